Context: an optimization exercise on an open-source flow, tuned for small area, a short achievable clock period and few clock cycles per item. The choices shown serve that exercise and are no tape-out recipe.
Where RTL was checked, it was by simulation tests only, not by an equivalence proof against the original.
Order is by start time. A run may have started before the one above it ended, and the first run may already hold edits.
Not every run is shown, and edits may drop behaviour that the tests do not exercise.
Only the layout flow was run in runs 1 to 5, 8, 12 to 15, 17, 23 to 26, 32, 34, 35, 37, 38, 41, 42, 45 and 47; the RTL was not checked for function there.
Power and IR drop assume default switching activity.

==> flow/config.mk <==
export PLATFORM = sky130hd
export DESIGN_NAME = time_based_processor
export DESIGN_NICKNAME = time_based_processor
export VERILOG_FILES = /design/flow/design.v
export SDC_FILE = /design/flow/constraint.sdc
export NUM_CORES = 4
export LEC_CHECK = 0
export CAP_MARGIN = 20
export CORE_MARGIN = 2
export CORE_UTILIZATION = 40
export SLEW_MARGIN = 20
==> flow/constraint.sdc <==
create_clock -name core_clock -period 5.5 [get_ports {clk}]
set_input_delay 1.1000 -clock core_clock [delete_from_list [all_inputs] [get_ports {clk}]]
set_output_delay 1.1000 -clock core_clock [all_outputs]
set_load 0.01 [all_outputs]
==> flow/design.v <==
`timescale 1ns / 1ps
module time_based_processor(
    input           clk,             
    input           rst_n,           
    input  [7:0]    data_in,         
    input  [2:0]    opcode,          
    input           data_valid,      
    output [15:0]   data_out,        
    output          data_ready,      
    output [3:0]    status_flags     
);
    localparam OP_NOP     = 3'b000;
    localparam OP_ADD     = 3'b001;
    localparam OP_SUB     = 3'b010;
    localparam OP_MUL     = 3'b011;
    localparam OP_SHIFT   = 3'b100;
    localparam OP_FILTER  = 3'b101;
    localparam OP_INVERT  = 3'b110;
    localparam OP_COMPARE = 3'b111;
    reg        wait_b;        
    reg        busy;          
    reg        ready;         
    reg [1:0]  cnt;           
    reg [7:0]  operand_a;
    reg [2:0]  op;
    reg [15:0] result;
    reg        flag_ovf;
    reg        flag_zero;
    wire idle = ~(wait_b | busy | ready);
    wire [7:0] b = data_in;
    wire       first  = wait_b;
    wire [7:0] acc_in = first ? 8'h00 : result[15:8];
    wire [7:0] mb     = first ? b : result[7:0];
    wire [9:0] msum   = {2'b00, acc_in} + (mb[0] ? {2'b00, operand_a} : 10'd0)
                                        + (mb[1] ? {1'b0, operand_a, 1'b0} : 10'd0);
    wire [15:0] mstep = {msum, mb[7:2]};
    wire [8:0] sum  = {1'b0, operand_a} + {1'b0, b};
    wire [8:0] diff = {1'b0, operand_a} - {1'b0, b};
    wire       lt   = diff[8];
    wire       eq   = (operand_a == b);
    wire [7:0] shl  = operand_a << b[2:0];
    wire [7:0] shr  = operand_a >> b[2:0];
    reg [7:0] alu;
    reg       alu_ovf, alu_zero;
    always @(*) begin
        alu = 8'h00; alu_ovf = 1'b0; alu_zero = 1'b0;
        case (op)
            OP_ADD:     begin alu = sum[7:0];  alu_ovf = sum[8]; alu_zero = (operand_a == 8'h00) && (b == 8'h00); end
            OP_SUB:     begin alu = diff[7:0]; alu_ovf = lt;     alu_zero = eq; end
            OP_MUL:     begin alu = 8'h00;     alu_ovf = 1'b0;   alu_zero = (operand_a == 8'h00) || (b == 8'h00); end
            OP_SHIFT:   alu = b[3] ? shr : shl;
            OP_FILTER:  alu = operand_a & b;
            OP_COMPARE: begin alu = {6'b0, lt, ~lt & ~eq}; alu_zero = eq; end
            default:    alu = 8'h00;
        endcase
    end
    always @(posedge clk or negedge rst_n) begin
        if (!rst_n) begin
            wait_b <= 1'b0;
            busy   <= 1'b0;
            ready  <= 1'b0;
        end else begin
            if (idle) begin
                if (data_valid) begin
                    if (opcode == OP_NOP || opcode == OP_INVERT) ready <= 1'b1;
                    else wait_b <= 1'b1;
                end
            end
            if (wait_b && data_valid) begin
                wait_b <= 1'b0;
                if (op == OP_MUL) busy <= 1'b1;
                else ready <= 1'b1;
            end
            if (busy && cnt == 2'd0) begin
                busy  <= 1'b0;
                ready <= 1'b1;
            end
            if (ready && data_valid) ready <= 1'b0;
        end
    end
    always @(posedge clk) begin
        if (idle) begin
            operand_a <= data_in;
            op        <= opcode;
            result    <= {8'h00, data_in ^ {8{opcode == OP_INVERT}}};
            flag_ovf  <= 1'b0;
            flag_zero <= 1'b0;
        end
        if (wait_b) begin
            cnt       <= 2'd2;
            flag_ovf  <= alu_ovf;
            flag_zero <= alu_zero;
            result    <= (op == OP_MUL) ? mstep : {8'h00, alu};
        end
        if (busy) begin
            cnt    <= cnt - 2'd1;
            result <= mstep;
        end
    end
    assign data_out     = result;
    assign data_ready   = ready;
    assign status_flags = {flag_ovf, flag_zero, 1'b0, ready};
endmodule
==> flow/run.sh <==
#!/bin/bash
# synth_recipe.tcl (not shown) runs the flow's synth.tcl, then flattens the netlist and writes it again
# the make line also repeats each setting of config.mk as NAME=value (left out here)
make -C /OpenROAD-flow-scripts/flow DESIGN_CONFIG=/design/flow/config.mk WORK_HOME=/design/flow/orfs CLKGATE_MAP_FILE= SYNTH_SCRIPT=/design/flow/synth_recipe.tcl finish
==> out/qor.csv, run 1 <==
metric,value,unit
RSZ-0062 raised after global routing,no,
worst hold slack,0.5684,ns
"Primary FF master, synth",edfxtp_1,
crit path max fanout,8,
starting density of the core,41.37,%
net switching power,1.174,mW
first-pass GRT wire length,17.97,mm
Finished Layout Cells,597,
Via density,5.920,
Final Hold Vio Count,0,
DR vias,3534,
vias in the first global route,3388,
MaxCap Viol Count,0,
combinational share of power,62.6,%
Post-synth EDFFs,31,
crit path DAT,4.10,ns
Final HPWL DP,8.234,mm
largest net degree at the start of global routing,27,
placer congestion estimate,0.8977,
initial antenna violation count,0,
post-synthesis net count,505,
setup repair bufs after CTS,0,
pre-CTS setup slack,1.167,ns
synth warn,1,
reg-to-reg endpoint,result[14]$_DFFE_PP_,
overall power,2.503,mW
Post-CTS Hold Buffers,0,
Clock power frac,11.9,%
Routed Antenna Nets,0,
Rel. slew slack,49.20,%
Avg Inst Size Synth,8.461,sq um
cells after synthesis,454,
Yosys reg bits,34,
post_cts resized,0,
total track usage,22.26,%
top-area cell type share of the netlist area,24.23,%
Num CTS Buffers,5,
crit-path max cell delay,0.62,ns
CTS tree,yes,
Max rail drop VDD,291.5,uV
R2R cell count,11,
Multi-input gate area,2512,sq um
CP Cell Sequence,clkdlybuf4s50_1 > mux2_2 > nand2_1 > fa_1 > inv_1 > ha_1 > a21o_1 > a21oi_1 > o21ai_0 > o41ai_1 > xor2_1 > nor2_1,
mapped cell area,3841,sq um
Core ar.,9284,sq um
clock sinks,34,
ratio of final minimum period to clock period,73.91,%
sequential share of power,25.5,%
layout cells sized above 1,8.761,%
Avg WL per Cell,18.62,um
Die X,102.0,um
min cycle time layout,4.065,ns
Leak Pwr,1.734,nW
Slowest cell on crit path,fa_1,
Clock transition at path regs,0.08,ns
Sw Ratio,46.88,%
final count of negative-setup-slack endpoints,0,
Overflow after GRT,0,
critical path class,in -> reg,
final core utilization,46.59,%
Fillers,932,
Critical Path Stages,12,
FF-to-FF Start,wait_b$_DFFE_PN0P_,
n_diodes,0,
internal power,1.330,mW
port bufs,33,
Setup crit start,data_in[0],
"Distinct cells, synth",64,
post-route cell area,4325,sq um
post-synthesis sequential area ratio,26.19,%
Crit path buffers/inverters,2,
Hold Path Class,reg -> reg,
Storage cell area,1006,sq um
die area,10400,sq um
Max Fclk,246.0,MHz
DRC,0,
crit-path leading delay family,compound AO/OA/AOI/OAI gates,
most area-hungry cell type in the Yosys netlist,edfxtp_1,
DRT Pass-1 Iters,5,
H-tree Lvls,2,
status,timing/DRC/antenna clean,
asr flop ratio synth,8.824,%
IO Pins,35,
"Slew Viols, Final",0,
drt initial violations,271,
clk buf depth,2,
nature of the critical path startpoint,input port,
Nets,518,
PnR worst setup slack,1.435,ns
R2R Setup Slk,1.98,ns
Worst setup endpoint,result[14]$_DFFE_PP_,
Power Density,578.7,nW/um^2
setup TNS,0,ns
placed cell area,4180,sq um
die height,102.0,um
worst slew pin tran,0.7602,ns
Worst EP required,5.53,ns
Fin Clk Skew,0.007333,ns
root buf cell,clkbuf_8,
ranking of synthesized cells by area,"edfxtp_1 (24%), ha_1 (8.8%), nand2_1 (5.5%)",
num rows,35,
placed insts,589,
CP Capture Type,flop,
synthesis-to-finish area growth,12.61,%
latest clock arrival within the worst-skew pair,0.30,ns
total routed wirelength,11.12,mm
-- cell type report --
type	instances	area share, %
Clock inverter	2	1.388
Multi-Input combinational cell	350	58.09
Tap cell	129	3.732
Inverter	40	3.471
Clock buffer	6	1.909
Sequential cell	34	23.26
Timing Repair Buffer	36	8.157
-- worst reg2reg max path: cells and delay by family (launching register included) --
family / cells / cell delay, ns
compound gates: 4 / 0.91
flops: 1 / 0.70
fa+ha+maj: 2 / 0.90
simple gates: 2 / 0.15
buf+inv: 1 / 0.06
xor+xnor: 1 / 0.17
mux: 1 / 0.36
-- synth_stat cells, types with 10 or more instances --
library cell  count
a21oi_1          32
nand2b_1         10
mux2_2           10
o21ai_0          19
nand2_1          56
nor2_1           28
buf_2            11
inv_1            38
ha_1             27
edfxtp_1         31
fa_1             10
nor3_1           12
xnor2_1          11
o211ai_1         10
o22ai_1          10
-- worst min path at each step --
stage                                     from                    to  slack, ns  cells after the start
after global placement    cnt[0]$_SDFFCE_PN0P_  cnt[0]$_SDFFCE_PN0P_       0.54                      1
final                     cnt[0]$_SDFFCE_PN0P_  cnt[0]$_SDFFCE_PN0P_       0.57                      1
after CTS                 cnt[0]$_SDFFCE_PN0P_  cnt[0]$_SDFFCE_PN0P_       0.57                      1
after detailed placement  cnt[0]$_SDFFCE_PN0P_  cnt[0]$_SDFFCE_PN0P_       0.56                      1
after floorplan           cnt[0]$_SDFFCE_PN0P_  cnt[0]$_SDFFCE_PN0P_       0.53                      1
after global routing      cnt[0]$_SDFFCE_PN0P_  cnt[0]$_SDFFCE_PN0P_       0.60                      1
-- per-layer routing --
layer | up-vias | GRT usage, % | routed length, um | part of all wire, %
met1 | 1679 | 30.40 | 4796 | 43
met2 | 152 | 34.36 | 5111 | 46
met5 | - | 0 | 0 | 0
li1 | 1663 | - | - | -
met3 | 40 | 4.104 | 764 | 6.9
met4 | 0 | 10.15 | 447 | 4.0
-- logic make-up after synthesis --
kind of cell             synth area share, %
multiplexers                           6.450
AO/OA/AOI/OAI                          22.05
adder cells (fa/ha/maj)                14.01
XOR/XNOR                               3.420
other                                0.09763
AND/OR/NAND/NOR                        19.32
flip-flops                             26.19
buffers and inverters                  8.469
-- power by group through the flow --
stage	logic (mW)	registers (mW)	clock network [mW]
after CTS	1.56	0.634	0.302
after detailed placement	1.55	0.637	0
final	1.57	0.639	0.297
after floorplan	1.18	0.562	0
after global placement	1.54	0.640	0
after global routing	1.75	0.656	0.313
-- sequential cells by signal (all words and copies together) (netlist names) --
name	flops
cnt	2
op	3
busy	1
wait_b	1
result	16
flag_zero	1
flag_ovf	1
ready	1
operand_a	8
-- cells in the final DEF, fill, tap and decap left out, types with 10 or more instances in the layout --
| master | count |
|---|---|
| clkdlybuf4s50_1 | 33 |
| ha_1 | 27 |
| inv_1 | 38 |
| o22ai_1 | 10 |
| edfxtp_1 | 31 |
| nor3_1 | 12 |
| a21oi_1 | 32 |
| mux2_2 | 10 |
| nand2b_1 | 10 |
| nand2_1 | 56 |
| o21ai_0 | 19 |
| xnor2_1 | 11 |
| fa_1 | 10 |
| nor2_1 | 27 |
| o211ai_1 | 10 |
==> run 2, diff against run 1 <==
==> flow/design.v (replaced) <==
`timescale 1ns / 1ps
module time_based_processor(
    input           clk,             
    input           rst_n,           
    input  [7:0]    data_in,         
    input  [2:0]    opcode,          
    input           data_valid,      
    output [15:0]   data_out,        
    output          data_ready,      
    output [3:0]    status_flags     
);
    localparam OP_NOP     = 3'b000;
    localparam OP_ADD     = 3'b001;
    localparam OP_SUB     = 3'b010;
    localparam OP_MUL     = 3'b011;
    localparam OP_SHIFT   = 3'b100;
    localparam OP_FILTER  = 3'b101;
    localparam OP_INVERT  = 3'b110;
    localparam OP_COMPARE = 3'b111;
    reg        wait_b;        
    reg        busy;          
    reg        ready;         
    reg [7:0]  x;             
    reg [2:0]  op;            
    reg [15:0] result;
    reg        flag_ovf;
    reg        flag_zero;
    wire idle = ~(wait_b | busy | ready);
    wire [7:0] b = data_in;
    function [10:0] radd;    
        input [9:0] p, q;
        input       ci;
        integer i;
        reg cy;
        begin
            cy = ci;
            for (i = 0; i < 10; i = i + 1) begin
                radd[i] = p[i] ^ q[i] ^ cy;
                cy = (p[i] & q[i]) | (cy & (p[i] ^ q[i]));
            end
            radd[10] = cy;
        end
    endfunction
    wire [10:0] a3s = radd({2'b00, x}, {1'b0, x, 1'b0}, 1'b0);
    wire [1:0]  d   = wait_b ? b[1:0] : result[1:0];
    reg  [9:0]  pp;
    always @(*) begin
        case (d)
            2'd0: pp = 10'd0;
            2'd1: pp = {2'b00, x};
            2'd2: pp = {1'b0, x, 1'b0};
            default: pp = a3s[9:0];
        endcase
    end
    wire [15:0] mfirst = {pp, b[7:2]};
    wire [10:0] msum   = radd({2'b00, result[15:8]}, pp, 1'b0);
    wire [15:0] mstep  = {msum[9:0], result[7:2]};
    wire       sub = (op == OP_SUB) || (op == OP_COMPARE);
    wire [7:0] y   = b ^ {8{sub}};
    wire [10:0] sums = radd({2'b00, x}, {2'b00, y}, sub);
    wire       c   = sums[8];              
    wire       eq  = &(x ^ ~b);
    wire [2:0] s   = b[2:0];
    wire [2:0] rl  = b[3] ? -s : s;        
    wire [7:0] r1  = rl[0] ? {x[6:0], x[7]} : x;
    wire [7:0] r2  = rl[1] ? {r1[5:0], r1[7:6]} : r1;
    wire [7:0] r3  = rl[2] ? {r2[3:0], r2[7:4]} : r2;
    wire [7:0] keep_l = 8'hFF << s;
    wire [7:0] keep_r = 8'hFF >> s;
    wire [7:0] shifted = r3 & (b[3] ? keep_r : keep_l);
    reg [15:0] alu;
    reg        alu_ovf, alu_zero;
    always @(*) begin
        alu = 16'h0000; alu_ovf = 1'b0; alu_zero = 1'b0;
        case (op)
            OP_ADD:     begin alu[7:0] = sums[7:0]; alu_ovf = c;  alu_zero = ~|(x | b); end
            OP_SUB:     begin alu[7:0] = sums[7:0]; alu_ovf = ~c; alu_zero = eq; end
            OP_MUL:     begin alu = mfirst; alu_zero = ~|x | ~|b; end
            OP_SHIFT:   alu[7:0] = shifted;
            OP_FILTER:  alu[7:0] = x & b;
            OP_COMPARE: begin alu[1:0] = {~c, c & ~eq}; alu_zero = eq; end
            default:    alu = 16'h0000;
        endcase
    end
    always @(posedge clk or negedge rst_n) begin
        if (!rst_n) begin
            wait_b <= 1'b0;
            busy   <= 1'b0;
            ready  <= 1'b0;
        end else begin
            if (idle && data_valid) begin
                if (opcode == OP_NOP || opcode == OP_INVERT) ready <= 1'b1;
                else wait_b <= 1'b1;
            end
            if (wait_b && data_valid) begin
                wait_b <= 1'b0;
                if (op == OP_MUL) busy <= 1'b1;
                else ready <= 1'b1;
            end
            if (busy && !op[1]) begin
                busy  <= 1'b0;
                ready <= 1'b1;
            end
            if (ready && data_valid) ready <= 1'b0;
        end
    end
    always @(posedge clk) begin
        if (idle) begin
            x         <= data_in;
            op        <= opcode;
            result    <= {8'h00, data_in ^ {8{opcode == OP_INVERT}}};
            flag_ovf  <= 1'b0;
            flag_zero <= 1'b0;
        end
        if (wait_b) begin
            flag_ovf  <= alu_ovf;
            flag_zero <= alu_zero;
            result    <= alu;
        end
        if (busy) begin
            op     <= op - 3'd1;
            result <= mstep;
        end
    end
    assign data_out     = result;
    assign data_ready   = ready;
    assign status_flags = {flag_ovf, flag_zero, 1'b0, ready};
endmodule
--- a/flow/config.mk
+++ b/flow/config.mk
@@ -6,6 +6,8 @@
 export NUM_CORES = 4
 export LEC_CHECK = 0
+export ABC_AREA = 1
 export CAP_MARGIN = 20
 export CORE_MARGIN = 2
 export CORE_UTILIZATION = 40
+export SETUP_SLACK_MARGIN = 2
 export SLEW_MARGIN = 20
==> run 2 against run 1 <==
Compared with the run above: die area decreased by 9.7%; non-clock buffer count rose by 27; sequential cell count fell by 2; first-iteration DRC count up 16%; critical path depth rose by 9; largest power group unchanged.
==> out/qor.csv, run 2 <==
metric,value,unit,change
min cycle time layout,4.530,ns,+0.4648 ns
synth warn,1,,unchanged
drt initial violations,315,,+16%
placed insts,568,,-3.6%
setup TNS,0,ns,unchanged
CP Capture Type,flop,,
ratio of final minimum period to clock period,82.36,%,+8.5 points
post-synthesis net count,504,,-0.20%
post-synthesis sequential area ratio,27.40,%,+1.2 points
"Slew Viols, Final",0,,unchanged
total track usage,21.16,%,-1.1 points
worst hold start,ready$_DFF_PN0_,,
starting density of the core,41.60,%,+0.22 points
initial antenna violation count,0,,unchanged
MaxCap Viol Count,0,,unchanged
Crit path buffers/inverters,6,,+4
Hold Path End,ready$_DFF_PN0_,,
root buf cell,clkbuf_8,,
FF-to-FF Start,x[1]$_DFFE_PP_,,
ranking of synthesized cells by area,"edfxtp_1 (25%), ha_1 (12%), nand2_1 (12%)",,
Num CTS Buffers,5,,unchanged
IO Pins,35,,unchanged
combinational share of power,67.7,%,+5.1 points
most frequent cells after synthesis,"nand2_1 (109), inv_1 (56), ha_1 (33), nand3_1 (31), o21ai_0 (30)",,
post-synthesis mux area share,0,%,-6.4 points
post-synthesis xor/xnor area fraction,2.283,%,-1.1 points
Finished Layout Cells,600,,+0.50%
Power Density,557.3,nW/um^2,-3.7%
Post-synth EDFFs,29,,-6.5%
Routed Antenna Nets,0,,unchanged
Hold Path Class,reg -> reg,,
reg-to-reg endpoint,result[14]$_DFFE_PP_,,
vias in the first global route,3032,,-11%
pre-CTS setup slack,0.1814,ns,-0.9851 ns
Largest regs,"result (16), x (8), op (3)",,
"most common cell after layout, fill and taps aside",nand2_1,,
Yosys reg bits,32,,-5.9%
PnR worst setup slack,0.9702,ns,-0.4648 ns
final count of negative-setup-slack endpoints,0,,unchanged
n_diodes,0,,unchanged
main combinational cell family by area after synthesis,adder cells,,
Final HPWL DP,7.503,mm,-8.9%
clock sinks,32,,-5.9%
Overflow after GRT,0,,unchanged
DR vias,3255,,-7.9%
Post-Synth Simple-Gate Area,22.69,%,+3.4 points
clk buf depth,2,,unchanged
Avg Inst Size Synth,7.899,sq um,-6.6%
H-tree Lvls,2,,unchanged
crit path DAT,4.58,ns,+0.48 ns
Via density,5.425,,-8.4%
total routed wirelength,10.09,mm,-9.3%
crit-path leading delay family,adder cells,,
placer congestion estimate,0.9105,,+1.4%
cells after synthesis,437,,-3.7%
RSZ-0062 raised after global routing,yes,,
Worst EP required,5.55,ns,+0.02 ns
Critical Path Most Common Cell,fa_2,,
Slowest cell on crit path,fa_2,,
sequential share of power,23.7,%,-1.8 points
most frequent cells in the layout,"nand2_1 (104), inv_1 (47), nand3_1 (31)",,
DRC,0,,unchanged
die height,96.90,um,-5.0%
critical path class,in -> reg,,
top-count cell post-synth,nand2_1,,
Fin Clk Skew,0.005322,ns,-0.002011 ns
port bufs,33,,unchanged
worst slew pin tran,1.074,ns,+0.3133 ns
"Distinct cells, synth",42,,-34%
R2R cell count,15,,+4
die area,9390,sq um,-9.7%
mapped cell area,3452,sq um,-10%
Avg WL per Cell,16.81,um,-9.8%
Nets,561,,+8.3%
Max Fclk,220.8,MHz,-10%
Biggest register,result,,
Core ar.,8299,sq um,-11%
Leak Pwr,1.899,nW,+9.5%
asr flop ratio synth,9.375,%,+0.55 points
Die X,96.90,um,-5.0%
synthesis-to-finish area growth,27.15,%,
Max rail drop VDD,254.9,uV,-13%
CTS tree,yes,,
Clock transition at path regs,0.07,ns,about the same
max reg flops,16,,unchanged
"Primary FF master, synth",edfxtp_1,,
R2R Setup Slk,1.09,ns,-0.89 ns
Synth Area in Compound Gates,14.43,%,-7.6 points
first-pass GRT wire length,15.67,mm,-13%
overall power,2.446,mW,-2.3%
status,timing/DRC/antenna clean,,
most area-hungry cell type in the Yosys netlist,edfxtp_1,,
Rel. slew slack,28.17,%,-21 points
CP Cell Sequence,buf_6 > buf_6 > buf_6 > nand2_8 > nand2_8 > inv_8 > nor2_4 > ha_4 > inv_2 > fa_2 > fa_2 > fa_2 > fa_2 > fa_2 > fa_2 > inv_2 > fa_2 > ha_4 > nor2_1 > nor2_1 > o21ai_1,,
top-area cell type share of the netlist area,25.23,%,+0.99 points
crit path max fanout,5,,-3
internal power,1.248,mW,-6.2%
Final Hold Vio Count,0,,unchanged
net switching power,1.199,mW,+2.1%
Sw Ratio,49.00,%,+2.1 points
Synth Area in Adders,23.56,%,+9.6 points
layout cells sized above 1,21.21,%,+12 points
Post-CTS Hold Buffers,0,,unchanged
Min-Delay Path Depth,1,,unchanged
num rows,33,,-5.7%
DRT Pass-1 Iters,5,,unchanged
latest clock arrival within the worst-skew pair,0.29,ns,about the same
largest net degree at the start of global routing,22,,-19%
Clock power frac,8.6,%,-3.3 points
crit-path max cell delay,0.35,ns,-0.27 ns
nature of the critical path startpoint,input port,,
[run 2: changes by cell type after synthesis, moves of 9 or more]
cell,before,now
nand3_1,9,31
o21ai_0,19,30
mux2_2,10,0
mux2i_1,9,0
inv_1,38,56
fa_1,10,20
nand2b_1,10,0
nand2_1,56,109
xnor2_1,11,1
a21oi_1,32,22
[run 2: stage by stage]
step | utilization [%] | area (sq um) | hold slack (ns)
floorplan | - | 3547 | 0.5612
global placement | 47.79 | 3966 | 0.5654
detailed placement | 47.79 | 3966 | 0.5726
CTS | 50.55 | 4195 | 0.5832
global route | 52.89 | 4389 | 0.6117
finish | 52.89 | 4389 | 0.5769
[run 2: area by class of cell]
type	count	area, sq um
clock buffer	8	100.1
fill	767	3910
inverter	63	265.3
multi-input combinational	329	2366
sequential	32	947.2
tap	105	131.4
timing repair buffer	63	579.3
[run 2: kinds of logic (layout without fill, tap and decap cells)]
group,count (synthesis),in the layout
flops,32,32
xor+xnor,9,9
other cells,1,1
simple gates,184,184
buf+inv,76,134
compound gates,82,82
fa+ha+maj,53,53
[run 2: routing by layer]
metal,wire length (um),GRT usage (%)
met1,4371,28.02
met2,4883,36.38
met3,585,3.035
met4,245,5.417
met5,0,0
[run 2: worst reg2reg max path, cell delays in order (launching register included)]
cell and delay (ns):
edfxtp_1 0.51, ha_2 0.24, inv_1 0.05, fa_2 0.35, fa_1 0.38, fa_1 0.39
fa_1 0.39, fa_2 0.35, inv_1 0.08, fa_1 0.42, o221ai_2 0.20, inv_2 0.06
fa_2 0.38, ha_4 0.24, nand2_1 0.05, o21ai_1 0.07
[run 2: worst max-delay path by stage]
stage | from | endpoint | slack, ns | cells after the start
floorplan | data_in[0] | result[13]$_DFFE_PP_ | 1.09 | 16
global placement | data_in[0] | result[14]$_DFFE_PP_ | 0.23 | 19
detailed placement | data_in[0] | result[13]$_DFFE_PP_ | 0.18 | 18
CTS | data_in[0] | result[13]$_DFFE_PP_ | 0.70 | 18
global route | data_in[0] | result[7]$_DFFE_PP_ | 0.85 | 20
finish | data_in[0] | result[15]$_DFFE_PP_ | 0.97 | 21
[run 2: what timing repair did]
item | CTS | global route
cloned | 0 | 0
endpoints found under the setup margin | 16 | 13
setup buffers | 10 | 14
resized for setup | 25 | 24
pin swaps | 18 | 19
[run 2: power groups by stage]
stage	logic [mW]	registers, mW	clock network, mW
finish	1.66	0.579	0.211
CTS	1.51	0.577	0.212
global placement	1.41	0.581	0
floorplan	1.03	0.535	0
global route	1.85	0.593	0.220
detailed placement	1.43	0.577	0
==> run 3, diff against run 2 <==
--- a/flow/config.mk
+++ b/flow/config.mk
@@ -6,5 +6,4 @@
 export NUM_CORES = 4
 export LEC_CHECK = 0
-export ABC_AREA = 1
 export CAP_MARGIN = 20
 export CORE_MARGIN = 2
==> run 3 against run 2 <==
Compared with the run above: die area increased by 2.0%; final cell count decreased by 14%; global-route usage increased by 1.3 points; power decreased by 0.58%; clock skew decreased by 0.00079 ns; still clean; synthesized area increased by 2.1%; count of clock-buffer cells in the layout decreased by 2.
==> out/qor.csv, run 3 <==
metric,value,unit,change
Finished Layout Cells,517,,-14%
mapped cell area,3525,sq um,+2.1%
die height,97.87,um,+1.0%
Worst setup endpoint,result[13]$_DFFE_PP_,,
layout cells sized above 1,25.18,%,+4.0 points
final count of negative-setup-slack endpoints,0,,unchanged
worst slew pin tran,0.8611,ns,-0.2124 ns
initial antenna violation count,0,,unchanged
Final Hold Vio Count,0,,unchanged
reg-to-reg endpoint,result[0]$_DFFE_PP_,,
first-pass GRT wire length,16.96,mm,+8.2%
R2R cell count,15,,unchanged
n_diodes,0,,unchanged
Fillers,797,,+3.9%
Rel. slew slack,42.43,%,+14 points
max reg flops,16,,unchanged
Via density,5.983,,+10%
CTS tree,yes,,
Avg Inst Size Synth,9.764,sq um,+24%
crit-path leading delay family,adder cells,,
ranking of synthesized cells by area,"edfxtp_1 (25%), ha_1 (12%), fa_1 (11%)",,
Largest regs,"result (16), x (8), op (3)",,
nature of the critical path startpoint,input port,,
Clock transition at path regs,0.07,ns,about the same
R2R Setup Slk,1.20,ns,+0.11 ns
Avg WL per Cell,20.23,um,+20%
vias in the first global route,3126,,+3.1%
H-tree Lvls,2,,unchanged
post-synthesis sequential area ratio,26.84,%,-0.56 points
Biggest register,result,,
Core ar.,8636,sq um,+4.1%
Crit path buffers/inverters,4,,-2
DR vias,3093,,-5.0%
Yosys reg bits,32,,unchanged
clock sinks,32,,unchanged
Overflow after GRT,0,,unchanged
worst hold slack,0.6070,ns,+0.03006 ns
Setup crit start,data_in[0],,
pre-CTS setup slack,0.2056,ns,+0.02421 ns
Leak Pwr,1.711,nW,-9.9%
CP Capture Type,flop,,
DRT Pass-1 Iters,5,,unchanged
MaxCap Viol Count,0,,unchanged
FF-to-FF Start,op[0]$_DFFE_PP_,,
Fin Clk Skew,0.004527,ns,-0.0007948 ns
status,timing/DRC/antenna clean,,
"Distinct cells, synth",60,,+43%
Routed Antenna Nets,0,,unchanged
DRC,0,,unchanged
ratio of final minimum period to clock period,79.78,%,-2.6 points
largest net degree at the start of global routing,28,,+27%
final core utilization,51.16,%,-1.7 points
Critical Path Stages,15,,-29%
Max Fclk,227.9,MHz,+3.2%
synthesis-to-finish area growth,25.35,%,
Critical Path Most Common Cell,fa_2,,
asr flop ratio synth,9.375,%,unchanged
Final HPWL DP,7.830,mm,+4.4%
critical path class,in -> reg,,
most frequent cells after synthesis,"ha_1 (33), inv_1 (31), nand2_1 (30), edfxtp_1 (29)",,
Power Density,550.5,nW/um^2,-1.2%
most frequent cells in the layout,"clkdlybuf4s50_1 (31), buf_4 (31), nand2_1 (29), ha_1 (29), edfxtp_1 (29)",,
root buf cell,clkbuf_8,,
Worst EP required,5.55,ns,about the same
most area-hungry cell type in the Yosys netlist,edfxtp_1,,
Hold Path Class,reg -> reg,,
top-count cell post-synth,ha_1,,
Slowest cell on crit path,fa_1,,
crit-path max cell delay,0.39,ns,+0.04 ns
CP Cell Sequence,buf_8 > buf_6 > clkinv_4 > nor3_4 > a31oi_2 > o21ai_2 > fa_2 > fa_2 > fa_2 > fa_2 > fa_2 > fa_2 > inv_2 > fa_1 > a22o_1,,
Die X,97.87,um,+1.0%
starting density of the core,40.81,%,-0.78 points
setup TNS,0,ns,unchanged
crit path max fanout,3,,-2
num rows,34,,+3.0%
latest clock arrival within the worst-skew pair,0.29,ns,about the same
Num CTS Buffers,5,,unchanged
crit path DAT,4.44,ns,-0.14 ns
IO Pins,35,,unchanged
synth warn,1,,unchanged
Nets,475,,-15%
post-route cell area,4418,sq um,+0.66%
Max rail drop VDD,247.3,uV,-3.0%
placed insts,491,,-14%
clk buf depth,2,,unchanged
die area,9579,sq um,+2.0%
drt initial violations,275,,-13%
Post-synth EDFFs,29,,unchanged
min cycle time layout,4.388,ns,-0.1420 ns
PnR worst setup slack,1.112,ns,+0.1420 ns
placed cell area,4060,sq um,+2.4%
"Primary FF master, synth",edfxtp_1,,
port bufs,33,,unchanged
RSZ-0062 raised after global routing,yes,,
Post-CTS Hold Buffers,0,,unchanged
total routed wirelength,10.46,mm,+3.7%
cells after synthesis,361,,-17%
total track usage,22.43,%,+1.3 points
placer congestion estimate,0.9838,,+8.1%
overall power,2.432,mW,-0.58%
top-area cell type share of the netlist area,24.71,%,-0.52 points
"Slew Viols, Final",0,,unchanged
post-synthesis net count,428,,-15%
-- run 3: changes by cell type after synthesis, sizes merged, moves of 7 or more --
cell / before / now
a21oi: 26 / 18
clkbuf: 2 / 13
inv: 62 / 31
mux2i: 0 / 20
nand2: 115 / 30
nand3: 32 / 9
nor2: 27 / 20
o21ai: 34 / 15
xnor2: 1 / 16
xor2: 8 / 1
-- run 3: kinds of logic (layout without fill, tap and decap cells) --
kind of cell    after synthesis  count (layout)  share of synthesized area [%]
flops                        32              32                          26.84
buf+inv                      59             107                          7.100
fa+ha+maj                    53              53                          23.07
other cells                   1               1                         0.1064
mux                          29              29                          11.04
xor+xnor                     17              17                          4.224
simple gates                 87              87                          11.64
compound gates               83              83                          15.97
-- run 3: how the worst min path moves through the flow --
stage / from / to / slack, ns / cells after the start
detailed placement: result[5]$_DFFE_PP_ / result[3]$_DFFE_PP_ / 0.60 / 2
finish: result[5]$_DFFE_PP_ / result[3]$_DFFE_PP_ / 0.61 / 2
global placement: result[5]$_DFFE_PP_ / result[3]$_DFFE_PP_ / 0.57 / 2
floorplan: op[1]$_DFFE_PP_ / busy$_DFFE_PN0P_ / 0.52 / 2
global route: result[5]$_DFFE_PP_ / result[3]$_DFFE_PP_ / 0.65 / 2
CTS: result[5]$_DFFE_PP_ / result[3]$_DFFE_PP_ / 0.61 / 2
-- run 3: metal layers --
metal	track usage (%)	up-vias	routed length, um
met5	0	-	0
met4	7.265	0	261
met3	2.935	36	918
met2	37.57	187	4991
met1	30.19	1481	4287
li1	-	1389	-
-- run 3: power by group --
part           leakage, nW  internal (mW)  switching [mW]
Sequential           0.338          0.418           0.143
Combinational         1.32          0.775           0.900
Clock               0.0510         0.0999          0.0969
-- run 3: worst register-to-register path: cells and delay by family (launching register included) --
kind	cells	cell delay, ns
AO/OA/AOI/OAI	2	0.33
flip-flops	1	0.47
buffers and inverters	2	0.17
multiplexers	2	0.40
adder cells (fa/ha/maj)	8	2.49
AND/OR/NAND/NOR	1	0.20
-- run 3: cell type report --
class | instances | area [sq um] | share of cell area (%)
clock inverter | 2 | 10.01 | 0.2266
timing repair buffer | 65 | 580.6 | 13.14
inverter | 34 | 136.4 | 3.087
tap | 108 | 135.1 | 3.059
sequential | 32 | 947.2 | 21.44
clock buffer | 6 | 82.58 | 1.869
multi-input combinational | 270 | 2526 | 57.18
-- run 3: repair_timing --
item                                    in CTS  in global routing
setup buffers                               18                  0
gates cloned                                 0                  0
gates resized for setup                     42                  7
endpoints found under the setup margin      15                 13
pin swaps                                    4                  1
==> run 4, diff against run 3 <==
--- a/flow/design.v
+++ b/flow/design.v
@@ -43,7 +43,6 @@
     endfunction
     wire [10:0] a3s = radd({2'b00, x}, {1'b0, x, 1'b0}, 1'b0);
-    wire [1:0]  d   = wait_b ? b[1:0] : result[1:0];
-    reg  [9:0]  pp;
-    always @(*) begin
+    function [9:0] pp;
+        input [1:0] d;
         case (d)
             2'd0: pp = 10'd0;
@@ -52,7 +51,7 @@
             default: pp = a3s[9:0];
         endcase
-    end
-    wire [15:0] mfirst = {pp, b[7:2]};
-    wire [10:0] msum   = radd({2'b00, result[15:8]}, pp, 1'b0);
+    endfunction
+    wire [15:0] mfirst = {pp(b[1:0]), b[7:2]};
+    wire [10:0] msum   = radd({2'b00, result[15:8]}, pp(result[1:0]), 1'b0);
     wire [15:0] mstep  = {msum[9:0], result[7:2]};
     wire       sub = (op == OP_SUB) || (op == OP_COMPARE);
--- a/flow/config.mk
+++ b/flow/config.mk
@@ -6,4 +6,5 @@
 export NUM_CORES = 4
 export LEC_CHECK = 0
+export ABC_AREA = 1
 export CAP_MARGIN = 20
 export CORE_MARGIN = 2
==> run 4 against run 3 <==
Compared with the run above: still clean; sequential power grew 5.7%; setup slack gained 0.028 ns; final cell count grew 21%; hold slack gained 0.021 ns; register-to-register slack lost 0.06 ns; non-clock buffer count grew 1; first-iteration DRC count shrank 19%; largest power group unchanged.
==> out/qor.csv, run 4 <==
metric,value,unit,change
placer congestion estimate,0.9775,,-0.64%
CTS tree,yes,,
final count of negative-setup-slack endpoints,0,,unchanged
ratio of final minimum period to clock period,79.26,%,-0.52 points
Largest regs,"result (16), x (8), op (3)",,
most frequent cells after synthesis,"nand2_1 (124), inv_1 (47), ha_1 (35), nor2_1 (32), edfxtp_1 (29)",,
root buf cell,clkbuf_8,,
die area,9800,sq um,+2.3%
IO Pins,35,,unchanged
crit path max fanout,4,,+1
Power Density,583.7,nW/um^2,+6.0%
Worst setup endpoint,result[7]$_DFFE_PP_,,
die height,99.00,um,+1.1%
drt initial violations,224,,-19%
R2R cell count,16,,+1
Leak Pwr,1.944,nW,+14%
initial antenna violation count,0,,unchanged
most frequent cells in the layout,"nand2_1 (120), inv_1 (38), nor2_1 (32)",,
Final Hold Vio Count,0,,unchanged
top-area cell type share of the netlist area,24.12,%,-0.58 points
H-tree Lvls,2,,unchanged
R2R Setup Slk,1.14,ns,-0.06 ns
Biggest register,result,,
num rows,34,,unchanged
mapped cell area,3610,sq um,+2.4%
"Slew Viols, Final",0,,unchanged
n_diodes,0,,unchanged
clk buf depth,2,,unchanged
Post-synth EDFFs,29,,unchanged
min cycle time layout,4.359,ns,-0.02834 ns
Setup crit start,op[1]$_DFFE_PP_,,
"Primary FF master, synth",edfxtp_1,,
"Distinct cells, synth",41,,-32%
RSZ-0062 raised after global routing,yes,,
total routed wirelength,11.64,mm,+11%
Fin Clk Skew,0.008158,ns,+0.003631 ns
Routed Antenna Nets,0,,unchanged
cells after synthesis,461,,+28%
DRT Pass-1 Iters,5,,unchanged
crit-path leading delay family,adder cells,,
placed cell area,4070,sq um,+0.25%
post-synthesis net count,530,,+24%
Via density,5.548,,-7.3%
Clock transition at path regs,0.09,ns,+0.02 ns
Max rail drop VDD,172.5,uV,-30%
vias in the first global route,3343,,+6.9%
Worst EP required,5.66,ns,+0.11 ns
total track usage,23.77,%,+1.3 points
reg-to-reg endpoint,result[7]$_DFFE_PP_,,
post-route cell area,4526,sq um,+2.4%
Final HPWL DP,8.540,mm,+9.1%
post-synthesis sequential area ratio,26.20,%,-0.63 points
CP Capture Type,flop,,
setup TNS,0,ns,unchanged
port bufs,33,,unchanged
Rel. slew slack,48.72,%,+6.3 points
DRC,0,,unchanged
FF-to-FF Start,op[1]$_DFFE_PP_,,
synth warn,1,,unchanged
latest clock arrival within the worst-skew pair,0.30,ns,about the same
nature of the critical path startpoint,flop,,
first-pass GRT wire length,18.13,mm,+6.9%
worst slew pin tran,0.7674,ns,-0.09376 ns
Critical Path Most Common Cell,fa_2,,
Crit path buffers/inverters,2,,-2
Avg WL per Cell,18.54,um,-8.4%
crit path DAT,4.52,ns,+0.08 ns
Num CTS Buffers,5,,unchanged
max reg flops,16,,unchanged
Max Fclk,229.4,MHz,+0.65%
Die X,99.00,um,+1.1%
Avg Inst Size Synth,7.830,sq um,-20%
Min-Delay Path Depth,2,,unchanged
CP Cell Sequence,ha_4 > nand2_4 > o21ai_4 > buf_6 > o21a_1 > fa_2 > fa_2 > fa_2 > fa_2 > fa_2 > fa_2 > inv_2 > fa_2 > o211ai_1 > nor2_1 > a21oi_1,,
Yosys reg bits,32,,unchanged
most area-hungry cell type in the Yosys netlist,edfxtp_1,,
Critical Path Stages,16,,+1
status,timing/DRC/antenna clean,,
crit-path max cell delay,0.51,ns,+0.12 ns
Overflow after GRT,0,,unchanged
DR vias,3484,,+13%
Core ar.,8721,sq um,+0.99%
MaxCap Viol Count,0,,unchanged
Nets,588,,+24%
Hold Path Class,reg -> reg,,
asr flop ratio synth,9.375,%,unchanged
largest net degree at the start of global routing,20,,-29%
"most common cell after layout, fill and taps aside",nand2_1,,
critical path class,reg -> reg,,
Slowest cell on crit path,edfxtp_1,,
clock sinks,32,,unchanged
ranking of synthesized cells by area,"edfxtp_1 (24%), nand2_1 (13%), ha_1 (12%)",,
synthesis-to-finish area growth,25.37,%,about the same
top-count cell post-synth,nand2_1,,
layout cells sized above 1,22.31,%,-2.9 points
starting density of the core,41.39,%,+0.58 points
run 4: cell count changes in the layout (fill, tap and decap cells not counted), moves of 12 or more:
| cell | delta |
|---|---|
| xnor2_1 | -14 |
| mux2i_1 | -15 |
| nand2_1 | +91 |
| nand3_1 | +12 |
| nor2_1 | +12 |
| inv_1 | +13 |
run 4: per-layer routing:
metal	up-vias	routed length [um]	global-route usage (%)	part of all wire (%)
met1	1665	5211	34.03	45
li1	1652	-	-	-
met4	0	361	7.271	3.1
met5	-	0	0	0
met3	28	737	3.475	6.3
met2	139	5332	37.21	46
run 4: cell type report:
class	instances	area, sq um
repair buffers	66	578.1
well taps	108	135.1
inverters	58	229.0
multi-input cells	356	2526
clock buffers	5	68.82
clock inverters	3	42.54
fillers	827	4195
flip-flops and latches	32	945.9
run 4: how the worst min path moves through the flow:
stage	from	slack, ns	to
floorplan	wait_b$_DFFE_PN0P_	0.59	wait_b$_DFFE_PN0P_
global placement	result[6]$_DFFE_PP_	0.60	result[4]$_DFFE_PP_
detailed placement	result[6]$_DFFE_PP_	0.62	result[4]$_DFFE_PP_
CTS	result[7]$_DFFE_PP_	0.62	result[5]$_DFFE_PP_
global route	result[7]$_DFFE_PP_	0.64	result[5]$_DFFE_PP_
finish	result[7]$_DFFE_PP_	0.63	result[5]$_DFFE_PP_
run 4: cell families after synthesis:
| group | Yosys count | share of synthesized area, % |
|---|---|---|
| AND/OR/NAND/NOR | 196 | 22.46 |
| adder cells (fa/ha/maj) | 55 | 23.22 |
| XOR/XNOR | 12 | 2.912 |
| flip-flops | 32 | 26.20 |
| buffers and inverters | 73 | 8.908 |
| AO/OA/AOI/OAI | 92 | 16.19 |
| other | 1 | 0.1039 |
run 4: repair_timing:
item | CTS | global route
endpoints found under the setup margin | 13 | 10
pin swaps | 5 | 11
hold buffers | 0 | 0
cloned | 0 | 0
resized for setup | 28 | 15
setup buffers | 20 | 9
run 4: where the power goes:
| group | switching, mW | internal [mW] |
|---|---|---|
| sequential | 0.154 | 0.438 |
| clock | 0.109 | 0.134 |
| combinational | 1.02 | 0.790 |
run 4: through the flow:
step / hold slack (ns) / utilization (%) / total power, mW / setup slack (ns) / instances
finish: 0.6279 / 51.89 / 2.642 / 1.141 / 628
global placement: 0.5993 / 46.67 / 2.052 / 0.5032 / 591
floorplan: 0.5918 / - / 1.579 / 1.146 / 461
detailed placement: 0.6203 / 46.67 / 2.087 / 0.4492 / 591
global route: 0.6406 / 51.89 / 2.851 / 1.033 / 628
CTS: 0.6214 / 50.40 / 2.495 / 1.180 / 619
==> run 5, diff against run 4 <==
--- a/flow/design.v
+++ b/flow/design.v
@@ -42,5 +42,5 @@
         end
     endfunction
-    wire [10:0] a3s = radd({2'b00, x}, {1'b0, x, 1'b0}, 1'b0);
+    wire [10:0] a3s = {2'b00, x} + {1'b0, x, 1'b0};
     function [9:0] pp;
         input [1:0] d;
@@ -53,9 +53,9 @@
     endfunction
     wire [15:0] mfirst = {pp(b[1:0]), b[7:2]};
-    wire [10:0] msum   = radd({2'b00, result[15:8]}, pp(result[1:0]), 1'b0);
+    wire [10:0] msum   = {2'b00, result[15:8]} + pp(result[1:0]);
     wire [15:0] mstep  = {msum[9:0], result[7:2]};
     wire       sub = (op == OP_SUB) || (op == OP_COMPARE);
     wire [7:0] y   = b ^ {8{sub}};
-    wire [10:0] sums = radd({2'b00, x}, {2'b00, y}, sub);
+    wire [10:0] sums = {2'b00, x} + {2'b00, y} + sub;
     wire       c   = sums[8];              
     wire       eq  = &(x ^ ~b);
==> run 5 against run 4 <==
Compared with the run above: clock power decreased by 25%; global-route usage increased by 0.058 points; clock skew increased by 0.00067 ns; synthesized area increased by 11%; combinational power increased by 8%; register-to-register slack improved by 1.1 ns; first-iteration DRC count increased by 41%; wire length increased by 13%; utilization decreased by 4.5 points; setup slack improved by 1.1 ns; non-clock buffer count decreased by 19.
==> out/qor.csv, run 5 <==
metric,value,unit,change
status,timing/DRC/antenna clean,,
Post-CTS Hold Buffers,0,,unchanged
most area-hungry cell type in the Yosys netlist,edfxtp_1,,
crit path max fanout,9,,+5
Fin Clk Skew,0.008832,ns,+0.0006744 ns
root buf cell,clkbuf_8,,
setup TNS,0,ns,unchanged
most frequent cells in the layout,"nand2_1 (141), inv_1 (63), ha_1 (55)",,
Critical Path Most Common Cell,nand2_1,,
Max Fclk,304.5,MHz,+33%
total track usage,23.83,%,+0.058 points
Via density,5.485,,-1.1%
IO Pins,35,,unchanged
die height,104.3,um,+5.4%
top-count cell post-synth,nand2_1,,
DRC,0,,unchanged
PnR worst setup slack,2.216,ns,+1.076 ns
Clock transition at path regs,0.07,ns,-0.02 ns
max reg flops,16,,unchanged
vias in the first global route,3749,,+12%
DRT Pass-1 Iters,5,,unchanged
most frequent cells after synthesis,"nand2_1 (141), inv_1 (65), ha_1 (55), a21oi_1 (44), nand3_1 (40)",,
post-route cell area,4633,sq um,+2.4%
FF-to-FF Start,x[1]$_DFFE_PP_,,
critical path class,reg -> reg,,
R2R Setup Slk,2.22,ns,+1.08 ns
combinational share of power,72.0,%,+3.6 points
Post-synth EDFFs,29,,unchanged
"Slew Viols, Final",0,,unchanged
CTS tree,yes,,
Fillers,1006,,+22%
RSZ-0062 raised after global routing,yes,,
crit path DAT,3.32,ns,-1.20 ns
DR vias,4092,,+17%
Sw Ratio,53.86,%,+5.4 points
largest net degree at the start of global routing,24,,+20%
min cycle time layout,3.284,ns,-1.076 ns
placer congestion estimate,0.9052,,-7.4%
n_diodes,0,,unchanged
worst slew pin tran,0.9356,ns,+0.1682 ns
Core ar.,9774,sq um,+12%
pre-CTS setup slack,1.509,ns,+1.059 ns
starting density of the core,41.17,%,-0.22 points
internal power,1.255,mW,-7.8%
crit-path max cell delay,0.54,ns,+0.03 ns
ratio of final minimum period to clock period,59.70,%,-20 points
first-pass GRT wire length,20.36,mm,+12%
Slowest cell on crit path,edfxtp_1,,
Worst EP required,5.53,ns,-0.13 ns
Hold Path End,ready$_DFF_PN0_,,
setup repair bufs after CTS,2,,-90%
Clock power frac,6.7,%,-2.5 points
drt initial violations,315,,+41%
clk buf depth,2,,unchanged
ranking of synthesized cells by area,"edfxtp_1 (22%), ha_1 (17%), nand2_1 (13%)",,
H-tree Lvls,2,,unchanged
asr flop ratio synth,9.375,%,unchanged
worst hold start,ready$_DFF_PN0_,,
Final HPWL DP,10.16,mm,+19%
Final Hold Vio Count,0,,unchanged
reg-to-reg endpoint,result[15]$_DFFE_PP_,,
Rel. slew slack,37.40,%,-11 points
layout cells sized above 1,7.667,%,-15 points
Largest regs,"result (16), x (8), op (3)",,
Avg Inst Size Synth,7.022,sq um,-10%
net switching power,1.465,mW,+14%
num rows,36,,+5.9%
Num CTS Buffers,5,,unchanged
Power Density,587.0,nW/um^2,+0.55%
Setup crit start,x[1]$_DFFE_PP_,,
"Distinct cells, synth",44,,+7.3%
"most common cell after layout, fill and taps aside",nand2_1,,
mapped cell area,4024,sq um,+11%
synth warn,1,,unchanged
sequential share of power,21.2,%,-1.2 points
post-synthesis net count,645,,+22%
nature of the critical path startpoint,flop,,
Routed Antenna Nets,0,,unchanged
latest clock arrival within the worst-skew pair,0.28,ns,-0.02 ns
Max rail drop VDD,270.4,uV,+57%
port bufs,33,,unchanged
Leak Pwr,2.227,nW,+15%
Hold Path Class,reg -> reg,,
top-area cell type share of the netlist area,21.64,%,-2.5 points
Die X,104.3,um,+5.4%
CP Cell Sequence,ha_1 > fa_1 > nand3_1 > nand2_1 > xnor2_1 > a221oi_2 > ha_1 > nand2_1 > nor2_1 > nand2_1 > o211ai_1 > nand2_1 > nand2_1 > nand4_1 > nand3_1 > nand2_1,,
Min-Delay Path Depth,1,,-1
synthesis-to-finish area growth,15.14,%,
total routed wirelength,13.13,mm,+13%
die area,10880,sq um,+11%
final count of negative-setup-slack endpoints,0,,unchanged
placed cell area,4438,sq um,+9.0%
Crit path buffers/inverters,0,,-2
clock sinks,32,,unchanged
cells after synthesis,573,,+24%
Yosys reg bits,32,,unchanged
"Primary FF master, synth",edfxtp_1,,
post_cts resized,1,,-96%
Nets,684,,+16%
initial antenna violation count,0,,unchanged
CP Capture Type,flop,,
Avg WL per Cell,17.60,um,-5.1%
Overflow after GRT,0,,unchanged
R2R cell count,16,,unchanged
post-synthesis sequential area ratio,23.51,%,-2.7 points
MaxCap Viol Count,0,,unchanged
crit-path leading delay family,adder cells,,
Biggest register,result,,
[run 5: cell types whose count changed in the layout (fill, tap and decap cells not counted), sizes merged, moves of 19 or more]
cell,change
a21oi,+19
ha,+20
o21ai,+19
buf,-21
inv,+24
[run 5: area by class of cell]
type / instances / area (sq um) / share of cell area (%)
multi-input cells: 445 / 2698 / 58.22
flip-flops and latches: 32 / 945.9 / 20.42
repair buffers: 47 / 437.9 / 9.452
inverters: 81 / 304.0 / 6.562
well taps: 133 / 166.4 / 3.592
clock buffers: 7 / 76.32 / 1.647
clock inverters: 1 / 5.005 / 0.1080
[run 5: cell families after synthesis]
kind of cell             synth area share, %
flip-flops                             23.51
adder cells (fa/ha/maj)                18.59
AND/OR/NAND/NOR                        24.97
XOR/XNOR                               3.482
buffers and inverters                  9.608
AO/OA/AOI/OAI                          19.25
multiplexers                          0.4975
other                                0.09319
[run 5: power groups by stage]
stage	sequential, mW	clock [mW]	combinational (mW)
after floorplan	0.547	0	1.33
after global routing	0.590	0.196	2.19
after global placement	0.614	0	1.83
after detailed placement	0.610	0	1.85
after CTS	0.591	0.185	1.89
final	0.577	0.183	1.96
[run 5: worst register-to-register path: stages (launching register included)]
cell and delay, ns:
edfxtp_1 0.54, ha_1 0.30, fa_1 0.41, nand3_1 0.09, nand2_1 0.11, xnor2_1 0.29, a221oi_2 0.11, ha_1 0.39
nand2_1 0.09, nor2_1 0.11, nand2_1 0.06, o211ai_1 0.11, nand2_1 0.11, nand2_1 0.09, nand4_1 0.09, nand3_1 0.09
nand2_1 0.06
[run 5: metrics by stage]
step | power [mW] | instances | hold slack [ns] | util, %
2_1_floorplan | 1.877 | 573 | 0.5612 | -
3_5_place_dp | 2.457 | 724 | 0.5524 | 45.40
5_1_grt | 2.975 | 746 | 0.5950 | 47.40
6_report | 2.720 | 746 | 0.5644 | 47.40
3_3_place_gp | 2.442 | 724 | 0.5494 | 45.40
4_1_cts | 2.663 | 734 | 0.5634 | 46.38
[run 5: worst max-delay path by stage]
stage	end	cells after the start	slack [ns]
after floorplan	result[15]$_DFFE_PP_	17	2.59
after global placement	result[6]$_DFFE_PP_	17	1.58
after detailed placement	result[6]$_DFFE_PP_	17	1.51
after CTS	result[12]$_DFFE_PP_	15	2.01
after global routing	result[15]$_DFFE_PP_	19	1.97
final	result[15]$_DFFE_PP_	16	2.22
[run 5: routing by layer]
layer	global-route usage (%)	wire, um	part of all wire (%)	vias up
met5	0	0	0	-
met4	4.151	208	1.6	0
met2	42.90	6510	50	135
met3	2.068	678	5.2	17
li1	-	-	-	2028
met1	31.27	5729	44	1912
==> run 6, diff against run 5 <==
--- a/flow/design.v
+++ b/flow/design.v
@@ -53,5 +53,10 @@
     endfunction
     wire [15:0] mfirst = {pp(b[1:0]), b[7:2]};
-    wire [10:0] msum   = {2'b00, result[15:8]} + pp(result[1:0]);
+    wire [9:0]  t0     = {2'b00, result[15:8]};
+    wire [9:0]  t1     = {2'b00, x & {8{result[0]}}};
+    wire [9:0]  t2     = {1'b0, x & {8{result[1]}}, 1'b0};
+    wire [9:0]  cs_s   = t0 ^ t1 ^ t2;
+    wire [9:0]  cs_c   = (t0 & t1) | (t0 & t2) | (t1 & t2);
+    wire [10:0] msum   = {1'b0, cs_s} + {cs_c, 1'b0};
     wire [15:0] mstep  = {msum[9:0], result[7:2]};
     wire       sub = (op == OP_SUB) || (op == OP_COMPARE);
==> run 6 against run 5 <==
Compared with the run above: hold slack worse by 0.014 ns; final area is 0.92% lower; largest power group unchanged; highest routed layer unchanged; clock power hardly changed.
==> out/qor.csv, run 6 <==
metric,value,unit,change
nature of the critical path startpoint,input port,,
port bufs,33,,unchanged
DRC,0,,unchanged
status,timing/DRC/antenna clean,,
most frequent cells after synthesis,"nand2_1 (133), inv_1 (74), ha_1 (56), a21oi_1 (41), nand3_1 (37)",,
reg-to-reg endpoint,result[6]$_DFFE_PP_,,
Max rail drop VDD,237.4,uV,-12%
worst hold start,ready$_DFF_PN0_,,
CTS tree,yes,,
Biggest register,result,,
most area-hungry cell type in the Yosys netlist,edfxtp_1,,
PnR worst setup slack,2.165,ns,-0.05102 ns
Fin Clk Skew,0.009112,ns,+0.0002801 ns
CP Cell Sequence,clkdlybuf4s50_1 > inv_1 > ha_1 > o21ai_4 > inv_2 > nand3_1 > nand4_1 > nand3b_1 > nand2_1 > a21oi_1,,
first-pass GRT wire length,19.40,mm,-4.7%
Rel. slew slack,39.86,%,+2.5 points
die height,105.4,um,+1.0%
Final HPWL DP,9.315,mm,-8.4%
Largest regs,"result (16), x (8), op (3)",,
die area,11100,sq um,+2.1%
pre-CTS setup slack,1.518,ns,+0.009820 ns
critical path class,in -> reg,,
combinational share of power,69.1,%,-2.9 points
ranking of synthesized cells by area,"edfxtp_1 (21%), ha_1 (17%), nand2_1 (12%)",,
Num CTS Buffers,5,,unchanged
worst slew pin tran,0.8988,ns,-0.03681 ns
internal power,1.221,mW,-2.7%
cells after synthesis,569,,-0.70%
Slowest cell on crit path,clkdlybuf4s50_1,,
synthesis-to-finish area growth,11.69,%,
CP Capture Type,flop,,
largest net degree at the start of global routing,24,,unchanged
sequential share of power,23.9,%,+2.7 points
clk buf depth,2,,unchanged
Crit path buffers/inverters,3,,+3
top-count cell post-synth,nand2_1,,
net switching power,1.414,mW,-3.5%
placed insts,721,,-0.41%
Min-Delay Path Depth,1,,unchanged
ratio of final minimum period to clock period,60.63,%,+0.93 points
layout cells sized above 1,5.396,%,-2.3 points
starting density of the core,40.54,%,-0.63 points
R2R Setup Slk,2.44,ns,+0.22 ns
root buf cell,clkbuf_8,,
post-route cell area,4591,sq um,-0.92%
Die X,105.4,um,+1.0%
Sw Ratio,53.66,%,-0.20 points
"Slew Viols, Final",0,,unchanged
post-synthesis net count,649,,+0.62%
Via density,5.422,,-1.1%
Post-CTS Hold Buffers,0,,unchanged
top-area cell type share of the netlist area,21.19,%,-0.45 points
Avg WL per Cell,16.71,um,-5.0%
Post-synth EDFFs,29,,unchanged
asr flop ratio synth,9.375,%,unchanged
drt initial violations,359,,+14%
placer congestion estimate,0.8976,,-0.84%
Core ar.,10140,sq um,+3.7%
Clock transition at path regs,0.08,ns,about the same
clock sinks,32,,unchanged
Max Fclk,299.9,MHz,-1.5%
crit path max fanout,11,,+2
setup TNS,0,ns,unchanged
most frequent cells in the layout,"nand2_1 (133), inv_1 (74), ha_1 (56)",,
"most common cell after layout, fill and taps aside",nand2_1,,
MaxCap Viol Count,0,,unchanged
Leak Pwr,2.257,nW,+1.3%
"Primary FF master, synth",edfxtp_1,,
Hold Path Class,reg -> reg,,
Clock power frac,7.0,%,+0.3 points
IO Pins,35,,unchanged
n_diodes,0,,unchanged
Hold Path End,ready$_DFF_PN0_,,
"Distinct cells, synth",47,,+6.8%
post-synthesis sequential area ratio,23.01,%,-0.49 points
min cycle time layout,3.335,ns,+0.05102 ns
Worst EP required,5.65,ns,+0.12 ns
H-tree Lvls,2,,unchanged
num rows,37,,+2.8%
final count of negative-setup-slack endpoints,0,,unchanged
max reg flops,16,,unchanged
total track usage,22.19,%,-1.6 points
Finished Layout Cells,729,,-2.3%
crit-path max cell delay,0.76,ns,+0.22 ns
Nets,672,,-1.8%
Power Density,573.9,nW/um^2,-2.2%
DR vias,3953,,-3.4%
mapped cell area,4110,sq um,+2.1%
RSZ-0062 raised after global routing,yes,,
Avg Inst Size Synth,7.224,sq um,+2.9%
latest clock arrival within the worst-skew pair,0.29,ns,about the same
Final Hold Vio Count,0,,unchanged
initial antenna violation count,0,,unchanged
R2R cell count,18,,+2
crit path DAT,3.48,ns,+0.16 ns
Overflow after GRT,0,,unchanged
placed cell area,4503,sq um,+1.5%
Routed Antenna Nets,0,,unchanged
total routed wirelength,12.18,mm,-7.2%
synth warn,1,,unchanged
FF-to-FF Start,op[0]$_DFFE_PP_,,
vias in the first global route,3632,,-3.1%
DRT Pass-1 Iters,5,,unchanged
crit-path leading delay family,buffers and inverters,,
Yosys reg bits,32,,unchanged
[run 6: changes by cell type after synthesis, sizes merged, moves of 2 or more]
cell and delta:
mux2i -2, nand4 +3, or2 +2, nand3 -3, o31ai -2, fa +7, a21oi -2, o22ai -2
inv +6, o21ai -3, nor4 -2, clkbuf +2, a221oi -4, nand2 -7
[run 6: worst max-delay path by stage]
| stage | end | cells past startpoint | startpoint |
|---|---|---|---|
| CTS | result[3]$_DFFE_PP_ | 11 | data_in[1] |
| global placement | result[3]$_DFFE_PP_ | 11 | data_in[0] |
| finish | result[3]$_DFFE_PP_ | 10 | data_in[2] |
| floorplan | result[6]$_DFFE_PP_ | 17 | data_in[0] |
| detailed placement | result[6]$_DFFE_PP_ | 17 | data_in[0] |
| global route | result[3]$_DFFE_PP_ | 10 | data_in[2] |
[run 6: power groups by stage]
stage	sequential, mW	combinational (mW)	clock (mW)
after detailed placement	0.632	1.78	0
after global routing	0.651	2.05	0.193
final	0.631	1.82	0.184
after floorplan	0.551	1.32	0
after global placement	0.633	1.77	0
after CTS	0.629	1.80	0.186
[run 6: metal layers]
layer	GRT usage, %	up-vias	share of wire, %
li1	-	1950	-
met1	31.90	1837	46
met2	36.27	143	47
met3	1.175	23	5.6
met4	5.810	0	2.2
met5	0	-	0
[run 6: cells by family after synthesis]
logic type / count (synthesis) / share of synthesized area [%]
AO/OA/AOI/OAI: 119 / 17.14
XOR/XNOR: 15 / 3.196
adder cells (fa/ha/maj): 66 / 21.92
buffers and inverters: 105 / 10.72
flip-flops: 32 / 23.01
other: 1 / 0.09124
AND/OR/NAND/NOR: 231 / 23.93
[run 6: timing repair]
action                     CTS  global route
gates resized for setup      1             4
setup endpoints to repair    9             9
setup buffers                0             0
[run 6: through the flow]
stage | power (mW) | hold WS (ns) | util (%)
floorplan | 1.874 | 0.5612 | -
global placement | 2.403 | 0.5447 | 44.42
detailed placement | 2.413 | 0.5446 | 44.42
CTS | 2.618 | 0.5547 | 45.27
global route | 2.898 | 0.5705 | 45.28
finish | 2.635 | 0.5504 | 45.28
[run 6: area by class of cell]
class,instances,area [sq um]
inverters,88,332.8
multi-input cells,432,2724
repair buffers,33,330.3
clock buffers,5,68.82
fillers,1055,5548
well taps,136,170.2
clock inverters,3,18.77
flip-flops and latches,32,945.9
Testbench counts for the RTL of run 6, summed over its fixed seeds: cycles 14,892, ops 4,800.
==> run 7, diff against run 6 <==
==> flow/flow/run.sh (new file) <==
#!/bin/bash
# Standard layout, with plain buf_1 cells as the port buffers.
bash standard.sh "BUFFER_PORTS_ARGS=-buffer_cell sky130_fd_sc_hd__buf_1" finish > standard.log 2>&1
==> flow/standard.sh (new file) <==
#!/bin/bash
# synth_recipe.tcl (not shown) runs the flow's synth.tcl, then flattens the netlist and writes it again
# the make line also repeats each setting of config.mk as NAME=value (left out here)
make -C /OpenROAD-flow-scripts/flow DESIGN_CONFIG=/design/flow/config.mk WORK_HOME=/design/flow/orfs CLKGATE_MAP_FILE= SYNTH_SCRIPT=/design/flow/synth_recipe.tcl "${@:-finish}"
removed: flow/run.sh
==> run 7 against run 6 <==
Compared with the run above: still clean; count of clock-buffer cells in the layout unchanged; wire length down 3.9%; sequential power down 0.6%; non-clock buffer count unchanged; largest power group unchanged; highest routed layer unchanged.
==> out/qor.csv, run 7 <==
metric,value,unit,change
largest net degree at the start of global routing,24,,unchanged
layout cells sized above 1,5.396,%,unchanged
vias in the first global route,3808,,+4.8%
num rows,37,,unchanged
placer congestion estimate,0.8821,,-1.7%
final core utilization,43.49,%,-1.8 points
CP Cell Sequence,buf_1 > inv_2 > ha_1 > ha_1 > o21ai_4 > inv_2 > nand2_1 > nand3_1 > nand2_1 > inv_1 > nand2_1 > nand2_1 > a21oi_2,,
Rel. slew slack,44.10,%,+4.2 points
post-synthesis sequential area ratio,23.01,%,unchanged
combinational share of power,66.7,%,-2.4 points
synthesis-to-finish area growth,7.276,%,
Via density,5.431,,+0.15%
"Distinct cells, synth",47,,unchanged
die height,105.4,um,unchanged
H-tree Lvls,2,,unchanged
ranking of synthesized cells by area,"edfxtp_1 (21%), ha_1 (17%), nand2_1 (12%)",,
Final Hold Vio Count,0,,unchanged
Overflow after GRT,0,,unchanged
DRT Pass-1 Iters,6,,+1
"most common cell after layout, fill and taps aside",nand2_1,,
Yosys reg bits,32,,unchanged
Fin Clk Skew,0.008461,ns,-0.0006507 ns
port bufs,33,,unchanged
Hold Path Class,reg -> reg,,
sequential share of power,24.4,%,+0.5 points
Biggest register,result,,
most frequent cells after synthesis,"nand2_1 (133), inv_1 (74), ha_1 (56), a21oi_1 (41), nand3_1 (37)",,
n_diodes,0,,unchanged
mapped cell area,4110,sq um,unchanged
RSZ-0062 raised after global routing,no,,
Max rail drop VDD,220.6,uV,-7.1%
top-area cell type share of the netlist area,21.19,%,unchanged
Storage cell area,945.9,sq um,unchanged
max reg flops,16,,unchanged
worst slew pin tran,0.8385,ns,-0.06028 ns
worst hold slack,0.5587,ns,+0.008326 ns
Routed Antenna Nets,0,,unchanged
Fillers,1030,,-2.4%
total track usage,21.84,%,-0.35 points
starting density of the core,40.54,%,unchanged
latest clock arrival within the worst-skew pair,0.29,ns,about the same
ratio of final minimum period to clock period,58.28,%,-2.4 points
critical path class,in -> reg,,
asr flop ratio synth,9.375,%,unchanged
root buf cell,clkbuf_8,,
Nets,672,,unchanged
post-synthesis net count,649,,unchanged
Post-CTS Hold Buffers,0,,unchanged
Critical Path Most Common Cell,nand2_1,,
initial antenna violation count,0,,unchanged
Leak Pwr,2.161,nW,-4.3%
first-pass GRT wire length,19.43,mm,+0.18%
top-count cell post-synth,nand2_1,,
Post-synth EDFFs,29,,unchanged
Avg WL per Cell,16.06,um,-3.9%
Clock power frac,8.9,%,+1.9 points
crit path max fanout,10,,-1
Power Density,582.7,nW/um^2,+1.5%
Worst EP required,5.65,ns,about the same
MaxCap Viol Count,0,,unchanged
min cycle time layout,3.205,ns,-0.1295 ns
Sw Ratio,54.22,%,+0.57 points
internal power,1.176,mW,-3.7%
most frequent cells in the layout,"nand2_1 (133), inv_1 (74), ha_1 (56)",,
Core ar.,10140,sq um,unchanged
Largest regs,"result (16), x (8), op (3)",,
Clock transition at path regs,0.07,ns,about the same
Die X,105.4,um,unchanged
drt initial violations,333,,-7.2%
Final HPWL DP,9.176,mm,-1.5%
clock sinks,32,,unchanged
"Slew Viols, Final",0,,unchanged
crit-path max cell delay,0.47,ns,-0.29 ns
Multi-input gate area,2724,sq um,unchanged
cells after synthesis,569,,unchanged
synth warn,1,,unchanged
setup TNS,0,ns,unchanged
Num CTS Buffers,5,,unchanged
clk buf depth,2,,unchanged
Max Fclk,312.0,MHz,+4.0%
most area-hungry cell type in the Yosys netlist,edfxtp_1,,
CTS tree,yes,,
CP Capture Type,flop,,
DR vias,3959,,+0.15%
Slowest cell on crit path,buf_1,,
net switching power,1.393,mW,-1.5%
total routed wirelength,11.71,mm,-3.9%
final count of negative-setup-slack endpoints,0,,unchanged
setup repair bufs after CTS,0,,unchanged
IO Pins,35,,unchanged
Avg Inst Size Synth,7.224,sq um,unchanged
DRC,0,,unchanged
nature of the critical path startpoint,input port,,
status,timing/DRC/antenna clean,,
"Primary FF master, synth",edfxtp_1,,
die area,11100,sq um,unchanged
crit path DAT,3.35,ns,-0.13 ns
==> run 7: cell counts after synthesis <==
Identical to the previous run, type by type.
==> run 7: worst paths after layout <==
path	from	to	slack [ns]	cells after the start
worst max-delay path	data_in[1]	result[7]$_DFFE_PP_	2.29	13
worst min-delay path	ready$_DFF_PN0_	ready$_DFF_PN0_	0.56	1
worst max register to register	op[0]$_DFFE_PP_	result[6]$_DFFE_PP_	2.52	19
worst min register to register	ready$_DFF_PN0_	ready$_DFF_PN0_	0.56	1
max in group asynchronous	rst_n	wait_b$_DFFE_PN0P_	4.76	1
min in group asynchronous	rst_n	busy$_DFFE_PN0P_	0.60	1
==> run 7: critical path, delay by kind of cell <==
kind                     cells  cell delay (ns)
AND/OR/NAND/NOR              5             0.40
AO/OA/AOI/OAI                2             0.40
buffers and inverters        4             0.84
adder cells (fa/ha/maj)      2             0.60
==> run 7: power by group through the flow <==
stage | Clock, mW | Combinational [mW] | Sequential, mW
floorplan | 0 | 1.32 | 0.551
CTS | 0.232 | 1.70 | 0.628
finish | 0.229 | 1.71 | 0.627
global placement | 0 | 1.67 | 0.630
detailed placement | 0 | 1.69 | 0.632
global route | 0.243 | 1.97 | 0.647
==> run 7: metal layers <==
layer / global-route usage (%) / routed length, um / up-vias
li1: - / - / 1951
met1: 30.79 / 5429 / 1831
met2: 35.02 / 5205 / 145
met3: 1.979 / 725 / 32
met4: 7.429 / 347 / 0
met5: 0 / 0 / -
==> run 7: kinds of logic (layout without fill, tap and decap cells) <==
kind of cell             after synthesis  count (layout)  synth area share, %
AND/OR/NAND/NOR                      231             231                23.93
AO/OA/AOI/OAI                        119             119                17.14
buffers and inverters                105             129                10.72
adder cells (fa/ha/maj)               66              66                21.92
flip-flops                            32              32                23.01
XOR/XNOR                              15              15                3.196
other                                  1               1              0.09124
==> run 7: layout make-up <==
type / count / share of cell area, %
multi-input combinational: 432 / 61.78
sequential: 32 / 21.45
inverter: 88 / 7.548
tap: 136 / 3.859
timing repair buffer: 33 / 2.838
clock buffer: 5 / 1.561
clock inverter: 3 / 0.9648
==> run 7: per-stage QoR <==
step	cell area (sq um)	power, mW	std cells	setup WS [ns]
3_3_place_gp	4297	2.303	721	1.913
6_report	4409	2.569	729	2.295
2_1_floorplan	4110	1.874	569	2.656
4_1_cts	4408	2.563	729	2.095
3_5_place_dp	4297	2.323	721	1.801
5_1_grt	4409	2.858	729	2.093
==> run 7: timing repair <==
action	4_1_cts	5_1_grt
gates resized for setup	0	2
endpoints found under the setup margin	0	9
hold endpoints to repair	0	0
==> run 8, diff against run 7 <==
--- a/flow/design.v
+++ b/flow/design.v
@@ -53,10 +53,5 @@
     endfunction
     wire [15:0] mfirst = {pp(b[1:0]), b[7:2]};
-    wire [9:0]  t0     = {2'b00, result[15:8]};
-    wire [9:0]  t1     = {2'b00, x & {8{result[0]}}};
-    wire [9:0]  t2     = {1'b0, x & {8{result[1]}}, 1'b0};
-    wire [9:0]  cs_s   = t0 ^ t1 ^ t2;
-    wire [9:0]  cs_c   = (t0 & t1) | (t0 & t2) | (t1 & t2);
-    wire [10:0] msum   = {1'b0, cs_s} + {cs_c, 1'b0};
+    wire [10:0] msum   = {2'b00, result[15:8]} + pp(result[1:0]);
     wire [15:0] mstep  = {msum[9:0], result[7:2]};
     wire       sub = (op == OP_SUB) || (op == OP_COMPARE);
==> run 8 against run 7 <==
Compared with the run above: final cell count increased by 1.8%; first-iteration DRC count decreased by 4.2%; sequential share of layout area increased by 0.098 points; sequential cell count unchanged; die area decreased by 2.0%; power increased by 2.1%; largest cell class unchanged; register-to-register slack got worse by 0.38 ns; clock skew increased by 0.0035 ns; non-clock buffer count increased by 10; wire length increased by 9.4%; critical path type is now reg -> reg.
==> out/qor.csv, run 8 <==
metric,value,unit,change
Rel. slew slack,37.65,%,-6.4 points
Crit path buffers/inverters,2,,-2
crit-path leading delay family,simple AND/OR/NAND/NOR gates,,
Max rail drop VDD,288.3,uV,+31%
crit-path max cell delay,0.62,ns,+0.15 ns
RSZ-0062 raised after global routing,yes,,
Fillers,1030,,unchanged
MaxCap Viol Count,0,,unchanged
clock sinks,32,,unchanged
Overflow after GRT,0,,unchanged
Max Fclk,297.2,MHz,-4.7%
worst slew pin tran,0.9318,ns,+0.09329 ns
starting density of the core,41.17,%,+0.63 points
met2 routed WL,6.203,mm,+19%
Num CTS Buffers,5,,unchanged
cells after synthesis,573,,+0.70%
top-area cell type share of the netlist area,21.64,%,+0.45 points
DRT Pass-1 Iters,5,,-1
asr flop ratio synth,9.375,%,unchanged
Largest regs,"result (16), x (8), op (3)",,
Clock power frac,6.8,%,-2.1 points
Post-synth EDFFs,29,,unchanged
synth warn,1,,unchanged
ranking of synthesized cells by area,"edfxtp_1 (22%), ha_1 (17%), nand2_1 (13%)",,
min cycle time layout,3.364,ns,+0.1591 ns
crit path DAT,3.41,ns,+0.06 ns
vias in the first global route,3932,,+3.3%
IO Pins,35,,unchanged
setup TNS,0,ns,unchanged
"Distinct cells, synth",44,,-6.4%
Post-CTS Hold Buffers,0,,unchanged
post-synthesis sequential area ratio,23.51,%,+0.49 points
DRC,0,,unchanged
initial antenna violation count,0,,unchanged
most frequent cells after synthesis,"nand2_1 (141), inv_1 (65), ha_1 (55), a21oi_1 (44), nand3_1 (40)",,
Critical Path Most Common Cell,nand2_1,,
n_diodes,0,,unchanged
internal power,1.157,mW,-1.6%
max reg flops,16,,unchanged
worst hold slack,0.5573,ns,-0.001389 ns
die area,10880,sq um,-2.0%
Hold Path Class,reg -> reg,,
Fin Clk Skew,0.01193,ns,+0.003465 ns
layout cells sized above 1,6.568,%,+1.2 points
latest clock arrival within the worst-skew pair,0.29,ns,about the same
uppermost layer routed,met4,,
top-count cell post-synth,nand2_1,,
Sw Ratio,55.88,%,+1.7 points
Worst EP required,5.55,ns,-0.10 ns
R2R Setup Slk,2.14,ns,-0.38 ns
PnR worst setup slack,2.136,ns,-0.1591 ns
mapped cell area,4024,sq um,-2.1%
placer congestion estimate,0.9016,,+2.2%
overall power,2.623,mW,+2.1%
Clock transition at path regs,0.07,ns,about the same
DR vias,4134,,+4.4%
most area-hungry cell type in the Yosys netlist,edfxtp_1,,
Avg WL per Cell,17.26,um,+7.5%
Via density,5.571,,+2.6%
combinational share of power,71.3,%,+4.6 points
drt initial violations,319,,-4.2%
ratio of final minimum period to clock period,61.17,%,+2.9 points
num rows,36,,-2.7%
die height,104.3,um,-1.0%
CP Cell Sequence,inv_2 > ha_1 > nand2_1 > nand2_1 > a21oi_1 > xor2_1 > nand2_1 > o21ai_0 > inv_1 > ha_1 > nand2_1 > nor2_1 > nand2_1 > o211ai_1 > nand2_1 > nand2_1 > nand4_1 > nand3_1 > nand2_1,,
Die X,104.3,um,-1.0%
pre-CTS setup slack,1.760,ns,-0.04066 ns
root buf cell,clkbuf_8,,
Leak Pwr,2.097,nW,-3.0%
first-pass GRT wire length,20.51,mm,+5.5%
post-synthesis net count,645,,-0.62%
Final HPWL DP,9.862,mm,+7.5%
H-tree Lvls,2,,unchanged
critical path class,reg -> reg,,
sequential share of power,21.9,%,-2.5 points
Yosys reg bits,32,,unchanged
"Primary FF master, synth",edfxtp_1,,
final count of negative-setup-slack endpoints,0,,unchanged
Routed Antenna Nets,0,,unchanged
port bufs,33,,unchanged
nature of the critical path startpoint,flop,,
status,timing/DRC/antenna clean,,
Met3 Wirelength,650,um,-10%
largest net degree at the start of global routing,24,,unchanged
Avg Inst Size Synth,7.022,sq um,-2.8%
net switching power,1.466,mW,+5.2%
Nets,680,,+1.2%
CTS tree,yes,,
total track usage,23.80,%,+2.0 points
CP Capture Type,flop,,
Biggest register,result,,
M1 WL,5.698,mm,+5.0%
"Slew Viols, Final",0,,unchanged
Power Density,597.5,nW/um^2,+2.6%
Core ar.,9774,sq um,-3.6%
Final Hold Vio Count,0,,unchanged
most frequent cells in the layout,"nand2_1 (141), inv_1 (65), ha_1 (55)",,
Slowest cell on crit path,edfxtp_1,,
crit path max fanout,7,,-3
total routed wirelength,12.81,mm,+9.4%
"most common cell after layout, fill and taps aside",nand2_1,,
synthesis-to-finish area growth,9.080,%,
clk buf depth,2,,unchanged
## run 8: changes by cell type in the layout (fill, tap and decap cells not counted), sizes merged, moves of 4 or more
cell,before,now
buf,32,42
fa,10,3
nand2,135,142
inv,86,80
a221oi,5,9
## run 8: metal layers
metal,GRT usage [%],up-vias
met5,0,-
met4,6.853,0
met3,2.945,23
met2,40.66,139
met1,31.45,1944
li1,-,2028
## run 8: final timing paths
check                           startpoint                    to  cells after the start
max                         x[5]$_DFFE_PP_  result[15]$_DFFE_PP_                     19
min                        ready$_DFF_PN0_       ready$_DFF_PN0_                      1
max reg2reg                 x[5]$_DFFE_PP_  result[15]$_DFFE_PP_                     19
min reg2reg                ready$_DFF_PN0_       ready$_DFF_PN0_                      1
max in group asynchronous            rst_n    wait_b$_DFFE_PN0P_                      1
min in group asynchronous            rst_n       ready$_DFF_PN0_                      1
## run 8: metrics by stage
stage / utilization, % / cells / cell area, sq um
after floorplan: - / 573 / 4024
after global placement: 43.29 / 724 / 4232
after detailed placement: 43.29 / 724 / 4232
after CTS: 44.28 / 734 / 4328
after global routing: 44.91 / 742 / 4389
final: 44.91 / 742 / 4389
## run 8: power groups by stage
stage	Clock (mW)	Combinational [mW]	Sequential, mW
6_report	0.179	1.87	0.574
5_1_grt	0.190	2.12	0.590
4_1_cts	0.180	1.80	0.588
3_5_place_dp	0	1.76	0.608
3_3_place_gp	0	1.74	0.604
2_1_floorplan	0	1.33	0.547
## run 8: repair_timing
item,4_1_cts,5_1_grt
setup buffers,2,8
gates resized for setup,0,3
setup endpoints to repair,1,14
## run 8: final cells by class
cell class,count,area (sq um),share of cell area (%)
clock buffers,7,76.32,1.739
clock inverters,1,5.005,0.1140
inverters,81,304.0,6.927
multi-input cells,445,2691,61.32
flip-flops and latches,32,945.9,21.55
well taps,133,166.4,3.791
repair buffers,43,200.2,4.561
## run 8: cells by family (layout without fill, tap and decap cells)
group / after synthesis / in the layout / synth area share [%]
simple gates: 238 / 238 / 24.97
other cells: 1 / 1 / 0.09319
xor+xnor: 16 / 16 / 3.482
buf+inv: 96 / 132 / 9.608
fa+ha+maj: 58 / 58 / 18.59
mux: 2 / 2 / 0.4975
flops: 32 / 32 / 23.51
compound gates: 130 / 130 / 19.25
==> run 9, diff against run 8 <==
--- a/flow/design.v
+++ b/flow/design.v
@@ -53,5 +53,10 @@
     endfunction
     wire [15:0] mfirst = {pp(b[1:0]), b[7:2]};
-    wire [10:0] msum   = {2'b00, result[15:8]} + pp(result[1:0]);
+    wire [9:0]  t0     = {2'b00, result[15:8]};
+    wire [9:0]  t1     = {2'b00, x & {8{result[0]}}};
+    wire [9:0]  t2     = {1'b0, x & {8{result[1]}}, 1'b0};
+    wire [9:0]  cs_s   = t0 ^ t1 ^ t2;
+    wire [9:0]  cs_c   = (t0 & t1) | (t0 & t2) | (t1 & t2);
+    wire [10:0] msum   = {1'b0, cs_s} + {cs_c, 1'b0};
     wire [15:0] mstep  = {msum[9:0], result[7:2]};
     wire       sub = (op == OP_SUB) || (op == OP_COMPARE);
==> flow/flow/run.sh (replaced) <==
#!/bin/bash
# Standard layout with two changes: plain buf_1 cells as the port buffers,
# and half adders left to abc as plain gates (flow/noha.mk).
bash standard.sh "DESIGN_CONFIG=$PWD/flow/noha.mk" "BUFFER_PORTS_ARGS=-buffer_cell sky130_fd_sc_hd__buf_1" finish > standard.log 2>&1
==> flow/flow/noha.mk (new file) <==
# The standard flow's settings, plus the half-adder cells marked don't-use so that
# synthesis leaves half adders to abc as plain gates.
include $(FLOW_CONFIG)
export DONT_USE_CELLS += sky130_fd_sc_hd__ha_1 sky130_fd_sc_hd__ha_2 sky130_fd_sc_hd__ha_4
--- a/flow/config.mk
+++ b/flow/config.mk
@@ -10,4 +10,4 @@
 export CORE_MARGIN = 2
 export CORE_UTILIZATION = 40
-export SETUP_SLACK_MARGIN = 2
+export SETUP_SLACK_MARGIN = 2.5
 export SLEW_MARGIN = 20
==> run 9 against run 8 <==
Compared with the run above: sequential share of layout area increased by 0.31 points; setup slack improved by 0.36 ns; critical path depth decreased by 4; final cell count increased by 5.4%; wire length increased by 8.6%; combinational power decreased by 3%; global-route usage increased by 2.7 points.
==> out/qor.csv, run 9 <==
metric,value,unit,change
Avg Inst Size Synth,6.242,sq um,-11%
placer congestion estimate,0.9876,,+9.5%
placed cell area,3971,sq um,-6.2%
starting density of the core,41.28,%,+0.11 points
"Slew Viols, Final",0,,unchanged
placed insts,750,,+3.6%
post-synthesis mux area share,0,%,-0.50 points
Synth Area in Compound Gates,16.72,%,-2.5 points
post-route cell area,4328,sq um,-1.4%
DRT Pass-1 Iters,6,,+1
internal power,1.189,mW,+2.7%
pre-CTS setup slack,1.638,ns,-0.1227 ns
DR vias,4420,,+6.9%
post-synthesis sequential area ratio,24.68,%,+1.2 points
nature of the critical path startpoint,flop,,
post-synthesis net count,638,,-1.1%
Rel. slew slack,37.01,%,-0.65 points
R2R Setup Slk,2.49,ns,+0.36 ns
worst slew pin tran,0.9423,ns,+0.01048 ns
port bufs,33,,unchanged
"Distinct cells, synth",46,,+4.5%
Largest regs,"result (16), x (8), op (3)",,
reg-to-reg endpoint,result[15]$_DFFE_PP_,,
num rows,35,,-2.8%
Avg WL per Cell,17.78,um,+3.0%
Max Fclk,332.3,MHz,+12%
CTS tree,yes,,
setup TNS,0,ns,unchanged
Leak Pwr,2.038,nW,-2.8%
largest net degree at the start of global routing,23,,-4.2%
DRC,0,,unchanged
most area-hungry cell type in the Yosys netlist,edfxtp_1,,
Power Density,615.8,nW/um^2,+3.1%
H-tree Lvls,2,,unchanged
first-pass GRT wire length,21.02,mm,+2.5%
Routed Antenna Nets,0,,unchanged
status,timing/DRC/antenna clean,,
crit path max fanout,3,,-4
crit path DAT,3.16,ns,-0.25 ns
layout cells sized above 1,12.56,%,+6.0 points
Fin Clk Skew,0.009912,ns,-0.002014 ns
most frequent cells after synthesis,"nand2_1 (200), inv_1 (79), nand3_1 (55), nor2_1 (48), o21ai_0 (32)",,
synthesis-to-finish area growth,12.93,%,
cells after synthesis,614,,+7.2%
IO Pins,35,,unchanged
clock sinks,32,,unchanged
overall power,2.665,mW,+1.6%
post-synthesis xor/xnor area fraction,0.9141,%,-2.6 points
RSZ-0062 raised after global routing,yes,,
top-area cell type share of the netlist area,22.72,%,+1.1 points
Setup crit start,result[1]$_DFFE_PP_,,
top-count cell post-synth,nand2_1,,
drt initial violations,486,,+52%
total routed wirelength,13.91,mm,+8.6%
Nets,676,,-0.59%
Post-Synth Simple-Gate Area,40.03,%,+15 points
main combinational cell family by area after synthesis,simple AND/OR/NAND/NOR gates,,
Biggest register,result,,
Overflow after GRT,0,,unchanged
Via density,5.652,,+1.4%
"Primary FF master, synth",edfxtp_1,,
critical path class,reg -> reg,,
Hold Path Class,reg -> reg,,
Die X,101.9,um,-2.3%
Final HPWL DP,10.19,mm,+3.3%
n_diodes,0,,unchanged
mapped cell area,3832,sq um,-4.8%
Post-CTS Hold Buffers,0,,unchanged
Final Hold Vio Count,0,,unchanged
"most common cell after layout, fill and taps aside",nand2_1,,
asr flop ratio synth,9.375,%,unchanged
latest clock arrival within the worst-skew pair,0.29,ns,about the same
net switching power,1.476,mW,+0.72%
MaxCap Viol Count,0,,unchanged
Sw Ratio,55.39,%,-0.49 points
PnR worst setup slack,2.491,ns,+0.3552 ns
ranking of synthesized cells by area,"edfxtp_1 (23%), nand2_1 (20%), inv_1 (7.7%)",,
ratio of final minimum period to clock period,54.71,%,-6.5 points
Clock power frac,8.9,%,+2.1 points
die area,10380,sq um,-4.6%
CP Capture Type,flop,,
Max rail drop VDD,244.2,uV,-15%
Yosys reg bits,32,,unchanged
Worst EP required,5.65,ns,+0.10 ns
clk buf depth,2,,unchanged
initial antenna violation count,0,,unchanged
root buf cell,clkbuf_8,,
Num CTS Buffers,5,,unchanged
die height,101.9,um,-2.3%
most frequent cells in the layout,"nand2_1 (200), inv_1 (73), nand3_1 (55)",,
synth warn,1,,unchanged
min cycle time layout,3.009,ns,-0.3552 ns
Core ar.,9284,sq um,-5.0%
Clock transition at path regs,0.08,ns,about the same
R2R cell count,15,,-4
FF-to-FF Start,result[1]$_DFFE_PP_,,
Finished Layout Cells,782,,+5.4%
Post-synth EDFFs,29,,unchanged
final count of negative-setup-slack endpoints,0,,unchanged
Synth Area in Adders,5.224,%,-13 points
max reg flops,16,,unchanged
combinational share of power,67.8,%,-3.5 points
total track usage,26.47,%,+2.7 points
sequential share of power,23.3,%,+1.4 points
vias in the first global route,3922,,-0.25%
Worst setup endpoint,result[15]$_DFFE_PP_,,
-- run 9: changes by cell type after synthesis, sizes merged, moves of 12 or more --
cell / change
o21ai: -12
nand2: +67
nor2: +15
ha: -55
nand3: +23
-- run 9: worst min-delay path by stage --
stage	start	endpoint	slack [ns]	cells past startpoint
2_1_floorplan	ready$_DFF_PN0_	ready$_DFF_PN0_	0.56	1
3_3_place_gp	ready$_DFF_PN0_	ready$_DFF_PN0_	0.55	1
3_5_place_dp	ready$_DFF_PN0_	ready$_DFF_PN0_	0.56	1
4_1_cts	ready$_DFF_PN0_	ready$_DFF_PN0_	0.58	1
5_1_grt	rst_n	ready$_DFF_PN0_	0.60	1
6_report	ready$_DFF_PN0_	ready$_DFF_PN0_	0.56	1
-- run 9: power groups by stage --
| stage | Sequential (mW) | Combinational, mW | Clock, mW |
|---|---|---|---|
| finish | 0.622 | 1.81 | 0.237 |
| floorplan | 0.531 | 1.31 | 0 |
| CTS | 0.612 | 1.70 | 0.237 |
| global route | 0.632 | 2.02 | 0.244 |
| detailed placement | 0.655 | 1.61 | 0 |
| global placement | 0.652 | 1.61 | 0 |
-- run 9: cell type report --
cell class / count / area (sq um)
clock buffers: 5 / 68.82
repair buffers: 59 / 339.1
inverters: 83 / 322.8
clock inverters: 3 / 42.54
fillers: 999 / 4956
flip-flops and latches: 32 / 945.9
well taps: 129 / 161.4
multi-input cells: 471 / 2447
-- run 9: worst max-delay path: stages, from the launching register on --
cell and delay [ns]:
edfxtp_1 0.47, nand2_1 0.10, inv_1 0.05, fa_1 0.50
inv_2 0.06, nor2_4 0.09, inv_2 0.06, fa_2 0.38
nand3b_1 0.21, a31oi_2 0.24, nand2_1 0.12, a31oi_2 0.21
nand2_1 0.09, nand3_1 0.08, nand3_1 0.09, o21ai_1 0.11
-- run 9: per-layer routing --
layer,GRT usage (%),wire [um],vias to the layer above
met2,39.37,6111,210
met5,0,0,-
li1,-,-,2092
met1,38.92,6354,2078
met3,3.488,1022,40
met4,10.26,417,0
-- run 9: what timing repair did --
action | 4_1_cts | 5_1_grt
setup buffers | 9 | 15
setup endpoints to repair | 12 | 11
gates resized for setup | 6 | 21
pin swaps | 0 | 8
-- run 9: through the flow --
step / hold WS, ns / utilization [%]
final: 0.5638 / 46.62
after global routing: 0.5966 / 46.62
after CTS: 0.5818 / 44.87
after detailed placement: 0.5632 / 42.78
after global placement: 0.5475 / 42.78
after floorplan: 0.5617 / -
-- run 9: logic make-up after synthesis --
logic type,Yosys count
buf+inv,111
fa+ha+maj,10
flops,32
simple gates,348
other cells,1
compound gates,108
xor+xnor,4
Testbench counts for the RTL of run 9, summed over its fixed seeds: cycles 14,892, ops 4,800.
==> run 10, diff against run 9 <==
--- a/flow/config.mk
+++ b/flow/config.mk
@@ -10,4 +10,4 @@
 export CORE_MARGIN = 2
 export CORE_UTILIZATION = 40
-export SETUP_SLACK_MARGIN = 2.5
+export SETUP_SLACK_MARGIN = 2
 export SLEW_MARGIN = 20
==> run 10 against run 9 <==
Compared with the run above: maximum frequency fell by 6.4%; setup slack got worse by 0.20 ns; hold slack barely moved; final cell count fell by 3.1%; non-clock buffer count fell by 24; critical path depth fell by 2; power fell by 5.2%; global-route usage fell by 0.32 points; combinational power fell by 9.9%; clock skew fell by 0.0039 ns; count of clock-buffer cells in the layout did not move; wire length fell by 3.9%; critical endpoint is now result[5]$_DFFE_PP_; largest power group unchanged; highest routed layer unchanged.
==> out/qor.csv, run 10 <==
metric,value,unit,change
status,timing/DRC/antenna clean,,
asr flop ratio synth,9.375,%,unchanged
num rows,35,,unchanged
Core ar.,9284,sq um,unchanged
Post-synth EDFFs,29,,unchanged
synth warn,1,,unchanged
clk buf depth,2,,unchanged
Largest regs,"result (16), x (8), op (3)",,
setup TNS,0,ns,unchanged
top-area cell type share of the netlist area,22.72,%,unchanged
H-tree Lvls,2,,unchanged
starting density of the core,41.28,%,unchanged
ranking of synthesized cells by area,"edfxtp_1 (23%), nand2_1 (20%), inv_1 (7.7%)",,
"Primary FF master, synth",edfxtp_1,,
total track usage,26.15,%,-0.32 points
first-pass GRT wire length,20.77,mm,-1.2%
Rel. slew slack,37.79,%,+0.78 points
Max rail drop VDD,243.1,uV,-0.45%
drt initial violations,402,,-17%
Biggest register,result,,
max reg flops,16,,unchanged
ratio of final minimum period to clock period,58.43,%,+3.7 points
Yosys reg bits,32,,unchanged
Num CTS Buffers,5,,unchanged
total routed wirelength,13.36,mm,-3.9%
port bufs,33,,unchanged
Fin Clk Skew,0.006026,ns,-0.003886 ns
initial antenna violation count,0,,unchanged
latest clock arrival within the worst-skew pair,0.29,ns,about the same
Power Density,618.2,nW/um^2,+0.40%
Clock transition at path regs,0.08,ns,about the same
CTS tree,yes,,
met2 routed WL,5.844,mm,-4.4%
Hold Path Class,reg -> reg,,
die area,10380,sq um,unchanged
Worst EP required,5.54,ns,-0.11 ns
Leak Pwr,1.931,nW,-5.3%
MaxCap Viol Count,0,,unchanged
most area-hungry cell type in the Yosys netlist,edfxtp_1,,
critical path class,in -> reg,,
vias in the first global route,3856,,-1.7%
root buf cell,clkbuf_8,,
Avg Inst Size Synth,6.242,sq um,unchanged
"Distinct cells, synth",46,,unchanged
Routed Antenna Nets,0,,unchanged
most frequent cells after synthesis,"nand2_1 (200), inv_1 (79), nand3_1 (55), nor2_1 (48), o21ai_0 (32)",,
"Slew Viols, Final",0,,unchanged
DR vias,4271,,-3.4%
DRT Pass-1 Iters,5,,-1
"most common cell after layout, fill and taps aside",nand2_1,,
top-count cell post-synth,nand2_1,,
nature of the critical path startpoint,input port,,
overall power,2.526,mW,-5.2%
final count of negative-setup-slack endpoints,0,,unchanged
min cycle time layout,3.214,ns,+0.2046 ns
synthesis-to-finish area growth,6.627,%,
IO Pins,35,,unchanged
RSZ-0062 raised after global routing,no,,
Met3 Wirelength,1.105,mm,+8.1%
n_diodes,0,,unchanged
post-synthesis net count,638,,unchanged
placer congestion estimate,0.9876,,unchanged
setup repair bufs after CTS,0,,-9
Avg WL per Cell,17.63,um,-0.86%
crit path max fanout,12,,+9
die height,101.9,um,unchanged
Overflow after GRT,0,,unchanged
DRC,0,,unchanged
Die X,101.9,um,unchanged
cells after synthesis,614,,unchanged
post-synthesis sequential area ratio,24.68,%,unchanged
Final Hold Vio Count,0,,unchanged
M1 WL,6.090,mm,-4.2%
crit path DAT,3.26,ns,+0.10 ns
mapped cell area,3832,sq um,unchanged
CP Capture Type,flop,,
Max Fclk,311.2,MHz,-6.4%
Final HPWL DP,10.19,mm,unchanged
layout cells sized above 1,7.313,%,-5.2 points
uppermost layer routed,met4,,
worst slew pin tran,0.9306,ns,-0.01172 ns
Min-Delay Path Depth,1,,unchanged
R2R cell count,15,,unchanged
clock sinks,32,,unchanged
largest net degree at the start of global routing,23,,unchanged
most frequent cells in the layout,"nand2_1 (200), inv_1 (79), nand3_1 (55)",,
Via density,5.635,,-0.31%
Nets,652,,-3.6%
[run 10: cell counts after synthesis]
No cell type changed its count.
[run 10: worst max-delay path: stages]
cell and delay (ns):
buf_1 0.49, inv_1 0.35, nand2_1 0.15, nand2_2 0.12, or2_2 0.29, o21ai_0 0.12, nand2_1 0.08, nand4_1 0.15
o211ai_1 0.13, inv_1 0.08, nand2_1 0.06, nand2_1 0.07, a21oi_2 0.05
[run 10: metal layers]
metal | vias up | global-route usage (%)
met3 | 22 | 3.488
met1 | 1999 | 38.59
li1 | 2042 | -
met5 | - | 0
met2 | 208 | 38.66
met4 | 0 | 10.26
[run 10: timing repair]
| item | in CTS | in global routing |
|---|---|---|
| gates resized for setup | 1 | 3 |
| gates cloned | 0 | 0 |
| hold buffers | 0 | 0 |
| endpoints found under the setup margin | 4 | 9 |
[run 10: worst paths after layout]
kind	startpoint	end	slack [ns]
max reg2reg	result[1]$_DFFE_PP_	result[15]$_DFFE_PP_	2.32
max in group asynchronous	rst_n	wait_b$_DFFE_PN0P_	4.76
max	data_in[3]	result[5]$_DFFE_PP_	2.29
min reg2reg	ready$_DFF_PN0_	ready$_DFF_PN0_	0.56
min in group asynchronous	rst_n	busy$_DFFE_PN0P_	0.60
min	ready$_DFF_PN0_	ready$_DFF_PN0_	0.56
[run 10: power by group]
group	switching (mW)	internal, mW	leakage (nW)
combinational	1.09	0.544	1.54
clock	0.0992	0.134	0.0541
sequential	0.228	0.431	0.335
[run 10: area by class of cell]
type                            instances  area (sq um)
Clock buffer                            5         68.82
Clock inverter                          3         42.54
Fill cell                            1024          5197
Inverter                               83         311.5
Multi-Input combinational cell        471          2414
Sequential cell                        32         945.9
Tap cell                              129         161.4
Timing Repair Buffer                   35         142.6
[run 10: through the flow]
step	utilization (%)	cell area, sq um	worst slack, ns	cells	hold slack (ns)
floorplan	-	3832	2.676	614	0.5617
global placement	42.78	3971	1.678	750	0.5475
detailed placement	42.78	3971	1.638	750	0.5632
CTS	43.99	4084	2.158	758	0.5818
global route	44.02	4086	2.031	758	0.5966
finish	44.02	4086	2.286	758	0.5634
[run 10: cell families after synthesis]
group | Yosys count | synth area share (%)
AOI/OAI and AO/OA | 108 | 16.72
and+or+nand+nor | 348 | 40.03
other | 1 | 0.09785
DFF | 32 | 24.68
buffers and inverters | 111 | 12.34
xor gates and xnor gates | 4 | 0.9143
adders and majority gates | 10 | 5.224
==> run 11, diff against run 10 <==
--- a/flow/config.mk
+++ b/flow/config.mk
@@ -9,5 +9,5 @@
 export CAP_MARGIN = 20
 export CORE_MARGIN = 2
-export CORE_UTILIZATION = 40
+export CORE_UTILIZATION = 60
 export SETUP_SLACK_MARGIN = 2
 export SLEW_MARGIN = 20
==> run 11 against run 10 <==
Compared with the run above: power about the same; first-iteration DRC count grew 46%; global-route usage rose by 10 points; via count grew 3.8%; sequential power fell by 1%; largest power group unchanged; synthesized cell count unchanged; sequential cell count is the same; setup slack improved by 0.026 ns; clock skew is 0.0048 ns higher; highest routed layer unchanged; critical path depth rose by 2; combinational power barely moved.
==> out/qor.csv, run 11 <==
metric,value,unit,change
Power Density,628.8,nW/um^2,+1.7%
Rel. slew slack,38.42,%,+0.63 points
IO Pins,35,,unchanged
Worst EP required,5.64,ns,+0.10 ns
num rows,29,,-17%
Biggest register,result,,
cells after synthesis,614,,unchanged
mapped cell area,3832,sq um,unchanged
"Primary FF master, synth",edfxtp_1,,
Multi-input gate area,2419,sq um,+0.21%
Via density,6.289,,+12%
final core utilization,64.00,%,+20 points
DRC,0,,unchanged
post-synthesis sequential area ratio,24.68,%,unchanged
clk buf depth,2,,unchanged
overall power,2.526,mW,about the same
total track usage,36.60,%,+10 points
"most common cell after layout, fill and taps aside",nand2_1,,
crit path DAT,3.33,ns,+0.07 ns
Core ar.,6277,sq um,-32%
Max rail drop VDD,432.4,uV,+78%
post_cts resized,1,,unchanged
Num CTS Buffers,5,,unchanged
most frequent cells in the layout,"nand2_1 (200), inv_1 (79), nand3_1 (55)",,
vias in the first global route,4112,,+6.6%
crit path max fanout,11,,-1
Yosys reg bits,32,,unchanged
post-synthesis net count,638,,unchanged
Post-synth EDFFs,29,,unchanged
ratio of final minimum period to clock period,57.96,%,-0.47 points
Largest regs,"result (16), x (8), op (3)",,
Die X,83.92,um,-18%
starting density of the core,61.05,%,+20 points
nature of the critical path startpoint,flop,,
Leak Pwr,1.924,nW,-0.33%
n_diodes,0,,unchanged
top-count cell post-synth,nand2_1,,
Avg Inst Size Synth,6.242,sq um,unchanged
Clock transition at path regs,0.08,ns,about the same
setup TNS,0,ns,unchanged
crit-path max cell delay,0.63,ns,+0.14 ns
Avg WL per Cell,17.64,um,about the same
drt initial violations,585,,+46%
Fillers,607,,-41%
Finished Layout Cells,705,,-7.0%
layout cells sized above 1,7.166,%,-0.15 points
Final HPWL DP,9.525,mm,-6.5%
Slowest cell on crit path,edfxtp_1,,
Max Fclk,313.7,MHz,+0.82%
DR vias,4434,,+3.8%
setup repair bufs after CTS,0,,unchanged
die height,83.92,um,-18%
RSZ-0062 raised after global routing,no,,
placed cell area,3904,sq um,-1.7%
post-route cell area,4018,sq um,-1.7%
Nets,651,,-0.15%
clock sinks,32,,unchanged
synthesis-to-finish area growth,4.832,%,
first-pass GRT wire length,20.58,mm,-0.90%
most area-hungry cell type in the Yosys netlist,edfxtp_1,,
largest net degree at the start of global routing,23,,unchanged
status,timing/DRC/antenna clean,,
min cycle time layout,3.188,ns,-0.02609 ns
DRT Pass-1 Iters,5,,unchanged
CP Cell Sequence,nand2_1 > inv_1 > fa_1 > inv_1 > nor2_1 > inv_1 > fa_1 > nand3b_1 > a31oi_1 > nand2_1 > a31oi_1 > nand2_1 > nand3_1 > nand3_1 > o21ai_0,,
CTS tree,yes,,
CP Capture Type,flop,,
total routed wirelength,12.44,mm,-6.9%
max reg flops,16,,unchanged
placer congestion estimate,1.116,,+13%
MaxCap Viol Count,0,,unchanged
"Slew Viols, Final",0,,unchanged
Final Hold Vio Count,0,,unchanged
root buf cell,clkbuf_8,,
final count of negative-setup-slack endpoints,0,,unchanged
Post-CTS Hold Buffers,0,,unchanged
initial antenna violation count,0,,unchanged
Hold Path Class,reg -> reg,,
Overflow after GRT,0,,unchanged
Routed Antenna Nets,0,,unchanged
Storage cell area,945.9,sq um,unchanged
top-area cell type share of the netlist area,22.72,%,unchanged
placed insts,697,,-7.1%
asr flop ratio synth,9.375,%,unchanged
port bufs,33,,unchanged
critical path class,reg -> reg,,
die area,7043,sq um,-32%
most frequent cells after synthesis,"nand2_1 (200), inv_1 (79), nand3_1 (55), nor2_1 (48), o21ai_0 (32)",,
Fin Clk Skew,0.01079,ns,+0.004765 ns
synth warn,1,,unchanged
"Distinct cells, synth",46,,unchanged
H-tree Lvls,2,,unchanged
latest clock arrival within the worst-skew pair,0.30,ns,about the same
worst slew pin tran,0.9187,ns,-0.01190 ns
ranking of synthesized cells by area,"edfxtp_1 (23%), nand2_1 (20%), inv_1 (7.7%)",,
## run 11: cell counts after synthesis
Identical to the previous run, type by type.
## run 11: critical path, delay by kind of cell (launching register included)
family          cells  cell delay (ns)
fa+ha+maj           2             0.87
compound gates      3             0.50
simple gates        7             0.81
flops               1             0.63
buf+inv             3             0.21
## run 11: per-layer routing
metal  up-vias  global-route usage, %  routed length, um
met5         -                      0                  0
met4         0                  19.79                667
met3        65                  6.924               1399
met2       303                  54.47               5376
met1      2016                  50.16               4993
li1       2050                      -                  -
## run 11: kinds of logic after synthesis
kind of cell               synth area share (%)
xor gates and xnor gates                 0.9143
and+or+nand+nor                           40.03
AOI/OAI and AO/OA                         16.72
adders and majority gates                 5.224
other                                   0.09785
DFF                                       24.68
buffers and inverters                     12.34
## run 11: final cells by class
| class | count | area share, % |
|---|---|---|
| clock buffer | 5 | 1.713 |
| sequential | 32 | 23.54 |
| multi-input combinational | 471 | 60.20 |
| clock inverter | 3 | 1.059 |
| timing repair buffer | 34 | 3.332 |
| tap | 77 | 2.398 |
| inverter | 83 | 7.755 |
## run 11: worst paths after layout
kind,startpoint,slack (ns),endpoint,depth (start not counted)
max reg2reg,x[1]$_DFFE_PP_,2.31,result[15]$_DFFE_PP_,15
min,ready$_DFF_PN0_,0.58,ready$_DFF_PN0_,1
min in group asynchronous,rst_n,0.59,busy$_DFFE_PN0P_,1
max in group asynchronous,rst_n,4.77,wait_b$_DFFE_PN0P_,1
min reg2reg,ready$_DFF_PN0_,0.58,ready$_DFF_PN0_,1
max,x[1]$_DFFE_PP_,2.31,result[15]$_DFFE_PP_,15
## run 11: through the flow
stage | setup slack (ns) | hold slack (ns)
2_1_floorplan | 2.676 | 0.5617
3_3_place_gp | 1.677 | 0.5715
3_5_place_dp | 1.682 | 0.5702
4_1_cts | 2.005 | 0.5812
5_1_grt | 2.023 | 0.5892
6_report | 2.312 | 0.5771
## run 11: where the power goes
group / switching (mW) / leakage [nW] / internal [mW]
clock: 0.101 / 0.0541 / 0.134
sequential: 0.218 / 0.335 / 0.432
combinational: 1.10 / 1.54 / 0.541
==> run 12, diff against run 11 <==
--- a/flow/design.v
+++ b/flow/design.v
@@ -28,29 +28,23 @@
     wire idle = ~(wait_b | busy | ready);
     wire [7:0] b = data_in;
-    function [10:0] radd;    
-        input [9:0] p, q;
+    function [10:0] padd;
+        input [9:0] a, b;
         input       ci;
-        integer i;
-        reg cy;
+        reg   [9:0] g, p, gg, pp;
+        integer i, l;
         begin
-            cy = ci;
-            for (i = 0; i < 10; i = i + 1) begin
-                radd[i] = p[i] ^ q[i] ^ cy;
-                cy = (p[i] & q[i]) | (cy & (p[i] ^ q[i]));
-            end
-            radd[10] = cy;
+            p = a ^ b;
+            g = (a & b) | {9'd0, p[0] & ci};
+            gg = g;
+            pp = p;
+            for (l = 0; l < 4; l = l + 1)
+                for (i = 9; i >= 0; i = i - 1)
+                    if ((i >> l) & 1) begin
+                        gg[i] = gg[i] | (pp[i] & gg[((i >> l) << l) - 1]);
+                        pp[i] = pp[i] & pp[((i >> l) << l) - 1];
+                    end
+            padd = {gg[9], p ^ {gg[8:0], ci}};
         end
     endfunction
-    wire [10:0] a3s = {2'b00, x} + {1'b0, x, 1'b0};
-    function [9:0] pp;
-        input [1:0] d;
-        case (d)
-            2'd0: pp = 10'd0;
-            2'd1: pp = {2'b00, x};
-            2'd2: pp = {1'b0, x, 1'b0};
-            default: pp = a3s[9:0];
-        endcase
-    endfunction
-    wire [15:0] mfirst = {pp(b[1:0]), b[7:2]};
     wire [9:0]  t0     = {2'b00, result[15:8]};
     wire [9:0]  t1     = {2'b00, x & {8{result[0]}}};
@@ -58,9 +52,9 @@
     wire [9:0]  cs_s   = t0 ^ t1 ^ t2;
     wire [9:0]  cs_c   = (t0 & t1) | (t0 & t2) | (t1 & t2);
-    wire [10:0] msum   = {1'b0, cs_s} + {cs_c, 1'b0};
+    wire [10:0] msum   = padd(cs_s, {cs_c[8:0], 1'b0}, 1'b0);
     wire [15:0] mstep  = {msum[9:0], result[7:2]};
     wire       sub = (op == OP_SUB) || (op == OP_COMPARE);
     wire [7:0] y   = b ^ {8{sub}};
-    wire [10:0] sums = {2'b00, x} + {2'b00, y} + sub;
+    wire [10:0] sums = padd({2'b00, x}, {2'b00, y}, sub);
     wire       c   = sums[8];              
     wire       eq  = &(x ^ ~b);
@@ -80,5 +74,5 @@
             OP_ADD:     begin alu[7:0] = sums[7:0]; alu_ovf = c;  alu_zero = ~|(x | b); end
             OP_SUB:     begin alu[7:0] = sums[7:0]; alu_ovf = ~c; alu_zero = eq; end
-            OP_MUL:     begin alu = mfirst; alu_zero = ~|x | ~|b; end
+            OP_MUL:     begin alu[7:0] = b; alu_zero = ~|x | ~|b; end
             OP_SHIFT:   alu[7:0] = shifted;
             OP_FILTER:  alu[7:0] = x & b;
@@ -102,5 +96,5 @@
                 else ready <= 1'b1;
             end
-            if (busy && !op[1]) begin
+            if (busy && op[1:0] == 2'b00) begin
                 busy  <= 1'b0;
                 ready <= 1'b1;
--- a/flow/config.mk
+++ b/flow/config.mk
@@ -9,5 +9,5 @@
 export CAP_MARGIN = 20
 export CORE_MARGIN = 2
-export CORE_UTILIZATION = 60
+export CORE_UTILIZATION = 40
 export SETUP_SLACK_MARGIN = 2
 export SLEW_MARGIN = 20
==> run 12 against run 11 <==
Compared with the run above: largest cell class unchanged; power down 11%; highest routed layer unchanged; still clean on timing, DRC and antenna; sequential cell count unchanged; critical endpoint is now result[5]$_DFFE_PP_; sequential share of layout area rose by 2.7 points; via count down 26%; die area rose by 29%; sequential power fell by 5.8%.
==> out/qor.csv, run 12 <==
metric,value,unit,change
status,timing/DRC/antenna clean,,
Routed Antenna Nets,0,,unchanged
CP Cell Sequence,clkbuf_4 > nand2_4 > o21ai_0 > fa_2 > or2_2 > nand3_1 > nand2_1 > nand2_1 > nand2_2 > fa_1 > xor2_1 > o211ai_1 > a21oi_1 > nor2_1,,
Crit path buffers/inverters,1,,-2
PnR worst setup slack,2.187,ns,-0.1257 ns
max reg flops,16,,unchanged
n_diodes,0,,unchanged
post-synthesis mux area share,1.506,%,+1.5 points
Core ar.,8134,sq um,+30%
Final HPWL DP,7.525,mm,-21%
Via density,5.384,,-14%
ranking of synthesized cells by area,"edfxtp_1 (26%), nand2_1 (15%), inv_1 (7.9%)",,
crit path max fanout,20,,+9
placer congestion estimate,0.9333,,-16%
top-area cell type share of the netlist area,26.20,%,+3.5 points
Overflow after GRT,0,,unchanged
Largest regs,"result (16), x (8), op (3)",,
final count of negative-setup-slack endpoints,0,,unchanged
Hold Path Class,reg -> reg,,
min cycle time layout,3.313,ns,+0.1257 ns
crit-path max cell delay,0.41,ns,-0.22 ns
Biggest register,result,,
internal power,1.080,mW,-2.4%
die height,95.15,um,+13%
sequential share of power,27.3,%,+1.6 points
Slowest cell on crit path,fa_1,,
crit-path leading delay family,adder cells,,
clk buf depth,2,,unchanged
DR vias,3295,,-26%
"most common cell after layout, fill and taps aside",nand2_1,,
DRC,0,,unchanged
Post-CTS Hold Buffers,0,,unchanged
num rows,33,,+14%
total routed wirelength,9.654,mm,-22%
Die X,95.15,um,+13%
Critical Path Most Common Cell,nand2_1,,
Synth Area in Adders,7.831,%,+2.6 points
latest clock arrival within the worst-skew pair,0.29,ns,about the same
Post-synth EDFFs,29,,unchanged
critical path class,in -> reg,,
Avg Inst Size Synth,6.824,sq um,+9.3%
clock sinks,32,,unchanged
H-tree Lvls,2,,unchanged
vias in the first global route,2915,,-29%
IO Pins,35,,unchanged
"Distinct cells, synth",44,,-4.3%
final core utilization,44.36,%,-20 points
most frequent cells after synthesis,"nand2_1 (132), inv_1 (70), nor2_1 (46), o21ai_0 (37), nand3_1 (31)",,
synth warn,1,,unchanged
synthesis-to-finish area growth,8.584,%,
nature of the critical path startpoint,input port,,
net switching power,1.161,mW,-18%
Worst EP required,5.55,ns,-0.09 ns
Leak Pwr,1.746,nW,-9.3%
Yosys reg bits,32,,unchanged
combinational share of power,61.2,%,-3.8 points
Final Hold Vio Count,0,,unchanged
Clock transition at path regs,0.07,ns,about the same
most area-hungry cell type in the Yosys netlist,edfxtp_1,,
layout cells sized above 1,8.679,%,+1.5 points
Post-Synth Simple-Gate Area,33.13,%,-6.9 points
Max rail drop VDD,157.7,uV,-64%
overall power,2.241,mW,-11%
Clock power frac,11.5,%,+2.2 points
cells after synthesis,487,,-21%
pre-CTS setup slack,1.436,ns,-0.2464 ns
ratio of final minimum period to clock period,60.24,%,+2.3 points
mapped cell area,3323,sq um,-13%
Rel. slew slack,30.28,%,-8.1 points
initial antenna violation count,0,,unchanged
post-synthesis sequential area ratio,28.46,%,+3.8 points
DRT Pass-1 Iters,6,,+1
RSZ-0062 raised after global routing,no,,
die area,9054,sq um,+29%
setup TNS,0,ns,unchanged
drt initial violations,281,,-52%
largest net degree at the start of global routing,22,,-4.3%
post-synthesis xor/xnor area fraction,1.807,%,+0.89 points
worst slew pin tran,1.042,ns,+0.1234 ns
first-pass GRT wire length,14.88,mm,-28%
main combinational cell family by area after synthesis,simple AND/OR/NAND/NOR gates,,
asr flop ratio synth,9.375,%,unchanged
port bufs,33,,unchanged
CTS tree,yes,,
Num CTS Buffers,5,,unchanged
root buf cell,clkbuf_8,,
CP Capture Type,flop,,
Fin Clk Skew,0.003600,ns,-0.007191 ns
"Slew Viols, Final",0,,unchanged
Nets,533,,-18%
placed insts,601,,-14%
Synth Area in Compound Gates,14.65,%,-2.1 points
crit path DAT,3.36,ns,+0.03 ns
post-synthesis net count,514,,-19%
Sw Ratio,51.81,%,-4.4 points
Power Density,621.2,nW/um^2,-1.2%
starting density of the core,40.86,%,-20 points
Finished Layout Cells,612,,-13%
Max Fclk,301.8,MHz,-3.8%
top-count cell post-synth,nand2_1,,
MaxCap Viol Count,0,,unchanged
total track usage,21.64,%,-15 points
Avg WL per Cell,15.77,um,-11%
most frequent cells in the layout,"nand2_1 (131), inv_1 (70), nor2_1 (46)",,
"Primary FF master, synth",edfxtp_1,,
==> run 12: area by class of cell <==
| type | count | area [sq um] |
|---|---|---|
| Tap cell | 105 | 131.4 |
| Fill cell | 842 | 4526 |
| Multi-Input combinational cell | 356 | 1972 |
| Sequential cell | 32 | 945.9 |
| Inverter | 75 | 281.5 |
| Clock inverter | 1 | 30.03 |
| Timing Repair Buffer | 36 | 151.4 |
| Clock buffer | 7 | 96.34 |
==> run 12: per-layer routing <==
| layer | global-route usage (%) | up-vias | part of all wire (%) |
|---|---|---|---|
| met2 | 37.15 | 127 | 48 |
| met3 | 2.451 | 13 | 5.7 |
| met5 | 0 | - | 0 |
| li1 | - | 1604 | - |
| met4 | 4.710 | 0 | 1.3 |
| met1 | 29.30 | 1551 | 45 |
==> run 12: repair_timing <==
action / CTS / global route
pin swaps: 0 / 1
setup buffers: 0 / 3
resized for setup: 1 / 4
setup endpoints to repair: 2 / 3
==> run 12: power groups by stage <==
stage	clock [mW]	combinational, mW	sequential, mW
3_5_place_dp	0	1.34	0.623
4_1_cts	0.260	1.34	0.617
2_1_floorplan	0	1.09	0.544
3_3_place_gp	0	1.31	0.617
6_report	0.257	1.37	0.612
5_1_grt	0.269	1.56	0.634
==> run 12: cells by family (layout without fill, tap and decap cells) <==
kind of cell | count (synthesis) | count (layout)
and+or+nand+nor | 245 | 245
buffers and inverters | 99 | 119
AOI/OAI and AO/OA | 86 | 86
DFF | 32 | 32
adders and majority gates | 13 | 13
xor gates and xnor gates | 6 | 6
muxes | 5 | 5
other | 1 | 1
==> run 12: path summary, 6_finish.rpt <==
path | slack, ns | end | start | cells after the start
setup reg to reg | 2.19 | result[14]$_SDFFCE_PN0P_ | x[1]$_DFFE_PP_ | 16
setup / recovery | 2.19 | result[5]$_DFFE_PP_ | data_in[0] | 14
hold / removal | 0.57 | ready$_DFF_PN0_ | ready$_DFF_PN0_ | 1
hold reg to reg | 0.57 | ready$_DFF_PN0_ | ready$_DFF_PN0_ | 1
max in group asynchronous | 4.75 | wait_b$_DFFE_PN0P_ | rst_n | 1
min in group asynchronous | 0.60 | ready$_DFF_PN0_ | rst_n | 1
==> run 12: metrics by stage <==
stage                     hold WS [ns]  cell area, sq um
after CTS                       0.5627              3575
after global placement          0.5408              3447
after global routing            0.5912              3608
final                           0.5676              3608
after detailed placement        0.5538              3447
after floorplan                 0.5381              3338
==> run 13, diff against run 12 <==
--- a/flow/design.v
+++ b/flow/design.v
@@ -28,23 +28,4 @@
     wire idle = ~(wait_b | busy | ready);
     wire [7:0] b = data_in;
-    function [10:0] padd;
-        input [9:0] a, b;
-        input       ci;
-        reg   [9:0] g, p, gg, pp;
-        integer i, l;
-        begin
-            p = a ^ b;
-            g = (a & b) | {9'd0, p[0] & ci};
-            gg = g;
-            pp = p;
-            for (l = 0; l < 4; l = l + 1)
-                for (i = 9; i >= 0; i = i - 1)
-                    if ((i >> l) & 1) begin
-                        gg[i] = gg[i] | (pp[i] & gg[((i >> l) << l) - 1]);
-                        pp[i] = pp[i] & pp[((i >> l) << l) - 1];
-                    end
-            padd = {gg[9], p ^ {gg[8:0], ci}};
-        end
-    endfunction
     wire [9:0]  t0     = {2'b00, result[15:8]};
     wire [9:0]  t1     = {2'b00, x & {8{result[0]}}};
@@ -52,9 +33,9 @@
     wire [9:0]  cs_s   = t0 ^ t1 ^ t2;
     wire [9:0]  cs_c   = (t0 & t1) | (t0 & t2) | (t1 & t2);
-    wire [10:0] msum   = padd(cs_s, {cs_c[8:0], 1'b0}, 1'b0);
+    wire [10:0] msum   = {1'b0, cs_s} + {cs_c, 1'b0};
     wire [15:0] mstep  = {msum[9:0], result[7:2]};
     wire       sub = (op == OP_SUB) || (op == OP_COMPARE);
     wire [7:0] y   = b ^ {8{sub}};
-    wire [10:0] sums = padd({2'b00, x}, {2'b00, y}, sub);
+    wire [10:0] sums = {2'b00, x} + {2'b00, y} + sub;
     wire       c   = sums[8];              
     wire       eq  = &(x ^ ~b);
==> run 13 against run 12 <==
Compared with the run above: clock power down 8.9%; power up 1.8%; clock skew up 0.0025 ns; synthesized cell count up 8.8%; final area up 2.8%; highest routed layer unchanged; hold slack about the same; critical endpoint is now result[4]$_DFFE_PP_; non-clock buffer count down 2; first-iteration DRC count up 25%; combinational power up 5%.
==> out/qor.csv, run 13 <==
metric,value,unit,change
reg-to-reg endpoint,result[13]$_SDFFCE_PN0P_,,
"most common cell after layout, fill and taps aside",nand2_1,,
Max Fclk,309.2,MHz,+2.5%
Hold Path Class,reg -> reg,,
H-tree Lvls,2,,unchanged
MaxCap Viol Count,0,,unchanged
Num CTS Buffers,5,,unchanged
placer congestion estimate,1.006,,+7.8%
most frequent cells in the layout,"nand2_1 (139), inv_1 (75), nor2_1 (54)",,
post_cts resized,0,,-1
Avg Inst Size Synth,6.549,sq um,-4.0%
ranking of synthesized cells by area,"edfxtp_1 (25%), nand2_1 (15%), inv_1 (8.1%)",,
top-area cell type share of the netlist area,25.09,%,-1.1 points
R2R cell count,15,,-1
post-synthesis net count,553,,+7.6%
port bufs,33,,unchanged
largest net degree at the start of global routing,23,,+4.5%
DRC,0,,unchanged
num rows,33,,unchanged
Core ar.,8299,sq um,+2.0%
initial antenna violation count,0,,unchanged
top-count cell post-synth,nand2_1,,
Max rail drop VDD,224.6,uV,+42%
Finished Layout Cells,653,,+6.7%
PnR worst setup slack,2.266,ns,+0.07937 ns
Fillers,862,,+2.4%
DR vias,3624,,+10%
mapped cell area,3471,sq um,+4.4%
synthesis-to-finish area growth,6.921,%,
"Distinct cells, synth",43,,-2.3%
crit-path max cell delay,0.43,ns,+0.02 ns
"Slew Viols, Final",0,,unchanged
RSZ-0062 raised after global routing,no,,
Nets,570,,+6.9%
Overflow after GRT,0,,unchanged
Routed Antenna Nets,0,,unchanged
Slowest cell on crit path,clkinv_1,,
starting density of the core,41.82,%,+0.97 points
Clock transition at path regs,0.08,ns,about the same
CTS tree,yes,,
latest clock arrival within the worst-skew pair,0.29,ns,about the same
Final Hold Vio Count,0,,unchanged
pre-CTS setup slack,1.744,ns,+0.3080 ns
Largest regs,"result (16), x (8), op (3)",,
Fin Clk Skew,0.006114,ns,+0.002515 ns
synth warn,1,,unchanged
Worst EP required,5.55,ns,about the same
met3 Use GR,2.878,%,+0.43 points
crit path max fanout,11,,-45%
asr flop ratio synth,9.375,%,unchanged
Multi-input gate area,2082,sq um,+5.6%
Avg WL per Cell,16.95,um,+7.4%
IO Pins,35,,unchanged
nature of the critical path startpoint,input port,,
clock sinks,32,,unchanged
drt initial violations,351,,+25%
max reg flops,16,,unchanged
setup repair bufs after CTS,0,,unchanged
Power Density,614.7,nW/um^2,-1.0%
CP Cell Sequence,buf_1 > clkinv_1 > nand2_1 > nand2_1 > mux2i_1 > nand2_1 > nand4_1 > nand3_1 > a21oi_1 > nor2_1,,
Die X,97.15,um,+2.1%
Hold Path End,ready$_DFF_PN0_,,
Biggest register,result,,
min cycle time layout,3.234,ns,-0.07937 ns
Post-synth EDFFs,29,,unchanged
most area-hungry cell type in the Yosys netlist,edfxtp_1,,
Via density,5.550,,+3.1%
critical path class,in -> reg,,
Min-Delay Path Depth,1,,unchanged
GR met2 Demand/Resource,36.81,%,-0.34 points
clk buf depth,2,,unchanged
worst slew pin tran,0.8845,ns,-0.1576 ns
layout cells sized above 1,6.022,%,-2.7 points
vias in the first global route,3286,,+13%
final count of negative-setup-slack endpoints,0,,unchanged
most frequent cells after synthesis,"nand2_1 (139), inv_1 (75), nor2_1 (54), o21ai_0 (49), nand3_1 (43)",,
cells after synthesis,530,,+8.8%
die area,9438,sq um,+4.2%
total routed wirelength,11.07,mm,+15%
Final HPWL DP,8.455,mm,+12%
CP Capture Type,flop,,
post-synthesis sequential area ratio,27.25,%,-1.2 points
ratio of final minimum period to clock period,58.80,%,-1.4 points
crit path DAT,3.29,ns,-0.07 ns
worst hold start,ready$_DFF_PN0_,,
root buf cell,clkbuf_8,,
met1 Track Usage GR,33.42,%,+4.1 points
Crit path buffers/inverters,2,,+1
crit-path leading delay family,buffers and inverters,,
"Primary FF master, synth",edfxtp_1,,
Rel. slew slack,40.82,%,+11 points
Critical Path Most Common Cell,nand2_1,,
total track usage,23.43,%,+1.8 points
Post-CTS Hold Buffers,0,,unchanged
Leak Pwr,1.777,nW,+1.8%
R2R Setup Slk,2.33,ns,+0.14 ns
Storage cell area,945.9,sq um,unchanged
first-pass GRT wire length,17.73,mm,+19%
setup TNS,0,ns,unchanged
placed insts,645,,+7.3%
die height,97.15,um,+2.1%
GR peak layer,met2,,
DRT Pass-1 Iters,5,,-1
FF-to-FF Start,result[0]$_DFFE_PP_,,
n_diodes,0,,unchanged
status,timing/DRC/antenna clean,,
Yosys reg bits,32,,unchanged
==> run 13: cell types whose count changed in the layout (fill, tap and decap cells not counted), sizes merged, moves of 4 or more <==
cell,previous run,this run
nand3,35,49
o21ai,40,50
fa,13,9
inv,74,81
nand4,4,13
nor2,49,57
==> run 13: logic make-up (layout without fill, tap and decap cells) <==
| family | after synthesis | in the layout | synth area share, % |
|---|---|---|---|
| DFF | 32 | 32 | 27.25 |
| buffers and inverters | 106 | 124 | 12.76 |
| xor gates and xnor gates | 3 | 3 | 1.514 |
| other | 1 | 1 | 0.1080 |
| adders and majority gates | 9 | 9 | 5.191 |
| and+or+nand+nor | 271 | 271 | 34.82 |
| AOI/OAI and AO/OA | 100 | 100 | 16.04 |
| muxes | 8 | 8 | 2.307 |
==> run 13: worst max path at each step <==
stage                        start                       end  depth (start not counted)
3_5_place_dp            data_in[0]       result[1]$_DFFE_PP_                         15
5_1_grt        result[0]$_DFFE_PP_  result[15]$_SDFFCE_PN0P_                         15
3_3_place_gp            data_in[0]       result[1]$_DFFE_PP_                         15
2_1_floorplan  result[0]$_DFFE_PP_  result[13]$_SDFFCE_PN0P_                         16
4_1_cts                 data_in[0]       result[1]$_DFFE_PP_                         15
6_report                data_in[3]       result[4]$_DFFE_PP_                         10
==> run 13: metrics by stage <==
step                hold slack (ns)  total power [mW]  util, %  instance area (sq um)
finish                       0.5679             2.281    44.72                   3711
global route                 0.6053             2.500    44.72                   3711
CTS                          0.5772             2.261    44.70                   3710
detailed placement           0.5667             2.025    43.36                   3598
global placement             0.5613             2.015    43.36                   3598
floorplan                    0.5551             1.677        -                   3471
==> run 13: per-layer routing <==
layer	vias to the layer above	share of wire, %
met3	24	6.8
met2	156	45
li1	1773	-
met1	1671	45
met5	-	0
met4	0	2.3
==> run 13: worst reg2reg max path, delay by kind of cell, from the launching register on <==
kind / cells / cell delay (ns)
flops: 1 / 0.54
buf+inv: 4 / 0.26
compound gates: 4 / 0.61
simple gates: 5 / 0.76
fa+ha+maj: 2 / 0.88
==> run 13: final cells by class <==
type / instances / area share (%)
clock inverter: 3 / 1.146
sequential: 32 / 25.49
multi-input combinational: 392 / 56.10
timing repair buffer: 34 / 3.574
tap: 105 / 3.540
inverter: 82 / 8.294
clock buffer: 5 / 1.854
==> run 13: where the power goes <==
group / leakage, nW / switching, mW / internal [mW]
registers: 0.336 / 0.175 / 0.436
logic: 1.39 / 0.981 / 0.455
clock network: 0.0541 / 0.100 / 0.134
==> run 14, diff against run 13 <==
--- a/flow/design.v
+++ b/flow/design.v
@@ -28,4 +28,23 @@
     wire idle = ~(wait_b | busy | ready);
     wire [7:0] b = data_in;
+    function [10:0] padd;
+        input [9:0] a, b;
+        input       ci;
+        reg   [9:0] g, p, gg, pp;
+        integer i, l;
+        begin
+            p = a ^ b;
+            g = (a & b) | {9'd0, p[0] & ci};
+            gg = g;
+            pp = p;
+            for (l = 0; l < 4; l = l + 1)
+                for (i = 9; i >= 0; i = i - 1)
+                    if ((i >> l) & 1) begin
+                        gg[i] = gg[i] | (pp[i] & gg[((i >> l) << l) - 1]);
+                        pp[i] = pp[i] & pp[((i >> l) << l) - 1];
+                    end
+            padd = {gg[9], p ^ {gg[8:0], ci}};
+        end
+    endfunction
     wire [9:0]  t0     = {2'b00, result[15:8]};
     wire [9:0]  t1     = {2'b00, x & {8{result[0]}}};
@@ -33,9 +52,9 @@
     wire [9:0]  cs_s   = t0 ^ t1 ^ t2;
     wire [9:0]  cs_c   = (t0 & t1) | (t0 & t2) | (t1 & t2);
-    wire [10:0] msum   = {1'b0, cs_s} + {cs_c, 1'b0};
+    wire [10:0] msum   = padd(cs_s, {cs_c[8:0], 1'b0}, 1'b0);
     wire [15:0] mstep  = {msum[9:0], result[7:2]};
     wire       sub = (op == OP_SUB) || (op == OP_COMPARE);
     wire [7:0] y   = b ^ {8{sub}};
-    wire [10:0] sums = {2'b00, x} + {2'b00, y} + sub;
+    wire [10:0] sums = padd({2'b00, x}, {2'b00, y}, sub);
     wire       c   = sums[8];              
     wire       eq  = &(x ^ ~b);
==> flow/flow/noha.mk (replaced) <==
# The standard flow's settings, plus the half adders cells marked don't-use so that
# synthesis leaves half adders to abc as plain gates.
include $(FLOW_CONFIG)
export DONT_USE_CELLS += sky130_fd_sc_hd__ha_1 sky130_fd_sc_hd__ha_2 sky130_fd_sc_hd__ha_4
--- a/flow/config.mk
+++ b/flow/config.mk
@@ -10,4 +10,4 @@
 export CORE_MARGIN = 2
 export CORE_UTILIZATION = 40
-export SETUP_SLACK_MARGIN = 2
+export SETUP_SLACK_MARGIN = 2.5
 export SLEW_MARGIN = 20
==> run 14 against run 13 <==
Compared with the run above: still clean; utilization up 2.3 points; setup slack better by 0.18 ns; count of clock-buffer cells in the layout rose by 1; power grew 6.0%; wire length decreased by 2.4%; sequential share of layout area decreased by 0.77 points; synthesized area shrank 4.3%; largest power group unchanged.
==> out/qor.csv, run 14 <==
metric,value,unit,change
M1 WL,4.720,mm,-6.2%
MaxCap Viol Count,0,,unchanged
CTS tree,yes,,
root buf cell,clkbuf_8,,
R2R cell count,20,,+5
die area,9054,sq um,-4.1%
setup TNS,0,ns,unchanged
IO Pins,35,,unchanged
Num CTS Buffers,5,,unchanged
crit path DAT,3.11,ns,-0.18 ns
clk buf depth,2,,unchanged
total routed wirelength,10.80,mm,-2.4%
mapped cell area,3323,sq um,-4.3%
Fin Clk Skew,0.009448,ns,+0.003334 ns
max reg flops,16,,unchanged
Die X,95.15,um,-2.1%
post-synthesis net count,514,,-7.1%
ranking of synthesized cells by area,"edfxtp_1 (26%), nand2_1 (15%), inv_1 (7.9%)",,
met3 Use GR,6.245,%,+3.4 points
Power Density,632.2,nW/um^2,+2.9%
top-area cell type share of the netlist area,26.20,%,+1.1 points
Fillers,843,,-2.2%
"Slew Viols, Final",0,,unchanged
Yosys reg bits,32,,unchanged
CP Capture Type,flop,,
vias in the first global route,3267,,-0.58%
ratio of final minimum period to clock period,55.45,%,-3.3 points
n_diodes,0,,unchanged
initial antenna violation count,0,,unchanged
Avg Inst Size Synth,6.824,sq um,+4.2%
clock sinks,32,,unchanged
nature of the critical path startpoint,input port,,
Max rail drop VDD,147.1,uV,-35%
Nets,552,,-3.2%
most area-hungry cell type in the Yosys netlist,edfxtp_1,,
met1 Track Usage GR,33.48,%,+0.058 points
Via density,5.425,,-2.3%
most frequent cells in the layout,"nand2_1 (128), inv_1 (70), nor2_1 (45)",,
Met3 Wirelength,882,um,+18%
status,timing/DRC/antenna clean,,
Final HPWL DP,8.068,mm,-4.6%
synthesis-to-finish area growth,15.14,%,
Avg WL per Cell,17.11,um,+0.99%
uppermost layer routed,met4,,
Overflow after GRT,0,,unchanged
Biggest register,result,,
die height,95.15,um,-2.1%
largest net degree at the start of global routing,22,,-4.3%
top-count cell post-synth,nand2_1,,
Leak Pwr,1.857,nW,+4.5%
asr flop ratio synth,9.375,%,unchanged
GR met2 Demand/Resource,38.67,%,+1.9 points
cells after synthesis,487,,-8.1%
Setup crit start,data_in[0],,
Rel. slew slack,32.91,%,-7.9 points
Max Fclk,327.9,MHz,+6.0%
met2 routed WL,4.889,mm,-2.7%
worst slew pin tran,1.003,ns,+0.1182 ns
"Distinct cells, synth",44,,+2.3%
DRT Pass-1 Iters,5,,unchanged
starting density of the core,40.86,%,-0.97 points
first-pass GRT wire length,17.09,mm,-3.6%
total track usage,25.28,%,+1.8 points
Min-Delay Path Depth,1,,unchanged
synth warn,1,,unchanged
Post-synth EDFFs,29,,unchanged
Worst EP required,5.56,ns,about the same
crit path max fanout,4,,-7
Core ar.,8134,sq um,-2.0%
GR peak layer,met2,,
Largest regs,"result (16), x (8), op (3)",,
Routed Antenna Nets,0,,unchanged
Hold Path Class,reg -> reg,,
overall power,2.419,mW,+6.0%
Post-CTS Hold Buffers,0,,unchanged
RSZ-0062 raised after global routing,yes,,
"Primary FF master, synth",edfxtp_1,,
Clock transition at path regs,0.08,ns,about the same
H-tree Lvls,2,,unchanged
drt initial violations,296,,-16%
port bufs,33,,unchanged
"most common cell after layout, fill and taps aside",nand2_1,,
DRC,0,,unchanged
final count of negative-setup-slack endpoints,0,,unchanged
num rows,33,,unchanged
DR vias,3423,,-5.5%
FF-to-FF Start,op[0]$_DFFE_PP_,,
worst hold start,ready$_DFF_PN0_,,
most frequent cells after synthesis,"nand2_1 (132), inv_1 (70), nor2_1 (46), o21ai_0 (37), nand3_1 (31)",,
latest clock arrival within the worst-skew pair,0.30,ns,about the same
R2R Setup Slk,2.53,ns,+0.20 ns
post-synthesis sequential area ratio,28.46,%,+1.2 points
Final Hold Vio Count,0,,unchanged
critical path class,in -> reg,,
layout cells sized above 1,15.21,%,+9.2 points
placer congestion estimate,0.9696,,-3.6%
min cycle time layout,3.050,ns,-0.1841 ns
==> run 14: logic make-up after synthesis <==
| group | count (synthesis) | share of synthesized area, % |
|---|---|---|
| mux | 5 | 1.506 |
| xor+xnor | 6 | 1.807 |
| compound gates | 86 | 14.65 |
| simple gates | 245 | 33.13 |
| buf+inv | 99 | 12.50 |
| fa+ha+maj | 13 | 7.831 |
| flops | 32 | 28.46 |
| other cells | 1 | 0.1128 |
==> run 14: per-stage QoR <==
stage               utilization [%]  hold slack (ns)  setup slack, ns  std cells  cell area [sq um]
finish                        47.04           0.5701            2.450        631               3826
global route                  47.04           0.6002            2.321        631               3826
CTS                           45.79           0.5717            2.485        625               3725
detailed placement            42.76           0.5601            1.916        602               3478
global placement              42.76           0.5499            1.954        602               3478
floorplan                         -           0.5381            2.226        487               3369
==> run 14: report_power, final <==
group | total, mW | leakage (nW) | switching, mW | internal [mW]
clock network | 0.244 | 0.0552 | 0.109 | 0.135
registers | 0.592 | 0.335 | 0.154 | 0.438
logic | 1.58 | 1.47 | 1.01 | 0.577
total | 2.42 | 1.86 | 1.27 | 1.15
==> run 14: area by class of cell <==
| class | count | area, sq um | area share [%] |
|---|---|---|---|
| Inverter | 75 | 281.5 | 7.358 |
| Clock inverter | 2 | 35.03 | 0.9156 |
| Timing Repair Buffer | 55 | 311.5 | 8.143 |
| Sequential cell | 32 | 945.9 | 24.72 |
| Tap cell | 105 | 131.4 | 3.434 |
| Clock buffer | 6 | 72.57 | 1.897 |
| Multi-Input combinational cell | 356 | 2048 | 53.53 |
==> run 14: worst max-delay path, stage by stage <==
cell,delay (ns)
buf_6,0.09
buf_6,0.12
nand2_4,0.06
o21ai_4,0.06
fa_2,0.36
or2_4,0.23
nand3_2,0.07
nand2_1,0.05
nand2_1,0.06
nand2_2,0.07
buf_4,0.14
buf_6,0.11
nand2_4,0.08
nand2_2,0.05
nand2_2,0.07
nand2_2,0.08
nand2_1,0.06
nand2_1,0.07
a21oi_2,0.13
nor2_1,0.05
==> run 14: worst paths after layout <==
kind                                  endpoint
max reg2reg                result[0]$_DFFE_PP_
max                        result[0]$_DFFE_PP_
min reg2reg                    ready$_DFF_PN0_
max in group asynchronous      ready$_DFF_PN0_
min                            ready$_DFF_PN0_
min in group asynchronous     busy$_DFFE_PN0P_
==> run 14: timing repair <==
action / 4_1_cts / 5_1_grt
gates cloned: 1 / 0
setup endpoints to repair: 9 / 8
setup buffers: 14 / 6
pin swaps: 12 / 12
gates resized for setup: 11 / 16
==> run 15, diff against run 14 <==
==> flow/flow/run.sh (replaced) <==
#!/bin/bash
# Standard layout with two changes: plain buf_1 cells as the port buffers,
# and half and full adders left to abc as plain gates (flow/noha.mk).
bash standard.sh "DESIGN_CONFIG=$PWD/flow/noha.mk" "BUFFER_PORTS_ARGS=-buffer_cell sky130_fd_sc_hd__buf_1" finish > standard.log 2>&1
==> flow/flow/noha.mk (replaced) <==
# The standard flow's settings, plus the half and full adders cells marked don't-use so that
# synthesis leaves half and full adders to abc as plain gates.
include $(FLOW_CONFIG)
export DONT_USE_CELLS += sky130_fd_sc_hd__ha_1 sky130_fd_sc_hd__ha_2 sky130_fd_sc_hd__ha_4 sky130_fd_sc_hd__fa_1 sky130_fd_sc_hd__fa_2 sky130_fd_sc_hd__fa_4
--- a/flow/config.mk
+++ b/flow/config.mk
@@ -10,4 +10,4 @@
 export CORE_MARGIN = 2
 export CORE_UTILIZATION = 40
-export SETUP_SLACK_MARGIN = 2.5
+export SETUP_SLACK_MARGIN = 2
 export SLEW_MARGIN = 20
==> run 15 against run 14 <==
Compared with the run above: still clean; setup slack got worse by 0.26 ns; sequential power increased by 3.7%; synthesized area increased by 2.4%; via count increased by 5.9%; hold slack improved by 0.035 ns; first-iteration DRC count decreased by 9.5%; critical path depth decreased by 10; clock skew about the same; largest power group unchanged.
==> out/qor.csv, run 15 <==
metric,value,unit,change
port bufs,33,,unchanged
met3 Use GR,3.367,%,-2.9 points
n_diodes,0,,unchanged
total track usage,23.02,%,-2.3 points
critical path class,in -> reg,,
placed cell area,3500,sq um,+0.61%
"Primary FF master, synth",edfxtp_1,,
Fin Clk Skew,0.009000,ns,-0.0004478 ns
sequential share of power,27.8,%,+3.3 points
worst hold slack,0.6047,ns,+0.03469 ns
ratio of final minimum period to clock period,60.20,%,+4.8 points
Largest regs,"result (16), x (8), op (3)",,
Avg WL per Cell,14.97,um,-13%
Clock power frac,10.5,%,+0.4 points
"Distinct cells, synth",46,,+4.5%
internal power,1.005,mW,-13%
net switching power,1.203,mW,-5.2%
crit path max fanout,20,,+16
most frequent cells after synthesis,"nand2_1 (180), inv_1 (74), nor2_1 (54), nand3_1 (47), o21ai_0 (37)",,
RSZ-0062 raised after global routing,no,,
Worst EP required,5.53,ns,-0.03 ns
Hold Path Class,in -> async,,
crit-path leading delay family,buffers and inverters,,
status,timing/DRC/antenna clean,,
combinational share of power,61.7,%,-3.8 points
clk buf depth,2,,unchanged
worst slew pin tran,0.8382,ns,-0.1644 ns
Routed Antenna Nets,0,,unchanged
Final Hold Vio Count,0,,unchanged
Biggest register,result,,
"Slew Viols, Final",0,,unchanged
setup TNS,0,ns,unchanged
DRT Pass-1 Iters,5,,unchanged
DRC,0,,unchanged
cells after synthesis,562,,+15%
Die X,96.22,um,+1.1%
crit-path max cell delay,0.60,ns,+0.24 ns
Slowest cell on crit path,buf_1,,
Finished Layout Cells,679,,+7.6%
"most common cell after layout, fill and taps aside",nand2_1,,
Clock transition at path regs,0.08,ns,about the same
Post-CTS Hold Buffers,0,,unchanged
overall power,2.208,mW,-8.7%
final count of negative-setup-slack endpoints,0,,unchanged
CP Capture Type,flop,,
post_cts resized,0,,-11
MaxCap Viol Count,0,,unchanged
die area,9258,sq um,+2.3%
IO Pins,35,,unchanged
latest clock arrival within the worst-skew pair,0.29,ns,about the same
CTS tree,yes,,
GR peak layer,met2,,
clock sinks,32,,unchanged
vias in the first global route,3327,,+1.8%
root buf cell,clkbuf_8,,
post-synthesis sequential area ratio,27.80,%,-0.66 points
Leak Pwr,1.786,nW,-3.8%
Via density,5.340,,-1.6%
DR vias,3626,,+5.9%
Overflow after GRT,0,,unchanged
final core utilization,43.95,%,-3.1 points
CP Cell Sequence,buf_1 > nor2_1 > o21ai_0 > buf_4 > mux2i_1 > nand2_1 > nand4_1 > o21ai_0 > o21ai_0 > a21oi_1,,
ranking of synthesized cells by area,"edfxtp_1 (26%), nand2_1 (20%), inv_1 (8.2%)",,
total routed wirelength,10.16,mm,-5.9%
die height,96.22,um,+1.1%
num rows,33,,unchanged
Fillers,895,,+6.2%
Crit path buffers/inverters,2,,-2
synthesis-to-finish area growth,6.142,%,
Max rail drop VDD,220.7,uV,+50%
synth warn,1,,unchanged
GR met2 Demand/Resource,38.25,%,-0.42 points
placer congestion estimate,1.000,,+3.1%
crit path DAT,3.34,ns,+0.23 ns
Sw Ratio,54.48,%,+2.0 points
Final HPWL DP,7.945,mm,-1.5%
Avg Inst Size Synth,6.053,sq um,-11%
Yosys reg bits,32,,unchanged
post-route cell area,3611,sq um,-5.6%
Num CTS Buffers,5,,unchanged
Core ar.,8217,sq um,+1.0%
H-tree Lvls,2,,unchanged
asr flop ratio synth,9.375,%,unchanged
largest net degree at the start of global routing,22,,unchanged
Post-synth EDFFs,29,,unchanged
Rel. slew slack,43.91,%,+11 points
Critical Path Most Common Cell,o21ai_0,,
layout cells sized above 1,4.181,%,-11 points
post-synthesis net count,576,,+12%
initial antenna violation count,0,,unchanged
nature of the critical path startpoint,input port,,
drt initial violations,268,,-9.5%
min cycle time layout,3.311,ns,+0.2613 ns
setup repair bufs after CTS,0,,-14
most area-hungry cell type in the Yosys netlist,edfxtp_1,,
placed insts,671,,+11%
PnR worst setup slack,2.189,ns,-0.2613 ns
pre-CTS setup slack,1.945,ns,+0.02884 ns
top-area cell type share of the netlist area,25.60,%,-0.61 points
starting density of the core,41.40,%,+0.55 points
met1 Track Usage GR,31.13,%,-2.4 points
mapped cell area,3402,sq um,+2.4%
max reg flops,16,,unchanged
Nets,587,,+6.3%
most frequent cells in the layout,"nand2_1 (180), inv_1 (74), nor2_1 (54)",,
Max Fclk,302.0,MHz,-7.9%
Power Density,611.3,nW/um^2,-3.3%
top-count cell post-synth,nand2_1,,
first-pass GRT wire length,16.35,mm,-4.4%
-- run 15: final cells by class --
cell class | count | area, sq um | share of cell area, %
clock buffer | 5 | 68.82 | 1.906
multi-input combinational | 421 | 1991 | 55.13
inverter | 78 | 292.8 | 8.108
tap | 105 | 131.4 | 3.638
sequential | 32 | 945.9 | 26.20
timing repair buffer | 35 | 138.9 | 3.846
clock inverter | 3 | 42.54 | 1.178
-- run 15: final timing paths --
check	endpoint	start	slack (ns)	depth (start not counted)
min in group core_clock	result[5]$_DFFE_PP_	result[7]$_DFFE_PP_	0.61	2
max	result[2]$_DFFE_PP_	data_in[0]	2.19	10
max reg2reg	result[5]$_DFFE_PP_	op[2]$_DFFE_PP_	3.09	16
min reg2reg	result[5]$_DFFE_PP_	result[7]$_DFFE_PP_	0.61	2
max in group asynchronous	ready$_DFF_PN0_	rst_n	4.74	1
min	busy$_DFFE_PN0P_	rst_n	0.60	1
-- run 15: cell families (layout without fill, tap and decap cells) --
group                  after synthesis  count (layout)  share of synthesized area (%)
AND/OR/NAND/NOR                    304             304                          37.37
buffers and inverters              109             121                          13.68
AO/OA/AOI/OAI                      100             100                          16.73
flip-flops                          32              32                          27.80
XOR/XNOR                            11              11                          2.832
multiplexers                         5               5                          1.471
other                                1               1                         0.1102
-- run 15: power by group through the flow --
stage	combinational, mW	clock, mW	sequential, mW
finish	1.36	0.232	0.614
floorplan	1.14	0	0.516
detailed placement	1.35	0	0.617
global route	1.57	0.244	0.635
CTS	1.36	0.236	0.612
global placement	1.34	0	0.617
-- run 15: per-layer routing --
layer  wire length, um  share of wire (%)
met1              4673                 46
met2              4633                 46
met3               624                6.1
met4               231                2.3
met5                 0                  0
==> run 16, diff against run 15 <==
--- a/flow/design.v
+++ b/flow/design.v
@@ -54,9 +54,7 @@
     wire [10:0] msum   = padd(cs_s, {cs_c[8:0], 1'b0}, 1'b0);
     wire [15:0] mstep  = {msum[9:0], result[7:2]};
-    wire       sub = (op == OP_SUB) || (op == OP_COMPARE);
-    wire [7:0] y   = b ^ {8{sub}};
-    wire [10:0] sums = padd({2'b00, x}, {2'b00, y}, sub);
-    wire       c   = sums[8];              
-    wire       eq  = &(x ^ ~b);
+    wire [10:0] sums = padd({2'b00, x}, {2'b00, b}, 1'b0);
+    wire       c   = sums[8];
+    wire       eq  = &(x ^ b);             
     wire [2:0] s   = b[2:0];
     wire [2:0] rl  = b[3] ? -s : s;        
@@ -73,9 +71,9 @@
         case (op)
             OP_ADD:     begin alu[7:0] = sums[7:0]; alu_ovf = c;  alu_zero = ~|(x | b); end
-            OP_SUB:     begin alu[7:0] = sums[7:0]; alu_ovf = ~c; alu_zero = eq; end
+            OP_SUB:     begin alu[7:0] = sums[7:0]; alu_ovf = c;  alu_zero = eq; end
             OP_MUL:     begin alu[7:0] = b; alu_zero = ~|x | ~|b; end
             OP_SHIFT:   alu[7:0] = shifted;
             OP_FILTER:  alu[7:0] = x & b;
-            OP_COMPARE: begin alu[1:0] = {~c, c & ~eq}; alu_zero = eq; end
+            OP_COMPARE: begin alu[1:0] = {c, ~c & ~eq}; alu_zero = eq; end
             default:    alu = 16'h0000;
         endcase
@@ -105,7 +103,7 @@
     always @(posedge clk) begin
         if (idle) begin
-            x         <= data_in;
+            x         <= data_in ^ {8{opcode == OP_SUB || opcode == OP_COMPARE}};
             op        <= opcode;
-            result    <= {8'h00, data_in ^ {8{opcode == OP_INVERT}}};
+            result    <= {8'h00, data_in};
             flag_ovf  <= 1'b0;
             flag_zero <= 1'b0;
@@ -121,5 +119,6 @@
         end
     end
-    assign data_out     = result;
+    wire   out_inv      = (op == OP_SUB) || (op == OP_INVERT);
+    assign data_out     = {result[15:8], result[7:0] ^ {8{out_inv}}};
     assign data_ready   = ready;
     assign status_flags = {flag_ovf, flag_zero, 1'b0, ready};
==> flow/flow/run.sh (replaced) <==
#!/bin/bash
# Standard layout with two changes: plain buf_1 cells as the port buffers,
# and half adders left to abc as plain gates (flow/noha.mk).
bash standard.sh "DESIGN_CONFIG=$PWD/flow/noha.mk" "BUFFER_PORTS_ARGS=-buffer_cell sky130_fd_sc_hd__buf_1" finish > standard.log 2>&1
==> flow/flow/noha.mk (replaced) <==
# The standard flow's settings, plus the half adders cells marked don't-use so that
# synthesis leaves half adders to abc as plain gates.
include $(FLOW_CONFIG)
export DONT_USE_CELLS += sky130_fd_sc_hd__ha_1 sky130_fd_sc_hd__ha_2 sky130_fd_sc_hd__ha_4
==> run 16 against run 15 <==
Compared with the run above: sequential share of layout area rose by 0.40 points; sequential power down 1%; register-to-register slack got worse by 0.63 ns; global-route usage shrank 1.6 points; maximum frequency is 4.0% higher; highest routed layer unchanged; combinational power decreased by 11%.
==> out/qor.csv, run 16 <==
metric,value,unit,change
status,timing/DRC/antenna clean,,
H-tree Lvls,2,,unchanged
Hold Path Class,reg -> reg,,
setup repair bufs after CTS,0,,unchanged
reg-to-reg endpoint,result[14]$_SDFFCE_PN0P_,,
Biggest register,result,,
Largest regs,"result (16), x (8), op (3)",,
CP Capture Type,flop,,
Fin Clk Skew,0.006201,ns,-0.002799 ns
placer congestion estimate,0.9541,,-4.6%
crit-path max cell delay,0.55,ns,-0.05 ns
total routed wirelength,9.324,mm,-8.3%
die height,95.68,um,-0.56%
IO Pins,35,,unchanged
worst hold start,ready$_DFF_PN0_,,
net switching power,1.058,mW,-12%
largest net degree at the start of global routing,22,,unchanged
Max rail drop VDD,339.7,uV,+54%
latest clock arrival within the worst-skew pair,0.29,ns,about the same
R2R Setup Slk,2.46,ns,-0.63 ns
Post-synth EDFFs,29,,unchanged
DRT Pass-1 Iters,5,,unchanged
CTS tree,yes,,
post_cts resized,0,,unchanged
Core ar.,8175,sq um,-0.50%
Min-Delay Path Depth,1,,
Yosys reg bits,32,,unchanged
"Distinct cells, synth",46,,unchanged
crit path DAT,3.24,ns,-0.10 ns
final core utilization,43.51,%,-0.44 points
Sw Ratio,51.52,%,-3.0 points
Final HPWL DP,7.254,mm,-8.7%
n_diodes,0,,unchanged
critical path class,in -> reg,,
ranking of synthesized cells by area,"edfxtp_1 (26%), nand2_1 (13%), inv_1 (8.0%)",,
Die X,95.68,um,-0.56%
Worst EP required,5.55,ns,+0.02 ns
top-area cell type share of the netlist area,25.90,%,+0.30 points
internal power,0.9956,mW,-0.92%
total track usage,21.42,%,-1.6 points
post-synthesis sequential area ratio,28.14,%,+0.33 points
"Slew Viols, Final",0,,unchanged
Clock power frac,11.4,%,+0.9 points
num rows,33,,unchanged
layout cells sized above 1,8.402,%,+4.2 points
first-pass GRT wire length,14.82,mm,-9.3%
synth warn,1,,unchanged
Fillers,888,,-0.78%
Post-CTS Hold Buffers,0,,unchanged
Slowest cell on crit path,buf_1,,
port bufs,33,,unchanged
starting density of the core,41.12,%,-0.28 points
RSZ-0062 raised after global routing,no,,
crit path max fanout,20,,unchanged
Leak Pwr,1.668,nW,-6.6%
"Primary FF master, synth",edfxtp_1,,
Routed Antenna Nets,0,,unchanged
synthesis-to-finish area growth,5.806,%,
Avg WL per Cell,15.72,um,+5.0%
MaxCap Viol Count,0,,unchanged
final count of negative-setup-slack endpoints,0,,unchanged
vias in the first global route,2935,,-12%
crit-path leading delay family,simple AND/OR/NAND/NOR gates,,
post-route cell area,3557,sq um,-1.5%
Power Density,577.3,nW/um^2,-5.6%
clk buf depth,2,,unchanged
overall power,2.053,mW,-7.0%
root buf cell,clkbuf_8,,
most area-hungry cell type in the Yosys netlist,edfxtp_1,,
max reg flops,16,,unchanged
Max Fclk,314.0,MHz,+4.0%
mapped cell area,3362,sq um,-1.2%
DRC,0,,unchanged
min cycle time layout,3.184,ns,-0.1268 ns
ratio of final minimum period to clock period,57.90,%,-2.3 points
Avg Inst Size Synth,7.153,sq um,+18%
placed cell area,3446,sq um,-1.5%
worst slew pin tran,0.9200,ns,+0.08180 ns
asr flop ratio synth,9.375,%,unchanged
Critical Path Most Common Cell,nand2_1,,
FF-to-FF Start,result[0]$_DFFE_PP_,,
drt initial violations,208,,-22%
die area,9155,sq um,-1.1%
Hold Path End,ready$_DFF_PN0_,,
cells after synthesis,470,,-16%
combinational share of power,59.0,%,-2.7 points
Rel. slew slack,38.66,%,-5.2 points
top-count cell post-synth,nand2_1,,
most frequent cells after synthesis,"nand2_1 (120), inv_1 (72), nand3_1 (44), nor2_1 (30), edfxtp_1 (29)",,
Setup crit start,data_in[0],,
Crit path buffers/inverters,3,,+1
Final Hold Vio Count,0,,unchanged
Nets,514,,-12%
DR vias,3190,,-12%
setup TNS,0,ns,unchanged
CP Cell Sequence,buf_1 > nand2_1 > inv_1 > fa_1 > nand3_2 > nand2_2 > inv_1 > fa_1 > or2_2 > nand3_1 > nand3_1 > nand2_1 > nand2_1,,
clock sinks,32,,unchanged
post-synthesis net count,497,,-14%
"most common cell after layout, fill and taps aside",nand2_1,,
most frequent cells in the layout,"nand2_1 (120), inv_1 (72), nand3_1 (44)",,
Clock transition at path regs,0.08,ns,about the same
Via density,5.379,,+0.73%
Overflow after GRT,0,,unchanged
R2R cell count,12,,-4
initial antenna violation count,0,,unchanged
sequential share of power,29.6,%,+1.8 points
Num CTS Buffers,5,,unchanged
nature of the critical path startpoint,input port,,
[run 16: changes by cell type in the layout (fill, tap and decap cells not counted), moves of 9 or more]
cell / change
xnor2_1: +9
o21ai_0: -14
nor2_1: -24
fa_1: +13
a21oi_1: -12
nand2_1: -60
[run 16: kinds of logic (layout without fill, tap and decap cells)]
| group | Yosys count | count (layout) | synth area share, % |
|---|---|---|---|
| other | 1 | 1 | 0.1115 |
| buffers and inverters | 102 | 120 | 13.99 |
| AOI/OAI and AO/OA | 70 | 70 | 12.65 |
| xor gates and xnor gates | 21 | 21 | 5.471 |
| adders and majority gates | 13 | 13 | 7.741 |
| and+or+nand+nor | 231 | 231 | 31.89 |
| DFF | 32 | 32 | 28.14 |
[run 16: per-layer routing]
metal	share of wire [%]	vias up	GRT usage, %
li1	-	1538	-
met1	44	1494	29.34
met2	45	133	34.38
met3	7.8	25	3.162
met4	2.8	0	7.738
met5	0	-	0
[run 16: layout make-up]
type | count | area, sq um | share of cell area (%)
Inverter | 79 | 299.0 | 8.407
Multi-Input combinational cell | 336 | 1946 | 54.70
Clock buffer | 5 | 68.82 | 1.935
Timing Repair Buffer | 33 | 123.9 | 3.482
Clock inverter | 3 | 42.54 | 1.196
Tap cell | 105 | 131.4 | 3.693
Sequential cell | 32 | 945.9 | 26.59
[run 16: worst max path at each step]
stage,cells after the start,slack (ns),to
2_1_floorplan,14,2.53,result[5]$_DFFE_PP_
3_3_place_gp,13,2.07,result[5]$_DFFE_PP_
3_5_place_dp,13,2.02,result[5]$_DFFE_PP_
4_1_cts,13,2.34,result[5]$_DFFE_PP_
5_1_grt,13,2.08,result[5]$_DFFE_PP_
6_report,13,2.32,result[5]$_DFFE_PP_
[run 16: power by group through the flow]
stage          clock network [mW]  logic, mW  registers [mW]
6_report                    0.234       1.21           0.608
5_1_grt                     0.245       1.37           0.629
4_1_cts                     0.239       1.21           0.607
3_5_place_dp                    0       1.20           0.612
3_3_place_gp                    0       1.19           0.610
2_1_floorplan                   0       1.01           0.512
[run 16: metrics by stage]
step,cells,setup slack (ns),hold slack (ns)
final,593,2.316,0.5912
after global routing,593,2.079,0.5938
after CTS,593,2.344,0.5905
after detailed placement,585,2.021,0.5858
after global placement,585,2.068,0.5821
after floorplan,470,2.529,0.5720
Testbench counts for the RTL of run 16, summed over its fixed seeds: cycles 15,476, ops 4,800.
==> run 17, diff against run 16 <==
--- a/flow/design.v
+++ b/flow/design.v
@@ -54,7 +54,9 @@
     wire [10:0] msum   = padd(cs_s, {cs_c[8:0], 1'b0}, 1'b0);
     wire [15:0] mstep  = {msum[9:0], result[7:2]};
-    wire [10:0] sums = padd({2'b00, x}, {2'b00, b}, 1'b0);
-    wire       c   = sums[8];
-    wire       eq  = &(x ^ b);             
+    wire       sub = (op == OP_SUB) || (op == OP_COMPARE);
+    wire [7:0] y   = b ^ {8{sub}};
+    wire [10:0] sums = padd({2'b00, x}, {2'b00, y}, sub);
+    wire       c   = sums[8];              
+    wire       eq  = &(x ^ ~b);
     wire [2:0] s   = b[2:0];
     wire [2:0] rl  = b[3] ? -s : s;        
@@ -71,9 +73,9 @@
         case (op)
             OP_ADD:     begin alu[7:0] = sums[7:0]; alu_ovf = c;  alu_zero = ~|(x | b); end
-            OP_SUB:     begin alu[7:0] = sums[7:0]; alu_ovf = c;  alu_zero = eq; end
+            OP_SUB:     begin alu[7:0] = sums[7:0]; alu_ovf = ~c; alu_zero = eq; end
             OP_MUL:     begin alu[7:0] = b; alu_zero = ~|x | ~|b; end
             OP_SHIFT:   alu[7:0] = shifted;
             OP_FILTER:  alu[7:0] = x & b;
-            OP_COMPARE: begin alu[1:0] = {c, ~c & ~eq}; alu_zero = eq; end
+            OP_COMPARE: begin alu[1:0] = {~c, c & ~eq}; alu_zero = eq; end
             default:    alu = 16'h0000;
         endcase
@@ -103,7 +105,7 @@
     always @(posedge clk) begin
         if (idle) begin
-            x         <= data_in ^ {8{opcode == OP_SUB || opcode == OP_COMPARE}};
+            x         <= data_in;
             op        <= opcode;
-            result    <= {8'h00, data_in};
+            result    <= {8'h00, data_in ^ {8{opcode == OP_INVERT}}};
             flag_ovf  <= 1'b0;
             flag_zero <= 1'b0;
@@ -119,6 +121,5 @@
         end
     end
-    wire   out_inv      = (op == OP_SUB) || (op == OP_INVERT);
-    assign data_out     = {result[15:8], result[7:0] ^ {8{out_inv}}};
+    assign data_out     = result;
     assign data_ready   = ready;
     assign status_flags = {flag_ovf, flag_zero, 1'b0, ready};
--- a/flow/config.mk
+++ b/flow/config.mk
@@ -10,4 +10,4 @@
 export CORE_MARGIN = 2
 export CORE_UTILIZATION = 40
-export SETUP_SLACK_MARGIN = 2
+export SETUP_SLACK_MARGIN = 3
 export SLEW_MARGIN = 20
==> run 17 against run 16 <==
Compared with the run above: die area is 1.1% lower; setup slack better by 0.13 ns; largest power group unchanged; non-clock buffer count is 22 higher; critical endpoint unchanged; sequential cell count stayed put; utilization is 4.3 points higher; global-route usage is 1.8 points higher; clock power hardly changed.
==> out/qor.csv, run 17 <==
metric,value,unit,change
status,timing/DRC/antenna clean,,
layout cells sized above 1,17.65,%,+9.2 points
MaxCap Viol Count,0,,unchanged
ratio of final minimum period to clock period,55.54,%,-2.4 points
"most common cell after layout, fill and taps aside",nand2_1,,
post-synthesis xor/xnor area fraction,1.807,%,-3.7 points
Yosys reg bits,32,,unchanged
Avg Inst Size Synth,6.824,sq um,-4.6%
largest net degree at the start of global routing,22,,unchanged
critical path class,in -> reg,,
GR met2 Demand/Resource,37.97,%,+3.6 points
total track usage,23.27,%,+1.8 points
top-count cell post-synth,nand2_1,,
most area-hungry cell type in the Yosys netlist,edfxtp_1,,
drt initial violations,311,,+50%
Core ar.,8134,sq um,-0.51%
Post-synth EDFFs,29,,unchanged
asr flop ratio synth,9.375,%,unchanged
ranking of synthesized cells by area,"edfxtp_1 (26%), nand2_1 (15%), inv_1 (7.9%)",,
Routed Antenna Nets,0,,unchanged
PnR worst setup slack,2.445,ns,+0.1297 ns
Hold Path Class,reg -> reg,,
min cycle time layout,3.055,ns,-0.1297 ns
die area,9054,sq um,-1.1%
DR vias,3357,,+5.2%
crit path DAT,3.11,ns,-0.13 ns
RSZ-0062 raised after global routing,yes,,
post-synthesis net count,514,,+3.4%
Nets,553,,+7.6%
Synth Area in Adders,7.831,%,+0.090 points
main combinational cell family by area after synthesis,simple AND/OR/NAND/NOR gates,,
Via density,5.312,,-1.3%
pre-CTS setup slack,1.876,ns,-0.1452 ns
mapped cell area,3323,sq um,-1.2%
post-synthesis sequential area ratio,28.46,%,+0.33 points
root buf cell,clkbuf_8,,
Clock transition at path regs,0.07,ns,about the same
Max rail drop VDD,153.9,uV,-55%
DRT Pass-1 Iters,5,,unchanged
Synth Area in Compound Gates,14.65,%,+2.0 points
Final HPWL DP,7.781,mm,+7.3%
starting density of the core,40.86,%,-0.27 points
vias in the first global route,2978,,+1.5%
n_diodes,0,,unchanged
worst hold slack,0.5729,ns,-0.01824 ns
initial antenna violation count,0,,unchanged
Leak Pwr,1.869,nW,+12%
Power Density,627.7,nW/um^2,+8.7%
total routed wirelength,10.43,mm,+12%
worst hold start,ready$_DFF_PN0_,,
synth warn,1,,unchanged
cells after synthesis,487,,+3.6%
"Slew Viols, Final",0,,unchanged
met3 Use GR,2.609,%,-0.55 points
Die X,95.15,um,-0.55%
GR peak layer,met2,,
die height,95.15,um,-0.55%
latest clock arrival within the worst-skew pair,0.29,ns,about the same
Fillers,835,,-6.0%
Rel. slew slack,50.07,%,+11 points
synthesis-to-finish area growth,17.13,%,
crit path max fanout,4,,-80%
"Primary FF master, synth",edfxtp_1,,
setup TNS,0,ns,unchanged
met1 Track Usage GR,31.95,%,+2.6 points
post-synthesis mux area share,1.506,%,+1.5 points
CTS tree,yes,,
Avg WL per Cell,16.51,um,+5.0%
FF-to-FF Start,x[0]$_DFFE_PP_,,
H-tree Lvls,2,,unchanged
most frequent cells after synthesis,"nand2_1 (132), inv_1 (70), nor2_1 (46), o21ai_0 (37), nand3_1 (31)",,
nature of the critical path startpoint,input port,,
Max Fclk,327.4,MHz,+4.2%
clock sinks,32,,unchanged
Final Hold Vio Count,0,,unchanged
CP Capture Type,flop,,
Post-Synth Simple-Gate Area,33.13,%,+1.2 points
placer congestion estimate,0.9378,,-1.7%
most frequent cells in the layout,"nand2_1 (127), inv_1 (68), nor2_1 (44)",,
Setup crit start,data_in[0],,
IO Pins,35,,unchanged
clk buf depth,2,,unchanged
"Distinct cells, synth",44,,-4.3%
worst slew pin tran,0.7471,ns,-0.1729 ns
final count of negative-setup-slack endpoints,0,,unchanged
Overflow after GRT,0,,unchanged
Biggest register,result,,
max reg flops,16,,unchanged
Largest regs,"result (16), x (8), op (3)",,
num rows,33,,unchanged
DRC,0,,unchanged
top-area cell type share of the netlist area,26.20,%,+0.30 points
first-pass GRT wire length,15.80,mm,+6.6%
Worst EP required,5.55,ns,about the same
Num CTS Buffers,5,,unchanged
Fin Clk Skew,0.006030,ns,-0.0001705 ns
placed insts,602,,+2.9%
Finished Layout Cells,632,,+6.6%
port bufs,33,,unchanged
[run 17: cell count changes after synthesis, moves of 7 or more]
cell / previous run / this run
a21oi_1: 19 / 27
nand3_1: 44 / 31
xnor2_1: 11 / 0
nor2_1: 30 / 46
clkbuf_1: 2 / 9
a22oi_1: 10 / 0
nand2_1: 120 / 132
o21ai_0: 23 / 37
[run 17: per-layer routing]
layer  part of all wire (%)  vias up
met5                      0        -
met4                    2.7        0
met3                    4.2       23
met2                     47      121
met1                     46     1569
li1                       -     1644
[run 17: critical path: stages]
cell	delay [ns]
buf_6	0.09
buf_6	0.12
nand2_4	0.06
o21ai_4	0.06
fa_2	0.38
or2_4	0.24
nand3_2	0.06
nand2_1	0.05
nand2_1	0.07
nand2_2	0.07
fa_2	0.34
xor2_1	0.14
o211ai_1	0.10
a21oi_1	0.18
nor2_1	0.06
[run 17: what timing repair did]
action                     CTS  global route
hold buffers                 0             0
gates resized for setup     19            20
pin swaps                   19            15
setup buffers               17             3
cloned                       1             1
setup endpoints to repair   15            20
[run 17: area by class of cell]
type                            count  area [sq um]  area share [%]
Clock inverter                      3         42.54           1.093
Clock buffer                        5         68.82           1.768
Sequential cell                    32         945.9           24.30
Timing Repair Buffer               55         315.3           8.100
Multi-Input combinational cell    357          2107           54.13
Tap cell                          105         131.4           3.375
Inverter                           75         281.5           7.232
[run 17: where the power goes]
part           switching (mW)  total (mW)  internal, mW
clock network           0.103       0.237         0.134
registers               0.152       0.591         0.439
logic                    1.02        1.62         0.592
total                    1.28        2.44          1.17
[run 17: kinds of logic (layout without fill, tap and decap cells)]
kind of cell / after synthesis / in the layout
flops: 32 / 32
other cells: 1 / 1
simple gates: 245 / 246
buf+inv: 99 / 138
xor+xnor: 6 / 6
fa+ha+maj: 13 / 13
mux: 5 / 5
compound gates: 86 / 86
[run 17: metrics by stage]
stage / cell area, sq um / power, mW / utilization, %
final: 3892 / 2.443 / 47.85
after global routing: 3892 / 2.661 / 47.85
after CTS: 3791 / 2.354 / 46.61
after detailed placement: 3478 / 1.992 / 42.76
after global placement: 3478 / 1.961 / 42.76
after floorplan: 3378 / 1.663 / -
[run 17: final timing paths]
check                      slack, ns                       end  cells past startpoint
setup / recovery                2.45       result[5]$_DFFE_PP_                     15
hold reg to reg                 0.57           ready$_DFF_PN0_                      1
setup reg to reg                2.46  result[14]$_SDFFCE_PN0P_                     16
min in group asynchronous       0.59        wait_b$_DFFE_PN0P_                      1
max in group asynchronous       4.75          busy$_DFFE_PN0P_                      1
hold / removal                  0.57           ready$_DFF_PN0_                      1
==> run 18, diff against run 17 <==
--- a/flow/design.v
+++ b/flow/design.v
@@ -54,9 +54,7 @@
     wire [10:0] msum   = padd(cs_s, {cs_c[8:0], 1'b0}, 1'b0);
     wire [15:0] mstep  = {msum[9:0], result[7:2]};
-    wire       sub = (op == OP_SUB) || (op == OP_COMPARE);
-    wire [7:0] y   = b ^ {8{sub}};
-    wire [10:0] sums = padd({2'b00, x}, {2'b00, y}, sub);
-    wire       c   = sums[8];              
-    wire       eq  = &(x ^ ~b);
+    wire [10:0] sums = padd({2'b00, x}, {2'b00, b}, 1'b0);
+    wire       c   = sums[8];
+    wire       eq  = &(x ^ b);             
     wire [2:0] s   = b[2:0];
     wire [2:0] rl  = b[3] ? -s : s;        
@@ -73,9 +71,9 @@
         case (op)
             OP_ADD:     begin alu[7:0] = sums[7:0]; alu_ovf = c;  alu_zero = ~|(x | b); end
-            OP_SUB:     begin alu[7:0] = sums[7:0]; alu_ovf = ~c; alu_zero = eq; end
+            OP_SUB:     begin alu[7:0] = sums[7:0]; alu_ovf = c;  alu_zero = eq; end
             OP_MUL:     begin alu[7:0] = b; alu_zero = ~|x | ~|b; end
             OP_SHIFT:   alu[7:0] = shifted;
             OP_FILTER:  alu[7:0] = x & b;
-            OP_COMPARE: begin alu[1:0] = {~c, c & ~eq}; alu_zero = eq; end
+            OP_COMPARE: begin alu[1:0] = {c, ~c & ~eq}; alu_zero = eq; end
             default:    alu = 16'h0000;
         endcase
@@ -105,7 +103,7 @@
     always @(posedge clk) begin
         if (idle) begin
-            x         <= data_in;
+            x         <= data_in ^ {8{opcode == OP_SUB || opcode == OP_COMPARE}};
             op        <= opcode;
-            result    <= {8'h00, data_in ^ {8{opcode == OP_INVERT}}};
+            result    <= {8'h00, data_in};
             flag_ovf  <= 1'b0;
             flag_zero <= 1'b0;
@@ -121,5 +119,6 @@
         end
     end
-    assign data_out     = result;
+    wire   out_inv      = (op == OP_SUB) || (op == OP_INVERT);
+    assign data_out     = {result[15:8], result[7:0] ^ {8{out_inv}}};
     assign data_ready   = ready;
     assign status_flags = {flag_ovf, flag_zero, 1'b0, ready};
--- a/flow/config.mk
+++ b/flow/config.mk
@@ -10,4 +10,5 @@
 export CORE_MARGIN = 2
 export CORE_UTILIZATION = 40
-export SETUP_SLACK_MARGIN = 3
+export CTS_BUF_LIST = sky130_fd_sc_hd__clkbuf_4
+export SETUP_SLACK_MARGIN = 2
 export SLEW_MARGIN = 20
==> run 18 against run 17 <==
Compared with the run above: still clean; die area up 1.1%; power down 18%; non-clock buffer count down 22; clock skew up 0.0096 ns; clock power down about 20%; hold slack worse by 0.038 ns; critical path type unchanged; largest power group unchanged.
==> out/qor.csv, run 18 <==
metric,value,unit,change
MaxCap Viol Count,0,,unchanged
H-tree Lvls,2,,unchanged
worst hold slack,0.5345,ns,-0.03845 ns
"Distinct cells, synth",46,,+4.5%
Num CTS Buffers,5,,unchanged
Rel. slew slack,38.12,%,-12 points
die area,9155,sq um,+1.1%
Via density,5.396,,+1.6%
most area-hungry cell type in the Yosys netlist,edfxtp_1,,
IO Pins,35,,unchanged
Avg Inst Size Synth,7.153,sq um,+4.8%
nature of the critical path startpoint,input port,,
setup TNS,0,ns,unchanged
sequential share of power,30.3,%,+6.1 points
DRT Pass-1 Iters,5,,unchanged
Fin Clk Skew,0.01566,ns,+0.009632 ns
root buf cell,clkbuf_4,,
post_cts resized,0,,-19
CP Capture Type,flop,,
Final HPWL DP,7.254,mm,-6.8%
PnR worst setup slack,2.397,ns,-0.04856 ns
total track usage,21.40,%,-1.9 points
crit-path leading delay family,simple AND/OR/NAND/NOR gates,,
vias in the first global route,2934,,-1.5%
first-pass GRT wire length,14.77,mm,-6.6%
cells after synthesis,470,,-3.5%
internal power,0.9551,mW,-18%
latest clock arrival within the worst-skew pair,0.35,ns,+0.06 ns
status,timing/DRC/antenna clean,,
top-count cell post-synth,nand2_1,,
Die X,95.68,um,+0.56%
Leak Pwr,1.655,nW,-11%
Core ar.,8175,sq um,+0.51%
post-synthesis mux area share,0,%,-1.5 points
overall power,2.010,mW,-18%
drt initial violations,187,,-40%
Post-Synth Simple-Gate Area,31.89,%,-1.2 points
Critical Path Most Common Cell,nand2_1,,
CTS tree,yes,,
pre-CTS setup slack,2.021,ns,+0.1452 ns
Max rail drop VDD,309.3,uV,+100%
Power Density,570.1,nW/um^2,-9.2%
main combinational cell family by area after synthesis,simple AND/OR/NAND/NOR gates,,
n_diodes,0,,unchanged
mapped cell area,3362,sq um,+1.2%
Largest regs,"result (16), x (8), op (3)",,
synthesis-to-finish area growth,4.875,%,
"Slew Viols, Final",0,,unchanged
Hold Path Class,in -> async,,
placed cell area,3446,sq um,-0.94%
crit path DAT,3.23,ns,+0.12 ns
Storage cell area,945.9,sq um,unchanged
"most common cell after layout, fill and taps aside",nand2_1,,
RSZ-0062 raised after global routing,no,,
Post-CTS Hold Buffers,0,,unchanged
placer congestion estimate,0.9541,,+1.7%
post-synthesis sequential area ratio,28.14,%,-0.33 points
crit path max fanout,20,,+16
starting density of the core,41.12,%,+0.27 points
min cycle time layout,3.103,ns,+0.04856 ns
clk buf depth,2,,unchanged
synth warn,1,,unchanged
DRC,0,,unchanged
initial antenna violation count,0,,unchanged
Slowest cell on crit path,buf_1,,
Overflow after GRT,0,,unchanged
setup repair bufs after CTS,0,,-17
clock sinks,32,,unchanged
Multi-input gate area,1946,sq um,-7.7%
Post-synth EDFFs,29,,unchanged
Worst EP required,5.63,ns,+0.08 ns
Avg WL per Cell,15.76,um,-4.5%
Synth Area in Adders,7.741,%,-0.090 points
worst slew pin tran,0.9282,ns,+0.1811 ns
FF-to-FF Start,result[0]$_DFFE_PP_,,
post-synthesis net count,497,,-3.3%
top-area cell type share of the netlist area,25.90,%,-0.30 points
die height,95.68,um,+0.56%
Biggest register,result,,
Crit path buffers/inverters,3,,+1
num rows,33,,unchanged
max reg flops,16,,unchanged
Yosys reg bits,32,,unchanged
Sw Ratio,52.48,%,+0.17 points
largest net degree at the start of global routing,22,,unchanged
total routed wirelength,9.348,mm,-10%
Max Fclk,322.3,MHz,-1.6%
R2R cell count,12,,-4
post-synthesis xor/xnor area fraction,5.471,%,+3.7 points
crit-path max cell delay,0.55,ns,+0.17 ns
ratio of final minimum period to clock period,56.42,%,+0.88 points
post-route cell area,3526,sq um,-9.4%
final count of negative-setup-slack endpoints,0,,unchanged
asr flop ratio synth,9.375,%,unchanged
DR vias,3200,,-4.7%
Fillers,894,,+7.1%
combinational share of power,60.3,%,-5.8 points
Nets,514,,-7.1%
reg-to-reg endpoint,result[14]$_SDFFCE_PN0P_,,
Clock transition at path regs,0.12,ns,+0.05 ns
most frequent cells after synthesis,"nand2_1 (120), inv_1 (72), nand3_1 (44), nor2_1 (30), edfxtp_1 (29)",,
Routed Antenna Nets,0,,unchanged
R2R Setup Slk,2.46,ns,about the same
layout cells sized above 1,8.402,%,-9.2 points
Final Hold Vio Count,0,,unchanged
Clock power frac,9.4,%,-0.3 points
critical path class,in -> reg,,
most frequent cells in the layout,"nand2_1 (120), inv_1 (72), nand3_1 (44)",,
port bufs,33,,unchanged
ranking of synthesized cells by area,"edfxtp_1 (26%), nand2_1 (13%), inv_1 (8.0%)",,
Synth Area in Compound Gates,12.65,%,-2.0 points
net switching power,1.055,mW,-17%
"Primary FF master, synth",edfxtp_1,,
CP Cell Sequence,buf_1 > nand2_1 > inv_1 > fa_1 > nand3_2 > nand2_2 > inv_1 > fa_1 > or2_2 > nand3_1 > nand3_1 > nand2_1 > nand2_1,,
## run 18: kinds of logic (layout without fill, tap and decap cells)
group                      count (synthesis)  in the layout
buffers and inverters                    102            120
DFF                                       32             32
xor gates and xnor gates                  21             21
AOI/OAI and AO/OA                         70             70
and+or+nand+nor                          231            231
adders and majority gates                 13             13
other                                      1              1
## run 18: final cells by class
type                    count  share of cell area (%)
inverters                  79                   8.481
clock buffers               5                   1.065
well taps                 105                   3.726
clock inverters             3                   1.207
multi-input cells         336                   55.18
flip-flops and latches     32                   26.83
repair buffers             33                   3.513
## run 18: how the worst max path moves through the flow
| stage | startpoint | endpoint | depth (start not counted) |
|---|---|---|---|
| floorplan | data_in[0] | result[5]$_DFFE_PP_ | 14 |
| global placement | data_in[0] | result[5]$_DFFE_PP_ | 13 |
| detailed placement | data_in[0] | result[5]$_DFFE_PP_ | 13 |
| CTS | data_in[0] | result[5]$_DFFE_PP_ | 13 |
| global route | data_in[0] | result[5]$_DFFE_PP_ | 13 |
| finish | data_in[0] | result[5]$_DFFE_PP_ | 13 |
## run 18: routing by layer
| metal | track usage [%] | routed length, um | vias up |
|---|---|---|---|
| met3 | 3.162 | 672 | 23 |
| met2 | 34.27 | 4286 | 128 |
| met1 | 29.24 | 4120 | 1510 |
| met4 | 8.095 | 268 | 0 |
| met5 | 0 | 0 | - |
| li1 | - | - | 1539 |
## run 18: power groups by stage
stage	combinational, mW	clock, mW	sequential [mW]
2_1_floorplan	1.01	0	0.512
3_3_place_gp	1.19	0	0.610
3_5_place_dp	1.20	0	0.612
4_1_cts	1.21	0.193	0.606
5_1_grt	1.37	0.200	0.628
6_report	1.21	0.189	0.609
## run 18: metrics by stage
| stage | cells | util [%] |
|---|---|---|
| final | 593 | 43.13 |
| after CTS | 593 | 43.13 |
| after detailed placement | 585 | 42.15 |
| after global placement | 585 | 42.15 |
| after global routing | 593 | 43.13 |
| after floorplan | 470 | - |
Testbench counts for the RTL of run 18, summed over its fixed seeds: cycles 15,476, ops 4,800.
==> run 19, diff against run 18 <==
--- a/flow/config.mk
+++ b/flow/config.mk
@@ -10,5 +10,4 @@
 export CORE_MARGIN = 2
 export CORE_UTILIZATION = 40
-export CTS_BUF_LIST = sky130_fd_sc_hd__clkbuf_4
-export SETUP_SLACK_MARGIN = 2
+export SETUP_SLACK_MARGIN = 2.5
 export SLEW_MARGIN = 20
==> run 19 against run 18 <==
Compared with the run above: still clean; sequential power decreased by 4.6%; final cell count is 2.2% higher; via count barely moved; maximum frequency increased by 9.2%; clock power grew 24%; wire length is 0.44% higher; non-clock buffer count rose by 13; final area rose by 3.9%; die area unchanged; critical path type is now reg -> reg; largest power group unchanged.
==> out/qor.csv, run 19 <==
metric,value,unit,change
max reg flops,16,,unchanged
top-count cell post-synth,nand2_1,,
most frequent cells in the layout,"nand2_1 (120), inv_1 (72), nand3_1 (44)",,
reg-to-reg endpoint,result[14]$_SDFFCE_PN0P_,,
Max Fclk,351.8,MHz,+9.2%
num rows,33,,unchanged
CP Cell Sequence,nand2_1 > inv_1 > fa_1 > xor2_1 > inv_1 > a21boi_1 > nand2_1 > o21ai_0 > nand2_1 > fa_1 > nand2_1 > inv_1,,
clock sinks,32,,unchanged
starting density of the core,41.12,%,unchanged
initial antenna violation count,0,,unchanged
Die X,95.68,um,unchanged
MaxCap Viol Count,0,,unchanged
root buf cell,clkbuf_8,,
DR vias,3202,,+0.063%
synth warn,1,,unchanged
ranking of synthesized cells by area,"edfxtp_1 (26%), nand2_1 (13%), inv_1 (8.0%)",,
pre-CTS setup slack,2.021,ns,unchanged
Max rail drop VDD,339.1,uV,+9.6%
Routed Antenna Nets,0,,unchanged
clk buf depth,2,,unchanged
mapped cell area,3362,sq um,unchanged
FF-to-FF Start,x[6]$_DFFE_PP_,,
first-pass GRT wire length,14.88,mm,+0.74%
crit path max fanout,7,,-65%
worst slew pin tran,0.8103,ns,-0.1179 ns
DRT Pass-1 Iters,5,,unchanged
Core ar.,8175,sq um,unchanged
Via density,5.284,,-2.1%
H-tree Lvls,2,,unchanged
Power Density,576.6,nW/um^2,+1.1%
total routed wirelength,9.389,mm,+0.44%
Avg Inst Size Synth,7.153,sq um,unchanged
post-synthesis sequential area ratio,28.14,%,unchanged
final count of negative-setup-slack endpoints,0,,unchanged
vias in the first global route,2946,,+0.41%
worst hold slack,0.5905,ns,+0.05608 ns
PnR worst setup slack,2.657,ns,+0.2606 ns
Fin Clk Skew,0.005353,ns,-0.01031 ns
CTS tree,yes,,
R2R Setup Slk,2.66,ns,+0.20 ns
synthesis-to-finish area growth,8.932,%,
total track usage,21.50,%,+0.10 points
status,timing/DRC/antenna clean,,
Worst setup endpoint,result[14]$_SDFFCE_PN0P_,,
n_diodes,0,,unchanged
DRC,0,,unchanged
latest clock arrival within the worst-skew pair,0.29,ns,-0.06 ns
critical path class,reg -> reg,,
ratio of final minimum period to clock period,51.68,%,-4.7 points
drt initial violations,228,,+22%
placer congestion estimate,0.9541,,unchanged
asr flop ratio synth,9.375,%,unchanged
sequential share of power,27.5,%,-2.8 points
IO Pins,35,,unchanged
Post-CTS Hold Buffers,0,,unchanged
port bufs,33,,unchanged
Post-synth EDFFs,29,,unchanged
die height,95.68,um,unchanged
largest net degree at the start of global routing,22,,unchanged
die area,9155,sq um,unchanged
post-synthesis net count,497,,unchanged
setup TNS,0,ns,unchanged
crit-path max cell delay,0.57,ns,+0.02 ns
top-area cell type share of the netlist area,25.90,%,unchanged
crit-path leading delay family,adder cells,,
Overflow after GRT,0,,unchanged
Final Hold Vio Count,0,,unchanged
Rel. slew slack,45.98,%,+7.9 points
most area-hungry cell type in the Yosys netlist,edfxtp_1,,
Largest regs,"result (16), x (8), op (3)",,
Biggest register,result,,
Crit path buffers/inverters,3,,unchanged
crit path DAT,2.89,ns,-0.34 ns
Hold Path Class,reg -> reg,,
nature of the critical path startpoint,flop,,
Nets,527,,+2.5%
net switching power,1.069,mW,+1.4%
RSZ-0062 raised after global routing,yes,,
Final HPWL DP,7.254,mm,unchanged
Critical Path Most Common Cell,nand2_1,,
Sw Ratio,50.64,%,-1.8 points
Critical Path Stages,12,,-1
min cycle time layout,2.843,ns,-0.2606 ns
combinational share of power,61.4,%,+1.1 points
Setup crit start,x[6]$_DFFE_PP_,,
Slowest cell on crit path,edfxtp_1,,
"Slew Viols, Final",0,,unchanged
internal power,1.042,mW,+9.1%
Leak Pwr,1.743,nW,+5.3%
"Distinct cells, synth",46,,unchanged
layout cells sized above 1,11.58,%,+3.2 points
"most common cell after layout, fill and taps aside",nand2_1,,
CP Capture Type,flop,,
Num CTS Buffers,5,,unchanged
Yosys reg bits,32,,unchanged
R2R cell count,12,,unchanged
most frequent cells after synthesis,"nand2_1 (120), inv_1 (72), nand3_1 (44), nor2_1 (30), edfxtp_1 (29)",,
cells after synthesis,470,,unchanged
Avg WL per Cell,15.49,um,-1.7%
Worst EP required,5.55,ns,-0.08 ns
Clock transition at path regs,0.07,ns,-0.05 ns
"Primary FF master, synth",edfxtp_1,,
Clock power frac,11.1,%,+1.7 points
==> run 19: cell counts after synthesis <==
Identical to the previous run, type by type.
==> run 19: worst min-delay path by stage <==
stage | startpoint | endpoint | slack, ns | cells past startpoint
2_1_floorplan | wait_b$_DFFE_PN0P_ | wait_b$_DFFE_PN0P_ | 0.57 | 3
3_3_place_gp | ready$_DFF_PN0_ | ready$_DFF_PN0_ | 0.58 | 1
3_5_place_dp | ready$_DFF_PN0_ | ready$_DFF_PN0_ | 0.59 | 1
4_1_cts | rst_n | ready$_DFF_PN0_ | 0.59 | 1
5_1_grt | rst_n | ready$_DFF_PN0_ | 0.59 | 1
6_report | ready$_DFF_PN0_ | ready$_DFF_PN0_ | 0.59 | 1
==> run 19: cell type report <==
cell class | instances | area (sq um)
Fill cell | 883 | 4513
Multi-Input combinational cell | 336 | 1946
Timing Repair Buffer | 46 | 229.0
Inverter | 79 | 299.0
Clock buffer | 5 | 68.82
Clock inverter | 3 | 42.54
Sequential cell | 32 | 945.9
Tap cell | 105 | 131.4
==> run 19: power by group through the flow <==
stage / combinational [mW] / sequential [mW] / clock (mW)
floorplan: 1.01 / 0.512 / 0
global placement: 1.19 / 0.610 / 0
detailed placement: 1.20 / 0.612 / 0
CTS: 1.24 / 0.596 / 0.239
global route: 1.47 / 0.598 / 0.246
finish: 1.30 / 0.581 / 0.234
==> run 19: repair_timing <==
item,CTS,global route
gates resized for setup,5,4
setup endpoints to repair,6,3
gates cloned,0,0
buffers inserted,4,9
==> run 19: metal layers <==
layer / global-route usage [%] / up-vias / share of wire [%] / routed length, um
met5: 0 / - / 0 / 0
met4: 7.738 / 0 / 2.7 / 249
met3: 3.162 / 23 / 6.2 / 583
met2: 34.50 / 106 / 46 / 4303
met1: 29.49 / 1505 / 45 / 4253
li1: - / 1568 / - / -
==> run 19: logic make-up (layout without fill, tap and decap cells) <==
family	Yosys count	count (layout)	share of synthesized area (%)
DFF	32	32	28.14
AOI/OAI and AO/OA	70	70	12.65
adders and majority gates	13	13	7.741
and+or+nand+nor	231	231	31.89
other	1	1	0.1115
xor gates and xnor gates	21	21	5.471
buffers and inverters	102	133	13.99
==> run 19: metrics by stage <==
stage                     cells  total power, mW  instance area (sq um)  util, %
after detailed placement    585            1.815                   3446    42.15
after floorplan             470            1.526                   3362        -
final                       606            2.112                   3662    44.80
after global placement      585            1.805                   3446    42.15
after CTS                   597            2.078                   3598    44.02
after global routing        606            2.311                   3662    44.80
==> run 20, diff against run 19 <==
--- a/flow/config.mk
+++ b/flow/config.mk
@@ -10,4 +10,4 @@
 export CORE_MARGIN = 2
 export CORE_UTILIZATION = 40
-export SETUP_SLACK_MARGIN = 2.5
+export SETUP_SLACK_MARGIN = 2.75
 export SLEW_MARGIN = 20
==> run 20 against run 19 <==
Compared with the run above: register-to-register slack gained 0.15 ns; clock skew rose by 0.0038 ns; largest cell class unchanged; synthesized area stayed put; critical path type unchanged; global-route usage is 0.62 points higher; count of clock-buffer cells in the layout unchanged; final area rose by 2.5%; critical path depth is 1 higher; still clean; die area unchanged.
==> out/qor.csv, run 20 <==
metric,value,unit,change
Post-Synth Simple-Gate Area,31.89,%,unchanged
final core utilization,45.91,%,+1.1 points
R2R Setup Slk,2.80,ns,+0.15 ns
initial antenna violation count,0,,unchanged
main combinational cell family by area after synthesis,simple AND/OR/NAND/NOR gates,,
DR vias,3271,,+2.2%
top-count cell post-synth,nand2_1,,
PnR worst setup slack,2.803,ns,+0.1455 ns
RSZ-0062 raised after global routing,yes,,
Power Density,586.5,nW/um^2,+1.7%
IO Pins,35,,unchanged
Rel. slew slack,42.65,%,-3.3 points
post-synthesis xor/xnor area fraction,5.471,%,unchanged
largest net degree at the start of global routing,22,,unchanged
worst hold slack,0.6020,ns,+0.01149 ns
Yosys reg bits,32,,unchanged
num rows,33,,unchanged
synth warn,1,,unchanged
"most common cell after layout, fill and taps aside",nand2_1,,
Final Hold Vio Count,0,,unchanged
Nets,532,,+0.95%
Hold Path Class,in -> async,,
nature of the critical path startpoint,flop,,
Synth Area in Adders,7.741,%,unchanged
Biggest register,result,,
Leak Pwr,1.773,nW,+1.7%
Routed Antenna Nets,0,,unchanged
Post-CTS Hold Buffers,0,,unchanged
vias in the first global route,3078,,+4.5%
FF-to-FF Start,result[0]$_DFFE_PP_,,
Final HPWL DP,7.406,mm,+2.1%
Finished Layout Cells,611,,+0.83%
ratio of final minimum period to clock period,49.04,%,-2.6 points
synthesis-to-finish area growth,11.65,%,
final count of negative-setup-slack endpoints,0,,unchanged
status,timing/DRC/antenna clean,,
Avg WL per Cell,15.90,um,+2.6%
CP Capture Type,flop,,
"Primary FF master, synth",edfxtp_1,,
Max Fclk,370.8,MHz,+5.4%
Avg Inst Size Synth,7.153,sq um,unchanged
pre-CTS setup slack,2.061,ns,+0.04014 ns
placer congestion estimate,0.9520,,-0.22%
Die X,95.68,um,unchanged
port bufs,33,,unchanged
Worst EP required,5.55,ns,about the same
layout cells sized above 1,15.22,%,+3.6 points
DRT Pass-1 Iters,5,,unchanged
asr flop ratio synth,9.375,%,unchanged
top-area cell type share of the netlist area,25.90,%,unchanged
crit path DAT,2.74,ns,-0.15 ns
placed cell area,3461,sq um,+0.44%
min cycle time layout,2.697,ns,-0.1455 ns
mapped cell area,3362,sq um,unchanged
Core ar.,8175,sq um,unchanged
cells after synthesis,470,,unchanged
Fin Clk Skew,0.009110,ns,+0.003756 ns
Setup crit start,result[0]$_DFFE_PP_,,
latest clock arrival within the worst-skew pair,0.29,ns,about the same
clk buf depth,2,,unchanged
CTS tree,yes,,
DRC,0,,unchanged
critical path class,reg -> reg,,
post-synthesis sequential area ratio,28.14,%,unchanged
"Slew Viols, Final",0,,unchanged
Clock transition at path regs,0.07,ns,about the same
most area-hungry cell type in the Yosys netlist,edfxtp_1,,
most frequent cells in the layout,"nand2_1 (115), inv_1 (69), nand3_1 (43)",,
Num CTS Buffers,5,,unchanged
setup TNS,0,ns,unchanged
placed insts,585,,unchanged
ranking of synthesized cells by area,"edfxtp_1 (26%), nand2_1 (13%), inv_1 (8.0%)",,
crit path max fanout,4,,-3
max reg flops,16,,unchanged
MaxCap Viol Count,0,,unchanged
drt initial violations,247,,+8.3%
die height,95.68,um,unchanged
starting density of the core,41.12,%,unchanged
Overflow after GRT,0,,unchanged
clock sinks,32,,unchanged
worst slew pin tran,0.8603,ns,+0.04996 ns
overall power,2.201,mW,+4.3%
die area,9155,sq um,unchanged
Post-synth EDFFs,29,,unchanged
first-pass GRT wire length,15.22,mm,+2.3%
"Distinct cells, synth",46,,unchanged
H-tree Lvls,2,,unchanged
n_diodes,0,,unchanged
root buf cell,clkbuf_8,,
post-synthesis net count,497,,unchanged
total routed wirelength,9.713,mm,+3.5%
Synth Area in Compound Gates,12.65,%,unchanged
post-route cell area,3754,sq um,+2.5%
post-synthesis mux area share,0,%,unchanged
Largest regs,"result (16), x (8), op (3)",,
total track usage,22.12,%,+0.62 points
Via density,5.354,,+1.3%
most frequent cells after synthesis,"nand2_1 (120), inv_1 (72), nand3_1 (44), nor2_1 (30), edfxtp_1 (29)",,
Fillers,830,,-6.0%
Max rail drop VDD,358.1,uV,+5.6%
-- run 20: final timing paths --
| kind | cells past startpoint | endpoint |
|---|---|---|
| worst max-delay path | 13 | result[14]$_SDFFCE_PN0P_ |
| worst min-delay path | 1 | ready$_DFF_PN0_ |
| worst max register to register | 13 | result[14]$_SDFFCE_PN0P_ |
| worst min register to register | 1 | ready$_DFF_PN0_ |
| max in group asynchronous | 1 | wait_b$_DFFE_PN0P_ |
| min in group core_clock | 1 | ready$_DFF_PN0_ |
-- run 20: routing by layer --
metal  GRT usage, %  part of all wire (%)
met3          3.557                   6.7
met5              0                     0
met2          37.06                    48
met1          28.08                    42
met4          9.643                   3.3
-- run 20: critical path, cell delays in order (launching register included) --
cell      delay, ns
edfxtp_1       0.41
buf_4          0.17
nand2_1        0.06
inv_1          0.04
fa_1           0.52
xor2_1         0.19
inv_1          0.11
a21boi_2       0.19
nand2_1        0.08
o21ai_2        0.06
nand2_1        0.07
fa_1           0.42
nand2_1        0.08
inv_1          0.05
-- run 20: area by class of cell --
class / instances / area, sq um / share of cell area (%)
clock inverters: 3 / 42.54 / 1.133
well taps: 105 / 131.4 / 3.500
repair buffers: 51 / 282.8 / 7.533
inverters: 79 / 299.0 / 7.967
flip-flops and latches: 32 / 945.9 / 25.20
clock buffers: 5 / 68.82 / 1.833
multi-input cells: 336 / 1983 / 52.83
-- run 20: cells by family after synthesis --
logic type,Yosys count
xor+xnor,21
fa+ha+maj,13
flops,32
simple gates,231
buf+inv,102
compound gates,70
other cells,1
-- run 20: repair_timing --
| action | CTS | global route |
|---|---|---|
| setup buffers | 9 | 9 |
| setup endpoints to repair | 10 | 4 |
| gates resized for setup | 9 | 16 |
| pin swaps | 5 | 7 |
| hold endpoints to repair | 0 | 0 |
-- run 20: report_power, final --
group	internal [mW]	leakage, nW	total (mW)	switching, mW
Clock	0.134	0.0541	0.233	0.0990
Combinational	0.521	1.38	1.40	0.882
Sequential	0.436	0.337	0.566	0.130
==> run 21, diff against run 20 <==
--- a/flow/config.mk
+++ b/flow/config.mk
@@ -10,4 +10,4 @@
 export CORE_MARGIN = 2
 export CORE_UTILIZATION = 40
-export SETUP_SLACK_MARGIN = 2.75
+export SETUP_SLACK_MARGIN = 3
 export SLEW_MARGIN = 20
==> run 21 against run 20 <==
Compared with the run above: still clean; clock skew fell by 0.0044 ns; sequential power fell by 4.6%; clock power fell by 16%; wire length rose by 4.1%; sequential cell count did not move; register-to-register slack improved by 0.05 ns; first-iteration DRC count rose by 0.40%; utilization rose by 2.3 points; final cell count rose by 2.1%.
==> out/qor.csv, run 21 <==
metric,value,unit,change
port bufs,33,,unchanged
final count of negative-setup-slack endpoints,0,,unchanged
Max Fclk,377.8,MHz,+1.9%
vias in the first global route,3163,,+2.8%
initial antenna violation count,0,,unchanged
Fin Clk Skew,0.004740,ns,-0.004369 ns
Multi-input gate area,2047,sq um,+3.2%
ratio of final minimum period to clock period,48.12,%,-0.92 points
Largest regs,"result (16), x (8), op (3)",,
root buf cell,clkbuf_8,,
placer congestion estimate,0.9501,,-0.20%
Clock transition at path regs,0.08,ns,about the same
post-synthesis sequential area ratio,28.14,%,unchanged
status,timing/DRC/antenna clean,,
post_cts resized,25,,+16
Avg WL per Cell,16.20,um,+1.9%
clk buf depth,2,,unchanged
first-pass GRT wire length,15.96,mm,+4.8%
H-tree Lvls,2,,unchanged
CTS tree,yes,,
Hold Path Class,reg -> reg,,
Rel. slew slack,45.14,%,+2.5 points
starting density of the core,41.12,%,unchanged
ranking of synthesized cells by area,"edfxtp_1 (26%), nand2_1 (13%), inv_1 (8.0%)",,
"Distinct cells, synth",46,,unchanged
critical path class,reg -> reg,,
layout cells sized above 1,19.46,%,+4.2 points
Overflow after GRT,0,,unchanged
Worst EP required,5.57,ns,+0.02 ns
total routed wirelength,10.11,mm,+4.1%
die height,95.68,um,unchanged
Num CTS Buffers,5,,unchanged
Avg Inst Size Synth,7.153,sq um,unchanged
n_diodes,0,,unchanged
max reg flops,16,,unchanged
Core ar.,8175,sq um,unchanged
MaxCap Viol Count,0,,unchanged
top-area cell type share of the netlist area,25.90,%,unchanged
top-count cell post-synth,nand2_1,,
Slowest cell on crit path,fa_1,,
num rows,33,,unchanged
IO Pins,35,,unchanged
crit-path max cell delay,0.43,ns,-0.09 ns
"Slew Viols, Final",0,,unchanged
crit path DAT,2.71,ns,-0.03 ns
most frequent cells after synthesis,"nand2_1 (120), inv_1 (72), nand3_1 (44), nor2_1 (30), edfxtp_1 (29)",,
Storage cell area,945.9,sq um,unchanged
most area-hungry cell type in the Yosys netlist,edfxtp_1,,
Biggest register,result,,
Routed Antenna Nets,0,,unchanged
Critical Path Most Common Cell,nand2_1,,
Post-CTS Hold Buffers,0,,unchanged
total track usage,23.26,%,+1.1 points
Finished Layout Cells,624,,+2.1%
Yosys reg bits,32,,unchanged
Final Hold Vio Count,0,,unchanged
DRT Pass-1 Iters,5,,unchanged
nature of the critical path startpoint,flop,,
crit path max fanout,5,,+1
placed insts,586,,+0.17%
worst slew pin tran,0.8209,ns,-0.03935 ns
Die X,95.68,um,unchanged
setup TNS,0,ns,unchanged
worst hold slack,0.5850,ns,-0.01704 ns
drt initial violations,248,,+0.40%
overall power,2.325,mW,+5.6%
asr flop ratio synth,9.375,%,unchanged
cells after synthesis,470,,unchanged
min cycle time layout,2.647,ns,-0.05046 ns
mapped cell area,3362,sq um,unchanged
RSZ-0062 raised after global routing,yes,,
latest clock arrival within the worst-skew pair,0.30,ns,about the same
die area,9155,sq um,unchanged
synthesis-to-finish area growth,17.19,%,
Power Density,590.0,nW/um^2,+0.60%
DR vias,3325,,+1.7%
Fillers,859,,+3.5%
DRC,0,,unchanged
"most common cell after layout, fill and taps aside",nand2_1,,
setup repair bufs after CTS,25,,+16
Nets,545,,+2.4%
"Primary FF master, synth",edfxtp_1,,
synth warn,1,,unchanged
post-synthesis net count,497,,unchanged
Final HPWL DP,7.405,mm,about the same
CP Capture Type,flop,,
Max rail drop VDD,362.0,uV,+1.1%
CP Cell Sequence,buf_6 > nand2_1 > fa_1 > or2_4 > nand2_4 > o21ai_2 > a21boi_2 > nand2_1 > o21ai_1 > nand2_1 > fa_1 > nand2_1 > inv_1,,
Via density,5.329,,-0.47%
Leak Pwr,1.871,nW,+5.6%
largest net degree at the start of global routing,22,,unchanged
clock sinks,32,,unchanged
most frequent cells in the layout,"nand2_1 (113), inv_1 (66), nand3_1 (43)",,
Post-synth EDFFs,29,,unchanged
==> run 21: cell count changes in the layout (fill, tap and decap cells not counted), moves of 2 or more <==
cell	change
buf_4	+11
inv_1	-3
xnor2_1	-3
xnor2_2	+3
buf_1	-2
clkbuf_2	+2
nand2_1	-2
nand2_4	+2
nor2_2	-2
nor2_4	+2
==> run 21: cell type report <==
type | instances | area share (%)
Sequential cell | 32 | 24.01
Clock inverter | 3 | 0.4763
Multi-Input combinational cell | 336 | 51.95
Tap cell | 105 | 3.334
Inverter | 79 | 7.748
Clock buffer | 5 | 1.747
Timing Repair Buffer | 64 | 10.73
==> run 21: worst paths after layout <==
kind | startpoint | end | slack [ns] | cells after the start
min | ready$_DFF_PN0_ | ready$_DFF_PN0_ | 0.59 | 1
min in group asynchronous | rst_n | busy$_DFFE_PN0P_ | 0.60 | 1
max in group asynchronous | rst_n | wait_b$_DFFE_PN0P_ | 4.74 | 1
max | result[0]$_DFFE_PP_ | result[14]$_SDFFCE_PN0P_ | 2.85 | 13
max reg2reg | result[0]$_DFFE_PP_ | result[14]$_SDFFCE_PN0P_ | 2.85 | 13
min reg2reg | ready$_DFF_PN0_ | ready$_DFF_PN0_ | 0.59 | 1
==> run 21: worst max-delay path: cells and delay by family, from the launching register on <==
kind            cells  cell delay, ns
simple gates        6            0.66
buf+inv             2            0.19
compound gates      3            0.29
fa+ha+maj           2            0.86
flops               1            0.41
==> run 21: logic make-up after synthesis <==
family,Yosys count,synth area share [%]
AND/OR/NAND/NOR,231,31.89
buffers and inverters,102,13.99
AO/OA/AOI/OAI,70,12.65
flip-flops,32,28.14
XOR/XNOR,21,5.471
adder cells (fa/ha/maj),13,7.741
other,1,0.1115
==> run 21: routing by layer <==
| layer | vias to the layer above | part of all wire [%] | GRT usage (%) |
|---|---|---|---|
| met5 | - | 0 | 0 |
| met4 | 0 | 2.8 | 8.095 |
| met3 | 25 | 6.6 | 3.478 |
| met2 | 130 | 45 | 36.48 |
| met1 | 1567 | 45 | 32.67 |
| li1 | 1603 | - | - |
==> run 21: where the power goes <==
part,internal (mW),switching (mW),total [mW]
logic,0.628,0.961,1.59
registers,0.436,0.104,0.540
clock network,0.0884,0.107,0.195
==> run 21: metrics by stage <==
step | util, % | area (sq um) | setup slack [ns]
2_1_floorplan | - | 3406 | 2.652
3_3_place_gp | 42.52 | 3476 | 2.141
3_5_place_dp | 42.52 | 3476 | 2.105
4_1_cts | 46.74 | 3821 | 2.885
5_1_grt | 48.19 | 3940 | 2.720
6_report | 48.19 | 3940 | 2.853
==> run 22, diff against run 21 <==
==> flow/flow/run.sh (replaced) <==
#!/bin/bash
# Standard layout with two changes: plain buf_1 cells as the port buffers,
# and half and full adders left to abc as plain gates (flow/noha.mk).
bash standard.sh "DESIGN_CONFIG=$PWD/flow/noha.mk" "BUFFER_PORTS_ARGS=-buffer_cell sky130_fd_sc_hd__buf_1" finish > standard.log 2>&1
==> flow/flow/noha.mk (replaced) <==
# The standard flow's settings, plus the half and full adders cells marked don't-use so that
# synthesis leaves half and full adders to abc as plain gates.
include $(FLOW_CONFIG)
export DONT_USE_CELLS += sky130_fd_sc_hd__ha_1 sky130_fd_sc_hd__ha_2 sky130_fd_sc_hd__ha_4 sky130_fd_sc_hd__fa_1 sky130_fd_sc_hd__fa_2 sky130_fd_sc_hd__fa_4
--- a/flow/config.mk
+++ b/flow/config.mk
@@ -10,4 +10,4 @@
 export CORE_MARGIN = 2
 export CORE_UTILIZATION = 40
-export SETUP_SLACK_MARGIN = 3
+export SETUP_SLACK_MARGIN = 2.5
 export SLEW_MARGIN = 20
==> run 22 against run 21 <==
Compared with the run above: die area grew 1.6%; clock power shrank 7%; combinational power shrank 16%; non-clock buffer count shrank 31; final area shrank 9.0%; maximum frequency shrank 4.8%; via count grew 3.2%; sequential share of layout area grew 2.4 points.
==> out/qor.csv, run 22 <==
metric,value,unit,change
Finished Layout Cells,658,,+5.4%
status,timing/DRC/antenna clean,,
worst hold slack,0.5852,ns,+0.0002130 ns
met1 Track Usage GR,29.73,%,-2.9 points
DR vias,3433,,+3.2%
Avg WL per Cell,14.64,um,-9.6%
"Slew Viols, Final",0,,unchanged
ratio of final minimum period to clock period,50.54,%,+2.4 points
most frequent cells after synthesis,"nand2_1 (166), inv_1 (73), nor2_1 (46), nand3_1 (41), edfxtp_1 (29)",,
Multi-input gate area,1984,sq um,-3.1%
R2R cell count,5,,-8
internal power,0.9608,mW,-17%
Fin Clk Skew,0.007317,ns,+0.002577 ns
Fillers,875,,+1.9%
Largest regs,"result (16), x (8), op (3)",,
DRT Pass-1 Iters,6,,+1
CP Capture Type,flop,,
sequential share of power,30.3,%,+7.1 points
Die X,96.46,um,+0.82%
total track usage,21.78,%,-1.5 points
crit path max fanout,10,,+5
top-count cell post-synth,nand2_1,,
post-synthesis mux area share,0,%,unchanged
crit-path leading delay family,buffers and inverters,,
Rel. slew slack,33.10,%,-12 points
min cycle time layout,2.780,ns,+0.1333 ns
mapped cell area,3420,sq um,+1.7%
final count of negative-setup-slack endpoints,0,,unchanged
"Distinct cells, synth",44,,-4.3%
"Primary FF master, synth",edfxtp_1,,
Max rail drop VDD,287.5,uV,-21%
CTS tree,yes,,
Hold Path Class,reg -> reg,,
Max Fclk,359.7,MHz,-4.8%
clock sinks,32,,unchanged
"most common cell after layout, fill and taps aside",nand2_1,,
FF-to-FF Start,busy$_DFFE_PN0P_,,
post-synthesis xor/xnor area fraction,5.086,%,-0.38 points
n_diodes,0,,unchanged
Slowest cell on crit path,o211ai_1,,
RSZ-0062 raised after global routing,no,,
Via density,5.217,,-2.1%
worst hold start,wait_b$_DFFE_PN0P_,,
num rows,33,,unchanged
cells after synthesis,536,,+14%
port bufs,33,,unchanged
initial antenna violation count,0,,unchanged
crit path DAT,2.83,ns,+0.12 ns
DRC,0,,unchanged
total routed wirelength,9.633,mm,-4.7%
post-synthesis sequential area ratio,27.66,%,-0.47 points
most frequent cells in the layout,"nand2_1 (165), inv_1 (73), nor2_1 (46)",,
post-synthesis net count,550,,+11%
Final Hold Vio Count,0,,unchanged
Overflow after GRT,0,,unchanged
largest net degree at the start of global routing,20,,-9.1%
placed insts,650,,+11%
worst slew pin tran,0.9974,ns,+0.1765 ns
combinational share of power,61.4,%,-7.0 points
IO Pins,35,,unchanged
Core ar.,8258,sq um,+1.0%
die area,9305,sq um,+1.6%
Synth Area in Adders,0,%,-7.7 points
Setup crit start,data_in[3],,
starting density of the core,41.41,%,+0.29 points
Post-Synth Simple-Gate Area,37.32,%,+5.4 points
Sw Ratio,55.90,%,+5.5 points
root buf cell,clkbuf_8,,
Routed Antenna Nets,0,,unchanged
Num CTS Buffers,5,,unchanged
synth warn,1,,unchanged
H-tree Lvls,2,,unchanged
Avg Inst Size Synth,6.380,sq um,-11%
Leak Pwr,1.737,nW,-7.2%
vias in the first global route,3102,,-1.9%
reg-to-reg endpoint,op[2]$_DFFE_PP_,,
Power Density,607.7,nW/um^2,+3.0%
Clock transition at path regs,0.07,ns,about the same
clk buf depth,2,,unchanged
drt initial violations,352,,+42%
asr flop ratio synth,9.375,%,unchanged
synthesis-to-finish area growth,4.830,%,
max reg flops,16,,unchanged
Post-synth EDFFs,29,,unchanged
ranking of synthesized cells by area,"edfxtp_1 (25%), nand2_1 (18%), inv_1 (8.0%)",,
Final HPWL DP,7.575,mm,+2.3%
top-area cell type share of the netlist area,25.47,%,-0.44 points
Synth Area in Compound Gates,15.44,%,+2.8 points
Nets,566,,+3.9%
first-pass GRT wire length,15.41,mm,-3.5%
Critical Path Most Common Cell,nand2_1,,
Worst EP required,5.55,ns,-0.02 ns
Hold Path End,wait_b$_DFFE_PN0P_,,
placer congestion estimate,0.9800,,+3.1%
Clock power frac,8.4,%,about the same
Biggest register,result,,
nature of the critical path startpoint,input port,,
most area-hungry cell type in the Yosys netlist,edfxtp_1,,
setup TNS,0,ns,unchanged
net switching power,1.218,mW,+3.9%
MaxCap Viol Count,0,,unchanged
Crit path buffers/inverters,3,,+1
crit-path max cell delay,0.35,ns,-0.08 ns
critical path class,in -> reg,,
latest clock arrival within the worst-skew pair,0.29,ns,about the same
Min-Delay Path Depth,2,,+1
die height,96.46,um,+0.82%
R2R Setup Slk,2.92,ns,+0.07 ns
GR peak layer,met2,,
layout cells sized above 1,8.680,%,-11 points
CP Cell Sequence,buf_1 > inv_1 > a21oi_2 > nand2_1 > o21ai_2 > inv_2 > o211ai_1 > nand3_1 > nand2_1 > nand2_1,,
Post-CTS Hold Buffers,0,,unchanged
main combinational cell family by area after synthesis,simple AND/OR/NAND/NOR gates,,
GR met2 Demand/Resource,36.23,%,-0.25 points
Yosys reg bits,32,,unchanged
Storage cell area,945.9,sq um,unchanged
met3 Use GR,3.879,%,+0.40 points
run 22: worst max path at each step:
stage	endpoint	slack, ns	cells past startpoint
after CTS	data_out[2]	2.63	4
final	result[7]$_DFFE_PP_	2.72	10
after detailed placement	result[7]$_DFFE_PP_	2.20	12
after global placement	result[7]$_DFFE_PP_	2.18	12
after floorplan	result[7]$_DFFE_PP_	3.04	15
after global routing	result[7]$_DFFE_PP_	2.53	14
run 22: kinds of logic (layout without fill, tap and decap cells):
logic type      Yosys count  in the layout
compound gates           88             88
xor+xnor                 19             19
buf+inv                 108            125
flops                    32             32
other cells               1              1
simple gates            288            288
run 22: per-layer routing:
metal  up-vias  wire length (um)
li1       1759                 -
met4         0               111
met1      1531              4449
met2       128              4351
met5         -                 0
met3        15               722
run 22: final cells by class:
class / count / share of cell area [%]
Clock buffer: 5 / 1.920
Clock inverter: 3 / 0.3839
Inverter: 84 / 8.796
Multi-Input combinational cell: 396 / 55.36
Sequential cell: 32 / 26.39
Tap cell: 105 / 3.665
Timing Repair Buffer: 33 / 3.490
run 22: power by group through the flow:
| stage | sequential [mW] | clock [mW] | combinational (mW) |
|---|---|---|---|
| after floorplan | 0.539 | 0 | 1.14 |
| after global placement | 0.660 | 0 | 1.32 |
| after detailed placement | 0.662 | 0 | 1.33 |
| after CTS | 0.658 | 0.183 | 1.34 |
| after global routing | 0.680 | 0.191 | 1.52 |
| final | 0.660 | 0.182 | 1.34 |
run 22: per-stage QoR:
| step | instance area (sq um) | setup slack (ns) | power, mW | util [%] |
|---|---|---|---|---|
| after global placement | 3498 | 2.182 | 1.982 | 42.36 |
| after detailed placement | 3498 | 2.201 | 1.993 | 42.36 |
| after CTS | 3582 | 2.634 | 2.179 | 43.38 |
| after global routing | 3585 | 2.532 | 2.394 | 43.41 |
| final | 3585 | 2.720 | 2.179 | 43.41 |
| after floorplan | 3420 | 3.036 | 1.677 | - |
run 22: what timing repair did:
| item | CTS | global route |
|---|---|---|
| resized for setup | 1 | 1 |
| setup buffers | 0 | 0 |
| setup endpoints to repair | 1 | 1 |
run 22: worst min-delay path, cell delays in order (launching register included):
cell and delay (ns):
dfrtp_1 0.41, nand2_1 0.07, o31ai_1 0.06
==> run 23, diff against run 22 <==
--- a/flow/design.v
+++ b/flow/design.v
@@ -25,5 +25,4 @@
     reg [15:0] result;
     reg        flag_ovf;
-    reg        flag_zero;
     wire idle = ~(wait_b | busy | ready);
     wire [7:0] b = data_in;
@@ -66,14 +65,14 @@
     wire [7:0] shifted = r3 & (b[3] ? keep_r : keep_l);
     reg [15:0] alu;
-    reg        alu_ovf, alu_zero;
+    reg        alu_ovf;
     always @(*) begin
-        alu = 16'h0000; alu_ovf = 1'b0; alu_zero = 1'b0;
+        alu = 16'h0000; alu_ovf = 1'b0;
         case (op)
-            OP_ADD:     begin alu[7:0] = sums[7:0]; alu_ovf = c;  alu_zero = ~|(x | b); end
-            OP_SUB:     begin alu[7:0] = sums[7:0]; alu_ovf = c;  alu_zero = eq; end
-            OP_MUL:     begin alu[7:0] = b; alu_zero = ~|x | ~|b; end
+            OP_ADD:     begin alu[7:0] = sums[7:0]; alu_ovf = c; end
+            OP_SUB:     begin alu[7:0] = sums[7:0]; alu_ovf = c; end
+            OP_MUL:     alu[7:0] = b;
             OP_SHIFT:   alu[7:0] = shifted;
             OP_FILTER:  alu[7:0] = x & b;
-            OP_COMPARE: begin alu[1:0] = {c, ~c & ~eq}; alu_zero = eq; end
+            OP_COMPARE: alu[1:0] = {c, ~c & ~eq};
             default:    alu = 16'h0000;
         endcase
@@ -107,13 +106,11 @@
             result    <= {8'h00, data_in};
             flag_ovf  <= 1'b0;
-            flag_zero <= 1'b0;
         end
         if (wait_b) begin
             flag_ovf  <= alu_ovf;
-            flag_zero <= alu_zero;
             result    <= alu;
         end
         if (busy) begin
-            op     <= op - 3'd1;
+            op     <= op - 3'd1;      
             result <= mstep;
         end
@@ -122,4 +119,8 @@
     assign data_out     = {result[15:8], result[7:0] ^ {8{out_inv}}};
     assign data_ready   = ready;
+    wire   res_zero     = ~|result[15:8] &
+                          ((op == OP_SUB) ? &result[7:0] : ~|result[7:0]);
+    wire   flag_zero    = res_zero & ((op == OP_SUB) || (op == OP_COMPARE) ||
+                                      (op == OP_ADD && !flag_ovf));
     assign status_flags = {flag_ovf, flag_zero, 1'b0, ready};
 endmodule
==> flow/flow/run.sh (replaced) <==
#!/bin/bash
# Standard layout with two changes: plain buf_1 cells as the port buffers,
# and half adders left to abc as plain gates (flow/noha.mk).
bash standard.sh "DESIGN_CONFIG=$PWD/flow/noha.mk" "BUFFER_PORTS_ARGS=-buffer_cell sky130_fd_sc_hd__buf_1" finish > standard.log 2>&1
==> flow/flow/noha.mk (replaced) <==
# The standard flow's settings, plus the half adders cells marked don't-use so that
# synthesis leaves half adders to abc as plain gates.
include $(FLOW_CONFIG)
export DONT_USE_CELLS += sky130_fd_sc_hd__ha_1 sky130_fd_sc_hd__ha_2 sky130_fd_sc_hd__ha_4
==> run 23 against run 22 <==
Compared with the run above: hold slack improved by 0.015 ns; still clean; final cell count is 10% lower; register-to-register slack got worse by 0.31 ns; sequential power decreased by 4.4%; highest routed layer unchanged; count of clock-buffer cells in the layout grew 2; setup slack lost 0.11 ns; sequential cell count decreased by 1; non-clock buffer count increased by 10; die area is 3.9% lower; utilization is 0.81 points higher; wire length down 5.1%; combinational power hardly changed; largest power group unchanged.
==> out/qor.csv, run 23 <==
metric,value,unit,change
status,timing/DRC/antenna clean,,
Via density,5.300,,+1.6%
Overflow after GRT,0,,unchanged
pre-CTS setup slack,2.096,ns,-0.1041 ns
Avg WL per Cell,15.49,um,+5.8%
post-synthesis sequential area ratio,27.91,%,+0.25 points
most frequent cells in the layout,"nand2_1 (112), inv_1 (61), nor2_1 (42)",,
top-count cell post-synth,nand2_1,,
Core ar.,8093,sq um,-2.0%
Post-CTS Hold Buffers,0,,unchanged
post-route cell area,3578,sq um,-0.17%
total routed wirelength,9.140,mm,-5.1%
Nets,511,,-9.7%
H-tree Lvls,2,,unchanged
Power Density,604.3,nW/um^2,-0.57%
die height,94.58,um,-1.9%
R2R cell count,10,,+5
layout cells sized above 1,12.37,%,+3.7 points
DRC,0,,unchanged
final count of negative-setup-slack endpoints,0,,unchanged
crit path DAT,2.93,ns,+0.10 ns
Fin Clk Skew,0.008118,ns,+0.0008005 ns
nature of the critical path startpoint,flop,,
num rows,33,,unchanged
Biggest register,result,,
setup TNS,0,ns,unchanged
Clock transition at path regs,0.07,ns,about the same
"Primary FF master, synth",edfxtp_1,,
port bufs,33,,unchanged
worst hold slack,0.5999,ns,+0.01472 ns
Max Fclk,346.5,MHz,-3.7%
Yosys reg bits,31,,-3.1%
ratio of final minimum period to clock period,52.48,%,+1.9 points
synth warn,1,,unchanged
"Slew Viols, Final",0,,unchanged
latest clock arrival within the worst-skew pair,0.29,ns,about the same
Final HPWL DP,7.110,mm,-6.1%
n_diodes,0,,unchanged
placed cell area,3396,sq um,-2.9%
cells after synthesis,456,,-15%
initial antenna violation count,0,,unchanged
IO Pins,35,,unchanged
most area-hungry cell type in the Yosys netlist,edfxtp_1,,
"most common cell after layout, fill and taps aside",nand2_1,,
CTS tree,yes,,
Finished Layout Cells,590,,-10%
placer congestion estimate,0.9641,,-1.6%
vias in the first global route,2840,,-8.4%
Post-synth EDFFs,28,,-3.4%
starting density of the core,40.55,%,-0.86 points
min cycle time layout,2.886,ns,+0.1063 ns
worst slew pin tran,0.9663,ns,-0.03115 ns
asr flop ratio synth,9.677,%,+0.30 points
Routed Antenna Nets,0,,unchanged
root buf cell,clkbuf_8,,
reg-to-reg endpoint,result[14]$_SDFFCE_PN0P_,,
ranking of synthesized cells by area,"edfxtp_1 (26%), nand2_1 (13%), fa_1 (7.9%)",,
Num CTS Buffers,5,,unchanged
first-pass GRT wire length,14.59,mm,-5.3%
synthesis-to-finish area growth,9.035,%,
CP Capture Type,flop,,
clk buf depth,2,,unchanged
largest net degree at the start of global routing,23,,+15%
critical path class,reg -> reg,,
Worst setup endpoint,result[14]$_SDFFCE_PN0P_,,
Final Hold Vio Count,0,,unchanged
"Distinct cells, synth",45,,+2.3%
Worst EP required,5.54,ns,about the same
placed insts,573,,-12%
final core utilization,44.22,%,+0.81 points
most frequent cells after synthesis,"nand2_1 (113), inv_1 (62), nand3_1 (42), nor2_1 (42), edfxtp_1 (28)",,
Leak Pwr,1.664,nW,-4.2%
overall power,2.162,mW,-0.74%
total track usage,21.37,%,-0.41 points
mapped cell area,3282,sq um,-4.0%
DRT Pass-1 Iters,7,,+1
clock sinks,31,,-3.1%
MaxCap Viol Count,0,,unchanged
PnR worst setup slack,2.614,ns,-0.1063 ns
Rel. slew slack,35.58,%,+2.5 points
Setup crit start,result[1]$_DFFE_PP_,,
R2R Setup Slk,2.61,ns,-0.31 ns
Largest regs,"result (16), x (8), op (3)",,
Hold Path Class,reg -> reg,,
max reg flops,16,,unchanged
DR vias,3127,,-8.9%
drt initial violations,207,,-41%
Die X,94.58,um,-1.9%
Avg Inst Size Synth,7.197,sq um,+13%
RSZ-0062 raised after global routing,yes,,
Max rail drop VDD,200.6,uV,-30%
die area,8945,sq um,-3.9%
post-synthesis net count,483,,-12%
top-area cell type share of the netlist area,25.62,%,+0.15 points
FF-to-FF Start,result[1]$_DFFE_PP_,,
crit path max fanout,11,,+1
[run 23: cell types whose count changed after synthesis, sizes merged, moves of 4 or more]
| cell | previous run | this run |
|---|---|---|
| nand2 | 176 | 124 |
| o21ai | 31 | 17 |
| fa | 0 | 13 |
| inv | 83 | 70 |
| a21oi | 27 | 17 |
| xor2 | 11 | 18 |
| nand3 | 49 | 45 |
| o211ai | 8 | 4 |
| xnor2 | 8 | 4 |
[run 23: worst min path at each step]
stage	slack [ns]	startpoint	end	cells past startpoint
after floorplan	0.58	wait_b$_DFFE_PN0P_	wait_b$_DFFE_PN0P_	2
after global routing	0.61	rst_n	busy$_DFFE_PN0P_	1
final	0.60	ready$_DFF_PN0_	ready$_DFF_PN0_	1
after detailed placement	0.58	ready$_DFF_PN0_	ready$_DFF_PN0_	1
after CTS	0.59	ready$_DFF_PN0_	ready$_DFF_PN0_	1
after global placement	0.58	ready$_DFF_PN0_	ready$_DFF_PN0_	1
[run 23: what timing repair did]
item,in CTS,in global routing
setup endpoints to repair,1,4
buffers inserted,1,8
gates cloned,0,0
pin swaps,0,3
resized for setup,2,3
[run 23: cell families after synthesis]
group | count (synthesis) | share of synthesized area [%]
simple gates | 234 | 32.75
flops | 31 | 27.91
buf+inv | 92 | 13.30
xor+xnor | 22 | 5.871
compound gates | 63 | 12.12
fa+ha+maj | 13 | 7.930
other cells | 1 | 0.1143
[run 23: report_power, final]
part	switching, mW	internal [mW]	total, mW
Clock	0.0898	0.136	0.225
Sequential	0.206	0.425	0.631
Combinational	0.820	0.486	1.31
Total	1.12	1.05	2.16
[run 23: layout make-up]
cell class	count	area, sq um
Clock buffer	7	76.32
Clock inverter	1	30.03
Fill cell	873	4514
Inverter	70	267.8
Multi-Input combinational cell	333	1949
Sequential cell	31	915.9
Tap cell	105	131.4
Timing Repair Buffer	43	207.7
[run 23: metal layers]
| layer | vias up | global-route usage, % | wire, um | share of wire (%) |
|---|---|---|---|---|
| li1 | 1535 | - | - | - |
| met1 | 1461 | 31.80 | 4244 | 46 |
| met2 | 123 | 33.81 | 4174 | 46 |
| met3 | 8 | 2.235 | 631 | 6.9 |
| met4 | 0 | 4.227 | 89 | 0.97 |
| met5 | - | 0 | 0 | 0 |
[run 23: critical path: stages, from the launching register on]
cell and delay (ns):
edfxtp_1 0.57, nand2_1 0.12, fa_1 0.51, or2_2 0.14, nand2_1 0.08, nor3b_1 0.31
nand3_2 0.15, a31oi_1 0.21, fa_1 0.44, nand2_1 0.07, inv_1 0.05
==> run 24, diff against run 23 <==
==> flow/flow/run.sh (replaced) <==
#!/bin/bash
# Standard layout with two changes: plain buf_1 cells as the port buffers,
# and half and full adders left to abc as plain gates (flow/noha.mk).
bash standard.sh "DESIGN_CONFIG=$PWD/flow/noha.mk" "BUFFER_PORTS_ARGS=-buffer_cell sky130_fd_sc_hd__buf_1" finish > standard.log 2>&1
==> flow/flow/noha.mk (replaced) <==
# The standard flow's settings, plus the half and full adders cells marked don't-use so that
# synthesis leaves half and full adders to abc as plain gates.
include $(FLOW_CONFIG)
export DONT_USE_CELLS += sky130_fd_sc_hd__ha_1 sky130_fd_sc_hd__ha_2 sky130_fd_sc_hd__ha_4 sky130_fd_sc_hd__fa_1 sky130_fd_sc_hd__fa_2 sky130_fd_sc_hd__fa_4
--- a/flow/config.mk
+++ b/flow/config.mk
@@ -10,4 +10,4 @@
 export CORE_MARGIN = 2
 export CORE_UTILIZATION = 40
-export SETUP_SLACK_MARGIN = 2.5
+export SETUP_SLACK_MARGIN = 2.75
 export SLEW_MARGIN = 20
==> run 24 against run 23 <==
Compared with the run above: count of clock-buffer cells in the layout did not move; sequential cell count did not move; non-clock buffer count rose by 4; global-route usage fell by 0.54 points; sequential share of layout area fell by 1.8 points; largest power group unchanged; critical path type is now reg -> out; combinational power rose by 15%; critical endpoint is now status_flags[2]; register-to-register slack improved by 0.42 ns; clock skew rose by 0.0075 ns.
==> out/qor.csv, run 24 <==
metric,value,unit,change
ranking of synthesized cells by area,"edfxtp_1 (24%), nand2_1 (18%), inv_1 (8.0%)",,
ratio of final minimum period to clock period,53.93,%,+1.5 points
Biggest register,result,,
crit path DAT,1.87,ns,-1.06 ns
reg-to-reg endpoint,op[2]$_DFFE_PP_,,
Worst setup endpoint,status_flags[2],,
Yosys reg bits,31,,unchanged
Nets,589,,+15%
mapped cell area,3451,sq um,+5.1%
final core utilization,46.30,%,+2.1 points
Sw Ratio,54.68,%,+3.1 points
Avg WL per Cell,14.28,um,-7.8%
vias in the first global route,3267,,+15%
Routed Antenna Nets,0,,unchanged
most area-hungry cell type in the Yosys netlist,edfxtp_1,,
synth warn,1,,unchanged
Clock power frac,9.0,%,-1.4 points
H-tree Lvls,2,,unchanged
total routed wirelength,9.725,mm,+6.4%
Post-CTS Hold Buffers,0,,unchanged
top-area cell type share of the netlist area,24.37,%,-1.3 points
CTS tree,yes,,
most frequent cells after synthesis,"nand2_1 (169), inv_1 (74), nor2_1 (48), nand3_1 (41), o21ai_0 (30)",,
Post-synth EDFFs,28,,unchanged
first-pass GRT wire length,15.93,mm,+9.1%
IO Pins,35,,unchanged
top-count cell post-synth,nand2_1,,
asr flop ratio synth,9.677,%,unchanged
crit path max fanout,4,,-7
combinational share of power,63.7,%,+3.3 points
R2R cell count,5,,-5
Leak Pwr,1.890,nW,+14%
DRC,0,,unchanged
Power Density,614.4,nW/um^2,+1.7%
final count of negative-setup-slack endpoints,0,,unchanged
placer congestion estimate,0.9497,,-1.5%
PnR worst setup slack,2.534,ns,-0.08009 ns
worst slew pin tran,0.7731,ns,-0.1932 ns
Setup crit start,result[3]$_DFFE_PP_,,
DRT Pass-1 Iters,4,,-3
port bufs,33,,unchanged
clk buf depth,2,,unchanged
Final Hold Vio Count,0,,unchanged
"most common cell after layout, fill and taps aside",nand2_1,,
DR vias,3436,,+9.9%
num rows,33,,unchanged
root buf cell,clkbuf_8,,
placed cell area,3538,sq um,+4.2%
layout cells sized above 1,16.49,%,+4.1 points
CP Cell Sequence,nor4_1 > nand3_2 > a2111oi_4 > buf_2,,
die height,96.88,um,+2.4%
RSZ-0062 raised after global routing,yes,,
"Slew Viols, Final",0,,unchanged
MaxCap Viol Count,0,,unchanged
clock sinks,31,,unchanged
"Distinct cells, synth",43,,-4.4%
status,timing/DRC/antenna clean,,
n_diodes,0,,unchanged
cells after synthesis,543,,+19%
nature of the critical path startpoint,flop,,
FF-to-FF Start,busy$_DFFE_PN0P_,,
total track usage,20.83,%,-0.54 points
starting density of the core,41.58,%,+1.0 points
internal power,1.070,mW,+2.2%
sequential share of power,27.2,%,-2.0 points
post-route cell area,3842,sq um,+7.4%
Max rail drop VDD,220.9,uV,+10%
Fin Clk Skew,0.01558,ns,+0.007463 ns
Worst EP required,4.40,ns,-1.14 ns
max reg flops,16,,unchanged
latest clock arrival within the worst-skew pair,0.30,ns,about the same
most frequent cells in the layout,"nand2_1 (168), inv_1 (71), nor2_1 (47)",,
net switching power,1.291,mW,+16%
pre-CTS setup slack,2.156,ns,+0.05910 ns
crit-path max cell delay,0.50,ns,-0.07 ns
post-synthesis sequential area ratio,26.54,%,-1.4 points
critical path class,reg -> out,,
Max Fclk,337.1,MHz,-2.7%
drt initial violations,151,,-27%
Hold Path Class,in -> async,,
synthesis-to-finish area growth,11.35,%,
post-synthesis net count,557,,+15%
largest net degree at the start of global routing,21,,-8.7%
Die X,96.88,um,+2.4%
Via density,5.046,,-4.8%
CP Capture Type,output pin,,
Clock transition at path regs,0.08,ns,about the same
R2R Setup Slk,3.03,ns,+0.42 ns
min cycle time layout,2.966,ns,+0.08009 ns
Largest regs,"result (16), x (8), op (3)",,
Final HPWL DP,7.704,mm,+8.4%
Rel. slew slack,48.33,%,+13 points
setup TNS,0,ns,unchanged
Num CTS Buffers,5,,unchanged
Avg Inst Size Synth,6.355,sq um,-12%
Overflow after GRT,0,,unchanged
initial antenna violation count,0,,unchanged
die area,9386,sq um,+4.9%
worst hold slack,0.5883,ns,-0.01160 ns
Core ar.,8299,sq um,+2.6%
Slowest cell on crit path,edfxtp_1,,
"Primary FF master, synth",edfxtp_1,,
-- run 24: cell families (layout without fill, tap and decap cells) --
kind of cell,count (synthesis),after routing,share of synthesized area [%]
compound gates,85,85,15.16
xor+xnor,17,17,4.533
simple gates,303,303,39.67
flops,31,31,26.54
other cells,1,1,0.1087
buf+inv,106,139,14.00
-- run 24: what timing repair did --
| item | 4_1_cts | 5_1_grt |
|---|---|---|
| buffers inserted | 8 | 6 |
| gates resized for setup | 5 | 25 |
| endpoints found under the setup margin | 17 | 10 |
| pin swaps | 1 | 4 |
-- run 24: area by class of cell --
| cell class | instances | area [sq um] |
|---|---|---|
| clock buffer | 7 | 96.34 |
| clock inverter | 1 | 7.507 |
| fill | 858 | 4457 |
| inverter | 84 | 315.3 |
| multi-input combinational | 406 | 2128 |
| sequential | 31 | 915.9 |
| tap | 105 | 131.4 |
| timing repair buffer | 47 | 247.7 |
-- run 24: worst min-delay path by stage --
stage	slack (ns)	to	start	cells after the start
4_1_cts	0.60	busy$_DFFE_PN0P_	rst_n	1
2_1_floorplan	0.53	wait_b$_DFFE_PN0P_	wait_b$_DFFE_PN0P_	2
6_report	0.59	busy$_DFFE_PN0P_	rst_n	1
3_3_place_gp	0.57	ready$_DFF_PN0_	ready$_DFF_PN0_	1
5_1_grt	0.61	ready$_DFF_PN0_	rst_n	1
3_5_place_dp	0.58	wait_b$_DFFE_PN0P_	wait_b$_DFFE_PN0P_	2
-- run 24: metrics by stage --
step                cells  total power [mW]
floorplan             543             1.705
global placement      659             1.991
detailed placement    659             2.014
CTS                   675             2.280
global route          681             2.607
finish                681             2.361
-- run 24: power by group through the flow --
stage          clock network (mW)  logic [mW]  registers, mW
2_1_floorplan                   0        1.17          0.539
3_3_place_gp                    0        1.31          0.678
3_5_place_dp                    0        1.33          0.680
4_1_cts                     0.212        1.44          0.630
5_1_grt                     0.224        1.72          0.663
6_report                    0.213        1.50          0.643
-- run 24: metal layers --
metal / vias up / part of all wire, % / global-route usage (%)
li1: 1796 / - / -
met1: 1552 / 45 / 26.95
met2: 77 / 49 / 37.07
met3: 11 / 4.1 / 1.951
met4: 0 / 1.3 / 5.525
met5: - / 0 / 0
-- run 24: worst max-delay path, delay by kind of cell (launching register included) --
family | cells | cell delay [ns]
AO/OA/AOI/OAI | 1 | 0.39
flip-flops | 1 | 0.50
AND/OR/NAND/NOR | 2 | 0.50
buffers and inverters | 1 | 0.19
==> run 25, diff against run 24 <==
--- a/flow/config.mk
+++ b/flow/config.mk
@@ -10,4 +10,4 @@
 export CORE_MARGIN = 2
 export CORE_UTILIZATION = 40
-export SETUP_SLACK_MARGIN = 2.75
+export SETUP_SLACK_MARGIN = 3
 export SLEW_MARGIN = 20
==> run 25 against run 24 <==
Compared with the run above: maximum frequency grew 2.6%; wire length grew 2.0%; utilization grew 0.45 points; largest power group unchanged; register-to-register slack gained 0.19 ns; clock power shrank 21%; highest routed layer unchanged; final area grew 0.98%; synthesized area is the same; hold slack gained 0.0071 ns; clock skew shrank 0.0055 ns; combinational power is essentially flat; die area is the same.
==> out/qor.csv, run 25 <==
metric,value,unit,change
Clock transition at path regs,0.07,ns,about the same
drt initial violations,185,,+23%
"Distinct cells, synth",43,,unchanged
Biggest register,result,,
Worst EP required,4.40,ns,about the same
min cycle time layout,2.892,ns,-0.07383 ns
final count of negative-setup-slack endpoints,0,,unchanged
root buf cell,clkbuf_8,,
post-synthesis xor/xnor area fraction,4.532,%,unchanged
met1 Track Usage GR,28.11,%,+1.2 points
clock sinks,31,,unchanged
GR met2 Demand/Resource,36.22,%,-0.85 points
CTS tree,yes,,
Max Fclk,345.7,MHz,+2.6%
most frequent cells after synthesis,"nand2_1 (169), inv_1 (74), nor2_1 (48), nand3_1 (41), o21ai_0 (30)",,
clk buf depth,2,,unchanged
asr flop ratio synth,9.677,%,unchanged
crit-path max cell delay,0.42,ns,-0.08 ns
PnR worst setup slack,2.608,ns,+0.07383 ns
mapped cell area,3451,sq um,unchanged
status,timing/DRC/antenna clean,,
CP Cell Sequence,buf_4 > nor3_1 > nand4_1 > a2111oi_4 > buf_2,,
Avg WL per Cell,14.57,um,+2.0%
vias in the first global route,3336,,+2.1%
post-synthesis mux area share,0,%,unchanged
setup TNS,0,ns,unchanged
Post-Synth Simple-Gate Area,39.67,%,unchanged
total track usage,21.21,%,+0.38 points
total routed wirelength,9.921,mm,+2.0%
n_diodes,0,,unchanged
DR vias,3549,,+3.3%
max reg flops,16,,unchanged
starting density of the core,41.58,%,unchanged
Hold Path Class,reg -> reg,,
GR peak layer,met2,,
H-tree Lvls,2,,unchanged
Nets,590,,+0.17%
Core ar.,8299,sq um,unchanged
Synth Area in Adders,0,%,unchanged
layout cells sized above 1,18.75,%,+2.3 points
cells after synthesis,543,,unchanged
die area,9386,sq um,unchanged
crit path DAT,1.79,ns,-0.08 ns
placer congestion estimate,1.016,,+7.0%
DRC,0,,unchanged
post-synthesis net count,557,,unchanged
Num CTS Buffers,5,,unchanged
met3 Use GR,2.529,%,+0.58 points
Synth Area in Compound Gates,15.16,%,unchanged
"Slew Viols, Final",0,,unchanged
largest net degree at the start of global routing,21,,unchanged
CP Capture Type,output pin,,
ratio of final minimum period to clock period,52.59,%,-1.3 points
port bufs,33,,unchanged
Rel. slew slack,49.26,%,+0.92 points
"Primary FF master, synth",edfxtp_1,,
Overflow after GRT,0,,unchanged
Power Density,599.5,nW/um^2,-2.4%
most area-hungry cell type in the Yosys netlist,edfxtp_1,,
Post-synth EDFFs,28,,unchanged
critical path class,reg -> out,,
Leak Pwr,1.913,nW,+1.2%
Slowest cell on crit path,edfxtp_1,,
Yosys reg bits,31,,unchanged
first-pass GRT wire length,16.24,mm,+1.9%
crit path max fanout,5,,+1
post-synthesis sequential area ratio,26.54,%,unchanged
top-count cell post-synth,nand2_1,,
Via density,5.211,,+3.3%
Final Hold Vio Count,0,,unchanged
nature of the critical path startpoint,flop,,
Final HPWL DP,7.796,mm,+1.2%
MaxCap Viol Count,0,,unchanged
num rows,33,,unchanged
latest clock arrival within the worst-skew pair,0.28,ns,-0.02 ns
DRT Pass-1 Iters,5,,+1
ranking of synthesized cells by area,"edfxtp_1 (24%), nand2_1 (18%), inv_1 (8.0%)",,
Avg Inst Size Synth,6.355,sq um,unchanged
IO Pins,35,,unchanged
pre-CTS setup slack,2.256,ns,+0.1001 ns
worst slew pin tran,0.7593,ns,-0.01383 ns
Die X,96.88,um,unchanged
synthesis-to-finish area growth,12.44,%,
RSZ-0062 raised after global routing,yes,,
top-area cell type share of the netlist area,24.37,%,unchanged
synth warn,1,,unchanged
Fillers,898,,+4.7%
Largest regs,"result (16), x (8), op (3)",,
Routed Antenna Nets,0,,unchanged
die height,96.88,um,unchanged
"most common cell after layout, fill and taps aside",nand2_1,,
overall power,2.326,mW,-1.5%
Fin Clk Skew,0.01010,ns,-0.005485 ns
initial antenna violation count,0,,unchanged
main combinational cell family by area after synthesis,simple AND/OR/NAND/NOR gates,,
Max rail drop VDD,217.5,uV,-1.5%
most frequent cells in the layout,"nand2_1 (167), inv_1 (72), nor2_1 (42)",,
[run 25: cell type report]
type,count,area [sq um],area share [%]
flip-flops and latches,31,915.9,23.61
clock buffers,5,68.82,1.774
multi-input cells,406,2162,55.72
clock inverters,2,8.758,0.2257
well taps,105,131.4,3.386
repair buffers,48,274.0,7.062
inverters,84,319.1,8.223
[run 25: final timing paths]
kind	startpoint	end	slack, ns	cells past startpoint
hold reg to reg	wait_b$_DFFE_PN0P_	wait_b$_DFFE_PN0P_	0.60	2
min in group asynchronous	rst_n	busy$_DFFE_PN0P_	0.61	1
max in group asynchronous	rst_n	ready$_DFF_PN0_	4.74	1
setup reg to reg	busy$_DFFE_PN0P_	op[2]$_DFFE_PP_	3.22	5
setup / recovery	op[2]$_DFFE_PP_	status_flags[2]	2.61	5
hold / removal	wait_b$_DFFE_PN0P_	wait_b$_DFFE_PN0P_	0.60	2
[run 25: timing repair]
item / in CTS / in global routing
buffers inserted: 11 / 4
resized for setup: 26 / 19
pin swaps: 1 / 3
setup endpoints to repair: 21 / 17
hold buffers: 0 / 0
[run 25: layer usage]
metal  routed length (um)  share of wire, %
met5                    0                 0
met2                 4706                47
met1                 4378                44
met3                  609               6.1
met4                  226               2.3
[run 25: critical path: cells and delay by family, from the launching register on]
kind	cells	cell delay, ns
AND/OR/NAND/NOR	2	0.35
AO/OA/AOI/OAI	1	0.38
flip-flops	1	0.42
buffers and inverters	2	0.37
[run 25: cells by family (layout without fill, tap and decap cells)]
| family | count (synthesis) | count (layout) |
|---|---|---|
| and+or+nand+nor | 303 | 303 |
| buffers and inverters | 106 | 139 |
| AOI/OAI and AO/OA | 85 | 85 |
| DFF | 31 | 31 |
| xor gates and xnor gates | 17 | 17 |
| other | 1 | 1 |
[run 25: power breakdown]
| group | switching, mW | total, mW | internal (mW) |
|---|---|---|---|
| combinational | 1.01 | 1.53 | 0.518 |
| sequential | 0.196 | 0.630 | 0.434 |
| clock | 0.0846 | 0.169 | 0.0841 |
| total | 1.29 | 2.33 | 1.04 |
[run 25: stage by stage]
step	cell area, sq um	hold slack, ns	std cells	util [%]
floorplan	3468	0.5312	543	-
global placement	3556	0.5693	659	42.85
detailed placement	3556	0.5815	659	42.85
CTS	3780	0.5981	677	45.55
global route	3880	0.6239	681	46.75
finish	3880	0.5955	681	46.75
==> run 26, diff against run 25 <==
==> flow/flow/run.sh (replaced) <==
#!/bin/bash
# Standard layout with these changes: plain buf_1 cells as the port buffers,
# and half and full adders left to abc as plain gates (flow/noha.mk); after global routing, gates off the critical paths are downsized (RECOVER_POWER).
bash standard.sh "DESIGN_CONFIG=$PWD/flow/noha.mk" "BUFFER_PORTS_ARGS=-buffer_cell sky130_fd_sc_hd__buf_1" RECOVER_POWER=100 finish > standard.log 2>&1
--- a/flow/config.mk
+++ b/flow/config.mk
@@ -10,4 +10,4 @@
 export CORE_MARGIN = 2
 export CORE_UTILIZATION = 40
-export SETUP_SLACK_MARGIN = 3
+export SETUP_SLACK_MARGIN = 2.75
 export SLEW_MARGIN = 20
==> run 26 against run 25 <==
Compared with the run above: sequential power up 2%; largest power group unchanged; sequential share of layout area up 0.59 points; global-route usage down 0.38 points; non-clock buffer count down 1; highest routed layer unchanged; critical path type unchanged; clock power up 27%; final cell count unchanged; via count down 2.3%.
==> out/qor.csv, run 26 <==
metric,value,unit,change
Largest regs,"result (16), x (8), op (3)",,
Final HPWL DP,7.704,mm,-1.2%
Crit path buffers/inverters,4,,+2
IO Pins,35,,unchanged
M1 WL,4.476,mm,+2.2%
R2R cell count,5,,unchanged
layout cells sized above 1,12.85,%,-5.9 points
drt initial violations,140,,-24%
synthesis-to-finish area growth,9.681,%,
internal power,1.037,mW,about the same
met2 routed WL,4.828,mm,+2.6%
Avg Inst Size Synth,6.355,sq um,unchanged
cells after synthesis,543,,unchanged
"Primary FF master, synth",edfxtp_1,,
min cycle time layout,3.219,ns,+0.3263 ns
post-synthesis net count,557,,unchanged
post-synthesis sequential area ratio,26.54,%,unchanged
Hold Path End,wait_b$_DFFE_PN0P_,,
worst slew pin tran,1.420,ns,+0.6611 ns
DR vias,3468,,-2.3%
RSZ-0062 raised after global routing,yes,,
FF-to-FF Start,busy$_DFFE_PN0P_,,
DRC,0,,unchanged
Core ar.,8299,sq um,unchanged
crit-path leading delay family,buffers and inverters,,
worst hold slack,0.5808,ns,-0.01463 ns
initial antenna violation count,0,,unchanged
Met3 Wirelength,342,um,-44%
PnR worst setup slack,2.281,ns,-0.3263 ns
MaxCap Viol Count,0,,unchanged
"Distinct cells, synth",43,,unchanged
clock sinks,31,,unchanged
pre-CTS setup slack,2.156,ns,-0.1001 ns
R2R Setup Slk,2.79,ns,-0.43 ns
die area,9386,sq um,unchanged
clk buf depth,2,,unchanged
worst hold start,wait_b$_DFFE_PN0P_,,
total routed wirelength,9.776,mm,-1.5%
Min-Delay Path Depth,2,,unchanged
final count of negative-setup-slack endpoints,0,,unchanged
sequential share of power,27.7,%,+0.6 points
max reg flops,16,,unchanged
mapped cell area,3451,sq um,unchanged
crit-path max cell delay,0.55,ns,+0.13 ns
num rows,33,,unchanged
Nets,589,,-0.17%
ratio of final minimum period to clock period,58.52,%,+5.9 points
Routed Antenna Nets,0,,unchanged
Clock transition at path regs,0.08,ns,about the same
root buf cell,clkbuf_8,,
largest net degree at the start of global routing,21,,unchanged
most frequent cells after synthesis,"nand2_1 (169), inv_1 (74), nor2_1 (48), nand3_1 (41), o21ai_0 (30)",,
most frequent cells in the layout,"nand2_1 (172), inv_1 (74), nor2_1 (49)",,
latest clock arrival within the worst-skew pair,0.30,ns,+0.02 ns
final core utilization,45.61,%,-1.1 points
crit path max fanout,8,,+3
Yosys reg bits,31,,unchanged
asr flop ratio synth,9.677,%,unchanged
top-area cell type share of the netlist area,24.37,%,unchanged
DRT Pass-1 Iters,5,,unchanged
Num CTS Buffers,5,,unchanged
Clock power frac,9.2,%,+1.9 points
status,timing/DRC/antenna clean,,
Rel. slew slack,4.307,%,-45 points
Sw Ratio,55.19,%,-0.24 points
Final Hold Vio Count,0,,unchanged
Die X,96.88,um,unchanged
port bufs,33,,unchanged
starting density of the core,41.58,%,unchanged
crit path DAT,2.12,ns,+0.33 ns
CTS tree,yes,,
reg-to-reg endpoint,op[2]$_DFFE_PP_,,
most area-hungry cell type in the Yosys netlist,edfxtp_1,,
net switching power,1.277,mW,-0.95%
critical path class,reg -> out,,
setup TNS,0,ns,unchanged
ranking of synthesized cells by area,"edfxtp_1 (24%), nand2_1 (18%), inv_1 (8.0%)",,
Leak Pwr,1.854,nW,-3.1%
total track usage,20.83,%,-0.38 points
Biggest register,result,,
H-tree Lvls,2,,unchanged
"most common cell after layout, fill and taps aside",nand2_1,,
Fin Clk Skew,0.01600,ns,+0.005907 ns
overall power,2.314,mW,-0.52%
die height,96.88,um,unchanged
first-pass GRT wire length,15.93,mm,-1.9%
n_diodes,0,,unchanged
Hold Path Class,reg -> reg,,
combinational share of power,63.0,%,-2.6 points
CP Capture Type,output pin,,
CP Cell Sequence,inv_1 > clkbuf_4 > nor2_1 > clkbuf_1 > xor2_1 > buf_1,,
uppermost layer routed,met4,,
nature of the critical path startpoint,flop,,
"Slew Viols, Final",0,,unchanged
Slowest cell on crit path,clkbuf_1,,
vias in the first global route,3267,,-2.1%
Max rail drop VDD,221.8,uV,+1.9%
Avg WL per Cell,14.36,um,-1.5%
top-count cell post-synth,nand2_1,,
Overflow after GRT,0,,unchanged
placer congestion estimate,0.9497,,-6.5%
Max Fclk,310.7,MHz,-10%
Post-synth EDFFs,28,,unchanged
Worst EP required,4.40,ns,about the same
synth warn,1,,unchanged
Via density,5.093,,-2.3%
Power Density,611.3,nW/um^2,+2.0%
## run 26: changes by cell type in the layout (fill, tap and decap cells not counted), sizes merged
cell    change
clkinv      -2
inv         +1
buf         -9
clkbuf     +10
## run 26: routing by layer
layer  GRT usage (%)  vias up
met1           26.95     1582
met5               0        -
met2           37.07       76
li1                -     1799
met4           5.525        0
met3           1.951       11
## run 26: area by class of cell
| type | count | area (sq um) |
|---|---|---|
| well taps | 105 | 131.4 |
| multi-input cells | 406 | 2096 |
| clock buffers | 7 | 96.34 |
| clock inverters | 1 | 7.507 |
| repair buffers | 47 | 222.7 |
| inverters | 84 | 315.3 |
| flip-flops and latches | 31 | 915.9 |
| fillers | 872 | 4514 |
## run 26: tightest hold or removal path, cell delays in order (launching register included)
cell	delay (ns)
dfrtp_1	0.41
nand2_1	0.08
o31ai_1	0.06
## run 26: power by group through the flow
stage / Sequential [mW] / Combinational [mW] / Clock, mW
after detailed placement: 0.680 / 1.33 / 0
after global placement: 0.678 / 1.31 / 0
final: 0.642 / 1.46 / 0.214
after CTS: 0.630 / 1.44 / 0.212
after floorplan: 0.539 / 1.17 / 0
after global routing: 0.661 / 1.67 / 0.224
## run 26: cell families (layout without fill, tap and decap cells)
kind of cell,count (synthesis),count (layout),share of synthesized area (%)
xor gates and xnor gates,17,17,4.533
and+or+nand+nor,303,303,39.67
buffers and inverters,106,139,14.00
DFF,31,31,26.54
AOI/OAI and AO/OA,85,85,15.16
other,1,1,0.1087
## run 26: stage by stage
step,std cells,cell area [sq um]
2_1_floorplan,543,3451
3_3_place_gp,659,3538
3_5_place_dp,659,3538
4_1_cts,675,3715
5_1_grt,681,3785
6_report,681,3785
## run 26: how the worst max path moves through the flow
stage / from / end / slack [ns] / cells past startpoint
2_1_floorplan: op[0]$_DFFE_PP_ / status_flags[2] / 2.85 / 5
3_3_place_gp: data_in[0] / result[3]$_DFFE_PP_ / 2.18 / 12
3_5_place_dp: data_in[0] / result[3]$_DFFE_PP_ / 2.16 / 12
4_1_cts: op[0]$_DFFE_PP_ / status_flags[2] / 2.49 / 7
5_1_grt: op[1]$_DFFE_PP_ / data_out[3] / 2.17 / 6
6_report: op[1]$_DFFE_PP_ / data_out[0] / 2.28 / 6
## run 26: timing repair
action / in CTS / in global routing
resized for setup: 5 / 25
pin swaps: 1 / 4
cloned: 0 / 0
hold endpoints to repair: 0 / 0
endpoints found under the setup margin: 17 / 10
setup buffers: 8 / 6
hold buffers: 0 / 0
==> run 27, diff against run 26 <==
--- a/flow/design.v
+++ b/flow/design.v
@@ -25,4 +25,5 @@
     reg [15:0] result;
     reg        flag_ovf;
+    reg        flag_zero;
     wire idle = ~(wait_b | busy | ready);
     wire [7:0] b = data_in;
@@ -65,14 +66,14 @@
     wire [7:0] shifted = r3 & (b[3] ? keep_r : keep_l);
     reg [15:0] alu;
-    reg        alu_ovf;
+    reg        alu_ovf, alu_zero;
     always @(*) begin
-        alu = 16'h0000; alu_ovf = 1'b0;
+        alu = 16'h0000; alu_ovf = 1'b0; alu_zero = 1'b0;
         case (op)
-            OP_ADD:     begin alu[7:0] = sums[7:0]; alu_ovf = c; end
-            OP_SUB:     begin alu[7:0] = sums[7:0]; alu_ovf = c; end
-            OP_MUL:     alu[7:0] = b;
+            OP_ADD:     begin alu[7:0] = sums[7:0]; alu_ovf = c;  alu_zero = ~|(x | b); end
+            OP_SUB:     begin alu[7:0] = sums[7:0]; alu_ovf = c;  alu_zero = eq; end
+            OP_MUL:     begin alu[7:0] = b; alu_zero = ~|x | ~|b; end
             OP_SHIFT:   alu[7:0] = shifted;
             OP_FILTER:  alu[7:0] = x & b;
-            OP_COMPARE: alu[1:0] = {c, ~c & ~eq};
+            OP_COMPARE: begin alu[1:0] = {c, ~c & ~eq}; alu_zero = eq; end
             default:    alu = 16'h0000;
         endcase
@@ -106,11 +107,13 @@
             result    <= {8'h00, data_in};
             flag_ovf  <= 1'b0;
+            flag_zero <= 1'b0;
         end
         if (wait_b) begin
             flag_ovf  <= alu_ovf;
+            flag_zero <= alu_zero;
             result    <= alu;
         end
         if (busy) begin
-            op     <= op - 3'd1;      
+            op     <= op - 3'd1;
             result <= mstep;
         end
@@ -119,8 +122,4 @@
     assign data_out     = {result[15:8], result[7:0] ^ {8{out_inv}}};
     assign data_ready   = ready;
-    wire   res_zero     = ~|result[15:8] &
-                          ((op == OP_SUB) ? &result[7:0] : ~|result[7:0]);
-    wire   flag_zero    = res_zero & ((op == OP_SUB) || (op == OP_COMPARE) ||
-                                      (op == OP_ADD && !flag_ovf));
     assign status_flags = {flag_ovf, flag_zero, 1'b0, ready};
 endmodule
==> flow/flow/run.sh (replaced) <==
#!/bin/bash
# Standard layout with these changes: plain buf_1 cells as the port buffers,
# and half and full adders left to abc as plain gates (flow/noha.mk).
bash standard.sh "DESIGN_CONFIG=$PWD/flow/noha.mk" "BUFFER_PORTS_ARGS=-buffer_cell sky130_fd_sc_hd__buf_1"  finish > standard.log 2>&1
--- a/flow/config.mk
+++ b/flow/config.mk
@@ -10,4 +10,4 @@
 export CORE_MARGIN = 2
 export CORE_UTILIZATION = 40
-export SETUP_SLACK_MARGIN = 2.75
+export SETUP_SLACK_MARGIN = 3
 export SLEW_MARGIN = 20
==> run 27 against run 26 <==
Compared with the run above: still clean; sequential cell count grew 1; synthesized area shrank 0.91%; sequential power grew 1%; non-clock buffer count shrank 7.
==> out/qor.csv, run 27 <==
metric,value,unit,change
ratio of final minimum period to clock period,45.26,%,-13 points
H-tree Lvls,2,,unchanged
die area,9305,sq um,-0.87%
max reg flops,16,,unchanged
latest clock arrival within the worst-skew pair,0.29,ns,about the same
layout cells sized above 1,15.86,%,+3.0 points
Fillers,865,,-0.80%
RSZ-0062 raised after global routing,yes,,
Max Fclk,401.7,MHz,+29%
Final HPWL DP,7.575,mm,-1.7%
DRC,0,,unchanged
die height,96.46,um,-0.43%
port bufs,33,,unchanged
Power Density,609.2,nW/um^2,-0.35%
Slowest cell on crit path,edfxtp_1,,
num rows,33,,unchanged
met2 routed WL,4.616,mm,-4.4%
Overflow after GRT,0,,unchanged
Routed Antenna Nets,0,,unchanged
starting density of the core,41.41,%,-0.17 points
crit path max fanout,5,,-3
status,timing/DRC/antenna clean,,
Post-synth EDFFs,29,,+3.6%
Core ar.,8258,sq um,-0.50%
Leak Pwr,1.877,nW,+1.2%
most frequent cells after synthesis,"nand2_1 (166), inv_1 (73), nor2_1 (46), nand3_1 (41), edfxtp_1 (29)",,
IO Pins,35,,unchanged
Nets,574,,-2.5%
drt initial violations,302,,+120%
Finished Layout Cells,666,,-2.2%
root buf cell,clkbuf_8,,
Avg Inst Size Synth,6.380,sq um,+0.39%
Hold Path Class,in -> async,,
n_diodes,0,,unchanged
CP Cell Sequence,nand2_4 > xnor2_2 > buf_1,,
crit path DAT,1.39,ns,-0.73 ns
Max rail drop VDD,303.8,uV,+37%
Yosys reg bits,32,,+3.2%
synth warn,1,,unchanged
DRT Pass-1 Iters,5,,unchanged
cells after synthesis,536,,-1.3%
Num CTS Buffers,5,,unchanged
worst slew pin tran,1.052,ns,-0.3683 ns
total track usage,21.89,%,+1.1 points
asr flop ratio synth,9.375,%,-0.30 points
crit-path leading delay family,flip-flops,,
Storage cell area,945.9,sq um,+3.3%
synthesis-to-finish area growth,12.04,%,
total routed wirelength,10.10,mm,+3.3%
top-area cell type share of the netlist area,25.47,%,+1.1 points
post-synthesis net count,550,,-1.3%
placed insts,650,,-1.4%
Multi-input gate area,2127,sq um,+1.5%
post-synthesis sequential area ratio,27.66,%,+1.1 points
vias in the first global route,3100,,-5.1%
Via density,5.248,,+3.0%
first-pass GRT wire length,15.50,mm,-2.7%
Met3 Wirelength,713,um,+110%
"Slew Viols, Final",0,,unchanged
"Distinct cells, synth",44,,+2.3%
crit-path max cell delay,0.54,ns,about the same
final count of negative-setup-slack endpoints,0,,unchanged
Die X,96.46,um,-0.43%
Setup crit start,op[1]$_DFFE_PP_,,
Fin Clk Skew,0.003360,ns,-0.01264 ns
initial antenna violation count,0,,unchanged
Avg WL per Cell,15.16,um,+5.6%
ranking of synthesized cells by area,"edfxtp_1 (25%), nand2_1 (18%), inv_1 (8.0%)",,
most area-hungry cell type in the Yosys netlist,edfxtp_1,,
most frequent cells in the layout,"nand2_1 (161), inv_1 (70), nor2_1 (41)",,
Final Hold Vio Count,0,,unchanged
setup TNS,0,ns,unchanged
"Primary FF master, synth",edfxtp_1,,
final core utilization,46.39,%,+0.79 points
M1 WL,4.635,mm,+3.6%
uppermost layer routed,met4,,
DR vias,3495,,+0.78%
Clock transition at path regs,0.07,ns,about the same
CTS tree,yes,,
clock sinks,32,,+3.2%
CP Capture Type,output pin,,
clk buf depth,2,,unchanged
MaxCap Viol Count,0,,unchanged
nature of the critical path startpoint,flop,,
mapped cell area,3420,sq um,-0.91%
top-count cell post-synth,nand2_1,,
FF-to-FF Start,op[1]$_DFFE_PP_,,
Crit path buffers/inverters,1,,-3
min cycle time layout,2.490,ns,-0.7292 ns
Biggest register,result,,
Largest regs,"result (16), x (8), op (3)",,
Worst EP required,4.40,ns,about the same
largest net degree at the start of global routing,20,,-4.8%
Rel. slew slack,29.44,%,+25 points
"most common cell after layout, fill and taps aside",nand2_1,,
critical path class,reg -> out,,
placer congestion estimate,0.9800,,+3.2%
run 27: changes by cell type after synthesis, moves of 4 or more:
cell     delta
o21ai_0     -5
xor2_1      -5
a21oi_1     +4
xnor2_1     +7
nand2_2     -5
run 27: logic make-up (layout without fill, tap and decap cells):
family	Yosys count	after routing	synth area share (%)
compound gates	88	88	15.44
other cells	1	1	0.1097
buf+inv	108	132	14.38
xor+xnor	19	19	5.086
flops	32	32	27.66
simple gates	288	289	37.32
run 27: metal layers:
metal | GRT usage, % | vias up
met1 | 29.78 | 1575
li1 | - | 1785
met3 | 3.569 | 13
met2 | 36.81 | 122
met4 | 4.460 | 0
met5 | 0 | -
run 27: layout make-up:
type / instances / area share (%)
Timing Repair Buffer: 40 / 5.683
Inverter: 84 / 8.524
Sequential cell: 32 / 24.69
Tap cell: 105 / 3.429
Multi-Input combinational cell: 397 / 55.52
Clock inverter: 3 / 0.3592
Clock buffer: 5 / 1.796
run 27: what timing repair did:
action                                 in CTS  in global routing
pin swaps                                   1                  9
resized for setup                           8                 45
endpoints found under the hold margin       0                  0
setup buffers                               2                  5
gates cloned                                0                  1
hold buffers                                0                  0
setup endpoints to repair                  24                 20
run 27: worst paths after layout:
path,end,depth (start not counted),slack (ns)
hold reg to reg,ready$_DFF_PN0_,1,0.61
min in group core_clock,ready$_DFF_PN0_,1,0.61
setup reg to reg,result[2]$_DFFE_PP_,5,3.19
hold / removal,wait_b$_DFFE_PN0P_,1,0.60
max in group asynchronous,busy$_DFFE_PN0P_,1,4.76
setup / recovery,data_out[5],3,3.01
run 27: worst reg2reg max path, cell delays in order, from the launching register on:
cell and delay (ns):
edfxtp_1 0.54, buf_4 0.20, or2_1 0.27, a211oi_1 0.90, nand2_1 0.17, nand2_1 0.10
run 27: power by group:
part	internal, mW	switching, mW	leakage (nW)
Sequential	0.446	0.203	0.335
Combinational	0.516	0.986	1.50
Clock	0.0859	0.0970	0.0453
Total	1.05	1.29	1.88
run 27: stage by stage:
step	hold WS (ns)	total power [mW]	instance area [sq um]	setup slack, ns
global placement	0.5407	1.982	3498	2.182
finish	0.5956	2.334	3831	3.010
detailed placement	0.5568	1.993	3498	2.201
CTS	0.5797	2.201	3613	2.911
global route	0.6090	2.543	3831	2.906
floorplan	0.5135	1.677	3420	3.036
Testbench counts for the RTL of run 27, summed over its fixed seeds: cycles 15,476, ops 4,800.
==> run 28, diff against run 27 <==
--- a/flow/config.mk
+++ b/flow/config.mk
@@ -9,5 +9,5 @@
 export CAP_MARGIN = 20
 export CORE_MARGIN = 2
-export CORE_UTILIZATION = 40
-export SETUP_SLACK_MARGIN = 3
+export CORE_UTILIZATION = 60
+export SETUP_SLACK_MARGIN = 2.5
 export SLEW_MARGIN = 20
==> run 28 against run 27 <==
Compared with the run above: synthesized cell count did not move; via count did not move; final cell count fell by 6.2%; critical endpoint is now data_out[4]; hold slack got worse by 0.022 ns; first-iteration DRC count rose by 7.0%; critical path depth rose by 1; still clean; non-clock buffer count fell by 7.
==> out/qor.csv, run 28 <==
metric,value,unit,change
PnR worst setup slack,2.744,ns,-0.2662 ns
final core utilization,64.53,%,+18 points
overall power,2.166,mW,-7.2%
Finished Layout Cells,625,,-6.2%
Overflow after GRT,0,,unchanged
Core ar.,5507,sq um,-33%
RSZ-0062 raised after global routing,no,,
total track usage,28.47,%,+6.6 points
"most common cell after layout, fill and taps aside",nand2_1,,
Hold Path End,ready$_DFF_PN0_,,
placed cell area,3457,sq um,-1.2%
worst hold slack,0.5732,ns,-0.02237 ns
top-count cell post-synth,nand2_1,,
starting density of the core,62.10,%,+21 points
cells after synthesis,536,,unchanged
Final Hold Vio Count,0,,unchanged
crit path DAT,1.66,ns,+0.27 ns
ranking of synthesized cells by area,"edfxtp_1 (25%), nand2_1 (18%), inv_1 (8.0%)",,
Die X,79.50,um,-18%
ratio of final minimum period to clock period,50.10,%,+4.8 points
reg-to-reg endpoint,op[0]$_DFFE_PP_,,
Hold Path Class,reg -> reg,,
Leak Pwr,1.739,nW,-7.4%
most area-hungry cell type in the Yosys netlist,edfxtp_1,,
min cycle time layout,2.756,ns,+0.2662 ns
R2R cell count,5,,unchanged
setup repair bufs after CTS,0,,-2
Num CTS Buffers,5,,unchanged
pre-CTS setup slack,2.306,ns,+0.1057 ns
root buf cell,clkbuf_8,,
placed insts,617,,-5.1%
internal power,0.9757,mW,-6.9%
post-synthesis net count,550,,unchanged
post-synthesis sequential area ratio,27.66,%,unchanged
Fin Clk Skew,0.008346,ns,+0.004987 ns
worst slew pin tran,0.9109,ns,-0.1412 ns
DR vias,3495,,unchanged
FF-to-FF Start,busy$_DFFE_PN0P_,,
CTS tree,yes,,
worst hold start,ready$_DFF_PN0_,,
Final HPWL DP,7.057,mm,-6.8%
most frequent cells after synthesis,"nand2_1 (166), inv_1 (73), nor2_1 (46), nand3_1 (41), edfxtp_1 (29)",,
post-route cell area,3553,sq um,-7.3%
final count of negative-setup-slack endpoints,0,,unchanged
DRC,0,,unchanged
Largest regs,"result (16), x (8), op (3)",,
MaxCap Viol Count,0,,unchanged
clk buf depth,2,,unchanged
crit path max fanout,9,,+4
placer congestion estimate,0.9851,,+0.52%
Avg WL per Cell,14.21,um,-6.3%
sequential share of power,30.1,%,+2.3 points
Clock transition at path regs,0.07,ns,about the same
Worst EP required,4.40,ns,about the same
num rows,27,,-18%
Power Density,609.4,nW/um^2,about the same
latest clock arrival within the worst-skew pair,0.28,ns,about the same
Max rail drop VDD,374.1,uV,+23%
top-area cell type share of the netlist area,25.47,%,unchanged
most frequent cells in the layout,"nand2_1 (166), inv_1 (73), nor2_1 (46)",,
n_diodes,0,,unchanged
Min-Delay Path Depth,1,,
CP Capture Type,output pin,,
drt initial violations,323,,+7.0%
synth warn,1,,unchanged
Rel. slew slack,39.27,%,+9.8 points
Max Fclk,362.9,MHz,-9.7%
Post-synth EDFFs,29,,unchanged
die height,79.50,um,-18%
largest net degree at the start of global routing,20,,unchanged
"Distinct cells, synth",44,,unchanged
Avg Inst Size Synth,6.380,sq um,unchanged
first-pass GRT wire length,13.94,mm,-10%
vias in the first global route,3031,,-2.2%
mapped cell area,3420,sq um,unchanged
max reg flops,16,,unchanged
Sw Ratio,54.94,%,-0.15 points
net switching power,1.190,mW,-7.5%
DRT Pass-1 Iters,5,,unchanged
Yosys reg bits,32,,unchanged
setup TNS,0,ns,unchanged
die area,6319,sq um,-32%
asr flop ratio synth,9.375,%,unchanged
Routed Antenna Nets,0,,unchanged
"Slew Viols, Final",0,,unchanged
Clock power frac,8.8,%,+1.0 points
status,timing/DRC/antenna clean,,
nature of the critical path startpoint,flop,,
critical path class,reg -> out,,
"Primary FF master, synth",edfxtp_1,,
port bufs,33,,unchanged
Nets,566,,-1.4%
IO Pins,35,,unchanged
Biggest register,result,,
total routed wirelength,8.879,mm,-12%
combinational share of power,61.2,%,-3.1 points
R2R Setup Slk,3.03,ns,-0.16 ns
initial antenna violation count,0,,unchanged
synthesis-to-finish area growth,3.915,%,
H-tree Lvls,2,,unchanged
clock sinks,32,,unchanged
layout cells sized above 1,8.680,%,-7.2 points
Via density,5.592,,+6.6%
run 28: final cells by class:
class / count / area [sq um]
multi-input combinational: 396 / 1982
fill: 529 / 1953
sequential: 32 / 945.9
inverter: 84 / 315.3
timing repair buffer: 33 / 126.4
tap: 72 / 90.09
clock buffer: 7 / 86.33
clock inverter: 1 / 7.507
run 28: logic make-up after synthesis:
logic type	share of synthesized area, %
DFF	27.66
xor gates and xnor gates	5.086
other	0.1097
buffers and inverters	14.38
AOI/OAI and AO/OA	15.44
and+or+nand+nor	37.32
run 28: power by group through the flow:
stage | Clock (mW) | Combinational (mW) | Sequential [mW]
after floorplan | 0 | 1.14 | 0.539
after global placement | 0 | 1.29 | 0.646
after detailed placement | 0 | 1.30 | 0.650
after CTS | 0.189 | 1.31 | 0.646
after global routing | 0.198 | 1.51 | 0.666
final | 0.190 | 1.32 | 0.651
run 28: critical path, stage by stage (launching register included):
cell      delay [ns]
edfxtp_1        0.49
inv_1           0.11
nand2_1         0.29
xnor2_1         0.30
buf_1           0.17
run 28: worst max-delay path by stage:
stage	from	endpoint	slack, ns	cells past startpoint
after global routing	op[0]$_DFFE_PP_	data_out[6]	2.61	4
after detailed placement	data_in[0]	result[7]$_DFFE_PP_	2.31	12
after floorplan	data_in[1]	result[7]$_DFFE_PP_	3.04	15
after CTS	data_in[0]	result[7]$_DFFE_PP_	2.61	12
final	op[0]$_DFFE_PP_	data_out[4]	2.74	4
after global placement	data_in[0]	result[7]$_DFFE_PP_	2.28	12
run 28: layer usage:
layer	track usage (%)	up-vias	wire length, um
met5	0	-	0
met4	13.10	0	275
met3	4.977	31	858
met2	47.98	168	4160
met1	35.37	1547	3585
li1	-	1749	-
run 28: repair_timing:
item,in CTS,in global routing
hold buffers,0,0
setup endpoints to repair,0,5
resized for setup,0,2
==> run 29, diff against run 28 <==
--- a/flow/config.mk
+++ b/flow/config.mk
@@ -9,5 +9,5 @@
 export CAP_MARGIN = 20
 export CORE_MARGIN = 2
-export CORE_UTILIZATION = 60
-export SETUP_SLACK_MARGIN = 2.5
+export CORE_UTILIZATION = 40
+export SETUP_SLACK_MARGIN = 2.75
 export SLEW_MARGIN = 20
==> run 29 against run 28 <==
Compared with the run above: still clean; critical path depth up 8; synthesized area unchanged; sequential power shrank 1%; clock skew shrank 0.0017 ns; critical path type is now in -> reg; register-to-register slack gained 0.10 ns; largest power group unchanged; via count increased by 0.86%; maximum frequency up 6.6%; non-clock buffer count grew 7; final area grew 3.0%; combinational power up 7%; critical endpoint is now result[7]$_DFFE_PP_.
==> out/qor.csv, run 29 <==
metric,value,unit,change
"Distinct cells, synth",44,,unchanged
most frequent cells after synthesis,"nand2_1 (166), inv_1 (73), nor2_1 (46), nand3_1 (41), edfxtp_1 (29)",,
port bufs,33,,unchanged
root buf cell,clkbuf_8,,
most frequent cells in the layout,"nand2_1 (165), inv_1 (72), nor2_1 (45)",,
Routed Antenna Nets,0,,unchanged
Overflow after GRT,0,,unchanged
top-area cell type share of the netlist area,25.47,%,unchanged
ranking of synthesized cells by area,"edfxtp_1 (25%), nand2_1 (18%), inv_1 (8.0%)",,
most area-hungry cell type in the Yosys netlist,edfxtp_1,,
Leak Pwr,1.787,nW,+2.8%
internal power,0.9946,mW,+1.9%
MaxCap Viol Count,0,,unchanged
H-tree Lvls,2,,unchanged
initial antenna violation count,0,,unchanged
placer congestion estimate,0.9800,,-0.52%
DRT Pass-1 Iters,6,,+1
R2R cell count,5,,unchanged
Post-CTS Hold Buffers,0,,unchanged
Avg Inst Size Synth,6.380,sq um,unchanged
Final Hold Vio Count,0,,unchanged
Clock power frac,8.1,%,-0.7 points
Rel. slew slack,29.24,%,-10 points
num rows,33,,+22%
setup repair bufs after CTS,0,,unchanged
net switching power,1.241,mW,+4.3%
PnR worst setup slack,2.916,ns,+0.1717 ns
crit path DAT,2.64,ns,+0.98 ns
drt initial violations,322,,-0.31%
Nets,573,,+1.2%
reg-to-reg endpoint,op[0]$_DFFE_PP_,,
clock sinks,32,,unchanged
Clock transition at path regs,0.07,ns,about the same
total track usage,21.79,%,-6.7 points
Sw Ratio,55.51,%,+0.57 points
IO Pins,35,,unchanged
min cycle time layout,2.584,ns,-0.1717 ns
"most common cell after layout, fill and taps aside",nand2_1,,
synth warn,1,,unchanged
top-count cell post-synth,nand2_1,,
Worst EP required,5.55,ns,+1.15 ns
CTS tree,yes,,
critical path class,in -> reg,,
DR vias,3525,,+0.86%
Min-Delay Path Depth,2,,+1
vias in the first global route,3106,,+2.5%
Max rail drop VDD,292.0,uV,-22%
"Primary FF master, synth",edfxtp_1,,
Setup crit start,data_in[0],,
mapped cell area,3420,sq um,unchanged
Avg WL per Cell,14.88,um,+4.7%
latest clock arrival within the worst-skew pair,0.29,ns,about the same
Max Fclk,387.0,MHz,+6.6%
cells after synthesis,536,,unchanged
FF-to-FF Start,busy$_DFFE_PN0P_,,
pre-CTS setup slack,2.201,ns,-0.1057 ns
"Slew Viols, Final",0,,unchanged
max reg flops,16,,unchanged
nature of the critical path startpoint,input port,,
worst slew pin tran,1.055,ns,+0.1441 ns
RSZ-0062 raised after global routing,no,,
Largest regs,"result (16), x (8), op (3)",,
Final HPWL DP,7.575,mm,+7.4%
crit path max fanout,19,,+10
largest net degree at the start of global routing,20,,unchanged
post_cts resized,2,,+2
first-pass GRT wire length,15.43,mm,+11%
Die X,96.46,um,+21%
worst hold slack,0.5852,ns,+0.01203 ns
synthesis-to-finish area growth,7.062,%,
Num CTS Buffers,5,,unchanged
Biggest register,result,,
Post-synth EDFFs,29,,unchanged
R2R Setup Slk,3.13,ns,+0.10 ns
die area,9305,sq um,+47%
Worst setup endpoint,result[7]$_DFFE_PP_,,
CP Capture Type,flop,,
Power Density,610.6,nW/um^2,+0.20%
Via density,5.301,,-5.2%
status,timing/DRC/antenna clean,,
post-synthesis sequential area ratio,27.66,%,unchanged
Fin Clk Skew,0.006616,ns,-0.001730 ns
setup TNS,0,ns,unchanged
n_diodes,0,,unchanged
total routed wirelength,9.896,mm,+11%
combinational share of power,63.2,%,+2.0 points
Core ar.,8258,sq um,+50%
Hold Path Class,reg -> reg,,
clk buf depth,2,,unchanged
sequential share of power,28.7,%,-1.4 points
starting density of the core,41.41,%,-21 points
Finished Layout Cells,665,,+6.4%
post-synthesis net count,550,,unchanged
final count of negative-setup-slack endpoints,0,,unchanged
ratio of final minimum period to clock period,46.98,%,-3.1 points
placed insts,650,,+5.3%
asr flop ratio synth,9.375,%,unchanged
DRC,0,,unchanged
Yosys reg bits,32,,unchanged
layout cells sized above 1,10.71,%,+2.0 points
die height,96.46,um,+21%
[run 29: cell count changes in the layout (fill, tap and decap cells not counted), moves of 2 or more]
cell      change
buf_1         -2
clkinv_2      +2
nand2_4       +2
buf_4         +7
[run 29: worst min path at each step]
| stage | slack (ns) | startpoint | endpoint |
|---|---|---|---|
| final | 0.59 | wait_b$_DFFE_PN0P_ | wait_b$_DFFE_PN0P_ |
| after global routing | 0.61 | rst_n | wait_b$_DFFE_PN0P_ |
| after CTS | 0.58 | wait_b$_DFFE_PN0P_ | wait_b$_DFFE_PN0P_ |
| after detailed placement | 0.56 | wait_b$_DFFE_PN0P_ | wait_b$_DFFE_PN0P_ |
| after global placement | 0.54 | wait_b$_DFFE_PN0P_ | wait_b$_DFFE_PN0P_ |
| after floorplan | 0.51 | wait_b$_DFFE_PN0P_ | wait_b$_DFFE_PN0P_ |
[run 29: cell families after synthesis]
logic type	count (synthesis)	share of synthesized area (%)
simple gates	288	37.32
buf+inv	108	14.38
compound gates	88	15.44
flops	32	27.66
xor+xnor	19	5.086
other cells	1	0.1097
[run 29: metrics by stage]
step / cell area, sq um / util, % / total power, mW
2_1_floorplan: 3420 / - / 1.677
3_3_place_gp: 3498 / 42.36 / 1.982
3_5_place_dp: 3498 / 42.36 / 1.993
4_1_cts: 3585 / 43.41 / 2.181
5_1_grt: 3661 / 44.33 / 2.444
6_report: 3661 / 44.33 / 2.236
[run 29: power groups by stage]
| stage | logic, mW | clock network, mW | registers [mW] |
|---|---|---|---|
| after floorplan | 1.14 | 0 | 0.539 |
| after global placement | 1.32 | 0 | 0.660 |
| final | 1.41 | 0.182 | 0.642 |
| after detailed placement | 1.33 | 0 | 0.662 |
| after CTS | 1.34 | 0.183 | 0.658 |
| after global routing | 1.60 | 0.191 | 0.657 |
[run 29: area by class of cell]
class                      count  area, sq um
clock buffer                   5        68.82
clock inverter                 3        13.76
fill                         871         4597
inverter                      84        315.3
multi-input combinational    396         2002
sequential                    32        945.9
tap                          105        131.4
timing repair buffer          40        183.9
[run 29: metal layers]
layer,track usage [%],part of all wire [%]
met1,29.93,46
met2,36.17,47
met3,3.646,6.3
met4,4.577,0.94
met5,0,0
[run 29: critical path, cell delays in order]
cell      delay, ns
clkbuf_4       0.24
nor2_4         0.07
inv_1          0.11
nand3_1        0.13
nand2_4        0.14
inv_2          0.08
nand2_1        0.05
o21ai_0        0.11
o211ai_1       0.33
nand3_1        0.12
nand2_1        0.08
nand2_1        0.06
==> run 30, diff against run 29 <==
--- a/flow/config.mk
+++ b/flow/config.mk
@@ -10,4 +10,4 @@
 export CORE_MARGIN = 2
 export CORE_UTILIZATION = 40
-export SETUP_SLACK_MARGIN = 2.75
+export SETUP_SLACK_MARGIN = 3.5
 export SLEW_MARGIN = 20
==> run 30 against run 29 <==
Compared with the run above: final area increased by 29%; setup slack gained 0.19 ns; first-iteration DRC count decreased by 35%; global-route usage up 2.2 points; non-clock buffer count grew 40; largest cell class unchanged; still clean; synthesized area unchanged; critical path depth shrank 8; combinational power rose by 44%.
==> out/qor.csv, run 30 <==
metric,value,unit,change
status,timing/DRC/antenna clean,,
most frequent cells after synthesis,"nand2_1 (166), inv_1 (73), nor2_1 (46), nand3_1 (41), edfxtp_1 (29)",,
asr flop ratio synth,9.375,%,unchanged
min cycle time layout,2.392,ns,-0.1919 ns
n_diodes,0,,unchanged
max reg flops,16,,unchanged
Storage cell area,948.4,sq um,+0.26%
most frequent cells in the layout,"nand2_1 (124), inv_1 (59), nand2_2 (41)",,
Synth Area in Adders,0,%,unchanged
crit path DAT,1.29,ns,-1.35 ns
Multi-input gate area,2535,sq um,+27%
met2 routed WL,5.377,mm,+16%
crit-path max cell delay,0.44,ns,+0.11 ns
M1 WL,4.695,mm,+3.1%
Post-synth EDFFs,29,,unchanged
Slowest cell on crit path,edfxtp_1,,
Post-Synth Simple-Gate Area,37.32,%,unchanged
sequential share of power,21.7,%,-7.0 points
Fillers,781,,-10%
latest clock arrival within the worst-skew pair,0.29,ns,about the same
reg-to-reg endpoint,result[1]$_DFFE_PP_,,
Final Hold Vio Count,0,,unchanged
Yosys reg bits,32,,unchanged
H-tree Lvls,2,,unchanged
DRT Pass-1 Iters,5,,-1
placed insts,650,,unchanged
top-area cell type share of the netlist area,25.47,%,unchanged
most area-hungry cell type in the Yosys netlist,edfxtp_1,,
FF-to-FF Start,op[1]$_DFFE_PP_,,
post-synthesis net count,550,,unchanged
Worst EP required,4.40,ns,-1.15 ns
main combinational cell family by area after synthesis,simple AND/OR/NAND/NOR gates,,
Num CTS Buffers,5,,unchanged
"most common cell after layout, fill and taps aside",nand2_1,,
CTS tree,yes,,
clk buf depth,2,,unchanged
mapped cell area,3420,sq um,unchanged
post-synthesis xor/xnor area fraction,5.086,%,unchanged
synthesis-to-finish area growth,37.91,%,
crit path max fanout,5,,-14
post-synthesis mux area share,0,%,unchanged
DR vias,3775,,+7.1%
internal power,1.422,mW,+43%
Avg Inst Size Synth,6.380,sq um,unchanged
Finished Layout Cells,706,,+6.2%
"Primary FF master, synth",edfxtp_1,,
vias in the first global route,3425,,+10%
clock sinks,32,,unchanged
Rel. slew slack,39.73,%,+10 points
synth warn,1,,unchanged
placer congestion estimate,0.9374,,-4.3%
final count of negative-setup-slack endpoints,0,,unchanged
R2R Setup Slk,3.21,ns,+0.08 ns
largest net degree at the start of global routing,18,,-10%
Clock transition at path regs,0.08,ns,about the same
root buf cell,clkbuf_8,,
Clock power frac,8.8,%,+0.7 points
Final HPWL DP,7.858,mm,+3.7%
total track usage,24.00,%,+2.2 points
Biggest register,result,,
layout cells sized above 1,36.94,%,+26 points
Setup crit start,op[0]$_DFFE_PP_,,
nature of the critical path startpoint,flop,,
Die X,96.46,um,unchanged
Nets,614,,+7.2%
Core ar.,8258,sq um,unchanged
num rows,33,,unchanged
CP Capture Type,output pin,,
Power Density,617.4,nW/um^2,+1.1%
initial antenna violation count,0,,unchanged
port bufs,33,,unchanged
setup TNS,0,ns,unchanged
Met3 Wirelength,639,um,+1.8%
Max Fclk,418.0,MHz,+8.0%
MaxCap Viol Count,0,,unchanged
net switching power,1.489,mW,+20%
CP Cell Sequence,inv_4 > nand2_8 > xnor2_2 > buf_2,,
drt initial violations,209,,-35%
Worst setup endpoint,data_out[2],,
ranking of synthesized cells by area,"edfxtp_1 (25%), nand2_1 (18%), inv_1 (8.0%)",,
IO Pins,35,,unchanged
DRC,0,,unchanged
Max rail drop VDD,205.5,uV,-30%
Fin Clk Skew,0.01378,ns,+0.007167 ns
Via density,5.347,,+0.87%
critical path class,reg -> out,,
Sw Ratio,51.16,%,-4.4 points
worst slew pin tran,0.8986,ns,-0.1565 ns
Post-CTS Hold Buffers,0,,unchanged
starting density of the core,41.41,%,unchanged
RSZ-0062 raised after global routing,yes,,
total routed wirelength,11.04,mm,+12%
ratio of final minimum period to clock period,43.49,%,-3.5 points
post-synthesis sequential area ratio,27.66,%,unchanged
Overflow after GRT,0,,unchanged
top-count cell post-synth,nand2_1,,
"Distinct cells, synth",44,,unchanged
Avg WL per Cell,15.63,um,+5.0%
cells after synthesis,536,,unchanged
first-pass GRT wire length,16.86,mm,+9.3%
Routed Antenna Nets,0,,unchanged
uppermost layer routed,met4,,
combinational share of power,69.6,%,+6.4 points
"Slew Viols, Final",0,,unchanged
Leak Pwr,2.213,nW,+24%
Synth Area in Compound Gates,15.44,%,unchanged
Hold Path Class,reg -> reg,,
die area,9305,sq um,unchanged
R2R cell count,10,,+5
Largest regs,"result (16), x (8), op (3)",,
die height,96.46,um,unchanged
[run 30: through the flow]
stage                     util (%)  hold slack, ns  area [sq um]  worst slack, ns  power (mW)
final                        57.11          0.5956          4716            3.108       2.911
after global routing         57.11          0.6102          4716            3.050       3.147
after CTS                    53.48          0.5613          4417            3.110       2.692
after detailed placement     44.41          0.5642          3667            2.197       2.105
after global placement       44.41          0.5405          3667            2.156       2.098
after floorplan                  -          0.5135          3615            3.147       1.800
[run 30: final cells by class]
| class | instances | share of cell area (%) |
|---|---|---|
| clock buffers | 7 | 2.043 |
| clock inverters | 1 | 0.6368 |
| inverters | 84 | 7.190 |
| multi-input cells | 397 | 53.75 |
| flip-flops and latches | 32 | 20.11 |
| well taps | 105 | 2.786 |
| repair buffers | 80 | 13.48 |
[run 30: cells by family (layout without fill, tap and decap cells)]
family,count (synthesis),in the layout
buf+inv,108,172
compound gates,88,88
other cells,1,1
flops,32,32
xor+xnor,19,19
simple gates,288,289
[run 30: worst min-delay path by stage]
stage                             from            endpoint  slack (ns)  cells past startpoint
finish                 ready$_DFF_PN0_     ready$_DFF_PN0_        0.60                      2
global route                     rst_n  wait_b$_DFFE_PN0P_        0.61                      1
CTS                    ready$_DFF_PN0_     ready$_DFF_PN0_        0.56                      1
detailed placement     ready$_DFF_PN0_     ready$_DFF_PN0_        0.56                      1
global placement       ready$_DFF_PN0_     ready$_DFF_PN0_        0.54                      1
floorplan           wait_b$_DFFE_PN0P_  wait_b$_DFFE_PN0P_        0.51                      2
[run 30: routing by layer]
layer  GRT usage (%)  vias to the layer above
met3           2.405                       23
met5               0                        -
met1           30.75                     1744
li1                -                     1862
met4           8.216                        0
met2           42.13                      146
[run 30: power groups by stage]
| stage | combinational, mW | sequential (mW) | clock (mW) |
|---|---|---|---|
| after floorplan | 1.24 | 0.560 | 0 |
| after global routing | 2.24 | 0.642 | 0.269 |
| after detailed placement | 1.42 | 0.686 | 0 |
| after CTS | 1.79 | 0.648 | 0.255 |
| after global placement | 1.42 | 0.683 | 0 |
| final | 2.03 | 0.631 | 0.255 |
[run 30: repair_timing]
| item | in CTS | in global routing |
|---|---|---|
| pin swaps | 36 | 29 |
| buffers inserted | 34 | 12 |
| gates cloned | 2 | 0 |
| endpoints found under the setup margin | 62 | 38 |
| gates resized for setup | 105 | 61 |
[run 30: critical path: cells and delay by family (launching register included)]
| family | cells | cell delay [ns] |
|---|---|---|
| DFF | 1 | 0.44 |
| buffers and inverters | 2 | 0.29 |
| xor gates and xnor gates | 1 | 0.15 |
| and+or+nand+nor | 1 | 0.11 |
==> run 31, diff against run 30 <==
--- a/flow/config.mk
+++ b/flow/config.mk
@@ -10,4 +10,6 @@
 export CORE_MARGIN = 2
 export CORE_UTILIZATION = 40
-export SETUP_SLACK_MARGIN = 3.5
+export CTS_CLUSTER_DIAMETER = 100
+export CTS_CLUSTER_SIZE = 50
+export SETUP_SLACK_MARGIN = 2.75
 export SLEW_MARGIN = 20
==> run 31 against run 30 <==
Compared with the run above: maximum frequency decreased by 7.4%; largest power group unchanged; critical endpoint is now result[7]$_DFFE_PP_; count of clock-buffer cells in the layout decreased by 2; critical path depth increased by 8; synthesized area unchanged; global-route usage decreased by 2.2 points.
==> out/qor.csv, run 31 <==
metric,value,unit,change
num rows,33,,unchanged
uppermost layer routed,met4,,
Die X,96.46,um,unchanged
clk buf depth,2,,unchanged
CP Capture Type,flop,,
die height,96.46,um,unchanged
M1 WL,4.555,mm,-3.0%
Finished Layout Cells,665,,-5.8%
PnR worst setup slack,2.916,ns,-0.1919 ns
CTS tree,yes,,
Post-Synth Simple-Gate Area,37.32,%,unchanged
total track usage,21.79,%,-2.2 points
Post-CTS Hold Buffers,0,,unchanged
Biggest register,result,,
Via density,5.301,,-0.87%
post-synthesis sequential area ratio,27.66,%,unchanged
critical path class,in -> reg,,
DRT Pass-1 Iters,6,,+1
synth warn,1,,unchanged
Rel. slew slack,29.24,%,-10 points
MaxCap Viol Count,0,,unchanged
status,timing/DRC/antenna clean,,
crit path DAT,2.64,ns,+1.35 ns
mapped cell area,3420,sq um,unchanged
post-synthesis mux area share,0,%,unchanged
Core ar.,8258,sq um,unchanged
Avg Inst Size Synth,6.380,sq um,unchanged
crit path max fanout,19,,+14
R2R Setup Slk,3.13,ns,-0.08 ns
Num CTS Buffers,5,,unchanged
synthesis-to-finish area growth,7.062,%,
final count of negative-setup-slack endpoints,0,,unchanged
largest net degree at the start of global routing,20,,+2
main combinational cell family by area after synthesis,simple AND/OR/NAND/NOR gates,,
asr flop ratio synth,9.375,%,unchanged
ratio of final minimum period to clock period,46.98,%,+3.5 points
nature of the critical path startpoint,input port,,
root buf cell,clkbuf_8,,
Synth Area in Adders,0,%,unchanged
Hold Path Class,reg -> reg,,
port bufs,33,,unchanged
DRC,0,,unchanged
starting density of the core,41.41,%,unchanged
Power Density,610.6,nW/um^2,-1.1%
min cycle time layout,2.584,ns,+0.1919 ns
Final Hold Vio Count,0,,unchanged
die area,9305,sq um,unchanged
most frequent cells in the layout,"nand2_1 (165), inv_1 (72), nor2_1 (45)",,
most area-hungry cell type in the Yosys netlist,edfxtp_1,,
"Slew Viols, Final",0,,unchanged
"Primary FF master, synth",edfxtp_1,,
max reg flops,16,,unchanged
placer congestion estimate,0.9800,,+4.5%
layout cells sized above 1,10.71,%,-26 points
cells after synthesis,536,,unchanged
pre-CTS setup slack,2.201,ns,+0.003660 ns
n_diodes,0,,unchanged
latest clock arrival within the worst-skew pair,0.29,ns,about the same
Avg WL per Cell,14.88,um,-4.8%
vias in the first global route,3106,,-9.3%
overall power,2.236,mW,-23%
Fin Clk Skew,0.006616,ns,-0.007167 ns
met2 routed WL,4.618,mm,-14%
Met3 Wirelength,628,um,-1.7%
drt initial violations,322,,+54%
RSZ-0062 raised after global routing,no,,
Routed Antenna Nets,0,,unchanged
post-synthesis xor/xnor area fraction,5.086,%,unchanged
Yosys reg bits,32,,unchanged
"most common cell after layout, fill and taps aside",nand2_1,,
Synth Area in Compound Gates,15.44,%,unchanged
Final HPWL DP,7.575,mm,-3.6%
top-area cell type share of the netlist area,25.47,%,unchanged
"Distinct cells, synth",44,,unchanged
Max Fclk,387.0,MHz,-7.4%
post-synthesis net count,550,,unchanged
Largest regs,"result (16), x (8), op (3)",,
top-count cell post-synth,nand2_1,,
Fillers,871,,+12%
Overflow after GRT,0,,unchanged
first-pass GRT wire length,15.43,mm,-8.5%
total routed wirelength,9.896,mm,-10%
clock sinks,32,,unchanged
initial antenna violation count,0,,unchanged
Worst EP required,5.55,ns,+1.15 ns
Nets,573,,-6.7%
DR vias,3525,,-6.6%
most frequent cells after synthesis,"nand2_1 (166), inv_1 (73), nor2_1 (46), nand3_1 (41), edfxtp_1 (29)",,
placed cell area,3498,sq um,-4.6%
Clock transition at path regs,0.07,ns,about the same
placed insts,650,,unchanged
setup TNS,0,ns,unchanged
post-route cell area,3661,sq um,-22%
H-tree Lvls,2,,unchanged
IO Pins,35,,unchanged
worst slew pin tran,1.055,ns,+0.1565 ns
Max rail drop VDD,292.0,uV,+42%
ranking of synthesized cells by area,"edfxtp_1 (25%), nand2_1 (18%), inv_1 (8.0%)",,
Leak Pwr,1.787,nW,-19%
Post-synth EDFFs,29,,unchanged
-- run 31: cell types whose count changed in the layout (fill, tap and decap cells not counted), moves of 9 or more --
cell and change:
inv_1 +13, buf_1 +14, nand2_1 +41, nand2_2 -32
nor2_1 +14, nand3_1 +11, buf_6 -9, nand2_4 -9
nand3_2 -10, buf_4 -30
-- run 31: cell families after synthesis --
group / after synthesis
and+or+nand+nor: 288
buffers and inverters: 108
AOI/OAI and AO/OA: 88
DFF: 32
xor gates and xnor gates: 19
other: 1
-- run 31: layout make-up --
class / count / area [sq um] / share of cell area (%)
Multi-Input combinational cell: 396 / 2002 / 54.68
Sequential cell: 32 / 945.9 / 25.84
Inverter: 84 / 315.3 / 8.612
Timing Repair Buffer: 40 / 183.9 / 5.024
Tap cell: 105 / 131.4 / 3.589
Clock buffer: 5 / 68.82 / 1.880
Clock inverter: 3 / 13.76 / 0.3759
-- run 31: critical path, cell delays in order --
cell	delay, ns
clkbuf_4	0.24
nor2_4	0.07
inv_1	0.11
nand3_1	0.13
nand2_4	0.14
inv_2	0.08
nand2_1	0.05
o21ai_0	0.11
o211ai_1	0.33
nand3_1	0.12
nand2_1	0.08
nand2_1	0.06
-- run 31: final timing paths --
kind | start | end | cells past startpoint
max | data_in[0] | result[7]$_DFFE_PP_ | 12
min | wait_b$_DFFE_PN0P_ | wait_b$_DFFE_PN0P_ | 2
max reg2reg | busy$_DFFE_PN0P_ | op[0]$_DFFE_PP_ | 5
min reg2reg | wait_b$_DFFE_PN0P_ | wait_b$_DFFE_PN0P_ | 2
max in group asynchronous | rst_n | busy$_DFFE_PN0P_ | 1
min in group asynchronous | rst_n | wait_b$_DFFE_PN0P_ | 1
-- run 31: metal layers --
layer	vias to the layer above	global-route usage [%]
li1	1769	-
met1	1613	29.93
met2	127	36.17
met3	16	3.646
met4	0	4.577
met5	-	0
-- run 31: timing repair --
item,in CTS,in global routing
gates resized for setup,2,9
endpoints found under the hold margin,0,0
pin swaps,0,1
endpoints found under the setup margin,14,20
buffers inserted,0,7
-- run 31: metrics by stage --
stage,hold WS [ns],util [%]
global placement,0.5407,42.36
global route,0.6090,44.33
floorplan,0.5135,-
finish,0.5852,44.33
CTS,0.5797,43.41
detailed placement,0.5568,42.36
-- run 31: report_power, final --
part | switching (mW) | internal (mW) | total, mW
logic | 0.950 | 0.462 | 1.41
registers | 0.195 | 0.446 | 0.642
clock network | 0.0961 | 0.0859 | 0.182
==> run 32, diff against run 31 <==
--- a/flow/design.v
+++ b/flow/design.v
@@ -25,4 +25,5 @@
     reg [15:0] result;
     reg        flag_ovf;
+    reg        out_inv;       
     reg        flag_zero;
     wire idle = ~(wait_b | busy | ready);
@@ -105,4 +106,5 @@
             x         <= data_in ^ {8{opcode == OP_SUB || opcode == OP_COMPARE}};
             op        <= opcode;
+            out_inv   <= (opcode == OP_SUB) || (opcode == OP_INVERT);
             result    <= {8'h00, data_in};
             flag_ovf  <= 1'b0;
@@ -119,5 +121,4 @@
         end
     end
-    wire   out_inv      = (op == OP_SUB) || (op == OP_INVERT);
     assign data_out     = {result[15:8], result[7:0] ^ {8{out_inv}}};
     assign data_ready   = ready;
--- a/flow/config.mk
+++ b/flow/config.mk
@@ -10,6 +10,4 @@
 export CORE_MARGIN = 2
 export CORE_UTILIZATION = 40
-export CTS_CLUSTER_DIAMETER = 100
-export CTS_CLUSTER_SIZE = 50
-export SETUP_SLACK_MARGIN = 2.75
+export SETUP_SLACK_MARGIN = 3
 export SLEW_MARGIN = 20
==> run 32 against run 31 <==
Compared with the run above: still clean; setup slack better by 0.19 ns; power decreased by 6.7%; via count is 0.51% lower; critical endpoint is now result[1]$_DFFE_PP_; largest power group unchanged; highest routed layer unchanged.
==> out/qor.csv, run 32 <==
metric,value,unit,change
setup TNS,0,ns,unchanged
worst slew pin tran,0.7752,ns,-0.2798 ns
vias in the first global route,3109,,+0.097%
"most common cell after layout, fill and taps aside",nand2_1,,
CP Cell Sequence,buf_4 > inv_2 > nand2_1 > nand3_1 > nand2_4 > buf_4 > nand2_1 > o21ai_0 > inv_1 > nand2_1 > o211ai_1 > o211ai_1 > nand2_1 > nand2_1,,
Hold Path Class,in -> async,,
IO Pins,35,,unchanged
Routed Antenna Nets,0,,unchanged
most frequent cells after synthesis,"nand2_1 (171), inv_1 (78), nor2_1 (56), o21ai_0 (35), nand3_1 (34)",,
Setup crit start,data_in[1],,
status,timing/DRC/antenna clean,,
Overflow after GRT,0,,unchanged
MaxCap Viol Count,0,,unchanged
Nets,589,,+2.8%
root buf cell,clkbuf_8,,
Max rail drop VDD,152.3,uV,-48%
mapped cell area,3483,sq um,+1.9%
Critical Path Most Common Cell,nand2_1,,
post-synthesis sequential area ratio,28.02,%,+0.36 points
"Slew Viols, Final",0,,unchanged
Max Fclk,417.4,MHz,+7.9%
Fin Clk Skew,0.007061,ns,+0.0004454 ns
largest net degree at the start of global routing,24,,+20%
first-pass GRT wire length,15.33,mm,-0.63%
CP Capture Type,flop,,
asr flop ratio synth,9.091,%,-0.28 points
pre-CTS setup slack,2.259,ns,+0.05807 ns
Final HPWL DP,7.409,mm,-2.2%
min cycle time layout,2.396,ns,-0.1884 ns
cells after synthesis,550,,+2.6%
post-route cell area,3810,sq um,+4.1%
crit path max fanout,9,,-10
clock sinks,33,,+3.1%
post-synthesis net count,564,,+2.5%
placer congestion estimate,0.9598,,-2.1%
Crit path buffers/inverters,4,,+1
Avg WL per Cell,13.84,um,-7.0%
top-count cell post-synth,nand2_1,,
Yosys reg bits,33,,+3.1%
DRC,0,,unchanged
Die X,97.32,um,+0.89%
starting density of the core,40.54,%,-0.87 points
port bufs,33,,unchanged
crit path DAT,2.44,ns,-0.20 ns
Slowest cell on crit path,buf_4,,
DR vias,3507,,-0.51%
placed cell area,3572,sq um,+2.1%
crit-path leading delay family,simple AND/OR/NAND/NOR gates,,
synthesis-to-finish area growth,9.375,%,
most frequent cells in the layout,"nand2_1 (166), inv_1 (77), nor2_1 (51)",,
Avg Inst Size Synth,6.333,sq um,-0.73%
crit-path max cell delay,0.15,ns,-0.18 ns
"Distinct cells, synth",36,,-18%
initial antenna violation count,0,,unchanged
n_diodes,0,,unchanged
ratio of final minimum period to clock period,43.56,%,-3.4 points
clk buf depth,2,,unchanged
DRT Pass-1 Iters,5,,-1
nature of the critical path startpoint,input port,,
die height,97.32,um,+0.89%
Leak Pwr,1.879,nW,+5.1%
latest clock arrival within the worst-skew pair,0.29,ns,about the same
die area,9471,sq um,+1.8%
Via density,5.127,,-3.3%
most area-hungry cell type in the Yosys netlist,edfxtp_1,,
reg-to-reg endpoint,op[0]$_DFFE_PP_,,
Core ar.,8593,sq um,+4.1%
"Primary FF master, synth",edfxtp_1,,
PnR worst setup slack,3.104,ns,+0.1884 ns
drt initial violations,144,,-55%
ranking of synthesized cells by area,"edfxtp_1 (26%), nand2_1 (18%), inv_1 (8.4%)",,
Post-synth EDFFs,30,,+3.4%
FF-to-FF Start,busy$_DFFE_PN0P_,,
H-tree Lvls,2,,unchanged
synth warn,1,,unchanged
total track usage,20.22,%,-1.6 points
R2R cell count,5,,unchanged
RSZ-0062 raised after global routing,no,,
Clock transition at path regs,0.07,ns,about the same
critical path class,in -> reg,,
Largest regs,"result (16), x (8), op (3)",,
layout cells sized above 1,12.85,%,+2.1 points
total routed wirelength,9.466,mm,-4.3%
R2R Setup Slk,3.39,ns,+0.26 ns
num rows,34,,+3.0%
max reg flops,16,,unchanged
Rel. slew slack,48.19,%,+19 points
Power Density,547.5,nW/um^2,-10%
CTS tree,yes,,
Final Hold Vio Count,0,,unchanged
Worst EP required,5.54,ns,about the same
final count of negative-setup-slack endpoints,0,,unchanged
top-area cell type share of the netlist area,25.86,%,+0.40 points
Num CTS Buffers,5,,unchanged
Biggest register,result,,
==> run 32: metal layers <==
layer  global-route usage, %  up-vias  part of all wire (%)
met5                       0        -                     0
met4                   7.692        0                   3.5
met3                   2.446       22                   5.0
met2                   33.55      113                    47
met1                   27.04     1568                    45
li1                        -     1804                     -
==> run 32: area by class of cell <==
cell class	count	area (sq um)
fill	930	4783
multi-input combinational	409	2061
sequential	33	975.9
inverter	84	317.8
timing repair buffer	42	237.7
tap	108	135.1
clock buffer	6	72.57
clock inverter	2	10.01
==> run 32: timing repair <==
action                     in CTS  in global routing
pin swaps                       0                  4
buffers inserted                4                  5
gates resized for setup         6                 24
cloned                          0                  0
hold buffers                    0                  0
hold endpoints to repair        0                  0
setup endpoints to repair      18                 21
==> run 32: logic make-up after synthesis <==
kind of cell | after synthesis | synth area share, %
AO/OA/AOI/OAI | 90 | 14.91
AND/OR/NAND/NOR | 301 | 38.76
XOR/XNOR | 17 | 4.274
flip-flops | 33 | 28.02
buffers and inverters | 108 | 13.94
other | 1 | 0.1077
==> run 32: how the worst max path moves through the flow <==
stage	cells after the start	to
detailed placement	12	result[2]$_DFFE_PP_
CTS	12	result[2]$_DFFE_PP_
floorplan	15	result[5]$_DFFE_PP_
finish	14	result[1]$_DFFE_PP_
global route	14	result[1]$_DFFE_PP_
global placement	12	result[2]$_DFFE_PP_
==> run 32: power breakdown <==
part           leakage (nW)  switching, mW  total [mW]  internal, mW
clock                0.0450         0.0951       0.183        0.0878
combinational          1.49          0.861        1.29         0.428
sequential            0.347          0.171       0.614         0.442
total                  1.88           1.13        2.09         0.958
==> run 32: stage by stage <==
step           power (mW)  utilization [%]  hold WS [ns]  std cells
2_1_floorplan       1.563                -        0.5559        550
3_3_place_gp        1.824            41.57        0.5889        667
3_5_place_dp        1.831            41.57        0.5855        667
4_1_cts             2.053            43.16        0.6085        679
5_1_grt             2.303            44.34        0.6117        684
6_report            2.086            44.34        0.6061        684
==> run 32: worst reg2reg max path, stage by stage, from the launching register on <==
cell,delay (ns)
dfrtp_1,0.65
nor2_2,0.43
inv_1,0.16
nor2_4,0.27
inv_1,0.14
nand2_1,0.16
==> run 33, diff against run 32 <==
--- a/flow/design.v
+++ b/flow/design.v
@@ -25,5 +25,4 @@
     reg [15:0] result;
     reg        flag_ovf;
-    reg        out_inv;       
     reg        flag_zero;
     wire idle = ~(wait_b | busy | ready);
@@ -106,5 +105,4 @@
             x         <= data_in ^ {8{opcode == OP_SUB || opcode == OP_COMPARE}};
             op        <= opcode;
-            out_inv   <= (opcode == OP_SUB) || (opcode == OP_INVERT);
             result    <= {8'h00, data_in};
             flag_ovf  <= 1'b0;
@@ -121,4 +119,5 @@
         end
     end
+    wire   out_inv      = (op == OP_SUB) || (op == OP_INVERT);
     assign data_out     = {result[15:8], result[7:0] ^ {8{out_inv}}};
     assign data_ready   = ready;
--- a/flow/config.mk
+++ b/flow/config.mk
@@ -9,5 +9,5 @@
 export CAP_MARGIN = 20
 export CORE_MARGIN = 2
-export CORE_UTILIZATION = 40
-export SETUP_SLACK_MARGIN = 3
+export CORE_UTILIZATION = 60
+export SETUP_SLACK_MARGIN = 2.75
 export SLEW_MARGIN = 20
==> run 33 against run 32 <==
Compared with the run above: still clean; sequential power up 2%; via count grew 0.17%; global-route usage is 8.3 points higher; hold slack got worse by 0.038 ns; utilization up 21 points; clock power rose by 4%; first-iteration DRC count grew 85%; setup slack worse by 0.20 ns; register-to-register slack got worse by 0.42 ns; largest cell class unchanged; highest routed layer unchanged.
==> out/qor.csv, run 33 <==
metric,value,unit,change
Avg Inst Size Synth,6.380,sq um,+0.73%
asr flop ratio synth,9.375,%,+0.28 points
Min-Delay Path Depth,1,,
MaxCap Viol Count,0,,unchanged
"Primary FF master, synth",edfxtp_1,,
final count of negative-setup-slack endpoints,0,,unchanged
DR vias,3513,,+0.17%
mapped cell area,3420,sq um,-1.8%
"Slew Viols, Final",0,,unchanged
Hold Path End,ready$_DFF_PN0_,,
CP Capture Type,output pin,,
die height,79.50,um,-18%
starting density of the core,62.10,%,+22 points
setup TNS,0,ns,unchanged
Leak Pwr,1.759,nW,-6.4%
RSZ-0062 raised after global routing,yes,,
min cycle time layout,2.593,ns,+0.1973 ns
vias in the first global route,3031,,-2.5%
Biggest register,result,,
n_diodes,0,,unchanged
Nets,568,,-3.6%
FF-to-FF Start,busy$_DFFE_PN0P_,,
die area,6319,sq um,-33%
R2R Setup Slk,2.97,ns,-0.42 ns
Core ar.,5507,sq um,-36%
placer congestion estimate,0.9851,,+2.6%
Via density,5.603,,+9.3%
"Distinct cells, synth",44,,+22%
most frequent cells in the layout,"nand2_1 (165), inv_1 (73), nor2_1 (46)",,
clock sinks,32,,-3.0%
Rel. slew slack,47.07,%,-1.1 points
Avg WL per Cell,14.25,um,+2.9%
most frequent cells after synthesis,"nand2_1 (166), inv_1 (73), nor2_1 (46), nand3_1 (41), edfxtp_1 (29)",,
top-area cell type share of the netlist area,25.47,%,-0.40 points
Final HPWL DP,7.057,mm,-4.8%
top-count cell post-synth,nand2_1,,
critical path class,reg -> out,,
Die X,79.50,um,-18%
Yosys reg bits,32,,-3.0%
post-synthesis sequential area ratio,27.66,%,-0.36 points
Worst EP required,4.40,ns,-1.14 ns
Overflow after GRT,0,,unchanged
initial antenna violation count,0,,unchanged
root buf cell,clkbuf_8,,
first-pass GRT wire length,13.94,mm,-9.0%
max reg flops,16,,unchanged
latest clock arrival within the worst-skew pair,0.28,ns,about the same
"most common cell after layout, fill and taps aside",nand2_1,,
ranking of synthesized cells by area,"edfxtp_1 (25%), nand2_1 (18%), inv_1 (8.0%)",,
nature of the critical path startpoint,flop,,
overall power,2.193,mW,+5.1%
most area-hungry cell type in the Yosys netlist,edfxtp_1,,
IO Pins,35,,unchanged
R2R cell count,5,,unchanged
layout cells sized above 1,9.550,%,-3.3 points
synthesis-to-finish area growth,4.866,%,
largest net degree at the start of global routing,20,,-17%
crit path DAT,1.49,ns,-0.95 ns
reg-to-reg endpoint,op[1]$_DFFE_PP_,,
Final Hold Vio Count,0,,unchanged
Power Density,611.6,nW/um^2,+12%
Routed Antenna Nets,0,,unchanged
Clock transition at path regs,0.07,ns,about the same
total routed wirelength,8.932,mm,-5.6%
DRC,0,,unchanged
ratio of final minimum period to clock period,47.14,%,+3.6 points
cells after synthesis,536,,-2.5%
worst slew pin tran,0.7910,ns,+0.01573 ns
DRT Pass-1 Iters,6,,+1
status,timing/DRC/antenna clean,,
Fin Clk Skew,0.008463,ns,+0.001402 ns
synth warn,1,,unchanged
worst hold start,ready$_DFF_PN0_,,
port bufs,33,,unchanged
CTS tree,yes,,
drt initial violations,266,,+85%
Post-synth EDFFs,29,,-3.3%
total track usage,28.47,%,+8.3 points
Num CTS Buffers,5,,unchanged
Max rail drop VDD,376.3,uV,+150%
clk buf depth,2,,unchanged
Largest regs,"result (16), x (8), op (3)",,
num rows,27,,-21%
post-synthesis net count,550,,-2.5%
H-tree Lvls,2,,unchanged
Max Fclk,385.7,MHz,-7.6%
Hold Path Class,reg -> reg,,
crit path max fanout,9,,unchanged
run 33: cell types whose count changed in the layout (fill, tap and decap cells not counted), moves of 4 or more:
| cell | delta |
|---|---|
| buf_4 | -7 |
| xor2_1 | -7 |
| inv_2 | +4 |
| nor2_1 | -5 |
| nand3_1 | +7 |
| xnor2_1 | +8 |
| nor2_2 | -4 |
| inv_1 | -4 |
| nand2_2 | -8 |
| o21ai_0 | -8 |
run 33: metal layers:
metal	part of all wire (%)	routed length (um)	track usage, %
met5	0	0	0
met4	3.3	295	13.10
met3	9.1	813	4.977
met2	47	4156	47.98
met1	41	3666	35.37
run 33: area by class of cell:
class,instances,area (sq um)
multi-input combinational,396,1984
sequential,32,945.9
clock buffer,7,86.33
clock inverter,1,7.507
fill,522,1921
inverter,84,315.3
timing repair buffer,35,156.4
tap,72,90.09
run 33: report_power, final:
part / internal, mW / switching [mW] / total, mW
Combinational: 0.447 / 0.927 / 1.37
Clock: 0.102 / 0.0891 / 0.191
Sequential: 0.447 / 0.182 / 0.629
Total: 0.995 / 1.20 / 2.19
run 33: cells by family after synthesis:
logic type / count (synthesis) / synth area share (%)
DFF: 32 / 27.66
AOI/OAI and AO/OA: 88 / 15.44
xor gates and xnor gates: 19 / 5.086
and+or+nand+nor: 288 / 37.32
other: 1 / 0.1097
buffers and inverters: 108 / 14.38
run 33: critical path: stages (launching register included):
cell	delay (ns)
edfxtp_1	0.48
inv_1	0.13
nand2_2	0.19
xnor2_1	0.24
buf_1	0.17
run 33: worst max path at each step:
| stage | slack (ns) | start | endpoint | cells after the start |
|---|---|---|---|---|
| after floorplan | 3.04 | data_in[1] | result[7]$_DFFE_PP_ | 15 |
| after global placement | 2.28 | data_in[0] | result[7]$_DFFE_PP_ | 12 |
| final | 2.91 | op[0]$_DFFE_PP_ | data_out[4] | 4 |
| after detailed placement | 2.31 | data_in[0] | result[7]$_DFFE_PP_ | 12 |
| after global routing | 2.73 | data_in[0] | result[6]$_DFFE_PP_ | 12 |
| after CTS | 2.75 | op[0]$_DFFE_PP_ | data_out[4] | 4 |
run 33: stage by stage:
stage	hold WS, ns	std cells	setup WS [ns]	cell area (sq um)	utilization [%]
floorplan	0.5135	536	3.036	3420	-
global placement	0.5412	617	2.281	3457	62.78
detailed placement	0.5535	617	2.306	3457	62.78
CTS	0.5645	625	2.751	3552	64.51
global route	0.5935	627	2.733	3586	65.12
finish	0.5677	627	2.907	3586	65.12
run 33: timing repair:
action                     4_1_cts  5_1_grt
gates cloned                     0        0
gates resized for setup          1        4
buffers inserted                 0        2
pin swaps                        0        0
setup endpoints to repair        7       16
hold buffers                     0        0
Testbench counts for the RTL of run 33, summed over its fixed seeds: cycles 15,476, ops 4,800.
==> run 34, diff against run 33 <==
--- a/flow/design.v
+++ b/flow/design.v
@@ -25,4 +25,5 @@
     reg [15:0] result;
     reg        flag_ovf;
+    reg        out_inv;       
     reg        flag_zero;
     wire idle = ~(wait_b | busy | ready);
@@ -105,4 +106,5 @@
             x         <= data_in ^ {8{opcode == OP_SUB || opcode == OP_COMPARE}};
             op        <= opcode;
+            out_inv   <= (opcode == OP_SUB) || (opcode == OP_INVERT);
             result    <= {8'h00, data_in};
             flag_ovf  <= 1'b0;
@@ -119,5 +121,4 @@
         end
     end
-    wire   out_inv      = (op == OP_SUB) || (op == OP_INVERT);
     assign data_out     = {result[15:8], result[7:0] ^ {8{out_inv}}};
     assign data_ready   = ready;
--- a/flow/config.mk
+++ b/flow/config.mk
@@ -9,5 +9,5 @@
 export CAP_MARGIN = 20
 export CORE_MARGIN = 2
-export CORE_UTILIZATION = 60
-export SETUP_SLACK_MARGIN = 2.75
+export CORE_UTILIZATION = 40
+export SETUP_SLACK_MARGIN = 3.25
 export SLEW_MARGIN = 20
==> run 34 against run 33 <==
Compared with the run above: still clean; sequential power decreased by 1%; non-clock buffer count increased by 9; register-to-register slack improved by 0.56 ns.
==> out/qor.csv, run 34 <==
metric,value,unit,change
pre-CTS setup slack,2.318,ns,+0.01217 ns
placed cell area,3595,sq um,+4.0%
most frequent cells after synthesis,"nand2_1 (171), inv_1 (78), nor2_1 (56), o21ai_0 (35), nand3_1 (34)",,
"Slew Viols, Final",0,,unchanged
Via density,5.221,,-6.8%
Storage cell area,977.2,sq um,+3.3%
synthesis-to-finish area growth,20.55,%,
"most common cell after layout, fill and taps aside",nand2_1,,
Post-Synth Simple-Gate Area,38.76,%,+1.4 points
die height,97.32,um,+22%
PnR worst setup slack,3.216,ns,+0.3088 ns
mapped cell area,3483,sq um,+1.9%
post-synthesis xor/xnor area fraction,4.274,%,-0.81 points
first-pass GRT wire length,15.75,mm,+13%
largest net degree at the start of global routing,24,,+20%
Max rail drop VDD,186.8,uV,-50%
placer congestion estimate,0.9491,,-3.7%
n_diodes,0,,unchanged
Avg Inst Size Synth,6.333,sq um,-0.73%
num rows,34,,+26%
RSZ-0062 raised after global routing,yes,,
top-area cell type share of the netlist area,25.86,%,+0.40 points
worst hold slack,0.5934,ns,+0.02577 ns
placed insts,667,,+8.1%
Avg WL per Cell,14.22,um,-0.16%
starting density of the core,40.54,%,-22 points
Rel. slew slack,50.90,%,+3.8 points
most area-hungry cell type in the Yosys netlist,edfxtp_1,,
Power Density,541.2,nW/um^2,-12%
Post-CTS Hold Buffers,0,,unchanged
DRC,0,,unchanged
ratio of final minimum period to clock period,41.53,%,-5.6 points
CP Cell Sequence,buf_12 > xor2_4 > buf_2,,
Worst EP required,4.40,ns,about the same
status,timing/DRC/antenna clean,,
post-synthesis mux area share,0,%,unchanged
initial antenna violation count,0,,unchanged
Largest regs,"result (16), x (8), op (3)",,
vias in the first global route,3278,,+8.1%
worst slew pin tran,0.7347,ns,-0.05629 ns
crit path max fanout,8,,-1
most frequent cells in the layout,"nand2_1 (148), inv_1 (76), nor2_1 (43)",,
Synth Area in Adders,0,%,unchanged
post-synthesis net count,564,,+2.5%
CP Capture Type,output pin,,
port bufs,33,,unchanged
Num CTS Buffers,5,,unchanged
Crit path buffers/inverters,2,,unchanged
crit-path max cell delay,0.42,ns,-0.06 ns
Fin Clk Skew,0.008137,ns,-0.0003259 ns
overall power,2.272,mW,+3.6%
"Primary FF master, synth",edfxtp_1,,
clk buf depth,2,,unchanged
DRT Pass-1 Iters,5,,-1
DR vias,3587,,+2.1%
Synth Area in Compound Gates,14.91,%,-0.53 points
final count of negative-setup-slack endpoints,0,,unchanged
Fillers,879,,+68%
MaxCap Viol Count,0,,unchanged
Routed Antenna Nets,0,,unchanged
Finished Layout Cells,687,,+9.6%
Leak Pwr,2.023,nW,+15%
Final HPWL DP,7.349,mm,+4.1%
post-synthesis sequential area ratio,28.02,%,+0.36 points
H-tree Lvls,2,,unchanged
crit path DAT,1.18,ns,-0.31 ns
Nets,592,,+4.2%
main combinational cell family by area after synthesis,simple AND/OR/NAND/NOR gates,,
max reg flops,16,,unchanged
Post-synth EDFFs,30,,+3.4%
Multi-input gate area,2336,sq um,+18%
die area,9471,sq um,+50%
synth warn,1,,unchanged
Core ar.,8593,sq um,+56%
Die X,97.32,um,+22%
Clock transition at path regs,0.08,ns,about the same
root buf cell,clkbuf_8,,
drt initial violations,185,,-30%
layout cells sized above 1,23.32,%,+14 points
critical path class,reg -> out,,
Slowest cell on crit path,edfxtp_1,,
Final Hold Vio Count,0,,unchanged
IO Pins,35,,unchanged
latest clock arrival within the worst-skew pair,0.30,ns,+0.02 ns
crit-path leading delay family,flip-flops,,
"Distinct cells, synth",36,,-18%
Max Fclk,437.8,MHz,+14%
min cycle time layout,2.284,ns,-0.3088 ns
final core utilization,48.86,%,-16 points
cells after synthesis,550,,+2.6%
Biggest register,result,,
Hold Path Class,in -> async,,
CTS tree,yes,,
top-count cell post-synth,nand2_1,,
asr flop ratio synth,9.091,%,-0.28 points
Yosys reg bits,33,,+3.1%
nature of the critical path startpoint,flop,,
total track usage,20.62,%,-7.9 points
Overflow after GRT,0,,unchanged
setup TNS,0,ns,unchanged
ranking of synthesized cells by area,"edfxtp_1 (26%), nand2_1 (18%), inv_1 (8.4%)",,
clock sinks,33,,+3.1%
post-route cell area,4199,sq um,+17%
total routed wirelength,9.771,mm,+9.4%
-- run 34: cell count changes after synthesis, sizes merged, moves of 2 or more --
cell / previous run / this run
clkbuf: 4 / 2
nor4: 2 / 0
xnor2: 8 / 0
xor2: 11 / 17
o21bai: 2 / 0
buf: 20 / 22
nand3: 49 / 44
a21oi: 27 / 29
nor2: 50 / 59
nand2: 176 / 187
o21ai: 31 / 38
-- run 34: kinds of logic after synthesis --
family | count (synthesis)
other | 1
XOR/XNOR | 17
flip-flops | 33
buffers and inverters | 108
AO/OA/AOI/OAI | 90
AND/OR/NAND/NOR | 301
-- run 34: per-layer routing --
layer	vias to the layer above	global-route usage, %	share of wire, %
met5	-	0	0
met4	0	7.479	2.9
met3	19	2.662	4.5
met2	110	34.29	48
met1	1635	27.58	44
li1	1823	-	-
-- run 34: worst paths after layout --
path | from | endpoint | slack (ns) | depth (start not counted)
max | out_inv$_DFFE_PP_ | data_out[6] | 3.22 | 3
max in group asynchronous | rst_n | busy$_DFFE_PN0P_ | 4.74 | 1
min | rst_n | wait_b$_DFFE_PN0P_ | 0.59 | 1
min reg2reg | ready$_DFF_PN0_ | ready$_DFF_PN0_ | 0.67 | 1
min in group core_clock | ready$_DFF_PN0_ | ready$_DFF_PN0_ | 0.67 | 1
max reg2reg | result[0]$_DFFE_PP_ | result[14]$_SDFFCE_PN0P_ | 3.53 | 16
-- run 34: layout make-up --
| cell class | instances | area share, % |
|---|---|---|
| clock buffer | 6 | 1.967 |
| clock inverter | 2 | 0.8939 |
| inverter | 84 | 7.926 |
| multi-input combinational | 410 | 55.63 |
| sequential | 33 | 23.27 |
| tap | 108 | 3.218 |
| timing repair buffer | 44 | 7.092 |
-- run 34: repair_timing --
action | CTS | global route
setup endpoints to repair | 57 | 37
buffers inserted | 3 | 8
gates cloned | 1 | 0
resized for setup | 42 | 73
pin swaps | 3 | 18
-- run 34: power by group --
part           switching, mW  total, mW  internal [mW]
clock network         0.0966      0.244          0.147
registers              0.178      0.621          0.443
logic                  0.927       1.41          0.480
total                   1.20       2.27           1.07
==> run 35, diff against run 34 <==
--- a/flow/config.mk
+++ b/flow/config.mk
@@ -9,5 +9,5 @@
 export CAP_MARGIN = 20
 export CORE_MARGIN = 2
-export CORE_UTILIZATION = 40
-export SETUP_SLACK_MARGIN = 3.25
+export CORE_UTILIZATION = 60
+export SETUP_SLACK_MARGIN = 3
 export SLEW_MARGIN = 20
==> run 35 against run 34 <==
Compared with the run above: still clean on timing, DRC and antenna; wire length shrank 1.8%; sequential power shrank 4.0%; combinational power shrank 6%.
==> out/qor.csv, run 35 <==
metric,value,unit,change
die area,6431,sq um,-32%
Post-CTS Hold Buffers,0,,unchanged
"Primary FF master, synth",edfxtp_1,,
CP Cell Sequence,buf_6 > inv_2 > or2_2 > nand2_1 > nand3_1 > nor3_1 > nor2_1 > nand2_1 > nand3_1 > nand2_1 > nand2_1,,
n_diodes,0,,unchanged
clk buf depth,2,,unchanged
Hold Path Class,in -> async,,
vias in the first global route,3333,,+1.7%
nature of the critical path startpoint,input port,,
Max Fclk,407.7,MHz,-6.9%
most area-hungry cell type in the Yosys netlist,edfxtp_1,,
die height,80.20,um,-18%
crit path DAT,2.50,ns,+1.32 ns
synth warn,1,,unchanged
starting density of the core,62.87,%,+22 points
MaxCap Viol Count,0,,unchanged
root buf cell,clkbuf_8,,
IO Pins,35,,unchanged
worst slew pin tran,0.8210,ns,+0.08630 ns
post-synthesis net count,564,,unchanged
Yosys reg bits,33,,unchanged
Fin Clk Skew,0.008717,ns,+0.0005796 ns
Via density,5.597,,+7.2%
"Distinct cells, synth",36,,unchanged
RSZ-0062 raised after global routing,no,,
Final Hold Vio Count,0,,unchanged
Power Density,555.8,nW/um^2,+2.7%
setup TNS,0,ns,unchanged
final count of negative-setup-slack endpoints,0,,unchanged
layout cells sized above 1,13.49,%,-9.8 points
Nets,591,,-0.17%
crit path max fanout,18,,+10
DRC,0,,unchanged
crit-path leading delay family,simple AND/OR/NAND/NOR gates,,
worst hold slack,0.6093,ns,+0.01582 ns
most frequent cells in the layout,"nand2_1 (165), inv_1 (77), nor2_1 (52)",,
Core ar.,5540,sq um,-36%
largest net degree at the start of global routing,24,,unchanged
crit-path max cell delay,0.28,ns,-0.14 ns
top-area cell type share of the netlist area,25.86,%,unchanged
Rel. slew slack,45.14,%,-5.8 points
"Slew Viols, Final",0,,unchanged
drt initial violations,438,,+140%
Routed Antenna Nets,0,,unchanged
cells after synthesis,550,,unchanged
Worst EP required,5.55,ns,+1.15 ns
Biggest register,result,,
R2R cell count,14,,-2
Post-synth EDFFs,30,,unchanged
mapped cell area,3483,sq um,unchanged
Slowest cell on crit path,or2_2,,
latest clock arrival within the worst-skew pair,0.29,ns,about the same
DRT Pass-1 Iters,5,,unchanged
ratio of final minimum period to clock period,44.60,%,+3.1 points
Largest regs,"result (16), x (8), op (3)",,
Critical Path Most Common Cell,nand2_1,,
synthesis-to-finish area growth,8.692,%,
initial antenna violation count,0,,unchanged
max reg flops,16,,unchanged
total routed wirelength,9.594,mm,-1.8%
Avg Inst Size Synth,6.333,sq um,unchanged
R2R Setup Slk,3.37,ns,-0.16 ns
asr flop ratio synth,9.091,%,unchanged
Clock transition at path regs,0.08,ns,about the same
ranking of synthesized cells by area,"edfxtp_1 (26%), nand2_1 (18%), inv_1 (8.4%)",,
min cycle time layout,2.453,ns,+0.1687 ns
CTS tree,yes,,
post-synthesis sequential area ratio,28.02,%,unchanged
clock sinks,33,,unchanged
total track usage,30.76,%,+10 points
top-count cell post-synth,nand2_1,,
most frequent cells after synthesis,"nand2_1 (171), inv_1 (78), nor2_1 (56), o21ai_0 (35), nand3_1 (34)",,
first-pass GRT wire length,15.32,mm,-2.8%
H-tree Lvls,2,,unchanged
Final HPWL DP,7.287,mm,-0.85%
port bufs,33,,unchanged
num rows,27,,-21%
status,timing/DRC/antenna clean,,
Num CTS Buffers,5,,unchanged
"most common cell after layout, fill and taps aside",nand2_1,,
Fillers,521,,-41%
DR vias,3638,,+1.4%
critical path class,in -> reg,,
placer congestion estimate,1.002,,+5.6%
Max rail drop VDD,363.0,uV,+94%
Overflow after GRT,0,,unchanged
Crit path buffers/inverters,2,,unchanged
Critical Path Stages,11,,+8
Leak Pwr,1.888,nW,-6.7%
CP Capture Type,flop,,
Multi-input gate area,2071,sq um,-11%
Storage cell area,975.9,sq um,-0.13%
Avg WL per Cell,14.76,um,+3.8%
Die X,80.20,um,-18%
==> run 35: cell counts after synthesis <==
No cell type changed its count.
==> run 35: report_power, final <==
group	total (mW)	switching, mW	internal [mW]
Clock	0.188	0.100	0.0875
Sequential	0.596	0.154	0.443
Combinational	1.32	0.894	0.426
==> run 35: area by class of cell <==
class	count	share of cell area, %
sequential	33	25.78
clock buffer	5	1.818
clock inverter	3	0.4627
multi-input combinational	409	54.69
timing repair buffer	44	6.444
tap	72	2.379
inverter	84	8.427
==> run 35: what timing repair did <==
| action | 4_1_cts | 5_1_grt |
|---|---|---|
| setup endpoints to repair | 11 | 19 |
| buffers inserted | 4 | 6 |
| pin swaps | 0 | 5 |
| resized for setup | 6 | 24 |
==> run 35: worst paths after layout <==
check                                          from                        to
worst max-delay path                     data_in[0]       result[0]$_DFFE_PP_
worst min-delay path                          rst_n           ready$_DFF_PN0_
worst max register to register  result[0]$_DFFE_PP_  result[14]$_SDFFCE_PN0P_
worst min register to register      ready$_DFF_PN0_           ready$_DFF_PN0_
max in group asynchronous                     rst_n        wait_b$_DFFE_PN0P_
min in group core_clock             ready$_DFF_PN0_           ready$_DFF_PN0_
==> run 35: logic make-up (layout without fill, tap and decap cells) <==
group / count (synthesis) / count (layout) / share of synthesized area (%)
AO/OA/AOI/OAI: 90 / 90 / 14.91
other: 1 / 1 / 0.1077
XOR/XNOR: 17 / 17 / 4.274
AND/OR/NAND/NOR: 301 / 301 / 38.76
flip-flops: 33 / 33 / 28.02
buffers and inverters: 108 / 136 / 13.94
==> run 35: metrics by stage <==
step | util, % | cell area, sq um | setup WS [ns] | instances | total power, mW
detailed placement | 63.80 | 3535 | 2.247 | 632 | 1.825
CTS | 66.33 | 3675 | 2.997 | 644 | 2.049
floorplan | - | 3483 | 3.040 | 550 | 1.563
finish | 68.34 | 3786 | 3.047 | 650 | 2.104
global placement | 63.80 | 3535 | 2.275 | 632 | 1.790
global route | 68.34 | 3786 | 3.007 | 650 | 2.291
==> run 35: routing by layer <==
layer  part of all wire, %  GRT usage [%]
met1                    43          41.15
met2                    47          50.33
met3                   8.6          6.180
met4                   1.8          8.983
met5                     0              0
==> run 36, diff against run 35 <==
--- a/flow/design.v
+++ b/flow/design.v
@@ -25,5 +25,4 @@
     reg [15:0] result;
     reg        flag_ovf;
-    reg        out_inv;       
     reg        flag_zero;
     wire idle = ~(wait_b | busy | ready);
@@ -106,5 +105,4 @@
             x         <= data_in ^ {8{opcode == OP_SUB || opcode == OP_COMPARE}};
             op        <= opcode;
-            out_inv   <= (opcode == OP_SUB) || (opcode == OP_INVERT);
             result    <= {8'h00, data_in};
             flag_ovf  <= 1'b0;
@@ -121,4 +119,5 @@
         end
     end
+    wire   out_inv      = (op == OP_SUB) || (op == OP_INVERT);
     assign data_out     = {result[15:8], result[7:0] ^ {8{out_inv}}};
     assign data_ready   = ready;
==> run 36 against run 35 <==
Compared with the run above: clock power is 2% higher; sequential share of layout area is 0.12 points higher; still clean; die area is 1.7% lower.
==> out/qor.csv, run 36 <==
metric,value,unit,change
net switching power,1.206,mW,+5.0%
Storage cell area,945.9,sq um,-3.1%
synthesis-to-finish area growth,6.806,%,
worst slew pin tran,0.7050,ns,-0.1160 ns
critical path class,reg -> out,,
Clock transition at path regs,0.07,ns,about the same
Clock power frac,8.7,%,-0.2 points
top-area cell type share of the netlist area,25.47,%,-0.40 points
ranking of synthesized cells by area,"edfxtp_1 (25%), nand2_1 (18%), inv_1 (8.0%)",,
initial antenna violation count,0,,unchanged
top-count cell post-synth,nand2_1,,
Worst EP required,4.40,ns,-1.15 ns
clock sinks,32,,-3.0%
post-synthesis sequential area ratio,27.66,%,-0.36 points
total routed wirelength,9.003,mm,-6.2%
"Primary FF master, synth",edfxtp_1,,
nature of the critical path startpoint,flop,,
post-synthesis xor/xnor area fraction,5.086,%,+0.81 points
worst hold slack,0.5780,ns,-0.03131 ns
combinational share of power,63.1,%,+0.4 points
final count of negative-setup-slack endpoints,0,,unchanged
root buf cell,clkbuf_8,,
sequential share of power,28.2,%,about the same
Avg WL per Cell,14.31,um,-3.0%
Post-CTS Hold Buffers,0,,unchanged
latest clock arrival within the worst-skew pair,0.28,ns,about the same
vias in the first global route,3041,,-8.8%
layout cells sized above 1,11.85,%,-1.6 points
Post-Synth Simple-Gate Area,37.32,%,-1.4 points
crit path max fanout,9,,-9
Sw Ratio,54.66,%,+0.10 points
Max rail drop VDD,373.0,uV,+2.8%
largest net degree at the start of global routing,20,,-17%
Nets,570,,-3.6%
Max Fclk,414.4,MHz,+1.6%
num rows,27,,unchanged
mapped cell area,3420,sq um,-1.8%
clk buf depth,2,,unchanged
Final HPWL DP,7.057,mm,-3.2%
Multi-input gate area,2027,sq um,-2.1%
H-tree Lvls,2,,unchanged
DR vias,3512,,-3.5%
max reg flops,16,,unchanged
min cycle time layout,2.413,ns,-0.03967 ns
first-pass GRT wire length,13.97,mm,-8.8%
Post-synth EDFFs,29,,-3.3%
Avg Inst Size Synth,6.380,sq um,+0.73%
Synth Area in Compound Gates,15.44,%,+0.53 points
DRC,0,,unchanged
setup TNS,0,ns,unchanged
Hold Path Class,reg -> reg,,
DRT Pass-1 Iters,5,,unchanged
internal power,1.000,mW,+4.6%
Die X,79.50,um,-0.87%
placer congestion estimate,0.9851,,-1.7%
post-synthesis net count,550,,-2.5%
Routed Antenna Nets,0,,unchanged
Fillers,513,,-1.5%
overall power,2.206,mW,+4.8%
Via density,5.583,,-0.24%
Yosys reg bits,32,,-3.0%
most area-hungry cell type in the Yosys netlist,edfxtp_1,,
drt initial violations,346,,-21%
port bufs,33,,unchanged
status,timing/DRC/antenna clean,,
RSZ-0062 raised after global routing,yes,,
Fin Clk Skew,0.01046,ns,+0.001740 ns
cells after synthesis,536,,-2.5%
"Slew Viols, Final",0,,unchanged
CP Capture Type,output pin,,
Overflow after GRT,0,,unchanged
PnR worst setup slack,3.087,ns,+0.03967 ns
CTS tree,yes,,
Synth Area in Adders,0,%,unchanged
most frequent cells after synthesis,"nand2_1 (166), inv_1 (73), nor2_1 (46), nand3_1 (41), edfxtp_1 (29)",,
Power Density,604.0,nW/um^2,+8.7%
Leak Pwr,1.783,nW,-5.6%
IO Pins,35,,unchanged
Core ar.,5507,sq um,-0.61%
synth warn,1,,unchanged
ratio of final minimum period to clock period,43.88,%,-0.72 points
post-synthesis mux area share,0,%,unchanged
most frequent cells in the layout,"nand2_1 (161), inv_1 (72), nor2_1 (42)",,
pre-CTS setup slack,2.306,ns,+0.05914 ns
Num CTS Buffers,5,,unchanged
Rel. slew slack,52.89,%,+7.8 points
Largest regs,"result (16), x (8), op (3)",,
main combinational cell family by area after synthesis,simple AND/OR/NAND/NOR gates,,
starting density of the core,62.10,%,-0.77 points
die area,6319,sq um,-1.7%
"Distinct cells, synth",44,,+22%
"most common cell after layout, fill and taps aside",nand2_1,,
Final Hold Vio Count,0,,unchanged
n_diodes,0,,unchanged
total track usage,28.54,%,-2.2 points
die height,79.50,um,-0.87%
MaxCap Viol Count,0,,unchanged
crit path DAT,1.31,ns,-1.19 ns
Biggest register,result,,
asr flop ratio synth,9.375,%,+0.28 points
run 36: routing by layer:
| metal | global-route usage, % | vias to the layer above | part of all wire, % |
|---|---|---|---|
| met3 | 4.864 | 26 | 8.8 |
| met4 | 13.10 | 0 | 3.1 |
| met1 | 35.44 | 1567 | 41 |
| met2 | 48.24 | 161 | 47 |
| li1 | - | 1758 | - |
| met5 | 0 | - | 0 |
run 36: repair_timing:
action | CTS | global route
buffers inserted | 2 | 2
gates resized for setup | 6 | 22
endpoints found under the setup margin | 17 | 22
pin swaps | 0 | 2
run 36: final timing paths:
| kind | to | slack [ns] | startpoint | depth (start not counted) |
|---|---|---|---|---|
| min | ready$_DFF_PN0_ | 0.58 | ready$_DFF_PN0_ | 1 |
| max | data_out[4] | 3.09 | op[0]$_DFFE_PP_ | 4 |
| min in group asynchronous | ready$_DFF_PN0_ | 0.60 | rst_n | 1 |
| min reg2reg | ready$_DFF_PN0_ | 0.58 | ready$_DFF_PN0_ | 1 |
| max reg2reg | op[1]$_DFFE_PP_ | 3.28 | busy$_DFFE_PN0P_ | 5 |
| max in group asynchronous | wait_b$_DFFE_PN0P_ | 4.75 | rst_n | 1 |
run 36: metrics by stage:
stage	cell area, sq um	std cells	util [%]
detailed placement	3457	617	62.78
finish	3652	629	66.33
floorplan	3420	536	-
global placement	3457	617	62.78
global route	3652	629	66.33
CTS	3576	627	64.94
run 36: area by class of cell:
cell class                 instances  area share (%)
clock buffer                       7           2.364
clock inverter                     1          0.2056
inverter                          84           8.770
multi-input combinational        396           55.50
sequential                        32           25.90
tap                               72           2.467
timing repair buffer              37           4.796
run 36: power by group through the flow:
stage	logic [mW]	clock network [mW]	registers (mW)
after detailed placement	1.30	0	0.650
after global routing	1.58	0.198	0.636
final	1.39	0.192	0.623
after CTS	1.36	0.189	0.614
after floorplan	1.14	0	0.539
after global placement	1.29	0	0.646
run 36: kinds of logic after synthesis:
kind of cell,Yosys count
buffers and inverters,108
other,1
xor gates and xnor gates,19
and+or+nand+nor,288
AOI/OAI and AO/OA,88
DFF,32
run 36: critical path: stages, from the launching register on:
cell and delay [ns]:
edfxtp_1 0.40, inv_1 0.12, nand2_4 0.12, xnor2_1 0.21, buf_1 0.17
Testbench counts for the RTL of run 36, summed over its fixed seeds: cycles 15,476, ops 4,800.
==> run 37, diff against run 36 <==
--- a/flow/design.v
+++ b/flow/design.v
@@ -25,4 +25,5 @@
     reg [15:0] result;
     reg        flag_ovf;
+    reg        out_inv;       
     reg        flag_zero;
     wire idle = ~(wait_b | busy | ready);
@@ -65,18 +66,30 @@
     wire [7:0] keep_r = 8'hFF >> s;
     wire [7:0] shifted = r3 & (b[3] ? keep_r : keep_l);
-    reg [15:0] alu;
     reg        alu_ovf, alu_zero;
     always @(*) begin
-        alu = 16'h0000; alu_ovf = 1'b0; alu_zero = 1'b0;
+        alu_ovf = 1'b0; alu_zero = 1'b0;
         case (op)
-            OP_ADD:     begin alu[7:0] = sums[7:0]; alu_ovf = c;  alu_zero = ~|(x | b); end
-            OP_SUB:     begin alu[7:0] = sums[7:0]; alu_ovf = c;  alu_zero = eq; end
-            OP_MUL:     begin alu[7:0] = b; alu_zero = ~|x | ~|b; end
-            OP_SHIFT:   alu[7:0] = shifted;
-            OP_FILTER:  alu[7:0] = x & b;
-            OP_COMPARE: begin alu[1:0] = {c, ~c & ~eq}; alu_zero = eq; end
-            default:    alu = 16'h0000;
+            OP_ADD:     begin alu_ovf = c; alu_zero = ~|(x | b); end
+            OP_SUB:     begin alu_ovf = c; alu_zero = eq; end
+            OP_MUL:     alu_zero = ~|x | ~|b;
+            OP_COMPARE: alu_zero = eq;
+            default:    ;
         endcase
     end
+    wire       use_sum  = wait_b && (op == OP_ADD || op == OP_SUB);
+    wire       load_b   = idle || (wait_b && op == OP_MUL);
+    reg  [7:0] other_lo;
+    always @(*) begin
+        if (load_b)                          other_lo = b;
+        else if (busy)                       other_lo = mstep[7:0];
+        else case (op)
+            OP_SHIFT:   other_lo = shifted;
+            OP_FILTER:  other_lo = x & b;
+            OP_COMPARE: other_lo = {6'b0, c, ~c & ~eq};
+            default:    other_lo = 8'h00;
+        endcase
+    end
+    wire [15:0] next_result = {busy ? mstep[15:8] : 8'h00,
+                               use_sum ? sums[7:0] : other_lo};
     always @(posedge clk or negedge rst_n) begin
         if (!rst_n) begin
@@ -105,5 +118,5 @@
             x         <= data_in ^ {8{opcode == OP_SUB || opcode == OP_COMPARE}};
             op        <= opcode;
-            result    <= {8'h00, data_in};
+            out_inv   <= (opcode == OP_SUB) || (opcode == OP_INVERT);
             flag_ovf  <= 1'b0;
             flag_zero <= 1'b0;
@@ -112,12 +125,11 @@
             flag_ovf  <= alu_ovf;
             flag_zero <= alu_zero;
-            result    <= alu;
         end
+        if (!ready)
+            result <= next_result;
         if (busy) begin
             op     <= op - 3'd1;
-            result <= mstep;
         end
     end
-    wire   out_inv      = (op == OP_SUB) || (op == OP_INVERT);
     assign data_out     = {result[15:8], result[7:0] ^ {8{out_inv}}};
     assign data_ready   = ready;
--- a/flow/config.mk
+++ b/flow/config.mk
@@ -9,5 +9,5 @@
 export CAP_MARGIN = 20
 export CORE_MARGIN = 2
-export CORE_UTILIZATION = 60
+export CORE_UTILIZATION = 40
 export SETUP_SLACK_MARGIN = 3
 export SLEW_MARGIN = 20
==> run 37 against run 36 <==
Compared with the run above: still clean on timing, DRC and antenna; final area is 7.6% higher; count of clock-buffer cells in the layout down 2; via count rose by 2.2%; clock power is 3% lower; register-to-register slack improved by 0.13 ns; sequential share of layout area fell by 1.1 points; hold slack got worse by 0.033 ns; global-route usage decreased by 8.3 points; wire length increased by 7.5%; clock skew about the same; combinational power grew 3%.
==> out/qor.csv, run 37 <==
metric,value,unit,change
status,timing/DRC/antenna clean,,
"most common cell after layout, fill and taps aside",nand2_1,,
most frequent cells in the layout,"nand2_1 (169), inv_1 (72), nor2_1 (54)",,
Largest regs,"result (16), x (8), op (3)",,
mapped cell area,3605,sq um,+5.4%
crit path max fanout,18,,+9
post-route cell area,3929,sq um,+7.6%
Num CTS Buffers,5,,unchanged
post-synthesis net count,581,,+5.6%
crit path DAT,2.50,ns,+1.19 ns
MaxCap Viol Count,0,,unchanged
synth warn,1,,unchanged
ranking of synthesized cells by area,"edfxtp_1 (25%), nand2_1 (18%), inv_1 (7.6%)",,
Post-CTS Hold Buffers,0,,unchanged
worst hold start,ready$_DFF_PN0_,,
Clock transition at path regs,0.08,ns,about the same
most area-hungry cell type in the Yosys netlist,edfxtp_1,,
Post-synth EDFFs,30,,+3.4%
n_diodes,0,,unchanged
top-area cell type share of the netlist area,24.99,%,-0.48 points
Avg Inst Size Synth,6.358,sq um,-0.35%
post-synthesis sequential area ratio,27.07,%,-0.59 points
Final Hold Vio Count,0,,unchanged
"Primary FF master, synth",edfxtp_1,,
Power Density,575.5,nW/um^2,-4.7%
placed cell area,3667,sq um,+6.1%
synthesis-to-finish area growth,8.990,%,
worst slew pin tran,0.7407,ns,+0.03573 ns
layout cells sized above 1,13.56,%,+1.7 points
Max rail drop VDD,250.7,uV,-33%
total track usage,20.23,%,-8.3 points
Fillers,910,,+77%
asr flop ratio synth,9.091,%,-0.28 points
Biggest register,result,,
die height,98.93,um,+24%
most frequent cells after synthesis,"nand2_1 (173), inv_1 (73), nor2_1 (56), nand3_1 (47), a21oi_1 (34)",,
DRT Pass-1 Iters,4,,-1
placer congestion estimate,1.056,,+7.2%
vias in the first global route,3389,,+11%
port bufs,33,,unchanged
Worst EP required,5.55,ns,+1.15 ns
"Distinct cells, synth",37,,-16%
top-count cell post-synth,nand2_1,,
Leak Pwr,1.898,nW,+6.4%
IO Pins,35,,unchanged
H-tree Lvls,2,,unchanged
setup TNS,0,ns,unchanged
ratio of final minimum period to clock period,44.63,%,+0.75 points
critical path class,in -> reg,,
DR vias,3590,,+2.2%
nature of the critical path startpoint,input port,,
cells after synthesis,567,,+5.8%
DRC,0,,unchanged
min cycle time layout,2.455,ns,+0.04144 ns
total routed wirelength,9.677,mm,+7.5%
FF-to-FF Start,x[3]$_DFFE_PP_,,
drt initial violations,181,,-48%
RSZ-0062 raised after global routing,yes,,
CTS tree,yes,,
max reg flops,16,,unchanged
initial antenna violation count,0,,unchanged
Yosys reg bits,33,,+3.1%
Avg WL per Cell,13.86,um,-3.1%
Max Fclk,407.4,MHz,-1.7%
largest net degree at the start of global routing,21,,+5.0%
latest clock arrival within the worst-skew pair,0.30,ns,+0.02 ns
Overflow after GRT,0,,unchanged
Die X,98.93,um,+24%
Nets,603,,+5.8%
starting density of the core,41.33,%,-21 points
R2R Setup Slk,3.41,ns,+0.13 ns
clk buf depth,2,,unchanged
Fin Clk Skew,0.01016,ns,-0.0002931 ns
"Slew Viols, Final",0,,unchanged
first-pass GRT wire length,15.95,mm,+14%
R2R cell count,11,,+6
final count of negative-setup-slack endpoints,0,,unchanged
die area,9787,sq um,+55%
Via density,5.143,,-7.9%
reg-to-reg endpoint,result[7]$_DFFE_PN_,,
worst hold slack,0.5450,ns,-0.03300 ns
clock sinks,33,,+3.1%
Core ar.,8721,sq um,+58%
Setup crit start,data_in[0],,
Final HPWL DP,7.645,mm,+8.3%
Min-Delay Path Depth,1,,unchanged
num rows,34,,+26%
Rel. slew slack,50.61,%,-2.3 points
root buf cell,clkbuf_8,,
Hold Path Class,reg -> reg,,
Routed Antenna Nets,0,,unchanged
CP Capture Type,flop,,
Hold Path End,ready$_DFF_PN0_,,
==> run 37: routing by layer <==
layer	vias up	share of wire, %	global-route usage (%)	wire length (um)
met5	-	0	0	0
met4	0	3.1	8.746	298
met3	20	4.7	2.695	454
met2	94	47	34.15	4519
met1	1628	46	25.85	4404
li1	1848	-	-	-
==> run 37: logic make-up (layout without fill, tap and decap cells) <==
| family | Yosys count | after routing | share of synthesized area [%] |
|---|---|---|---|
| simple gates | 324 | 324 | 41.03 |
| other cells | 1 | 1 | 0.1040 |
| xor+xnor | 19 | 19 | 4.825 |
| flops | 33 | 33 | 27.07 |
| compound gates | 80 | 80 | 12.67 |
| buf+inv | 110 | 133 | 14.30 |
==> run 37: worst max-delay path by stage <==
stage	to	slack (ns)
after floorplan	result[2]$_DFFE_PN_	3.04
after global placement	result[6]$_DFFE_PN_	2.34
after detailed placement	result[6]$_DFFE_PN_	2.31
after CTS	result[2]$_DFFE_PN_	2.99
after global routing	result[4]$_DFFE_PN_	2.99
final	result[7]$_DFFE_PN_	3.05
==> run 37: final cells by class <==
class / instances / area (sq um) / share of cell area [%]
inverters: 81 / 314.1 / 7.994
flip-flops and latches: 33 / 975.9 / 24.84
clock inverters: 3 / 17.52 / 0.4459
multi-input cells: 424 / 2151 / 54.75
repair buffers: 44 / 266.5 / 6.783
well taps: 108 / 135.1 / 3.439
clock buffers: 5 / 68.82 / 1.752
==> run 37: through the flow <==
stage          setup WS, ns  utilization (%)  power (mW)  cells
2_1_floorplan         3.041                -       1.753    567
3_3_place_gp          2.340            42.05       2.011    681
3_5_place_dp          2.306            42.05       2.023    681
4_1_cts               2.988            43.56       2.242    694
5_1_grt               2.988            45.05       2.491    698
6_report              3.045            45.05       2.261    698
==> run 37: report_power, final <==
group	switching, mW	internal (mW)	leakage, nW
clock network	0.0996	0.0874	0.0439
registers	0.182	0.460	0.338
logic	0.947	0.484	1.52
total	1.23	1.03	1.90
==> run 37: repair_timing <==
action / in CTS / in global routing
setup buffers: 5 / 4
endpoints found under the setup margin: 9 / 10
resized for setup: 5 / 22
pin swaps: 0 / 3
==> run 37: worst max-delay path, cell delays in order <==
cell     delay (ns)
buf_6          0.15
nand2_1        0.14
o21ai_0        0.29
nand2_1        0.14
nand2_2        0.12
nand2_1        0.08
a31oi_1        0.20
a21oi_1        0.09
o21ai_0        0.09
nand2_1        0.09
==> run 38, diff against run 37 <==
--- a/flow/config.mk
+++ b/flow/config.mk
@@ -9,5 +9,5 @@
 export CAP_MARGIN = 20
 export CORE_MARGIN = 2
-export CORE_UTILIZATION = 40
+export CORE_UTILIZATION = 60
 export SETUP_SLACK_MARGIN = 3
 export SLEW_MARGIN = 20
==> run 38 against run 37 <==
Compared with the run above: largest cell class unchanged; critical endpoint is now result[2]$_DFFE_PN_; first-iteration DRC count rose by 19%; critical path depth rose by 4; clock power barely moved; die area fell by 32%; final cell count fell by 5.3%; sequential share of layout area rose by 0.69 points; setup slack improved by 0.038 ns.
==> out/qor.csv, run 38 <==
metric,value,unit,change
"Distinct cells, synth",37,,unchanged
final core utilization,65.33,%,+20 points
Rel. slew slack,41.07,%,-9.5 points
Final HPWL DP,7.351,mm,-3.8%
Post-synth EDFFs,30,,unchanged
post-synthesis net count,581,,unchanged
total track usage,29.18,%,+9.0 points
max reg flops,16,,unchanged
cells after synthesis,567,,unchanged
ratio of final minimum period to clock period,43.94,%,-0.69 points
status,timing/DRC/antenna clean,,
asr flop ratio synth,9.091,%,unchanged
mapped cell area,3605,sq um,unchanged
final count of negative-setup-slack endpoints,0,,unchanged
top-area cell type share of the netlist area,24.99,%,unchanged
Via density,5.543,,+7.8%
Core ar.,5851,sq um,-33%
port bufs,33,,unchanged
n_diodes,0,,unchanged
R2R Setup Slk,3.38,ns,-0.03 ns
Worst EP required,5.56,ns,about the same
setup TNS,0,ns,unchanged
starting density of the core,61.61,%,+20 points
CTS tree,yes,,
clock sinks,33,,unchanged
Slowest cell on crit path,o211ai_1,,
post-synthesis sequential area ratio,27.07,%,unchanged
DRT Pass-1 Iters,6,,+2
H-tree Lvls,2,,unchanged
Clock transition at path regs,0.07,ns,about the same
Clock power frac,8.1,%,-0.2 points
root buf cell,clkbuf_8,,
Overflow after GRT,0,,unchanged
internal power,1.020,mW,-1.2%
DRC,0,,unchanged
Largest regs,"result (16), x (8), op (3)",,
placer congestion estimate,0.9705,,-8.1%
synthesis-to-finish area growth,6.040,%,
DR vias,3664,,+2.1%
num rows,28,,-18%
Nets,599,,-0.66%
ranking of synthesized cells by area,"edfxtp_1 (25%), nand2_1 (18%), inv_1 (7.6%)",,
Setup crit start,data_in[0],,
Avg Inst Size Synth,6.358,sq um,unchanged
clk buf depth,2,,unchanged
MaxCap Viol Count,0,,unchanged
die height,81.51,um,-18%
overall power,2.255,mW,-0.28%
Power Density,589.9,nW/um^2,+2.5%
Hold Path Class,reg -> reg,,
Num CTS Buffers,5,,unchanged
Routed Antenna Nets,0,,unchanged
Biggest register,result,,
top-count cell post-synth,nand2_1,,
Sw Ratio,54.77,%,+0.42 points
synth warn,1,,unchanged
"Primary FF master, synth",edfxtp_1,,
total routed wirelength,9.603,mm,-0.76%
CP Capture Type,flop,,
Max Fclk,413.8,MHz,+1.6%
crit path max fanout,18,,unchanged
Critical Path Stages,14,,+4
sequential share of power,28.6,%,+0.2 points
initial antenna violation count,0,,unchanged
CP Cell Sequence,buf_8 > inv_2 > nand2_2 > nand3_2 > nand2_4 > buf_4 > nand2_1 > nand2_1 > o211ai_1 > nand2_1 > nand2_1 > nand2_1 > nand2_1 > nand2_1,,
first-pass GRT wire length,14.70,mm,-7.9%
latest clock arrival within the worst-skew pair,0.30,ns,about the same
critical path class,in -> reg,,
Fin Clk Skew,0.01187,ns,+0.001702 ns
reg-to-reg endpoint,result[0]$_DFFE_PN_,,
Leak Pwr,1.862,nW,-1.9%
die area,6644,sq um,-32%
Avg WL per Cell,14.53,um,+4.8%
drt initial violations,216,,+19%
crit-path leading delay family,simple AND/OR/NAND/NOR gates,,
Critical Path Most Common Cell,nand2_1,,
FF-to-FF Start,op[2]$_DFFE_PP_,,
vias in the first global route,3206,,-5.4%
layout cells sized above 1,13.31,%,-0.25 points
IO Pins,35,,unchanged
Worst setup endpoint,result[2]$_DFFE_PN_,,
net switching power,1.235,mW,+0.48%
crit path DAT,2.47,ns,-0.03 ns
"Slew Viols, Final",0,,unchanged
Final Hold Vio Count,0,,unchanged
Die X,81.51,um,-18%
Crit path buffers/inverters,3,,+2
worst slew pin tran,0.8791,ns,+0.1384 ns
Yosys reg bits,33,,unchanged
min cycle time layout,2.417,ns,-0.03785 ns
RSZ-0062 raised after global routing,no,,
most area-hungry cell type in the Yosys netlist,edfxtp_1,,
R2R cell count,6,,-5
Max rail drop VDD,450.5,uV,+80%
most frequent cells after synthesis,"nand2_1 (173), inv_1 (73), nor2_1 (56), nand3_1 (47), a21oi_1 (34)",,
combinational share of power,63.3,%,about the same
nature of the critical path startpoint,input port,,
largest net degree at the start of global routing,21,,unchanged
crit-path max cell delay,0.25,ns,-0.04 ns
most frequent cells in the layout,"nand2_1 (168), inv_1 (72), nor2_1 (54)",,
"most common cell after layout, fill and taps aside",nand2_1,,
run 38: cell counts after synthesis:
No cell type changed its count.
run 38: timing repair:
item,in CTS,in global routing
pin swaps,0,2
hold buffers,0,0
gates resized for setup,6,21
setup buffers,3,3
endpoints found under the setup margin,9,8
run 38: cells by family after synthesis:
family                 Yosys count  synth area share, %
AO/OA/AOI/OAI                   80                12.67
XOR/XNOR                        19                4.825
buffers and inverters          110                14.30
flip-flops                      33                27.07
other                            1               0.1040
AND/OR/NAND/NOR                324                41.03
run 38: area by class of cell:
cell class              count  area, sq um
clock buffers               7        76.32
clock inverters             1        5.005
fillers                   536         2028
inverters                  81        314.1
multi-input cells         424         2148
flip-flops and latches     33        975.9
well taps                  75        93.84
repair buffers             40        209.0
run 38: power groups by stage:
stage                     registers (mW)  clock network, mW  logic [mW]
after global routing               0.659              0.194        1.62
after floorplan                    0.550                  0        1.20
after CTS                          0.642              0.181        1.40
final                              0.645              0.184        1.43
after detailed placement           0.677                  0        1.34
after global placement             0.669                  0        1.31
run 38: worst min-delay path by stage:
stage	to	startpoint	cells past startpoint	slack, ns
global route	busy$_DFFE_PN0P_	rst_n	1	0.61
global placement	ready$_DFF_PN0_	ready$_DFF_PN0_	1	0.55
CTS	ready$_DFF_PN0_	ready$_DFF_PN0_	1	0.59
finish	ready$_DFF_PN0_	ready$_DFF_PN0_	1	0.59
floorplan	ready$_DFF_PN0_	ready$_DFF_PN0_	1	0.54
detailed placement	ready$_DFF_PN0_	ready$_DFF_PN0_	1	0.58
run 38: layer usage:
| metal | global-route usage [%] | share of wire (%) | wire length (um) |
|---|---|---|---|
| met4 | 11.19 | 2.8 | 269 |
| met1 | 35.66 | 42 | 3987 |
| met5 | 0 | 0 | 0 |
| met3 | 3.407 | 5.5 | 531 |
| met2 | 52.30 | 50 | 4814 |
run 38: metrics by stage:
| stage | setup WS, ns | hold WS [ns] | cell area (sq um) | instances |
|---|---|---|---|---|
| 2_1_floorplan | 3.041 | 0.5407 | 3605 | 567 |
| 3_3_place_gp | 2.342 | 0.5470 | 3623 | 647 |
| 3_5_place_dp | 2.256 | 0.5769 | 3623 | 647 |
| 4_1_cts | 2.940 | 0.5926 | 3747 | 658 |
| 5_1_grt | 2.981 | 0.6058 | 3822 | 661 |
| 6_report | 3.083 | 0.5944 | 3822 | 661 |
==> run 39, diff against run 38 <==
==> flow/design.v: back to that of run 16 <==
--- a/flow/config.mk
+++ b/flow/config.mk
@@ -10,4 +10,4 @@
 export CORE_MARGIN = 2
 export CORE_UTILIZATION = 60
-export SETUP_SLACK_MARGIN = 3
+export SETUP_SLACK_MARGIN = 3.25
 export SLEW_MARGIN = 20
==> run 39 against run 38 <==
Compared with the run above: utilization grew 9.9 points; hold slack worse by 0.022 ns; wire length up 6.2%; sequential share of layout area fell by 2.7 points; sequential power hardly changed; first-iteration DRC count rose by 46%; sequential cell count decreased by 1; still clean on timing, DRC and antenna; largest cell class unchanged; synthesized area fell by 5.1%; clock skew decreased by 0.0042 ns; setup slack got worse by 0.0089 ns; maximum frequency fell by 0.37%.
==> out/qor.csv, run 39 <==
metric,value,unit,change
Storage cell area,945.9,sq um,-3.1%
worst slew pin tran,0.8965,ns,+0.01742 ns
most frequent cells in the layout,"nand2_1 (143), inv_1 (67), nand3_1 (37)",,
"most common cell after layout, fill and taps aside",nand2_1,,
asr flop ratio synth,9.375,%,+0.28 points
placer congestion estimate,1.050,,+8.2%
Avg Inst Size Synth,6.380,sq um,+0.35%
CTS tree,yes,,
Num CTS Buffers,5,,unchanged
starting density of the core,62.10,%,+0.49 points
DRT Pass-1 Iters,6,,unchanged
Post-synth EDFFs,29,,-3.3%
ratio of final minimum period to clock period,44.10,%,+0.16 points
Post-CTS Hold Buffers,0,,unchanged
CP Capture Type,output pin,,
Die X,79.50,um,-2.5%
port bufs,33,,unchanged
Max rail drop VDD,326.1,uV,-28%
die area,6319,sq um,-4.9%
placed cell area,3506,sq um,-3.2%
Rel. slew slack,39.87,%,-1.2 points
critical path class,reg -> out,,
Worst EP required,4.40,ns,-1.16 ns
setup TNS,0,ns,unchanged
Avg WL per Cell,15.76,um,+8.5%
DRC,0,,unchanged
crit path DAT,1.33,ns,-1.14 ns
Routed Antenna Nets,0,,unchanged
Yosys reg bits,32,,-3.0%
Final Hold Vio Count,0,,unchanged
"Distinct cells, synth",44,,+19%
Via density,5.887,,+6.2%
"Slew Viols, Final",0,,unchanged
placed insts,617,,-4.6%
layout cells sized above 1,25.39,%,+12 points
Clock transition at path regs,0.07,ns,about the same
top-area cell type share of the netlist area,25.47,%,+0.48 points
synth warn,1,,unchanged
DR vias,3809,,+4.0%
Nets,588,,-1.8%
Power Density,606.8,nW/um^2,+2.9%
Final HPWL DP,7.197,mm,-2.1%
mapped cell area,3420,sq um,-5.1%
total routed wirelength,10.20,mm,+6.2%
RSZ-0062 raised after global routing,yes,,
H-tree Lvls,2,,unchanged
IO Pins,35,,unchanged
Overflow after GRT,0,,unchanged
total track usage,31.78,%,+2.6 points
cells after synthesis,536,,-5.5%
num rows,27,,-3.6%
drt initial violations,316,,+46%
PnR worst setup slack,3.074,ns,-0.008940 ns
status,timing/DRC/antenna clean,,
nature of the critical path startpoint,flop,,
latest clock arrival within the worst-skew pair,0.29,ns,about the same
final count of negative-setup-slack endpoints,0,,unchanged
max reg flops,16,,unchanged
post-synthesis net count,550,,-5.3%
vias in the first global route,3257,,+1.6%
final core utilization,75.21,%,+9.9 points
die height,79.50,um,-2.5%
MaxCap Viol Count,0,,unchanged
Hold Path Class,reg -> reg,,
Multi-input gate area,2288,sq um,+6.5%
Max Fclk,412.3,MHz,-0.37%
ranking of synthesized cells by area,"edfxtp_1 (25%), nand2_1 (18%), inv_1 (8.0%)",,
Finished Layout Cells,647,,-2.1%
post-route cell area,4141,sq um,+8.3%
largest net degree at the start of global routing,18,,-14%
most frequent cells after synthesis,"nand2_1 (166), inv_1 (73), nor2_1 (46), nand3_1 (41), edfxtp_1 (29)",,
first-pass GRT wire length,15.63,mm,+6.3%
Fillers,437,,-18%
post-synthesis sequential area ratio,27.66,%,+0.59 points
crit path max fanout,5,,-13
synthesis-to-finish area growth,21.11,%,
Core ar.,5507,sq um,-5.9%
pre-CTS setup slack,2.272,ns,+0.01563 ns
overall power,2.513,mW,+11%
clk buf depth,2,,unchanged
top-count cell post-synth,nand2_1,,
Leak Pwr,2.010,nW,+8.0%
"Primary FF master, synth",edfxtp_1,,
n_diodes,0,,unchanged
clock sinks,32,,-3.0%
most area-hungry cell type in the Yosys netlist,edfxtp_1,,
worst hold slack,0.5723,ns,-0.02208 ns
Largest regs,"result (16), x (8), op (3)",,
Fin Clk Skew,0.007645,ns,-0.004221 ns
min cycle time layout,2.426,ns,+0.008940 ns
initial antenna violation count,0,,unchanged
root buf cell,clkbuf_8,,
Biggest register,result,,
-- run 39: cell count changes after synthesis, moves of 3 or more --
cell / previous run / this run
nand3_1: 47 / 41
nor3_1: 10 / 4
xnor2_1: 1 / 8
nand2_2: 22 / 10
o21ai_0: 20 / 25
nand3_4: 6 / 3
a21oi_1: 34 / 24
xor2_1: 17 / 10
nor2_1: 56 / 46
nand2_1: 173 / 166
buf_4: 17 / 13
a22oi_1: 0 / 9
-- run 39: logic make-up (layout without fill, tap and decap cells) --
kind of cell / after synthesis / in the layout / share of synthesized area, %
flip-flops: 32 / 32 / 27.66
AO/OA/AOI/OAI: 88 / 88 / 15.44
other: 1 / 1 / 0.1097
buffers and inverters: 108 / 146 / 14.38
XOR/XNOR: 19 / 19 / 5.086
AND/OR/NAND/NOR: 288 / 289 / 37.32
-- run 39: worst paths after layout --
| kind | slack, ns | cells after the start | startpoint | to |
|---|---|---|---|---|
| max in group asynchronous | 4.75 | 1 | rst_n | busy$_DFFE_PN0P_ |
| min reg2reg | 0.57 | 2 | wait_b$_DFFE_PN0P_ | wait_b$_DFFE_PN0P_ |
| min in group asynchronous | 0.60 | 1 | rst_n | ready$_DFF_PN0_ |
| max reg2reg | 3.21 | 9 | op[1]$_DFFE_PP_ | result[6]$_DFFE_PP_ |
| min | 0.57 | 2 | wait_b$_DFFE_PN0P_ | wait_b$_DFFE_PN0P_ |
| max | 3.07 | 4 | op[0]$_DFFE_PP_ | data_out[2] |
-- run 39: power by group --
group / switching (mW) / leakage [nW] / internal (mW) / total [mW]
Clock: 0.0928 / 0.0645 / 0.160 / 0.253
Sequential: 0.200 / 0.335 / 0.446 / 0.646
Combinational: 1.05 / 1.61 / 0.569 / 1.61
Total: 1.34 / 2.01 / 1.17 / 2.51
-- run 39: repair_timing --
action,CTS,global route
endpoints found under the setup margin,30,19
pin swaps,11,23
setup buffers,13,8
endpoints found under the hold margin,0,0
cloned,1,0
resized for setup,52,54
-- run 39: critical path, cell delays in order (launching register included) --
cell      delay, ns
edfxtp_1       0.42
inv_2          0.15
nand2_4        0.13
xnor2_2        0.19
buf_2          0.15
-- run 39: layer usage --
metal	vias up	track usage, %	part of all wire, %
met2	241	54.03	49
met3	41	4.638	10
met5	-	0	0
met1	1722	41.56	38
li1	1805	-	-
met4	0	10.17	3.0
-- run 39: layout make-up --
class                           instances  area share [%]
Inverter                               84           8.036
Clock inverter                          1          0.7251
Clock buffer                            7           2.326
Timing Repair Buffer                   54           8.640
Tap cell                               72           2.175
Sequential cell                        32           22.84
Multi-Input combinational cell        397           55.26
Testbench counts for the RTL of run 39, summed over its fixed seeds: cycles 15,476, ops 4,800.
==> run 40, diff against run 39 <==
--- a/flow/config.mk
+++ b/flow/config.mk
@@ -10,4 +10,5 @@
 export CORE_MARGIN = 2
 export CORE_UTILIZATION = 60
-export SETUP_SLACK_MARGIN = 3.25
+export PLACE_DENSITY = 0.75
+export SETUP_SLACK_MARGIN = 3
 export SLEW_MARGIN = 20
==> run 40 against run 39 <==
Compared with the run above: still clean on timing, DRC and antenna; die area did not move; sequential power fell by 3%; utilization fell by 8.8 points; largest cell class unchanged; critical path depth rose by 8; setup slack got worse by 0.0036 ns; clock skew fell by 0.00066 ns; power fell by 10%; sequential cell count did not move; synthesized cell count did not move.
==> out/qor.csv, run 40 <==
metric,value,unit,change
DRC,0,,unchanged
CP Cell Sequence,clkbuf_4 > nand2_2 > inv_1 > nor2_2 > nand2_1 > nand2_2 > nand2_1 > nand2_2 > a21oi_1 > o211ai_1 > nand2_1 > nand2_1,,
Finished Layout Cells,628,,-2.9%
R2R cell count,5,,-4
worst slew pin tran,0.8767,ns,-0.01978 ns
most frequent cells in the layout,"nand2_1 (162), inv_1 (71), nor2_1 (43)",,
Fin Clk Skew,0.006984,ns,-0.0006613 ns
Nets,569,,-3.2%
max reg flops,16,,unchanged
Post-synth EDFFs,29,,unchanged
critical path class,in -> reg,,
placed insts,617,,unchanged
top-area cell type share of the netlist area,25.47,%,unchanged
Avg Inst Size Synth,6.380,sq um,unchanged
reg-to-reg endpoint,op[0]$_DFFE_PP_,,
Avg WL per Cell,14.86,um,-5.7%
starting density of the core,62.10,%,unchanged
drt initial violations,296,,-6.3%
synthesis-to-finish area growth,6.879,%,
final count of negative-setup-slack endpoints,0,,unchanged
"Slew Viols, Final",0,,unchanged
Core ar.,5507,sq um,unchanged
vias in the first global route,3156,,-3.1%
most frequent cells after synthesis,"nand2_1 (166), inv_1 (73), nor2_1 (46), nand3_1 (41), edfxtp_1 (29)",,
H-tree Lvls,2,,unchanged
"Primary FF master, synth",edfxtp_1,,
Die X,79.50,um,unchanged
IO Pins,35,,unchanged
CTS tree,yes,,
Max rail drop VDD,440.7,uV,+35%
crit path max fanout,8,,+3
crit-path max cell delay,0.26,ns,-0.16 ns
clock sinks,32,,unchanged
Biggest register,result,,
nature of the critical path startpoint,input port,,
"Distinct cells, synth",44,,unchanged
Num CTS Buffers,5,,unchanged
Hold Path Class,reg -> reg,,
clk buf depth,2,,unchanged
top-count cell post-synth,nand2_1,,
Setup crit start,data_in[1],,
port bufs,33,,unchanged
Worst setup endpoint,result[1]$_DFFE_PP_,,
Rel. slew slack,41.20,%,+1.3 points
ranking of synthesized cells by area,"edfxtp_1 (25%), nand2_1 (18%), inv_1 (8.0%)",,
n_diodes,0,,unchanged
FF-to-FF Start,busy$_DFFE_PN0P_,,
status,timing/DRC/antenna clean,,
DR vias,3559,,-6.6%
setup TNS,0,ns,unchanged
placed cell area,3457,sq um,-1.4%
Final Hold Vio Count,0,,unchanged
die area,6319,sq um,unchanged
first-pass GRT wire length,14.72,mm,-5.8%
mapped cell area,3420,sq um,unchanged
Critical Path Most Common Cell,nand2_1,,
Overflow after GRT,0,,unchanged
total routed wirelength,9.330,mm,-8.5%
Clock transition at path regs,0.07,ns,about the same
min cycle time layout,2.429,ns,+0.003620 ns
root buf cell,clkbuf_8,,
ratio of final minimum period to clock period,44.17,%,+0.066 points
Routed Antenna Nets,0,,unchanged
most area-hungry cell type in the Yosys netlist,edfxtp_1,,
post-synthesis net count,550,,unchanged
layout cells sized above 1,12.05,%,-13 points
DRT Pass-1 Iters,7,,+1
Final HPWL DP,7.188,mm,-0.13%
die height,79.50,um,unchanged
num rows,27,,unchanged
"most common cell after layout, fill and taps aside",nand2_1,,
synth warn,1,,unchanged
placer congestion estimate,0.9999,,-4.7%
asr flop ratio synth,9.375,%,unchanged
Leak Pwr,1.798,nW,-11%
crit path DAT,2.47,ns,+1.14 ns
R2R Setup Slk,3.23,ns,+0.02 ns
MaxCap Viol Count,0,,unchanged
largest net degree at the start of global routing,20,,+2
latest clock arrival within the worst-skew pair,0.29,ns,about the same
CP Capture Type,flop,,
RSZ-0062 raised after global routing,yes,,
initial antenna violation count,0,,unchanged
Max Fclk,411.6,MHz,-0.15%
post-synthesis sequential area ratio,27.66,%,unchanged
total track usage,29.92,%,-1.9 points
Yosys reg bits,32,,unchanged
post-route cell area,3655,sq um,-12%
Largest regs,"result (16), x (8), op (3)",,
Via density,5.667,,-3.7%
cells after synthesis,536,,unchanged
Slowest cell on crit path,a21oi_1,,
Worst EP required,5.54,ns,+1.14 ns
Power Density,619.2,nW/um^2,+2.0%
## run 40: worst min path at each step
| stage | cells past startpoint | endpoint | slack [ns] | start |
|---|---|---|---|---|
| final | 2 | wait_b$_DFFE_PN0P_ | 0.58 | wait_b$_DFFE_PN0P_ |
| after global routing | 1 | ready$_DFF_PN0_ | 0.61 | rst_n |
| after CTS | 2 | wait_b$_DFFE_PN0P_ | 0.57 | wait_b$_DFFE_PN0P_ |
| after detailed placement | 2 | wait_b$_DFFE_PN0P_ | 0.55 | wait_b$_DFFE_PN0P_ |
| after global placement | 2 | wait_b$_DFFE_PN0P_ | 0.54 | wait_b$_DFFE_PN0P_ |
| after floorplan | 2 | wait_b$_DFFE_PN0P_ | 0.51 | wait_b$_DFFE_PN0P_ |
## run 40: cell families (layout without fill, tap and decap cells)
| group | after synthesis | count (layout) | synth area share (%) |
|---|---|---|---|
| and+or+nand+nor | 288 | 288 | 37.32 |
| buffers and inverters | 108 | 128 | 14.38 |
| AOI/OAI and AO/OA | 88 | 88 | 15.44 |
| DFF | 32 | 32 | 27.66 |
| xor gates and xnor gates | 19 | 19 | 5.086 |
| other | 1 | 1 | 0.1097 |
## run 40: report_power, final
group / switching [mW] / leakage, nW / internal (mW)
logic: 0.955 / 1.41 / 0.455
clock network: 0.0928 / 0.0552 / 0.134
registers: 0.180 / 0.335 / 0.446
## run 40: critical path: cells and delay by family
family / cells / cell delay [ns]
simple gates: 8 / 0.68
compound gates: 2 / 0.39
buf+inv: 2 / 0.31
## run 40: per-stage QoR
stage                     hold WS [ns]  util (%)  setup WS, ns  total power [mW]
after detailed placement        0.5520     62.78         2.318             1.961
after global placement          0.5417     62.78         2.299             1.938
after floorplan                 0.5135         -         3.036             1.677
after global routing            0.6129     66.37         2.951             2.458
after CTS                       0.5750     65.19         3.004             2.208
final                           0.5848     66.37         3.071             2.263
## run 40: layer usage
metal / wire, um / GRT usage [%] / part of all wire (%) / up-vias
li1: - / - / - / 1763
met1: 3828 / 38.20 / 41 / 1600
met2: 4267 / 49.75 / 46 / 162
met3: 897 / 5.656 / 9.6 / 34
met4: 337 / 12.07 / 3.6 / 0
met5: 0 / 0 / 0 / -
## run 40: area by class of cell
type,count,area (sq um)
repair buffers,36,166.4
clock buffers,6,72.57
inverters,84,317.8
fillers,502,1852
clock inverters,2,35.03
flip-flops and latches,32,945.9
well taps,72,90.09
multi-input cells,396,2027
## run 40: timing repair
item / 4_1_cts / 5_1_grt
resized for setup: 6 / 21
pin swaps: 0 / 5
setup endpoints to repair: 18 / 23
hold endpoints to repair: 0 / 0
hold buffers: 0 / 0
setup buffers: 2 / 1
==> run 41, diff against run 40 <==
--- a/flow/design.v
+++ b/flow/design.v
@@ -52,5 +52,17 @@
     wire [9:0]  cs_s   = t0 ^ t1 ^ t2;
     wire [9:0]  cs_c   = (t0 & t1) | (t0 & t2) | (t1 & t2);
-    wire [10:0] msum   = padd(cs_s, {cs_c[8:0], 1'b0}, 1'b0);
+    function [10:0] radd;
+        input [9:0] a, b;
+        reg cy; integer i;
+        begin
+            cy = 1'b0;
+            for (i = 0; i < 10; i = i + 1) begin
+                radd[i] = a[i] ^ b[i] ^ cy;
+                cy = (a[i] & b[i]) | (cy & (a[i] ^ b[i]));
+            end
+            radd[10] = cy;
+        end
+    endfunction
+    wire [10:0] msum   = radd(cs_s, {cs_c[8:0], 1'b0});
     wire [15:0] mstep  = {msum[9:0], result[7:2]};
     wire [10:0] sums = padd({2'b00, x}, {2'b00, b}, 1'b0);
--- a/flow/config.mk
+++ b/flow/config.mk
@@ -10,5 +10,4 @@
 export CORE_MARGIN = 2
 export CORE_UTILIZATION = 60
-export PLACE_DENSITY = 0.75
-export SETUP_SLACK_MARGIN = 3
+export SETUP_SLACK_MARGIN = 2.75
 export SLEW_MARGIN = 20
==> run 41 against run 40 <==
Compared with the run above: still clean on timing, DRC and antenna; final area shrank 3.2%; utilization grew 2.0 points; wire length fell by 9.3%; setup slack got worse by 0.29 ns; critical path type unchanged; critical endpoint is now result[7]$_DFFE_PP_; largest power group unchanged.
==> out/qor.csv, run 41 <==
metric,value,unit,change
final count of negative-setup-slack endpoints,0,,unchanged
Rel. slew slack,33.57,%,-7.6 points
Hold Path Class,reg -> reg,,
Final Hold Vio Count,0,,unchanged
Worst EP required,5.55,ns,about the same
drt initial violations,336,,+14%
Biggest register,result,,
Multi-input gate area,1919,sq um,-5.3%
main combinational cell family by area after synthesis,simple AND/OR/NAND/NOR gates,,
Yosys reg bits,32,,unchanged
critical path class,in -> reg,,
starting density of the core,62.80,%,+0.70 points
crit path max fanout,11,,+3
crit path DAT,2.76,ns,+0.29 ns
post-synthesis xor/xnor area fraction,5.894,%,+0.81 points
total routed wirelength,8.461,mm,-9.3%
most frequent cells in the layout,"nand2_1 (117), inv_1 (66), nor2_1 (39)",,
synthesis-to-finish area growth,8.937,%,
MaxCap Viol Count,0,,unchanged
post-synthesis net count,499,,-9.3%
"Primary FF master, synth",edfxtp_1,,
worst slew pin tran,0.9898,ns,+0.1131 ns
Met3 Wirelength,754,um,-16%
Max Fclk,368.1,MHz,-11%
Routed Antenna Nets,0,,unchanged
Largest regs,"result (16), x (8), op (3)",,
M1 WL,3.509,mm,-8.3%
clk buf depth,2,,unchanged
num rows,26,,-3.7%
Clock transition at path regs,0.07,ns,about the same
met2 routed WL,3.811,mm,-11%
root buf cell,clkbuf_8,,
R2R cell count,19,,+14
initial antenna violation count,0,,unchanged
post-synthesis sequential area ratio,29.12,%,+1.5 points
Post-CTS Hold Buffers,0,,unchanged
Fin Clk Skew,0.008379,ns,+0.001395 ns
FF-to-FF Start,result[0]$_DFFE_PP_,,
Avg WL per Cell,14.64,um,-1.5%
Die X,77.58,um,-2.4%
Max rail drop VDD,325.5,uV,-26%
total track usage,28.22,%,-1.7 points
mapped cell area,3248,sq um,-5.0%
die height,77.58,um,-2.4%
Hold Path End,ready$_DFF_PN0_,,
nature of the critical path startpoint,input port,,
die area,6018,sq um,-4.8%
CTS tree,yes,,
post-synthesis mux area share,0.9245,%,+0.92 points
port bufs,33,,unchanged
Leak Pwr,1.672,nW,-7.0%
Min-Delay Path Depth,1,,-1
max reg flops,16,,unchanged
setup TNS,0,ns,unchanged
reg-to-reg endpoint,result[14]$_SDFFCE_PN0P_,,
"Slew Viols, Final",0,,unchanged
R2R Setup Slk,2.99,ns,-0.24 ns
status,timing/DRC/antenna clean,,
synth warn,1,,unchanged
Post-Synth Simple-Gate Area,32.32,%,-5.0 points
DRT Pass-1 Iters,6,,-1
Final HPWL DP,6.361,mm,-12%
IO Pins,35,,unchanged
uppermost layer routed,met4,,
most area-hungry cell type in the Yosys netlist,edfxtp_1,,
placer congestion estimate,0.9656,,-3.4%
Core ar.,5172,sq um,-6.1%
final core utilization,68.41,%,+2.0 points
DR vias,3304,,-7.2%
layout cells sized above 1,15.35,%,+3.3 points
top-count cell post-synth,nand2_1,,
Synth Area in Compound Gates,17.87,%,+2.4 points
Storage cell area,945.9,sq um,unchanged
largest net degree at the start of global routing,17,,-15%
H-tree Lvls,2,,unchanged
Via density,5.716,,+0.87%
cells after synthesis,485,,-9.5%
first-pass GRT wire length,13.56,mm,-7.9%
Fillers,459,,-8.6%
RSZ-0062 raised after global routing,yes,,
DRC,0,,unchanged
Num CTS Buffers,5,,unchanged
vias in the first global route,2893,,-8.3%
Overflow after GRT,0,,unchanged
latest clock arrival within the worst-skew pair,0.29,ns,about the same
Post-synth EDFFs,29,,unchanged
clock sinks,32,,unchanged
worst hold start,ready$_DFF_PN0_,,
worst hold slack,0.5933,ns,+0.008432 ns
Nets,521,,-8.4%
top-area cell type share of the netlist area,26.81,%,+1.3 points
CP Capture Type,flop,,
Avg Inst Size Synth,6.697,sq um,+5.0%
asr flop ratio synth,9.375,%,unchanged
Power Density,596.0,nW/um^2,-3.7%
min cycle time layout,2.717,ns,+0.2874 ns
most frequent cells after synthesis,"nand2_1 (124), inv_1 (67), nor2_1 (42), o21ai_0 (33), edfxtp_1 (29)",,
overall power,2.109,mW,-6.8%
"most common cell after layout, fill and taps aside",nand2_1,,
"Distinct cells, synth",45,,+2.3%
Synth Area in Adders,0,%,unchanged
ratio of final minimum period to clock period,49.39,%,+5.2 points
n_diodes,0,,unchanged
ranking of synthesized cells by area,"edfxtp_1 (27%), nand2_1 (14%), inv_1 (7.7%)",,
[run 41: per-layer routing]
| layer | vias to the layer above | track usage, % |
|---|---|---|
| li1 | 1616 | - |
| met1 | 1456 | 38.78 |
| met2 | 177 | 44.17 |
| met3 | 55 | 4.535 |
| met4 | 0 | 11.96 |
| met5 | - | 0 |
[run 41: layout make-up]
class	count	share of cell area (%)
multi-input combinational	353	54.24
sequential	32	26.73
inverter	77	8.380
timing repair buffer	38	5.021
tap	70	2.475
clock buffer	5	1.945
clock inverter	3	1.202
[run 41: where the power goes]
| part | leakage (nW) | internal (mW) | switching (mW) |
|---|---|---|---|
| Clock | 0.0541 | 0.134 | 0.0963 |
| Sequential | 0.337 | 0.435 | 0.180 |
| Combinational | 1.28 | 0.422 | 0.841 |
[run 41: logic make-up (layout without fill, tap and decap cells)]
group                  after synthesis  after routing
other                                1              1
AO/OA/AOI/OAI                       95             95
flip-flops                          32             32
AND/OR/NAND/NOR                    233            233
XOR/XNOR                            21             21
buffers and inverters              100            123
multiplexers                         3              3
[run 41: how the worst max path moves through the flow]
stage                     startpoint                   to  slack (ns)
after floorplan           data_in[0]  result[4]$_DFFE_PP_        2.83
after global placement    data_in[0]  result[1]$_DFFE_PP_        2.26
after detailed placement  data_in[0]  result[4]$_DFFE_PP_        2.23
after CTS                 data_in[0]  result[1]$_DFFE_PP_        2.77
after global routing      data_in[2]  result[7]$_DFFE_PP_        2.66
final                     data_in[2]  result[7]$_DFFE_PP_        2.78
[run 41: critical path, cell delays in order]
cell      delay [ns]
clkbuf_4        0.17
nand2_2         0.11
inv_2           0.06
nor2_2          0.17
nand2_2         0.09
inv_2           0.09
nor2_4          0.04
o21ai_4         0.21
a21oi_2         0.09
or2_1           0.26
nand2_1         0.07
nand2_1         0.05
nand3_1         0.07
nand2_1         0.07
nand2_1         0.06
nand2_1         0.05
[run 41: stage by stage]
stage               instances  area, sq um  setup WS [ns]
floorplan                 485         3248          2.829
global placement          565         3302          2.256
detailed placement        565         3302          2.229
CTS                       573         3422          2.772
global route              578         3538          2.655
finish                    578         3538          2.783
[run 41: what timing repair did]
action	in CTS	in global routing
resized for setup	6	33
cloned	0	0
hold endpoints to repair	0	0
pin swaps	0	9
setup buffers	0	5
setup endpoints to repair	8	8
==> run 42, diff against run 41 <==
--- a/flow/config.mk
+++ b/flow/config.mk
@@ -10,4 +10,4 @@
 export CORE_MARGIN = 2
 export CORE_UTILIZATION = 60
-export SETUP_SLACK_MARGIN = 2.75
+export SETUP_SLACK_MARGIN = 3
 export SLEW_MARGIN = 20
==> run 42 against run 41 <==
Compared with the run above: critical path type unchanged; via count rose by 1.2%; wire length is 4.9% higher; still clean; hold slack better by 0.0013 ns.
==> out/qor.csv, run 42 <==
metric,value,unit,change
status,timing/DRC/antenna clean,,
largest net degree at the start of global routing,17,,unchanged
ratio of final minimum period to clock period,46.32,%,-3.1 points
Max rail drop VDD,319.7,uV,-1.8%
post-route cell area,3819,sq um,+7.9%
Overflow after GRT,0,,unchanged
ranking of synthesized cells by area,"edfxtp_1 (27%), nand2_1 (14%), inv_1 (7.7%)",,
layout cells sized above 1,22.75,%,+7.4 points
Synth Area in Adders,0,%,unchanged
H-tree Lvls,2,,unchanged
crit path DAT,2.60,ns,-0.16 ns
Post-synth EDFFs,29,,unchanged
RSZ-0062 raised after global routing,yes,,
placer congestion estimate,1.031,,+6.8%
Final HPWL DP,6.394,mm,+0.53%
most area-hungry cell type in the Yosys netlist,edfxtp_1,,
"Slew Viols, Final",0,,unchanged
clk buf depth,2,,unchanged
cells after synthesis,485,,unchanged
internal power,1.062,mW,+7.1%
clock sinks,32,,unchanged
nature of the critical path startpoint,input port,,
post-synthesis net count,499,,unchanged
Core ar.,5172,sq um,unchanged
Routed Antenna Nets,0,,unchanged
Biggest register,result,,
min cycle time layout,2.548,ns,-0.1691 ns
Storage cell area,945.9,sq um,unchanged
Sw Ratio,52.52,%,-0.47 points
initial antenna violation count,0,,unchanged
PnR worst setup slack,2.952,ns,+0.1691 ns
"Distinct cells, synth",45,,unchanged
Via density,5.641,,-1.3%
Fillers,423,,-7.8%
most frequent cells after synthesis,"nand2_1 (124), inv_1 (67), nor2_1 (42), o21ai_0 (33), edfxtp_1 (29)",,
max reg flops,16,,unchanged
Clock transition at path regs,0.08,ns,about the same
FF-to-FF Start,x[2]$_DFFE_PP_,,
mapped cell area,3248,sq um,unchanged
"most common cell after layout, fill and taps aside",nand2_1,,
pre-CTS setup slack,2.225,ns,-0.003940 ns
Clock power frac,10.3,%,-0.6 points
Critical Path Most Common Cell,nand2_2,,
critical path class,in -> reg,,
Avg WL per Cell,14.96,um,+2.2%
crit path max fanout,6,,-5
asr flop ratio synth,9.375,%,unchanged
total routed wirelength,8.874,mm,+4.9%
Fin Clk Skew,0.008131,ns,-0.0002479 ns
synth warn,1,,unchanged
sequential share of power,27.1,%,-2.1 points
top-count cell post-synth,nand2_1,,
CP Capture Type,flop,,
IO Pins,35,,unchanged
Worst EP required,5.55,ns,about the same
total track usage,29.15,%,+0.93 points
Synth Area in Compound Gates,17.87,%,unchanged
MaxCap Viol Count,0,,unchanged
Crit path buffers/inverters,3,,unchanged
top-area cell type share of the netlist area,26.81,%,unchanged
first-pass GRT wire length,13.95,mm,+2.9%
drt initial violations,258,,-23%
worst slew pin tran,0.9650,ns,-0.02476 ns
reg-to-reg endpoint,result[14]$_SDFFCE_PN0P_,,
Yosys reg bits,32,,unchanged
Num CTS Buffers,5,,unchanged
post-synthesis xor/xnor area fraction,5.894,%,unchanged
most frequent cells in the layout,"nand2_1 (111), inv_1 (64), nor2_1 (36)",,
main combinational cell family by area after synthesis,simple AND/OR/NAND/NOR gates,,
"Primary FF master, synth",edfxtp_1,,
R2R Setup Slk,3.19,ns,+0.20 ns
Multi-input gate area,2051,sq um,+6.8%
post-synthesis sequential area ratio,29.12,%,unchanged
R2R cell count,17,,-2
CP Cell Sequence,buf_12 > nand2_8 > clkinv_4 > nor2_4 > nand2_2 > nand2_2 > nand2_2 > inv_2 > nor2_4 > o21ai_4 > a21oi_2 > or2_1 > nand3_1 > o21ai_1 > o21ai_1 > nand2_1,,
Post-Synth Simple-Gate Area,32.32,%,unchanged
die area,6018,sq um,unchanged
die height,77.58,um,unchanged
vias in the first global route,2988,,+3.3%
Die X,77.58,um,unchanged
latest clock arrival within the worst-skew pair,0.29,ns,about the same
crit-path leading delay family,simple AND/OR/NAND/NOR gates,,
Largest regs,"result (16), x (8), op (3)",,
DRT Pass-1 Iters,5,,-1
Post-CTS Hold Buffers,0,,unchanged
combinational share of power,62.5,%,+2.6 points
port bufs,33,,unchanged
Slowest cell on crit path,or2_1,,
DRC,0,,unchanged
synthesis-to-finish area growth,17.57,%,
crit-path max cell delay,0.24,ns,-0.02 ns
starting density of the core,62.80,%,unchanged
Power Density,585.6,nW/um^2,-1.7%
Leak Pwr,1.807,nW,+8.1%
Nets,536,,+2.9%
num rows,26,,unchanged
DR vias,3345,,+1.2%
placed cell area,3357,sq um,+1.7%
post-synthesis mux area share,0.9245,%,unchanged
n_diodes,0,,unchanged
Final Hold Vio Count,0,,unchanged
CTS tree,yes,,
net switching power,1.175,mW,+5.1%
Max Fclk,392.5,MHz,+6.6%
root buf cell,clkbuf_8,,
setup TNS,0,ns,unchanged
Rel. slew slack,35.23,%,+1.7 points
Hold Path Class,in -> async,,
Avg Inst Size Synth,6.697,sq um,unchanged
final count of negative-setup-slack endpoints,0,,unchanged
run 42: worst max path at each step:
stage | startpoint | endpoint | slack [ns] | depth (start not counted)
global route | data_in[1] | result[6]$_DFFE_PP_ | 2.82 | 16
CTS | data_in[1] | result[6]$_DFFE_PP_ | 2.87 | 16
finish | data_in[1] | result[6]$_DFFE_PP_ | 2.95 | 16
global placement | data_in[1] | result[6]$_DFFE_PP_ | 2.26 | 15
floorplan | data_in[2] | result[7]$_DFFE_PP_ | 2.92 | 15
detailed placement | data_in[1] | result[7]$_DFFE_PP_ | 2.22 | 16
run 42: worst reg2reg max path, stage by stage (launching register included):
cell	delay [ns]
edfxtp_1	0.59
nand3_1	0.22
nand3_1	0.13
nand2_1	0.08
nor2_1	0.22
o21ai_4	0.09
nand2_2	0.06
nand2_2	0.06
nand2_2	0.06
nand2_2	0.06
nand2_2	0.06
nand2_2	0.06
nand2_2	0.06
nand2_2	0.06
nand2_2	0.06
nand2_2	0.05
nor2_1	0.11
nor2_2	0.05
run 42: repair_timing:
action	in CTS	in global routing
pin swaps	14	18
setup buffers	6	14
setup endpoints to repair	21	23
gates cloned	0	0
resized for setup	20	49
run 42: layout make-up:
| type | count | share of cell area, % |
|---|---|---|
| Inverter | 77 | 8.060 |
| Clock inverter | 3 | 1.114 |
| Sequential cell | 32 | 24.77 |
| Clock buffer | 5 | 1.802 |
| Timing Repair Buffer | 53 | 8.257 |
| Multi-Input combinational cell | 353 | 53.70 |
| Tap cell | 70 | 2.294 |
run 42: routing by layer:
metal  global-route usage, %  wire [um]
met1                   37.58       3665
met2                   49.74       4242
met3                   4.535        683
met4                   10.18        282
met5                       0          0
run 42: power groups by stage:
| stage | Clock (mW) | Combinational (mW) | Sequential [mW] |
|---|---|---|---|
| detailed placement | 0 | 1.20 | 0.614 |
| finish | 0.231 | 1.40 | 0.607 |
| global route | 0.240 | 1.56 | 0.619 |
| floorplan | 0 | 1.05 | 0.516 |
| CTS | 0.232 | 1.24 | 0.611 |
| global placement | 0 | 1.18 | 0.612 |
run 42: per-stage QoR:
step                hold WS, ns  total power [mW]  utilization, %  instances
floorplan                0.5448             1.568               -        485
global placement         0.5669             1.795           64.90        565
detailed placement       0.5564             1.815           64.90        565
CTS                      0.5830             2.081           69.06        579
global route             0.6080             2.420           73.83        593
finish                   0.5946             2.236           73.83        593
==> run 43, diff against run 42 <==
--- a/flow/design.v
+++ b/flow/design.v
@@ -52,17 +52,5 @@
     wire [9:0]  cs_s   = t0 ^ t1 ^ t2;
     wire [9:0]  cs_c   = (t0 & t1) | (t0 & t2) | (t1 & t2);
-    function [10:0] radd;
-        input [9:0] a, b;
-        reg cy; integer i;
-        begin
-            cy = 1'b0;
-            for (i = 0; i < 10; i = i + 1) begin
-                radd[i] = a[i] ^ b[i] ^ cy;
-                cy = (a[i] & b[i]) | (cy & (a[i] ^ b[i]));
-            end
-            radd[10] = cy;
-        end
-    endfunction
-    wire [10:0] msum   = radd(cs_s, {cs_c[8:0], 1'b0});
+    wire [10:0] msum   = padd(cs_s, {cs_c[8:0], 1'b0}, 1'b0);
     wire [15:0] mstep  = {msum[9:0], result[7:2]};
     wire [10:0] sums = padd({2'b00, x}, {2'b00, b}, 1'b0);
--- a/flow/config.mk
+++ b/flow/config.mk
@@ -9,5 +9,5 @@
 export CAP_MARGIN = 20
 export CORE_MARGIN = 2
-export CORE_UTILIZATION = 60
+export CORE_UTILIZATION = 70
 export SETUP_SLACK_MARGIN = 3
 export SLEW_MARGIN = 20
==> run 43 against run 42 <==
Compared with the run above: still clean; final area fell by 4.0%; wire length rose by 12%; critical path depth fell by 5; critical path type unchanged.
==> out/qor.csv, run 43 <==
metric,value,unit,change
setup TNS,0,ns,unchanged
Core ar.,4723,sq um,-8.7%
ratio of final minimum period to clock period,45.28,%,-1.0 points
crit-path leading delay family,simple AND/OR/NAND/NOR gates,,
total track usage,37.85,%,+8.7 points
Max Fclk,401.5,MHz,+2.3%
Via density,5.928,,+5.1%
clk buf depth,2,,unchanged
Overflow after GRT,0,,unchanged
min cycle time layout,2.491,ns,-0.05696 ns
most area-hungry cell type in the Yosys netlist,edfxtp_1,,
placed cell area,3451,sq um,+2.8%
initial antenna violation count,0,,unchanged
ranking of synthesized cells by area,"edfxtp_1 (25%), nand2_1 (18%), inv_1 (8.0%)",,
R2R cell count,5,,-12
Die X,73.90,um,-4.7%
crit-path max cell delay,0.29,ns,+0.05 ns
Met3 Wirelength,1.165,mm,+71%
uppermost layer routed,met4,,
Clock transition at path regs,0.06,ns,-0.02 ns
"Distinct cells, synth",44,,-2.2%
pre-CTS setup slack,2.205,ns,-0.01984 ns
placer congestion estimate,1.000,,-3.0%
CP Capture Type,flop,,
Final Hold Vio Count,0,,unchanged
Worst setup endpoint,result[7]$_DFFE_PP_,,
met3 Use GR,7.956,%,+3.4 points
Fin Clk Skew,0.009891,ns,+0.001760 ns
crit path DAT,2.54,ns,-0.06 ns
FF-to-FF Start,busy$_DFFE_PN0P_,,
Leak Pwr,1.797,nW,-0.55%
drt initial violations,658,,+160%
vias in the first global route,3389,,+13%
max reg flops,16,,unchanged
asr flop ratio synth,9.375,%,unchanged
Rel. slew slack,38.66,%,+3.4 points
met2 routed WL,4.683,mm,+10%
"most common cell after layout, fill and taps aside",nand2_1,,
layout cells sized above 1,11.85,%,-11 points
H-tree Lvls,2,,unchanged
Avg WL per Cell,15.89,um,+6.2%
status,timing/DRC/antenna clean,,
GR peak layer,met2,,
mapped cell area,3420,sq um,+5.3%
Max rail drop VDD,505.0,uV,+58%
DR vias,3699,,+11%
Slowest cell on crit path,o211ai_1,,
post-synthesis net count,550,,+10%
CTS tree,yes,,
n_diodes,0,,unchanged
Avg Inst Size Synth,6.380,sq um,-4.7%
top-count cell post-synth,nand2_1,,
Num CTS Buffers,5,,unchanged
Routed Antenna Nets,0,,unchanged
total routed wirelength,9.914,mm,+12%
Setup crit start,data_in[0],,
Biggest register,result,,
most frequent cells after synthesis,"nand2_1 (166), inv_1 (73), nor2_1 (46), nand3_1 (41), edfxtp_1 (29)",,
synthesis-to-finish area growth,7.208,%,
Power Density,633.9,nW/um^2,+8.2%
M1 WL,3.751,mm,+2.3%
DRT Pass-1 Iters,7,,+2
post-synthesis sequential area ratio,27.66,%,-1.5 points
DRC,0,,unchanged
Yosys reg bits,32,,unchanged
reg-to-reg endpoint,op[2]$_DFFE_PP_,,
first-pass GRT wire length,15.68,mm,+12%
Worst EP required,5.55,ns,about the same
PnR worst setup slack,3.009,ns,+0.05696 ns
worst slew pin tran,0.9146,ns,-0.05046 ns
top-area cell type share of the netlist area,25.47,%,-1.3 points
CP Cell Sequence,buf_6 > nor2_2 > inv_2 > nand3_1 > nand2_4 > inv_4 > o21ai_0 > o211ai_1 > nand3_1 > nand2_1 > nand2_1,,
starting density of the core,72.40,%,+9.6 points
"Slew Viols, Final",0,,unchanged
crit path max fanout,19,,+13
"Primary FF master, synth",edfxtp_1,,
die height,73.90,um,-4.7%
Hold Path Class,in -> async,,
most frequent cells in the layout,"nand2_1 (162), inv_1 (71), nor2_1 (42)",,
Critical Path Stages,11,,-5
RSZ-0062 raised after global routing,yes,,
clock sinks,32,,unchanged
synth warn,1,,unchanged
Crit path buffers/inverters,3,,unchanged
nature of the critical path startpoint,input port,,
Nets,570,,+6.3%
final count of negative-setup-slack endpoints,0,,unchanged
IO Pins,35,,unchanged
num rows,25,,-3.8%
post-route cell area,3666,sq um,-4.0%
Largest regs,"result (16), x (8), op (3)",,
cells after synthesis,536,,+11%
R2R Setup Slk,3.26,ns,+0.07 ns
Final HPWL DP,7.445,mm,+16%
die area,5460,sq um,-9.3%
MaxCap Viol Count,0,,unchanged
largest net degree at the start of global routing,20,,+3
critical path class,in -> reg,,
Fillers,356,,-16%
port bufs,33,,unchanged
root buf cell,clkbuf_8,,
latest clock arrival within the worst-skew pair,0.30,ns,about the same
GR met2 Demand/Resource,61.90,%,+12 points
met1 Track Usage GR,49.13,%,+12 points
Post-synth EDFFs,29,,unchanged
## run 43: cell count changes after synthesis, sizes merged, moves of 4 or more
| cell | change |
|---|---|
| o2111ai | -6 |
| inv | +8 |
| o221ai | -5 |
| a22oi | +7 |
| o211ai | +7 |
| nand2 | +33 |
| nand3 | +23 |
| xor2 | -5 |
| nor2 | +4 |
| o21ai | -14 |
## run 43: how the worst min path moves through the flow
| stage | from | end | slack [ns] | depth (start not counted) |
|---|---|---|---|---|
| after floorplan | wait_b$_DFFE_PN0P_ | wait_b$_DFFE_PN0P_ | 0.51 | 2 |
| after global placement | ready$_DFF_PN0_ | ready$_DFF_PN0_ | 0.55 | 1 |
| after detailed placement | ready$_DFF_PN0_ | ready$_DFF_PN0_ | 0.56 | 1 |
| after CTS | ready$_DFF_PN0_ | ready$_DFF_PN0_ | 0.57 | 1 |
| after global routing | ready$_DFF_PN0_ | ready$_DFF_PN0_ | 0.61 | 1 |
| final | rst_n | busy$_DFFE_PN0P_ | 0.59 | 1 |
## run 43: report_power, final
| part | internal, mW | total, mW | switching [mW] |
|---|---|---|---|
| clock network | 0.132 | 0.227 | 0.0956 |
| registers | 0.446 | 0.639 | 0.193 |
| logic | 0.459 | 1.46 | 0.998 |
| total | 1.04 | 2.32 | 1.29 |
## run 43: through the flow
stage                     std cells  utilization, %  hold WS, ns  total power, mW
after global routing            624           77.62       0.6099            2.500
after detailed placement        612           73.06       0.5557            1.990
after floorplan                 536               -       0.5135            1.677
after global placement          612           73.06       0.5479            1.933
after CTS                       623           76.56       0.5676            2.251
final                           624           77.62       0.5856            2.324
## run 43: final cells by class
type / instances / area (sq um) / area share, %
Multi-Input combinational cell: 396 / 2039 / 55.63
Timing Repair Buffer: 37 / 170.2 / 4.642
Tap cell: 67 / 83.83 / 2.287
Inverter: 84 / 320.3 / 8.737
Sequential cell: 32 / 945.9 / 25.80
Clock inverter: 3 / 37.54 / 1.024
Clock buffer: 5 / 68.82 / 1.877
## run 43: kinds of logic (layout without fill, tap and decap cells)
group	after synthesis	in the layout	share of synthesized area, %
XOR/XNOR	19	19	5.086
AO/OA/AOI/OAI	88	88	15.44
other	1	1	0.1097
flip-flops	32	32	27.66
AND/OR/NAND/NOR	288	288	37.32
buffers and inverters	108	129	14.38
## run 43: timing repair
action                                  CTS  global route
hold buffers                              0             0
buffers inserted                          3             1
resized for setup                        13            14
pin swaps                                 1             3
endpoints found under the setup margin   17            14
## run 43: worst register-to-register path, delay by kind of cell, from the launching register on
kind,cells,cell delay (ns)
flops,1,0.62
simple gates,3,1.01
buf+inv,2,0.32
Testbench counts for the RTL of run 43, summed over its fixed seeds: cycles 15,476, ops 4,800.
==> run 44, diff against run 43 <==
--- a/flow/config.mk
+++ b/flow/config.mk
@@ -9,5 +9,5 @@
 export CAP_MARGIN = 20
 export CORE_MARGIN = 2
-export CORE_UTILIZATION = 70
+export CORE_UTILIZATION = 50
 export SETUP_SLACK_MARGIN = 3
 export SLEW_MARGIN = 20
==> run 44 against run 43 <==
Compared with the run above: utilization is 23 points lower; count of clock-buffer cells in the layout is 1 higher; combinational power is 3% lower; maximum frequency is 1.7% higher.
==> out/qor.csv, run 44 <==
metric,value,unit,change
status,timing/DRC/antenna clean,,
"Distinct cells, synth",44,,unchanged
worst hold slack,0.5742,ns,-0.01145 ns
asr flop ratio synth,9.375,%,unchanged
Clock transition at path regs,0.08,ns,+0.02 ns
Final Hold Vio Count,0,,unchanged
post-synthesis net count,550,,unchanged
final core utilization,54.86,%,-23 points
root buf cell,clkbuf_8,,
port bufs,33,,unchanged
top-count cell post-synth,nand2_1,,
CTS tree,yes,,
clk buf depth,2,,unchanged
Avg Inst Size Synth,6.380,sq um,unchanged
"most common cell after layout, fill and taps aside",nand2_1,,
Post-Synth Simple-Gate Area,37.32,%,unchanged
mapped cell area,3420,sq um,unchanged
DR vias,3505,,-5.2%
min cycle time layout,2.449,ns,-0.04136 ns
vias in the first global route,3107,,-8.3%
n_diodes,0,,unchanged
top-area cell type share of the netlist area,25.47,%,unchanged
Largest regs,"result (16), x (8), op (3)",,
Worst EP required,4.40,ns,-1.15 ns
placed cell area,3467,sq um,+0.47%
overall power,2.284,mW,-1.7%
Nets,570,,unchanged
post-synthesis xor/xnor area fraction,5.086,%,unchanged
Power Density,619.5,nW/um^2,-2.3%
Storage cell area,945.9,sq um,unchanged
die height,86.70,um,+17%
RSZ-0062 raised after global routing,yes,,
post-route cell area,3686,sq um,+0.55%
starting density of the core,50.89,%,-22 points
Post-CTS Hold Buffers,0,,unchanged
latest clock arrival within the worst-skew pair,0.29,ns,about the same
Biggest register,result,,
Post-synth EDFFs,29,,unchanged
nature of the critical path startpoint,flop,,
Num CTS Buffers,5,,unchanged
Synth Area in Compound Gates,15.44,%,unchanged
Die X,86.70,um,+17%
Yosys reg bits,32,,unchanged
die area,7517,sq um,+38%
placer congestion estimate,0.9294,,-7.1%
"Primary FF master, synth",edfxtp_1,,
Via density,5.502,,-7.2%
Fillers,699,,+96%
drt initial violations,286,,-57%
Rel. slew slack,42.95,%,+4.3 points
final count of negative-setup-slack endpoints,0,,unchanged
crit path DAT,1.35,ns,-1.19 ns
total track usage,26.50,%,-11 points
ranking of synthesized cells by area,"edfxtp_1 (25%), nand2_1 (18%), inv_1 (8.0%)",,
most area-hungry cell type in the Yosys netlist,edfxtp_1,,
worst slew pin tran,0.8506,ns,-0.06396 ns
first-pass GRT wire length,15.32,mm,-2.3%
Synth Area in Adders,0,%,unchanged
CP Capture Type,output pin,,
"Slew Viols, Final",0,,unchanged
Hold Path Class,reg -> reg,,
H-tree Lvls,2,,unchanged
Core ar.,6719,sq um,+42%
Overflow after GRT,0,,unchanged
Multi-input gate area,2047,sq um,+0.37%
post-synthesis mux area share,0,%,unchanged
IO Pins,35,,unchanged
Routed Antenna Nets,0,,unchanged
synth warn,1,,unchanged
most frequent cells after synthesis,"nand2_1 (166), inv_1 (73), nor2_1 (46), nand3_1 (41), edfxtp_1 (29)",,
Max Fclk,408.3,MHz,+1.7%
Final HPWL DP,7.501,mm,+0.75%
post-synthesis sequential area ratio,27.66,%,unchanged
DRC,0,,unchanged
largest net degree at the start of global routing,20,,unchanged
crit path max fanout,6,,-13
Fin Clk Skew,0.008143,ns,-0.001748 ns
synthesis-to-finish area growth,7.794,%,
Max rail drop VDD,320.0,uV,-37%
layout cells sized above 1,12.75,%,+0.90 points
num rows,30,,+20%
max reg flops,16,,unchanged
setup TNS,0,ns,unchanged
critical path class,reg -> out,,
cells after synthesis,536,,unchanged
DRT Pass-1 Iters,5,,-2
Avg WL per Cell,15.32,um,-3.6%
initial antenna violation count,0,,unchanged
clock sinks,32,,unchanged
Leak Pwr,1.798,nW,about the same
total routed wirelength,9.756,mm,-1.6%
most frequent cells in the layout,"nand2_1 (162), inv_1 (71), nor2_1 (41)",,
main combinational cell family by area after synthesis,simple AND/OR/NAND/NOR gates,,
MaxCap Viol Count,0,,unchanged
ratio of final minimum period to clock period,44.53,%,-0.75 points
## run 44: changes by cell type in the layout (fill, tap and decap cells not counted), moves of 2 or more
| cell | delta |
|---|---|
| o21ai_1 | +2 |
| clkbuf_2 | +2 |
| clkinv_1 | -2 |
| buf_1 | -2 |
| buf_4 | -2 |
| o21ai_0 | -2 |
## run 44: final cells by class
class / count / share of cell area, %
inverters: 84 / 8.690
repair buffers: 36 / 4.481
flip-flops and latches: 32 / 25.66
clock inverters: 2 / 0.9504
clock buffers: 6 / 1.969
multi-input cells: 397 / 55.53
well taps: 80 / 2.716
## run 44: cell families (layout without fill, tap and decap cells)
logic type      after synthesis  after routing
simple gates                288            289
buf+inv                     108            128
compound gates               88             88
flops                        32             32
xor+xnor                     19             19
other cells                   1              1
## run 44: timing repair
| item | 4_1_cts | 5_1_grt |
|---|---|---|
| gates cloned | 0 | 1 |
| setup endpoints to repair | 23 | 11 |
| setup buffers | 2 | 1 |
| hold endpoints to repair | 0 | 0 |
| pin swaps | 0 | 5 |
| gates resized for setup | 9 | 23 |
## run 44: path summary, 6_finish.rpt
path,startpoint,endpoint,slack (ns),depth (start not counted)
worst max-delay path,op[1]$_DFFE_PP_,data_out[4],3.05,3
worst min-delay path,ready$_DFF_PN0_,ready$_DFF_PN0_,0.57,1
worst max register to register,busy$_DFFE_PN0P_,op[1]$_DFFE_PP_,3.16,5
worst min register to register,ready$_DFF_PN0_,ready$_DFF_PN0_,0.57,1
max in group asynchronous,rst_n,wait_b$_DFFE_PN0P_,4.75,1
min in group asynchronous,rst_n,ready$_DFF_PN0_,0.60,1
## run 44: critical path: stages, from the launching register on
cell	delay [ns]
edfxtp_1	0.52
nand2_2	0.20
xnor2_1	0.17
buf_1	0.17
## run 44: routing by layer
metal | track usage [%] | routed length, um
met4 | 8.807 | 293
met5 | 0 | 0
met1 | 34.46 | 4196
met3 | 2.476 | 533
met2 | 46.15 | 4732
## run 44: where the power goes
group          internal, mW  total (mW)  switching [mW]
clock                 0.135       0.229          0.0944
combinational         0.455        1.42           0.963
sequential            0.446       0.637           0.191
## run 44: metrics by stage
step	setup WS, ns	std cells
floorplan	3.036	536
global placement	2.332	625
detailed placement	2.337	625
CTS	3.006	635
global route	2.991	637
finish	3.051	637
==> run 45, diff against run 44 <==
--- a/flow/design.v
+++ b/flow/design.v
@@ -52,5 +52,26 @@
     wire [9:0]  cs_s   = t0 ^ t1 ^ t2;
     wire [9:0]  cs_c   = (t0 & t1) | (t0 & t2) | (t1 & t2);
-    wire [10:0] msum   = padd(cs_s, {cs_c[8:0], 1'b0}, 1'b0);
+    function [10:0] bkadd;
+        input [9:0] a, b;
+        reg   [9:0] g, p, G, P;
+        integer i, l;
+        begin
+            p = a ^ b;
+            g = a & b;
+            G = g; P = p;
+            for (l = 1; l < 16; l = l * 2)
+                for (i = 2 * l - 1; i < 10; i = i + 2 * l) begin
+                    G[i] = G[i] | (P[i] & G[i - l]);
+                    P[i] = P[i] & P[i - l];
+                end
+            for (l = 4; l >= 1; l = l / 2)
+                for (i = 3 * l - 1; i < 10; i = i + 2 * l) begin
+                    G[i] = G[i] | (P[i] & G[i - l]);
+                    P[i] = P[i] & P[i - l];
+                end
+            bkadd = {G[9], p ^ {G[8:0], 1'b0}};
+        end
+    endfunction
+    wire [10:0] msum   = bkadd(cs_s, {cs_c[8:0], 1'b0});
     wire [15:0] mstep  = {msum[9:0], result[7:2]};
     wire [10:0] sums = padd({2'b00, x}, {2'b00, b}, 1'b0);
--- a/flow/config.mk
+++ b/flow/config.mk
@@ -9,5 +9,5 @@
 export CAP_MARGIN = 20
 export CORE_MARGIN = 2
-export CORE_UTILIZATION = 50
+export CORE_UTILIZATION = 60
 export SETUP_SLACK_MARGIN = 3
 export SLEW_MARGIN = 20
==> run 45 against run 44 <==
Compared with the run above: largest cell class unchanged; clock power grew 2%; die area shrank 19%; hold slack gained 0.012 ns.
==> out/qor.csv, run 45 <==
metric,value,unit,change
status,timing/DRC/antenna clean,,
Biggest register,result,,
CTS tree,yes,,
min cycle time layout,2.458,ns,+0.009080 ns
Avg WL per Cell,14.83,um,-3.2%
Via density,5.661,,+2.9%
placed insts,598,,-4.3%
Largest regs,"result (16), x (8), op (3)",,
R2R cell count,5,,unchanged
Worst setup endpoint,data_out[7],,
Yosys reg bits,32,,unchanged
port bufs,33,,unchanged
RSZ-0062 raised after global routing,yes,,
total track usage,30.38,%,+3.9 points
die area,6124,sq um,-19%
critical path class,reg -> out,,
Leak Pwr,1.845,nW,+2.6%
H-tree Lvls,2,,unchanged
largest net degree at the start of global routing,19,,-5.0%
IO Pins,35,,unchanged
top-count cell post-synth,nand2_1,,
DRT Pass-1 Iters,6,,+1
"Primary FF master, synth",edfxtp_1,,
crit-path max cell delay,0.44,ns,-0.08 ns
Max Fclk,406.8,MHz,-0.37%
post-synthesis sequential area ratio,28.59,%,+0.93 points
nature of the critical path startpoint,flop,,
Post-synth EDFFs,29,,unchanged
Routed Antenna Nets,0,,unchanged
Avg Inst Size Synth,6.399,sq um,+0.30%
crit path DAT,1.36,ns,about the same
Final HPWL DP,6.936,mm,-7.5%
MaxCap Viol Count,0,,unchanged
R2R Setup Slk,3.26,ns,+0.10 ns
root buf cell,clkbuf_8,,
clock sinks,32,,unchanged
num rows,27,,-10%
Nets,560,,-1.8%
DR vias,3504,,-0.029%
starting density of the core,61.20,%,+10 points
vias in the first global route,3148,,+1.3%
reg-to-reg endpoint,op[2]$_DFFE_PP_,,
max reg flops,16,,unchanged
Overflow after GRT,0,,unchanged
Slowest cell on crit path,edfxtp_1,,
worst hold slack,0.5866,ns,+0.01248 ns
crit path max fanout,9,,+3
first-pass GRT wire length,14.68,mm,-4.2%
CP Cell Sequence,inv_2 > nand2_8 > xnor2_1 > buf_1,,
PnR worst setup slack,3.042,ns,-0.009080 ns
Post-CTS Hold Buffers,0,,unchanged
synth warn,1,,unchanged
Finished Layout Cells,619,,-2.8%
Max rail drop VDD,293.3,uV,-8.3%
total routed wirelength,9.179,mm,-5.9%
placer congestion estimate,1.030,,+11%
cells after synthesis,517,,-3.5%
Rel. slew slack,32.17,%,-11 points
DRC,0,,unchanged
Hold Path Class,in -> async,,
asr flop ratio synth,9.375,%,unchanged
ratio of final minimum period to clock period,44.70,%,+0.17 points
initial antenna violation count,0,,unchanged
post-synthesis net count,531,,-3.5%
top-area cell type share of the netlist area,26.32,%,+0.86 points
Final Hold Vio Count,0,,unchanged
Num CTS Buffers,5,,unchanged
CP Capture Type,output pin,,
die height,78.26,um,-9.7%
Power Density,613.1,nW/um^2,-1.0%
"Slew Viols, Final",0,,unchanged
final count of negative-setup-slack endpoints,0,,unchanged
final core utilization,68.68,%,+14 points
Fillers,475,,-32%
Clock transition at path regs,0.08,ns,about the same
mapped cell area,3308,sq um,-3.3%
drt initial violations,329,,+15%
layout cells sized above 1,14.44,%,+1.7 points
worst slew pin tran,1.011,ns,+0.1601 ns
Setup crit start,op[0]$_DFFE_PP_,,
"most common cell after layout, fill and taps aside",nand2_1,,
most frequent cells in the layout,"nand2_1 (147), inv_1 (74), nor2_1 (42)",,
synthesis-to-finish area growth,12.22,%,
"Distinct cells, synth",40,,-9.1%
latest clock arrival within the worst-skew pair,0.29,ns,about the same
n_diodes,0,,unchanged
pre-CTS setup slack,2.340,ns,+0.003340 ns
Worst EP required,4.40,ns,about the same
Core ar.,5405,sq um,-20%
ranking of synthesized cells by area,"edfxtp_1 (26%), nand2_1 (17%), inv_1 (8.7%)",,
most area-hungry cell type in the Yosys netlist,edfxtp_1,,
Die X,78.26,um,-9.7%
most frequent cells after synthesis,"nand2_1 (152), inv_1 (77), nor2_1 (45), nand3_1 (40), edfxtp_1 (29)",,
Fin Clk Skew,0.009579,ns,+0.001435 ns
clk buf depth,2,,unchanged
FF-to-FF Start,busy$_DFFE_PN0P_,,
setup TNS,0,ns,unchanged
## run 45: metal layers
metal,track usage [%],up-vias,wire length [um]
met5,0,-,0
li1,-,1725,-
met1,38.96,1577,3863
met4,10.53,0,267
met3,5.402,27,753
met2,51.64,175,4295
## run 45: critical path, delay by kind of cell, from the launching register on
family | cells | cell delay, ns
XOR/XNOR | 1 | 0.19
buffers and inverters | 2 | 0.31
AND/OR/NAND/NOR | 1 | 0.12
flip-flops | 1 | 0.44
## run 45: power by group
group          switching (mW)  leakage [nW]  internal [mW]  total (mW)
sequential              0.179         0.335          0.446       0.626
combinational           0.932          1.46          0.484        1.42
clock                  0.0996        0.0541          0.134       0.234
## run 45: final cells by class
| cell class | count | area (sq um) | area share (%) |
|---|---|---|---|
| clock buffers | 5 | 68.82 | 1.854 |
| clock inverters | 3 | 42.54 | 1.146 |
| repair buffers | 45 | 232.7 | 6.269 |
| multi-input cells | 379 | 2014 | 54.26 |
| flip-flops and latches | 32 | 945.9 | 25.48 |
| well taps | 72 | 90.09 | 2.427 |
| inverters | 83 | 317.8 | 8.561 |
## run 45: cells by family (layout without fill, tap and decap cells)
group	after synthesis	after routing	share of synthesized area, %
buffers and inverters	107	136	14.52
xor gates and xnor gates	21	21	5.787
other	1	1	0.1134
muxes	5	5	1.513
and+or+nand+nor	272	273	35.48
DFF	32	32	28.59
AOI/OAI and AO/OA	79	79	13.99
## run 45: per-stage QoR
step / power, mW / cell area (sq um)
detailed placement: 1.894 / 3353
global placement: 1.873 / 3353
finish: 2.276 / 3712
floorplan: 1.619 / 3308
CTS: 2.161 / 3511
global route: 2.479 / 3712
## run 45: what timing repair did
action	in CTS	in global routing
resized for setup	11	31
gates cloned	0	1
setup buffers	2	10
hold endpoints to repair	0	0
endpoints found under the setup margin	23	22
pin swaps	0	5
## run 45: how the worst min path moves through the flow
stage / from / endpoint / slack (ns) / cells past startpoint
floorplan: wait_b$_DFFE_PN0P_ / wait_b$_DFFE_PN0P_ / 0.50 / 2
global placement: wait_b$_DFFE_PN0P_ / wait_b$_DFFE_PN0P_ / 0.53 / 2
detailed placement: wait_b$_DFFE_PN0P_ / wait_b$_DFFE_PN0P_ / 0.55 / 2
CTS: wait_b$_DFFE_PN0P_ / wait_b$_DFFE_PN0P_ / 0.57 / 2
global route: rst_n / ready$_DFF_PN0_ / 0.60 / 1
finish: rst_n / wait_b$_DFFE_PN0P_ / 0.59 / 1
==> run 46, diff against run 45 <==
--- a/flow/design.v
+++ b/flow/design.v
@@ -75,5 +75,5 @@
     wire [10:0] msum   = bkadd(cs_s, {cs_c[8:0], 1'b0});
     wire [15:0] mstep  = {msum[9:0], result[7:2]};
-    wire [10:0] sums = padd({2'b00, x}, {2'b00, b}, 1'b0);
+    wire [10:0] sums = bkadd({2'b00, x}, {2'b00, b});
     wire       c   = sums[8];
     wire       eq  = &(x ^ b);             
==> run 46 against run 45 <==
Compared with the run above: clock power shrank 3%; clock skew is 0.0015 ns lower; critical path depth is the same; count of clock-buffer cells in the layout is the same; die area is 1.3% lower; final area is 2.9% lower.
==> out/qor.csv, run 46 <==
metric,value,unit,change
Hold Path Class,reg -> reg,,
Yosys reg bits,32,,unchanged
reg-to-reg endpoint,op[2]$_DFFE_PP_,,
largest net degree at the start of global routing,20,,+1
most frequent cells after synthesis,"nand2_1 (160), inv_1 (66), nor2_1 (49), nand3_1 (34), edfxtp_1 (29)",,
Hold Path End,ready$_DFF_PN0_,,
mapped cell area,3262,sq um,-1.4%
Clock transition at path regs,0.08,ns,about the same
Fin Clk Skew,0.008062,ns,-0.001516 ns
post-route cell area,3603,sq um,-2.9%
first-pass GRT wire length,14.13,mm,-3.7%
RSZ-0062 raised after global routing,yes,,
final core utilization,69.67,%,+0.99 points
CP Capture Type,output pin,,
Min-Delay Path Depth,1,,
Post-synth EDFFs,29,,unchanged
pre-CTS setup slack,2.256,ns,-0.08409 ns
status,timing/DRC/antenna clean,,
"most common cell after layout, fill and taps aside",nand2_1,,
top-count cell post-synth,nand2_1,,
crit-path max cell delay,0.41,ns,-0.03 ns
Die X,77.73,um,-0.67%
Final HPWL DP,6.645,mm,-4.2%
post-synthesis mux area share,0,%,-1.5 points
Num CTS Buffers,5,,unchanged
ranking of synthesized cells by area,"edfxtp_1 (27%), nand2_1 (18%), inv_1 (7.6%)",,
overall power,2.228,mW,-2.1%
crit path DAT,1.38,ns,+0.02 ns
Slowest cell on crit path,edfxtp_1,,
Nets,551,,-1.6%
MaxCap Viol Count,0,,unchanged
R2R Setup Slk,3.30,ns,+0.04 ns
Post-Synth Simple-Gate Area,36.75,%,+1.3 points
nature of the critical path startpoint,flop,,
DR vias,3402,,-2.9%
latest clock arrival within the worst-skew pair,0.29,ns,about the same
FF-to-FF Start,busy$_DFFE_PN0P_,,
Final Hold Vio Count,0,,unchanged
Avg WL per Cell,14.36,um,-3.1%
Routed Antenna Nets,0,,unchanged
top-area cell type share of the netlist area,26.70,%,+0.37 points
critical path class,reg -> out,,
most frequent cells in the layout,"nand2_1 (155), inv_1 (65), nor2_1 (41)",,
root buf cell,clkbuf_8,,
layout cells sized above 1,12.64,%,-1.8 points
Worst EP required,4.40,ns,about the same
placer congestion estimate,1.012,,-1.7%
clk buf depth,2,,unchanged
min cycle time layout,2.483,ns,+0.02431 ns
drt initial violations,181,,-45%
placed insts,592,,-1.0%
synthesis-to-finish area growth,10.47,%,
Synth Area in Adders,0,%,unchanged
R2R cell count,5,,unchanged
clock sinks,32,,unchanged
Overflow after GRT,0,,unchanged
Avg Inst Size Synth,6.334,sq um,-1.0%
vias in the first global route,2975,,-5.5%
die height,77.73,um,-0.67%
Power Density,618.4,nW/um^2,+0.87%
max reg flops,16,,unchanged
Max Fclk,402.8,MHz,-0.98%
die area,6042,sq um,-1.3%
"Slew Viols, Final",0,,unchanged
DRT Pass-1 Iters,5,,-1
Clock power frac,10.2,%,about the same
main combinational cell family by area after synthesis,simple AND/OR/NAND/NOR gates,,
Core ar.,5172,sq um,-4.3%
sequential share of power,28.1,%,+0.6 points
worst hold slack,0.5900,ns,+0.003376 ns
post-synthesis net count,529,,-0.38%
post-synthesis sequential area ratio,29.00,%,+0.41 points
crit path max fanout,9,,unchanged
Synth Area in Compound Gates,14.04,%,+0.045 points
internal power,1.057,mW,-0.71%
cells after synthesis,515,,-0.39%
Max rail drop VDD,298.5,uV,+1.8%
Leak Pwr,1.763,nW,-4.5%
H-tree Lvls,2,,unchanged
post-synthesis xor/xnor area fraction,5.869,%,+0.082 points
port bufs,33,,unchanged
DRC,0,,unchanged
placed cell area,3302,sq um,-1.5%
Largest regs,"result (16), x (8), op (3)",,
worst slew pin tran,0.9228,ns,-0.08793 ns
total routed wirelength,8.732,mm,-4.9%
setup TNS,0,ns,unchanged
num rows,26,,-3.7%
asr flop ratio synth,9.375,%,unchanged
CTS tree,yes,,
PnR worst setup slack,3.017,ns,-0.02431 ns
crit-path leading delay family,flip-flops,,
Rel. slew slack,38.07,%,+5.9 points
final count of negative-setup-slack endpoints,0,,unchanged
initial antenna violation count,0,,unchanged
combinational share of power,61.7,%,-0.5 points
synth warn,1,,unchanged
Sw Ratio,52.56,%,-0.66 points
total track usage,29.76,%,-0.63 points
worst hold start,ready$_DFF_PN0_,,
Biggest register,result,,
Via density,5.595,,-1.2%
n_diodes,0,,unchanged
"Distinct cells, synth",39,,-2.5%
ratio of final minimum period to clock period,45.14,%,+0.44 points
IO Pins,35,,unchanged
most area-hungry cell type in the Yosys netlist,edfxtp_1,,
starting density of the core,63.06,%,+1.9 points
Fillers,463,,-2.5%
Crit path buffers/inverters,2,,unchanged
Finished Layout Cells,608,,-1.8%
CP Cell Sequence,inv_1 > nand2_4 > xnor2_1 > buf_1,,
net switching power,1.171,mW,-3.3%
"Primary FF master, synth",edfxtp_1,,
[run 46: cell types whose count changed after synthesis, moves of 3 or more]
| cell | change |
|---|---|
| inv_1 | -11 |
| nand2_1 | +8 |
| nand2_2 | -6 |
| nand3_1 | -6 |
| mux2i_1 | -5 |
| nand4_1 | +4 |
| nor2_1 | +4 |
| a21oi_1 | -3 |
| buf_4 | +3 |
| o21ai_1 | +3 |
[run 46: area by class of cell]
type	count	area [sq um]	area share (%)
Sequential cell	32	945.9	26.25
Timing Repair Buffer	40	211.5	5.868
Inverter	75	286.5	7.951
Clock buffer	5	68.82	1.910
Tap cell	70	87.58	2.431
Multi-Input combinational cell	383	1961	54.41
Clock inverter	3	42.54	1.181
[run 46: how the worst max path moves through the flow]
stage                                from                   to  slack (ns)  cells past startpoint
after floorplan                data_in[2]  result[7]$_DFFE_PP_        3.01                     17
after global placement         data_in[0]  result[4]$_DFFE_PP_        2.34                     12
after detailed placement       data_in[0]  result[4]$_DFFE_PP_        2.26                     12
after CTS                      data_in[2]  result[4]$_DFFE_PP_        2.97                     10
after global routing           data_in[0]  result[4]$_DFFE_PP_        2.95                     11
final                     op[0]$_DFFE_PP_          data_out[4]        3.02                      4
[run 46: kinds of logic after synthesis]
| logic type | Yosys count |
|---|---|
| buf+inv | 101 |
| simple gates | 280 |
| other cells | 1 |
| xor+xnor | 21 |
| compound gates | 80 |
| flops | 32 |
[run 46: repair_timing]
| item | CTS | global route |
|---|---|---|
| hold endpoints to repair | 0 | 0 |
| gates cloned | 0 | 1 |
| pin swaps | 0 | 5 |
| resized for setup | 9 | 31 |
| setup buffers | 6 | 1 |
| hold buffers | 0 | 0 |
| setup endpoints to repair | 22 | 17 |
[run 46: layer usage]
metal | share of wire [%] | global-route usage (%)
met1 | 42 | 39.52
met2 | 47 | 48.88
met3 | 9.5 | 5.233
met4 | 1.9 | 10.18
met5 | 0 | 0
[run 46: power groups by stage]
stage          clock, mW  sequential [mW]  combinational [mW]
6_report           0.228            0.626                1.37
5_1_grt            0.236            0.642                1.55
4_1_cts            0.229            0.611                1.32
3_5_place_dp           0            0.634                1.24
3_3_place_gp           0            0.630                1.23
2_1_floorplan          0            0.522                1.09
Testbench counts for the RTL of run 46, summed over its fixed seeds: cycles 15,476, ops 4,800.
==> run 47, diff against run 46 <==
--- a/flow/design.v
+++ b/flow/design.v
@@ -25,4 +25,5 @@
     reg [15:0] result;
     reg        flag_ovf;
+    reg        out_inv;       
     reg        flag_zero;
     wire idle = ~(wait_b | busy | ready);
@@ -126,4 +127,5 @@
             x         <= data_in ^ {8{opcode == OP_SUB || opcode == OP_COMPARE}};
             op        <= opcode;
+            out_inv   <= (opcode == OP_SUB) || (opcode == OP_INVERT);
             result    <= {8'h00, data_in};
             flag_ovf  <= 1'b0;
@@ -140,5 +142,4 @@
         end
     end
-    wire   out_inv      = (op == OP_SUB) || (op == OP_INVERT);
     assign data_out     = {result[15:8], result[7:0] ^ {8{out_inv}}};
     assign data_ready   = ready;
==> run 47 against run 46 <==
Compared with the run above: wire length rose by 2.8%; setup slack improved by 0.043 ns; clock power rose by 3%; maximum frequency up 1.7%; sequential power is 3% higher; highest routed layer unchanged.
==> out/qor.csv, run 47 <==
metric,value,unit,change
critical path class,in -> reg,,
Num CTS Buffers,5,,unchanged
MaxCap Viol Count,0,,unchanged
"Slew Viols, Final",0,,unchanged
Post-CTS Hold Buffers,0,,unchanged
Power Density,594.1,nW/um^2,-3.9%
met2 routed WL,4.239,mm,+3.7%
Setup crit start,data_in[1],,
die height,79.33,um,+2.1%
Synth Area in Adders,0,%,unchanged
placed insts,599,,+1.2%
Avg WL per Cell,14.50,um,+0.96%
first-pass GRT wire length,13.90,mm,-1.7%
worst hold start,ready$_DFF_PN0_,,
post-synthesis mux area share,0,%,unchanged
Via density,5.632,,+0.65%
Hold Path Class,reg -> reg,,
n_diodes,0,,unchanged
post-synthesis sequential area ratio,28.67,%,-0.33 points
sequential share of power,28.7,%,+0.6 points
RSZ-0062 raised after global routing,yes,,
Post-Synth Simple-Gate Area,34.73,%,-2.0 points
final core utilization,68.83,%,-0.84 points
crit path max fanout,9,,unchanged
most frequent cells in the layout,"nand2_1 (125), inv_1 (74), nor2_1 (41)",,
min cycle time layout,2.440,ns,-0.04262 ns
most area-hungry cell type in the Yosys netlist,edfxtp_1,,
Clock power frac,10.5,%,+0.3 points
Yosys reg bits,33,,+3.1%
final count of negative-setup-slack endpoints,0,,unchanged
Leak Pwr,1.837,nW,+4.2%
asr flop ratio synth,9.091,%,-0.28 points
drt initial violations,175,,-3.3%
"Distinct cells, synth",42,,+7.7%
Max Fclk,409.8,MHz,+1.7%
latest clock arrival within the worst-skew pair,0.29,ns,about the same
internal power,1.070,mW,+1.2%
ranking of synthesized cells by area,"edfxtp_1 (26%), nand2_1 (14%), inv_1 (8.3%)",,
Biggest register,result,,
CP Capture Type,flop,,
main combinational cell family by area after synthesis,simple AND/OR/NAND/NOR gates,,
synthesis-to-finish area growth,11.32,%,
synth warn,1,,unchanged
setup TNS,0,ns,unchanged
Avg Inst Size Synth,6.560,sq um,+3.6%
M1 WL,3.732,mm,+2.2%
clk buf depth,2,,unchanged
Finished Layout Cells,619,,+1.8%
H-tree Lvls,2,,unchanged
initial antenna violation count,0,,unchanged
Nets,560,,+1.6%
starting density of the core,61.83,%,-1.2 points
die area,6292,sq um,+4.1%
IO Pins,35,,unchanged
largest net degree at the start of global routing,22,,+10%
post-synthesis net count,533,,+0.76%
mapped cell area,3405,sq um,+4.4%
vias in the first global route,3006,,+1.0%
post-synthesis xor/xnor area fraction,5.843,%,-0.025 points
max reg flops,16,,unchanged
Max rail drop VDD,268.4,uV,-10%
net switching power,1.182,mW,+0.91%
DR vias,3486,,+2.5%
Routed Antenna Nets,0,,unchanged
Largest regs,"result (16), x (8), op (3)",,
ratio of final minimum period to clock period,44.36,%,-0.77 points
Overflow after GRT,0,,unchanged
Core ar.,5507,sq um,+6.5%
placer congestion estimate,0.9713,,-4.0%
clock sinks,33,,+3.1%
Synth Area in Compound Gates,15.88,%,+1.8 points
Post-synth EDFFs,30,,+3.4%
most frequent cells after synthesis,"nand2_1 (130), inv_1 (75), nor2_1 (48), nand3_1 (34), o21ai_0 (31)",,
DRC,0,,unchanged
Die X,79.33,um,+2.1%
top-area cell type share of the netlist area,26.46,%,-0.24 points
DRT Pass-1 Iters,6,,+1
crit path DAT,2.60,ns,+1.22 ns
combinational share of power,60.9,%,-0.8 points
total routed wirelength,8.975,mm,+2.8%
num rows,27,,+3.8%
FF-to-FF Start,busy$_DFFE_PN0P_,,
"Primary FF master, synth",edfxtp_1,,
Rel. slew slack,49.49,%,+11 points
Worst EP required,5.66,ns,+1.26 ns
CTS tree,yes,,
top-count cell post-synth,nand2_1,,
Fin Clk Skew,0.01370,ns,+0.005642 ns
cells after synthesis,519,,+0.78%
Met3 Wirelength,710,um,-14%
root buf cell,clkbuf_8,,
Final HPWL DP,6.721,mm,+1.1%
Sw Ratio,52.50,%,-0.063 points
nature of the critical path startpoint,input port,,
status,timing/DRC/antenna clean,,
port bufs,33,,unchanged
Final Hold Vio Count,0,,unchanged
uppermost layer routed,met4,,
layout cells sized above 1,17.37,%,+4.7 points
worst slew pin tran,0.7531,ns,-0.1697 ns
Clock transition at path regs,0.07,ns,about the same
total track usage,28.32,%,-1.4 points
"most common cell after layout, fill and taps aside",nand2_1,,
## run 47: area by class of cell
| class | count | area, sq um |
|---|---|---|
| Sequential cell | 33 | 975.9 |
| Fill cell | 491 | 1717 |
| Clock buffer | 7 | 86.33 |
| Timing Repair Buffer | 44 | 274.0 |
| Clock inverter | 1 | 30.03 |
| Multi-Input combinational cell | 379 | 2012 |
| Inverter | 83 | 321.6 |
| Tap cell | 72 | 90.09 |
## run 47: power by group through the flow
stage | combinational (mW) | clock, mW | sequential, mW
global route | 1.56 | 0.247 | 0.660
floorplan | 1.11 | 0 | 0.538
global placement | 1.23 | 0 | 0.655
finish | 1.37 | 0.235 | 0.645
CTS | 1.31 | 0.236 | 0.635
detailed placement | 1.24 | 0 | 0.659
## run 47: final timing paths
path,to,slack (ns),cells past startpoint
min,ready$_DFF_PN0_,0.57,1
max,result[7]$_DFFE_PP_,3.06,15
min reg2reg,ready$_DFF_PN0_,0.57,1
max reg2reg,op[1]$_DFFE_PP_,3.29,5
max in group asynchronous,busy$_DFFE_PN0P_,4.76,1
min in group asynchronous,ready$_DFF_PN0_,0.60,1
## run 47: metrics by stage
step	setup WS [ns]	cell area, sq um	power, mW	hold slack [ns]
floorplan	3.024	3405	1.653	0.5150
global placement	2.201	3430	1.882	0.5423
detailed placement	2.123	3430	1.901	0.5451
CTS	2.972	3606	2.184	0.5687
global route	2.946	3790	2.466	0.5878
finish	3.060	3790	2.252	0.5687
## run 47: worst max-delay path, cell delays in order
cell and delay [ns]:
buf_6 0.13, inv_2 0.08, nand2_2 0.08, inv_2 0.06, nand2_2 0.07, nand2_2 0.08
o21ai_4 0.28, inv_4 0.09, nand2_1 0.07, nand3_1 0.09, o21ai_1 0.16, inv_1 0.05
o21ai_1 0.09, nand2_1 0.09, nand2_1 0.09
## run 47: what timing repair did
action                                  4_1_cts  5_1_grt
gates resized for setup                       8       40
pin swaps                                     0        6
gates cloned                                  0        1
endpoints found under the setup margin       17       14
buffers inserted                              3        8
## run 47: logic make-up after synthesis
kind of cell / after synthesis
AO/OA/AOI/OAI: 91
XOR/XNOR: 21
buffers and inverters: 108
flip-flops: 33
other: 1
AND/OR/NAND/NOR: 265
## run 47: per-layer routing
metal  track usage [%]  vias up
met4             12.59        0
met1             36.24     1531
met5                 0        -
li1                  -     1732
met3             5.227       28
met2             46.61      195
==> run 48, diff against run 47 <==
--- a/flow/design.v
+++ b/flow/design.v
@@ -25,5 +25,4 @@
     reg [15:0] result;
     reg        flag_ovf;
-    reg        out_inv;       
     reg        flag_zero;
     wire idle = ~(wait_b | busy | ready);
@@ -127,5 +126,4 @@
             x         <= data_in ^ {8{opcode == OP_SUB || opcode == OP_COMPARE}};
             op        <= opcode;
-            out_inv   <= (opcode == OP_SUB) || (opcode == OP_INVERT);
             result    <= {8'h00, data_in};
             flag_ovf  <= 1'b0;
@@ -142,4 +140,5 @@
         end
     end
+    wire   out_inv      = (op == OP_SUB) || (op == OP_INVERT);
     assign data_out     = {result[15:8], result[7:0] ^ {8{out_inv}}};
     assign data_ready   = ready;
--- a/flow/config.mk
+++ b/flow/config.mk
@@ -9,5 +9,5 @@
 export CAP_MARGIN = 20
 export CORE_MARGIN = 2
-export CORE_UTILIZATION = 60
-export SETUP_SLACK_MARGIN = 3
+export CORE_UTILIZATION = 50
+export SETUP_SLACK_MARGIN = 2.9
 export SLEW_MARGIN = 20
==> run 48 against run 47 <==
Compared with the run above: still clean on timing, DRC and antenna; count of clock-buffer cells in the layout is 2 lower; wire length is 0.62% higher; synthesized cell count is 0.77% lower; synthesized area is 4.2% lower; critical path depth is 3 lower; clock power is 2% lower; register-to-register slack worse by 0.14 ns; global-route usage is 2.7 points lower; utilization is 13 points lower; clock skew is 0.00098 ns lower; via count is 4.6% lower; critical path type unchanged; largest cell class unchanged.
==> out/qor.csv, run 48 <==
metric,value,unit,change
DRT Pass-1 Iters,5,,-1
RSZ-0062 raised after global routing,yes,,
Fillers,675,,+37%
Synth Area in Compound Gates,14.04,%,-1.8 points
clock sinks,32,,-3.0%
synthesis-to-finish area growth,7.710,%,
asr flop ratio synth,9.375,%,+0.28 points
DRC,0,,unchanged
Power Density,617.5,nW/um^2,+3.9%
Post-synth EDFFs,29,,-3.3%
Hold Path Class,in -> async,,
most area-hungry cell type in the Yosys netlist,edfxtp_1,,
post-synthesis xor/xnor area fraction,5.869,%,+0.025 points
total track usage,25.67,%,-2.7 points
final count of negative-setup-slack endpoints,0,,unchanged
starting density of the core,51.66,%,-10 points
total routed wirelength,9.031,mm,+0.62%
most frequent cells in the layout,"nand2_1 (159), inv_1 (65), nor2_1 (43)",,
"Slew Viols, Final",0,,unchanged
root buf cell,clkbuf_8,,
latest clock arrival within the worst-skew pair,0.30,ns,about the same
"Distinct cells, synth",39,,-7.1%
worst slew pin tran,1.054,ns,+0.3012 ns
Via density,5.423,,-3.7%
first-pass GRT wire length,14.37,mm,+3.4%
clk buf depth,2,,unchanged
crit path max fanout,18,,+9
main combinational cell family by area after synthesis,simple AND/OR/NAND/NOR gates,,
Post-CTS Hold Buffers,0,,unchanged
drt initial violations,277,,+58%
Nets,549,,-2.0%
setup TNS,0,ns,unchanged
crit path DAT,2.57,ns,-0.03 ns
synth warn,1,,unchanged
post-synthesis net count,529,,-0.75%
PnR worst setup slack,2.980,ns,-0.07997 ns
Setup crit start,data_in[0],,
max reg flops,16,,unchanged
Avg Inst Size Synth,6.334,sq um,-3.4%
Die X,84.77,um,+6.9%
top-count cell post-synth,nand2_1,,
port bufs,33,,unchanged
Max Fclk,396.8,MHz,-3.2%
R2R cell count,5,,unchanged
Post-Synth Simple-Gate Area,36.75,%,+2.0 points
n_diodes,0,,unchanged
largest net degree at the start of global routing,20,,-9.1%
Max rail drop VDD,355.2,uV,+32%
Routed Antenna Nets,0,,unchanged
"most common cell after layout, fill and taps aside",nand2_1,,
layout cells sized above 1,10.07,%,-7.3 points
num rows,29,,+7.4%
Core ar.,6314,sq um,+15%
"Primary FF master, synth",edfxtp_1,,
DR vias,3324,,-4.6%
Synth Area in Adders,0,%,unchanged
Final Hold Vio Count,0,,unchanged
CP Capture Type,flop,,
ratio of final minimum period to clock period,45.82,%,+1.5 points
CTS tree,yes,,
cells after synthesis,515,,-0.77%
IO Pins,35,,unchanged
min cycle time layout,2.520,ns,+0.07997 ns
FF-to-FF Start,busy$_DFFE_PN0P_,,
die area,7186,sq um,+14%
post-synthesis sequential area ratio,29.00,%,+0.33 points
critical path class,in -> reg,,
Num CTS Buffers,5,,unchanged
Largest regs,"result (16), x (8), op (3)",,
post-synthesis mux area share,0,%,unchanged
most frequent cells after synthesis,"nand2_1 (160), inv_1 (66), nor2_1 (49), nand3_1 (34), edfxtp_1 (29)",,
R2R Setup Slk,3.15,ns,-0.14 ns
initial antenna violation count,0,,unchanged
Worst EP required,5.55,ns,-0.11 ns
top-area cell type share of the netlist area,26.70,%,+0.24 points
mapped cell area,3262,sq um,-4.2%
pre-CTS setup slack,2.197,ns,+0.07395 ns
final core utilization,55.65,%,-13 points
nature of the critical path startpoint,input port,,
vias in the first global route,2919,,-2.9%
placer congestion estimate,0.9657,,-0.58%
reg-to-reg endpoint,op[2]$_DFFE_PP_,,
Final HPWL DP,7.037,mm,+4.7%
Yosys reg bits,32,,-3.0%
ranking of synthesized cells by area,"edfxtp_1 (27%), nand2_1 (18%), inv_1 (7.6%)",,
die height,84.77,um,+6.9%
Biggest register,result,,
status,timing/DRC/antenna clean,,
Clock transition at path regs,0.08,ns,about the same
H-tree Lvls,2,,unchanged
Leak Pwr,1.718,nW,-6.5%
Avg WL per Cell,14.73,um,+1.6%
Overflow after GRT,0,,unchanged
Rel. slew slack,29.25,%,-20 points
MaxCap Viol Count,0,,unchanged
Fin Clk Skew,0.01273,ns,-0.0009762 ns
## run 48: cell types whose count changed after synthesis, moves of 3 or more
cell      before  now
nand2_1      130  160
nand2_2       27    9
inv_1         75   66
xnor2_1        2    9
xor2_1        17   11
o21ai_0       31   27
buf_2          3    6
buf_4         18   15
clkinv_1       0    3
o22ai_1        1    4
## run 48: cell type report
type / instances / area, sq um / area share [%]
Clock inverter: 3 / 42.54 / 1.211
Clock buffer: 5 / 68.82 / 1.959
Inverter: 75 / 281.5 / 8.013
Timing Repair Buffer: 39 / 181.4 / 5.164
Multi-Input combinational cell: 382 / 1897 / 53.99
Sequential cell: 32 / 945.9 / 26.92
Tap cell: 77 / 96.34 / 2.742
## run 48: critical path, cell delays in order
cell     delay (ns)
buf_4          0.20
inv_2          0.10
nand2_1        0.08
nand3_2        0.10
nand2_4        0.15
nor2_1         0.05
a21oi_1        0.18
nand2_1        0.07
nand4_1        0.13
o21ai_0        0.10
o21ai_1        0.21
nand2_1        0.07
## run 48: repair_timing
item                       in CTS  in global routing
gates resized for setup         6                 18
pin swaps                       0                  2
buffers inserted                0                  6
cloned                          0                  0
setup endpoints to repair      22                 21
## run 48: per-stage QoR
step | power (mW) | cell area (sq um) | hold WS [ns] | instances
6_report | 2.169 | 3513 | 0.5895 | 613
5_1_grt | 2.374 | 3513 | 0.5984 | 613
4_1_cts | 2.125 | 3421 | 0.5675 | 607
3_5_place_dp | 1.886 | 3299 | 0.5489 | 599
3_3_place_gp | 1.881 | 3299 | 0.5358 | 599
2_1_floorplan | 1.604 | 3262 | 0.4958 | 515
## run 48: cells by family after synthesis
group,Yosys count
xor gates and xnor gates,21
other,1
AOI/OAI and AO/OA,80
and+or+nand+nor,280
DFF,32
buffers and inverters,101
## run 48: where the power goes
part | switching (mW) | internal (mW) | total [mW]
Sequential | 0.187 | 0.446 | 0.633
Clock | 0.0964 | 0.134 | 0.230
Combinational | 0.866 | 0.440 | 1.31
Total | 1.15 | 1.02 | 2.17
## run 48: worst max-delay path by stage
stage	endpoint	slack [ns]
global route	result[6]$_DFFE_PP_	2.86
detailed placement	result[6]$_DFFE_PP_	2.20
global placement	result[6]$_DFFE_PP_	2.20
finish	result[6]$_DFFE_PP_	2.98
floorplan	result[7]$_DFFE_PP_	2.98
CTS	result[6]$_DFFE_PP_	2.86
## run 48: layer usage
metal,GRT usage [%],part of all wire (%)
met1,34.01,43
met2,43.81,48
met3,3.933,7.6
met4,6.782,1.9
met5,0,0
Testbench counts for the RTL of run 48, summed over its fixed seeds: cycles 15,476, ops 4,800.
==> run 49, diff against run 48 <==
--- a/flow/config.mk
+++ b/flow/config.mk
@@ -9,5 +9,5 @@
 export CAP_MARGIN = 20
 export CORE_MARGIN = 2
-export CORE_UTILIZATION = 50
-export SETUP_SLACK_MARGIN = 2.9
+export CORE_UTILIZATION = 55
+export SETUP_SLACK_MARGIN = 3
 export SLEW_MARGIN = 20
==> run 49 against run 48 <==
Compared with the run above: first-iteration DRC count up 12%; via count grew 2.2%; combinational power is 7% higher; non-clock buffer count fell by 2; setup slack better by 0.014 ns; final area rose by 4.1%; global-route usage rose by 2.4 points; still clean; count of clock-buffer cells in the layout grew 1.
==> out/qor.csv, run 49 <==
metric,value,unit,change
DR vias,3396,,+2.2%
starting density of the core,56.09,%,+4.4 points
Yosys reg bits,32,,unchanged
total track usage,28.08,%,+2.4 points
first-pass GRT wire length,13.94,mm,-3.0%
Core ar.,5816,sq um,-7.9%
synth warn,1,,unchanged
ranking of synthesized cells by area,"edfxtp_1 (27%), nand2_1 (18%), inv_1 (7.6%)",,
final core utilization,62.89,%,+7.2 points
Overflow after GRT,0,,unchanged
top-area cell type share of the netlist area,26.70,%,unchanged
post-synthesis sequential area ratio,29.00,%,unchanged
port bufs,33,,unchanged
die height,81.01,um,-4.4%
IO Pins,35,,unchanged
most frequent cells in the layout,"nand2_1 (151), inv_1 (65), nor2_1 (40)",,
Final HPWL DP,6.899,mm,-2.0%
Max Fclk,399.1,MHz,+0.56%
total routed wirelength,9.016,mm,-0.17%
placer congestion estimate,1.008,,+4.3%
Synth Area in Adders,0,%,unchanged
DRC,0,,unchanged
cells after synthesis,515,,unchanged
crit path max fanout,9,,-9
ratio of final minimum period to clock period,45.56,%,-0.26 points
n_diodes,0,,unchanged
Clock transition at path regs,0.07,ns,about the same
Power Density,620.0,nW/um^2,+0.41%
Routed Antenna Nets,0,,unchanged
Avg Inst Size Synth,6.334,sq um,unchanged
die area,6563,sq um,-8.7%
post-synthesis net count,529,,unchanged
max reg flops,16,,unchanged
Num CTS Buffers,5,,unchanged
most frequent cells after synthesis,"nand2_1 (160), inv_1 (66), nor2_1 (49), nand3_1 (34), edfxtp_1 (29)",,
H-tree Lvls,2,,unchanged
vias in the first global route,2963,,+1.5%
main combinational cell family by area after synthesis,simple AND/OR/NAND/NOR gates,,
clock sinks,32,,unchanged
Avg WL per Cell,14.76,um,+0.16%
Nets,549,,unchanged
placed insts,597,,-0.33%
synthesis-to-finish area growth,12.12,%,
Leak Pwr,1.789,nW,+4.1%
top-count cell post-synth,nand2_1,,
Max rail drop VDD,425.8,uV,+20%
Synth Area in Compound Gates,14.04,%,unchanged
MaxCap Viol Count,0,,unchanged
asr flop ratio synth,9.375,%,unchanged
DRT Pass-1 Iters,6,,+1
Biggest register,result,,
final count of negative-setup-slack endpoints,0,,unchanged
Hold Path Class,reg -> reg,,
latest clock arrival within the worst-skew pair,0.29,ns,about the same
"Slew Viols, Final",0,,unchanged
Fin Clk Skew,0.01056,ns,-0.002169 ns
setup TNS,0,ns,unchanged
post-synthesis mux area share,0,%,unchanged
Worst EP required,5.54,ns,about the same
status,timing/DRC/antenna clean,,
mapped cell area,3262,sq um,unchanged
crit path DAT,2.55,ns,-0.02 ns
pre-CTS setup slack,2.193,ns,-0.004680 ns
drt initial violations,309,,+12%
"Distinct cells, synth",39,,unchanged
Largest regs,"result (16), x (8), op (3)",,
clk buf depth,2,,unchanged
most area-hungry cell type in the Yosys netlist,edfxtp_1,,
min cycle time layout,2.506,ns,-0.01407 ns
Rel. slew slack,36.24,%,+7.0 points
initial antenna violation count,0,,unchanged
critical path class,in -> reg,,
post-synthesis xor/xnor area fraction,5.869,%,unchanged
largest net degree at the start of global routing,20,,unchanged
Final Hold Vio Count,0,,unchanged
CP Capture Type,flop,,
Post-synth EDFFs,29,,unchanged
placed cell area,3308,sq um,+0.27%
worst slew pin tran,0.9500,ns,-0.1043 ns
layout cells sized above 1,15.67,%,+5.6 points
"Primary FF master, synth",edfxtp_1,,
post-route cell area,3657,sq um,+4.1%
Die X,81.01,um,-4.4%
RSZ-0062 raised after global routing,yes,,
root buf cell,clkbuf_8,,
"most common cell after layout, fill and taps aside",nand2_1,,
nature of the critical path startpoint,input port,,
CTS tree,yes,,
PnR worst setup slack,2.994,ns,+0.01407 ns
Post-Synth Simple-Gate Area,36.75,%,unchanged
num rows,28,,-3.4%
Finished Layout Cells,611,,-0.33%
Via density,5.558,,+2.5%
run 49: cell counts after synthesis:
No cell type changed its count.
run 49: cell type report:
type	instances	area (sq um)
Clock buffer	6	72.57
Clock inverter	2	35.03
Fill cell	590	2158
Inverter	75	289.0
Multi-Input combinational cell	384	2023
Sequential cell	32	945.9
Tap cell	75	93.84
Timing Repair Buffer	37	197.7
run 49: critical path: stages:
cell	delay [ns]
buf_4	0.15
inv_2	0.13
nand2_1	0.17
nand2_4	0.14
nor2_1	0.05
a21oi_1	0.18
nand2_1	0.08
nand4_1	0.12
o21ai_0	0.13
o21ai_2	0.20
nand2_1	0.08
run 49: where the power goes:
group	internal (mW)	total, mW	switching (mW)
logic	0.498	1.40	0.906
clock network	0.134	0.224	0.0896
registers	0.447	0.640	0.194
total	1.08	2.27	1.19
run 49: cell families (layout without fill, tap and decap cells):
kind of cell | after synthesis | after routing
flops | 32 | 32
compound gates | 80 | 81
buf+inv | 101 | 120
simple gates | 280 | 281
other cells | 1 | 1
xor+xnor | 21 | 21
run 49: per-stage QoR:
stage | power (mW) | hold slack, ns
after floorplan | 1.608 | 0.4958
after global placement | 1.875 | 0.5298
after detailed placement | 1.886 | 0.5463
after CTS | 2.142 | 0.5659
after global routing | 2.480 | 0.6041
final | 2.268 | 0.5626
run 49: timing repair:
action | in CTS | in global routing
endpoints found under the setup margin | 22 | 38
hold buffers | 0 | 0
resized for setup | 9 | 53
buffers inserted | 1 | 3
cloned | 0 | 2
pin swaps | 0 | 9
run 49: final timing paths:
check / start / end / slack (ns) / cells after the start
setup / recovery: data_in[3] / result[6]$_DFFE_PP_ / 2.99 / 11
hold / removal: ready$_DFF_PN0_ / ready$_DFF_PN0_ / 0.56 / 1
setup reg to reg: busy$_DFFE_PN0P_ / op[0]$_DFFE_PP_ / 3.23 / 5
hold reg to reg: ready$_DFF_PN0_ / ready$_DFF_PN0_ / 0.56 / 1
max in group asynchronous: rst_n / busy$_DFFE_PN0P_ / 4.74 / 1
min in group asynchronous: rst_n / ready$_DFF_PN0_ / 0.61 / 1
run 49: layer usage:
layer / vias up / part of all wire, % / track usage [%]
met3: 22 / 7.5 / 4.667
met1: 1518 / 43 / 37.16
met2: 145 / 46 / 45.29
met4: 0 / 3.4 / 12.20
li1: 1711 / - / -
met5: - / 0 / 0
==> run 50, diff against run 49 <==
--- a/flow/config.mk
+++ b/flow/config.mk
@@ -9,5 +9,5 @@
 export CAP_MARGIN = 20
 export CORE_MARGIN = 2
-export CORE_UTILIZATION = 55
+export CORE_UTILIZATION = 50
 export SETUP_SLACK_MARGIN = 3
 export SLEW_MARGIN = 20
==> run 50 against run 49 <==
Compared with the run above: global-route usage decreased by 2.2 points; sequential share of layout area increased by 0.29 points; clock skew decreased by 0.0050 ns; clock power about the same; combinational power decreased by 3%; synthesized area unchanged; final cell count increased by 0.49%; hold slack improved by 0.024 ns; critical endpoint is now data_out[3].
==> out/qor.csv, run 50 <==
metric,value,unit,change
"most common cell after layout, fill and taps aside",nand2_1,,
latest clock arrival within the worst-skew pair,0.29,ns,about the same
pre-CTS setup slack,2.254,ns,+0.06096 ns
RSZ-0062 raised after global routing,yes,,
final count of negative-setup-slack endpoints,0,,unchanged
ratio of final minimum period to clock period,44.28,%,-1.3 points
Core ar.,6314,sq um,+8.6%
root buf cell,clkbuf_8,,
Post-CTS Hold Buffers,0,,unchanged
Largest regs,"result (16), x (8), op (3)",,
"Primary FF master, synth",edfxtp_1,,
Crit path buffers/inverters,2,,unchanged
clock sinks,32,,unchanged
Max Fclk,410.6,MHz,+2.9%
drt initial violations,176,,-43%
most area-hungry cell type in the Yosys netlist,edfxtp_1,,
status,timing/DRC/antenna clean,,
Clock transition at path regs,0.07,ns,about the same
Avg Inst Size Synth,6.334,sq um,unchanged
synth warn,1,,unchanged
asr flop ratio synth,9.375,%,unchanged
Nets,550,,+0.18%
"Distinct cells, synth",39,,unchanged
crit path max fanout,9,,unchanged
Rel. slew slack,36.64,%,+0.40 points
setup TNS,0,ns,unchanged
Num CTS Buffers,5,,unchanged
synthesis-to-finish area growth,10.89,%,
Biggest register,result,,
Fin Clk Skew,0.005548,ns,-0.005012 ns
CP Cell Sequence,inv_2 > nand2_4 > xnor2_1 > buf_1,,
Hold Path Class,reg -> reg,,
Slowest cell on crit path,edfxtp_1,,
clk buf depth,2,,unchanged
"Slew Viols, Final",0,,unchanged
crit-path leading delay family,flip-flops,,
num rows,29,,+3.6%
overall power,2.222,mW,-2.0%
die height,84.77,um,+4.6%
die area,7186,sq um,+9.5%
port bufs,33,,unchanged
nature of the critical path startpoint,flop,,
Max rail drop VDD,410.6,uV,-3.6%
IO Pins,35,,unchanged
total track usage,25.89,%,-2.2 points
Final HPWL DP,6.914,mm,+0.21%
Yosys reg bits,32,,unchanged
Via density,5.432,,-2.3%
layout cells sized above 1,12.85,%,-2.8 points
Final Hold Vio Count,0,,unchanged
DR vias,3335,,-1.8%
Power Density,614.4,nW/um^2,-0.91%
critical path class,reg -> out,,
crit-path max cell delay,0.44,ns,+0.24 ns
MaxCap Viol Count,0,,unchanged
vias in the first global route,3074,,+3.7%
DRC,0,,unchanged
crit path DAT,1.34,ns,-1.21 ns
post-synthesis net count,529,,unchanged
CTS tree,yes,,
max reg flops,16,,unchanged
Overflow after GRT,0,,unchanged
PnR worst setup slack,3.065,ns,+0.07041 ns
post-synthesis sequential area ratio,29.00,%,unchanged
most frequent cells after synthesis,"nand2_1 (160), inv_1 (66), nor2_1 (49), nand3_1 (34), edfxtp_1 (29)",,
top-count cell post-synth,nand2_1,,
cells after synthesis,515,,unchanged
initial antenna violation count,0,,unchanged
Avg WL per Cell,14.63,um,-0.87%
largest net degree at the start of global routing,20,,unchanged
DRT Pass-1 Iters,5,,-1
n_diodes,0,,unchanged
min cycle time layout,2.435,ns,-0.07041 ns
first-pass GRT wire length,14.81,mm,+6.2%
Leak Pwr,1.774,nW,-0.84%
placer congestion estimate,0.9460,,-6.1%
ranking of synthesized cells by area,"edfxtp_1 (27%), nand2_1 (18%), inv_1 (7.6%)",,
Worst EP required,4.40,ns,-1.14 ns
CP Capture Type,output pin,,
total routed wirelength,8.981,mm,-0.39%
Die X,84.77,um,+4.6%
Fillers,634,,+7.5%
Routed Antenna Nets,0,,unchanged
H-tree Lvls,2,,unchanged
mapped cell area,3262,sq um,unchanged
worst slew pin tran,0.9440,ns,-0.005945 ns
top-area cell type share of the netlist area,26.70,%,unchanged
most frequent cells in the layout,"nand2_1 (157), inv_1 (64), nor2_1 (43)",,
starting density of the core,51.66,%,-4.4 points
Post-synth EDFFs,29,,unchanged
run 50: worst paths after layout:
| path | from | to | slack (ns) | depth (start not counted) |
|---|---|---|---|---|
| max | op[0]$_DFFE_PP_ | data_out[3] | 3.06 | 4 |
| max in group asynchronous | rst_n | wait_b$_DFFE_PN0P_ | 4.75 | 1 |
| min reg2reg | ready$_DFF_PN0_ | ready$_DFF_PN0_ | 0.59 | 1 |
| min in group asynchronous | rst_n | ready$_DFF_PN0_ | 0.60 | 1 |
| min | ready$_DFF_PN0_ | ready$_DFF_PN0_ | 0.59 | 1 |
| max reg2reg | busy$_DFFE_PN0P_ | op[1]$_DFFE_PP_ | 3.24 | 5 |
run 50: kinds of logic after synthesis:
kind of cell	count (synthesis)	synth area share, %
compound gates	80	14.04
xor+xnor	21	5.869
flops	32	29.00
other cells	1	0.1150
buf+inv	101	14.23
simple gates	280	36.75
run 50: per-stage QoR:
stage,hold slack [ns],std cells,instance area [sq um],utilization [%]
after floorplan,0.4958,515,3273,-
after global placement,0.5352,599,3311,52.44
after detailed placement,0.5530,599,3311,52.44
after CTS,0.5727,610,3477,55.07
after global routing,0.6098,614,3617,57.29
final,0.5866,614,3617,57.29
run 50: report_power, final:
group	internal, mW	total, mW	switching, mW	leakage, nW
combinational	0.474	1.36	0.883	1.38
clock	0.134	0.227	0.0929	0.0541
sequential	0.446	0.638	0.191	0.335
run 50: timing repair:
action,in CTS,in global routing
endpoints found under the hold margin,0,0
pin swaps,0,5
resized for setup,10,37
setup endpoints to repair,23,22
cloned,0,1
buffers inserted,3,3
run 50: worst reg2reg max path: cells and delay by family (launching register included):
family / cells / cell delay [ns]
buf+inv: 2 / 0.31
flops: 1 / 0.63
simple gates: 3 / 1.02
run 50: layer usage:
metal | share of wire (%) | track usage, % | wire length (um) | vias to the layer above
met1 | 45 | 35.74 | 4072 | 1507
met3 | 4.8 | 2.950 | 431 | 18
met5 | 0 | 0 | 0 | -
met4 | 2.3 | 7.648 | 209 | 0
li1 | - | - | - | 1705
met2 | 48 | 42.88 | 4268 | 105
run 50: area by class of cell:
cell class / instances / area (sq um) / area share, %
clock buffers: 5 / 68.82 / 1.902
repair buffers: 39 / 197.7 / 5.465
multi-input cells: 383 / 1977 / 54.65
flip-flops and latches: 32 / 945.9 / 26.15
inverters: 75 / 289.0 / 7.990
clock inverters: 3 / 42.54 / 1.176
well taps: 77 / 96.34 / 2.663
==> run 51, diff against run 50 <==
--- a/flow/design.v
+++ b/flow/design.v
@@ -52,28 +52,7 @@
     wire [9:0]  cs_s   = t0 ^ t1 ^ t2;
     wire [9:0]  cs_c   = (t0 & t1) | (t0 & t2) | (t1 & t2);
-    function [10:0] bkadd;
-        input [9:0] a, b;
-        reg   [9:0] g, p, G, P;
-        integer i, l;
-        begin
-            p = a ^ b;
-            g = a & b;
-            G = g; P = p;
-            for (l = 1; l < 16; l = l * 2)
-                for (i = 2 * l - 1; i < 10; i = i + 2 * l) begin
-                    G[i] = G[i] | (P[i] & G[i - l]);
-                    P[i] = P[i] & P[i - l];
-                end
-            for (l = 4; l >= 1; l = l / 2)
-                for (i = 3 * l - 1; i < 10; i = i + 2 * l) begin
-                    G[i] = G[i] | (P[i] & G[i - l]);
-                    P[i] = P[i] & P[i - l];
-                end
-            bkadd = {G[9], p ^ {G[8:0], 1'b0}};
-        end
-    endfunction
-    wire [10:0] msum   = bkadd(cs_s, {cs_c[8:0], 1'b0});
+    wire [10:0] msum   = padd(cs_s, {cs_c[8:0], 1'b0}, 1'b0);
     wire [15:0] mstep  = {msum[9:0], result[7:2]};
-    wire [10:0] sums = bkadd({2'b00, x}, {2'b00, b});
+    wire [10:0] sums = padd({2'b00, x}, {2'b00, b}, 1'b0);
     wire       c   = sums[8];
     wire       eq  = &(x ^ b);             
==> flow/flow/run.sh (replaced) <==
#!/bin/bash
# Standard layout with these changes: plain buf_1 cells as the port buffers,
# and half and full adders left to abc as plain gates (flow/noha.mk); setup repair limited to resizing and pin swaps.
bash standard.sh "DESIGN_CONFIG=$PWD/flow/noha.mk" "BUFFER_PORTS_ARGS=-buffer_cell sky130_fd_sc_hd__buf_1" SETUP_REPAIR_SEQUENCE=unbuffer,sizedown,sizeup,swap finish > standard.log 2>&1
--- a/flow/config.mk
+++ b/flow/config.mk
@@ -9,5 +9,5 @@
 export CAP_MARGIN = 20
 export CORE_MARGIN = 2
-export CORE_UTILIZATION = 50
+export CORE_UTILIZATION = 60
 export SETUP_SLACK_MARGIN = 3
 export SLEW_MARGIN = 20
==> run 51 against run 50 <==
Compared with the run above: count of clock-buffer cells in the layout rose by 2; largest cell class unchanged; hold slack worse by 0.0086 ns; die area shrank 12%; synthesized cell count up 4.1%; critical path type unchanged; final area is 0.97% higher; register-to-register slack improved by 0.04 ns; synthesized area increased by 4.8%; highest routed layer unchanged; critical path depth unchanged.
==> out/qor.csv, run 51 <==
metric,value,unit,change
status,timing/DRC/antenna clean,,
Worst EP required,4.40,ns,about the same
CP Cell Sequence,inv_1 > nand2_4 > xnor2_1 > buf_1,,
PnR worst setup slack,3.087,ns,+0.02232 ns
post-route cell area,3652,sq um,+0.97%
starting density of the core,62.10,%,+10 points
CTS tree,yes,,
"most common cell after layout, fill and taps aside",nand2_1,,
pre-CTS setup slack,2.306,ns,+0.05259 ns
worst hold slack,0.5780,ns,-0.008628 ns
Biggest register,result,,
mapped cell area,3420,sq um,+4.8%
CP Capture Type,output pin,,
Hold Path Class,reg -> reg,,
R2R Setup Slk,3.28,ns,+0.04 ns
Post-CTS Hold Buffers,0,,unchanged
clock sinks,32,,unchanged
most frequent cells after synthesis,"nand2_1 (166), inv_1 (73), nor2_1 (46), nand3_1 (41), edfxtp_1 (29)",,
total track usage,28.54,%,+2.7 points
Final HPWL DP,7.057,mm,+2.1%
Die X,79.50,um,-6.2%
Largest regs,"result (16), x (8), op (3)",,
MaxCap Viol Count,0,,unchanged
first-pass GRT wire length,13.97,mm,-5.6%
Max Fclk,414.4,MHz,+0.92%
Leak Pwr,1.783,nW,+0.49%
Yosys reg bits,32,,unchanged
RSZ-0062 raised after global routing,yes,,
Finished Layout Cells,629,,+2.4%
"Primary FF master, synth",edfxtp_1,,
Routed Antenna Nets,0,,unchanged
Nets,570,,+3.6%
Overflow after GRT,0,,unchanged
Fillers,513,,-19%
DRC,0,,unchanged
ranking of synthesized cells by area,"edfxtp_1 (25%), nand2_1 (18%), inv_1 (8.0%)",,
overall power,2.206,mW,-0.73%
"Slew Viols, Final",0,,unchanged
port bufs,33,,unchanged
placer congestion estimate,0.9851,,+4.1%
final count of negative-setup-slack endpoints,0,,unchanged
top-count cell post-synth,nand2_1,,
layout cells sized above 1,11.85,%,-1.0 points
die height,79.50,um,-6.2%
Core ar.,5507,sq um,-13%
synth warn,1,,unchanged
crit-path max cell delay,0.40,ns,-0.04 ns
placed insts,617,,+3.0%
Avg Inst Size Synth,6.380,sq um,+0.73%
setup TNS,0,ns,unchanged
Via density,5.583,,+2.8%
cells after synthesis,536,,+4.1%
vias in the first global route,3041,,-1.1%
post-synthesis sequential area ratio,27.66,%,-1.3 points
Final Hold Vio Count,0,,unchanged
"Distinct cells, synth",44,,+13%
most frequent cells in the layout,"nand2_1 (161), inv_1 (72), nor2_1 (42)",,
final core utilization,66.33,%,+9.0 points
H-tree Lvls,2,,unchanged
post-synthesis net count,550,,+4.0%
Power Density,604.0,nW/um^2,-1.7%
DRT Pass-1 Iters,5,,unchanged
Num CTS Buffers,5,,unchanged
worst slew pin tran,0.7050,ns,-0.2391 ns
Rel. slew slack,52.89,%,+16 points
nature of the critical path startpoint,flop,,
placed cell area,3457,sq um,+4.4%
ratio of final minimum period to clock period,43.88,%,-0.41 points
crit path max fanout,9,,unchanged
Avg WL per Cell,14.31,um,-2.1%
total routed wirelength,9.003,mm,+0.24%
drt initial violations,346,,+97%
most area-hungry cell type in the Yosys netlist,edfxtp_1,,
num rows,27,,-6.9%
die area,6319,sq um,-12%
Max rail drop VDD,373.0,uV,-9.2%
crit path DAT,1.31,ns,-0.03 ns
asr flop ratio synth,9.375,%,unchanged
root buf cell,clkbuf_8,,
critical path class,reg -> out,,
min cycle time layout,2.413,ns,-0.02232 ns
largest net degree at the start of global routing,20,,unchanged
initial antenna violation count,0,,unchanged
latest clock arrival within the worst-skew pair,0.28,ns,about the same
synthesis-to-finish area growth,6.806,%,
clk buf depth,2,,unchanged
Post-synth EDFFs,29,,unchanged
max reg flops,16,,unchanged
Fin Clk Skew,0.01046,ns,+0.004909 ns
IO Pins,35,,unchanged
top-area cell type share of the netlist area,25.47,%,-1.2 points
n_diodes,0,,unchanged
Clock transition at path regs,0.07,ns,about the same
Slowest cell on crit path,edfxtp_1,,
DR vias,3512,,+5.3%
==> run 51: cell count changes in the layout (fill, tap and decap cells not counted), moves of 3 or more <==
cell and change:
inv_1 +8, nand3_1 +7, nand4_1 -7, o211ai_1 +7
xnor2_2 -6, o21ai_1 -5, a21oi_1 +4, nand2_1 +4
nand2_2 +4, xnor2_1 +4, inv_2 +3
==> run 51: area by class of cell <==
class	count	area (sq um)	area share, %
clock buffer	7	86.33	2.364
clock inverter	1	7.507	0.2056
inverter	84	320.3	8.770
multi-input combinational	396	2027	55.50
sequential	32	945.9	25.90
tap	72	90.09	2.467
timing repair buffer	37	175.2	4.796
==> run 51: report_power, final <==
group	internal, mW	switching, mW
combinational	0.453	0.939
sequential	0.446	0.177
clock	0.102	0.0899
==> run 51: timing repair <==
action / 4_1_cts / 5_1_grt
gates cloned: 0 / 0
setup endpoints to repair: 17 / 22
pin swaps: 0 / 2
gates resized for setup: 6 / 22
setup buffers: 2 / 2
==> run 51: kinds of logic after synthesis <==
logic type / count (synthesis) / synth area share [%]
AOI/OAI and AO/OA: 88 / 15.44
xor gates and xnor gates: 19 / 5.086
buffers and inverters: 108 / 14.38
DFF: 32 / 27.66
other: 1 / 0.1097
and+or+nand+nor: 288 / 37.32
==> run 51: layer usage <==
metal	wire length [um]	GRT usage, %	vias to the layer above
li1	-	-	1758
met1	3689	35.44	1567
met2	4243	48.24	161
met3	794	4.864	26
met4	275	13.10	0
met5	0	0	-
==> run 51: final timing paths <==
| check | cells after the start | endpoint | startpoint |
|---|---|---|---|
| worst min register to register | 1 | ready$_DFF_PN0_ | ready$_DFF_PN0_ |
| max in group asynchronous | 1 | wait_b$_DFFE_PN0P_ | rst_n |
| worst max register to register | 5 | op[1]$_DFFE_PP_ | busy$_DFFE_PN0P_ |
| worst max-delay path | 4 | data_out[4] | op[0]$_DFFE_PP_ |
| worst min-delay path | 1 | ready$_DFF_PN0_ | ready$_DFF_PN0_ |
| min in group asynchronous | 1 | ready$_DFF_PN0_ | rst_n |
==> run 51: critical path, delay by kind of cell, from the launching register on <==
family / cells / cell delay (ns)
simple gates: 1 / 0.12
xor+xnor: 1 / 0.21
flops: 1 / 0.40
buf+inv: 2 / 0.29
Testbench counts for the RTL of run 51, summed over its fixed seeds: cycles 15,476, ops 4,800.

==> separate check: timing with driven ports <==
In the flow no input, the clock included, has a driving cell. The finished layouts below were timed again as built, in two steps. Step 1 assumes that a clkbuf_16 drives the clock port and a buf_2 every other input. Step 2, shift: input delay + t, output delay - t, t = (earliest + latest rising clock arrival at the registers) / 2. This alone moves slack from input paths to output paths. Slacks: no drivers / after step 1 / after step 2; pairs: no drivers / after step 1.
| run | shift t [ns] | slack for setup (ns) | worst slew at a driven data input, ns |
|---|---|---|---|
| run 1 | 0.325 | 1.435 / 1.437 / 1.112 | 0.04 |
| run 2 | 0.319 | 0.970 / 0.962 / 0.644 | 0.04 |
| run 3 | 0.321 | 1.112 / 1.103 / 0.782 | 0.05 |
| run 4 | 0.327 | 1.141 / 1.141 / 0.882 | 0.03 |
| run 5 | 0.309 | 2.216 / 2.216 / 2.089 | 0.03 |
| run 6 | 0.315 | 2.165 / 2.170 / 1.855 | 0.04 |
| run 7 | 0.311 | 2.295 / 2.301 / 1.990 | 0.05 |
| run 8 | 0.314 | 2.136 / 2.136 / 1.963 | 0.03 |
| run 9 | 0.318 | 2.491 / 2.491 / 2.331 | 0.04 |
| run 10 | 0.314 | 2.286 / 2.294 / 1.980 | 0.04 |
| run 11 | 0.326 | 2.312 / 2.312 / 2.010 | 0.04 |
| run 12 | 0.318 | 2.187 / 2.192 / 1.877 | 0.03 |
| run 13 | 0.317 | 2.266 / 2.270 / 1.954 | 0.03 |
| run 14 | 0.327 | 2.450 / 2.454 / 2.128 | 0.04 |
| run 15 | 0.310 | 2.189 / 2.192 / 1.881 | 0.04 |
| run 16 | 0.317 | 2.316 / 2.320 / 2.003 | 0.03 |
| run 17 | 0.322 | 2.445 / 2.445 / 2.123 | 0.04 |
| run 18 | 0.370 | 2.397 / 2.399 / 2.029 | 0.03 |
| run 19 | 0.317 | 2.657 / 2.657 / 2.388 | 0.03 |
| run 20 | 0.315 | 2.803 / 2.803 / 2.546 | 0.04 |
| run 21 | 0.322 | 2.853 / 2.853 / 2.592 | 0.12 |
| run 22 | 0.316 | 2.720 / 2.725 / 2.409 | 0.04 |
| run 23 | 0.314 | 2.614 / 2.614 / 2.340 | 0.03 |
| run 24 | 0.318 | 2.534 / 2.504 / 2.588 | 0.03 |
| run 25 | 0.309 | 2.608 / 2.576 / 2.774 | 0.04 |
| run 26 | 0.318 | 2.281 / 2.252 / 2.332 | 0.03 |
| run 27 | 0.320 | 3.010 / 2.984 / 2.698 | 0.04 |
| run 28 | 0.310 | 2.744 / 2.715 / 2.492 | 0.04 |
| run 29 | 0.317 | 2.916 / 2.917 / 2.603 | 0.04 |
| run 30 | 0.315 | 3.108 / 3.076 / 2.768 | 0.09 |
| run 31 | 0.317 | 2.916 / 2.917 / 2.603 | 0.04 |
| run 32 | 0.319 | 3.104 / 3.108 / 2.793 | 0.04 |
| run 33 | 0.308 | 2.907 / 2.878 / 2.619 | 0.03 |
| run 34 | 0.323 | 3.216 / 3.184 / 2.933 | 0.06 |
| run 35 | 0.308 | 3.047 / 3.035 / 2.727 | 0.05 |
| run 36 | 0.310 | 3.087 / 3.056 / 2.801 | 0.04 |
| run 37 | 0.326 | 3.045 / 3.041 / 2.715 | 0.04 |
| run 38 | 0.323 | 3.083 / 3.062 / 2.753 | 0.05 |
| run 39 | 0.318 | 3.074 / 3.044 / 2.840 | 0.06 |
| run 40 | 0.315 | 3.071 / 3.047 / 2.762 | 0.04 |
| run 41 | 0.314 | 2.783 / 2.784 / 2.471 | 0.04 |
| run 42 | 0.320 | 2.952 / 2.938 / 2.618 | 0.06 |
| run 43 | 0.322 | 3.009 / 2.994 / 2.682 | 0.04 |
| run 44 | 0.316 | 3.051 / 3.020 / 2.776 | 0.04 |
| run 45 | 0.319 | 3.042 / 3.013 / 2.765 | 0.04 |
| run 46 | 0.314 | 3.017 / 2.989 / 2.763 | 0.04 |
| run 47 | 0.313 | 3.060 / 3.051 / 2.738 | 0.06 |
| run 48 | 0.321 | 2.980 / 2.973 / 2.666 | 0.03 |
| run 49 | 0.314 | 2.994 / 3.000 / 2.687 | 0.04 |
| run 50 | 0.312 | 3.065 / 3.036 / 2.780 | 0.04 |
| run 51 | 0.310 | 3.087 / 3.056 / 2.801 | 0.04 |
After both steps every run listed still meets setup and hold. For run 18, which loses most, drivers alone change the setup slack by +0.002 ns; drivers and shift together by -0.368 ns.
